Context: an optimization exercise on an open-source flow, tuned for small area, a short achievable clock period and few clock cycles per item. The choices shown serve that exercise and are no tape-out recipe. At most, simulation tests tie the RTL to the original design; equivalence was not proved. Order is by start time. A run may have started before the one above it ended, and the first run may already hold edits. The series may have gaps, and a smaller design here may also do less where the tests do not look. No functional check of the RTL was part of runs 2 to 5, 12 to 16, 21, 23, 25 and 30 to 33.

### flow/config.mk
export PLATFORM = sky130hd
export DESIGN_NAME = bitcoin_miner
export DESIGN_NICKNAME = bitcoin_miner
export VERILOG_FILES = /design/flow/design.v
export SDC_FILE = /design/flow/constraint.sdc
export NUM_CORES = 8
export LEC_CHECK = 0
export CAP_MARGIN = 20
export CORE_MARGIN = 2
export CORE_UTILIZATION = 40
export SLEW_MARGIN = 20
### flow/constraint.sdc
create_clock -name core_clock -period 8.5 [get_ports {clk}]
set_input_delay 1.7000 -clock core_clock [delete_from_list [all_inputs] [get_ports {clk}]]
set_output_delay 1.7000 -clock core_clock [all_outputs]
set_load 0.01 [all_outputs]
### flow/design.v
module swap_endian #(
  parameter UNIT_WIDTH = 8,
  parameter UNIT_COUNT = 4
  ) (
    input wire [(UNIT_WIDTH*UNIT_COUNT)-1:0] src,
    output reg [(UNIT_WIDTH*UNIT_COUNT)-1:0] dst
  );
 integer i;
  always @* begin
    for (i = 0; i < UNIT_COUNT; i = i + 1) begin
      dst[(i * UNIT_WIDTH) +: UNIT_WIDTH] = src[((UNIT_COUNT - i) * UNIT_WIDTH - 1) -: UNIT_WIDTH];
    end
  end
endmodule
module sha256 (
  input wire clk,
  input wire rst,
  input wire [BLOCKSIZE-1:0] block,
  input wire block_valid,
  input wire [HASHSIZE-1:0] prev_hash,
  output wire [HASHSIZE-1:0] hash,
  output wire hash_valid,
  output wire ready
  );
  localparam  WORDSIZE = 32;
  localparam  BLOCKSIZE = 512;
  localparam  HASHSIZE = 256;
  reg running;
  reg [6:0] round;
  reg valid;
  reg [WORDSIZE-1:0] h_0, h_1, h_2, h_3, h_4, h_5, h_6, h_7;
  reg [WORDSIZE-1:0] reg_a, reg_b, reg_c, reg_d, reg_e, reg_f, reg_g, reg_h;
  wire [WORDSIZE-1:0] kt;
  wire [WORDSIZE-1:0] wt;
  wire req_update = ~running & block_valid;
  wire finished = (round == 64);
  assign hash = {h_0, h_1, h_2, h_3, h_4, h_5, h_6, h_7};
  assign hash_valid = valid;
  assign ready = ~running;
  always @ (posedge clk) begin
    if (rst) begin
      running <= 0;
    end else if (running) begin
      if (finished) begin
        running <= 0;
      end
    end else begin
      if (req_update) begin
        running <= 1;
      end
    end
  end
  always @ (posedge clk) begin
    if (rst) begin
      round <= 0;
    end else if (running) begin
      round <= round + 1;
    end else if (req_update) begin
      round <= 0;
    end
  end
  always @ (posedge clk) begin
    if (rst) begin
      valid <= 0;
    end else if (req_update) begin
      valid <= 0;
    end else if (finished) begin
      valid <= 1;
    end
  end
  wire [WORDSIZE-1:0] iv_0 = prev_hash[WORDSIZE*7 +: WORDSIZE];
  wire [WORDSIZE-1:0] iv_1 = prev_hash[WORDSIZE*6 +: WORDSIZE];
  wire [WORDSIZE-1:0] iv_2 = prev_hash[WORDSIZE*5 +: WORDSIZE];
  wire [WORDSIZE-1:0] iv_3 = prev_hash[WORDSIZE*4 +: WORDSIZE];
  wire [WORDSIZE-1:0] iv_4 = prev_hash[WORDSIZE*3 +: WORDSIZE];
  wire [WORDSIZE-1:0] iv_5 = prev_hash[WORDSIZE*2 +: WORDSIZE];
  wire [WORDSIZE-1:0] iv_6 = prev_hash[WORDSIZE*1 +: WORDSIZE];
  wire [WORDSIZE-1:0] iv_7 = prev_hash[WORDSIZE*0 +: WORDSIZE];
  always @ (posedge clk) begin
      if (req_update) begin
        h_0 <= iv_0;
        h_1 <= iv_1;
        h_2 <= iv_2;
        h_3 <= iv_3;
        h_4 <= iv_4;
        h_5 <= iv_5;
        h_6 <= iv_6;
        h_7 <= iv_7;
      end else if (running & finished) begin
        h_0 <= h_0 + reg_a;
        h_1 <= h_1 + reg_b;
        h_2 <= h_2 + reg_c;
        h_3 <= h_3 + reg_d;
        h_4 <= h_4 + reg_e;
        h_5 <= h_5 + reg_f;
        h_6 <= h_6 + reg_g;
        h_7 <= h_7 + reg_h;
      end
  end
  wire [WORDSIZE-1:0] t1 = reg_h + calc_sum_1(reg_e) + calc_ch(reg_e, reg_f, reg_g) + kt + wt;
  wire [WORDSIZE-1:0] t2 = calc_sum_0(reg_a) + calc_maj(reg_a, reg_b, reg_c);
  always @ (posedge clk) begin
    if (req_update) begin
      reg_a <= iv_0;
      reg_b <= iv_1;
      reg_c <= iv_2;
      reg_d <= iv_3;
      reg_e <= iv_4;
      reg_f <= iv_5;
      reg_g <= iv_6;
      reg_h <= iv_7;
    end else begin
      reg_a <= t1 + t2;
      reg_b <= reg_a;
      reg_c <= reg_b;
      reg_d <= reg_c;
      reg_e <= reg_d + t1;
      reg_f <= reg_e;
      reg_g <= reg_f;
      reg_h <= reg_g;
    end
  end
  reg [WORDSIZE*16-1:0] message;
  wire [WORDSIZE-1:0] wt_2 = message[WORDSIZE*1 +: WORDSIZE];
  wire [WORDSIZE-1:0] wt_7 = message[WORDSIZE*6 +: WORDSIZE];
  wire [WORDSIZE-1:0] wt_15 = message[WORDSIZE*14 +: WORDSIZE];
  wire [WORDSIZE-1:0] wt_16 = message[WORDSIZE*15 +: WORDSIZE];
  wire [WORDSIZE-1:0] wt_next = calc_s_sum_1(wt_2) + wt_7 + calc_s_sum_0(wt_15) + wt_16;
  assign wt = message[WORDSIZE*15 +: WORDSIZE];
  always @(posedge clk) begin
    if (req_update) begin
      message <= block;
    end else begin
      message <= {message[0 +: WORDSIZE*15], wt_next};
    end
  end
  function [WORDSIZE-1:0] calc_ch;
    input [WORDSIZE-1:0] x;
    input [WORDSIZE-1:0] y;
    input [WORDSIZE-1:0] z;
    begin
      calc_ch = (x & y) ^ (~x & z);
    end
  endfunction
  function [WORDSIZE-1:0] calc_maj;
    input [WORDSIZE-1:0] x;
    input [WORDSIZE-1:0] y;
    input [WORDSIZE-1:0] z;
    begin
      calc_maj = (x & y) ^ (x & z) ^ (y & z);
    end
  endfunction
  function [WORDSIZE-1:0] calc_sum_0;
    input [WORDSIZE-1:0] x;
    begin
      calc_sum_0 = {x[1:0], x[31:2]} ^ {x[12:0], x[31:13]} ^ {x[21:0], x[31:22]};
    end
  endfunction
  function [WORDSIZE-1:0] calc_sum_1;
    input [WORDSIZE-1:0] x;
    begin
      calc_sum_1 = {x[5:0], x[31:6]} ^ {x[10:0], x[31:11]} ^ {x[24:0], x[31:25]};
    end
  endfunction
  function [WORDSIZE-1:0] calc_s_sum_0;
    input [WORDSIZE-1:0] x;
    begin
      calc_s_sum_0 = {x[6:0], x[31:7]} ^ {x[17:0], x[31:18]} ^ (x >> 3);
    end
  endfunction
  function [WORDSIZE-1:0] calc_s_sum_1;
    input [WORDSIZE-1:0] x;
    begin
      calc_s_sum_1 = {x[16:0], x[31:17]} ^ {x[18:0], x[31:19]} ^ (x >> 10);
    end
  endfunction
  assign kt = k_table(round[5:0]);
  function [WORDSIZE-1:0] k_table;
    input [5:0] addr;
    begin
      case(addr)
        00: k_table = 32'h428a2f98;
        01: k_table = 32'h71374491;
        02: k_table = 32'hb5c0fbcf;
        03: k_table = 32'he9b5dba5;
        04: k_table = 32'h3956c25b;
        05: k_table = 32'h59f111f1;
        06: k_table = 32'h923f82a4;
        07: k_table = 32'hab1c5ed5;
        08: k_table = 32'hd807aa98;
        09: k_table = 32'h12835b01;
        10: k_table = 32'h243185be;
        11: k_table = 32'h550c7dc3;
        12: k_table = 32'h72be5d74;
        13: k_table = 32'h80deb1fe;
        14: k_table = 32'h9bdc06a7;
        15: k_table = 32'hc19bf174;
        16: k_table = 32'he49b69c1;
        17: k_table = 32'hefbe4786;
        18: k_table = 32'h0fc19dc6;
        19: k_table = 32'h240ca1cc;
        20: k_table = 32'h2de92c6f;
        21: k_table = 32'h4a7484aa;
        22: k_table = 32'h5cb0a9dc;
        23: k_table = 32'h76f988da;
        24: k_table = 32'h983e5152;
        25: k_table = 32'ha831c66d;
        26: k_table = 32'hb00327c8;
        27: k_table = 32'hbf597fc7;
        28: k_table = 32'hc6e00bf3;
        29: k_table = 32'hd5a79147;
        30: k_table = 32'h06ca6351;
        31: k_table = 32'h14292967;
        32: k_table = 32'h27b70a85;
        33: k_table = 32'h2e1b2138;
        34: k_table = 32'h4d2c6dfc;
        35: k_table = 32'h53380d13;
        36: k_table = 32'h650a7354;
        37: k_table = 32'h766a0abb;
        38: k_table = 32'h81c2c92e;
        39: k_table = 32'h92722c85;
        40: k_table = 32'ha2bfe8a1;
        41: k_table = 32'ha81a664b;
        42: k_table = 32'hc24b8b70;
        43: k_table = 32'hc76c51a3;
        44: k_table = 32'hd192e819;
        45: k_table = 32'hd6990624;
        46: k_table = 32'hf40e3585;
        47: k_table = 32'h106aa070;
        48: k_table = 32'h19a4c116;
        49: k_table = 32'h1e376c08;
        50: k_table = 32'h2748774c;
        51: k_table = 32'h34b0bcb5;
        52: k_table = 32'h391c0cb3;
        53: k_table = 32'h4ed8aa4a;
        54: k_table = 32'h5b9cca4f;
        55: k_table = 32'h682e6ff3;
        56: k_table = 32'h748f82ee;
        57: k_table = 32'h78a5636f;
        58: k_table = 32'h84c87814;
        59: k_table = 32'h8cc70208;
        60: k_table = 32'h90befffa;
        61: k_table = 32'ha4506ceb;
        62: k_table = 32'hbef9a3f7;
        63: k_table = 32'hc67178f2;
      endcase
    end
  endfunction
endmodule
module bitcoin_miner (
  input wire clk,
  input wire rst,
  input wire start,
  input wire [255:0] first_block_hash,
  input wire [127:0] second_block,
  input wire [255:0] target,
  input wire [31:0]  max_nonce,
  output reg running,
  output reg found,
  output reg [31:0] nonce
  );
  localparam  BLOCKSIZE = 512;
  localparam  HASHSIZE = 256;
  localparam  ST_IDLE  = 2'd0;
  localparam  ST_ISSUE = 2'd1;
  localparam  ST_HASH0 = 2'd2;
  localparam  ST_HASH1 = 2'd3;
  reg [1:0] state;
  reg [31:0] current_nonce_be;
  wire [31:0] current_nonce_le;
  swap_endian swap_nonce_b2l(.src(current_nonce_be),.dst(current_nonce_le));
  wire [31:0] start_nonce_le = second_block[31:0];
  wire [31:0] start_nonce_be;
  swap_endian swap_nonce_l2b(.src(start_nonce_le), .dst(start_nonce_be));
  wire [HASHSIZE-1:0] hash_0, hash_1;
  wire hash_valid_0, hash_valid_1;
  wire ready_0, ready_1;
  wire [BLOCKSIZE-1:0] block_0 = {
    second_block[127:32], current_nonce_le,
    32'h80000000, 32'h00000000, 32'h00000000, 32'h00000000,
    32'h00000000, 32'h00000000, 32'h00000000, 32'h00000000,
    32'h00000000, 32'h00000000, 32'h00000000, 32'h00000280};
  wire [BLOCKSIZE-1:0] block_1 = {
    hash_0,
    32'h80000000, 32'h00000000, 32'h00000000, 32'h00000000,
    32'h00000000, 32'h00000000, 32'h00000000, 32'h00000100};
  wire [HASHSIZE-1:0] prev_hash_0 = first_block_hash;
  wire [HASHSIZE-1:0] prev_hash_1 = {
    32'h6a09e667, 32'hbb67ae85, 32'h3c6ef372, 32'ha54ff53a,
    32'h510e527f, 32'h9b05688c, 32'h1f83d9ab, 32'h5be0cd19};
  wire block_valid_0 = (state == ST_ISSUE);
  wire block_valid_1 = (state == ST_HASH0) & hash_valid_0;
  sha256 sha256_0 (
    .clk(clk),
    .rst(rst),
    .block_valid(block_valid_0),
    .block(block_0),
    .prev_hash(prev_hash_0),
    .hash(hash_0),
    .hash_valid(hash_valid_0),
    .ready(ready_0));
  sha256 sha256_1 (
    .clk(clk),
    .rst(rst),
    .block_valid(block_valid_1),
    .block(block_1),
    .prev_hash(prev_hash_1),
    .hash(hash_1),
    .hash_valid(hash_valid_1),
    .ready(ready_1));
  wire [HASHSIZE-1:0] hash_sw;
  swap_endian #(.UNIT_WIDTH(8),
                .UNIT_COUNT(HASHSIZE/8)) swap_hash(.src(hash_1),
                                                   .dst(hash_sw));
  wire nonce_end_flag = (current_nonce_be == max_nonce);
  wire found_flag = (hash_sw <= target);
  always @ (posedge clk) begin
    if (rst) begin
      running <= 0;
      found <= 0;
      state <= ST_IDLE;
    end else begin
      case (state)
        ST_IDLE: begin
          if (start) begin
            running <= 1;
            found <= 0;
            current_nonce_be <= start_nonce_be;
            nonce <= start_nonce_be;
            state <= ST_ISSUE;
          end
        end
        ST_ISSUE: begin
          if (ready_0) begin
            state <= ST_HASH0;
          end
        end
        ST_HASH0: begin
          if (hash_valid_0 & ready_1) begin
            state <= ST_HASH1;
          end
        end
        ST_HASH1: begin
          if (hash_valid_1) begin
            nonce <= current_nonce_be;
            found <= found_flag;
            if (nonce_end_flag || found_flag) begin
              running <= 0;
              state <= ST_IDLE;
            end else begin
              current_nonce_be <= current_nonce_be + 1;
              state <= ST_ISSUE;
            end
          end
        end
      endcase
    end
  end
endmodule
### flow/run.sh
#!/bin/bash
# synth_recipe.tcl (not shown) runs the flow's synth.tcl, then flattens the netlist and writes it again
# the make line also repeats each setting of config.mk as NAME=value (left out here)
make -C /OpenROAD-flow-scripts/flow DESIGN_CONFIG=/design/flow/config.mk WORK_HOME=/design/flow/orfs CLKGATE_MAP_FILE= SYNTH_SCRIPT=/design/flow/synth_recipe.tcl finish
==> impl_metrics.csv, run 1 <==
group,metric,value,unit
route,drt-total-wl,469,mm
global_routing,globalRoute.totalOverflow,0,
logic_synthesis,synth_top_family_by_area,"simple AND/OR/NAND/NOR gates",
final_layout,area_growth,15.2,%
clocking,cts_buffers,239,
setup_path,crit_required,9.30,ns
final_layout,drive_above_1_share,4.52,%
clocking,tritoncts,"yes",
logic_synthesis,ys_async_sr_fraction,0,%
floorplan,die_x,570,um
global_routing,gr-max-usage-layer,"met2",
setup_path,cpMostUsedCell,"fa_1",
floorplan,die_y,570,um
sta,max_slew.worst_pin.slew,1.19,ns
floorplan,die-area,325000,sq um
place,gp_congestion,0.992,
logic_synthesis,synthAdderAreaFrac,16.6,%
setup_path,critical_path.endpoint_type,"flip-flop",
route,first_pass_iters,6,
setup_path,critPathMaxFanout,6,
job,drv_cap,0,
status,status,"complete, no violations",
setup_path,crit_type,"flip-flop to flip-flop",
sta,drv_slew,0,
clocking,clock_latency,0.95,ns
logic_synthesis,ys_types,103,
clocking,clkTransAtPathRegs,0.06,ns
sta,finClkSkew,0.0814,ns
logic_synthesis,synthXorXnorAreaFrac,8.29,%
global_routing,grt_pass1_wl,670,mm
place,post-dp-hpwl,368,mm
logic_synthesis,yosys_most_used_dff,"dfxtp_1",
final_layout,layout.nets,17036,
setup_path,start_kind,"flip-flop",
route,drt_iter0_drc,10883,
place,dpl_cell_area,139000,sq um
final_layout,utilization,46.3,%
logic_synthesis,synth.yosys.seq_area_share,36.9,%
sta,max_slew_margin,20.2,%
route,vias,106020,
global_routing,grt_util_met2,44.2,%
floorplan,initial_core_util,40.2,%
place,numPortBuffers,708,
route,ant_nets,0,
clocking,cts_max_level,4,
setup_path,cpPeakStageDelay,0.55,ns
sta,finalHoldViolations,0,
sta,fin_tns_setup,0,ns
clocking,postCtsSetupBuffers,0,
route,wl_per_cell,24.3,um
setup_path,slowest_stage,"dfxtp_1",
logic_synthesis,synth_seq_cells,2198,
logic_synthesis,synth_edf_count,320,
clocking,ctsRootBufferMaster,"clkbuf_16",
sta,setup_viol_count_final,0,
global_routing,grt_max_degree,230,
logic_synthesis,yosysWarningCount,4,
logic_synthesis,synthSimpleGateAreaFrac,17.4,%
final_layout,finalNonFillerCells,19328,
logic_synthesis,syn-mean-instance-area,8.83,sq um
clocking,numClockSinks,2198,
global_routing,grt_pass1_vias,99547,
logic_synthesis,synth_compound_area_share,15.6,%
final_layout,top_regs,"sha256_0.message: 512 flops, sha256_1.message: 512 flops",
logic_synthesis,syn_inst,14497,
setup_path,worst_ep_arrival_time,8.86,ns
global_routing,gr-usage-met1,37.6,%
sta,layout_min_cycle_time,8.05,ns
sta,fmax,124,MHz
clocking,clock_path_buffers,4,
floorplan,row_count,207,
route,drc,0,
logic_synthesis,synth_mux_area_share,0.909,%
global_routing,antenna_found_initial,33,
floorplan,io_pins,709,
global_routing,grtUsageTotal,27.9,%
logic_synthesis,synth.net_count,16604,
floorplan,coreArea,318000,sq um
logic_synthesis,syn_area,128000,sq um
global_routing,grt.met3_usage,4.23,%
place,dp_cells,18866,
sta,min_period_over_period,94.8,%
final_layout,design_area,147000,sq um
worst_hold_path,hp-class,"flip-flop to flip-flop",
route,avgViaCountPerCell,5.49,
==> worst max-delay path: cells and delay by family, from the launching register on <==
kind | cells | cell delay, ns
AO/OA/AOI/OAI | 10 | 2.10
flip-flops | 1 | 0.55
adder cells (fa/ha/maj) | 7 | 2.74
AND/OR/NAND/NOR | 8 | 1.42
buffers and inverters | 1 | 0.04
XOR/XNOR | 4 | 1.07
==> what timing repair did <==
action / CTS / global route
hold buffers: 0 / 0
endpoints found under the setup margin: 0 / 4
gates resized for setup: 0 / 4
==> cell families (layout without fill, tap and decap cells) <==
logic type,after synthesis,after routing
flops,2198,2198
fa+ha+maj,1468,1468
compound gates,3219,3219
buf+inv,1478,2114
simple gates,4820,4820
xor+xnor,1209,1209
other cells,0,15
mux,105,105
==> metrics by stage <==
step / hold slack [ns] / worst slack (ns)
after CTS: 0.392 / 0.256
after global routing: 0.410 / -0.00172
after detailed placement: 0.406 / 0.361
after global placement: 0.402 / 0.446
final: 0.389 / 0.446
after floorplan: 0.393 / 0.972
==> layer usage <==
layer | vias up | routed length, um
li1 | 50265 | -
met2 | 4343 | 208000
met1 | 50609 | 201000
met5 | - | 68
met3 | 793 | 37100
met4 | 10 | 22200
==> synthesized netlist by cell type, types with 76 or more instances <==
| cell | count | share of area [%] |
|---|---|---|
| o211ai_1 | 88 | 0.52 |
| nand2_1 | 2354 | 6.9 |
| nand2b_1 | 228 | 1.1 |
| o21ai_1 | 93 | 0.36 |
| and2_1 | 337 | 1.6 |
| a21oi_1 | 866 | 3.4 |
| o21a_1 | 123 | 0.72 |
| o21ai_0 | 877 | 3.4 |
| nand4_1 | 108 | 0.53 |
| edfxtp_1 | 320 | 7.5 |
| xor2_1 | 418 | 2.9 |
| o21bai_1 | 94 | 0.55 |
| nor2_1 | 605 | 1.8 |
| o31ai_1 | 76 | 0.45 |
| clkbuf_1 | 589 | 1.7 |
| a21o_1 | 433 | 2.5 |
| nor3_1 | 221 | 0.86 |
| inv_1 | 833 | 2.4 |
| fa_1 | 390 | 6.1 |
| nand3_1 | 276 | 1.1 |
| nor2b_1 | 454 | 2.2 |
| dfxtp_1 | 1878 | 29 |
| a211oi_1 | 105 | 0.62 |
| ha_1 | 1042 | 10 |
| a31oi_1 | 88 | 0.43 |
| xnor2_1 | 789 | 5.4 |
==> placed cells by master, fill, tap and decap left out, types with 453 or more instances in the layout <==
master and count:
nand2_1 2349, dfxtp_1 1878, ha_1 1041, o21ai_0 876, a21oi_1 866, inv_1 833, xnor2_1 788, clkdlybuf4s50_1 707
nor2_1 603, nor2b_1 453
==> final timing paths <==
kind                         start                    end  slack, ns  cells after the start
min reg2reg  sha256_1.message[119]  sha256_1.message[151]       0.39                      1
max             sha256_0.reg_e[11]     sha256_0.reg_a[31]       0.45                     30
max reg2reg     sha256_0.reg_e[11]     sha256_0.reg_a[31]       0.45                     30
min          sha256_1.message[119]  sha256_1.message[151]       0.39                      1
==> cell type report <==
| type | count | area, sq um |
|---|---|---|
| Clock inverter | 128 | 1440 |
| Clock buffer | 317 | 6840 |
| Inverter | 839 | 3150 |
| Fill cell | 30813 | 171000 |
| Timing Repair Buffer | 830 | 8180 |
| Multi-Input combinational cell | 10821 | 75400 |
| Tap cell | 4180 | 5230 |
| Antenna cell | 15 | 37.5 |
| Sequential cell | 2198 | 47200 |
Testbench counts, summed over its fixed seeds: cycles 251,011, nonces 1,887.
Power of run 1 is left out: the tool's default activity adds up to more than one toggle a clock period on the data nets, which glitch-free logic cannot reach.
==> run 2, diff against run 1 <==
==> flow/design.v (replaced) <==
module swap_endian #(
  parameter UNIT_WIDTH = 8,
  parameter UNIT_COUNT = 4
  ) (
    input wire [(UNIT_WIDTH*UNIT_COUNT)-1:0] src,
    output reg [(UNIT_WIDTH*UNIT_COUNT)-1:0] dst
  );
 integer i;
  always @* begin
    for (i = 0; i < UNIT_COUNT; i = i + 1) begin
      dst[(i * UNIT_WIDTH) +: UNIT_WIDTH] = src[((UNIT_COUNT - i) * UNIT_WIDTH - 1) -: UNIT_WIDTH];
    end
  end
endmodule
module sha256_k (
  input  wire [5:0]  idx,
  output reg  [31:0] k
  );
  always @* begin
    case (idx)
      6'd0: k = 32'h428a2f98;
      6'd1: k = 32'h71374491;
      6'd2: k = 32'hb5c0fbcf;
      6'd3: k = 32'he9b5dba5;
      6'd4: k = 32'h3956c25b;
      6'd5: k = 32'h59f111f1;
      6'd6: k = 32'h923f82a4;
      6'd7: k = 32'hab1c5ed5;
      6'd8: k = 32'hd807aa98;
      6'd9: k = 32'h12835b01;
      6'd10: k = 32'h243185be;
      6'd11: k = 32'h550c7dc3;
      6'd12: k = 32'h72be5d74;
      6'd13: k = 32'h80deb1fe;
      6'd14: k = 32'h9bdc06a7;
      6'd15: k = 32'hc19bf174;
      6'd16: k = 32'he49b69c1;
      6'd17: k = 32'hefbe4786;
      6'd18: k = 32'h0fc19dc6;
      6'd19: k = 32'h240ca1cc;
      6'd20: k = 32'h2de92c6f;
      6'd21: k = 32'h4a7484aa;
      6'd22: k = 32'h5cb0a9dc;
      6'd23: k = 32'h76f988da;
      6'd24: k = 32'h983e5152;
      6'd25: k = 32'ha831c66d;
      6'd26: k = 32'hb00327c8;
      6'd27: k = 32'hbf597fc7;
      6'd28: k = 32'hc6e00bf3;
      6'd29: k = 32'hd5a79147;
      6'd30: k = 32'h06ca6351;
      6'd31: k = 32'h14292967;
      6'd32: k = 32'h27b70a85;
      6'd33: k = 32'h2e1b2138;
      6'd34: k = 32'h4d2c6dfc;
      6'd35: k = 32'h53380d13;
      6'd36: k = 32'h650a7354;
      6'd37: k = 32'h766a0abb;
      6'd38: k = 32'h81c2c92e;
      6'd39: k = 32'h92722c85;
      6'd40: k = 32'ha2bfe8a1;
      6'd41: k = 32'ha81a664b;
      6'd42: k = 32'hc24b8b70;
      6'd43: k = 32'hc76c51a3;
      6'd44: k = 32'hd192e819;
      6'd45: k = 32'hd6990624;
      6'd46: k = 32'hf40e3585;
      6'd47: k = 32'h106aa070;
      6'd48: k = 32'h19a4c116;
      6'd49: k = 32'h1e376c08;
      6'd50: k = 32'h2748774c;
      6'd51: k = 32'h34b0bcb5;
      6'd52: k = 32'h391c0cb3;
      6'd53: k = 32'h4ed8aa4a;
      6'd54: k = 32'h5b9cca4f;
      6'd55: k = 32'h682e6ff3;
      6'd56: k = 32'h748f82ee;
      6'd57: k = 32'h78a5636f;
      6'd58: k = 32'h84c87814;
      6'd59: k = 32'h8cc70208;
      6'd60: k = 32'h90befffa;
      6'd61: k = 32'ha4506ceb;
      6'd62: k = 32'hbef9a3f7;
      default: k = 32'hc67178f2;
    endcase
  end
endmodule
module csa32 (
  input  wire [31:0] x,
  input  wire [31:0] y,
  input  wire [31:0] z,
  output wire [31:0] s,
  output wire [31:0] c
  );
  wire [31:0] m = (x & y) | (x & z) | (y & z);
  assign s = x ^ y ^ z;
  assign c = {m[30:0], 1'b0};
endmodule
module add32 (
  input  wire [31:0] x,
  input  wire [31:0] y,
  output reg  [31:0] s
  );
  reg [31:0] p, G, P;
  integer i, d;
  always @* begin
    p = x ^ y;
    G = x & y;
    P = p;
    for (d = 1; d < 32; d = d * 2)
      for (i = 2 * d - 1; i < 32; i = i + 2 * d) begin
        G[i] = G[i] | (P[i] & G[i - d]);
        P[i] = P[i] & P[i - d];
      end
    for (d = 8; d >= 1; d = d / 2)
      for (i = 3 * d - 1; i < 32; i = i + 2 * d) begin
        G[i] = G[i] | (P[i] & G[i - d]);
        P[i] = P[i] & P[i - d];
      end
    s[0] = p[0];
    for (i = 1; i < 32; i = i + 1)
      s[i] = p[i] ^ G[i - 1];
  end
endmodule
module bitcoin_miner (
  input wire clk,
  input wire rst,
  input wire start,
  input wire [255:0] first_block_hash,
  input wire [127:0] second_block,
  input wire [255:0] target,
  input wire [31:0]  max_nonce,
  output reg running,
  output reg found,
  output reg [31:0] nonce
  );
  localparam [255:0] IV = {
    32'h6a09e667, 32'hbb67ae85, 32'h3c6ef372, 32'ha54ff53a,
    32'h510e527f, 32'h9b05688c, 32'h1f83d9ab, 32'h5be0cd19};
  localparam [1:0] PH_IDLE = 2'd0;
  localparam [1:0] PH_RF   = 2'd1;
  localparam [1:0] PH_H1   = 2'd2;
  localparam [1:0] PH_H2   = 2'd3;
  reg [1:0] phase;
  reg [6:0] rnd;
  reg [31:0] kreg;
  reg hi_eq, hi_lt, lo_eq, lo_lt, reject;
  reg [3:0] sel_m, sel_v, sel_t;
  reg [31:0] a, b, c, d, e, f, g, h;
  reg [511:0] w;
  function [31:0] bswap;
    input [31:0] x;
    bswap = {x[7:0], x[15:8], x[23:16], x[31:24]};
  endfunction
  function [31:0] word;
    input [255:0] v;
    input integer i;
    word = v[255 - 32 * i -: 32];
  endfunction
  wire [31:0] sig1 = {e[5:0], e[31:6]} ^ {e[10:0], e[31:11]} ^ {e[24:0], e[31:25]};
  wire [31:0] sig0 = {a[1:0], a[31:2]} ^ {a[12:0], a[31:13]} ^ {a[21:0], a[31:22]};
  wire [31:0] ch   = (e & f) ^ (~e & g);
  wire [31:0] maj  = (a & b) | (a & c) | (b & c);
  wire [31:0] w0   = w[32*0 +: 32];
  wire [31:0] s_hkw, c_hkw, s_t, c_t, s_a1, c_a1, s_a2, c_a2, s_e1, c_e1, s_e2, c_e2;
  csa32 u_hkw (.x(h), .y(kreg), .z(w0), .s(s_hkw), .c(c_hkw));
  csa32 u_t   (.x(sig1), .y(sig0), .z(maj), .s(s_t), .c(c_t));
  csa32 u_a1  (.x(s_hkw), .y(c_hkw), .z(ch), .s(s_a1), .c(c_a1));
  csa32 u_a2  (.x(s_t), .y(c_t), .z(s_a1), .s(s_a2), .c(c_a2));
  wire [31:0] s_a3, c_a3;
  csa32 u_a3  (.x(s_a2), .y(c_a2), .z(c_a1), .s(s_a3), .c(c_a3));
  wire [31:0] a_new;
  add32 u_aadd (.x(s_a3), .y(c_a3), .s(a_new));
  csa32 u_e1  (.x(d), .y(sig1), .z(ch), .s(s_e1), .c(c_e1));
  csa32 u_e2  (.x(s_hkw), .y(c_hkw), .z(s_e1), .s(s_e2), .c(c_e2));
  wire [31:0] s_e3, c_e3;
  csa32 u_e3  (.x(s_e2), .y(c_e2), .z(c_e1), .s(s_e3), .c(c_e3));
  wire [31:0] e_new;
  add32 u_eadd (.x(s_e3), .y(c_e3), .s(e_new));
  wire [31:0] w1  = w[32*1  +: 32];
  wire [31:0] w9  = w[32*9  +: 32];
  wire [31:0] w14 = w[32*14 +: 32];
  wire [31:0] ss0 = {w1[6:0], w1[31:7]} ^ {w1[17:0], w1[31:18]} ^ {3'b000, w1[31:3]};
  wire [31:0] ss1 = {w14[16:0], w14[31:17]} ^ {w14[18:0], w14[31:19]} ^ {10'b0, w14[31:10]};
  wire [31:0] s_x1, c_x1, s_x2, c_x2, w_next;
  csa32 u_x1 (.x(w0), .y(w9), .z(ss1), .s(s_x1), .c(c_x1));
  csa32 u_x2 (.x(s_x1), .y(c_x1), .z(ss0), .s(s_x2), .c(c_x2));
  add32 u_xadd (.x(s_x2), .y(c_x2), .s(w_next));
  reg [31:0] op_a, op_e, t_hi, t_lo;
  integer k;
  always @* begin
    op_a = 32'h0; op_e = 32'h0; t_hi = 32'h0; t_lo = 32'h0;
    for (k = 0; k < 4; k = k + 1) begin
      op_a = op_a | ({32{sel_m[k]}} & word(first_block_hash, 3 - k))
                  | ({32{sel_v[k]}} & word(IV, 3 - k));
      op_e = op_e | ({32{sel_m[k]}} & word(first_block_hash, 7 - k))
                  | ({32{sel_v[k]}} & word(IV, 7 - k));
      t_hi = t_hi | ({32{sel_t[k]}} & word(target, k));
      t_lo = t_lo | ({32{sel_t[k]}} & word(target, 4 + k));
    end
  end
  wire [31:0] ff_a, ff_e;
  add32 u_ffa (.x(op_a), .y(a), .s(ff_a));
  add32 u_ffe (.x(op_e), .y(e), .s(ff_e));
  wire [31:0] v_hi = bswap(ff_e);
  wire [31:0] v_lo = bswap(ff_a);
  wire hi_w_lt = v_hi < t_hi;
  wire hi_w_eq = v_hi == t_hi;
  wire lo_w_lt = v_lo < t_lo;
  wire lo_w_eq = v_lo == t_lo;
  wire first_w = sel_t[0];
  wire hi_lt_n = first_w ? hi_w_lt : (hi_lt | (hi_eq & hi_w_lt));
  wire hi_eq_n = first_w ? hi_w_eq : (hi_eq & hi_w_eq);
  wire lo_lt_n = first_w ? lo_w_lt : (lo_lt | (lo_eq & lo_w_lt));
  wire lo_eq_n = first_w ? lo_w_eq : (lo_eq & lo_w_eq);
  always @(posedge clk) begin
    hi_lt <= hi_lt_n; hi_eq <= hi_eq_n;
    lo_lt <= lo_lt_n; lo_eq <= lo_eq_n;
    if (first_w) reject <= ~(hi_w_lt | hi_w_eq);
  end
  wire hit = hi_lt | (hi_eq & (lo_lt | lo_eq));
  wire in_h1 = (phase == PH_H1);
  wire in_h2 = (phase == PH_H2);
  wire in_rf = (phase == PH_RF);
  wire r62 = (rnd == 7'd62);
  wire r64 = (rnd == 7'd64);
  wire r65 = (rnd == 7'd65);
  wire last_nonce = (nonce == max_nonce);
  wire [31:0] nonce_inc = nonce + {31'd0, in_h2};
  wire early_end = in_h2 & r62 & reject;            
  wire full_end  = in_h2 & r65;                     
  wire load_h1   = (early_end & ~last_nonce) | (in_rf & r62);
  wire to_rf     = full_end & ~hit & ~last_nonce;
  wire stop      = (early_end & last_nonce) | (full_end & (hit | last_nonce));
  wire load_iv   = in_h1 & r64;
  wire start_ok  = (phase == PH_IDLE) & start;
  wire [6:0] rnd_inc = rnd + 7'd1;
  reg [6:0] rnd_nxt;
  always @* begin
    if (load_h1 | load_iv) rnd_nxt = 7'd0;
    else if (to_rf | start_ok) rnd_nxt = 7'd48;
    else rnd_nxt = rnd_inc;
  end
  wire [31:0] k_inc;
  sha256_k u_k (.idx(rnd_inc[5:0]), .k(k_inc));
  wire [1:0] phase_nxt_h = load_h1 ? PH_H1 : load_iv ? PH_H2 : phase;
  wire ff_nxt = (rnd_nxt >= 7'd61) & (rnd_nxt <= 7'd64);
  always @(posedge clk) begin
    rnd <= rnd_nxt;
    kreg <= (load_h1 | load_iv) ? 32'h428a2f98 : k_inc;
    for (k = 0; k < 4; k = k + 1) begin
      sel_t[k] <= ff_nxt & (rnd_nxt[1:0] == ((k + 1) & 3));
      sel_m[k] <= ff_nxt & (rnd_nxt[1:0] == ((k + 1) & 3)) & (phase_nxt_h == PH_H1);
      sel_v[k] <= ff_nxt & (rnd_nxt[1:0] == ((k + 1) & 3)) & (phase_nxt_h == PH_H2);
    end
  end
  always @(posedge clk) begin
    if (rst) begin
      phase <= PH_IDLE;
      running <= 1'b0;
      found <= 1'b0;
    end else begin
      if (start_ok) begin
        phase <= PH_RF;
        running <= 1'b1;
        found <= 1'b0;
      end
      if (load_h1) phase <= PH_H1;
      if (load_iv) phase <= PH_H2;
      if (to_rf) phase <= PH_RF;
      if (stop) begin
        phase <= PH_IDLE;
        running <= 1'b0;
        found <= full_end & hit;
      end
    end
  end
  always @(posedge clk) begin
    if (start_ok) nonce <= bswap(second_block[31:0]);
    else if ((early_end & ~last_nonce) | to_rf) nonce <= nonce_inc;
  end
  always @(posedge clk) begin
    if (load_h1) begin
      {a, b, c, d, e, f, g, h} <= first_block_hash;
    end else if (load_iv) begin
      {a, b, c, d, e, f, g, h} <= IV;
    end else begin
      a <= a_new; b <= a; c <= b; d <= c;
      e <= e_new; f <= e; g <= f; h <= g;
    end
  end
  reg [31:0] tail;
  always @* begin
    tail = w_next;
    if (in_h1 & (rnd >= 7'd57)) begin
      tail = (rnd == 7'd57) ? 32'h80000000 : r64 ? 32'h00000100 : 32'h0;
    end else if ((in_h2 | in_rf) & (rnd >= 7'd48)) begin
      case (rnd[5:0])
        6'd48:   tail = second_block[95:64];
        6'd49:   tail = second_block[63:32];
        6'd50:   tail = bswap(nonce_inc);
        6'd51:   tail = 32'h80000000;
        6'd62:   tail = 32'h00000280;
        default: tail = 32'h0;
      endcase
    end
  end
  wire h1_ff = in_h1 & (rnd >= 7'd61);
  reg [511:0] w_nxt;
  always @* begin
    w_nxt = {tail, w[511:32]};
    if (h1_ff) begin
      if (sel_t[0]) begin w_nxt[32*6 +: 32] = ff_a; w_nxt[32*10 +: 32] = ff_e; end
      if (sel_t[1]) begin w_nxt[32*4 +: 32] = ff_a; w_nxt[32*8  +: 32] = ff_e; end
      if (sel_t[2]) begin w_nxt[32*2 +: 32] = ff_a; w_nxt[32*6  +: 32] = ff_e; end
      if (sel_t[3]) begin w_nxt[32*0 +: 32] = ff_a; w_nxt[32*4  +: 32] = ff_e; end
    end
    if (load_h1) w_nxt[32*0 +: 32] = second_block[127:96];
  end
  always @(posedge clk) w <= w_nxt;
endmodule
==> impl_metrics.csv, run 2 <==
group,metric,value,unit
status,status,"complete, no violations",
floorplan,die_x,363,um
clocking,postCtsResizedCells,0,
logic_synthesis,synth_edf_count,33,
sta,max_slew_margin,19.5,%
logic_synthesis,syn-mean-instance-area,8.82,sq um
floorplan,coreArea,128000,sq um
global_routing,grtUsageTotal,37.0,%
setup_path,critical_path.endpoint_type,"flip-flop",
sta,finClkSkew,0.0681,ns
setup_path,crit_type,"input port to flip-flop",
route,drc,0,
logic_synthesis,synth_top_cell_by_area,"dfxtp_1",
final_layout,final_common_cell,"nand2_1",
global_routing,grt_max_degree,178,
route,first_pass_iters,10,
final_layout,area_growth,23.7,%
sta,drv_slew,0,
final_layout,drive_above_1_share,5.43,%
logic_synthesis,synth_seq_cells,860,
logic_synthesis,ys_async_sr_fraction,0,%
route,ant_nets,0,
logic_synthesis,yosys-top-cells-area,"dfxtp_1 32%, fa_1 15%, nand2_1 6.1%, ha_1 5.6%, xnor2_1 5.3%",
clocking,cts_buffers,93,
sta,fmax,138,MHz
sta,setup_viol_count_final,0,
route,vias,47291,
logic_synthesis,ys_types,79,
global_routing,grt_pass1_wl,344,mm
clocking,tritoncts,"yes",
setup_path,crit_required,9.09,ns
clocking,clock_latency,0.73,ns
route,drt_iter0_drc,6183,
clocking,clock_path_buffers,3,
logic_synthesis,synth.yosys.seq_area_share,33.9,%
sta,layout_min_cycle_time,7.24,ns
sta,min_period_over_period,85.2,%
place,numPortBuffers,708,
clocking,postCtsHoldBufs,0,
global_routing,antenna_found_initial,41,
sta,fin_tns_setup,0,ns
final_layout,layout.nets,7692,
worst_hold_path,hp-class,"flip-flop to flip-flop",
setup_path,critPathMaxFanout,5,
floorplan,die_y,363,um
clocking,cts_max_level,3,
logic_synthesis,synth_top_area_share,32.0,%
route,wl_per_cell,30.7,um
setup_path,start_kind,"input port",
job,drv_cap,0,
logic_synthesis,yosys_most_used_dff,"dfxtp_1",
logic_synthesis,syn_area,51700,sq um
sta,max_slew.worst_pin.slew,1.17,ns
clocking,postCtsSetupBuffers,0,
global_routing,grt_pass1_vias,45437,
logic_synthesis,synth_common_cells,"836 x nand2_1, 827 x dfxtp_1, 661 x inv_1, 384 x o21ai_0, 382 x fa_1",
floorplan,row_count,131,
setup_path,reg2reg_slack,1.43,ns
final_layout,top_register,"w",
floorplan,initial_core_util,40.4,%
clocking,ctsRootBufferMaster,"clkbuf_16",
place,gp_congestion,1.03,
clocking,numClockSinks,860,
route,avgViaCountPerCell,5.80,
global_routing,globalRoute.totalOverflow,0,
final_layout,largest_reg_flops,512,
logic_synthesis,syn_inst,5863,
logic_synthesis,yosysWarningCount,3,
sta,rsz0062_at_grt,"false",
place,post-dp-hpwl,200,mm
floorplan,die-area,132000,sq um
logic_synthesis,yosysMostFrequentCell,"nand2_1",
floorplan,io_pins,709,
clocking,clkTransAtPathRegs,0.07,ns
sta,finalHoldViolations,0,
final_layout,final_cell_mix,"833 x nand2_1, 819 x dfxtp_1, 708 x clkdlybuf4s50_1, 661 x inv_1, 384 x o21ai_0",
route,drt-total-wl,251,mm
setup_path,worst_ep_arrival_time,7.83,ns
logic_synthesis,synth.net_count,7151,
run 2: changes by cell type after synthesis, moves of 319 or more:
| cell | delta |
|---|---|
| and2_1 | -319 |
| nand2_1 | -1518 |
| xnor2_1 | -479 |
| o21ai_0 | -493 |
| xor2_1 | -319 |
| nor2b_1 | -435 |
| dfxtp_1 | -1051 |
| a21o_1 | -359 |
| a21oi_1 | -660 |
| ha_1 | -811 |
run 2: worst paths after layout:
| kind | endpoint | from | depth (start not counted) |
|---|---|---|---|
| min reg2reg | w[463] | w[495] | 0 |
| max | lo_lt | first_block_hash[160] | 23 |
| max reg2reg | a[31] | w[2] | 24 |
| min | w[463] | w[495] | 0 |
run 2: cell families (layout without fill, tap and decap cells):
| group | Yosys count | count (layout) | synth area share, % |
|---|---|---|---|
| fa+ha+maj | 643 | 643 | 21.0 |
| flops | 860 | 860 | 33.9 |
| compound gates | 1281 | 1281 | 16.3 |
| buf+inv | 1044 | 1660 | 7.72 |
| simple gates | 1558 | 1558 | 12.8 |
| xor+xnor | 410 | 410 | 6.96 |
| other cells | 0 | 12 | 0 |
| mux | 67 | 67 | 1.36 |
run 2: layout make-up:
| cell class | count | area (sq um) |
|---|---|---|
| Multi-Input combinational cell | 3959 | 30300 |
| Tap cell | 1662 | 2080 |
| Antenna cell | 12 | 30.0 |
| Clock buffer | 120 | 2660 |
| Inverter | 666 | 2500 |
| Clock inverter | 50 | 773 |
| Fill cell | 12154 | 63900 |
| Timing Repair Buffer | 824 | 8020 |
| Sequential cell | 860 | 17600 |
run 2: per-layer routing:
layer | up-vias | wire [um] | track usage (%)
li1 | 20680 | - | -
met1 | 23346 | 102000 | 50.1
met2 | 2752 | 107000 | 55.4
met3 | 495 | 27100 | 8.33
met4 | 18 | 14400 | 18.9
met5 | - | 127 | 0
run 2: worst max-delay path: stages:
cell             delay (ns)
clkdlybuf4s50_1        0.44
a22oi_1                0.18
nand3_1                0.12
ha_1                   0.22
fa_1                   0.45
a211oi_1               0.26
o21ai_1                0.20
o211ai_1               0.29
o211ai_1               0.41
o211a_1                0.37
a31o_2                 0.27
o41a_1                 0.36
a31o_2                 0.28
fa_1                   0.40
xor2_1                 0.16
xnor2_1                0.44
inv_1                  0.14
ha_1                   0.34
o21ai_0                0.09
a21oi_1                0.15
o21ai_0                0.11
a21o_1                 0.19
a32o_1                 0.24
run 2: stage by stage:
| step | cell area [sq um] | worst slack, ns | hold WS (ns) | util [%] | instances |
|---|---|---|---|---|---|
| final | 64000 | 1.26 | 0.293 | 50.0 | 8153 |
| after global routing | 64000 | 0.836 | 0.286 | 50.0 | 8149 |
| after floorplan | 51700 | 2.09 | 0.310 | - | 5863 |
| after detailed placement | 60500 | 0.684 | 0.312 | 47.3 | 7971 |
| after global placement | 60500 | 0.790 | 0.310 | 47.3 | 7967 |
| after CTS | 63900 | 1.40 | 0.289 | 50.0 | 8141 |
Power of run 2 is left out for the same reason.
==> run 3, diff against run 2 <==
--- a/flow/config.mk
+++ b/flow/config.mk
@@ -5,6 +5,7 @@
 export SDC_FILE = /design/flow/constraint.sdc
 export NUM_CORES = 8
 export LEC_CHECK = 0
+export ABC_CLOCK_PERIOD_IN_PS = 4000
 export CAP_MARGIN = 20
 export CORE_MARGIN = 2
 export CORE_UTILIZATION = 40
==> impl_metrics.csv, run 3 <==
group,metric,value,unit
sta,min_period_over_period,85.2,%
logic_synthesis,ys_types,79,
sta,rsz0062_at_grt,"false",
clocking,postCtsResizedCells,0,
final_layout,final_common_cell,"nand2_1",
setup_path,worst_ep_arrival_time,7.83,ns
setup_path,crit_type,"input port to flip-flop",
final_layout,largest_reg_flops,512,
setup_path,path_cells,"clkdlybuf4s50_1 -> a22oi_1 -> nand3_1 -> ha_1 -> fa_1 -> a211oi_1 -> o21ai_1 -> o211ai_1 -> o211ai_1 -> o211a_1 -> a31o_2 -> o41a_1 -> a31o_2 -> fa_1 -> xor2_1 -> xnor2_1 -> inv_1 -> ha_1 -> o21ai_0 -> a21oi_1 -> o21ai_0 -> a21o_1 -> a32o_1",
logic_synthesis,yosysMostFrequentCell,"nand2_1",
worst_hold_path,hp-class,"flip-flop to flip-flop",
clocking,cts_max_level,3,
clocking,clock_latency,0.73,ns
setup_path,cp_num_buf_inv,2,
place,gp_congestion,1.03,
logic_synthesis,ys_async_sr_fraction,0,%
sta,setup_viol_count_final,0,
setup_path,path_delay_family,"compound AO/OA/AOI/OAI gates",
setup_path,critPathMaxFanout,5,
clocking,clkTransAtPathRegs,0.07,ns
logic_synthesis,synth.net_count,7151,
floorplan,row_count,131,
sta,fmax,138,MHz
job,drv_cap,0,
final_layout,layout.nets,7692,
clocking,numClockSinks,860,
global_routing,globalRoute.totalOverflow,0,
global_routing,gr-max-usage-layer,"met2",
place,pre_cts_ws,0.684,ns
sta,holdWs,0.293,ns
route,drt_iter0_drc,6183,
setup_path,slowest_stage,"fa_1",
floorplan,initial_core_util,40.4,%
sta,setup_ws,1.26,ns
final_layout,top_register,"w",
route,avgViaCountPerCell,5.80,
floorplan,coreArea,128000,sq um
logic_synthesis,syn_area,51700,sq um
logic_synthesis,synth_seq_cells,860,
global_routing,antenna_found_initial,41,
sta,finalHoldViolations,0,
floorplan,io_pins,709,
clocking,ctsRootBufferMaster,"clkbuf_16",
clocking,postCtsSetupBuffers,0,
logic_synthesis,syn-mean-instance-area,8.82,sq um
global_routing,grt.met3_usage,8.33,%
route,wl_per_cell,30.7,um
logic_synthesis,synth_common_cells,"836 x nand2_1, 827 x dfxtp_1, 661 x inv_1, 384 x o21ai_0, 382 x fa_1",
final_layout,area_growth,23.7,%
global_routing,grt_pass1_vias,45437,
route,drc,0,
sta,max_slew.worst_pin.slew,1.17,ns
global_routing,grt_max_degree,178,
setup_path,cpPeakStageDelay,0.45,ns
global_routing,gr-usage-met1,50.1,%
sta,fin_tns_setup,0,ns
route,drt-total-wl,251,mm
sta,max_slew_margin,19.5,%
route,ant_nets,0,
logic_synthesis,synth.yosys.seq_area_share,33.9,%
logic_synthesis,synth_edf_count,33,
logic_synthesis,yosys_most_used_dff,"dfxtp_1",
sta,layout_min_cycle_time,7.24,ns
logic_synthesis,synth_top_area_share,32.0,%
logic_synthesis,yosys-top-cells-area,"dfxtp_1 32%, fa_1 15%, nand2_1 6.1%, ha_1 5.6%, xnor2_1 5.3%",
clocking,cts_buffers,93,
clocking,clock_path_buffers,3,
global_routing,grt_util_met2,55.4,%
global_routing,grt_pass1_wl,344,mm
route,first_pass_iters,10,
sta,drv_slew,0,
clocking,tritoncts,"yes",
place,post-dp-hpwl,200,mm
place,numPortBuffers,708,
floorplan,die_x,363,um
floorplan,die_y,363,um
logic_synthesis,synth_top_cell_by_area,"dfxtp_1",
floorplan,die-area,132000,sq um
clocking,postCtsHoldBufs,0,
route,vias,47291,
setup_path,start_kind,"input port",
setup_path,crit_required,9.09,ns
final_layout,final_cell_mix,"833 x nand2_1, 819 x dfxtp_1, 708 x clkdlybuf4s50_1, 661 x inv_1, 384 x o21ai_0",
global_routing,grtUsageTotal,37.0,%
logic_synthesis,yosysWarningCount,3,
final_layout,drive_above_1_share,5.43,%
logic_synthesis,syn_inst,5863,
setup_path,critical_path.endpoint_type,"flip-flop",
status,status,"complete, no violations",
sta,finClkSkew,0.0681,ns
## run 3: cell counts in the layout (fill, tap and decap cells not counted)
No cell type changed its count.
## run 3: stage by stage
step | instance area [sq um] | util (%) | cells
floorplan | 51700 | - | 5863
global placement | 60500 | 47.3 | 7967
detailed placement | 60500 | 47.3 | 7971
CTS | 63900 | 50.0 | 8141
global route | 64000 | 50.0 | 8149
finish | 64000 | 50.0 | 8153
## run 3: layer usage
| metal | vias up | part of all wire (%) |
|---|---|---|
| met5 | - | 0.051 |
| met4 | 18 | 5.7 |
| met3 | 495 | 11 |
| met2 | 2752 | 43 |
| met1 | 23346 | 41 |
| li1 | 20680 | - |
## run 3: path summary, 6_finish.rpt
path | from | to | slack [ns] | cells past startpoint
worst min register to register | w[495] | w[463] | 0.29 | 0
worst max-delay path | first_block_hash[160] | lo_lt | 1.26 | 23
worst min-delay path | w[495] | w[463] | 0.29 | 0
worst max register to register | w[2] | a[31] | 1.43 | 24
## run 3: cell families after synthesis
group                    Yosys count  synth area share, %
flip-flops                       860                 33.9
multiplexers                      67                 1.36
XOR/XNOR                         410                 6.96
buffers and inverters           1044                 7.72
AO/OA/AOI/OAI                   1281                 16.3
AND/OR/NAND/NOR                 1558                 12.8
adder cells (fa/ha/maj)          643                 21.0
## run 3: cell type report
type                    count  area, sq um
fillers                 12154        63900
multi-input cells        3959        30300
flip-flops and latches    860        17600
repair buffers            824         8020
clock buffers             120         2660
inverters                 666         2500
well taps                1662         2080
clock inverters            50          773
diodes                     12         30.0
## run 3: worst reg2reg max path: cells and delay by family (launching register included)
family / cells / cell delay, ns
AOI/OAI and AO/OA: 9 / 2.48
xor gates and xnor gates: 4 / 0.60
adders and majority gates: 7 / 3.14
buffers and inverters: 4 / 0.42
DFF: 1 / 0.30
Power of run 3 is left out for the same reason.
==> run 4, diff against run 3 <==
--- a/flow/config.mk
+++ b/flow/config.mk
@@ -5,8 +5,8 @@
 export SDC_FILE = /design/flow/constraint.sdc
 export NUM_CORES = 8
 export LEC_CHECK = 0
-export ABC_CLOCK_PERIOD_IN_PS = 4000
 export CAP_MARGIN = 20
 export CORE_MARGIN = 2
 export CORE_UTILIZATION = 40
+export SETUP_SLACK_MARGIN = 2.0
 export SLEW_MARGIN = 20
==> impl_metrics.csv, run 4 <==
group,metric,value,unit
logic_synthesis,yosysMostFrequentCell,"nand2_1",
sta,rsz0062_at_grt,"true",
route,avgViaCountPerCell,5.80,
setup_path,worstSetupEndpoint,"hi_lt",
final_layout,drive_above_1_share,6.67,%
route,first_pass_iters,8,
sta,holdWs,0.288,ns
final_layout,utilization,50.4,%
clocking,clkTransAtPathRegs,0.07,ns
logic_synthesis,synth_top_cell_by_area,"dfxtp_1",
floorplan,io_pins,709,
route,wl_per_cell,30.7,um
clocking,postCtsHoldBufs,0,
final_layout,fillers,12114,
logic_synthesis,synth_seq_cells,860,
route,drt-total-wl,251,mm
logic_synthesis,synth_common_cells,"836 x nand2_1, 827 x dfxtp_1, 661 x inv_1, 384 x o21ai_0, 382 x fa_1",
global_routing,grtUsageTotal,37.0,%
global_routing,grt_pass1_vias,45513,
logic_synthesis,ys_async_sr_fraction,0,%
final_layout,final_common_cell,"nand2_1",
sta,max_slew.worst_pin.slew,1.24,ns
sta,finalHoldViolations,0,
floorplan,die_x,363,um
logic_synthesis,synth_edf_count,33,
setup_path,setup.worst_path.start,"first_block_hash[41]",
sta,setup_viol_count_final,0,
setup_path,r2r_cells,22,
worst_hold_path,hp-class,"flip-flop to flip-flop",
sta,min_period_over_period,75.5,%
status,status,"complete, no violations",
global_routing,globalRoute.totalOverflow,0,
clocking,cts_buffers,93,
final_layout,final-seq-area,17600,sq um
logic_synthesis,syn-mean-instance-area,8.82,sq um
setup_path,worstReg2RegEnd,"a[31]",
place,numPortBuffers,708,
final_layout,area_growth,24.8,%
clocking,tritoncts,"yes",
setup_path,critPathMaxFanout,3,
clocking,numClockSinks,860,
final_layout,top_register,"w",
logic_synthesis,ys_types,79,
final_layout,layout.nets,7707,
global_routing,antenna_found_initial,39,
sta,max_slew_margin,17.3,%
logic_synthesis,syn_inst,5863,
route,drt_iter0_drc,6190,
place,gp_congestion,1.03,
route,ant_nets,0,
route,drc,0,
final_layout,largest_reg_flops,512,
setup_path,worst_ep_arrival_time,7.00,ns
place,post-dp-hpwl,200,mm
floorplan,coreArea,128000,sq um
floorplan,row_count,131,
floorplan,die_y,363,um
sta,drv_slew,0,
clocking,ctsRootBufferMaster,"clkbuf_16",
logic_synthesis,yosys_most_used_dff,"dfxtp_1",
logic_synthesis,synth.net_count,7151,
clocking,clock_path_buffers,3,
logic_synthesis,yosys-top-cells-area,"dfxtp_1 32%, fa_1 15%, nand2_1 6.1%, ha_1 5.6%, xnor2_1 5.3%",
logic_synthesis,yosysWarningCount,3,
setup_path,start_kind,"input port",
global_routing,grt_max_degree,178,
floorplan,initial_core_util,40.4,%
clocking,clock_latency,0.72,ns
logic_synthesis,synth_top_area_share,32.0,%
final_layout,design_area,64500,sq um
job,drv_cap,0,
sta,fin_tns_setup,0,ns
route,vias,47377,
setup_path,critical_path.endpoint_type,"flip-flop",
sta,layout_min_cycle_time,6.42,ns
final_layout,final_cell_mix,"833 x nand2_1, 803 x dfxtp_1, 702 x clkdlybuf4s50_1, 659 x inv_1",
setup_path,r2r-start,"a[16]",
sta,fmax,156,MHz
floorplan,die-area,132000,sq um
global_routing,grt_pass1_wl,344,mm
clocking,cts_max_level,3,
setup_path,crit_required,9.08,ns
sta,finClkSkew,0.0666,ns
setup_path,reg2reg_slack,2.12,ns
logic_synthesis,syn_area,51700,sq um
setup_path,crit_type,"input port to flip-flop",
place,dpl_cell_area,60500,sq um
final_layout,multi_input_area,30700,sq um
logic_synthesis,synth.yosys.seq_area_share,33.9,%
-- run 4: cell counts after synthesis --
No cell type changed its count.
-- run 4: through the flow --
stage / worst slack (ns) / std cells
after floorplan: 2.09 / 5863
after CTS: 1.96 / 8145
after global routing: 1.88 / 8166
final: 2.08 / 8169
after detailed placement: 0.684 / 7971
after global placement: 0.790 / 7967
-- run 4: cell type report --
| cell class | count | area share [%] |
|---|---|---|
| Timing Repair Buffer | 839 | 12.6 |
| Clock inverter | 50 | 1.20 |
| Inverter | 666 | 3.88 |
| Sequential cell | 860 | 27.3 |
| Clock buffer | 120 | 4.13 |
| Tap cell | 1662 | 3.22 |
| Antenna cell | 13 | 0.0504 |
| Multi-Input combinational cell | 3959 | 47.6 |
-- run 4: critical path, cell delays in order --
cell and delay (ns):
clkdlybuf4s50_1 0.42, a222oi_1 0.51, nand2_1 0.19, ha_1 0.41, a21oi_1 0.23, o21ai_0 0.16
a221oi_4 0.40, a311oi_4 0.18, nor4_2 0.29, nor2_1 0.09, nor4_1 0.33, nor3_1 0.16
fa_1 0.45, xnor2_2 0.19, inv_1 0.07, ha_1 0.29, o21ai_0 0.08, a21oi_1 0.17
nor3_2 0.06, o32a_1 0.34, a32o_1 0.24
-- run 4: routing by layer --
layer | track usage, % | vias to the layer above | share of wire, %
li1 | - | 20702 | -
met1 | 50.1 | 23438 | 41
met2 | 55.8 | 2719 | 43
met3 | 8.21 | 504 | 10
met4 | 18.1 | 14 | 5.6
met5 | 0 | - | 0.033
-- run 4: repair_timing --
action                     in CTS  in global routing
pin swaps                       5                 40
setup endpoints to repair      11                 11
setup buffers                   4                 10
gates resized for setup        26                 67
-- run 4: kinds of logic (layout without fill, tap and decap cells) --
kind of cell	after synthesis	after routing	share of synthesized area, %
simple gates	1558	1558	12.8
compound gates	1281	1281	16.3
buf+inv	1044	1675	7.72
flops	860	860	33.9
fa+ha+maj	643	643	21.0
xor+xnor	410	410	6.96
mux	67	67	1.36
other cells	0	13	0
-- run 4: worst min-delay path by stage --
| stage | from | cells after the start | slack [ns] | endpoint |
|---|---|---|---|---|
| floorplan | w[132] | 0 | 0.31 | w[100] |
| global placement | w[400] | 0 | 0.31 | w[368] |
| detailed placement | w[144] | 0 | 0.31 | w[112] |
| CTS | w[495] | 0 | 0.29 | w[463] |
| global route | w[495] | 0 | 0.29 | w[463] |
| finish | w[495] | 0 | 0.29 | w[463] |
Power of run 4 is left out for the same reason.
==> run 5, diff against run 4 <==
--- a/flow/config.mk
+++ b/flow/config.mk
@@ -5,6 +5,7 @@
 export SDC_FILE = /design/flow/constraint.sdc
 export NUM_CORES = 8
 export LEC_CHECK = 0
+export ABC_AREA = 1
 export CAP_MARGIN = 20
 export CORE_MARGIN = 2
 export CORE_UTILIZATION = 40
==> impl_metrics.csv, run 5 <==
group,metric,value,unit
logic_synthesis,yosys_most_used_dff,"dfxtp_1",
setup_path,slowest_stage,"fa_1",
sta,max_slew_margin,14.2,%
final_layout,drive_above_1_share,5.63,%
sta,fmax,160,MHz
final_layout,layout.nets,8000,
logic_synthesis,ys_types,65,
setup_path,crit_type,"flip-flop to flip-flop",
sta,rsz0062_at_grt,"false",
global_routing,grtUsageTotal,36.8,%
place,post-dp-hpwl,199,mm
setup_path,path_delay_family,"adder cells",
route,first_pass_iters,6,
global_routing,grt_pass1_vias,45756,
logic_synthesis,yosysMostFrequentCell,"inv_1",
logic_synthesis,syn_inst,6093,
floorplan,die_x,362,um
route,vias,47037,
global_routing,globalRoute.totalOverflow,0,
logic_synthesis,synth_seq_cells,860,
sta,layout_min_cycle_time,6.24,ns
global_routing,grt_max_degree,132,
logic_synthesis,yosysWarningCount,3,
final_layout,fillers,12318,
clocking,clock_latency,0.72,ns
clocking,clock_path_buffers,3,
final_layout,final-seq-area,17600,sq um
floorplan,coreArea,127000,sq um
global_routing,grt_pass1_wl,341,mm
logic_synthesis,ys_async_sr_fraction,0,%
sta,setup_ws,2.26,ns
logic_synthesis,synth_edf_count,33,
sta,finClkSkew,0.0576,ns
setup_path,crit_required,9.01,ns
route,drc,0,
status,status,"complete, no violations",
floorplan,initial_core_util,40.2,%
route,ant_nets,0,
place,numPortBuffers,708,
logic_synthesis,synth_top_area_share,32.3,%
place,pre_cts_ws,1.21,ns
setup_path,cpPeakStageDelay,0.54,ns
floorplan,die_y,362,um
clocking,clkTransAtPathRegs,0.07,ns
route,drt_iter0_drc,5313,
clocking,tritoncts,"yes",
place,gp_congestion,1.07,
sta,finalHoldViolations,0,
setup_path,cp_num_buf_inv,5,
final_layout,final_cell_mix,"1,035 x inv_1, 961 x nand2_1, 816 x dfxtp_1, 708 x clkdlybuf4s50_1, 422 x a21oi_1",
final_layout,multi_input_area,28600,sq um
logic_synthesis,syn_area,51300,sq um
final_layout,largest_reg_flops,512,
sta,drv_slew,0,
sta,setup_viol_count_final,0,
logic_synthesis,syn-mean-instance-area,8.41,sq um
setup_path,worst_ep_arrival_time,6.75,ns
final_layout,design_area,63500,sq um
setup_path,cpMostUsedCell,"nand2_1",
sta,min_period_over_period,73.4,%
job,drv_cap,0,
logic_synthesis,synth.yosys.seq_area_share,34.2,%
final_layout,final_common_cell,"inv_1",
logic_synthesis,synth.net_count,7381,
final_layout,area_growth,23.9,%
floorplan,die-area,131000,sq um
global_routing,antenna_found_initial,23,
route,avgViaCountPerCell,5.56,
setup_path,start_kind,"flip-flop",
worst_hold_path,hp-class,"flip-flop to flip-flop",
logic_synthesis,synth_common_cells,"1,036 x inv_1, 963 x nand2_1, 827 x dfxtp_1, 427 x a21oi_1, 404 x o21ai_0",
setup_path,reg2reg_slack,2.26,ns
place,dpl_cell_area,60000,sq um
final_layout,top_register,"w",
sta,holdWs,0.299,ns
logic_synthesis,yosys-top-cells-area,"dfxtp_1 32%, fa_1 15%, inv_1 7.6%, nand2_1 7.1%, ha_1 5.6%",
route,wl_per_cell,29.2,um
clocking,cts_buffers,95,
route,drt-total-wl,247,mm
clocking,cts_max_level,3,
logic_synthesis,synth_top_cell_by_area,"dfxtp_1",
clocking,numClockSinks,860,
clocking,ctsRootBufferMaster,"clkbuf_16",
sta,max_slew.worst_pin.slew,1.29,ns
floorplan,row_count,131,
setup_path,critical_path.endpoint_type,"flip-flop",
setup_path,critPathMaxFanout,3,
sta,fin_tns_setup,0,ns
floorplan,io_pins,709,
==> run 5: final cells by class <==
| cell class | instances | area share, % |
|---|---|---|
| clock buffer | 134 | 4.31 |
| inverter | 1056 | 6.26 |
| timing repair buffer | 817 | 12.5 |
| clock inverter | 39 | 0.924 |
| sequential | 860 | 27.7 |
| tap | 1662 | 3.28 |
| antenna | 12 | 0.0473 |
| multi-input combinational | 3882 | 45.0 |
==> run 5: path summary, 6_finish.rpt <==
check	to	start	depth (start not counted)
max	a[31]	w[2]	28
min	w[250]	w[282]	0
max reg2reg	a[31]	w[2]	28
min reg2reg	w[250]	w[282]	0
==> run 5: what timing repair did <==
action,in CTS,in global routing
pin swaps,0,1
hold buffers,0,0
setup endpoints to repair,1,9
buffers inserted,0,0
resized for setup,1,23
==> run 5: cells by family (layout without fill, tap and decap cells) <==
family / count (synthesis) / in the layout / synth area share [%]
AOI/OAI and AO/OA: 1316 / 1316 / 15.7
DFF: 860 / 860 / 34.2
other: 0 / 12 / 0
adders and majority gates: 639 / 639 / 21.1
buffers and inverters: 1351 / 2046 / 10.3
xor gates and xnor gates: 341 / 341 / 5.86
and+or+nand+nor: 1586 / 1586 / 12.9
==> run 5: layer usage <==
metal  vias to the layer above  share of wire (%)  track usage, %
met2                      2625                 43            56.3
met3                       517                9.6            7.24
met1                     23010                 40            48.2
met4                         8                6.8            21.7
met5                         -              0.018               0
li1                      20877                  -               -
==> run 5: stage by stage <==
step	util, %	instances
6_report	49.9	8462
5_1_grt	49.8	8458
4_1_cts	49.7	8445
3_5_place_dp	47.1	8272
3_3_place_gp	47.1	8269
2_1_floorplan	-	6093
==> run 5: worst reg2reg max path: cells and delay by family, from the launching register on <==
kind / cells / cell delay (ns)
AOI/OAI and AO/OA: 4 / 0.71
and+or+nand+nor: 10 / 0.87
buffers and inverters: 5 / 0.49
xor gates and xnor gates: 2 / 0.56
DFF: 1 / 0.30
adders and majority gates: 7 / 3.12
Power of run 5 is left out for the same reason.
==> run 6, diff against run 5 <==
--- a/flow/design.v
+++ b/flow/design.v
@@ -170,13 +170,13 @@
   wire [31:0] s_a3, c_a3;
   csa32 u_a3  (.x(s_a2), .y(c_a2), .z(c_a1), .s(s_a3), .c(c_a3));
   wire [31:0] a_new;
-  add32 u_aadd (.x(s_a3), .y(c_a3), .s(a_new));
+  assign a_new = s_a3 + c_a3;
   csa32 u_e1  (.x(d), .y(sig1), .z(ch), .s(s_e1), .c(c_e1));
   csa32 u_e2  (.x(s_hkw), .y(c_hkw), .z(s_e1), .s(s_e2), .c(c_e2));
   wire [31:0] s_e3, c_e3;
   csa32 u_e3  (.x(s_e2), .y(c_e2), .z(c_e1), .s(s_e3), .c(c_e3));
   wire [31:0] e_new;
-  add32 u_eadd (.x(s_e3), .y(c_e3), .s(e_new));
+  assign e_new = s_e3 + c_e3;
   wire [31:0] w1  = w[32*1  +: 32];
   wire [31:0] w9  = w[32*9  +: 32];
   wire [31:0] w14 = w[32*14 +: 32];
@@ -185,7 +185,7 @@
   wire [31:0] s_x1, c_x1, s_x2, c_x2, w_next;
   csa32 u_x1 (.x(w0), .y(w9), .z(ss1), .s(s_x1), .c(c_x1));
   csa32 u_x2 (.x(s_x1), .y(c_x1), .z(ss0), .s(s_x2), .c(c_x2));
-  add32 u_xadd (.x(s_x2), .y(c_x2), .s(w_next));
+  assign w_next = s_x2 + c_x2;
   reg [31:0] op_a, op_e, t_hi, t_lo;
   integer k;
   always @* begin
@@ -200,8 +200,8 @@
     end
   end
   wire [31:0] ff_a, ff_e;
-  add32 u_ffa (.x(op_a), .y(a), .s(ff_a));
-  add32 u_ffe (.x(op_e), .y(e), .s(ff_e));
+  assign ff_a = op_a + a;
+  assign ff_e = op_e + e;
   wire [31:0] v_hi = bswap(ff_e);
   wire [31:0] v_lo = bswap(ff_a);
   wire hi_w_lt = v_hi < t_hi;
--- a/flow/config.mk
+++ b/flow/config.mk
@@ -9,5 +9,5 @@
 export CAP_MARGIN = 20
 export CORE_MARGIN = 2
 export CORE_UTILIZATION = 40
-export SETUP_SLACK_MARGIN = 2.0
+export SETUP_SLACK_MARGIN = 3.0
 export SLEW_MARGIN = 20
==> impl_metrics.csv, run 6 <==
group,metric,value,unit
route,vias,51683,
clocking,ctsRootBufferMaster,"clkbuf_16",
global_routing,globalRoute.totalOverflow,0,
floorplan,row_count,134,
setup_path,setup.worst_path.start,"first_block_hash[16]",
sta,layout_min_cycle_time,5.59,ns
clocking,postCtsHoldBufs,0,
logic_synthesis,ys_types,70,
setup_path,cpPeakStageDelay,0.51,ns
route,drc,0,
sta,finalHoldViolations,0,
setup_path,crit_type,"input port to flip-flop",
sta,rsz0062_at_grt,"true",
final_layout,final-seq-area,17600,sq um
route,first_pass_iters,8,
final_layout,area_growth,23.4,%
route,avgViaCountPerCell,5.63,
logic_synthesis,synth_seq_cells,860,
clocking,tritoncts,"yes",
setup_path,worstReg2RegEnd,"a[31]",
logic_synthesis,syn_inst,6732,
sta,fin_tns_setup,0,ns
sta,min_period_over_period,65.7,%
sta,fmax,179,MHz
floorplan,die_y,370,um
logic_synthesis,synth_top_area_share,31.0,%
sta,max_slew_margin,14.1,%
setup_path,critPathMaxFanout,5,
final_layout,top_register,"w",
logic_synthesis,yosys_most_used_dff,"dfxtp_1",
logic_synthesis,synth_edf_count,33,
final_layout,final_common_cell,"nand2_1",
final_layout,design_area,66000,sq um
final_layout,fillers,13020,
setup_path,r2r_cells,20,
final_layout,final_cell_mix,"1,265 x nand2_1, 1,031 x inv_1, 814 x dfxtp_1, 708 x clkdlybuf4s50_1, 437 x a21oi_1",
global_routing,grt_pass1_vias,49691,
global_routing,grtUsageTotal,38.7,%
logic_synthesis,synth.net_count,7959,
place,gp_congestion,1.05,
sta,finClkSkew,0.0811,ns
logic_synthesis,ys_async_sr_fraction,0,%
place,post-dp-hpwl,221,mm
final_layout,largest_reg_flops,512,
clocking,clkTransAtPathRegs,0.06,ns
job,drv_cap,0,
route,drt-total-wl,272,mm
logic_synthesis,yosys-top-cells-area,"dfxtp_1 31%, fa_1 12%, nand2_1 8.9%, inv_1 7.2%, ha_1 5.7%",
logic_synthesis,syn-mean-instance-area,7.94,sq um
logic_synthesis,yosysMostFrequentCell,"nand2_1",
global_routing,grt_pass1_wl,375,mm
logic_synthesis,syn_area,53500,sq um
status,status,"complete, no violations",
setup_path,r2r-start,"e[3]",
clocking,cts_buffers,90,
setup_path,worst_ep_arrival_time,6.06,ns
place,numPortBuffers,708,
route,wl_per_cell,29.6,um
sta,setup_ws,2.91,ns
global_routing,antenna_found_initial,18,
setup_path,path_cells,"clkdlybuf4s50_1 -> a221oi_4 -> nand4_1 -> ha_4 -> nand2_1 -> nor4_2 -> nand3_1 -> nand3_2 -> a21oi_1 -> xor2_1 -> ha_1 -> nand2_1 -> o21ai_0 -> o21ai_0 -> o2111ai_1 -> nand2_1 -> a21boi_0",
final_layout,multi_input_area,31200,sq um
final_layout,layout.nets,8557,
setup_path,worstSetupEndpoint,"reject",
floorplan,die_x,370,um
floorplan,coreArea,133000,sq um
setup_path,slowest_stage,"nand4_1",
clocking,numClockSinks,860,
logic_synthesis,synth.yosys.seq_area_share,32.8,%
place,dpl_cell_area,62200,sq um
floorplan,die-area,137000,sq um
route,ant_nets,0,
setup_path,crit_required,8.98,ns
place,pre_cts_ws,1.66,ns
clocking,cts_max_level,3,
global_routing,grt_max_degree,140,
route,drt_iter0_drc,6506,
sta,max_slew.worst_pin.slew,1.28,ns
logic_synthesis,synth_common_cells,"1,269 x nand2_1, 1,032 x inv_1, 827 x dfxtp_1, 441 x a21oi_1, 432 x o21ai_0",
setup_path,cpMostUsedCell,"nand2_1",
clocking,clock_latency,0.76,ns
worst_hold_path,hp-class,"flip-flop to flip-flop",
setup_path,start_kind,"input port",
floorplan,io_pins,709,
logic_synthesis,yosysWarningCount,2,
final_layout,drive_above_1_share,5.23,%
setup_path,critical_path.endpoint_type,"flip-flop",
sta,drv_slew,0,
setup_path,reg2reg_slack,2.96,ns
sta,setup_viol_count_final,0,
logic_synthesis,synth_top_cell_by_area,"dfxtp_1",
floorplan,initial_core_util,40.2,%
clocking,clock_path_buffers,3,
run 6: cell count changes after synthesis, sizes merged, moves of 17 or more:
cell    previous run  this run
a21o               6        40
a31oi             13        34
fa               382       310
nand2            977      1282
nand3            153       277
nand4             37        64
nor2             287       406
nor3              79        52
o221ai            21        38
xor2             182       209
run 6: cells by family after synthesis:
kind of cell | Yosys count | share of synthesized area (%)
buf+inv | 1329 | 9.61
fa+ha+maj | 579 | 17.8
mux | 13 | 0.243
simple gates | 2150 | 16.9
xor+xnor | 367 | 6.03
flops | 860 | 32.8
compound gates | 1434 | 16.6
run 6: metal layers:
layer | up-vias | wire, um | GRT usage, %
met3 | 541 | 26600 | 8.18
li1 | 23188 | - | -
met2 | 2944 | 116000 | 59.0
met1 | 24992 | 113000 | 51.8
met5 | - | 120 | 0
met4 | 18 | 16200 | 19.8
run 6: cell type report:
cell class              instances  share of cell area, %
clock buffers                 121                   3.89
diodes                          9                 0.0341
inverters                    1048                   5.97
repair buffers                787                   11.7
well taps                    1768                   3.35
multi-input cells            4543                   47.3
flip-flops and latches        860                   26.6
clock inverters                44                   1.09
run 6: repair_timing:
action	CTS	global route
resized for setup	23	60
endpoints found under the setup margin	16	17
setup buffers	5	3
pin swaps	1	10
run 6: worst min path at each step:
| stage | startpoint | to | slack (ns) | cells past startpoint |
|---|---|---|---|---|
| floorplan | w[132] | w[100] | 0.31 | 0 |
| global placement | w[197] | w[165] | 0.31 | 0 |
| detailed placement | w[135] | w[103] | 0.31 | 0 |
| CTS | w[261] | w[229] | 0.31 | 0 |
| global route | w[410] | w[378] | 0.32 | 0 |
| finish | w[410] | w[378] | 0.31 | 0 |
run 6: stage by stage:
step / hold slack, ns / utilization [%] / instances
after floorplan: 0.310 / - / 6732
after detailed placement: 0.312 / 46.7 / 8997
after CTS: 0.307 / 49.3 / 9167
final: 0.307 / 49.6 / 9180
after global routing: 0.316 / 49.6 / 9172
after global placement: 0.310 / 46.7 / 8997
run 6: critical path, delay by kind of cell:
kind,cells,cell delay (ns)
adders and majority gates,2,0.84
and+or+nand+nor,7,1.61
xor gates and xnor gates,1,0.44
buffers and inverters,1,0.46
AOI/OAI and AO/OA,6,1.01
Testbench counts for the RTL of run 6, summed over its fixed seeds: cycles 242,107, nonces 1,887.
Power of run 6 is left out for the same reason.
==> run 7, diff against run 6 <==
==> flow/flow/run.sh (new file) <==
#!/bin/bash
# The standard layout, with the port buffers made of the smallest
# buffer cell instead of the flow's default delay buffer.
set -euo pipefail
bash standard.sh "BUFFER_PORTS_ARGS=-buffer_cell sky130_fd_sc_hd__buf_1" finish > standard.log 2>&1
==> flow/standard.sh (new file) <==
#!/bin/bash
# synth_recipe.tcl (not shown) runs the flow's synth.tcl, then flattens the netlist and writes it again
# the make line also repeats each setting of config.mk as NAME=value (left out here)
make -C /OpenROAD-flow-scripts/flow DESIGN_CONFIG=/design/flow/config.mk WORK_HOME=/design/flow/orfs CLKGATE_MAP_FILE= SYNTH_SCRIPT=/design/flow/synth_recipe.tcl "${@:-finish}"
--- a/flow/config.mk
+++ b/flow/config.mk
@@ -11,3 +11,4 @@
 export CORE_UTILIZATION = 40
 export SETUP_SLACK_MARGIN = 3.0
 export SLEW_MARGIN = 20
+export SYNTH_HIERARCHICAL = 1
removed: flow/run.sh
==> impl_metrics.csv, run 7 <==
group,metric,value,unit
route,drt-total-wl,270,mm
final_layout,largest_reg_flops,512,
logic_synthesis,ys_types,66,
sta,holdWs,0.289,ns
logic_synthesis,syn_area,52700,sq um
logic_synthesis,yosysWarningCount,8,
logic_synthesis,synth_top_cell_by_area,"dfxtp_1",
final_layout,layout.nets,8453,
route,drc,0,
logic_synthesis,yosysMostFrequentCell,"nand2_1",
logic_synthesis,synth_top_area_share,31.4,%
floorplan,coreArea,131000,sq um
setup_path,slowest_stage,"dfxtp_1",
logic_synthesis,syn-mean-instance-area,8.01,sq um
global_routing,antenna_found_initial,17,
final_layout,final_common_cell,"nand2_1",
setup_path,worst_ep_arrival_time,6.12,ns
logic_synthesis,yosys-top-cells-area,"dfxtp_1 31%, fa_1 12%, nand2_1 11%, ha_1 5.9%, a21oi_1 4.6%",
global_routing,globalRoute.totalOverflow,0,
sta,layout_min_cycle_time,5.55,ns
worst_hold_path,hp-class,"flip-flop to flip-flop",
sta,rsz0062_at_grt,"true",
sta,min_period_over_period,65.3,%
logic_synthesis,synth.yosys.seq_area_share,33.3,%
setup_path,crit_required,9.07,ns
setup_path,start_kind,"flip-flop",
setup_path,critical_path.endpoint_type,"flip-flop",
logic_synthesis,synth_edf_count,33,
floorplan,die-area,135000,sq um
place,gp_congestion,1.06,
setup_path,crit_type,"flip-flop to flip-flop",
clocking,ctsRootBufferMaster,"clkbuf_16",
logic_synthesis,synth_seq_cells,860,
clocking,cts_buffers,97,
global_routing,grt.met3_usage,8.53,%
clocking,postCtsHoldBufs,0,
sta,max_slew_margin,16.3,%
setup_path,cpPeakStageDelay,0.68,ns
clocking,cts_max_level,3,
global_routing,gr-max-usage-layer,"met2",
setup_path,worstReg2RegEnd,"a[31]",
clocking,clock_path_buffers,3,
route,avgViaCountPerCell,5.74,
setup_path,setup.worst_path.start,"e[29]",
clocking,clock_latency,0.76,ns
clocking,tritoncts,"yes",
final_layout,area_growth,15.2,%
status,status,"complete, no violations",
global_routing,grt_pass1_wl,375,mm
sta,fmax,180,MHz
floorplan,row_count,133,
setup_path,reg2reg_slack,2.95,ns
sta,finalHoldViolations,0,
logic_synthesis,yosys_most_used_dff,"dfxtp_1",
global_routing,grt_util_met2,58.1,%
global_routing,grt_max_degree,124,
floorplan,initial_core_util,40.2,%
route,drt_iter0_drc,6258,
final_layout,final_cell_mix,"1,510 x nand2_1, 816 x dfxtp_1, 708 x buf_1, 605 x inv_1, 478 x a21oi_1",
sta,finClkSkew,0.0681,ns
worst_hold_path,min_to,"w[397]",
final_layout,top_register,"w",
route,first_pass_iters,6,
route,wl_per_cell,29.8,um
global_routing,grt_pass1_vias,49867,
logic_synthesis,synth_common_cells,"1,510 x nand2_1, 827 x dfxtp_1, 609 x inv_1, 480 x a21oi_1, 448 x nor2_1",
place,numPortBuffers,708,
sta,drv_slew,0,
setup_path,cp_num_buf_inv,2,
clocking,clkTransAtPathRegs,0.06,ns
setup_path,r2r-start,"e[29]",
global_routing,gr-usage-met1,52.1,%
sta,fin_tns_setup,0,ns
floorplan,io_pins,709,
final_layout,fillers,13401,
floorplan,die_x,367,um
logic_synthesis,ys_async_sr_fraction,0,%
setup_path,path_cells,"inv_1 -> xor2_1 -> fa_1 -> fa_1 -> fa_1 -> ha_1 -> nand2_1 -> inv_1 -> a21oi_1 -> o21ai_0 -> nand3_1 -> nand2_1 -> nand3_1 -> nand2_1 -> xor2_1 -> o21ai_0",
worst_hold_path,hold_depth,0,
final_layout,drive_above_1_share,5.15,%
setup_path,r2r_cells,16,
global_routing,grtUsageTotal,39.0,%
sta,setup_viol_count_final,0,
worst_hold_path,min_from,"w[429]",
route,ant_nets,0,
sta,max_slew.worst_pin.slew,1.24,ns
logic_synthesis,synth.net_count,7822,
route,vias,51987,
floorplan,die_y,367,um
setup_path,path_delay_family,"adder cells",
logic_synthesis,syn_inst,6585,
place,post-dp-hpwl,221,mm
job,drv_cap,0,
clocking,numClockSinks,860,
setup_path,critPathMaxFanout,6,
==> run 7: kinds of logic (layout without fill, tap and decap cells) <==
| group | Yosys count | in the layout | share of synthesized area (%) |
|---|---|---|---|
| buf+inv | 876 | 1590 | 6.71 |
| xor+xnor | 370 | 370 | 6.14 |
| fa+ha+maj | 593 | 593 | 18.4 |
| mux | 8 | 8 | 0.152 |
| simple gates | 2537 | 2537 | 20.0 |
| other cells | 10 | 18 | 0.0712 |
| compound gates | 1331 | 1331 | 15.3 |
| flops | 860 | 860 | 33.3 |
==> run 7: area by class of cell <==
cell class | instances | area, sq um | share of cell area [%]
antenna | 8 | 20.0 | 0.0330
clock buffer | 127 | 2720 | 4.48
clock inverter | 55 | 729 | 1.20
inverter | 627 | 2370 | 3.90
multi-input combinational | 4849 | 31900 | 52.5
sequential | 860 | 17600 | 28.9
tap | 1755 | 2200 | 3.62
timing repair buffer | 781 | 3230 | 5.32
==> run 7: per-module statistics from Yosys, one instance, submodules excluded <==
module	cells	area (sq um)
bitcoin_miner	5529	43100
csa32	42	667
sha256_k	636	2950
==> run 7: how the worst max path moves through the flow <==
stage	endpoint	slack (ns)	depth (start not counted)
after floorplan	reject	3.74	20
after global placement	reject	2.28	22
after detailed placement	reject	2.19	22
after CTS	reject	2.97	24
after global routing	reject	3.00	23
final	a[31]	2.95	16
==> run 7: stage by stage <==
step / area (sq um) / instances / utilization (%) / worst slack (ns)
4_1_cts: 60600 / 9052 / 46.2 / 2.97
5_1_grt: 60700 / 9057 / 46.3 / 3.00
2_1_floorplan: 52700 / 6585 / - / 3.74
3_5_place_dp: 57100 / 8870 / 43.5 / 2.19
6_report: 60700 / 9062 / 46.3 / 2.95
3_3_place_gp: 57100 / 8870 / 43.5 / 2.28
==> run 7: what timing repair did <==
item / 4_1_cts / 5_1_grt
gates resized for setup: 9 / 25
cloned: 0 / 0
buffers inserted: 0 / 2
endpoints found under the setup margin: 10 / 15
==> run 7: worst reg2reg max path: stages, from the launching register on <==
cell and delay [ns]:
dfxtp_1 0.68, inv_1 0.23, xor2_1 0.60, fa_1 0.57, fa_1 0.53, fa_1 0.42, ha_1 0.48, nand2_1 0.09
inv_1 0.06, a21oi_1 0.14, o21ai_0 0.56, nand3_1 0.20, nand2_1 0.20, nand3_1 0.10, nand2_1 0.30, xor2_1 0.17
o21ai_0 0.08
==> run 7: metal layers <==
layer  part of all wire (%)  wire [um]
met4                    6.6      17700
met2                     42     114000
met1                     41     109000
met5                  0.027         73
met3                     11      28600
Power of run 7 is left out for the same reason.
==> run 8, diff against run 7 <==
==> flow/run.sh (new file) <==
#!/bin/bash
# synth_recipe.tcl (not shown) runs the flow's synth.tcl, then flattens the netlist and writes it again
# the make line also repeats each setting of config.mk as NAME=value (left out here)
make -C /OpenROAD-flow-scripts/flow DESIGN_CONFIG=/design/flow/config.mk WORK_HOME=/design/flow/orfs CLKGATE_MAP_FILE= SYNTH_SCRIPT=/design/flow/synth_recipe.tcl finish
removed: flow/flow/run.sh
removed: flow/standard.sh
==> impl_metrics.csv, run 8 <==
group,metric,value,unit
status,status,"complete, no violations",
logic_synthesis,ys_async_sr_fraction,0,%
final_layout,finalNonFillerCells,9069,
sta,max_slew_margin,18.4,%
global_routing,grt_pass1_vias,50571,
clocking,cts_max_level,3,
logic_synthesis,synth_common_cells,"1,510 x nand2_1, 827 x dfxtp_1, 609 x inv_1, 480 x a21oi_1, 448 x nor2_1",
route,avgViaCountPerCell,5.73,
clocking,tritoncts,"yes",
clocking,clock_path_buffers,3,
sta,max_slew.worst_pin.slew,1.22,ns
setup_path,worst_ep_arrival_time,6.08,ns
final_layout,area_growth,24.0,%
logic_synthesis,synth_top_cell_by_area,"dfxtp_1",
job,drv_cap,0,
sta,layout_min_cycle_time,5.44,ns
sta,fin_tns_setup,0,ns
logic_synthesis,synth_edf_count,33,
floorplan,die_x,367,um
setup_path,start_kind,"flip-flop",
floorplan,row_count,133,
logic_synthesis,ys_types,66,
place,gp_congestion,1.05,
floorplan,die-area,135000,sq um
final_layout,largest_reg_flops,512,
clocking,clock_latency,0.74,ns
route,ant_nets,0,
logic_synthesis,synth_mux_area_share,0.152,%
sta,drv_slew,0,
logic_synthesis,syn_area,52700,sq um
logic_synthesis,synth_seq_cells,860,
worst_hold_path,min_from,"w[80]",
setup_path,crit_required,9.14,ns
global_routing,grt_max_degree,98,
setup_path,critPathMaxFanout,6,
logic_synthesis,synthXorXnorAreaFrac,6.14,%
clocking,clkTransAtPathRegs,0.06,ns
global_routing,grt_pass1_wl,383,mm
setup_path,cpPeakStageDelay,0.70,ns
logic_synthesis,synth_top_area_share,31.4,%
setup_path,cp_num_buf_inv,1,
final_layout,final_cell_mix,"1,508 x nand2_1, 811 x dfxtp_1, 707 x clkdlybuf4s50_1, 606 x inv_1, 473 x a21oi_1",
global_routing,globalRoute.totalOverflow,0,
setup_path,r2r-start,"e[2]",
sta,rsz0062_at_grt,"true",
place,numPortBuffers,708,
setup_path,cpMostUsedCell,"fa_1",
final_layout,drive_above_1_share,5.76,%
worst_hold_path,hp-class,"flip-flop to flip-flop",
logic_synthesis,yosys_most_used_dff,"dfxtp_1",
logic_synthesis,syn_inst,6585,
final_layout,fillers,12903,
place,dp_cells,8874,
final_layout,layout.nets,8465,
route,vias,51926,
setup_path,worstSetupEndpoint,"a[31]",
route,drt_iter0_drc,6462,
clocking,ctsRootBufferMaster,"clkbuf_16",
floorplan,coreArea,131000,sq um
setup_path,r2r_cells,14,
place,post-dp-hpwl,225,mm
final_layout,utilization,49.9,%
sta,holdWs,0.297,ns
floorplan,io_pins,709,
route,wl_per_cell,30.5,um
global_routing,antenna_found_initial,20,
setup_path,slowest_stage,"dfxtp_1",
setup_path,worstReg2RegEnd,"a[31]",
final_layout,final_common_cell,"nand2_1",
global_routing,grtUsageTotal,39.9,%
logic_synthesis,synthSimpleGateAreaFrac,20.0,%
floorplan,die_y,367,um
setup_path,crit_type,"flip-flop to flip-flop",
sta,finalHoldViolations,0,
route,drc,0,
sta,fmax,184,MHz
setup_path,path_depth,14,
sta,min_period_over_period,64.0,%
clocking,numClockSinks,860,
setup_path,reg2reg_slack,3.06,ns
setup_path,path_cells,"inv_1 -> xor2_2 -> fa_1 -> fa_1 -> fa_1 -> ha_1 -> a21oi_1 -> o21ai_0 -> a21boi_1 -> nand2_1 -> nand3_1 -> nand2_1 -> xor2_1 -> o21ai_0",
logic_synthesis,yosys-top-cells-area,"dfxtp_1 31%, fa_1 12%, nand2_1 11%, ha_1 5.9%, a21oi_1 4.6%",
logic_synthesis,synthAdderAreaFrac,18.4,%
route,drt-total-wl,276,mm
logic_synthesis,syn-mean-instance-area,8.01,sq um
route,first_pass_iters,6,
setup_path,path_delay_family,"adder cells",
logic_synthesis,yosysWarningCount,8,
sta,setup_viol_count_final,0,
logic_synthesis,synth_compound_area_share,15.3,%
logic_synthesis,yosysMostFrequentCell,"nand2_1",
final_layout,top_register,"w",
setup_path,critical_path.endpoint_type,"flip-flop",
logic_synthesis,synth.yosys.seq_area_share,33.3,%
clocking,cts_buffers,93,
logic_synthesis,synth_top_family_by_area,"simple AND/OR/NAND/NOR gates",
sta,finClkSkew,0.0612,ns
logic_synthesis,synth.net_count,7822,
floorplan,initial_core_util,40.2,%
setup_path,setup.worst_path.start,"e[2]",
## run 8: cell counts after synthesis
Identical to the previous run, type by type.
## run 8: repair_timing
item	4_1_cts	5_1_grt
setup endpoints to repair	13	13
buffers inserted	0	13
hold buffers	0	0
pin swaps	0	12
gates resized for setup	26	62
## run 8: cell families (layout without fill, tap and decap cells)
kind of cell	after synthesis	after routing
other	10	19
buffers and inverters	876	1596
xor gates and xnor gates	370	370
and+or+nand+nor	2537	2537
muxes	8	8
adders and majority gates	593	593
DFF	860	860
AOI/OAI and AO/OA	1331	1331
## run 8: area by class of cell
type	instances	area [sq um]	share of cell area (%)
clock buffers	125	2630	4.02
diodes	9	22.5	0.0344
multi-input cells	4849	32200	49.2
clock inverters	47	671	1.03
inverters	627	2360	3.62
repair buffers	797	7790	11.9
flip-flops and latches	860	17600	26.9
well taps	1755	2200	3.36
## run 8: worst min-delay path by stage
stage	slack [ns]	to	depth (start not counted)
6_report	0.30	w[48]	0
3_5_place_dp	0.31	w[163]	0
2_1_floorplan	0.31	w[100]	0
4_1_cts	0.29	w[48]	0
5_1_grt	0.32	w[48]	0
3_3_place_gp	0.31	w[108]	0
## run 8: layer usage
metal	track usage, %	vias to the layer above	wire, um
li1	-	23121	-
met1	51.8	25153	111000
met2	60.1	3049	117000
met3	10.5	581	29000
met4	22.2	22	18400
met5	0	-	129
## run 8: metrics by stage
stage | area, sq um | setup slack, ns
floorplan | 52700 | 3.74
global placement | 61500 | 2.04
detailed placement | 61600 | 1.99
CTS | 65000 | 3.00
global route | 65400 | 2.97
finish | 65400 | 3.06
## run 8: modules after synthesis (local to each module, per instance)
module / flops+latches / cells inside / area [sq um] / copies in the design
csa32: 0 / 42 / 667 / 10
sha256_k: 0 / 636 / 2950 / 1
bitcoin_miner: 860 / 5529 / 43100 / 1
## run 8: worst reg2reg max path, stage by stage, from the launching register on
cell	delay [ns]
dfxtp_1	0.70
inv_1	0.35
xor2_2	0.38
fa_1	0.49
fa_1	0.41
fa_1	0.51
ha_1	0.40
a21oi_1	0.44
o21ai_0	0.36
a21boi_1	0.35
nand2_1	0.22
nand3_1	0.12
nand2_1	0.25
xor2_1	0.23
o21ai_0	0.14
Power of run 8 is left out for the same reason.
==> run 9, diff against run 8 <==
==> flow/flow/run.sh (new file) <==
#!/bin/bash
# The standard layout, with the port buffers made of the smallest
# buffer cell instead of the flow's default delay buffer.
set -euo pipefail
bash standard.sh "BUFFER_PORTS_ARGS=-buffer_cell sky130_fd_sc_hd__buf_1" finish > standard.log 2>&1
==> flow/standard.sh (new file) <==
#!/bin/bash
# synth_recipe.tcl (not shown) runs the flow's synth.tcl, then flattens the netlist and writes it again
# the make line also repeats each setting of config.mk as NAME=value (left out here)
make -C /OpenROAD-flow-scripts/flow DESIGN_CONFIG=/design/flow/config.mk WORK_HOME=/design/flow/orfs CLKGATE_MAP_FILE= SYNTH_SCRIPT=/design/flow/synth_recipe.tcl "${@:-finish}"
--- a/flow/config.mk
+++ b/flow/config.mk
@@ -9,6 +9,7 @@
 export CAP_MARGIN = 20
 export CORE_MARGIN = 2
 export CORE_UTILIZATION = 40
+export CTS_BUF_LIST = sky130_fd_sc_hd__clkbuf_4 sky130_fd_sc_hd__clkbuf_8
 export SETUP_SLACK_MARGIN = 3.0
 export SLEW_MARGIN = 20
 export SYNTH_HIERARCHICAL = 1
removed: flow/run.sh
==> impl_metrics.csv, run 9 <==
group,metric,value,unit
logic_synthesis,ys_async_sr_fraction,0,%
sta,finClkSkew,0.0575,ns
final_layout,final_common_cell,"nand2_1",
worst_hold_path,hp-class,"flip-flop to flip-flop",
sta,drv_slew,0,
clocking,ctsRootBufferMaster,"clkbuf_8",
global_routing,grt_pass1_vias,50194,
worst_hold_path,hold_depth,0,
setup_path,reg2reg_slack,2.99,ns
setup_path,r2r-start,"sel_v[3]",
floorplan,coreArea,131000,sq um
clocking,cts_buffers,153,
final_layout,final_cell_mix,"1,510 x nand2_1, 816 x dfxtp_1, 708 x buf_1, 605 x inv_1, 478 x a21oi_1",
global_routing,grt_pass1_wl,376,mm
setup_path,crit_type,"flip-flop to flip-flop",
logic_synthesis,synth_top_area_share,31.4,%
sta,fmax,181,MHz
logic_synthesis,synth_top_family_by_area,"simple AND/OR/NAND/NOR gates",
clocking,cts_max_level,4,
place,gp_congestion,1.06,
place,dpl_cell_area,57100,sq um
clocking,clock_latency,0.91,ns
setup_path,crit_required,9.32,ns
worst_hold_path,min_from,"w[446]",
logic_synthesis,yosysWarningCount,8,
route,wl_per_cell,29.6,um
clocking,clkTransAtPathRegs,0.07,ns
floorplan,die_x,367,um
setup_path,r2r_cells,24,
worst_hold_path,min_to,"w[414]",
sta,fin_tns_setup,0,ns
place,numPortBuffers,708,
global_routing,grt_max_degree,124,
final_layout,top_register,"w",
sta,setup_viol_count_final,0,
place,post-dp-hpwl,221,mm
setup_path,critPathMaxFanout,7,
logic_synthesis,yosys_most_used_dff,"dfxtp_1",
sta,min_period_over_period,64.9,%
logic_synthesis,synth.yosys.seq_area_share,33.3,%
logic_synthesis,yosysMostFrequentCell,"nand2_1",
logic_synthesis,ys_types,66,
route,ant_nets,0,
route,drc,0,
status,status,"complete, no violations",
route,avgViaCountPerCell,5.73,
clocking,postCtsHoldBufs,0,
setup_path,critical_path.endpoint_type,"flip-flop",
sta,max_slew.worst_pin.slew,1.26,ns
logic_synthesis,syn_inst,6585,
final_layout,area_growth,15.3,%
logic_synthesis,synthSimpleGateAreaFrac,20.0,%
logic_synthesis,synthAdderAreaFrac,18.4,%
logic_synthesis,synthXorXnorAreaFrac,6.14,%
final_layout,drive_above_1_share,6.61,%
clocking,clock_path_buffers,3,
route,drt_iter0_drc,6241,
logic_synthesis,synth_seq_cells,860,
floorplan,die-area,135000,sq um
final_layout,largest_reg_flops,512,
logic_synthesis,synth_mux_area_share,0.152,%
setup_path,worst_ep_arrival_time,6.33,ns
sta,finalHoldViolations,0,
logic_synthesis,synth_compound_area_share,15.3,%
logic_synthesis,syn-mean-instance-area,8.01,sq um
job,drv_cap,0,
logic_synthesis,synth_top_cell_by_area,"dfxtp_1",
setup_path,worstReg2RegEnd,"lo_lt",
floorplan,row_count,133,
sta,max_slew_margin,15.2,%
global_routing,grtUsageTotal,39.2,%
logic_synthesis,synth.net_count,7822,
clocking,tritoncts,"yes",
logic_synthesis,syn_area,52700,sq um
logic_synthesis,yosys-top-cells-area,"dfxtp_1 31%, fa_1 12%, nand2_1 11%, ha_1 5.9%, a21oi_1 4.6%",
global_routing,antenna_found_initial,21,
floorplan,io_pins,709,
route,drt-total-wl,271,mm
sta,layout_min_cycle_time,5.51,ns
clocking,numClockSinks,860,
logic_synthesis,synth_edf_count,33,
setup_path,start_kind,"flip-flop",
floorplan,die_y,367,um
final_layout,design_area,60800,sq um
logic_synthesis,synth_common_cells,"1,510 x nand2_1, 827 x dfxtp_1, 609 x inv_1, 480 x a21oi_1, 448 x nor2_1",
final_layout,layout.nets,8509,
sta,rsz0062_at_grt,"false",
route,vias,52474,
global_routing,globalRoute.totalOverflow,0,
route,first_pass_iters,10,
floorplan,initial_core_util,40.2,%
==> run 9: cell counts after synthesis <==
No cell type changed its count.
==> run 9: cells by family (layout without fill, tap and decap cells) <==
group	after synthesis	after routing
and+or+nand+nor	2537	2537
adders and majority gates	593	593
AOI/OAI and AO/OA	1331	1331
buffers and inverters	876	1684
DFF	860	860
other	10	19
muxes	8	8
xor gates and xnor gates	370	370
==> run 9: routing by layer <==
metal  GRT usage, %  vias to the layer above  wire length [um]
li1               -                    23253                 -
met1           52.1                    25435            110000
met2           58.7                     3233            116000
met3           9.49                      535             28500
met4           20.7                       18             16600
met5              0                        -               117
==> run 9: Yosys stat by module, one instance, submodules excluded <==
module / cells inside / cell area, sq um
bitcoin_miner: 5529 / 43100
sha256_k: 636 / 2950
csa32: 42 / 667
==> run 9: worst max path at each step <==
stage                               start     end  slack (ns)
finish                           sel_v[3]   lo_lt        2.99
global route                        e[27]   e[30]        3.00
CTS                              sel_m[3]  reject        2.98
detailed placement   first_block_hash[99]  reject        2.19
global placement     first_block_hash[99]  reject        2.28
floorplan           first_block_hash[110]  reject        3.74
==> run 9: timing repair <==
| item | in CTS | in global routing |
|---|---|---|
| resized for setup | 12 | 26 |
| buffers inserted | 0 | 2 |
| setup endpoints to repair | 10 | 21 |
==> run 9: worst max-delay path, cell delays in order, from the launching register on <==
cell	delay (ns)
dfxtp_1	0.49
nor2_2	0.52
inv_1	0.25
nor2_1	0.16
buf_4	0.24
inv_1	0.10
a21oi_1	0.12
nand4_1	0.31
ha_1	0.46
nand2_1	0.09
inv_1	0.06
a21oi_1	0.14
nand2_1	0.14
a31o_2	0.27
xor2_1	0.71
ha_1	0.39
nand2_1	0.12
nor2_1	0.06
a211oi_1	0.20
o21ai_0	0.11
nand2_1	0.07
a21oi_1	0.06
a211oi_1	0.25
nand2_1	0.09
nand2_1	0.06
==> run 9: final cells by class <==
type | count | area [sq um]
Tap cell | 1755 | 2200
Clock inverter | 51 | 619
Timing Repair Buffer | 781 | 3230
Sequential cell | 860 | 17600
Clock buffer | 225 | 2880
Inverter | 627 | 2370
Multi-Input combinational cell | 4849 | 31900
Fill cell | 13412 | 70300
Antenna cell | 9 | 22.5
==> run 9: per-stage QoR <==
step	hold slack [ns]	setup slack, ns	util, %	cells
2_1_floorplan	0.310	3.74	-	6585
3_3_place_gp	0.310	2.28	43.5	8870
3_5_place_dp	0.312	2.19	43.5	8870
4_1_cts	0.316	2.98	46.2	9146
5_1_grt	0.323	3.00	46.4	9154
6_report	0.306	2.99	46.4	9157
Power of run 9 is left out for the same reason.
==> run 10, diff against run 9 <==
--- a/flow/config.mk
+++ b/flow/config.mk
@@ -9,7 +9,6 @@
 export CAP_MARGIN = 20
 export CORE_MARGIN = 2
 export CORE_UTILIZATION = 40
-export CTS_BUF_LIST = sky130_fd_sc_hd__clkbuf_4 sky130_fd_sc_hd__clkbuf_8
-export SETUP_SLACK_MARGIN = 3.0
+export SETUP_SLACK_MARGIN = 4.0
 export SLEW_MARGIN = 20
 export SYNTH_HIERARCHICAL = 1
==> impl_metrics.csv, run 10 <==
group,metric,value,unit
route,avgViaCountPerCell,5.73,
logic_synthesis,ys_types,66,
final_layout,area_growth,24.0,%
sta,rsz0062_at_grt,"true",
clocking,postCtsHoldBufs,0,
sta,finalHoldViolations,0,
setup_path,setup.worst_path.start,"first_block_hash[119]",
clocking,clock_path_buffers,3,
clocking,cts_buffers,98,
final_layout,fillers,12942,
logic_synthesis,synth_seq_cells,860,
global_routing,grt_pass1_wl,375,mm
final_layout,multi_input_area,35000,sq um
sta,fin_tns_setup,0,ns
worst_hold_path,hp-class,"flip-flop to flip-flop",
final_layout,utilization,49.9,%
final_layout,largest_reg_flops,512,
final_layout,final-seq-area,17800,sq um
place,gp_congestion,1.05,
route,first_pass_iters,6,
setup_path,cpPeakStageDelay,0.41,ns
logic_synthesis,yosys_most_used_dff,"dfxtp_1",
sta,setup_viol_count_final,0,
setup_path,worst_ep_arrival_time,5.13,ns
global_routing,grt_pass1_vias,49851,
setup_path,r2r_cells,24,
place,dpl_cell_area,57300,sq um
sta,drv_slew,0,
floorplan,coreArea,131000,sq um
sta,max_slew_margin,17.8,%
logic_synthesis,yosysWarningCount,8,
setup_path,r2r-start,"sel_m[2]",
setup_path,crit_required,9.04,ns
setup_path,critPathMaxFanout,3,
logic_synthesis,synth_top_cell_by_area,"dfxtp_1",
place,numPortBuffers,708,
clocking,ctsRootBufferMaster,"clkbuf_16",
floorplan,io_pins,709,
global_routing,grt_max_degree,170,
setup_path,start_kind,"input port",
sta,fmax,218,MHz
sta,layout_min_cycle_time,4.60,ns
logic_synthesis,ys_async_sr_fraction,0,%
sta,finClkSkew,0.0661,ns
global_routing,antenna_found_initial,13,
worst_hold_path,min_from,"w[436]",
setup_path,slowest_stage,"ha_4",
logic_synthesis,syn_inst,6585,
clocking,numClockSinks,860,
clocking,clock_latency,0.78,ns
sta,min_period_over_period,54.1,%
setup_path,worstReg2RegEnd,"reject",
final_layout,top_register,"w",
logic_synthesis,synth_top_area_share,31.4,%
global_routing,globalRoute.totalOverflow,0,
clocking,tritoncts,"yes",
clocking,cts_max_level,3,
floorplan,initial_core_util,40.2,%
floorplan,die-area,135000,sq um
setup_path,cpMostUsedCell,"nand2_2",
floorplan,die_x,367,um
floorplan,die_y,367,um
route,vias,52700,
logic_synthesis,synth_edf_count,33,
clocking,clkTransAtPathRegs,0.07,ns
logic_synthesis,synth.net_count,7822,
worst_hold_path,hold_depth,0,
final_layout,design_area,65400,sq um
setup_path,crit_type,"input port to flip-flop",
final_layout,drive_above_1_share,14.1,%
logic_synthesis,synth_common_cells,"1,510 x nand2_1, 827 x dfxtp_1, 609 x inv_1, 480 x a21oi_1, 448 x nor2_1",
route,drt_iter0_drc,6588,
worst_hold_path,min_to,"w[404]",
route,wl_per_cell,29.6,um
route,ant_nets,0,
sta,max_slew.worst_pin.slew,1.23,ns
final_layout,layout.nets,8591,
logic_synthesis,yosysMostFrequentCell,"nand2_1",
global_routing,grtUsageTotal,39.1,%
place,post-dp-hpwl,217,mm
job,drv_cap,0,
route,drt-total-wl,272,mm
floorplan,row_count,133,
status,status,"complete, no violations",
logic_synthesis,syn-mean-instance-area,8.01,sq um
logic_synthesis,yosys-top-cells-area,"dfxtp_1 31%, fa_1 12%, nand2_1 11%, ha_1 5.9%, a21oi_1 4.6%",
route,drc,0,
logic_synthesis,synth.yosys.seq_area_share,33.3,%
final_layout,final_cell_mix,"1,458 x nand2_1, 732 x dfxtp_1, 703 x buf_1, 586 x inv_1, 421 x nor2_1",
final_layout,final_common_cell,"nand2_1",
setup_path,critical_path.endpoint_type,"flip-flop",
logic_synthesis,syn_area,52700,sq um
setup_path,reg2reg_slack,3.93,ns
run 10: cell counts after synthesis:
No cell type changed its count.
run 10: timing repair:
| item | CTS | global route |
|---|---|---|
| endpoints found under the hold margin | 0 | 0 |
| pin swaps | 49 | 131 |
| setup buffers | 54 | 78 |
| resized for setup | 376 | 416 |
| setup endpoints to repair | 118 | 38 |
run 10: cells by family after synthesis:
kind of cell | Yosys count | share of synthesized area [%]
AOI/OAI and AO/OA | 1331 | 15.3
xor gates and xnor gates | 370 | 6.14
adders and majority gates | 593 | 18.4
buffers and inverters | 876 | 6.71
DFF | 860 | 33.3
muxes | 8 | 0.152
other | 10 | 0.0712
and+or+nand+nor | 2537 | 20.0
run 10: modules after synthesis, one instance, submodules excluded:
module | copies in the design | area, sq um
sha256_k | 1 | 2950
bitcoin_miner | 1 | 43100
csa32 | 10 | 667
run 10: routing by layer:
layer	global-route usage [%]	vias up	part of all wire, %
met5	0	-	0.022
met4	21.3	10	7.0
met3	8.27	635	11
met2	58.3	3280	42
met1	52.7	25418	40
li1	-	23357	-
run 10: final cells by class:
cell class              instances  share of cell area, %
diodes                          4                 0.0153
clock buffers                 127                   4.15
clock inverters                57                   1.28
flip-flops and latches        860                   27.2
inverters                     627                   3.73
well taps                    1755                   3.36
repair buffers                918                   6.77
multi-input cells            4849                   53.5
run 10: critical path, delay by kind of cell:
kind,cells,cell delay [ns]
AOI/OAI and AO/OA,8,1.17
xor gates and xnor gates,1,0.22
buffers and inverters,6,0.53
and+or+nand+nor,9,0.81
adders and majority gates,2,0.69
run 10: worst max-delay path by stage:
stage               cells past startpoint     end  slack (ns)
finish                                 26  reject        3.90
global route                           23  reject        3.79
CTS                                    23  reject        3.94
detailed placement                     18  reject        2.34
global placement                       19  reject        2.45
floorplan                              26  reject        3.91
run 10: stage by stage:
stage | setup WS, ns | hold slack, ns | std cells
after floorplan | 3.91 | 0.310 | 6585
after global placement | 2.45 | 0.310 | 8875
after detailed placement | 2.34 | 0.312 | 8877
after CTS | 3.94 | 0.306 | 9115
after global routing | 3.79 | 0.302 | 9194
final | 3.90 | 0.296 | 9197
Power of run 10 is left out for the same reason.
==> run 11, diff against run 10 <==
--- a/flow/config.mk
+++ b/flow/config.mk
@@ -9,6 +9,6 @@
 export CAP_MARGIN = 20
 export CORE_MARGIN = 2
 export CORE_UTILIZATION = 40
-export SETUP_SLACK_MARGIN = 4.0
+export SETUP_SLACK_MARGIN = 5.0
 export SLEW_MARGIN = 20
 export SYNTH_HIERARCHICAL = 1
==> impl_metrics.csv, run 11 <==
group,metric,value,unit
floorplan,die_y,367,um
logic_synthesis,yosys-top-cells-area,"dfxtp_1 31%, fa_1 12%, nand2_1 11%, ha_1 5.9%, a21oi_1 4.6%",
logic_synthesis,synth_edf_count,33,
floorplan,die-area,135000,sq um
setup_path,start_kind,"flip-flop",
final_layout,final_cell_mix,"1,289 x nand2_1, 694 x buf_1, 682 x dfxtp_1, 521 x inv_1, 372 x buf_4",
sta,drv_slew,0,
floorplan,initial_core_util,40.2,%
logic_synthesis,syn_inst,6585,
sta,fmax,222,MHz
clocking,numClockSinks,860,
sta,max_slew.worst_pin.slew,1.30,ns
logic_synthesis,ys_types,66,
setup_path,cpPeakStageDelay,0.82,ns
place,post-dp-hpwl,223,mm
logic_synthesis,synth.yosys.seq_area_share,33.3,%
sta,rsz0062_at_grt,"true",
setup_path,slowest_stage,"o211ai_1",
place,gp_congestion,1.04,
floorplan,die_x,367,um
floorplan,coreArea,131000,sq um
sta,layout_min_cycle_time,4.51,ns
sta,finalHoldViolations,0,
setup_path,cpMostUsedCell,"nand2_1",
global_routing,antenna_found_initial,18,
worst_hold_path,hold_depth,0,
worst_hold_path,min_to,"w[183]",
setup_path,critPathMaxFanout,25,
route,drc,0,
clocking,clock_latency,0.77,ns
route,ant_nets,0,
final_layout,final_common_cell,"nand2_1",
logic_synthesis,synth_top_area_share,31.4,%
final_layout,top_register,"w",
final_layout,layout.nets,8944,
logic_synthesis,syn_area,52700,sq um
final_layout,fillers,11710,
route,first_pass_iters,6,
global_routing,globalRoute.totalOverflow,0,
logic_synthesis,yosysWarningCount,8,
floorplan,row_count,133,
setup_path,r2r_cells,24,
status,status,"complete, no violations",
final_layout,largest_reg_flops,512,
clocking,clkTransAtPathRegs,0.06,ns
logic_synthesis,ys_async_sr_fraction,0,%
clocking,postCtsHoldBufs,0,
logic_synthesis,syn-mean-instance-area,8.01,sq um
setup_path,r2r-start,"sel_m[0]",
global_routing,grt_pass1_vias,53441,
sta,min_period_over_period,53.0,%
route,vias,55655,
logic_synthesis,synth.net_count,7822,
sta,setup_viol_count_final,0,
setup_path,path_cells,"buf_12 -> inv_8 -> o211ai_1 -> ha_4 -> nand2_4 -> nor2_4 -> buf_4 -> buf_4 -> nand2_1 -> o2111ai_2 -> xor2_2 -> ha_1 -> inv_2 -> nor2_1 -> nor2_1 -> o21a_1 -> o21ai_2 -> nand2_1 -> nand2_1 -> nand2_1 -> o2111ai_2 -> nand2_1 -> o211ai_1 -> nand2_1",
logic_synthesis,yosys_most_used_dff,"dfxtp_1",
clocking,tritoncts,"yes",
setup_path,worst_ep_arrival_time,5.14,ns
worst_hold_path,min_from,"w[215]",
setup_path,crit_type,"flip-flop to flip-flop",
global_routing,grt_pass1_wl,400,mm
sta,fin_tns_setup,0,ns
logic_synthesis,synth_common_cells,"1,510 x nand2_1, 827 x dfxtp_1, 609 x inv_1, 480 x a21oi_1, 448 x nor2_1",
clocking,ctsRootBufferMaster,"clkbuf_16",
worst_hold_path,hp-class,"flip-flop to flip-flop",
setup_path,path_delay_family,"compound AO/OA/AOI/OAI gates",
setup_path,setup.worst_path.start,"sel_m[0]",
logic_synthesis,synth_seq_cells,860,
final_layout,drive_above_1_share,28.9,%
route,drt_iter0_drc,6338,
final_layout,area_growth,42.4,%
place,numPortBuffers,708,
route,avgViaCountPerCell,5.83,
setup_path,cp_num_buf_inv,5,
logic_synthesis,synth_top_cell_by_area,"dfxtp_1",
floorplan,io_pins,709,
logic_synthesis,yosysMostFrequentCell,"nand2_1",
setup_path,reg2reg_slack,3.99,ns
setup_path,worstReg2RegEnd,"hi_lt",
sta,max_slew_margin,13.2,%
global_routing,grtUsageTotal,41.7,%
setup_path,critical_path.endpoint_type,"flip-flop",
sta,finClkSkew,0.0695,ns
clocking,cts_buffers,97,
setup_path,crit_required,9.13,ns
route,drt-total-wl,292,mm
route,wl_per_cell,30.5,um
clocking,cts_max_level,3,
job,drv_cap,0,
global_routing,grt_max_degree,73,
clocking,clock_path_buffers,3,
run 11: cell types whose count changed in the layout (fill, tap and decap cells not counted), sizes merged, moves of 2 or more:
cell      previous run  this run
inv                622       620
buf                917      1264
clkinvlp            17        21
clkinv              31        25
nand2             1524      1527
clkbuf             128       131
run 11: Yosys stat by module (local to each module, per instance):
module,times used,area (sq um)
bitcoin_miner,1,43100
csa32,10,667
sha256_k,1,2950
run 11: area by class of cell:
type	instances	area [sq um]	share of cell area, %
repair buffers	1266	8050	10.7
multi-input cells	4854	40800	54.3
well taps	1755	2200	2.92
clock inverters	52	788	1.05
diodes	4	10.0	0.0133
repair inverters	1	8.76	0.0117
inverters	627	2530	3.38
flip-flops and latches	860	18000	23.9
clock buffers	130	2790	3.71
run 11: how the worst max path moves through the flow:
stage | endpoint | slack [ns] | cells after the start
6_report | hi_lt | 3.99 | 24
5_1_grt | hi_lt | 3.88 | 24
4_1_cts | reject | 4.20 | 22
3_5_place_dp | reject | 2.33 | 22
3_3_place_gp | reject | 2.46 | 20
2_1_floorplan | reject | 3.92 | 21
run 11: timing repair:
item | 4_1_cts | 5_1_grt
resized for setup | 1337 | 669
pin swaps | 407 | 437
buffers inserted | 342 | 147
gates cloned | 8 | 0
endpoints found under the setup margin | 530 | 264
run 11: metal layers:
layer | vias up | GRT usage [%] | share of wire [%]
met5 | - | 0 | 0.055
met4 | 20 | 25.3 | 7.6
met3 | 745 | 10.3 | 11
met2 | 3547 | 62.3 | 42
met1 | 27255 | 54.3 | 39
li1 | 24088 | - | -
run 11: logic make-up after synthesis:
kind of cell / share of synthesized area [%]
flip-flops: 33.3
AND/OR/NAND/NOR: 20.0
buffers and inverters: 6.71
AO/OA/AOI/OAI: 15.3
other: 0.0712
adder cells (fa/ha/maj): 18.4
multiplexers: 0.152
XOR/XNOR: 6.14
run 11: per-stage QoR:
stage	setup WS [ns]	area [sq um]	utilization, %	hold WS [ns]	std cells
after global routing	3.88	75100	57.3	0.320	9545
after global placement	2.46	58500	44.6	0.309	8865
after floorplan	3.92	54300	-	0.310	6585
final	3.99	75100	57.3	0.304	9549
after detailed placement	2.33	58600	44.7	0.312	8866
after CTS	4.20	70900	54.1	0.322	9398
Power of run 11 is left out for the same reason.
==> run 12, diff against run 11 <==
--- a/flow/design.v
+++ b/flow/design.v
@@ -145,7 +145,9 @@
   reg [6:0] rnd;
   reg [31:0] kreg;
   reg hi_eq, hi_lt, lo_eq, lo_lt, reject;
-  reg [3:0] sel_m, sel_v, sel_t;
+  reg [3:0] sel_t;
+  reg [31:0] op_a, op_e;
+  reg last_nonce;
   reg [31:0] a, b, c, d, e, f, g, h;
   reg [511:0] w;
   function [31:0] bswap;
@@ -186,15 +188,11 @@
   csa32 u_x1 (.x(w0), .y(w9), .z(ss1), .s(s_x1), .c(c_x1));
   csa32 u_x2 (.x(s_x1), .y(c_x1), .z(ss0), .s(s_x2), .c(c_x2));
   assign w_next = s_x2 + c_x2;
-  reg [31:0] op_a, op_e, t_hi, t_lo;
+  reg [31:0] t_hi, t_lo;
   integer k;
   always @* begin
-    op_a = 32'h0; op_e = 32'h0; t_hi = 32'h0; t_lo = 32'h0;
+    t_hi = 32'h0; t_lo = 32'h0;
     for (k = 0; k < 4; k = k + 1) begin
-      op_a = op_a | ({32{sel_m[k]}} & word(first_block_hash, 3 - k))
-                  | ({32{sel_v[k]}} & word(IV, 3 - k));
-      op_e = op_e | ({32{sel_m[k]}} & word(first_block_hash, 7 - k))
-                  | ({32{sel_v[k]}} & word(IV, 7 - k));
       t_hi = t_hi | ({32{sel_t[k]}} & word(target, k));
       t_lo = t_lo | ({32{sel_t[k]}} & word(target, 4 + k));
     end
@@ -225,7 +223,6 @@
   wire r62 = (rnd == 7'd62);
   wire r64 = (rnd == 7'd64);
   wire r65 = (rnd == 7'd65);
-  wire last_nonce = (nonce == max_nonce);
   wire [31:0] nonce_inc = nonce + {31'd0, in_h2};
   wire early_end = in_h2 & r62 & reject;            
   wire full_end  = in_h2 & r65;                     
@@ -245,14 +242,28 @@
   sha256_k u_k (.idx(rnd_inc[5:0]), .k(k_inc));
   wire [1:0] phase_nxt_h = load_h1 ? PH_H1 : load_iv ? PH_H2 : phase;
   wire ff_nxt = (rnd_nxt >= 7'd61) & (rnd_nxt <= 7'd64);
+  reg [3:0] sel_nxt;
+  reg [31:0] op_a_nxt, op_e_nxt;
+  always @* begin
+    op_a_nxt = 32'h0; op_e_nxt = 32'h0;
+    for (k = 0; k < 4; k = k + 1) begin
+      sel_nxt[k] = ff_nxt & (rnd_nxt[1:0] == ((k + 1) & 3));
+      if (phase_nxt_h == PH_H1) begin
+        op_a_nxt = op_a_nxt | ({32{sel_nxt[k]}} & word(first_block_hash, 3 - k));
+        op_e_nxt = op_e_nxt | ({32{sel_nxt[k]}} & word(first_block_hash, 7 - k));
+      end else begin
+        op_a_nxt = op_a_nxt | ({32{sel_nxt[k]}} & word(IV, 3 - k));
+        op_e_nxt = op_e_nxt | ({32{sel_nxt[k]}} & word(IV, 7 - k));
+      end
+    end
+  end
   always @(posedge clk) begin
     rnd <= rnd_nxt;
     kreg <= (load_h1 | load_iv) ? 32'h428a2f98 : k_inc;
-    for (k = 0; k < 4; k = k + 1) begin
-      sel_t[k] <= ff_nxt & (rnd_nxt[1:0] == ((k + 1) & 3));
-      sel_m[k] <= ff_nxt & (rnd_nxt[1:0] == ((k + 1) & 3)) & (phase_nxt_h == PH_H1);
-      sel_v[k] <= ff_nxt & (rnd_nxt[1:0] == ((k + 1) & 3)) & (phase_nxt_h == PH_H2);
-    end
+    sel_t <= sel_nxt;
+    op_a <= op_a_nxt;
+    op_e <= op_e_nxt;
+    last_nonce <= (nonce == max_nonce);
   end
   always @(posedge clk) begin
     if (rst) begin
--- a/flow/config.mk
+++ b/flow/config.mk
@@ -9,6 +9,6 @@
 export CAP_MARGIN = 20
 export CORE_MARGIN = 2
 export CORE_UTILIZATION = 40
-export SETUP_SLACK_MARGIN = 5.0
+export SETUP_SLACK_MARGIN = 4.0
 export SLEW_MARGIN = 20
 export SYNTH_HIERARCHICAL = 1
==> impl_metrics.csv, run 12 <==
group,metric,value,unit
status,status,"complete, no violations",
logic_synthesis,yosys-top-cells-area,"dfxtp_1 32%, fa_1 11%, nand2_1 11%, ha_1 5.4%, nand3_1 4.9%",
route,avgViaCountPerCell,5.82,
route,ant_nets,0,
sta,drv_slew,0,
setup_path,path_cells,"buf_4 -> xnor2_1 -> xnor2_2 -> fa_1 -> fa_1 -> fa_1 -> ha_4 -> nand2_2 -> nor2_2 -> inv_1 -> nor2_4 -> buf_12 -> nand3_1 -> o21ai_1 -> a21oi_1 -> o21ai_1 -> buf_4 -> nand2_1",
route,drc,0,
worst_hold_path,hp-class,"flip-flop to flip-flop",
sta,layout_min_cycle_time,4.57,ns
clocking,numClockSinks,917,
global_routing,grtUsageTotal,42.8,%
floorplan,coreArea,139000,sq um
final_layout,final_cell_mix,"1,596 x nand2_1, 807 x dfxtp_1, 708 x buf_1, 671 x inv_1, 543 x nand3_1",
logic_synthesis,synth.yosys.seq_area_share,33.4,%
global_routing,globalRoute.totalOverflow,0,
sta,finClkSkew,0.115,ns
floorplan,io_pins,709,
sta,fin_tns_setup,0,ns
logic_synthesis,yosysMostFrequentCell,"nand2_1",
logic_synthesis,ys_async_sr_fraction,0,%
place,gp_congestion,1.09,
floorplan,row_count,137,
setup_path,path_delay_family,"adder cells",
final_layout,final_common_cell,"nand2_1",
setup_path,start_kind,"flip-flop",
logic_synthesis,synth_seq_cells,917,
logic_synthesis,synth.net_count,8413,
logic_synthesis,yosysWarningCount,8,
logic_synthesis,ys_types,62,
final_layout,area_growth,18.5,%
job,drv_cap,0,
place,post-dp-hpwl,252,mm
sta,rsz0062_at_grt,"true",
final_layout,layout.nets,9049,
clocking,ctsRootBufferMaster,"clkbuf_16",
global_routing,grt_max_degree,120,
route,wl_per_cell,32.2,um
clocking,clkTransAtPathRegs,0.07,ns
sta,max_slew_margin,11.6,%
logic_synthesis,syn_inst,7182,
final_layout,fillers,14098,
setup_path,crit_type,"flip-flop to flip-flop",
logic_synthesis,synth_common_cells,"1,617 x nand2_1, 884 x dfxtp_1, 679 x inv_1, 551 x nand3_1, 549 x nor2_1",
floorplan,die_x,378,um
global_routing,grt_pass1_wl,423,mm
clocking,clock_path_buffers,3,
sta,max_slew.worst_pin.slew,1.33,ns
global_routing,antenna_found_initial,43,
route,vias,57020,
final_layout,top_register,"w",
route,drt-total-wl,316,mm
setup_path,worst_ep_arrival_time,5.23,ns
setup_path,critical_path.endpoint_type,"flip-flop",
sta,fmax,219,MHz
logic_synthesis,syn_area,56000,sq um
clocking,tritoncts,"yes",
logic_synthesis,synth_top_area_share,31.6,%
final_layout,multi_input_area,35000,sq um
logic_synthesis,synth_top_cell_by_area,"dfxtp_1",
worst_hold_path,min_from,"w[432]",
setup_path,crit_required,9.16,ns
final_layout,final-seq-area,18900,sq um
route,first_pass_iters,9,
global_routing,grt_pass1_vias,53290,
setup_path,setup.worst_path.start,"a[18]",
final_layout,largest_reg_flops,512,
sta,setup_viol_count_final,0,
setup_path,r2r-start,"a[18]",
setup_path,cpPeakStageDelay,0.53,ns
setup_path,cpMostUsedCell,"fa_1",
place,numPortBuffers,708,
setup_path,cp_num_buf_inv,4,
clocking,cts_buffers,102,
setup_path,critPathMaxFanout,6,
setup_path,slowest_stage,"fa_1",
floorplan,die-area,143000,sq um
logic_synthesis,synth_edf_count,33,
logic_synthesis,yosys_most_used_dff,"dfxtp_1",
logic_synthesis,syn-mean-instance-area,7.80,sq um
route,drt_iter0_drc,6998,
sta,min_period_over_period,53.8,%
clocking,cts_max_level,3,
sta,finalHoldViolations,0,
final_layout,drive_above_1_share,9.78,%
floorplan,die_y,378,um
floorplan,initial_core_util,40.2,%
clocking,clock_latency,0.79,ns
==> run 12: cells by family after synthesis <==
group / share of synthesized area [%]
AND/OR/NAND/NOR: 22.9
AO/OA/AOI/OAI: 14.0
buffers and inverters: 7.26
flip-flops: 33.4
adder cells (fa/ha/maj): 17.2
XOR/XNOR: 5.10
other: 0.0670
multiplexers: 0.161
==> run 12: area by class of cell <==
cell class | instances | area share [%]
multi-input cells | 5246 | 52.7
flip-flops and latches | 917 | 28.5
repair buffers | 855 | 5.81
clock buffers | 133 | 4.34
inverters | 696 | 3.98
clock inverters | 54 | 1.10
well taps | 1876 | 3.54
diodes | 20 | 0.0754
==> run 12: path summary, 6_finish.rpt <==
kind | cells after the start | end | slack (ns)
max reg2reg | 18 | a[22] | 3.93
max | 18 | a[22] | 3.93
min reg2reg | 0 | w[400] | 0.26
min | 0 | w[400] | 0.26
==> run 12: what timing repair did <==
action / 4_1_cts / 5_1_grt
endpoints found under the hold margin: 0 / 0
setup endpoints to repair: 126 / 59
resized for setup: 283 / 196
pin swaps: 23 / 30
buffers inserted: 33 / 23
cloned: 4 / 1
hold buffers: 0 / 0
==> run 12: worst reg2reg max path, stage by stage (launching register included) <==
cell	delay, ns
dfxtp_1	0.31
buf_4	0.28
xnor2_1	0.16
xnor2_2	0.38
fa_1	0.50
fa_1	0.53
fa_1	0.47
ha_4	0.36
nand2_2	0.14
nor2_2	0.15
inv_1	0.09
nor2_4	0.13
buf_12	0.14
nand3_1	0.16
o21ai_1	0.22
a21oi_1	0.09
o21ai_1	0.13
buf_4	0.18
nand2_1	0.05
==> run 12: per-layer routing <==
| layer | part of all wire [%] | GRT usage (%) | vias up |
|---|---|---|---|
| met5 | 0.098 | 0 | - |
| met4 | 6.4 | 23.9 | 40 |
| met3 | 13 | 15.0 | 757 |
| met2 | 41 | 61.5 | 3657 |
| met1 | 40 | 55.6 | 27633 |
| li1 | - | - | 24933 |
==> run 12: Yosys stat by module, one instance, submodules excluded <==
module / cells / flip-flops and latches
bitcoin_miner: 6155 / 917
sha256_k: 607 / 0
csa32: 42 / 0
==> run 12: metrics by stage <==
step	instances	setup slack, ns	util (%)	cell area [sq um]	hold slack, ns
3_5_place_dp	9528	2.45	43.4	60300	0.312
2_1_floorplan	7182	4.57	-	56000	0.310
6_report	9797	3.93	47.7	66300	0.259
3_3_place_gp	9528	2.40	43.4	60300	0.310
5_1_grt	9781	3.92	47.6	66300	0.258
4_1_cts	9752	3.98	46.9	65300	0.252
Power of run 12 is left out for the same reason.
==> run 13, diff against run 12 <==
--- a/flow/design.v
+++ b/flow/design.v
@@ -187,7 +187,9 @@
   wire [31:0] s_x1, c_x1, s_x2, c_x2, w_next;
   csa32 u_x1 (.x(w0), .y(w9), .z(ss1), .s(s_x1), .c(c_x1));
   csa32 u_x2 (.x(s_x1), .y(c_x1), .z(ss0), .s(s_x2), .c(c_x2));
-  assign w_next = s_x2 + c_x2;
+  wire ff_time = |sel_t;
+  wire [31:0] xsum = (ff_time ? op_a : s_x2) + (ff_time ? a : c_x2);
+  assign w_next = xsum;
   reg [31:0] t_hi, t_lo;
   integer k;
   always @* begin
@@ -198,7 +200,7 @@
     end
   end
   wire [31:0] ff_a, ff_e;
-  assign ff_a = op_a + a;
+  assign ff_a = xsum;
   assign ff_e = op_e + e;
   wire [31:0] v_hi = bswap(ff_e);
   wire [31:0] v_lo = bswap(ff_a);
==> impl_metrics.csv, run 13 <==
group,metric,value,unit
final_layout,top_register,"w",
global_routing,grtUsageTotal,40.2,%
logic_synthesis,syn_inst,6531,
setup_path,critical_path.endpoint_type,"flip-flop",
setup_path,r2r-start,"w[453]",
sta,finClkSkew,0.0640,ns
logic_synthesis,yosys_most_used_dff,"dfxtp_1",
route,first_pass_iters,6,
logic_synthesis,yosysWarningCount,8,
logic_synthesis,syn-mean-instance-area,8.16,sq um
final_layout,final_cell_mix,"1,377 x nand2_1, 749 x dfxtp_1, 708 x buf_1, 497 x inv_1, 431 x nor2_1",
setup_path,reg2reg_slack,3.77,ns
route,ant_nets,0,
global_routing,grt_pass1_wl,384,mm
sta,finalHoldViolations,0,
setup_path,crit_required,9.18,ns
global_routing,grt_max_degree,70,
floorplan,die_y,369,um
floorplan,die-area,136000,sq um
logic_synthesis,synth_top_area_share,33.2,%
worst_hold_path,min_to,"w[49]",
sta,max_slew.worst_pin.slew,1.24,ns
clocking,postCtsHoldBufs,0,
worst_hold_path,min_from,"w[81]",
clocking,tritoncts,"yes",
floorplan,coreArea,132000,sq um
logic_synthesis,synth.yosys.seq_area_share,35.1,%
sta,min_period_over_period,55.7,%
logic_synthesis,synth.net_count,7734,
clocking,clock_latency,0.79,ns
setup_path,slowest_stage,"fa_1",
final_layout,final_common_cell,"nand2_1",
place,post-dp-hpwl,228,mm
clocking,clkTransAtPathRegs,0.06,ns
clocking,cts_buffers,101,
final_layout,largest_reg_flops,512,
clocking,ctsRootBufferMaster,"clkbuf_16",
route,drt-total-wl,283,mm
route,avgViaCountPerCell,5.89,
route,drc,0,
setup_path,start_kind,"flip-flop",
worst_hold_path,hp-class,"flip-flop to flip-flop",
place,gp_congestion,1.10,
setup_path,setup.worst_path.start,"w[453]",
floorplan,row_count,133,
global_routing,grt_pass1_vias,49712,
final_layout,layout.nets,8446,
route,wl_per_cell,31.2,um
logic_synthesis,ys_types,68,
logic_synthesis,ys_async_sr_fraction,0,%
logic_synthesis,synth_common_cells,"1,438 x nand2_1, 884 x dfxtp_1, 534 x inv_1, 469 x o21ai_0, 456 x nor2_1",
status,status,"complete, no violations",
sta,layout_min_cycle_time,4.73,ns
sta,fin_tns_setup,0,ns
final_layout,drive_above_1_share,15.3,%
setup_path,r2r_cells,27,
setup_path,crit_type,"flip-flop to flip-flop",
logic_synthesis,yosys-top-cells-area,"dfxtp_1 33%, fa_1 12%, nand2_1 10%, ha_1 5.0%, o21ai_0 4.4%",
final_layout,utilization,49.8,%
setup_path,cpMostUsedCell,"nand2_1",
sta,max_slew_margin,16.5,%
setup_path,cpPeakStageDelay,0.58,ns
clocking,cts_max_level,3,
final_layout,area_growth,23.1,%
logic_synthesis,synth_edf_count,33,
logic_synthesis,synth_seq_cells,917,
route,drt_iter0_drc,7618,
floorplan,io_pins,709,
sta,rsz0062_at_grt,"true",
floorplan,initial_core_util,40.4,%
setup_path,worst_ep_arrival_time,5.41,ns
floorplan,die_x,369,um
setup_path,worstReg2RegEnd,"lo_lt",
job,drv_cap,0,
sta,drv_slew,0,
logic_synthesis,syn_area,53300,sq um
route,vias,53499,
clocking,clock_path_buffers,3,
sta,fmax,211,MHz
worst_hold_path,hold_depth,0,
sta,setup_viol_count_final,0,
logic_synthesis,synth_top_cell_by_area,"dfxtp_1",
global_routing,antenna_found_initial,34,
setup_path,critPathMaxFanout,5,
global_routing,globalRoute.totalOverflow,0,
clocking,numClockSinks,917,
logic_synthesis,yosysMostFrequentCell,"nand2_1",
place,numPortBuffers,708,
[run 13: cell count changes after synthesis, moves of 17 or more]
cell / delta
nand3_1: -184
nand2_1: -179
inv_1: -145
nor2_1: -93
a21oi_1: -59
xor2_1: +43
o21ai_1: +36
xnor2_1: -32
buf_2: -31
mux2_2: +31
ha_1: -27
a22o_1: -26
o22a_1: +25
or2_2: -17
[run 13: worst max path at each step]
stage,to,slack [ns]
2_1_floorplan,lo_lt,4.02
3_3_place_gp,op_a[5],2.51
3_5_place_dp,op_a[5],2.41
4_1_cts,lo_lt,3.77
5_1_grt,lo_lt,3.58
6_report,lo_lt,3.77
[run 13: per-layer routing]
metal / share of wire [%] / GRT usage (%) / vias up
li1: - / - / 23159
met1: 39 / 54.0 / 25912
met2: 41 / 58.2 / 3705
met3: 13 / 11.7 / 683
met4: 6.3 / 21.0 / 40
met5: 0.090 / 0 / -
[run 13: final cells by class]
cell class                 count  area (sq um)
antenna                        6          15.0
clock buffer                 131          2860
clock inverter                53           706
fill                       12923         66200
inverter                     552          2160
multi-input combinational   4774         34400
sequential                   917         19000
tap                         1755          2200
timing repair buffer         897          4240
[run 13: timing repair]
| action | 4_1_cts | 5_1_grt |
|---|---|---|
| pin swaps | 97 | 84 |
| resized for setup | 543 | 336 |
| buffers inserted | 66 | 52 |
| endpoints found under the setup margin | 208 | 92 |
[run 13: worst max-delay path, delay by kind of cell (launching register included)]
kind | cells | cell delay [ns]
DFF | 1 | 0.39
buffers and inverters | 3 | 0.22
xor gates and xnor gates | 2 | 0.32
muxes | 1 | 0.30
AOI/OAI and AO/OA | 2 | 0.26
adders and majority gates | 4 | 1.59
and+or+nand+nor | 15 | 1.55
[run 13: per-module statistics from Yosys, one instance, submodules excluded]
module / times used / cell area (sq um) / flip-flops and latches
bitcoin_miner: 1 / 43600 / 917
csa32: 10 / 667 / 0
sha256_k: 1 / 3020 / 0
[run 13: through the flow]
stage	hold WS [ns]	instance area (sq um)	cells	worst slack (ns)
2_1_floorplan	0.310	53300	6531	4.02
3_3_place_gp	0.310	57500	8776	2.51
3_5_place_dp	0.312	57500	8777	2.41
4_1_cts	0.313	63500	9027	3.77
5_1_grt	0.319	65600	9081	3.58
6_report	0.315	65600	9085	3.77
[run 13: cell families (layout without fill, tap and decap cells)]
family / count (synthesis) / in the layout / share of synthesized area, %
and+or+nand+nor: 2538 / 2538 / 20.1
AOI/OAI and AO/OA: 1284 / 1284 / 14.6
adders and majority gates: 559 / 559 / 17.4
xor gates and xnor gates: 337 / 337 / 5.54
other: 10 / 16 / 0.0705
buffers and inverters: 840 / 1633 / 6.27
DFF: 917 / 917 / 35.1
muxes: 46 / 46 / 0.937
Power of run 13 is left out for the same reason.
==> run 14, diff against run 13 <==
==> flow/design.v (replaced) <==
module swap_endian #(
  parameter UNIT_WIDTH = 8,
  parameter UNIT_COUNT = 4
  ) (
    input wire [(UNIT_WIDTH*UNIT_COUNT)-1:0] src,
    output reg [(UNIT_WIDTH*UNIT_COUNT)-1:0] dst
  );
 integer i;
  always @* begin
    for (i = 0; i < UNIT_COUNT; i = i + 1) begin
      dst[(i * UNIT_WIDTH) +: UNIT_WIDTH] = src[((UNIT_COUNT - i) * UNIT_WIDTH - 1) -: UNIT_WIDTH];
    end
  end
endmodule
module sha256_k (
  input  wire [5:0]  idx,
  output reg  [31:0] k
  );
  always @* begin
    case (idx)
      6'd0: k = 32'h428a2f98;
      6'd1: k = 32'h71374491;
      6'd2: k = 32'hb5c0fbcf;
      6'd3: k = 32'he9b5dba5;
      6'd4: k = 32'h3956c25b;
      6'd5: k = 32'h59f111f1;
      6'd6: k = 32'h923f82a4;
      6'd7: k = 32'hab1c5ed5;
      6'd8: k = 32'hd807aa98;
      6'd9: k = 32'h12835b01;
      6'd10: k = 32'h243185be;
      6'd11: k = 32'h550c7dc3;
      6'd12: k = 32'h72be5d74;
      6'd13: k = 32'h80deb1fe;
      6'd14: k = 32'h9bdc06a7;
      6'd15: k = 32'hc19bf174;
      6'd16: k = 32'he49b69c1;
      6'd17: k = 32'hefbe4786;
      6'd18: k = 32'h0fc19dc6;
      6'd19: k = 32'h240ca1cc;
      6'd20: k = 32'h2de92c6f;
      6'd21: k = 32'h4a7484aa;
      6'd22: k = 32'h5cb0a9dc;
      6'd23: k = 32'h76f988da;
      6'd24: k = 32'h983e5152;
      6'd25: k = 32'ha831c66d;
      6'd26: k = 32'hb00327c8;
      6'd27: k = 32'hbf597fc7;
      6'd28: k = 32'hc6e00bf3;
      6'd29: k = 32'hd5a79147;
      6'd30: k = 32'h06ca6351;
      6'd31: k = 32'h14292967;
      6'd32: k = 32'h27b70a85;
      6'd33: k = 32'h2e1b2138;
      6'd34: k = 32'h4d2c6dfc;
      6'd35: k = 32'h53380d13;
      6'd36: k = 32'h650a7354;
      6'd37: k = 32'h766a0abb;
      6'd38: k = 32'h81c2c92e;
      6'd39: k = 32'h92722c85;
      6'd40: k = 32'ha2bfe8a1;
      6'd41: k = 32'ha81a664b;
      6'd42: k = 32'hc24b8b70;
      6'd43: k = 32'hc76c51a3;
      6'd44: k = 32'hd192e819;
      6'd45: k = 32'hd6990624;
      6'd46: k = 32'hf40e3585;
      6'd47: k = 32'h106aa070;
      6'd48: k = 32'h19a4c116;
      6'd49: k = 32'h1e376c08;
      6'd50: k = 32'h2748774c;
      6'd51: k = 32'h34b0bcb5;
      6'd52: k = 32'h391c0cb3;
      6'd53: k = 32'h4ed8aa4a;
      6'd54: k = 32'h5b9cca4f;
      6'd55: k = 32'h682e6ff3;
      6'd56: k = 32'h748f82ee;
      6'd57: k = 32'h78a5636f;
      6'd58: k = 32'h84c87814;
      6'd59: k = 32'h8cc70208;
      6'd60: k = 32'h90befffa;
      6'd61: k = 32'ha4506ceb;
      6'd62: k = 32'hbef9a3f7;
      default: k = 32'hc67178f2;
    endcase
  end
endmodule
module csa32 (
  input  wire [31:0] x,
  input  wire [31:0] y,
  input  wire [31:0] z,
  output wire [31:0] s,
  output wire [31:0] c
  );
  wire [31:0] m = (x & y) | (x & z) | (y & z);
  assign s = x ^ y ^ z;
  assign c = {m[30:0], 1'b0};
endmodule
module add32 (
  input  wire [31:0] x,
  input  wire [31:0] y,
  output reg  [31:0] s
  );
  reg [31:0] p, G, P;
  integer i, d;
  always @* begin
    p = x ^ y;
    G = x & y;
    P = p;
    for (d = 1; d < 32; d = d * 2)
      for (i = 2 * d - 1; i < 32; i = i + 2 * d) begin
        G[i] = G[i] | (P[i] & G[i - d]);
        P[i] = P[i] & P[i - d];
      end
    for (d = 8; d >= 1; d = d / 2)
      for (i = 3 * d - 1; i < 32; i = i + 2 * d) begin
        G[i] = G[i] | (P[i] & G[i - d]);
        P[i] = P[i] & P[i - d];
      end
    s[0] = p[0];
    for (i = 1; i < 32; i = i + 1)
      s[i] = p[i] ^ G[i - 1];
  end
endmodule
module bitcoin_miner (
  input wire clk,
  input wire rst,
  input wire start,
  input wire [255:0] first_block_hash,
  input wire [127:0] second_block,
  input wire [255:0] target,
  input wire [31:0]  max_nonce,
  output reg running,
  output reg found,
  output reg [31:0] nonce
  );
  localparam [255:0] IV = {
    32'h6a09e667, 32'hbb67ae85, 32'h3c6ef372, 32'ha54ff53a,
    32'h510e527f, 32'h9b05688c, 32'h1f83d9ab, 32'h5be0cd19};
  localparam [1:0] PH_IDLE = 2'd0;
  localparam [1:0] PH_RF   = 2'd1;
  localparam [1:0] PH_H1   = 2'd2;
  localparam [1:0] PH_H2   = 2'd3;
  function [31:0] bswap;
    input [31:0] x;
    bswap = {x[7:0], x[15:8], x[23:16], x[31:24]};
  endfunction
  function [31:0] word;
    input [255:0] v;
    input integer i;
    word = v[255 - 32 * i -: 32];
  endfunction
  reg [1:0] phase;
  reg [6:0] rnd;           
  reg slot;                
  reg [31:0] kreg;         
  reg [3:0] sel_t;         
  reg [31:0] op_a, op_e;   
  reg [31:0] ff_a, ff_e;   
  reg [3:0] sel_c;         
  reg slot_c;              
  reg ffw;                 
  reg [31:0] t_hi, t_lo;   
  reg hi_eq_x, hi_lt_x, lo_eq_x, lo_lt_x, reject_x;
  reg hi_eq_y, hi_lt_y, lo_eq_y, lo_lt_y, reject_y;
  reg last_x, last_y;      
  reg [31:0] pa, pb, pc, pd, pe, pf, pg, ph;
  reg [31:0] qa, qb, qc, qe, qf, qg;
  reg [31:0] s_a, c_a, s_e, c_e;
  reg [991:0] w;
  reg [31:0] xs, xc;
  wire [31:0] sig1 = {pe[5:0], pe[31:6]} ^ {pe[10:0], pe[31:11]} ^ {pe[24:0], pe[31:25]};
  wire [31:0] sig0 = {pa[1:0], pa[31:2]} ^ {pa[12:0], pa[31:13]} ^ {pa[21:0], pa[31:22]};
  wire [31:0] ch   = (pe & pf) ^ (~pe & pg);
  wire [31:0] maj  = (pa & pb) | (pa & pc) | (pb & pc);
  wire [31:0] w0   = w[32*0 +: 32];
  wire [31:0] s_hkw, c_hkw, s_t, c_t, s_a1, c_a1, s_a2, c_a2, s_a3, c_a3;
  wire [31:0] s_e1, c_e1, s_e2, c_e2, s_e3, c_e3;
  csa32 u_hkw (.x(ph), .y(kreg), .z(w0), .s(s_hkw), .c(c_hkw));
  csa32 u_t   (.x(sig1), .y(sig0), .z(maj), .s(s_t), .c(c_t));
  csa32 u_a1  (.x(s_hkw), .y(c_hkw), .z(ch), .s(s_a1), .c(c_a1));
  csa32 u_a2  (.x(s_t), .y(c_t), .z(s_a1), .s(s_a2), .c(c_a2));
  csa32 u_a3  (.x(s_a2), .y(c_a2), .z(c_a1), .s(s_a3), .c(c_a3));
  csa32 u_e1  (.x(pd), .y(sig1), .z(ch), .s(s_e1), .c(c_e1));
  csa32 u_e2  (.x(s_hkw), .y(c_hkw), .z(s_e1), .s(s_e2), .c(c_e2));
  csa32 u_e3  (.x(s_e2), .y(c_e2), .z(c_e1), .s(s_e3), .c(c_e3));
  wire [31:0] a_new = s_a + c_a;
  wire [31:0] e_new = s_e + c_e;
  wire [31:0] w2  = w[32*2  +: 32];
  wire [31:0] w18 = w[32*18 +: 32];
  wire [31:0] w28 = w[32*28 +: 32];
  wire [31:0] ss0 = {w2[6:0], w2[31:7]} ^ {w2[17:0], w2[31:18]} ^ {3'b000, w2[31:3]};
  wire [31:0] ss1 = {w28[16:0], w28[31:17]} ^ {w28[18:0], w28[31:19]} ^ {10'b0, w28[31:10]};
  wire [31:0] s_x1, c_x1, s_x2, c_x2;
  csa32 u_x1 (.x(w0), .y(w18), .z(ss1), .s(s_x1), .c(c_x1));
  csa32 u_x2 (.x(s_x1), .y(c_x1), .z(ss0), .s(s_x2), .c(c_x2));
  wire ff_time = |sel_t;
  wire [31:0] xsum = (ff_time ? op_a : xs) + (ff_time ? pa : xc);
  always @(posedge clk) begin
    ff_a <= xsum;
    ff_e <= op_e + pe;
    sel_c <= sel_t;
    slot_c <= slot;
    ffw <= (phase == PH_H1) & ff_time;
    for (k = 0; k < 4; k = k + 1) begin
      if (sel_t[k]) begin
        t_hi <= word(target, k);
        t_lo <= word(target, 4 + k);
      end
    end
  end
  wire [31:0] v_hi = bswap(ff_e);
  wire [31:0] v_lo = bswap(ff_a);
  wire hi_w_lt = v_hi < t_hi;
  wire hi_w_eq = v_hi == t_hi;
  wire lo_w_lt = v_lo < t_lo;
  wire lo_w_eq = v_lo == t_lo;
  wire first_w = sel_c[0];
  wire cmp_time = |sel_c;
  wire hi_lt_o = slot_c ? hi_lt_y : hi_lt_x;
  wire hi_eq_o = slot_c ? hi_eq_y : hi_eq_x;
  wire lo_lt_o = slot_c ? lo_lt_y : lo_lt_x;
  wire lo_eq_o = slot_c ? lo_eq_y : lo_eq_x;
  wire hi_lt_n = first_w ? hi_w_lt : (hi_lt_o | (hi_eq_o & hi_w_lt));
  wire hi_eq_n = first_w ? hi_w_eq : (hi_eq_o & hi_w_eq);
  wire lo_lt_n = first_w ? lo_w_lt : (lo_lt_o | (lo_eq_o & lo_w_lt));
  wire lo_eq_n = first_w ? lo_w_eq : (lo_eq_o & lo_w_eq);
  wire rej_n = ~(hi_w_lt | hi_w_eq);
  always @(posedge clk) begin
    if (cmp_time & ~slot_c) begin
      hi_lt_x <= hi_lt_n; hi_eq_x <= hi_eq_n;
      lo_lt_x <= lo_lt_n; lo_eq_x <= lo_eq_n;
    end
    if (cmp_time & slot_c) begin
      hi_lt_y <= hi_lt_n; hi_eq_y <= hi_eq_n;
      lo_lt_y <= lo_lt_n; lo_eq_y <= lo_eq_n;
    end
    if (first_w & ~slot_c) reject_x <= rej_n;
    if (first_w & slot_c) reject_y <= rej_n;
  end
  wire hit_x = hi_lt_x | (hi_eq_x & (lo_lt_x | lo_eq_x));
  wire hit_y = hi_lt_y | (hi_eq_y & (lo_lt_y | lo_eq_y));
  wire in_h1 = (phase == PH_H1);
  wire in_h2 = (phase == PH_H2);
  wire in_rf = (phase == PH_RF);
  wire [7:0] step = {rnd, slot};                  
  wire dec_early = in_h2 & (step == 8'd125);
  wire both_rej  = reject_x & reject_y;
  wire dec_full  = in_h2 & (step == 8'd131);
  wire rf_end    = in_rf & (step == 8'd125);
  wire start_ok  = (phase == PH_IDLE) & start;
  wire early_next = dec_early & both_rej & ~last_x & ~last_y;
  wire early_stop = dec_early & both_rej & (last_x | last_y);
  wire full_stop  = dec_full & (hit_x | last_x | hit_y | last_y);
  wire to_rf      = dec_full & ~(hit_x | last_x | hit_y | last_y);
  wire to_h1      = early_next | rf_end;      
  wire to_h2      = in_h1 & (step == 8'd129);   
  wire stop       = early_stop | full_stop;
  wire [1:0] n_add = {in_h2, ~slot};
  wire [31:0] nonce_add = nonce + {30'd0, n_add};
  wire [31:0] nonce_p1 = nonce + 32'd1;
  wire [31:0] nonce_p2 = nonce + 32'd2;
  reg [1:0] phase_nxt;
  reg [6:0] rnd_nxt;
  reg slot_nxt;
  always @* begin
    phase_nxt = phase;
    rnd_nxt = rnd_step;
    slot_nxt = ~slot;
    if (to_h1) begin
      phase_nxt = PH_H1; rnd_nxt = 7'd0; slot_nxt = 1'b0;
    end else if (to_h2) begin
      phase_nxt = PH_H2; rnd_nxt = 7'd0; slot_nxt = 1'b0;
    end else if (to_rf | start_ok) begin
      phase_nxt = PH_RF; rnd_nxt = 7'd48; slot_nxt = 1'b1;
    end
    if (stop) phase_nxt = PH_IDLE;
  end
  wire load_mid = (phase_nxt == PH_H1) & (rnd_nxt == 7'd0);
  wire load_iv  = (phase_nxt == PH_H2) & (rnd_nxt == 7'd0);
  wire load_w01 = to_h1;
  wire [6:0] rnd_step = slot ? rnd + 7'd1 : rnd;
  wire [31:0] k_step;
  sha256_k u_k (.idx(rnd_step[5:0]), .k(k_step));
  wire ff_nxt = (phase_nxt[1]) & (rnd_nxt >= 7'd61) & (rnd_nxt <= 7'd64);
  reg [3:0] sel_nxt;
  reg [31:0] op_a_nxt, op_e_nxt;
  integer k;
  always @* begin
    op_a_nxt = 32'h0; op_e_nxt = 32'h0;
    for (k = 0; k < 4; k = k + 1) begin
      sel_nxt[k] = ff_nxt & (rnd_nxt[1:0] == ((k + 1) & 3));
      if (phase_nxt == PH_H1) begin
        op_a_nxt = op_a_nxt | ({32{sel_nxt[k]}} & word(first_block_hash, 3 - k));
        op_e_nxt = op_e_nxt | ({32{sel_nxt[k]}} & word(first_block_hash, 7 - k));
      end else begin
        op_a_nxt = op_a_nxt | ({32{sel_nxt[k]}} & word(IV, 3 - k));
        op_e_nxt = op_e_nxt | ({32{sel_nxt[k]}} & word(IV, 7 - k));
      end
    end
  end
  always @(posedge clk) begin
    rnd <= rnd_nxt;
    slot <= slot_nxt;
    kreg <= (load_mid | load_iv) ? 32'h428a2f98 : k_step;
    sel_t <= sel_nxt;
    op_a <= op_a_nxt;
    op_e <= op_e_nxt;
    last_x <= (nonce == max_nonce);
    last_y <= (nonce_p1 == max_nonce);
  end
  always @(posedge clk) begin
    if (rst) begin
      phase <= PH_IDLE;
      running <= 1'b0;
      found <= 1'b0;
    end else begin
      phase <= phase_nxt;
      if (start_ok) begin
        running <= 1'b1;
        found <= 1'b0;
      end
      if (stop) begin
        running <= 1'b0;
        found <= full_stop & (hit_x | (~last_x & hit_y));
      end
    end
  end
  wire stop_y = (early_stop & ~last_x) | (full_stop & ~hit_x & ~last_x);
  always @(posedge clk) begin
    if (start_ok) nonce <= bswap(second_block[31:0]);
    else if (early_next | to_rf) nonce <= nonce_p2;
    else if (stop_y) nonce <= nonce_p1;
  end
  always @(posedge clk) begin
    if (load_mid) begin
      {pa, pb, pc, pd, pe, pf, pg, ph} <= first_block_hash;
    end else if (load_iv) begin
      {pa, pb, pc, pd, pe, pf, pg, ph} <= IV;
    end else begin
      pa <= a_new; pb <= qa; pc <= qb; pd <= qc;
      pe <= e_new; pf <= qe; pg <= qf; ph <= qg;
    end
    qa <= pa; qb <= pb; qc <= pc;
    qe <= pe; qf <= pf; qg <= pg;
    s_a <= s_a3; c_a <= c_a3;
    s_e <= s_e3; c_e <= c_e3;
  end
  wire [7:0] k_h2 = step - 8'd99;
  wire [7:0] k_h1 = step - 8'd95;
  wire inj_h2 = (in_h1 & (step >= 8'd115)) | (in_h2 & (step == 8'd0));
  wire inj_h1 = ((in_h2 | in_rf) & (step >= 8'd97) & (step <= 8'd125)) | (in_h1 & (step == 8'd0));
  wire [3:0] j_h2 = (in_h2 ? 8'd31 : k_h2) >> 1;
  wire [3:0] j_h1 = (in_h1 ? 8'd31 : k_h1) >> 1;
  reg [31:0] tail;
  always @* begin
    tail = xsum;
    if (inj_h2) begin
      tail = (j_h2 == 4'd8) ? 32'h80000000 : (j_h2 == 4'd15) ? 32'h00000100 : 32'h0;
    end else if (inj_h1) begin
      case (j_h1)
        4'd1:    tail = second_block[95:64];
        4'd2:    tail = second_block[63:32];
        4'd3:    tail = bswap(nonce_add);
        4'd4:    tail = 32'h80000000;
        4'd15:   tail = 32'h00000280;
        default: tail = 32'h0;
      endcase
    end
  end
  reg [991:0] w_nxt;
  always @* begin
    w_nxt = {tail, w[991:32]};
    if (ffw) begin
      if (sel_c[0]) begin w_nxt[32*12 +: 32] = ff_a; w_nxt[32*20 +: 32] = ff_e; end
      if (sel_c[1]) begin w_nxt[32*8  +: 32] = ff_a; w_nxt[32*16 +: 32] = ff_e; end
      if (sel_c[2]) begin w_nxt[32*4  +: 32] = ff_a; w_nxt[32*12 +: 32] = ff_e; end
      if (sel_c[3]) begin w_nxt[32*0  +: 32] = ff_a; w_nxt[32*8  +: 32] = ff_e; end
    end
    if (load_w01) begin
      w_nxt[32*0 +: 32] = second_block[127:96];
      w_nxt[32*1 +: 32] = second_block[127:96];
    end
  end
  always @(posedge clk) begin
    w <= w_nxt;
    xs <= s_x2;
    xc <= c_x2;
  end
endmodule
--- a/flow/config.mk
+++ b/flow/config.mk
@@ -9,6 +9,6 @@
 export CAP_MARGIN = 20
 export CORE_MARGIN = 2
 export CORE_UTILIZATION = 40
-export SETUP_SLACK_MARGIN = 4.0
+export SETUP_SLACK_MARGIN = 5.0
 export SLEW_MARGIN = 20
 export SYNTH_HIERARCHICAL = 1
==> impl_metrics.csv, run 14 <==
group,metric,value,unit
setup_path,crit_type,"flip-flop to flip-flop",
global_routing,grt_pass1_vias,59260,
logic_synthesis,synth_common_cells,"1,816 x dfxtp_1, 1,430 x nand2_1, 711 x o21ai_0, 682 x inv_1, 458 x a21oi_1",
global_routing,grt_pass1_wl,454,mm
logic_synthesis,yosysWarningCount,8,
setup_path,worstSetupEndpoint,"s_e[21]",
setup_path,r2r_cells,5,
logic_synthesis,synth.yosys.seq_area_share,51.5,%
global_routing,antenna_found_initial,37,
setup_path,crit_required,9.26,ns
global_routing,grtUsageTotal,32.9,%
sta,max_slew_margin,27.7,%
sta,finalHoldViolations,0,
sta,fmax,280,MHz
final_layout,final_cell_mix,"1,807 x dfxtp_1, 1,407 x nand2_1, 708 x buf_1, 699 x o21ai_0, 671 x inv_1",
sta,fin_tns_setup,0,ns
floorplan,initial_core_util,40.3,%
setup_path,worst_ep_arrival_time,4.33,ns
global_routing,grt_max_degree,108,
place,gp_congestion,1.07,
sta,finClkSkew,0.0703,ns
final_layout,area_growth,17.3,%
floorplan,die_x,442,um
final_layout,layout.nets,9948,
floorplan,coreArea,190000,sq um
logic_synthesis,ys_types,68,
place,post-dp-hpwl,257,mm
final_layout,largest_reg_flops,992,
logic_synthesis,synth.net_count,9223,
setup_path,worstReg2RegEnd,"s_e[21]",
route,ant_nets,0,
logic_synthesis,synth_seq_cells,1922,
clocking,cts_buffers,188,
logic_synthesis,yosys-top-cells-area,"dfxtp_1 47%, fa_1 8.2%, nand2_1 7.0%, o21ai_0 4.6%, edfxtp_1 4.1%",
logic_synthesis,syn_inst,8019,
logic_synthesis,syn_area,76700,sq um
sta,layout_min_cycle_time,3.57,ns
clocking,numClockSinks,1922,
logic_synthesis,syn-mean-instance-area,9.57,sq um
logic_synthesis,synth_top_cell_by_area,"dfxtp_1",
route,first_pass_iters,8,
logic_synthesis,yosys_most_used_dff,"dfxtp_1",
global_routing,globalRoute.totalOverflow,0,
worst_hold_path,hp-class,"flip-flop to flip-flop",
final_layout,top_register,"w",
clocking,clock_latency,0.89,ns
clocking,clkTransAtPathRegs,0.06,ns
final_layout,drive_above_1_share,8.23,%
route,vias,61856,
sta,setup_viol_count_final,0,
setup_path,reg2reg_slack,4.93,ns
logic_synthesis,synth_edf_count,106,
logic_synthesis,synth_top_area_share,47.4,%
clocking,postCtsHoldBufs,0,
floorplan,die-area,195000,sq um
setup_path,start_kind,"flip-flop",
route,drc,0,
sta,drv_slew,0,
clocking,ctsRootBufferMaster,"clkbuf_16",
sta,min_period_over_period,42.0,%
clocking,cts_max_level,4,
clocking,tritoncts,"yes",
place,numPortBuffers,708,
route,drt_iter0_drc,6683,
logic_synthesis,ys_async_sr_fraction,0,%
status,status,"complete, no violations",
floorplan,die_y,442,um
sta,rsz0062_at_grt,"true",
job,drv_cap,0,
sta,max_slew.worst_pin.slew,1.08,ns
setup_path,critical_path.endpoint_type,"flip-flop",
route,avgViaCountPerCell,5.42,
setup_path,critPathMaxFanout,6,
setup_path,setup.worst_path.start,"pe[26]",
route,wl_per_cell,29.2,um
clocking,clock_path_buffers,3,
floorplan,row_count,160,
final_layout,final_common_cell,"dfxtp_1",
setup_path,r2r-start,"pe[26]",
route,drt-total-wl,334,mm
floorplan,io_pins,709,
logic_synthesis,yosysMostFrequentCell,"dfxtp_1",
-- run 14: changes by cell type in the layout (fill, tap and decap cells not counted), moves of 64 or more --
| cell | change |
|---|---|
| a21oi_1 | +144 |
| inv_1 | +174 |
| edfxtp_1 | +73 |
| xnor2_1 | +123 |
| xor2_1 | +87 |
| buf_4 | -71 |
| xnor2_2 | -75 |
| a221oi_1 | -64 |
| dfxtp_1 | +1058 |
| o21ai_0 | +306 |
| clkbuf_16 | +95 |
-- run 14: per-layer routing --
layer  GRT usage, %  up-vias  part of all wire (%)
li1               -    27673                     -
met1           44.1    30347                    42
met2           49.6     3214                    43
met3           6.80      608                   9.0
met4           17.7       14                   6.1
met5              0        -                 0.026
-- run 14: how the worst min path moves through the flow --
stage / start / endpoint / slack, ns / cells past startpoint
6_report: w[107] / w[75] / 0.27 / 0
5_1_grt: w[375] / w[343] / 0.28 / 0
4_1_cts: w[107] / w[75] / 0.27 / 0
3_5_place_dp: w[141] / w[109] / 0.31 / 0
3_3_place_gp: w[285] / w[253] / 0.31 / 0
2_1_floorplan: w[132] / w[100] / 0.31 / 0
-- run 14: area by class of cell --
type	count	area [sq um]
fill	18122	100000
sequential	1922	39600
multi-input combinational	5085	33700
clock buffer	246	5280
timing repair buffer	842	4130
tap	2511	3140
inverter	704	2750
clock inverter	98	1380
antenna	13	32.5
timing repair inverter	1	8.76
-- run 14: cells by family (layout without fill, tap and decap cells) --
group,after synthesis,in the layout,share of synthesized area [%]
xor gates and xnor gates,438,438,5.00
muxes,95,95,1.29
DFF,1922,1922,51.5
adders and majority gates,561,561,12.1
other,10,23,0.0489
AOI/OAI and AO/OA,1521,1521,11.2
buffers and inverters,1019,1891,5.28
and+or+nand+nor,2453,2460,13.5
-- run 14: stage by stage --
stage	hold slack (ns)	util (%)	instances	worst slack, ns	cell area, sq um
floorplan	0.310	-	8019	5.15	76700
finish	0.274	47.3	11422	4.93	90000
detailed placement	0.312	42.9	10979	2.03	81600
CTS	0.273	46.8	11362	4.97	89100
global route	0.275	47.3	11412	4.97	90000
global placement	0.310	42.9	10979	2.15	81600
-- run 14: modules after synthesis (local to each module, per instance) --
module         flops+latches  times used  cells
bitcoin_miner           1922           1   6992
sha256_k                   0           1    607
csa32                      0          10     42
-- run 14: repair_timing --
item | CTS | global route
buffers inserted | 32 | 38
pin swaps | 11 | 15
gates resized for setup | 118 | 87
cloned | 7 | 9
endpoints found under the setup margin | 432 | 291
-- run 14: critical path, stage by stage, from the launching register on --
cell and delay (ns):
dfxtp_1 0.73, xnor2_1 0.16, xnor2_1 0.84, fa_1 0.57
fa_1 0.44, fa_1 0.71
Power of run 14 is not shown: the default activity estimate is doubtful for this run.
==> run 15, diff against run 14 <==
==> flow/design.v (replaced) <==
module swap_endian #(
  parameter UNIT_WIDTH = 8,
  parameter UNIT_COUNT = 4
  ) (
    input wire [(UNIT_WIDTH*UNIT_COUNT)-1:0] src,
    output reg [(UNIT_WIDTH*UNIT_COUNT)-1:0] dst
  );
 integer i;
  always @* begin
    for (i = 0; i < UNIT_COUNT; i = i + 1) begin
      dst[(i * UNIT_WIDTH) +: UNIT_WIDTH] = src[((UNIT_COUNT - i) * UNIT_WIDTH - 1) -: UNIT_WIDTH];
    end
  end
endmodule
module sha256_k (
  input  wire [5:0]  idx,
  output reg  [31:0] k
  );
  always @* begin
    case (idx)
      6'd0: k = 32'h428a2f98;
      6'd1: k = 32'h71374491;
      6'd2: k = 32'hb5c0fbcf;
      6'd3: k = 32'he9b5dba5;
      6'd4: k = 32'h3956c25b;
      6'd5: k = 32'h59f111f1;
      6'd6: k = 32'h923f82a4;
      6'd7: k = 32'hab1c5ed5;
      6'd8: k = 32'hd807aa98;
      6'd9: k = 32'h12835b01;
      6'd10: k = 32'h243185be;
      6'd11: k = 32'h550c7dc3;
      6'd12: k = 32'h72be5d74;
      6'd13: k = 32'h80deb1fe;
      6'd14: k = 32'h9bdc06a7;
      6'd15: k = 32'hc19bf174;
      6'd16: k = 32'he49b69c1;
      6'd17: k = 32'hefbe4786;
      6'd18: k = 32'h0fc19dc6;
      6'd19: k = 32'h240ca1cc;
      6'd20: k = 32'h2de92c6f;
      6'd21: k = 32'h4a7484aa;
      6'd22: k = 32'h5cb0a9dc;
      6'd23: k = 32'h76f988da;
      6'd24: k = 32'h983e5152;
      6'd25: k = 32'ha831c66d;
      6'd26: k = 32'hb00327c8;
      6'd27: k = 32'hbf597fc7;
      6'd28: k = 32'hc6e00bf3;
      6'd29: k = 32'hd5a79147;
      6'd30: k = 32'h06ca6351;
      6'd31: k = 32'h14292967;
      6'd32: k = 32'h27b70a85;
      6'd33: k = 32'h2e1b2138;
      6'd34: k = 32'h4d2c6dfc;
      6'd35: k = 32'h53380d13;
      6'd36: k = 32'h650a7354;
      6'd37: k = 32'h766a0abb;
      6'd38: k = 32'h81c2c92e;
      6'd39: k = 32'h92722c85;
      6'd40: k = 32'ha2bfe8a1;
      6'd41: k = 32'ha81a664b;
      6'd42: k = 32'hc24b8b70;
      6'd43: k = 32'hc76c51a3;
      6'd44: k = 32'hd192e819;
      6'd45: k = 32'hd6990624;
      6'd46: k = 32'hf40e3585;
      6'd47: k = 32'h106aa070;
      6'd48: k = 32'h19a4c116;
      6'd49: k = 32'h1e376c08;
      6'd50: k = 32'h2748774c;
      6'd51: k = 32'h34b0bcb5;
      6'd52: k = 32'h391c0cb3;
      6'd53: k = 32'h4ed8aa4a;
      6'd54: k = 32'h5b9cca4f;
      6'd55: k = 32'h682e6ff3;
      6'd56: k = 32'h748f82ee;
      6'd57: k = 32'h78a5636f;
      6'd58: k = 32'h84c87814;
      6'd59: k = 32'h8cc70208;
      6'd60: k = 32'h90befffa;
      6'd61: k = 32'ha4506ceb;
      6'd62: k = 32'hbef9a3f7;
      default: k = 32'hc67178f2;
    endcase
  end
endmodule
module csa32 (
  input  wire [31:0] x,
  input  wire [31:0] y,
  input  wire [31:0] z,
  output wire [31:0] s,
  output wire [31:0] c
  );
  wire [31:0] m = (x & y) | (x & z) | (y & z);
  assign s = x ^ y ^ z;
  assign c = {m[30:0], 1'b0};
endmodule
module add32 (
  input  wire [31:0] x,
  input  wire [31:0] y,
  output reg  [31:0] s
  );
  reg [31:0] p, G, P;
  integer i, d;
  always @* begin
    p = x ^ y;
    G = x & y;
    P = p;
    for (d = 1; d < 32; d = d * 2)
      for (i = 2 * d - 1; i < 32; i = i + 2 * d) begin
        G[i] = G[i] | (P[i] & G[i - d]);
        P[i] = P[i] & P[i - d];
      end
    for (d = 8; d >= 1; d = d / 2)
      for (i = 3 * d - 1; i < 32; i = i + 2 * d) begin
        G[i] = G[i] | (P[i] & G[i - d]);
        P[i] = P[i] & P[i - d];
      end
    s[0] = p[0];
    for (i = 1; i < 32; i = i + 1)
      s[i] = p[i] ^ G[i - 1];
  end
endmodule
module bitcoin_miner (
  input wire clk,
  input wire rst,
  input wire start,
  input wire [255:0] first_block_hash,
  input wire [127:0] second_block,
  input wire [255:0] target,
  input wire [31:0]  max_nonce,
  output reg running,
  output reg found,
  output reg [31:0] nonce
  );
  localparam [255:0] IV = {
    32'h6a09e667, 32'hbb67ae85, 32'h3c6ef372, 32'ha54ff53a,
    32'h510e527f, 32'h9b05688c, 32'h1f83d9ab, 32'h5be0cd19};
  localparam [1:0] PH_IDLE = 2'd0;
  localparam [1:0] PH_RF   = 2'd1;
  localparam [1:0] PH_H1   = 2'd2;
  localparam [1:0] PH_H2   = 2'd3;
  reg [1:0] phase;
  reg [6:0] rnd;
  reg [31:0] kreg;
  reg hi_eq, hi_lt, lo_eq, lo_lt;
  reg [3:0] sel_t;
  reg [31:0] op_a, op_e;
  reg last_nonce;
  reg [31:0] a, b, c, d, e, f, g, h;
  reg [511:0] w;
  function [31:0] bswap;
    input [31:0] x;
    bswap = {x[7:0], x[15:8], x[23:16], x[31:24]};
  endfunction
  function [31:0] word;
    input [255:0] v;
    input integer i;
    word = v[255 - 32 * i -: 32];
  endfunction
  wire [31:0] sig1 = {e[5:0], e[31:6]} ^ {e[10:0], e[31:11]} ^ {e[24:0], e[31:25]};
  wire [31:0] sig0 = {a[1:0], a[31:2]} ^ {a[12:0], a[31:13]} ^ {a[21:0], a[31:22]};
  wire [31:0] ch   = (e & f) ^ (~e & g);
  wire [31:0] maj  = (a & b) | (a & c) | (b & c);
  wire [31:0] w0   = w[32*0 +: 32];
  wire [31:0] s_hkw, c_hkw, s_t, c_t, s_a1, c_a1, s_a2, c_a2, s_e1, c_e1, s_e2, c_e2;
  csa32 u_hkw (.x(h), .y(kreg), .z(w0), .s(s_hkw), .c(c_hkw));
  csa32 u_t   (.x(sig1), .y(sig0), .z(maj), .s(s_t), .c(c_t));
  csa32 u_a1  (.x(s_hkw), .y(c_hkw), .z(ch), .s(s_a1), .c(c_a1));
  csa32 u_a2  (.x(s_t), .y(c_t), .z(s_a1), .s(s_a2), .c(c_a2));
  wire [31:0] s_a3, c_a3;
  csa32 u_a3  (.x(s_a2), .y(c_a2), .z(c_a1), .s(s_a3), .c(c_a3));
  wire [31:0] a_new;
  assign a_new = s_a3 + c_a3;
  csa32 u_e1  (.x(d), .y(sig1), .z(ch), .s(s_e1), .c(c_e1));
  csa32 u_e2  (.x(s_hkw), .y(c_hkw), .z(s_e1), .s(s_e2), .c(c_e2));
  wire [31:0] s_e3, c_e3;
  csa32 u_e3  (.x(s_e2), .y(c_e2), .z(c_e1), .s(s_e3), .c(c_e3));
  wire [31:0] e_new;
  assign e_new = s_e3 + c_e3;
  wire [31:0] w1  = w[32*1  +: 32];
  wire [31:0] w9  = w[32*9  +: 32];
  wire [31:0] w14 = w[32*14 +: 32];
  wire [31:0] ss0 = {w1[6:0], w1[31:7]} ^ {w1[17:0], w1[31:18]} ^ {3'b000, w1[31:3]};
  wire [31:0] ss1 = {w14[16:0], w14[31:17]} ^ {w14[18:0], w14[31:19]} ^ {10'b0, w14[31:10]};
  wire [31:0] s_x1, c_x1, s_x2, c_x2, w_next;
  csa32 u_x1 (.x(w0), .y(w9), .z(ss1), .s(s_x1), .c(c_x1));
  csa32 u_x2 (.x(s_x1), .y(c_x1), .z(ss0), .s(s_x2), .c(c_x2));
  wire ff_time = |sel_t;
  wire [31:0] xsum = (ff_time ? op_a : s_x2) + (ff_time ? a : c_x2);
  assign w_next = xsum;
  reg [31:0] t_hi, t_lo;
  integer k;
  always @* begin
    t_hi = 32'h0; t_lo = 32'h0;
    for (k = 0; k < 4; k = k + 1) begin
      t_hi = t_hi | ({32{sel_t[k]}} & word(target, k));
      t_lo = t_lo | ({32{sel_t[k]}} & word(target, 4 + k));
    end
  end
  wire [31:0] ff_a, ff_e;
  assign ff_a = xsum;
  assign ff_e = op_e + e;
  wire [31:0] v_hi = bswap(ff_e);
  wire [31:0] v_lo = bswap(ff_a);
  wire hi_w_lt = v_hi < t_hi;
  wire hi_w_eq = v_hi == t_hi;
  wire lo_w_lt = v_lo < t_lo;
  wire lo_w_eq = v_lo == t_lo;
  wire first_w = sel_t[0];
  wire hi_lt_n = first_w ? hi_w_lt : (hi_lt | (hi_eq & hi_w_lt));
  wire hi_eq_n = first_w ? hi_w_eq : (hi_eq & hi_w_eq);
  wire lo_lt_n = first_w ? lo_w_lt : (lo_lt | (lo_eq & lo_w_lt));
  wire lo_eq_n = first_w ? lo_w_eq : (lo_eq & lo_w_eq);
  always @(posedge clk) begin
    hi_lt <= hi_lt_n; hi_eq <= hi_eq_n;
    lo_lt <= lo_lt_n; lo_eq <= lo_eq_n;
  end
  wire hit = hi_lt | (hi_eq & (lo_lt | lo_eq));
  wire in_h1 = (phase == PH_H1);
  wire in_h2 = (phase == PH_H2);
  wire in_rf = (phase == PH_RF);
  wire r61 = (rnd == 7'd61);
  wire reject = ~(hi_w_lt | hi_w_eq);
  wire r64 = (rnd == 7'd64);
  wire r65 = (rnd == 7'd65);
  wire [31:0] nonce_inc = nonce + {31'd0, in_h2};
  wire early_end = in_h2 & r61 & reject;            
  wire full_end  = in_h2 & r65;                     
  wire load_h1   = (early_end & ~last_nonce) | (in_rf & r61);
  wire to_rf     = full_end & ~hit & ~last_nonce;
  wire stop      = (early_end & last_nonce) | (full_end & (hit | last_nonce));
  wire load_iv   = in_h1 & r64;
  wire start_ok  = (phase == PH_IDLE) & start;
  wire [6:0] rnd_inc = rnd + 7'd1;
  reg [6:0] rnd_nxt;
  always @* begin
    if (load_h1 | load_iv) rnd_nxt = 7'd0;
    else if (to_rf | start_ok) rnd_nxt = 7'd48;
    else rnd_nxt = rnd_inc;
  end
  wire [31:0] k_inc;
  sha256_k u_k (.idx(rnd_inc[5:0]), .k(k_inc));
  wire [1:0] phase_nxt_h = load_h1 ? PH_H1 : load_iv ? PH_H2 : phase;
  wire ff_nxt = (rnd_nxt >= 7'd61) & (rnd_nxt <= 7'd64);
  reg [3:0] sel_nxt;
  reg [31:0] op_a_nxt, op_e_nxt;
  always @* begin
    op_a_nxt = 32'h0; op_e_nxt = 32'h0;
    for (k = 0; k < 4; k = k + 1) begin
      sel_nxt[k] = ff_nxt & (rnd_nxt[1:0] == ((k + 1) & 3));
      if (phase_nxt_h == PH_H1) begin
        op_a_nxt = op_a_nxt | ({32{sel_nxt[k]}} & word(first_block_hash, 3 - k));
        op_e_nxt = op_e_nxt | ({32{sel_nxt[k]}} & word(first_block_hash, 7 - k));
      end else begin
        op_a_nxt = op_a_nxt | ({32{sel_nxt[k]}} & word(IV, 3 - k));
        op_e_nxt = op_e_nxt | ({32{sel_nxt[k]}} & word(IV, 7 - k));
      end
    end
  end
  always @(posedge clk) begin
    rnd <= rnd_nxt;
    kreg <= (load_h1 | load_iv) ? 32'h428a2f98 : k_inc;
    sel_t <= sel_nxt;
    op_a <= op_a_nxt;
    op_e <= op_e_nxt;
    last_nonce <= (nonce == max_nonce);
  end
  always @(posedge clk) begin
    if (rst) begin
      phase <= PH_IDLE;
      running <= 1'b0;
      found <= 1'b0;
    end else begin
      if (start_ok) begin
        phase <= PH_RF;
        running <= 1'b1;
        found <= 1'b0;
      end
      if (load_h1) phase <= PH_H1;
      if (load_iv) phase <= PH_H2;
      if (to_rf) phase <= PH_RF;
      if (stop) begin
        phase <= PH_IDLE;
        running <= 1'b0;
        found <= full_end & hit;
      end
    end
  end
  always @(posedge clk) begin
    if (start_ok) nonce <= bswap(second_block[31:0]);
    else if ((early_end & ~last_nonce) | to_rf) nonce <= nonce_inc;
  end
  always @(posedge clk) begin
    if (load_h1) begin
      {a, b, c, d, e, f, g, h} <= first_block_hash;
    end else if (load_iv) begin
      {a, b, c, d, e, f, g, h} <= IV;
    end else begin
      a <= a_new; b <= a; c <= b; d <= c;
      e <= e_new; f <= e; g <= f; h <= g;
    end
  end
  reg [31:0] tail;
  always @* begin
    tail = w_next;
    if (in_h1 & (rnd >= 7'd57)) begin
      tail = (rnd == 7'd57) ? 32'h80000000 : r64 ? 32'h00000100 : 32'h0;
    end else if ((in_h2 | in_rf) & (rnd >= 7'd48)) begin
      case (rnd[5:0])
        6'd48:   tail = second_block[63:32];
        6'd49:   tail = bswap(nonce_inc);
        6'd50:   tail = 32'h80000000;
        6'd61:   tail = 32'h00000280;
        default: tail = 32'h0;
      endcase
    end
  end
  wire h1_ff = in_h1 & (rnd >= 7'd61);
  reg [511:0] w_nxt;
  always @* begin
    w_nxt = {tail, w[511:32]};
    if (h1_ff) begin
      if (sel_t[0]) begin w_nxt[32*6 +: 32] = ff_a; w_nxt[32*10 +: 32] = ff_e; end
      if (sel_t[1]) begin w_nxt[32*4 +: 32] = ff_a; w_nxt[32*8  +: 32] = ff_e; end
      if (sel_t[2]) begin w_nxt[32*2 +: 32] = ff_a; w_nxt[32*6  +: 32] = ff_e; end
      if (sel_t[3]) begin w_nxt[32*0 +: 32] = ff_a; w_nxt[32*4  +: 32] = ff_e; end
    end
    if (load_h1) begin
      w_nxt[32*0 +: 32] = second_block[127:96];
      w_nxt[32*1 +: 32] = second_block[95:64];
    end
  end
  always @(posedge clk) w <= w_nxt;
endmodule
--- a/flow/config.mk
+++ b/flow/config.mk
@@ -9,6 +9,6 @@
 export CAP_MARGIN = 20
 export CORE_MARGIN = 2
 export CORE_UTILIZATION = 40
-export SETUP_SLACK_MARGIN = 5.0
+export SETUP_SLACK_MARGIN = 4.0
 export SLEW_MARGIN = 20
 export SYNTH_HIERARCHICAL = 1
==> impl_metrics.csv, run 15 <==
group,metric,value,unit
status,status,"complete, no violations",
route,drc,0,
sta,fmax,185,MHz
route,ant_nets,0,
sta,finalHoldViolations,0,
clocking,ctsRootBufferMaster,"clkbuf_16",
setup_path,setup.worst_path.start,"w[469]",
sta,layout_min_cycle_time,5.40,ns
final_layout,final_common_cell,"nand2_1",
floorplan,coreArea,130000,sq um
worst_hold_path,hp-class,"flip-flop to flip-flop",
floorplan,die_y,365,um
logic_synthesis,synth_top_area_share,33.9,%
setup_path,worst_ep_arrival_time,6.08,ns
route,wl_per_cell,34.5,um
floorplan,io_pins,709,
route,drt-total-wl,317,mm
logic_synthesis,synth_seq_cells,916,
setup_path,start_kind,"flip-flop",
setup_path,critical_path.endpoint_type,"flip-flop",
global_routing,grt_pass1_wl,409,mm
final_layout,drive_above_1_share,25.6,%
place,gp_congestion,1.07,
place,dpl_cell_area,56800,sq um
final_layout,utilization,57.0,%
final_layout,area_growth,41.5,%
route,vias,55878,
logic_synthesis,yosys-top-cells-area,"dfxtp_1 34%, fa_1 12%, nand2_1 8.9%, ha_1 5.0%, o21ai_0 4.7%",
route,avgViaCountPerCell,6.09,
sta,setup_viol_count_final,0,
final_layout,largest_reg_flops,512,
clocking,cts_max_level,3,
sta,max_slew_margin,12.9,%
job,drv_cap,0,
logic_synthesis,synth_edf_count,32,
sta,holdWs,0.315,ns
logic_synthesis,syn-mean-instance-area,8.34,sq um
logic_synthesis,ys_async_sr_fraction,0,%
clocking,numClockSinks,916,
setup_path,crit_required,9.18,ns
sta,rsz0062_at_grt,"true",
setup_path,critPathMaxFanout,6,
logic_synthesis,syn_area,52200,sq um
logic_synthesis,syn_inst,6265,
global_routing,antenna_found_initial,28,
global_routing,grt_max_degree,90,
route,drt_iter0_drc,8515,
sta,min_period_over_period,63.5,%
clocking,cts_buffers,99,
setup_path,worstReg2RegEnd,"lo_lt",
clocking,clock_latency,0.76,ns
setup_path,r2r_cells,26,
logic_synthesis,ys_types,66,
setup_path,crit_type,"flip-flop to flip-flop",
logic_synthesis,yosysWarningCount,8,
global_routing,grt_pass1_vias,51265,
logic_synthesis,synth_top_cell_by_area,"dfxtp_1",
floorplan,initial_core_util,40.3,%
route,first_pass_iters,10,
place,numPortBuffers,708,
clocking,clock_path_buffers,3,
floorplan,die_x,365,um
clocking,postCtsHoldBufs,0,
logic_synthesis,synth_common_cells,"1,240 x nand2_1, 884 x dfxtp_1, 524 x inv_1, 494 x o21ai_0, 451 x nor2_1",
sta,fin_tns_setup,0,ns
final_layout,layout.nets,8548,
floorplan,die-area,134000,sq um
setup_path,reg2reg_slack,3.10,ns
clocking,tritoncts,"yes",
sta,max_slew.worst_pin.slew,1.30,ns
logic_synthesis,synth.net_count,7464,
setup_path,r2r-start,"w[469]",
place,post-dp-hpwl,220,mm
logic_synthesis,yosys_most_used_dff,"dfxtp_1",
final_layout,final_cell_mix,"1,068 x nand2_1, 760 x dfxtp_1, 708 x buf_1, 493 x inv_1, 342 x nor2_1",
sta,finClkSkew,0.0399,ns
global_routing,globalRoute.totalOverflow,0,
final_layout,design_area,73900,sq um
sta,drv_slew,0,
setup_path,worstSetupEndpoint,"lo_lt",
logic_synthesis,yosysMostFrequentCell,"nand2_1",
final_layout,top_register,"w",
logic_synthesis,synth.yosys.seq_area_share,35.7,%
global_routing,grtUsageTotal,44.4,%
clocking,clkTransAtPathRegs,0.06,ns
floorplan,row_count,132,
run 15: how the worst min path moves through the flow:
stage	start	end	slack [ns]	depth (start not counted)
after floorplan	w[497]	w[465]	0.31	0
after global placement	w[209]	w[177]	0.31	0
after detailed placement	w[136]	w[104]	0.31	0
after CTS	w[432]	w[400]	0.32	0
after global routing	w[280]	w[248]	0.32	0
final	w[494]	w[462]	0.32	0
run 15: critical path, cell delays in order (launching register included):
cell	delay (ns)
dfxtp_4	0.41
buf_4	0.16
xnor2_2	0.26
fa_1	0.48
fa_1	0.43
mux2_2	0.32
ha_1	0.39
nand2_2	0.18
nor2_1	0.07
nand2_1	0.07
o211ai_1	0.16
nand2_1	0.17
o2111ai_4	0.20
a21oi_2	0.21
xnor2_2	0.13
buf_6	0.19
ha_1	0.28
a21oi_1	0.23
o21ai_2	0.10
a21o_1	0.19
a21oi_2	0.11
o21ai_1	0.07
nand2_1	0.08
o2111ai_2	0.11
nand2_1	0.12
o211ai_1	0.12
nand2_1	0.08
run 15: repair_timing:
action | in CTS | in global routing
endpoints found under the setup margin | 556 | 533
gates resized for setup | 1231 | 764
gates cloned | 85 | 25
pin swaps | 255 | 237
buffers inserted | 243 | 121
hold endpoints to repair | 0 | 0
run 15: through the flow:
stage	setup slack (ns)	instances
3_5_place_dp	1.30	8515
6_report	3.10	9173
4_1_cts	3.16	9018
5_1_grt	2.97	9166
3_3_place_gp	1.46	8514
2_1_floorplan	3.85	6265
run 15: cells by family after synthesis:
| group | after synthesis | share of synthesized area [%] |
|---|---|---|
| AOI/OAI and AO/OA | 1345 | 15.4 |
| DFF | 916 | 35.7 |
| and+or+nand+nor | 2154 | 17.1 |
| adders and majority gates | 555 | 17.7 |
| muxes | 62 | 1.27 |
| xor gates and xnor gates | 387 | 6.49 |
| other | 10 | 0.0719 |
| buffers and inverters | 836 | 6.35 |
run 15: Yosys stat by module, one instance, submodules excluded:
module / cells / area, sq um
csa32: 42 / 667
bitcoin_miner: 5235 / 42700
sha256_k: 610 / 2840
run 15: layout make-up:
| type | count | area, sq um |
|---|---|---|
| fill | 11438 | 55700 |
| multi-input combinational | 4518 | 36500 |
| sequential | 916 | 19000 |
| timing repair buffer | 1247 | 10100 |
| clock buffer | 139 | 2850 |
| inverter | 540 | 2250 |
| tap | 1742 | 2180 |
| timing repair inverter | 27 | 609 |
| clock inverter | 36 | 428 |
| antenna | 8 | 20.0 |
run 15: routing by layer:
| layer | global-route usage, % | routed length, um |
|---|---|---|
| met1 | 57.5 | 116000 |
| met2 | 61.2 | 123000 |
| met3 | 17.9 | 49200 |
| met4 | 27.6 | 27800 |
| met5 | 0.0726 | 291 |
Power of run 15 is not shown: default switching activity piles up to over one toggle a cycle in this logic, so the estimate is an artifact.
==> run 16, diff against run 15 <==
==> flow/design.v: back to that of run 12 <==
--- a/flow/config.mk
+++ b/flow/config.mk
@@ -9,6 +9,8 @@
 export CAP_MARGIN = 20
 export CORE_MARGIN = 2
 export CORE_UTILIZATION = 40
+export CTS_CLUSTER_DIAMETER = 80
+export CTS_CLUSTER_SIZE = 24
 export SETUP_SLACK_MARGIN = 4.0
 export SLEW_MARGIN = 20
 export SYNTH_HIERARCHICAL = 1
==> impl_metrics.csv, run 16 <==
group,metric,value,unit
global_routing,grtUsageTotal,42.6,%
clocking,tritoncts,"yes",
setup_path,crit_required,9.09,ns
floorplan,die_y,378,um
logic_synthesis,synth_edf_count,33,
final_layout,final_common_cell,"nand2_1",
logic_synthesis,syn-mean-instance-area,7.80,sq um
setup_path,worst_ep_arrival_time,5.20,ns
clocking,clock_latency,0.72,ns
logic_synthesis,synth.net_count,8413,
final_layout,fillers,14175,
logic_synthesis,ys_async_sr_fraction,0,%
logic_synthesis,synthAdderAreaFrac,17.2,%
logic_synthesis,ys_types,62,
logic_synthesis,synthXorXnorAreaFrac,5.10,%
global_routing,grt_max_degree,120,
sta,max_slew.worst_pin.slew,1.15,ns
final_layout,top_register,"w",
sta,finClkSkew,0.0644,ns
clocking,cts_max_level,3,
final_layout,drive_above_1_share,8.72,%
floorplan,die-area,143000,sq um
route,wl_per_cell,32.5,um
logic_synthesis,syn_inst,7182,
floorplan,coreArea,139000,sq um
global_routing,grt_pass1_wl,421,mm
place,post-dp-hpwl,252,mm
place,gp_congestion,1.09,
logic_synthesis,yosysMostFrequentCell,"nand2_1",
route,ant_nets,0,
logic_synthesis,yosysWarningCount,8,
sta,layout_min_cycle_time,4.62,ns
logic_synthesis,synth_common_cells,"1,617 x nand2_1, 884 x dfxtp_1, 679 x inv_1, 551 x nand3_1, 549 x nor2_1",
clocking,clkTransAtPathRegs,0.09,ns
sta,min_period_over_period,54.3,%
final_layout,largest_reg_flops,512,
route,drt_iter0_drc,6796,
global_routing,grt_pass1_vias,52752,
sta,finalHoldViolations,0,
final_layout,area_growth,15.8,%
final_layout,final_cell_mix,"1,598 x nand2_1, 807 x dfxtp_1, 708 x buf_1, 671 x inv_1, 544 x nand3_1",
setup_path,crit_type,"flip-flop to flip-flop",
setup_path,start_kind,"flip-flop",
sta,fin_tns_setup,0,ns
route,drc,0,
sta,drv_slew,0,
floorplan,row_count,137,
logic_synthesis,synth_top_family_by_area,"simple AND/OR/NAND/NOR gates",
route,drt-total-wl,316,mm
job,drv_cap,0,
sta,rsz0062_at_grt,"true",
clocking,cts_buffers,67,
clocking,clock_path_buffers,3,
sta,fmax,217,MHz
floorplan,die_x,378,um
clocking,numClockSinks,917,
logic_synthesis,yosys_most_used_dff,"dfxtp_1",
route,vias,57054,
logic_synthesis,synth_top_cell_by_area,"dfxtp_1",
global_routing,globalRoute.totalOverflow,0,
logic_synthesis,synth_seq_cells,917,
floorplan,io_pins,709,
logic_synthesis,synth_top_area_share,31.6,%
clocking,ctsRootBufferMaster,"clkbuf_16",
route,first_pass_iters,9,
sta,setup_viol_count_final,0,
status,status,"complete, no violations",
sta,max_slew_margin,23.3,%
floorplan,initial_core_util,40.2,%
logic_synthesis,synthSimpleGateAreaFrac,22.9,%
global_routing,antenna_found_initial,45,
setup_path,critPathMaxFanout,6,
logic_synthesis,yosys-top-cells-area,"dfxtp_1 32%, fa_1 11%, nand2_1 11%, ha_1 5.4%, nand3_1 4.9%",
logic_synthesis,synth_mux_area_share,0.161,%
logic_synthesis,syn_area,56000,sq um
logic_synthesis,synth_compound_area_share,14.0,%
logic_synthesis,synth.yosys.seq_area_share,33.4,%
final_layout,layout.nets,9012,
route,avgViaCountPerCell,5.87,
place,numPortBuffers,708,
setup_path,critical_path.endpoint_type,"flip-flop",
worst_hold_path,hp-class,"flip-flop to flip-flop",
run 16: changes by cell type after synthesis, moves of 47 or more:
cell     change
xor2_1      -90
nor2_1      +98
nand3_1    +269
inv_1      +155
nand2_1    +377
nand4_1     +47
run 16: cell type report:
class                           instances  area (sq um)  share of cell area, %
Clock buffer                           74          1740                   2.69
Multi-Input combinational cell       5245         34900                   53.8
Tap cell                             1876          2350                   3.62
Sequential cell                       917         18900                   29.1
Inverter                              696          2640                   4.06
Timing Repair Buffer                  854          3840                   5.93
Antenna cell                           22          55.1                 0.0849
Clock inverter                         37           463                  0.714
run 16: kinds of logic (layout without fill, tap and decap cells):
kind of cell,after synthesis,in the layout
XOR/XNOR,326,326
AO/OA/AOI/OAI,1300,1300
buffers and inverters,1024,1661
multiplexers,9,9
adder cells (fa/ha/maj),587,587
AND/OR/NAND/NOR,3009,3013
flip-flops,917,917
other,10,32
run 16: layer usage:
layer  GRT usage, %  up-vias  wire length [um]
met1           56.0    27752            126000
met3           14.3      704             40400
met5              0        -               277
met4           23.3       34             19700
li1               -    24821                 -
met2           61.3     3743            129000
run 16: path summary, 6_finish.rpt:
check,start,end,slack (ns),cells after the start
hold reg to reg,w[347],w[315],0.30,0
hold / removal,w[347],w[315],0.30,0
setup reg to reg,a[14],a[23],3.88,17
setup / recovery,a[14],a[23],3.88,17
run 16: critical path: stages (launching register included):
cell and delay, ns:
dfxtp_2 0.55, maj3_1 0.54, fa_1 0.52, fa_1 0.51, fa_1 0.49, ha_4 0.36
nand2_2 0.13, nor2_4 0.23, nand2_1 0.07, and2_1 0.16, nand2_4 0.15, nand2_1 0.07
nand2_1 0.12, nand2_1 0.11, nand2_1 0.07, nand2_1 0.05, nand3_1 0.20, nand2_2 0.14
run 16: per-module statistics from Yosys, one instance, submodules excluded:
module / cells inside / copies in the design / area (sq um) / flip-flops and latches
sha256_k: 607 / 1 / 2780 / 0
csa32: 42 / 10 / 667 / 0
bitcoin_miner: 6155 / 1 / 46600 / 917
run 16: per-stage QoR:
step | hold WS, ns | cells | worst slack (ns) | instance area (sq um) | utilization, %
6_report | 0.302 | 9721 | 3.88 | 64800 | 46.6
5_1_grt | 0.317 | 9705 | 3.87 | 64800 | 46.6
4_1_cts | 0.312 | 9677 | 3.84 | 63800 | 45.8
3_5_place_dp | 0.312 | 9528 | 2.45 | 60300 | 43.4
3_3_place_gp | 0.310 | 9528 | 2.40 | 60300 | 43.4
2_1_floorplan | 0.310 | 7182 | 4.57 | 56000 | -
run 16: timing repair:
action | CTS | global route
resized for setup | 251 | 203
hold buffers | 0 | 0
cloned | 3 | 1
setup buffers | 35 | 21
pin swaps | 19 | 30
endpoints found under the setup margin | 126 | 82
Power of run 16 is left out for the same reason.
==> run 17, diff against run 16 <==
--- a/flow/design.v
+++ b/flow/design.v
@@ -144,7 +144,7 @@
   reg [1:0] phase;
   reg [6:0] rnd;
   reg [31:0] kreg;
-  reg hi_eq, hi_lt, lo_eq, lo_lt, reject;
+  reg hi_eq, hi_lt, lo_eq, lo_lt;
   reg [3:0] sel_t;
   reg [31:0] op_a, op_e;
   reg last_nonce;
@@ -214,22 +214,32 @@
   always @(posedge clk) begin
     hi_lt <= hi_lt_n; hi_eq <= hi_eq_n;
     lo_lt <= lo_lt_n; lo_eq <= lo_eq_n;
-    if (first_w) reject <= ~(hi_w_lt | hi_w_eq);
   end
   wire hit = hi_lt | (hi_eq & (lo_lt | lo_eq));
   wire in_h1 = (phase == PH_H1);
   wire in_h2 = (phase == PH_H2);
   wire in_rf = (phase == PH_RF);
-  wire r62 = (rnd == 7'd62);
+  wire r61 = (rnd == 7'd61);
+  wire r63 = (rnd == 7'd63);
   wire r64 = (rnd == 7'd64);
   wire r65 = (rnd == 7'd65);
   wire [31:0] nonce_inc = nonce + {31'd0, in_h2};
-  wire early_end = in_h2 & r62 & reject;            
+  reg load_h1, load_iv, early_stop;
+  wire rej_now = first_w & ~(hi_w_lt | hi_w_eq);
+  always @(posedge clk) begin
+    if (rst) begin
+      load_h1 <= 1'b0;
+      load_iv <= 1'b0;
+      early_stop <= 1'b0;
+    end else begin
+      load_h1 <= (in_h2 & r61 & rej_now & ~last_nonce) | (in_rf & r61);
+      load_iv <= in_h1 & r63;
+      early_stop <= in_h2 & r61 & rej_now & last_nonce;
+    end
+  end
   wire full_end  = in_h2 & r65;                     
-  wire load_h1   = (early_end & ~last_nonce) | (in_rf & r62);
   wire to_rf     = full_end & ~hit & ~last_nonce;
-  wire stop      = (early_end & last_nonce) | (full_end & (hit | last_nonce));
-  wire load_iv   = in_h1 & r64;
+  wire stop      = early_stop | (full_end & (hit | last_nonce));
   wire start_ok  = (phase == PH_IDLE) & start;
   wire [6:0] rnd_inc = rnd + 7'd1;
   reg [6:0] rnd_nxt;
@@ -240,15 +250,14 @@
   end
   wire [31:0] k_inc;
   sha256_k u_k (.idx(rnd_inc[5:0]), .k(k_inc));
-  wire [1:0] phase_nxt_h = load_h1 ? PH_H1 : load_iv ? PH_H2 : phase;
-  wire ff_nxt = (rnd_nxt >= 7'd61) & (rnd_nxt <= 7'd64);
+  wire ff_nxt = phase[1] & ~load_h1 & ~load_iv & (rnd_inc >= 7'd61) & (rnd_inc <= 7'd64);
   reg [3:0] sel_nxt;
   reg [31:0] op_a_nxt, op_e_nxt;
   always @* begin
     op_a_nxt = 32'h0; op_e_nxt = 32'h0;
     for (k = 0; k < 4; k = k + 1) begin
-      sel_nxt[k] = ff_nxt & (rnd_nxt[1:0] == ((k + 1) & 3));
-      if (phase_nxt_h == PH_H1) begin
+      sel_nxt[k] = ff_nxt & (rnd_inc[1:0] == ((k + 1) & 3));
+      if (in_h1) begin
         op_a_nxt = op_a_nxt | ({32{sel_nxt[k]}} & word(first_block_hash, 3 - k));
         op_e_nxt = op_e_nxt | ({32{sel_nxt[k]}} & word(first_block_hash, 7 - k));
       end else begin
@@ -288,7 +297,7 @@
   end
   always @(posedge clk) begin
     if (start_ok) nonce <= bswap(second_block[31:0]);
-    else if ((early_end & ~last_nonce) | to_rf) nonce <= nonce_inc;
+    else if ((load_h1 & in_h2) | to_rf) nonce <= nonce_inc;
   end
   always @(posedge clk) begin
     if (load_h1) begin
--- a/flow/config.mk
+++ b/flow/config.mk
@@ -9,8 +9,6 @@
 export CAP_MARGIN = 20
 export CORE_MARGIN = 2
 export CORE_UTILIZATION = 40
-export CTS_CLUSTER_DIAMETER = 80
-export CTS_CLUSTER_SIZE = 24
 export SETUP_SLACK_MARGIN = 4.0
 export SLEW_MARGIN = 20
 export SYNTH_HIERARCHICAL = 1
==> impl_metrics.csv, run 17 <==
group,metric,value,unit
place,numPortBuffers,708,
sta,layout_min_cycle_time,4.46,ns
sta,fmax,224,MHz
clocking,cts_max_level,3,
worst_hold_path,hp-class,"flip-flop to flip-flop",
sta,rsz0062_at_grt,"true",
global_routing,grtUsageTotal,42.0,%
route,ant_nets,0,
clocking,cts_buffers,101,
logic_synthesis,yosys_most_used_dff,"dfxtp_1",
sta,drv_slew,0,
sta,max_slew.worst_pin.slew,1.23,ns
route,drt-total-wl,305,mm
setup_path,cpMostUsedCell,"nand2_1",
place,post-dp-hpwl,245,mm
setup_path,crit_type,"flip-flop to flip-flop",
floorplan,initial_core_util,40.3,%
sta,fin_tns_setup,0,ns
setup_path,critPathMaxFanout,6,
final_layout,largest_reg_flops,512,
setup_path,r2r_cells,17,
final_layout,final_cell_mix,"1,791 x nand2_1, 802 x dfxtp_1, 706 x buf_1, 577 x inv_1, 547 x nand3_1",
logic_synthesis,syn_inst,7114,
clocking,clock_latency,0.78,ns
floorplan,die_y,377,um
clocking,numClockSinks,919,
global_routing,gr-max-usage-layer,"met2",
final_layout,multi_input_area,34000,sq um
final_layout,drive_above_1_share,8.02,%
global_routing,grt_pass1_wl,414,mm
setup_path,cp_num_buf_inv,2,
final_layout,design_area,64600,sq um
logic_synthesis,synth.net_count,8345,
logic_synthesis,syn-mean-instance-area,7.80,sq um
setup_path,slowest_stage,"fa_1",
clocking,ctsRootBufferMaster,"clkbuf_16",
floorplan,die-area,142000,sq um
global_routing,grt_util_met2,60.9,%
final_layout,final_common_cell,"nand2_1",
final_layout,fillers,13880,
logic_synthesis,yosys-top-cells-area,"dfxtp_1 32%, nand2_1 12%, fa_1 11%, ha_1 5.4%, nand3_1 4.9%",
setup_path,r2r-start,"e[31]",
global_routing,antenna_found_initial,58,
route,wl_per_cell,31.7,um
setup_path,reg2reg_slack,4.04,ns
final_layout,final-seq-area,18900,sq um
logic_synthesis,synth_top_area_share,32.0,%
sta,finClkSkew,0.0929,ns
setup_path,crit_required,9.10,ns
clocking,clkTransAtPathRegs,0.06,ns
logic_synthesis,ys_async_sr_fraction,0,%
route,drt_iter0_drc,7117,
setup_path,path_cells,"clkinvlp_4 -> xor2_4 -> buf_12 -> fa_1 -> fa_1 -> fa_1 -> ha_2 -> nand2_1 -> nor2_1 -> nand2_1 -> nand3_4 -> nand2_1 -> nand2_1 -> a21oi_1 -> or2_2 -> nand3_1 -> nand2_1",
logic_synthesis,synth_seq_cells,919,
logic_synthesis,synth.yosys.seq_area_share,33.7,%
global_routing,globalRoute.totalOverflow,0,
final_layout,top_register,"w",
setup_path,start_kind,"flip-flop",
setup_path,critical_path.endpoint_type,"flip-flop",
sta,min_period_over_period,52.4,%
logic_synthesis,yosysWarningCount,8,
global_routing,grt_max_degree,103,
sta,max_slew_margin,17.8,%
clocking,postCtsHoldBufs,0,
logic_synthesis,synth_top_cell_by_area,"dfxtp_1",
logic_synthesis,yosysMostFrequentCell,"nand2_1",
floorplan,die_x,377,um
final_layout,layout.nets,8925,
final_layout,area_growth,16.4,%
clocking,clock_path_buffers,3,
global_routing,grt_pass1_vias,52175,
sta,finalHoldViolations,0,
floorplan,io_pins,709,
sta,setup_viol_count_final,0,
setup_path,path_delay_family,"adder cells",
global_routing,grt.met3_usage,12.2,%
job,drv_cap,0,
route,vias,55866,
floorplan,row_count,136,
logic_synthesis,ys_types,56,
status,status,"complete, no violations",
place,dpl_cell_area,59600,sq um
global_routing,gr-usage-met1,54.4,%
clocking,tritoncts,"yes",
floorplan,coreArea,138000,sq um
setup_path,worstReg2RegEnd,"e[20]",
worst_hold_path,min_from,"w[339]",
route,first_pass_iters,8,
logic_synthesis,synth_edf_count,32,
logic_synthesis,synth_common_cells,"1,809 x nand2_1, 887 x dfxtp_1, 582 x inv_1, 549 x nand3_1, 490 x o21ai_0",
worst_hold_path,hold_depth,0,
route,avgViaCountPerCell,5.81,
worst_hold_path,min_to,"w[307]",
route,drc,0,
logic_synthesis,syn_area,55500,sq um
setup_path,cpPeakStageDelay,0.53,ns
final_layout,utilization,47.0,%
setup_path,worst_ep_arrival_time,5.06,ns
place,gp_congestion,1.05,
-- run 17: cell types whose count changed after synthesis, sizes merged, moves of 32 or more --
cell | previous run | this run
clkbuf | 200 | 232
a21oi | 429 | 354
inv | 693 | 597
o22a | 31 | 84
nand2 | 1628 | 1830
o21ai | 466 | 508
nor2 | 564 | 451
-- run 17: final cells by class --
class | instances | share of cell area (%)
Multi-Input combinational cell | 5266 | 52.6
Tap cell | 1794 | 3.47
Clock inverter | 58 | 1.14
Clock buffer | 133 | 4.47
Antenna cell | 35 | 0.135
Sequential cell | 919 | 29.2
Timing Repair Buffer | 805 | 5.45
Inverter | 601 | 3.52
-- run 17: metrics by stage --
stage               hold WS [ns]  cells  worst slack, ns
floorplan                  0.310   7114             4.63
finish                     0.311   9611             4.04
detailed placement         0.312   9348             2.90
CTS                        0.300   9555             3.97
global placement           0.310   9346             2.62
global route               0.322   9588             3.95
-- run 17: how the worst max path moves through the flow --
| stage | from | end | slack, ns | cells after the start |
|---|---|---|---|---|
| after floorplan | e[14] | e[30] | 4.63 | 18 |
| after global placement | e[7] | a[16] | 2.62 | 15 |
| after detailed placement | e[13] | a[16] | 2.90 | 15 |
| after CTS | e[20] | e[18] | 3.97 | 17 |
| after global routing | w[26] | a[28] | 3.95 | 12 |
| final | e[31] | e[20] | 4.04 | 17 |
-- run 17: per-module statistics from Yosys (local to each module, per instance) --
module	flip-flops and latches	copies in the design	area (sq um)
csa32	0	10	667
sha256_k	0	1	2880
bitcoin_miner	919	1	46000
-- run 17: repair_timing --
action                     in CTS  in global routing
pin swaps                      11                 13
setup buffers                  14                 19
gates resized for setup       112                176
cloned                          2                  0
setup endpoints to repair      86                 73
-- run 17: per-layer routing --
metal | part of all wire [%] | up-vias
li1 | - | 24705
met1 | 40 | 26924
met2 | 41 | 3453
met3 | 11 | 738
met4 | 7.6 | 46
met5 | 0.099 | -
-- run 17: logic make-up after synthesis --
kind of cell               Yosys count  share of synthesized area, %
AOI/OAI and AO/OA                 1263                          13.8
and+or+nand+nor                   3094                          23.5
other                               10                        0.0676
DFF                                919                          33.7
adders and majority gates          587                          17.3
buffers and inverters              931                          6.66
muxes                                2                        0.0361
xor gates and xnor gates           308                          4.86
Testbench counts for the RTL of run 17, summed over its fixed seeds: cycles 242,107, nonces 1,887.
Power of run 17 is left out for the same reason.
==> run 18, diff against run 17 <==
--- a/flow/config.mk
+++ b/flow/config.mk
@@ -9,6 +9,8 @@
 export CAP_MARGIN = 20
 export CORE_MARGIN = 2
 export CORE_UTILIZATION = 40
+export CTS_CLUSTER_DIAMETER = 80
+export CTS_CLUSTER_SIZE = 24
 export SETUP_SLACK_MARGIN = 4.0
 export SLEW_MARGIN = 20
 export SYNTH_HIERARCHICAL = 1
==> impl_metrics.csv, run 18 <==
group,metric,value,unit
worst_hold_path,hp-class,"flip-flop to flip-flop",
logic_synthesis,syn_area,55500,sq um
sta,fin_tns_setup,0,ns
sta,layout_min_cycle_time,4.50,ns
final_layout,final_common_cell,"nand2_1",
setup_path,worstReg2RegEnd,"e[23]",
logic_synthesis,synth_top_area_share,32.0,%
clocking,tritoncts,"yes",
floorplan,initial_core_util,40.3,%
logic_synthesis,ys_types,56,
floorplan,die_x,377,um
logic_synthesis,synth.net_count,8345,
final_layout,top_register,"w",
place,gp_congestion,1.05,
global_routing,grt_pass1_vias,51537,
status,status,"complete, no violations",
final_layout,area_growth,13.5,%
setup_path,critPathMaxFanout,5,
sta,finClkSkew,0.0759,ns
floorplan,die_y,377,um
logic_synthesis,yosysMostFrequentCell,"nand2_1",
floorplan,coreArea,138000,sq um
clocking,cts_max_level,2,
worst_hold_path,min_from,"w[156]",
route,vias,55612,
logic_synthesis,synth_seq_cells,919,
logic_synthesis,yosys-top-cells-area,"dfxtp_1 32%, nand2_1 12%, fa_1 11%, ha_1 5.4%, nand3_1 4.9%",
setup_path,start_kind,"flip-flop",
final_layout,drive_above_1_share,6.82,%
worst_hold_path,min_to,"w[124]",
setup_path,reg2reg_slack,4.00,ns
place,numPortBuffers,708,
floorplan,die-area,142000,sq um
clocking,clock_latency,0.75,ns
clocking,cts_buffers,60,
final_layout,largest_reg_flops,512,
place,post-dp-hpwl,245,mm
global_routing,grt_max_degree,103,
route,drt-total-wl,304,mm
logic_synthesis,syn_inst,7114,
route,wl_per_cell,31.9,um
setup_path,worst_ep_arrival_time,5.09,ns
logic_synthesis,synth_common_cells,"1,809 x nand2_1, 887 x dfxtp_1, 582 x inv_1, 549 x nand3_1, 490 x o21ai_0",
logic_synthesis,yosysWarningCount,8,
sta,drv_slew,0,
sta,max_slew.worst_pin.slew,1.37,ns
logic_synthesis,syn-mean-instance-area,7.80,sq um
global_routing,antenna_found_initial,62,
sta,min_period_over_period,52.9,%
sta,finalHoldViolations,0,
clocking,clock_path_buffers,3,
floorplan,io_pins,709,
final_layout,layout.nets,8887,
sta,rsz0062_at_grt,"true",
route,avgViaCountPerCell,5.84,
route,drt_iter0_drc,6993,
worst_hold_path,hold_depth,0,
global_routing,globalRoute.totalOverflow,0,
global_routing,grt_pass1_wl,411,mm
route,ant_nets,0,
logic_synthesis,yosys_most_used_dff,"dfxtp_1",
logic_synthesis,ys_async_sr_fraction,0,%
logic_synthesis,synth_edf_count,32,
sta,setup_viol_count_final,0,
sta,max_slew_margin,8.35,%
global_routing,grtUsageTotal,41.7,%
logic_synthesis,synth_top_cell_by_area,"dfxtp_1",
setup_path,crit_required,9.09,ns
clocking,numClockSinks,919,
clocking,ctsRootBufferMaster,"clkbuf_16",
route,drc,0,
setup_path,r2r_cells,19,
sta,fmax,222,MHz
final_layout,final_cell_mix,"1,796 x nand2_1, 799 x dfxtp_1, 706 x buf_1, 578 x inv_1, 548 x nand3_1",
logic_synthesis,synth.yosys.seq_area_share,33.7,%
setup_path,r2r-start,"e[7]",
route,first_pass_iters,6,
setup_path,critical_path.endpoint_type,"flip-flop",
clocking,clkTransAtPathRegs,0.09,ns
floorplan,row_count,136,
setup_path,crit_type,"flip-flop to flip-flop",
job,drv_cap,0,
run 18: changes by cell type in the layout (fill, tap and decap cells not counted), sizes merged:
| cell | change |
|---|---|
| inv | +11 |
| clkinvlp | -8 |
| clkinv | -21 |
| bufinv | -5 |
| buf | +2 |
| clkbuf | -68 |
run 18: how the worst max path moves through the flow:
stage / endpoint / start / cells past startpoint / slack (ns)
6_report: e[23] / e[7] / 19 / 4.00
5_1_grt: e[24] / e[21] / 15 / 3.92
4_1_cts: e[20] / e[11] / 17 / 3.97
3_5_place_dp: a[16] / e[13] / 15 / 2.90
3_3_place_gp: a[16] / e[7] / 15 / 2.62
2_1_floorplan: e[30] / e[14] / 18 / 4.63
run 18: layer usage:
metal	track usage [%]	routed length, um	vias to the layer above	part of all wire [%]
met2	61.1	126000	3379	42
met4	25.4	22000	42	7.3
met3	11.8	32900	709	11
met5	0	271	-	0.089
met1	54.4	122000	26903	40
li1	-	-	24579	-
run 18: cell type report:
class | count | area, sq um
Timing Repair Buffer | 808 | 3520
Sequential cell | 919 | 18900
Antenna cell | 35 | 87.6
Fill cell | 14048 | 74600
Multi-Input combinational cell | 5266 | 33900
Tap cell | 1794 | 2240
Clock buffer | 64 | 1550
Inverter | 601 | 2270
Clock inverter | 35 | 572
run 18: Yosys stat by module, one instance, submodules excluded:
module / copies in the design / cell area (sq um) / flip-flops and latches
bitcoin_miner: 1 / 46000 / 919
csa32: 10 / 667 / 0
sha256_k: 1 / 2880 / 0
run 18: metrics by stage:
| step | instances | setup WS (ns) | utilization, % | hold WS [ns] | area, sq um |
|---|---|---|---|---|---|
| 6_report | 9522 | 4.00 | 45.8 | 0.319 | 63000 |
| 5_1_grt | 9497 | 3.92 | 45.7 | 0.320 | 63000 |
| 4_1_cts | 9464 | 3.97 | 45.2 | 0.323 | 62200 |
| 3_5_place_dp | 9348 | 2.90 | 43.3 | 0.312 | 59600 |
| 3_3_place_gp | 9346 | 2.62 | 43.2 | 0.310 | 59500 |
| 2_1_floorplan | 7114 | 4.63 | - | 0.310 | 55500 |
run 18: logic make-up after synthesis:
logic type,after synthesis,share of synthesized area [%]
compound gates,1263,13.8
buf+inv,931,6.66
mux,2,0.0361
flops,919,33.7
other cells,10,0.0676
xor+xnor,308,4.86
fa+ha+maj,587,17.3
simple gates,3094,23.5
run 18: timing repair:
| action | 4_1_cts | 5_1_grt |
|---|---|---|
| hold buffers | 0 | 0 |
| setup buffers | 15 | 20 |
| setup endpoints to repair | 86 | 72 |
| resized for setup | 118 | 156 |
| cloned | 2 | 0 |
| pin swaps | 11 | 14 |
run 18: critical path: stages, from the launching register on:
cell	delay (ns)
dfxtp_4	0.43
xnor2_2	0.20
xnor2_4	0.39
fa_1	0.49
fa_1	0.46
fa_1	0.48
ha_1	0.40
nand2_1	0.08
inv_1	0.18
nand2_1	0.12
nand2_2	0.17
nand2_1	0.07
nand2_1	0.17
nand2_1	0.15
nand2_2	0.17
nand2_1	0.11
nand2_1	0.07
nand2_1	0.05
nand3_1	0.08
nand2_1	0.06
Power of run 18 is left out for the same reason.
==> run 19, diff against run 18 <==
--- a/flow/config.mk
+++ b/flow/config.mk
@@ -11,6 +11,6 @@
 export CORE_UTILIZATION = 40
 export CTS_CLUSTER_DIAMETER = 80
 export CTS_CLUSTER_SIZE = 24
-export SETUP_SLACK_MARGIN = 4.0
+export SETUP_SLACK_MARGIN = 4.5
 export SLEW_MARGIN = 20
 export SYNTH_HIERARCHICAL = 1
==> impl_metrics.csv, run 19 <==
group,metric,value,unit
route,vias,56578,
floorplan,row_count,136,
place,gp_congestion,1.05,
route,drt_iter0_drc,7005,
sta,min_period_over_period,48.7,%
setup_path,crit_type,"flip-flop to flip-flop",
sta,max_slew.worst_pin.slew,1.24,ns
clocking,clkTransAtPathRegs,0.09,ns
route,drt-total-wl,307,mm
sta,finalHoldViolations,0,
logic_synthesis,synth_top_cell_by_area,"dfxtp_1",
route,wl_per_cell,31.7,um
place,post-dp-hpwl,245,mm
clocking,tritoncts,"yes",
final_layout,fillers,13539,
global_routing,globalRoute.totalOverflow,0,
logic_synthesis,syn_area,55500,sq um
sta,fmax,242,MHz
setup_path,path_cells,"buf_6 -> buf_12 -> nand2_4 -> o21ai_4 -> fa_1 -> fa_2 -> fa_1 -> ha_4 -> a21oi_4 -> o21ai_4 -> a21oi_2 -> o21ai_1 -> buf_4 -> nand2_2 -> nand2_1 -> nand2_1 -> nand3_2 -> nand2_2 -> inv_1",
route,first_pass_iters,6,
setup_path,critPathMaxFanout,5,
logic_synthesis,ys_async_sr_fraction,0,%
setup_path,cp_num_buf_inv,4,
global_routing,grt_pass1_vias,52457,
logic_synthesis,synth.net_count,8345,
route,route.met3.wl,33.9,mm
setup_path,path_delay_family,"adder cells",
setup_path,slowest_stage,"fa_1",
job,drv_cap,0,
setup_path,cpPeakStageDelay,0.58,ns
logic_synthesis,yosys-top-cells-area,"dfxtp_1 32%, nand2_1 12%, fa_1 11%, ha_1 5.4%, nand3_1 4.9%",
sta,layout_min_cycle_time,4.14,ns
floorplan,die_y,377,um
route,avgViaCountPerCell,5.83,
global_routing,grt_pass1_wl,415,mm
clocking,numClockSinks,919,
setup_path,worst_ep_arrival_time,4.75,ns
sta,holdWs,0.318,ns
clocking,postCtsHoldBufs,0,
logic_synthesis,synth_top_area_share,32.0,%
logic_synthesis,synth_seq_cells,919,
final_layout,layout.nets,9075,
logic_synthesis,yosysMostFrequentCell,"nand2_1",
route,top_layer_used,"met5",
logic_synthesis,synth_common_cells,"1,809 x nand2_1, 887 x dfxtp_1, 582 x inv_1, 549 x nand3_1, 490 x o21ai_0",
setup_path,start_kind,"flip-flop",
logic_synthesis,ys_types,56,
worst_hold_path,hp-class,"flip-flop to flip-flop",
floorplan,die_x,377,um
route,drc,0,
final_layout,area_growth,22.2,%
setup_path,r2r-start,"e[7]",
logic_synthesis,yosysWarningCount,8,
logic_synthesis,syn-mean-instance-area,7.80,sq um
sta,setup_viol_count_final,0,
global_routing,antenna_found_initial,55,
final_layout,top_register,"w",
setup_path,crit_required,9.11,ns
global_routing,grtUsageTotal,42.1,%
sta,drv_slew,0,
floorplan,initial_core_util,40.3,%
floorplan,coreArea,138000,sq um
final_layout,final_common_cell,"nand2_1",
logic_synthesis,yosys_most_used_dff,"dfxtp_1",
floorplan,io_pins,709,
logic_synthesis,synth.yosys.seq_area_share,33.7,%
sta,rsz0062_at_grt,"true",
clocking,cts_buffers,60,
clocking,ctsRootBufferMaster,"clkbuf_16",
sta,fin_tns_setup,0,ns
setup_path,setup.worst_path.start,"e[7]",
sta,finClkSkew,0.0726,ns
worst_hold_path,min_from,"w[156]",
sta,max_slew_margin,16.7,%
place,numPortBuffers,708,
route,wl_met1,122,mm
global_routing,grt_max_degree,103,
route,ant_nets,0,
logic_synthesis,synth_edf_count,32,
clocking,clock_path_buffers,3,
floorplan,die-area,142000,sq um
final_layout,drive_above_1_share,15.3,%
clocking,clock_latency,0.75,ns
setup_path,critical_path.endpoint_type,"flip-flop",
clocking,cts_max_level,2,
final_layout,largest_reg_flops,512,
final_layout,final_cell_mix,"1,715 x nand2_1, 762 x dfxtp_1, 706 x buf_1, 551 x inv_1, 532 x nand3_1",
route,wl_met2,127,mm
status,status,"complete, no violations",
logic_synthesis,syn_inst,7114,
[run 19: changes by cell type in the layout (fill, tap and decap cells not counted), moves of 54 or more]
| cell | change |
|---|---|
| dfxtp_4 | +55 |
| fa_1 | -56 |
| ha_4 | +54 |
| nand2_1 | -81 |
| buf_4 | +148 |
| fa_2 | +56 |
[run 19: metal layers]
layer,vias to the layer above,global-route usage (%)
met4,60,27.8
met2,3379,60.8
met1,27335,54.2
met3,810,12.6
li1,24994,-
met5,-,0
[run 19: path summary, 6_finish.rpt]
path,slack (ns),depth (start not counted),endpoint
max,4.36,19,e[18]
min,0.32,0,w[124]
max reg2reg,4.36,19,e[18]
min reg2reg,0.32,0,w[124]
[run 19: metrics by stage]
| step | setup slack (ns) | std cells | instance area, sq um | utilization, % |
|---|---|---|---|---|
| 2_1_floorplan | 4.63 | 7114 | 55500 | - |
| 3_3_place_gp | 2.62 | 9346 | 59500 | 43.2 |
| 3_5_place_dp | 2.90 | 9348 | 59600 | 43.3 |
| 4_1_cts | 4.35 | 9560 | 65000 | 47.2 |
| 5_1_grt | 4.30 | 9684 | 67800 | 49.2 |
| 6_report | 4.36 | 9699 | 67800 | 49.3 |
[run 19: cell type report]
type,instances,area (sq um),share of cell area [%]
antenna,24,60.1,0.0885
multi-input combinational,5266,36800,54.3
sequential,919,19100,28.1
clock inverter,35,572,0.843
clock buffer,64,1550,2.28
tap,1794,2240,3.31
timing repair buffer,996,5210,7.68
inverter,601,2290,3.38
[run 19: cell families (layout without fill, tap and decap cells)]
| kind of cell | count (synthesis) | in the layout | share of synthesized area, % |
|---|---|---|---|
| AOI/OAI and AO/OA | 1263 | 1264 | 13.8 |
| xor gates and xnor gates | 308 | 308 | 4.86 |
| adders and majority gates | 587 | 587 | 17.3 |
| buffers and inverters | 931 | 1696 | 6.66 |
| DFF | 919 | 919 | 33.7 |
| muxes | 2 | 2 | 0.0361 |
| other | 10 | 34 | 0.0676 |
| and+or+nand+nor | 3094 | 3095 | 23.5 |
[run 19: modules after synthesis, one instance, submodules excluded]
| module | times used | flops+latches | cells inside | area (sq um) |
|---|---|---|---|---|
| bitcoin_miner | 1 | 919 | 6097 | 46000 |
| sha256_k | 1 | 0 | 597 | 2880 |
| csa32 | 10 | 0 | 42 | 667 |
[run 19: repair_timing]
| item | CTS | global route |
|---|---|---|
| pin swaps | 92 | 213 |
| gates resized for setup | 601 | 467 |
| cloned | 2 | 0 |
| setup buffers | 111 | 113 |
| setup endpoints to repair | 151 | 139 |
Power of run 19 is left out for the same reason.
==> run 20, diff against run 19 <==
--- a/flow/config.mk
+++ b/flow/config.mk
@@ -11,6 +11,6 @@
 export CORE_UTILIZATION = 40
 export CTS_CLUSTER_DIAMETER = 80
 export CTS_CLUSTER_SIZE = 24
-export SETUP_SLACK_MARGIN = 4.5
+export SETUP_SLACK_MARGIN = 5.0
 export SLEW_MARGIN = 20
 export SYNTH_HIERARCHICAL = 1
==> impl_metrics.csv, run 20 <==
group,metric,value,unit
final_layout,top_register,"w",
final_layout,final_cell_mix,"1,616 x nand2_1, 738 x dfxtp_1, 706 x buf_1, 534 x inv_1, 501 x nand3_1",
setup_path,slowest_stage,"fa_1",
route,drt-total-wl,300,mm
logic_synthesis,yosysMostFrequentCell,"nand2_1",
final_layout,layout.nets,9097,
logic_synthesis,ys_types,56,
worst_hold_path,hp-class,"flip-flop to flip-flop",
global_routing,grt_pass1_vias,52740,
setup_path,critPathMaxFanout,6,
status,status,"complete, no violations",
sta,max_slew_margin,20.5,%
sta,drv_slew,0,
sta,finClkSkew,0.0674,ns
sta,fin_tns_setup,0,ns
logic_synthesis,syn_inst,7114,
sta,min_period_over_period,48.7,%
floorplan,die-area,142000,sq um
setup_path,start_kind,"flip-flop",
sta,max_slew.worst_pin.slew,1.19,ns
logic_synthesis,synth_top_area_share,32.0,%
clocking,cts_buffers,58,
setup_path,path_delay_family,"adder cells",
sta,setup_viol_count_final,0,
floorplan,die_y,377,um
final_layout,largest_reg_flops,512,
clocking,clkTransAtPathRegs,0.10,ns
route,first_pass_iters,8,
route,wl_per_cell,30.9,um
place,numPortBuffers,708,
floorplan,row_count,136,
logic_synthesis,yosys-top-cells-area,"dfxtp_1 32%, nand2_1 12%, fa_1 11%, ha_1 5.4%, nand3_1 4.9%",
sta,fmax,242,MHz
setup_path,cp_num_buf_inv,2,
logic_synthesis,yosys_most_used_dff,"dfxtp_1",
global_routing,antenna_found_initial,59,
setup_path,cpPeakStageDelay,0.62,ns
clocking,clock_path_buffers,3,
global_routing,grtUsageTotal,40.9,%
clocking,clock_latency,0.74,ns
logic_synthesis,synth.net_count,8345,
sta,rsz0062_at_grt,"true",
clocking,postCtsHoldBufs,0,
logic_synthesis,synth_common_cells,"1,809 x nand2_1, 887 x dfxtp_1, 582 x inv_1, 549 x nand3_1, 490 x o21ai_0",
place,post-dp-hpwl,239,mm
route,avgViaCountPerCell,5.85,
sta,finalHoldViolations,0,
route,drt_iter0_drc,7017,
setup_path,path_cells,"xnor2_1 -> xnor2_2 -> fa_1 -> fa_1 -> fa_1 -> ha_4 -> inv_1 -> o21ai_0 -> o21bai_1 -> nand2_1 -> nand2_1 -> a21oi_2 -> nand2_1 -> nand2_1 -> nand3_2 -> nand2_1 -> inv_1",
floorplan,die_x,377,um
final_layout,final_common_cell,"nand2_1",
setup_path,crit_required,9.08,ns
global_routing,grt_pass1_wl,407,mm
clocking,ctsRootBufferMaster,"clkbuf_16",
setup_path,worst_ep_arrival_time,4.72,ns
final_layout,area_growth,25.2,%
route,vias,56899,
floorplan,coreArea,138000,sq um
route,drc,0,
setup_path,cpMostUsedCell,"nand2_1",
final_layout,drive_above_1_share,19.7,%
logic_synthesis,synth_edf_count,32,
global_routing,globalRoute.totalOverflow,0,
clocking,tritoncts,"yes",
global_routing,grt_max_degree,139,
job,drv_cap,0,
logic_synthesis,synth_top_cell_by_area,"dfxtp_1",
setup_path,crit_type,"flip-flop to flip-flop",
route,ant_nets,0,
logic_synthesis,syn-mean-instance-area,7.80,sq um
setup_path,critical_path.endpoint_type,"flip-flop",
place,gp_congestion,1.04,
clocking,numClockSinks,919,
clocking,cts_max_level,2,
floorplan,initial_core_util,40.3,%
floorplan,io_pins,709,
logic_synthesis,synth_seq_cells,919,
logic_synthesis,syn_area,55500,sq um
logic_synthesis,yosysWarningCount,8,
sta,layout_min_cycle_time,4.14,ns
logic_synthesis,synth.yosys.seq_area_share,33.7,%
logic_synthesis,ys_async_sr_fraction,0,%
==> run 20: changes by cell type in the layout (fill, tap and decap cells not counted), moves of 24 or more <==
cell | before | now
nor2_1 | 371 | 347
o21ai_0 | 404 | 376
nand2_1 | 1715 | 1616
dfxtp_1 | 762 | 738
a21oi_2 | 44 | 91
nand2_2 | 74 | 146
a21oi_1 | 288 | 230
nand3_2 | 20 | 46
nand3_1 | 532 | 501
ha_1 | 180 | 140
==> run 20: cell families after synthesis <==
kind of cell	count (synthesis)	synth area share, %
DFF	919	33.7
adders and majority gates	587	17.3
other	10	0.0676
and+or+nand+nor	3094	23.5
xor gates and xnor gates	308	4.86
AOI/OAI and AO/OA	1263	13.8
muxes	2	0.0361
buffers and inverters	931	6.66
==> run 20: worst paths after layout <==
| path | startpoint | to | slack, ns | cells past startpoint |
|---|---|---|---|---|
| worst max-delay path | a[5] | a[30] | 4.36 | 17 |
| worst min-delay path | w[94] | w[62] | 0.33 | 0 |
| worst max register to register | a[5] | a[30] | 4.36 | 17 |
| worst min register to register | w[94] | w[62] | 0.33 | 0 |
==> run 20: timing repair <==
item | 4_1_cts | 5_1_grt
endpoints found under the setup margin | 231 | 161
gates resized for setup | 880 | 550
gates cloned | 2 | 0
pin swaps | 193 | 230
buffers inserted | 151 | 98
==> run 20: routing by layer <==
layer  wire, um  vias to the layer above  track usage (%)
met4      22900                       34             25.1
met5        212                        -                0
met1     120000                    27656             54.8
met2     123000                     3506             58.8
met3      34000                      713             10.3
li1           -                    24990                -
==> run 20: through the flow <==
stage	util (%)	instances	setup WS, ns	cell area [sq um]	hold WS (ns)
2_1_floorplan	-	7114	4.96	56400	0.310
3_3_place_gp	43.8	9345	3.26	60300	0.310
3_5_place_dp	43.8	9345	3.26	60300	0.312
4_1_cts	48.2	9592	4.47	66400	0.328
5_1_grt	50.5	9714	4.34	69500	0.329
6_report	50.5	9727	4.36	69500	0.326
==> run 20: modules after synthesis (local to each module, per instance) <==
module | flops+latches | copies in the design | cells | cell area (sq um)
csa32 | 0 | 10 | 42 | 667
sha256_k | 0 | 1 | 597 | 2880
bitcoin_miner | 919 | 1 | 6097 | 46000
==> run 20: cell type report <==
| class | count | area [sq um] |
|---|---|---|
| diodes | 33 | 82.6 |
| clock buffers | 63 | 1500 |
| clock inverters | 31 | 452 |
| fillers | 13464 | 68100 |
| inverters | 601 | 2320 |
| multi-input cells | 5265 | 38400 |
| flip-flops and latches | 919 | 19200 |
| well taps | 1794 | 2240 |
| repair buffers | 1020 | 5370 |
| repair inverters | 1 | 7.51 |
Power of run 20 is left out for the same reason.
==> run 21, diff against run 20 <==
--- a/flow/design.v
+++ b/flow/design.v
@@ -241,7 +241,7 @@
   wire to_rf     = full_end & ~hit & ~last_nonce;
   wire stop      = early_stop | (full_end & (hit | last_nonce));
   wire start_ok  = (phase == PH_IDLE) & start;
-  wire [6:0] rnd_inc = rnd + 7'd1;
+  reg [6:0] rnd_inc;
   reg [6:0] rnd_nxt;
   always @* begin
     if (load_h1 | load_iv) rnd_nxt = 7'd0;
@@ -268,6 +268,7 @@
   end
   always @(posedge clk) begin
     rnd <= rnd_nxt;
+    rnd_inc <= rnd_nxt + 7'd1;
     kreg <= (load_h1 | load_iv) ? 32'h428a2f98 : k_inc;
     sel_t <= sel_nxt;
     op_a <= op_a_nxt;
--- a/flow/config.mk
+++ b/flow/config.mk
@@ -11,6 +11,6 @@
 export CORE_UTILIZATION = 40
 export CTS_CLUSTER_DIAMETER = 80
 export CTS_CLUSTER_SIZE = 24
-export SETUP_SLACK_MARGIN = 5.0
+export SETUP_SLACK_MARGIN = 4.5
 export SLEW_MARGIN = 20
 export SYNTH_HIERARCHICAL = 1
==> impl_metrics.csv, run 21 <==
group,metric,value,unit
status,status,"complete, no violations",
logic_synthesis,synth_common_cells,"2,114 x nand2_1, 894 x dfxtp_1, 744 x inv_1, 510 x nand3_1, 500 x nor2_1",
place,numPortBuffers,708,
logic_synthesis,synth.yosys.seq_area_share,33.1,%
clocking,ctsRootBufferMaster,"clkbuf_16",
logic_synthesis,synth.net_count,8708,
global_routing,grt_pass1_vias,53128,
setup_path,cp_num_buf_inv,0,
route,wl_per_cell,29.2,um
route,drc,0,
worst_hold_path,hold_depth,0,
route,drt-total-wl,294,mm
logic_synthesis,yosysMostFrequentCell,"nand2_1",
setup_path,setup.worst_path.start,"a[26]",
setup_path,slowest_stage,"dfxtp_2",
global_routing,grt_pass1_wl,401,mm
clocking,clkTransAtPathRegs,0.09,ns
worst_hold_path,min_to,"w[233]",
logic_synthesis,synth_seq_cells,926,
final_layout,area_growth,17.8,%
clocking,cts_max_level,2,
clocking,cts_buffers,61,
job,drv_cap,0,
worst_hold_path,min_from,"w[265]",
clocking,postCtsHoldBufs,0,
floorplan,io_pins,709,
place,gp_congestion,1.09,
sta,layout_min_cycle_time,4.05,ns
setup_path,critPathMaxFanout,6,
logic_synthesis,syn-mean-instance-area,7.61,sq um
setup_path,cpMostUsedCell,"nand2_1",
place,post-dp-hpwl,239,mm
floorplan,die-area,145000,sq um
setup_path,critical_path.endpoint_type,"flip-flop",
logic_synthesis,syn_inst,7480,
global_routing,antenna_found_initial,34,
final_layout,utilization,47.4,%
setup_path,worst_ep_arrival_time,4.68,ns
floorplan,die_y,381,um
setup_path,worstReg2RegEnd,"a[31]",
sta,fmax,247,MHz
sta,finClkSkew,0.0319,ns
setup_path,crit_type,"flip-flop to flip-flop",
final_layout,drive_above_1_share,11.2,%
logic_synthesis,yosys_most_used_dff,"dfxtp_1",
setup_path,r2r-start,"a[26]",
final_layout,layout.nets,9345,
logic_synthesis,synth_top_cell_by_area,"dfxtp_1",
setup_path,path_delay_family,"adder cells",
logic_synthesis,synth_top_area_share,31.5,%
route,ant_nets,0,
setup_path,reg2reg_slack,4.45,ns
global_routing,globalRoute.totalOverflow,0,
route,avgViaCountPerCell,5.70,
logic_synthesis,synth_edf_count,32,
floorplan,row_count,138,
clocking,clock_latency,0.75,ns
route,drt_iter0_drc,7415,
global_routing,grt_max_degree,69,
final_layout,largest_reg_flops,512,
logic_synthesis,yosysWarningCount,8,
route,first_pass_iters,8,
setup_path,crit_required,9.13,ns
sta,finalHoldViolations,0,
logic_synthesis,ys_async_sr_fraction,0,%
worst_hold_path,hp-class,"flip-flop to flip-flop",
setup_path,path_cells,"xnor2_1 -> xnor2_1 -> fa_1 -> fa_1 -> fa_1 -> ha_4 -> nand2_2 -> nor4_4 -> nand2_4 -> nand2_4 -> nand2_1 -> nand2_1 -> nand2_1 -> nand3_1 -> nand2_1",
setup_path,r2r_cells,15,
logic_synthesis,syn_area,56900,sq um
final_layout,final_cell_mix,"2,047 x nand2_1, 774 x dfxtp_1, 737 x inv_1, 708 x buf_1, 491 x nand3_1",
floorplan,coreArea,141000,sq um
floorplan,die_x,381,um
logic_synthesis,yosys-top-cells-area,"dfxtp_1 31%, nand2_1 14%, fa_1 11%, ha_1 5.2%, inv_1 4.9%",
sta,drv_slew,0,
setup_path,cpPeakStageDelay,0.58,ns
route,vias,57369,
sta,setup_viol_count_final,0,
clocking,tritoncts,"yes",
clocking,clock_path_buffers,3,
logic_synthesis,ys_types,61,
sta,max_slew_margin,23.4,%
final_layout,final_common_cell,"nand2_1",
sta,min_period_over_period,47.6,%
sta,fin_tns_setup,0,ns
global_routing,grtUsageTotal,38.8,%
final_layout,top_register,"w",
clocking,numClockSinks,926,
floorplan,initial_core_util,40.2,%
sta,rsz0062_at_grt,"true",
setup_path,start_kind,"flip-flop",
sta,max_slew.worst_pin.slew,1.14,ns
[run 21: final cells by class]
cell class                 count  area [sq um]
inverter                     767          2920
timing repair buffer         886          4170
fill                       14197         74400
antenna                       11          27.5
sequential                   926         19200
tap                         1890          2360
multi-input combinational   5475         36200
clock inverter                37           593
clock buffer                  65          1580
[run 21: per-module statistics from Yosys (local to each module, per instance)]
| module | copies in the design | flops+latches | cell area [sq um] | cells |
|---|---|---|---|---|
| sha256_k | 1 | 0 | 2990 | 602 |
| csa32 | 10 | 0 | 667 | 42 |
| bitcoin_miner | 1 | 926 | 47200 | 6458 |
[run 21: worst max-delay path by stage]
stage / endpoint / slack [ns] / depth (start not counted)
finish: a[31] / 4.45 / 15
global route: load_h1 / 4.34 / 21
CTS: e[29] / 4.45 / 15
detailed placement: e[29] / 3.11 / 14
global placement: e[13] / 3.08 / 12
floorplan: nonce[0] / 4.70 / 4
[run 21: timing repair]
action | CTS | global route
setup buffers | 39 | 77
resized for setup | 353 | 395
pin swaps | 30 | 122
endpoints found under the setup margin | 125 | 78
hold endpoints to repair | 0 | 0
[run 21: routing by layer]
metal,GRT usage (%),share of wire (%)
met4,18.8,6.0
met1,52.5,40
met5,0,0.077
met3,10.4,12
met2,57.0,42
[run 21: kinds of logic (layout without fill, tap and decap cells)]
kind of cell	Yosys count	count (layout)	synth area share, %
and+or+nand+nor	3444	3444	25.3
DFF	926	926	33.1
adders and majority gates	584	584	16.9
other	10	21	0.0660
buffers and inverters	1079	1755	7.53
AOI/OAI and AO/OA	1132	1132	12.4
xor gates and xnor gates	305	305	4.69
[run 21: worst reg2reg max path, stage by stage (launching register included)]
cell and delay, ns:
dfxtp_2 0.58, xnor2_1 0.16, xnor2_1 0.31, fa_1 0.48
fa_1 0.52, fa_1 0.46, ha_4 0.36, nand2_2 0.14
nor4_4 0.38, nand2_4 0.11, nand2_4 0.12, nand2_1 0.08
nand2_1 0.07, nand2_1 0.04, nand3_1 0.10, nand2_1 0.06
[run 21: per-stage QoR]
| stage | hold WS (ns) | worst slack [ns] | std cells | instance area (sq um) |
|---|---|---|---|---|
| global placement | 0.310 | 3.08 | 9826 | 61100 |
| global route | 0.328 | 4.34 | 10048 | 67000 |
| CTS | 0.315 | 4.45 | 9968 | 64600 |
| detailed placement | 0.312 | 3.11 | 9827 | 61100 |
| finish | 0.316 | 4.45 | 10057 | 67000 |
| floorplan | 0.310 | 4.70 | 7480 | 56900 |
Power of run 21 is left out for the same reason.
==> run 22, diff against run 21 <==
--- a/flow/design.v
+++ b/flow/design.v
@@ -241,7 +241,7 @@
   wire to_rf     = full_end & ~hit & ~last_nonce;
   wire stop      = early_stop | (full_end & (hit | last_nonce));
   wire start_ok  = (phase == PH_IDLE) & start;
-  reg [6:0] rnd_inc;
+  wire [6:0] rnd_inc = rnd + 7'd1;
   reg [6:0] rnd_nxt;
   always @* begin
     if (load_h1 | load_iv) rnd_nxt = 7'd0;
@@ -268,7 +268,6 @@
   end
   always @(posedge clk) begin
     rnd <= rnd_nxt;
-    rnd_inc <= rnd_nxt + 7'd1;
     kreg <= (load_h1 | load_iv) ? 32'h428a2f98 : k_inc;
     sel_t <= sel_nxt;
     op_a <= op_a_nxt;
==> flow/flow/run.sh (replaced) <==
#!/bin/bash
# The standard layout, with the port buffers made of the smallest
# buffer cell, and timing repair limited to resizing, pin swaps, buffer
# removal and gate cloning (no new buffer trees).
set -euo pipefail
bash standard.sh "BUFFER_PORTS_ARGS=-buffer_cell sky130_fd_sc_hd__buf_1" \
  "SETUP_MOVE_SEQUENCE=unbuffer,sizeup,swap,clone" finish > standard.log 2>&1
==> impl_metrics.csv, run 22 <==
group,metric,value,unit
status,status,"complete, no violations",
logic_synthesis,synth_top_family_by_area,"simple AND/OR/NAND/NOR gates",
sta,max_slew.worst_pin.slew,1.25,ns
setup_path,crit_required,9.11,ns
floorplan,row_count,136,
floorplan,io_pins,709,
global_routing,antenna_found_initial,60,
setup_path,critPathMaxFanout,7,
clocking,tritoncts,"yes",
final_layout,final_common_cell,"nand2_1",
final_layout,final_cell_mix,"1,717 x nand2_1, 762 x dfxtp_1, 705 x buf_1, 555 x inv_1, 531 x nand3_1",
route,drt_iter0_drc,6828,
final_layout,largest_reg_flops,512,
sta,fmax,237,MHz
setup_path,path_delay_family,"adder cells",
clocking,clkTransAtPathRegs,0.09,ns
route,drt-total-wl,304,mm
place,post-dp-hpwl,245,mm
clocking,cts_buffers,60,
logic_synthesis,synth_top_cell_by_area,"dfxtp_1",
global_routing,grt_pass1_vias,52084,
final_layout,layout.nets,8855,
setup_path,path_cells,"xnor2_4 -> xnor2_4 -> fa_1 -> fa_1 -> fa_1 -> ha_4 -> a21oi_2 -> nand2_2 -> inv_2 -> nor2_4 -> nor2_4 -> o21ai_2 -> buf_6 -> nand2_2 -> nand2_1 -> nand2_1 -> nand3_2 -> nand2_2 -> inv_1",
place,numPortBuffers,708,
logic_synthesis,synthAdderAreaFrac,17.3,%
sta,rsz0062_at_grt,"true",
final_layout,area_growth,18.1,%
logic_synthesis,yosysWarningCount,8,
place,gp_congestion,1.05,
clocking,ctsRootBufferMaster,"clkbuf_16",
clocking,cts_max_level,2,
setup_path,slowest_stage,"fa_1",
global_routing,grt_pass1_wl,413,mm
floorplan,coreArea,138000,sq um
logic_synthesis,yosys-top-cells-area,"dfxtp_1 32%, nand2_1 12%, fa_1 11%, ha_1 5.4%, nand3_1 4.9%",
floorplan,die-area,142000,sq um
sta,layout_min_cycle_time,4.22,ns
sta,finalHoldViolations,0,
final_layout,drive_above_1_share,12.1,%
global_routing,grtUsageTotal,41.9,%
logic_synthesis,synth_edf_count,32,
setup_path,worst_ep_arrival_time,4.83,ns
clocking,clock_path_buffers,3,
final_layout,design_area,65600,sq um
clocking,clock_latency,0.75,ns
floorplan,die_x,377,um
final_layout,fillers,13729,
logic_synthesis,synth_common_cells,"1,809 x nand2_1, 887 x dfxtp_1, 582 x inv_1, 549 x nand3_1, 490 x o21ai_0",
route,first_pass_iters,6,
logic_synthesis,yosys_most_used_dff,"dfxtp_1",
place,dpl_cell_area,59600,sq um
logic_synthesis,syn_inst,7114,
logic_synthesis,synth.yosys.seq_area_share,33.7,%
setup_path,critical_path.endpoint_type,"flip-flop",
logic_synthesis,synthSimpleGateAreaFrac,23.5,%
global_routing,grt_max_degree,103,
logic_synthesis,synth_top_area_share,32.0,%
final_layout,final-seq-area,19000,sq um
clocking,postCtsSetupBuffers,0,
sta,max_slew_margin,16.5,%
sta,finClkSkew,0.0745,ns
logic_synthesis,syn-mean-instance-area,7.80,sq um
global_routing,globalRoute.totalOverflow,0,
sta,setup_viol_count_final,0,
logic_synthesis,yosysMostFrequentCell,"nand2_1",
route,ant_nets,0,
logic_synthesis,syn_area,55500,sq um
logic_synthesis,ys_async_sr_fraction,0,%
setup_path,cp_num_buf_inv,3,
route,wl_per_cell,32.1,um
route,vias,55765,
final_layout,multi_input_area,36600,sq um
job,drv_cap,0,
sta,drv_slew,0,
logic_synthesis,synth_compound_area_share,13.8,%
clocking,postCtsHoldBufs,0,
route,avgViaCountPerCell,5.88,
route,drc,0,
sta,min_period_over_period,49.7,%
floorplan,initial_core_util,40.3,%
logic_synthesis,synth.net_count,8345,
logic_synthesis,ys_types,56,
sta,fin_tns_setup,0,ns
clocking,numClockSinks,919,
worst_hold_path,hp-class,"flip-flop to flip-flop",
setup_path,start_kind,"flip-flop",
final_layout,top_register,"w",
setup_path,cpPeakStageDelay,0.60,ns
logic_synthesis,synthXorXnorAreaFrac,4.86,%
logic_synthesis,synth_mux_area_share,0.0361,%
setup_path,crit_type,"flip-flop to flip-flop",
logic_synthesis,synth_seq_cells,919,
floorplan,die_y,377,um
run 22: cell count changes in the layout (fill, tap and decap cells not counted), moves of 21 or more:
cell,delta
a21boi_0,-30
a22oi_1,-22
buf_4,-104
diode_2,+21
inv_1,-182
nand2_1,-330
nand3_1,+40
nor2_1,-82
o21ai_0,+105
run 22: what timing repair did:
action | CTS | global route
setup endpoints to repair | 151 | 104
cloned | 5 | 0
resized for setup | 599 | 368
pin swaps | 111 | 143
run 22: cell type report:
class                           count  area share, %
Multi-Input combinational cell   5268           55.8
Sequential cell                   919           29.0
Timing Repair Buffer              773           4.88
Inverter                          601           3.52
Tap cell                         1794           3.42
Clock buffer                       64           2.36
Clock inverter                     35          0.872
Antenna cell                       32          0.122
Timing Repair inverter              1        0.00763
run 22: layer usage:
layer	wire, um	GRT usage (%)	part of all wire [%]	vias to the layer above
met4	23900	27.3	7.8	56
met2	126000	60.6	41	3291
li1	-	-	-	24558
met1	122000	54.5	40	27100
met3	32100	11.8	11	760
met5	370	0	0.12	-
run 22: path summary, 6_finish.rpt:
check / start / end / slack, ns / depth (start not counted)
worst min-delay path: w[156] / w[124] / 0.32 / 0
worst min register to register: w[156] / w[124] / 0.32 / 0
worst max register to register: e[9] / e[18] / 4.28 / 19
worst max-delay path: e[9] / e[18] / 4.28 / 19
run 22: metrics by stage:
step | hold WS [ns] | worst slack, ns | utilization [%] | instances
after global placement | 0.310 | 2.62 | 43.2 | 9346
after detailed placement | 0.312 | 2.90 | 43.3 | 9348
after CTS | 0.323 | 4.33 | 46.4 | 9452
after floorplan | 0.310 | 4.63 | - | 7114
after global routing | 0.315 | 4.23 | 47.6 | 9466
final | 0.317 | 4.28 | 47.6 | 9487
run 22: logic make-up after synthesis:
| family | Yosys count |
|---|---|
| AND/OR/NAND/NOR | 3094 |
| AO/OA/AOI/OAI | 1263 |
| buffers and inverters | 931 |
| flip-flops | 919 |
| adder cells (fa/ha/maj) | 587 |
| XOR/XNOR | 308 |
| other | 10 |
| multiplexers | 2 |
run 22: per-module statistics from Yosys, one instance, submodules excluded:
module         times used  area (sq um)  cells
sha256_k                1          2880    597
csa32                  10           667     42
bitcoin_miner           1         46000   6097
Testbench counts for the RTL of run 22, summed over its fixed seeds: cycles 242,107, nonces 1,887.
Power of run 22 is left out for the same reason.
==> run 23, diff against run 22 <==
--- a/flow/design.v
+++ b/flow/design.v
@@ -241,7 +241,7 @@
   wire to_rf     = full_end & ~hit & ~last_nonce;
   wire stop      = early_stop | (full_end & (hit | last_nonce));
   wire start_ok  = (phase == PH_IDLE) & start;
-  wire [6:0] rnd_inc = rnd + 7'd1;
+  reg [6:0] rnd_inc;
   reg [6:0] rnd_nxt;
   always @* begin
     if (load_h1 | load_iv) rnd_nxt = 7'd0;
@@ -268,6 +268,7 @@
   end
   always @(posedge clk) begin
     rnd <= rnd_nxt;
+    rnd_inc <= rnd_nxt + 7'd1;
     kreg <= (load_h1 | load_iv) ? 32'h428a2f98 : k_inc;
     sel_t <= sel_nxt;
     op_a <= op_a_nxt;
==> flow/flow/run.sh (replaced) <==
#!/bin/bash
# The standard layout, with the port buffers made of the smallest
# buffer cell instead of the flow's default delay buffer.
set -euo pipefail
bash standard.sh "BUFFER_PORTS_ARGS=-buffer_cell sky130_fd_sc_hd__buf_1" finish > standard.log 2>&1
--- a/flow/config.mk
+++ b/flow/config.mk
@@ -9,8 +9,8 @@
 export CAP_MARGIN = 20
 export CORE_MARGIN = 2
 export CORE_UTILIZATION = 40
-export CTS_CLUSTER_DIAMETER = 80
-export CTS_CLUSTER_SIZE = 24
+export CTS_CLUSTER_DIAMETER = 90
+export CTS_CLUSTER_SIZE = 28
 export SETUP_SLACK_MARGIN = 4.5
 export SLEW_MARGIN = 20
 export SYNTH_HIERARCHICAL = 1
==> impl_metrics.csv, run 23 <==
group,metric,value,unit
status,status,"complete, no violations",
final_layout,drive_above_1_share,11.1,%
clocking,clock_latency,0.74,ns
logic_synthesis,synth_top_area_share,31.5,%
logic_synthesis,yosys-top-cells-area,"dfxtp_1 31%, nand2_1 14%, fa_1 11%, ha_1 5.2%, inv_1 4.9%",
sta,finClkSkew,0.0375,ns
logic_synthesis,synth_top_cell_by_area,"dfxtp_1",
place,post-dp-hpwl,239,mm
sta,drv_slew,0,
sta,fin_tns_setup,0,ns
clocking,cts_max_level,2,
clocking,postCtsHoldBufs,0,
sta,max_slew.worst_pin.slew,1.13,ns
final_layout,final_cell_mix,"2,045 x nand2_1, 771 x dfxtp_1, 738 x inv_1, 708 x buf_1, 491 x nand3_1",
final_layout,top_register,"w",
route,drt-total-wl,293,mm
logic_synthesis,synth_seq_cells,926,
route,wl_per_cell,29.2,um
final_layout,final_common_cell,"nand2_1",
floorplan,coreArea,141000,sq um
route,first_pass_iters,6,
route,ant_nets,0,
global_routing,grt_max_degree,69,
floorplan,io_pins,709,
logic_synthesis,yosys_most_used_dff,"dfxtp_1",
global_routing,grtUsageTotal,38.7,%
global_routing,globalRoute.totalOverflow,0,
logic_synthesis,synth_edf_count,32,
final_layout,fillers,14238,
route,vias,57122,
route,drt_iter0_drc,7658,
global_routing,antenna_found_initial,33,
logic_synthesis,synth_common_cells,"2,114 x nand2_1, 894 x dfxtp_1, 744 x inv_1, 510 x nand3_1, 500 x nor2_1",
sta,layout_min_cycle_time,4.09,ns
sta,finalHoldViolations,0,
setup_path,crit_type,"flip-flop to flip-flop",
logic_synthesis,ys_types,61,
logic_synthesis,ys_async_sr_fraction,0,%
logic_synthesis,syn_inst,7480,
clocking,ctsRootBufferMaster,"clkbuf_16",
logic_synthesis,syn-mean-instance-area,7.61,sq um
route,avgViaCountPerCell,5.69,
global_routing,grt_pass1_vias,52766,
setup_path,worst_ep_arrival_time,4.70,ns
setup_path,crit_required,9.11,ns
floorplan,die_y,381,um
final_layout,layout.nets,9338,
sta,min_period_over_period,48.1,%
global_routing,grt_pass1_wl,401,mm
clocking,tritoncts,"yes",
floorplan,die_x,381,um
final_layout,area_growth,17.0,%
worst_hold_path,hp-class,"flip-flop to flip-flop",
place,gp_congestion,1.09,
clocking,cts_buffers,48,
sta,max_slew_margin,24.2,%
clocking,numClockSinks,926,
clocking,clock_path_buffers,3,
clocking,clkTransAtPathRegs,0.11,ns
sta,rsz0062_at_grt,"true",
logic_synthesis,synth.yosys.seq_area_share,33.1,%
logic_synthesis,yosysMostFrequentCell,"nand2_1",
setup_path,start_kind,"flip-flop",
route,drc,0,
setup_path,critical_path.endpoint_type,"flip-flop",
sta,fmax,245,MHz
place,numPortBuffers,708,
floorplan,initial_core_util,40.2,%
final_layout,largest_reg_flops,512,
floorplan,row_count,138,
setup_path,critPathMaxFanout,6,
logic_synthesis,yosysWarningCount,8,
job,drv_cap,0,
sta,setup_viol_count_final,0,
logic_synthesis,synth.net_count,8708,
logic_synthesis,syn_area,56900,sq um
floorplan,die-area,145000,sq um
-- run 23: changes by cell type after synthesis, sizes merged, moves of 28 or more --
| cell | previous run | this run |
|---|---|---|
| a21boi | 6 | 34 |
| inv | 597 | 763 |
| nand2 | 1830 | 2136 |
| nand3 | 553 | 512 |
| nor2 | 451 | 510 |
| o21ai | 508 | 387 |
-- run 23: Yosys stat by module (local to each module, per instance) --
| module | cell area (sq um) | cells | copies in the design | flops+latches |
|---|---|---|---|---|
| csa32 | 667 | 42 | 10 | 0 |
| bitcoin_miner | 47200 | 6458 | 1 | 926 |
| sha256_k | 2990 | 602 | 1 | 0 |
-- run 23: logic make-up after synthesis --
family | share of synthesized area, %
flip-flops | 33.1
AND/OR/NAND/NOR | 25.3
other | 0.0660
adder cells (fa/ha/maj) | 16.9
AO/OA/AOI/OAI | 12.4
buffers and inverters | 7.53
XOR/XNOR | 4.69
-- run 23: repair_timing --
| action | CTS | global route |
|---|---|---|
| buffers inserted | 37 | 85 |
| hold endpoints to repair | 0 | 0 |
| resized for setup | 369 | 388 |
| pin swaps | 33 | 129 |
| endpoints found under the setup margin | 127 | 80 |
-- run 23: layer usage --
layer / routed length (um) / track usage (%) / vias to the layer above
met1: 117000 / 52.3 / 27432
met2: 122000 / 56.9 / 3488
met3: 35800 / 10.8 / 646
met4: 17900 / 18.7 / 34
li1: - / - / 25522
met5: 238 / 0 / -
-- run 23: cell type report --
cell class	instances	area, sq um	share of cell area [%]
timing repair buffer	892	4180	6.28
sequential	926	19200	28.8
inverter	767	2920	4.38
antenna	10	25.0	0.0376
clock inverter	23	379	0.569
multi-input combinational	5475	36300	54.5
clock buffer	51	1220	1.84
tap	1890	2360	3.55
-- run 23: metrics by stage --
step | area [sq um] | hold slack [ns] | instances | worst slack [ns] | util [%]
3_3_place_gp | 61100 | 0.310 | 9826 | 3.08 | 43.2
2_1_floorplan | 56900 | 0.310 | 7480 | 4.70 | -
3_5_place_dp | 61100 | 0.312 | 9827 | 3.11 | 43.2
6_report | 66600 | 0.321 | 10034 | 4.41 | 47.1
4_1_cts | 64200 | 0.322 | 9938 | 4.44 | 45.4
5_1_grt | 66600 | 0.322 | 10026 | 4.35 | 47.1
-- run 23: path summary, 6_finish.rpt --
kind	startpoint	endpoint	slack, ns	cells past startpoint
worst min-delay path	w[145]	w[113]	0.32	0
worst max-delay path	a[21]	a[31]	4.41	15
worst max register to register	a[21]	a[31]	4.41	15
worst min register to register	w[145]	w[113]	0.32	0
-- run 23: worst max-delay path: stages (launching register included) --
cell and delay [ns]:
dfxtp_2 0.52, xnor2_1 0.13, xnor2_1 0.42, fa_1 0.50, fa_2 0.55, fa_1 0.46, ha_4 0.37, nand2_4 0.09
nor4_4 0.33, nand2_2 0.14, nand2_4 0.11, nand2_1 0.07, nand2_1 0.07, nand2_1 0.04, nand3_1 0.10, nand2_1 0.07
Power of run 23 is left out for the same reason.
==> run 24, diff against run 23 <==
--- a/flow/design.v
+++ b/flow/design.v
@@ -250,19 +250,21 @@
   end
   wire [31:0] k_inc;
   sha256_k u_k (.idx(rnd_inc[5:0]), .k(k_inc));
-  wire ff_nxt = phase[1] & ~load_h1 & ~load_iv & (rnd_inc >= 7'd61) & (rnd_inc <= 7'd64);
-  reg [3:0] sel_nxt;
+  wire ff_rng = (rnd_inc >= 7'd61) & (rnd_inc <= 7'd64);
+  wire ff_nxt = phase[1] & ~load_h1 & ~load_iv & ff_rng;
+  reg [3:0] sel_nxt, opsel;
   reg [31:0] op_a_nxt, op_e_nxt;
   always @* begin
     op_a_nxt = 32'h0; op_e_nxt = 32'h0;
     for (k = 0; k < 4; k = k + 1) begin
       sel_nxt[k] = ff_nxt & (rnd_inc[1:0] == ((k + 1) & 3));
+      opsel[k] = ff_rng & (rnd_inc[1:0] == ((k + 1) & 3));
       if (in_h1) begin
-        op_a_nxt = op_a_nxt | ({32{sel_nxt[k]}} & word(first_block_hash, 3 - k));
-        op_e_nxt = op_e_nxt | ({32{sel_nxt[k]}} & word(first_block_hash, 7 - k));
+        op_a_nxt = op_a_nxt | ({32{opsel[k]}} & word(first_block_hash, 3 - k));
+        op_e_nxt = op_e_nxt | ({32{opsel[k]}} & word(first_block_hash, 7 - k));
       end else begin
-        op_a_nxt = op_a_nxt | ({32{sel_nxt[k]}} & word(IV, 3 - k));
-        op_e_nxt = op_e_nxt | ({32{sel_nxt[k]}} & word(IV, 7 - k));
+        op_a_nxt = op_a_nxt | ({32{opsel[k]}} & word(IV, 3 - k));
+        op_e_nxt = op_e_nxt | ({32{opsel[k]}} & word(IV, 7 - k));
       end
     end
   end
==> flow/flow/run.sh (replaced) <==
#!/bin/bash
# The standard layout, with the port buffers made of the smallest
# buffer cell, and timing repair limited to resizing, pin swaps, buffer
# removal and gate cloning (no new buffer trees).
set -euo pipefail
bash standard.sh "BUFFER_PORTS_ARGS=-buffer_cell sky130_fd_sc_hd__buf_1" \
  "SETUP_MOVE_SEQUENCE=unbuffer,sizeup,swap,clone" finish > standard.log 2>&1
--- a/flow/config.mk
+++ b/flow/config.mk
@@ -9,8 +9,8 @@
 export CAP_MARGIN = 20
 export CORE_MARGIN = 2
 export CORE_UTILIZATION = 40
-export CTS_CLUSTER_DIAMETER = 90
-export CTS_CLUSTER_SIZE = 28
+export CTS_CLUSTER_DIAMETER = 80
+export CTS_CLUSTER_SIZE = 24
 export SETUP_SLACK_MARGIN = 4.5
 export SLEW_MARGIN = 20
 export SYNTH_HIERARCHICAL = 1
==> impl_metrics.csv, run 24 <==
group,metric,value,unit
final_layout,top_register,"w",
final_layout,final_common_cell,"nand2_1",
setup_path,crit_type,"flip-flop to flip-flop",
logic_synthesis,syn-mean-instance-area,7.64,sq um
sta,max_slew_margin,18.8,%
logic_synthesis,synth_common_cells,"2,080 x nand2_1, 894 x dfxtp_1, 804 x inv_1, 481 x nand3_1, 464 x nor2_1",
logic_synthesis,yosysMostFrequentCell,"nand2_1",
worst_hold_path,hold_depth,0,
setup_path,r2r_cells,16,
place,gp_congestion,1.05,
setup_path,reg2reg_slack,4.40,ns
logic_synthesis,synthSimpleGateAreaFrac,24.5,%
clocking,clock_latency,0.77,ns
clocking,cts_buffers,61,
job,drv_cap,0,
sta,layout_min_cycle_time,4.10,ns
clocking,clkTransAtPathRegs,0.10,ns
logic_synthesis,synth_edf_count,32,
worst_hold_path,min_from,"w[344]",
logic_synthesis,ys_async_sr_fraction,0,%
logic_synthesis,synth_seq_cells,926,
setup_path,critical_path.endpoint_type,"flip-flop",
route,avgViaCountPerCell,5.62,
status,status,"complete, no violations",
global_routing,grt_pass1_wl,394,mm
final_layout,final_cell_mix,"2,005 x nand2_1, 788 x inv_1, 776 x dfxtp_1, 708 x buf_1, 466 x nand3_1",
logic_synthesis,synth_compound_area_share,12.8,%
sta,max_slew.worst_pin.slew,1.22,ns
route,vias,55845,
clocking,ctsRootBufferMaster,"clkbuf_16",
floorplan,initial_core_util,40.4,%
logic_synthesis,syn_area,57200,sq um
setup_path,worst_ep_arrival_time,4.70,ns
global_routing,grt_pass1_vias,52670,
sta,rsz0062_at_grt,"true",
logic_synthesis,synth_top_cell_by_area,"dfxtp_1",
clocking,numClockSinks,926,
route,drt_iter0_drc,7036,
sta,finalHoldViolations,0,
floorplan,row_count,138,
setup_path,start_kind,"flip-flop",
global_routing,grt_max_degree,104,
setup_path,crit_required,9.10,ns
global_routing,globalRoute.totalOverflow,0,
worst_hold_path,min_to,"w[312]",
setup_path,worstReg2RegEnd,"e[27]",
route,drt-total-wl,285,mm
route,drc,0,
floorplan,coreArea,142000,sq um
floorplan,die-area,146000,sq um
setup_path,r2r-start,"e[0]",
global_routing,grtUsageTotal,37.9,%
clocking,postCtsHoldBufs,0,
logic_synthesis,yosysWarningCount,8,
final_layout,area_growth,16.1,%
logic_synthesis,synth_mux_area_share,0,%
logic_synthesis,syn_inst,7491,
sta,fmax,244,MHz
final_layout,drive_above_1_share,10.7,%
floorplan,die_x,382,um
clocking,cts_max_level,2,
global_routing,antenna_found_initial,20,
worst_hold_path,hp-class,"flip-flop to flip-flop",
clocking,clock_path_buffers,3,
setup_path,critPathMaxFanout,7,
place,numPortBuffers,708,
sta,fin_tns_setup,0,ns
clocking,postCtsSetupBuffers,0,
final_layout,layout.nets,9228,
logic_synthesis,yosys_most_used_dff,"dfxtp_1",
logic_synthesis,synth_top_area_share,31.3,%
sta,drv_slew,0,
logic_synthesis,synthXorXnorAreaFrac,4.67,%
sta,setup_viol_count_final,0,
logic_synthesis,synth.net_count,8719,
sta,min_period_over_period,48.2,%
final_layout,largest_reg_flops,512,
route,wl_per_cell,28.7,um
floorplan,die_y,382,um
floorplan,io_pins,709,
logic_synthesis,yosys-top-cells-area,"dfxtp_1 31%, nand2_1 14%, fa_1 11%, inv_1 5.3%, ha_1 5.2%",
logic_synthesis,synth.yosys.seq_area_share,33.0,%
route,first_pass_iters,6,
logic_synthesis,ys_types,67,
clocking,tritoncts,"yes",
place,dpl_cell_area,61200,sq um
logic_synthesis,synthAdderAreaFrac,16.8,%
sta,finClkSkew,0.0735,ns
final_layout,fillers,14479,
route,ant_nets,0,
logic_synthesis,synth_top_family_by_area,"simple AND/OR/NAND/NOR gates",
final_layout,design_area,66400,sq um
place,post-dp-hpwl,231,mm
run 24: cell types whose count changed after synthesis, sizes merged, moves of 19 or more:
cell and delta:
a22o -29, buf +19, inv +64, nand2 -28, nand3 -24, nand4 -27
nor2 -32, o2111ai +28, o21ai +20, o22ai +27
run 24: metal layers:
layer	part of all wire [%]	track usage (%)
met2	41	54.6
met4	5.3	16.5
met3	11	9.20
met1	43	53.5
met5	0.038	0
run 24: timing repair:
item | 4_1_cts | 5_1_grt
pin swaps | 68 | 142
gates resized for setup | 424 | 391
gates cloned | 1 | 0
endpoints found under the setup margin | 77 | 68
run 24: worst max-delay path: stages, from the launching register on:
cell and delay [ns]:
dfxtp_1 0.33, buf_8 0.15, xnor2_4 0.16, xnor2_4 0.36, fa_1 0.51, fa_1 0.54
fa_1 0.45, ha_4 0.33, nand2_1 0.11, nor2_2 0.18, inv_1 0.09, nor4_2 0.26
nand2_1 0.10, nand2_1 0.08, nand2_1 0.05, nand3_1 0.13, nand2_1 0.07
run 24: cell type report:
cell class | instances | area (sq um) | area share (%)
Sequential cell | 926 | 19200 | 28.9
Tap cell | 1890 | 2360 | 3.56
Clock inverter | 39 | 573 | 0.863
Inverter | 830 | 3150 | 4.74
Clock buffer | 63 | 1530 | 2.31
Multi-Input combinational cell | 5421 | 36500 | 55.0
Antenna cell | 5 | 12.5 | 0.0188
Timing Repair Buffer | 760 | 3100 | 4.68
run 24: cells by family after synthesis:
logic type	after synthesis
other	10
adders and majority gates	584
buffers and inverters	1145
xor gates and xnor gates	305
AOI/OAI and AO/OA	1182
and+or+nand+nor	3339
DFF	926
run 24: worst max path at each step:
stage	from	to	slack, ns
after floorplan	load_h1	nonce[0]	4.65
after global placement	e[7]	e[29]	3.30
after detailed placement	e[6]	e[29]	3.38
after CTS	e[30]	e[28]	4.41
after global routing	e[28]	e[27]	4.34
final	e[0]	e[27]	4.40
run 24: per-module statistics from Yosys, one instance, submodules excluded:
| module | cell area (sq um) | flip-flops and latches | cells inside |
|---|---|---|---|
| bitcoin_miner | 47500 | 926 | 6469 |
| sha256_k | 2990 | 0 | 602 |
| csa32 | 667 | 0 | 42 |
run 24: stage by stage:
stage	worst slack, ns	util, %	hold WS, ns	instances
2_1_floorplan	4.65	-	0.310	7491
3_3_place_gp	3.30	43.1	0.310	9825
3_5_place_dp	3.38	43.2	0.312	9826
4_1_cts	4.41	45.7	0.319	9929
5_1_grt	4.34	46.8	0.326	9931
6_report	4.40	46.8	0.308	9934
Testbench counts for the RTL of run 24, summed over its fixed seeds: cycles 242,107, nonces 1,887.
Power of run 24 is left out for the same reason.
==> run 25, diff against run 24 <==
--- a/flow/design.v
+++ b/flow/design.v
@@ -225,7 +225,8 @@
   wire r65 = (rnd == 7'd65);
   wire [31:0] nonce_inc = nonce + {31'd0, in_h2};
   reg load_h1, load_iv, early_stop;
-  wire rej_now = first_w & ~(hi_w_lt | hi_w_eq);
+  wire [7:0] top_byte = e[7:0] + 8'h19;
+  wire rej_now = top_byte > target[255:248];
   always @(posedge clk) begin
     if (rst) begin
       load_h1 <= 1'b0;
==> flow/flow/run.sh (replaced) <==
#!/bin/bash
# The standard layout, with the port buffers made of the smallest
# buffer cell instead of the flow's default delay buffer.
set -euo pipefail
bash standard.sh "BUFFER_PORTS_ARGS=-buffer_cell sky130_fd_sc_hd__buf_1" finish > standard.log 2>&1
==> impl_metrics.csv, run 25 <==
group,metric,value,unit
setup_path,worstReg2RegEnd,"e[18]",
floorplan,coreArea,142000,sq um
logic_synthesis,yosys_most_used_dff,"dfxtp_1",
place,post-dp-hpwl,252,mm
worst_hold_path,hp-class,"flip-flop to flip-flop",
logic_synthesis,synth.yosys.seq_area_share,33.0,%
setup_path,slowest_stage,"fa_2",
clocking,clkTransAtPathRegs,0.09,ns
setup_path,start_kind,"flip-flop",
setup_path,cpPeakStageDelay,0.61,ns
final_layout,fillers,14210,
final_layout,largest_reg_flops,512,
sta,max_slew_margin,18.2,%
worst_hold_path,min_to,"w[358]",
setup_path,reg2reg_slack,4.35,ns
place,numPortBuffers,708,
logic_synthesis,synth_edf_count,32,
logic_synthesis,synth_top_area_share,31.3,%
setup_path,path_depth,17,
worst_hold_path,hold_depth,0,
final_layout,layout.nets,9420,
logic_synthesis,synth_top_cell_by_area,"dfxtp_1",
route,first_pass_iters,6,
floorplan,io_pins,709,
floorplan,die_x,382,um
route,drt-total-wl,310,mm
route,vias,58379,
sta,fin_tns_setup,0,ns
global_routing,globalRoute.totalOverflow,0,
floorplan,row_count,138,
logic_synthesis,synth.net_count,8755,
clocking,ctsRootBufferMaster,"clkbuf_16",
route,drc,0,
sta,setup_viol_count_final,0,
global_routing,grtUsageTotal,41.1,%
route,avgViaCountPerCell,5.76,
logic_synthesis,syn-mean-instance-area,7.61,sq um
setup_path,crit_required,9.06,ns
status,status,"complete, no violations",
sta,min_period_over_period,48.8,%
global_routing,antenna_found_initial,37,
setup_path,critPathMaxFanout,7,
global_routing,grt_pass1_wl,420,mm
job,drv_cap,0,
clocking,postCtsHoldBufs,0,
final_layout,drive_above_1_share,12.0,%
setup_path,crit_type,"flip-flop to flip-flop",
logic_synthesis,synth_seq_cells,926,
setup_path,cp_num_buf_inv,3,
logic_synthesis,ys_types,60,
setup_path,critical_path.endpoint_type,"flip-flop",
logic_synthesis,synth_common_cells,"2,081 x nand2_1, 894 x dfxtp_1, 817 x inv_1, 544 x nand3_1, 431 x nor2_1",
clocking,tritoncts,"yes",
global_routing,grt_pass1_vias,53998,
sta,drv_slew,0,
sta,rsz0062_at_grt,"true",
logic_synthesis,ys_async_sr_fraction,0,%
clocking,clock_latency,0.75,ns
setup_path,path_delay_family,"adder cells",
final_layout,top_register,"w",
sta,layout_min_cycle_time,4.15,ns
logic_synthesis,syn_area,57200,sq um
final_layout,final_cell_mix,"2,007 x nand2_1, 798 x inv_1, 778 x dfxtp_1, 708 x buf_1, 527 x nand3_1",
setup_path,cpMostUsedCell,"nand2_1",
sta,fmax,241,MHz
place,gp_congestion,1.10,
final_layout,final_common_cell,"nand2_1",
route,ant_nets,0,
setup_path,r2r-start,"e[6]",
final_layout,area_growth,19.0,%
setup_path,worst_ep_arrival_time,4.71,ns
setup_path,path_cells,"clkinvlp_4 -> xor2_4 -> fa_2 -> fa_1 -> fa_1 -> ha_4 -> buf_4 -> a21oi_4 -> o21ai_4 -> a21oi_2 -> nand2_4 -> nand2_1 -> nand2_1 -> nand2_1 -> nand3_1 -> nand2_1 -> inv_1",
route,wl_per_cell,30.6,um
floorplan,die_y,382,um
worst_hold_path,min_from,"w[390]",
global_routing,grt_max_degree,138,
sta,max_slew.worst_pin.slew,1.23,ns
floorplan,die-area,146000,sq um
clocking,numClockSinks,926,
clocking,clock_path_buffers,3,
logic_synthesis,yosys-top-cells-area,"dfxtp_1 31%, nand2_1 14%, fa_1 11%, ha_1 5.4%, inv_1 5.4%",
logic_synthesis,yosysMostFrequentCell,"nand2_1",
floorplan,initial_core_util,40.4,%
clocking,cts_buffers,68,
clocking,cts_max_level,3,
logic_synthesis,yosysWarningCount,8,
route,drt_iter0_drc,7467,
sta,finalHoldViolations,0,
setup_path,r2r_cells,17,
sta,finClkSkew,0.0897,ns
logic_synthesis,syn_inst,7518,
[run 25: cell count changes after synthesis, sizes merged, moves of 10 or more]
cell    previous run  this run
a31oi             15         3
a22o             101        91
a21boi            33         0
nand3b            30        15
o21ai            407       438
nor2             478       446
nand3            488       546
inv              827       837
nand2           2108      2098
o21a               4        17
o211ai            15        27
[run 25: layout make-up]
cell class	instances	area, sq um	share of cell area (%)
Tap cell	1890	2360	3.47
Inverter	839	3190	4.68
Multi-Input combinational cell	5437	36600	53.8
Clock buffer	74	1770	2.61
Antenna cell	13	32.5	0.0478
Sequential cell	926	19200	28.2
Clock inverter	39	667	0.980
Timing Repair Buffer	911	4280	6.29
[run 25: Yosys stat by module (local to each module, per instance)]
module,times used,flip-flops and latches
sha256_k,1,0
bitcoin_miner,1,926
csa32,10,0
[run 25: worst max path at each step]
stage               start  endpoint
finish               e[6]     e[18]
global route         e[6]     a[28]
CTS                  w[8]     a[22]
detailed placement   e[6]     a[22]
global placement     e[6]     a[22]
floorplan            e[7]     a[31]
[run 25: layer usage]
| layer | part of all wire, % | global-route usage [%] | vias up | routed length [um] |
|---|---|---|---|---|
| met1 | 41 | 56.1 | 28369 | 129000 |
| met2 | 41 | 59.9 | 3609 | 128000 |
| met3 | 11 | 10.2 | 659 | 34500 |
| met4 | 5.9 | 20.8 | 20 | 18400 |
| met5 | 0.041 | 0 | - | 126 |
| li1 | - | - | 25722 | - |
[run 25: metrics by stage]
step | utilization, % | cells | hold WS, ns | instance area, sq um | setup slack (ns)
floorplan | - | 7518 | 0.310 | 57200 | 4.73
global placement | 43.3 | 9871 | 0.310 | 61400 | 2.85
detailed placement | 43.3 | 9871 | 0.312 | 61400 | 2.92
CTS | 46.8 | 10049 | 0.307 | 66400 | 4.45
global route | 48.0 | 10118 | 0.307 | 68100 | 4.31
finish | 48.0 | 10129 | 0.308 | 68100 | 4.35
[run 25: logic make-up after synthesis]
group	share of synthesized area, %
buf+inv	8.08
flops	33.0
xor+xnor	4.85
compound gates	12.6
mux	0.0175
simple gates	24.5
fa+ha+maj	17.0
other cells	0.0656
[run 25: timing repair]
item	in CTS	in global routing
pin swaps	96	113
cloned	0	0
resized for setup	548	269
setup endpoints to repair	66	48
setup buffers	65	66
Power of run 25 is left out for the same reason.
==> run 26, diff against run 25 <==
--- a/flow/design.v
+++ b/flow/design.v
@@ -225,8 +225,7 @@
   wire r65 = (rnd == 7'd65);
   wire [31:0] nonce_inc = nonce + {31'd0, in_h2};
   reg load_h1, load_iv, early_stop;
-  wire [7:0] top_byte = e[7:0] + 8'h19;
-  wire rej_now = top_byte > target[255:248];
+  wire rej_now = first_w & ~(hi_w_lt | hi_w_eq);
   always @(posedge clk) begin
     if (rst) begin
       load_h1 <= 1'b0;
==> impl_metrics.csv, run 26 <==
group,metric,value,unit
global_routing,grt_pass1_vias,52724,
sta,drv_slew,0,
clocking,clock_path_buffers,3,
final_layout,top_register,"w",
clocking,clock_latency,0.77,ns
global_routing,grt_pass1_wl,395,mm
final_layout,drive_above_1_share,11.1,%
route,vias,56413,
setup_path,cpMostUsedCell,"nand2_1",
final_layout,design_area,66800,sq um
logic_synthesis,syn-mean-instance-area,7.64,sq um
setup_path,crit_type,"flip-flop to flip-flop",
sta,layout_min_cycle_time,4.02,ns
sta,max_slew_margin,15.9,%
route,drt-total-wl,286,mm
setup_path,crit_required,9.17,ns
clocking,cts_max_level,2,
setup_path,start_kind,"flip-flop",
logic_synthesis,yosysWarningCount,8,
logic_synthesis,syn_inst,7491,
final_layout,final_common_cell,"nand2_1",
setup_path,critical_path.endpoint_type,"flip-flop",
route,ant_nets,0,
logic_synthesis,synth_common_cells,"2,080 x nand2_1, 894 x dfxtp_1, 804 x inv_1, 481 x nand3_1, 464 x nor2_1",
sta,min_period_over_period,47.3,%
setup_path,cpPeakStageDelay,0.62,ns
logic_synthesis,synth_edf_count,32,
setup_path,critPathMaxFanout,5,
final_layout,utilization,47.1,%
logic_synthesis,synth_top_area_share,31.3,%
place,gp_congestion,1.05,
global_routing,globalRoute.totalOverflow,0,
logic_synthesis,synth_top_cell_by_area,"dfxtp_1",
clocking,ctsRootBufferMaster,"clkbuf_16",
logic_synthesis,synth_top_family_by_area,"simple AND/OR/NAND/NOR gates",
setup_path,path_cells,"fa_2 -> fa_1 -> fa_1 -> fa_1 -> ha_4 -> nand2_1 -> nand2_1 -> nand2_1 -> nand2_1 -> nand2_1 -> a21oi_1 -> nor2_1 -> nand3_1 -> nand3_1 -> nand2_1 -> inv_1",
sta,fin_tns_setup,0,ns
sta,rsz0062_at_grt,"true",
logic_synthesis,synth_compound_area_share,12.8,%
logic_synthesis,synthSimpleGateAreaFrac,24.5,%
logic_synthesis,synth.yosys.seq_area_share,33.0,%
sta,finClkSkew,0.0745,ns
final_layout,area_growth,16.7,%
worst_hold_path,hp-class,"flip-flop to flip-flop",
clocking,postCtsHoldBufs,0,
logic_synthesis,ys_types,67,
logic_synthesis,yosys-top-cells-area,"dfxtp_1 31%, nand2_1 14%, fa_1 11%, inv_1 5.3%, ha_1 5.2%",
logic_synthesis,yosys_most_used_dff,"dfxtp_1",
floorplan,io_pins,709,
logic_synthesis,synth_seq_cells,926,
sta,max_slew.worst_pin.slew,1.26,ns
global_routing,antenna_found_initial,20,
worst_hold_path,min_from,"w[344]",
clocking,clkTransAtPathRegs,0.10,ns
final_layout,finalNonFillerCells,10049,
logic_synthesis,synth.net_count,8719,
logic_synthesis,ys_async_sr_fraction,0,%
logic_synthesis,yosysMostFrequentCell,"nand2_1",
setup_path,r2r-start,"w[14]",
floorplan,initial_core_util,40.4,%
floorplan,coreArea,142000,sq um
global_routing,grtUsageTotal,37.9,%
clocking,numClockSinks,926,
setup_path,worst_ep_arrival_time,4.69,ns
worst_hold_path,hold_depth,0,
clocking,tritoncts,"yes",
route,wl_per_cell,28.5,um
route,drt_iter0_drc,7447,
floorplan,die_y,382,um
final_layout,final-seq-area,19200,sq um
place,dp_cells,9826,
route,first_pass_iters,6,
logic_synthesis,synthAdderAreaFrac,16.8,%
setup_path,r2r_cells,16,
place,dpl_cell_area,61200,sq um
status,status,"complete, no violations",
place,numPortBuffers,708,
sta,fmax,249,MHz
sta,setup_viol_count_final,0,
place,post-dp-hpwl,231,mm
floorplan,die-area,146000,sq um
route,avgViaCountPerCell,5.61,
job,drv_cap,0,
global_routing,grt_max_degree,104,
logic_synthesis,synthXorXnorAreaFrac,4.67,%
final_layout,layout.nets,9343,
logic_synthesis,syn_area,57200,sq um
route,drc,0,
final_layout,multi_input_area,36000,sq um
final_layout,final_cell_mix,"2,032 x nand2_1, 795 x inv_1, 777 x dfxtp_1, 708 x buf_1, 472 x nand3_1",
floorplan,die_x,382,um
final_layout,largest_reg_flops,512,
sta,finalHoldViolations,0,
clocking,cts_buffers,61,
floorplan,row_count,138,
logic_synthesis,synth_mux_area_share,0,%
setup_path,slowest_stage,"fa_1",
final_layout,fillers,14453,
setup_path,setup.worst_path.start,"w[14]",
-- run 26: changes by cell type after synthesis, moves of 15 or more --
cell / previous run / this run
nor2_1: 431 / 464
nand3_1: 544 / 481
o21ai_1: 17 / 37
nand3b_1: 15 / 30
o21ai_0: 420 / 366
a21boi_0: 0 / 22
-- run 26: final timing paths --
| kind | end | slack [ns] |
|---|---|---|
| max | a[29] | 4.48 |
| min reg2reg | w[312] | 0.31 |
| min | w[312] | 0.31 |
| max reg2reg | a[29] | 4.48 |
-- run 26: cells by family (layout without fill, tap and decap cells) --
kind of cell,count (synthesis),in the layout
flops,926,926
buf+inv,1145,1807
fa+ha+maj,584,584
xor+xnor,305,305
simple gates,3339,3340
compound gates,1182,1182
other cells,10,15
-- run 26: cell type report --
class	count	share of cell area (%)
multi-input cells	5421	53.9
flip-flops and latches	926	28.7
repair buffers	875	6.00
inverters	830	4.72
well taps	1890	3.54
clock buffers	63	2.30
clock inverters	39	0.858
diodes	5	0.0187
-- run 26: per-stage QoR --
stage          hold WS (ns)  setup slack [ns]
6_report              0.306              4.48
3_3_place_gp          0.310              3.30
3_5_place_dp          0.312              3.38
4_1_cts               0.319              4.44
2_1_floorplan         0.310              4.65
5_1_grt               0.326              4.31
-- run 26: modules after synthesis (local to each module, per instance) --
module,times used,cells inside
bitcoin_miner,1,6469
sha256_k,1,602
csa32,10,42
-- run 26: repair_timing --
action,4_1_cts,5_1_grt
pin swaps,32,66
resized for setup,376,323
buffers inserted,44,71
endpoints found under the hold margin,0,0
setup endpoints to repair,77,72
gates cloned,1,0
-- run 26: routing by layer --
layer / vias to the layer above / share of wire, % / global-route usage (%)
met4: 18 / 5.2 / 16.6
met3: 490 / 11 / 8.30
li1: 25523 / - / -
met1: 27119 / 43 / 54.1
met5: - / 0.043 / 0
met2: 3263 / 41 / 54.7
-- run 26: worst max-delay path, delay by kind of cell, from the launching register on --
kind	cells	cell delay [ns]
adders and majority gates	5	2.48
and+or+nand+nor	9	0.81
DFF	1	0.42
AOI/OAI and AO/OA	1	0.18
buffers and inverters	1	0.03
Testbench counts for the RTL of run 26, summed over its fixed seeds: cycles 242,107, nonces 1,887.
Power of run 26 is left out for the same reason.
==> run 27, diff against run 26 <==
--- a/flow/config.mk
+++ b/flow/config.mk
@@ -14,3 +14,4 @@
 export SETUP_SLACK_MARGIN = 4.5
 export SLEW_MARGIN = 20
 export SYNTH_HIERARCHICAL = 1
+export TNS_END_PERCENT = 20
==> impl_metrics.csv, run 27 <==
group,metric,value,unit
final_layout,fillers,14492,
setup_path,path_cells,"buf_4 -> inv_1 -> nor4_1 -> nand2_1 -> buf_4 -> inv_2 -> buf_4 -> nand2_2 -> o2111ai_1",
clocking,cts_buffers,61,
global_routing,antenna_found_initial,20,
global_routing,grt_max_degree,104,
sta,holdWs,0.302,ns
setup_path,cpPeakStageDelay,0.87,ns
logic_synthesis,yosysMostFrequentCell,"nand2_1",
route,avgViaCountPerCell,5.60,
logic_synthesis,synth_top_cell_by_area,"dfxtp_1",
logic_synthesis,yosys_most_used_dff,"dfxtp_1",
floorplan,coreArea,142000,sq um
logic_synthesis,yosys-top-cells-area,"dfxtp_1 31%, nand2_1 14%, fa_1 11%, inv_1 5.3%, ha_1 5.2%",
global_routing,grt_pass1_wl,394,mm
logic_synthesis,ys_types,67,
sta,fmax,233,MHz
logic_synthesis,synth.net_count,8719,
setup_path,slowest_stage,"o2111ai_1",
setup_path,crit_required,9.05,ns
floorplan,io_pins,709,
job,drv_cap,0,
setup_path,r2r-start,"rnd_inc[3]",
sta,setup_viol_count_final,0,
clocking,postCtsHoldBufs,0,
route,ant_nets,0,
logic_synthesis,synth_seq_cells,926,
final_layout,final_common_cell,"nand2_1",
logic_synthesis,yosysWarningCount,8,
logic_synthesis,synth_edf_count,32,
place,numPortBuffers,708,
worst_hold_path,min_from,"w[344]",
clocking,ctsRootBufferMaster,"clkbuf_16",
setup_path,path_delay_family,"buffers and inverters",
global_routing,globalRoute.totalOverflow,0,
setup_path,worst_ep_arrival_time,4.84,ns
setup_path,start_kind,"flip-flop",
setup_path,critical_path.endpoint_type,"flip-flop",
floorplan,die_y,382,um
sta,max_slew.worst_pin.slew,1.25,ns
route,first_pass_iters,9,
logic_synthesis,syn_area,57200,sq um
floorplan,die_x,382,um
final_layout,largest_reg_flops,512,
clocking,clock_latency,0.78,ns
sta,drv_slew,0,
clocking,cts_max_level,2,
setup_path,cpMostUsedCell,"buf_4",
setup_path,cp_num_buf_inv,5,
logic_synthesis,synth.yosys.seq_area_share,33.0,%
sta,min_period_over_period,50.4,%
place,gp_congestion,1.05,
final_layout,area_growth,16.7,%
sta,finClkSkew,0.0812,ns
floorplan,row_count,138,
logic_synthesis,syn-mean-instance-area,7.64,sq um
sta,finalHoldViolations,0,
setup_path,critPathMaxFanout,55,
route,vias,56314,
route,drc,0,
sta,max_slew_margin,16.2,%
clocking,clock_path_buffers,3,
sta,rsz0062_at_grt,"true",
sta,layout_min_cycle_time,4.29,ns
sta,fin_tns_setup,0,ns
clocking,clkTransAtPathRegs,0.10,ns
final_layout,drive_above_1_share,11.3,%
logic_synthesis,syn_inst,7491,
route,wl_per_cell,28.4,um
setup_path,setup.worst_path.start,"rnd_inc[3]",
global_routing,grt_pass1_vias,52666,
clocking,numClockSinks,926,
clocking,tritoncts,"yes",
final_layout,final_cell_mix,"2,024 x nand2_1, 796 x inv_1, 777 x dfxtp_1, 708 x buf_1, 471 x nand3_1",
logic_synthesis,synth_common_cells,"2,080 x nand2_1, 894 x dfxtp_1, 804 x inv_1, 481 x nand3_1, 464 x nor2_1",
final_layout,layout.nets,9344,
route,drt_iter0_drc,7263,
worst_hold_path,hp-class,"flip-flop to flip-flop",
setup_path,crit_type,"flip-flop to flip-flop",
place,post-dp-hpwl,231,mm
logic_synthesis,synth_top_area_share,31.3,%
status,status,"complete, no violations",
final_layout,top_register,"w",
logic_synthesis,ys_async_sr_fraction,0,%
floorplan,die-area,146000,sq um
floorplan,initial_core_util,40.4,%
route,drt-total-wl,286,mm
global_routing,grtUsageTotal,37.8,%
[run 27: cell counts after synthesis]
Identical to the previous run, type by type.
[run 27: cell families after synthesis]
kind of cell	Yosys count	share of synthesized area, %
simple gates	3339	24.5
flops	926	33.0
buf+inv	1145	8.16
fa+ha+maj	584	16.8
xor+xnor	305	4.67
other cells	10	0.0656
compound gates	1182	12.8
[run 27: worst paths after layout]
| path | slack (ns) | cells past startpoint | endpoint |
|---|---|---|---|
| min reg2reg | 0.30 | 0 | w[312] |
| max reg2reg | 4.21 | 9 | op_e[17] |
| max | 4.21 | 9 | op_e[17] |
| min | 0.30 | 0 | w[312] |
[run 27: per-layer routing]
| layer | global-route usage, % | wire (um) | vias to the layer above |
|---|---|---|---|
| met5 | 0 | 109 | - |
| met4 | 16.3 | 15200 | 16 |
| met3 | 8.85 | 32700 | 498 |
| met2 | 54.6 | 116000 | 3288 |
| met1 | 53.6 | 121000 | 26976 |
| li1 | - | - | 25536 |
[run 27: per-module statistics from Yosys, one instance, submodules excluded]
module	copies in the design	cell area, sq um	flops+latches	cells inside
sha256_k	1	2990	0	602
bitcoin_miner	1	47500	926	6469
csa32	10	667	0	42
[run 27: repair_timing]
item                       4_1_cts  5_1_grt
resized for setup              315      387
pin swaps                       25      119
setup endpoints to repair       77       87
gates cloned                     0        1
setup buffers                   41       74
[run 27: layout make-up]
type | count | area (sq um) | share of cell area [%]
antenna | 8 | 20.0 | 0.0300
clock buffer | 63 | 1530 | 2.30
clock inverter | 39 | 573 | 0.858
inverter | 830 | 3150 | 4.72
multi-input combinational | 5421 | 35900 | 53.8
sequential | 926 | 19200 | 28.7
tap | 1890 | 2360 | 3.54
timing repair buffer | 876 | 4030 | 6.04
[run 27: through the flow]
step / worst slack, ns / area [sq um] / util (%) / cells
floorplan: 4.65 / 57200 / - / 7491
global placement: 3.30 / 61200 / 43.1 / 9825
detailed placement: 3.38 / 61200 / 43.2 / 9826
CTS: 4.41 / 64600 / 45.5 / 9969
global route: 4.21 / 66700 / 47.1 / 10048
finish: 4.21 / 66800 / 47.1 / 10053
Power of run 27 is left out for the same reason.
==> run 28, diff against run 27 <==
--- a/flow/config.mk
+++ b/flow/config.mk
@@ -11,7 +11,7 @@
 export CORE_UTILIZATION = 40
 export CTS_CLUSTER_DIAMETER = 80
 export CTS_CLUSTER_SIZE = 24
+export PLACE_DENSITY = 0.66
 export SETUP_SLACK_MARGIN = 4.5
 export SLEW_MARGIN = 20
 export SYNTH_HIERARCHICAL = 1
-export TNS_END_PERCENT = 20
==> impl_metrics.csv, run 28 <==
group,metric,value,unit
logic_synthesis,syn-mean-instance-area,7.64,sq um
setup_path,path_delay_family,"buffers and inverters",
sta,max_slew.worst_pin.slew,1.23,ns
worst_hold_path,hp-class,"flip-flop to flip-flop",
logic_synthesis,yosys-top-cells-area,"dfxtp_1 31%, nand2_1 14%, fa_1 11%, inv_1 5.3%, ha_1 5.2%",
clocking,clock_latency,0.75,ns
setup_path,crit_type,"flip-flop to flip-flop",
setup_path,critPathMaxFanout,43,
global_routing,grtUsageTotal,38.1,%
sta,finClkSkew,0.0596,ns
floorplan,row_count,138,
setup_path,slowest_stage,"o2111ai_1",
global_routing,gr-usage-met1,54.1,%
sta,rsz0062_at_grt,"true",
logic_synthesis,ys_types,67,
logic_synthesis,syn_area,57200,sq um
route,avgViaCountPerCell,5.67,
global_routing,grt.met3_usage,8.92,%
final_layout,area_growth,17.2,%
place,gp_congestion,1.08,
clocking,numClockSinks,926,
final_layout,drive_above_1_share,11.6,%
sta,finalHoldViolations,0,
route,first_pass_iters,8,
final_layout,top_register,"w",
global_routing,globalRoute.totalOverflow,0,
floorplan,io_pins,709,
sta,max_slew_margin,17.7,%
job,drv_cap,0,
logic_synthesis,synth_edf_count,32,
sta,fmax,248,MHz
logic_synthesis,syn_inst,7491,
sta,min_period_over_period,47.5,%
global_routing,grt_pass1_wl,396,mm
logic_synthesis,synth_common_cells,"2,080 x nand2_1, 894 x dfxtp_1, 804 x inv_1, 481 x nand3_1, 464 x nor2_1",
final_layout,final_cell_mix,"2,006 x nand2_1, 794 x inv_1, 777 x dfxtp_1, 708 x buf_1, 465 x nand3_1",
logic_synthesis,synth.net_count,8719,
sta,layout_min_cycle_time,4.04,ns
setup_path,crit_required,9.07,ns
route,drt_iter0_drc,7707,
global_routing,antenna_found_initial,23,
setup_path,cpMostUsedCell,"buf_4",
global_routing,grt_util_met2,55.0,%
setup_path,path_cells,"buf_4 -> inv_1 -> nor4_1 -> nand2_1 -> buf_4 -> inv_2 -> buf_4 -> nand2_4 -> o2111ai_1",
place,post-dp-hpwl,234,mm
route,wl_per_cell,28.7,um
final_layout,final_common_cell,"nand2_1",
final_layout,layout.nets,9352,
setup_path,cp_num_buf_inv,5,
clocking,cts_buffers,59,
sta,drv_slew,0,
floorplan,initial_core_util,40.4,%
floorplan,coreArea,142000,sq um
global_routing,grt_pass1_vias,52800,
logic_synthesis,synth.yosys.seq_area_share,33.0,%
global_routing,grt_max_degree,82,
global_routing,gr-max-usage-layer,"met2",
route,drc,0,
clocking,cts_max_level,2,
sta,setup_viol_count_final,0,
place,numPortBuffers,708,
logic_synthesis,synth_seq_cells,926,
logic_synthesis,ys_async_sr_fraction,0,%
final_layout,largest_reg_flops,512,
logic_synthesis,yosysMostFrequentCell,"nand2_1",
clocking,clock_path_buffers,3,
logic_synthesis,synth_top_area_share,31.3,%
route,drt-total-wl,289,mm
route,vias,57029,
floorplan,die_y,382,um
floorplan,die_x,382,um
setup_path,critical_path.endpoint_type,"flip-flop",
final_layout,fillers,14310,
logic_synthesis,yosys_most_used_dff,"dfxtp_1",
sta,fin_tns_setup,0,ns
status,status,"complete, no violations",
route,ant_nets,0,
setup_path,cpPeakStageDelay,0.89,ns
clocking,clkTransAtPathRegs,0.10,ns
setup_path,worst_ep_arrival_time,4.61,ns
clocking,tritoncts,"yes",
logic_synthesis,yosysWarningCount,8,
setup_path,start_kind,"flip-flop",
floorplan,die-area,146000,sq um
logic_synthesis,synth_top_cell_by_area,"dfxtp_1",
clocking,ctsRootBufferMaster,"clkbuf_16",
==> run 28: cell counts after synthesis <==
No cell type changed its count.
==> run 28: layout make-up <==
class / count / area [sq um] / area share, %
flip-flops and latches: 926 / 19200 / 28.6
clock buffers: 65 / 1520 / 2.26
inverters: 830 / 3150 / 4.69
repair buffers: 886 / 4080 / 6.08
well taps: 1890 / 2360 / 3.53
diodes: 13 / 32.5 / 0.0485
clock inverters: 34 / 552 / 0.823
multi-input cells: 5421 / 36200 / 54.0
==> run 28: kinds of logic after synthesis <==
logic type	synth area share, %
buffers and inverters	8.16
adder cells (fa/ha/maj)	16.8
AND/OR/NAND/NOR	24.5
AO/OA/AOI/OAI	12.8
other	0.0656
flip-flops	33.0
XOR/XNOR	4.67
==> run 28: worst register-to-register path, cell delays in order (launching register included) <==
cell,delay [ns]
dfxtp_1,0.32
buf_4,0.51
inv_1,0.19
nor4_1,0.26
nand2_1,0.17
buf_4,0.26
inv_2,0.26
buf_4,0.45
nand2_4,0.52
o2111ai_1,0.93
==> run 28: through the flow <==
stage	std cells	instance area (sq um)	hold WS [ns]	setup slack, ns	util [%]
2_1_floorplan	7491	57200	0.310	4.65	-
3_3_place_gp	9827	61200	0.310	3.18	43.2
3_5_place_dp	9828	61200	0.312	3.21	43.2
4_1_cts	9974	64900	0.329	4.43	45.8
5_1_grt	10053	67000	0.334	4.39	47.3
6_report	10065	67100	0.326	4.46	47.3
==> run 28: final timing paths <==
check	endpoint	cells after the start	from	slack, ns
worst min-delay path	w[293]	0	w[325]	0.33
worst min register to register	w[293]	0	w[325]	0.33
worst max-delay path	op_a[21]	9	rnd_inc[2]	4.46
worst max register to register	op_a[21]	9	rnd_inc[2]	4.46
==> run 28: routing by layer <==
layer,vias to the layer above,share of wire [%]
li1,25558,-
met1,27434,42
met2,3524,41
met3,501,12
met4,12,5.1
met5,-,0.028
==> run 28: repair_timing <==
| item | 4_1_cts | 5_1_grt |
|---|---|---|
| pin swaps | 43 | 152 |
| hold buffers | 0 | 0 |
| cloned | 1 | 0 |
| buffers inserted | 46 | 78 |
| setup endpoints to repair | 80 | 61 |
| resized for setup | 376 | 385 |
==> run 28: Yosys stat by module (local to each module, per instance) <==
module | times used | flip-flops and latches
bitcoin_miner | 1 | 926
sha256_k | 1 | 0
csa32 | 10 | 0
Power of run 28 is left out for the same reason.
==> run 29, diff against run 28 <==
--- a/flow/config.mk
+++ b/flow/config.mk
@@ -8,10 +8,9 @@
 export ABC_AREA = 1
 export CAP_MARGIN = 20
 export CORE_MARGIN = 2
-export CORE_UTILIZATION = 40
+export CORE_UTILIZATION = 50
 export CTS_CLUSTER_DIAMETER = 80
 export CTS_CLUSTER_SIZE = 24
-export PLACE_DENSITY = 0.66
 export SETUP_SLACK_MARGIN = 4.5
 export SLEW_MARGIN = 20
 export SYNTH_HIERARCHICAL = 1
==> impl_metrics.csv, run 29 <==
group,metric,value,unit
final_layout,largest_reg_flops,512,
final_layout,final_cell_mix,"2,023 x nand2_1, 798 x inv_1, 781 x dfxtp_1, 708 x buf_1, 464 x nand3_1",
setup_path,r2r_cells,14,
logic_synthesis,synth_common_cells,"2,080 x nand2_1, 894 x dfxtp_1, 804 x inv_1, 481 x nand3_1, 464 x nor2_1",
logic_synthesis,syn_inst,7491,
floorplan,die-area,117000,sq um
logic_synthesis,synth_top_cell_by_area,"dfxtp_1",
worst_hold_path,hp-class,"flip-flop to flip-flop",
global_routing,grt_pass1_vias,52224,
logic_synthesis,syn-mean-instance-area,7.64,sq um
sta,drv_slew,0,
route,wl_per_cell,27.7,um
sta,finalHoldViolations,0,
clocking,tritoncts,"yes",
clocking,cts_buffers,56,
final_layout,drive_above_1_share,10.2,%
setup_path,worstSetupEndpoint,"a[29]",
logic_synthesis,synth_top_area_share,31.3,%
sta,fin_tns_setup,0,ns
setup_path,crit_required,9.15,ns
floorplan,die_y,342,um
route,vias,56438,
setup_path,setup.worst_path.start,"kreg[27]",
route,drt_iter0_drc,6998,
logic_synthesis,synth_seq_cells,926,
global_routing,grt_pass1_wl,368,mm
floorplan,coreArea,114000,sq um
global_routing,globalRoute.totalOverflow,0,
sta,max_slew_margin,25.3,%
floorplan,row_count,124,
final_layout,final_common_cell,"nand2_1",
logic_synthesis,synth.yosys.seq_area_share,33.0,%
setup_path,worst_ep_arrival_time,4.70,ns
setup_path,critical_path.endpoint_type,"flip-flop",
setup_path,reg2reg_slack,4.45,ns
final_layout,top_register,"w",
logic_synthesis,yosysWarningCount,8,
job,drv_cap,0,
global_routing,antenna_found_initial,17,
floorplan,die_x,342,um
status,status,"complete, no violations",
clocking,clock_latency,0.75,ns
sta,setup_viol_count_final,0,
logic_synthesis,ys_async_sr_fraction,0,%
sta,rsz0062_at_grt,"true",
sta,fmax,247,MHz
final_layout,fillers,10816,
setup_path,worstReg2RegEnd,"a[29]",
route,drt-total-wl,267,mm
setup_path,start_kind,"flip-flop",
clocking,numClockSinks,926,
setup_path,critPathMaxFanout,5,
final_layout,final-seq-area,19200,sq um
clocking,cts_max_level,2,
sta,finClkSkew,0.0466,ns
logic_synthesis,yosys_most_used_dff,"dfxtp_1",
global_routing,grt_max_degree,132,
floorplan,initial_core_util,50.2,%
logic_synthesis,synth_edf_count,32,
clocking,clock_path_buffers,3,
logic_synthesis,ys_types,67,
final_layout,area_growth,14.6,%
setup_path,r2r-start,"kreg[27]",
place,post-dp-hpwl,214,mm
setup_path,crit_type,"flip-flop to flip-flop",
clocking,ctsRootBufferMaster,"clkbuf_16",
route,avgViaCountPerCell,5.86,
final_layout,multi_input_area,35700,sq um
logic_synthesis,synth.net_count,8719,
place,numPortBuffers,708,
route,first_pass_iters,9,
logic_synthesis,yosys-top-cells-area,"dfxtp_1 31%, nand2_1 14%, fa_1 11%, inv_1 5.3%, ha_1 5.2%",
global_routing,grtUsageTotal,44.0,%
clocking,clkTransAtPathRegs,0.10,ns
sta,layout_min_cycle_time,4.05,ns
route,drc,0,
place,gp_congestion,1.07,
sta,max_slew.worst_pin.slew,1.12,ns
sta,min_period_over_period,47.7,%
floorplan,io_pins,709,
route,ant_nets,0,
final_layout,layout.nets,9303,
logic_synthesis,syn_area,57200,sq um
logic_synthesis,yosysMostFrequentCell,"nand2_1",
[run 29: cell counts after synthesis]
Identical to the previous run, type by type.
[run 29: cell families (layout without fill, tap and decap cells)]
kind of cell	count (synthesis)	after routing	share of synthesized area [%]
buffers and inverters	1145	1761	8.16
DFF	926	926	33.0
AOI/OAI and AO/OA	1182	1182	12.8
adders and majority gates	584	584	16.8
xor gates and xnor gates	305	305	4.67
and+or+nand+nor	3339	3339	24.5
other	10	21	0.0656
[run 29: timing repair]
| action | 4_1_cts | 5_1_grt |
|---|---|---|
| setup buffers | 26 | 64 |
| resized for setup | 296 | 356 |
| pin swaps | 23 | 81 |
| hold buffers | 0 | 0 |
| setup endpoints to repair | 91 | 72 |
[run 29: metal layers]
layer	share of wire [%]	GRT usage, %	routed length [um]
met1	39	57.6	104000
met2	42	64.5	112000
met3	13	13.0	33400
met4	6.6	24.9	17600
met5	0.023	0	61
[run 29: how the worst min path moves through the flow]
stage / end / from / slack [ns] / cells past startpoint
finish: w[477] / w[509] / 0.32 / 0
global route: w[477] / w[509] / 0.32 / 0
CTS: w[477] / w[509] / 0.32 / 0
detailed placement: w[109] / w[141] / 0.31 / 0
global placement: w[179] / w[211] / 0.31 / 0
floorplan: w[100] / w[132] / 0.31 / 0
[run 29: final cells by class]
cell class | instances | share of cell area (%)
antenna | 11 | 0.0420
clock buffer | 61 | 2.21
clock inverter | 29 | 0.664
inverter | 830 | 4.80
multi-input combinational | 5420 | 54.5
sequential | 926 | 29.2
tap | 1512 | 2.89
timing repair buffer | 841 | 5.66
[run 29: through the flow]
step,hold WS [ns],std cells,setup slack [ns],area [sq um],utilization [%]
2_1_floorplan,0.310,7491,4.65,57200,-
3_3_place_gp,0.310,9438,3.35,60600,53.2
3_5_place_dp,0.312,9438,3.41,60600,53.2
6_report,0.321,9630,4.45,65500,57.6
5_1_grt,0.315,9624,4.35,65500,57.5
4_1_cts,0.320,9554,4.45,63600,55.8
[run 29: per-module statistics from Yosys, one instance, submodules excluded]
module | cells | cell area, sq um
bitcoin_miner | 6469 | 47500
sha256_k | 602 | 2990
csa32 | 42 | 667
[run 29: critical path: stages (launching register included)]
cell     delay [ns]
dfxtp_1        0.42
fa_1           0.65
fa_1           0.49
fa_1           0.56
fa_1           0.43
ha_1           0.40
nand2_1        0.14
nor2_1         0.27
nand2_1        0.12
a21oi_1        0.15
nor2_1         0.07
nand3_1        0.08
nand3_1        0.07
nand2_1        0.10
inv_1          0.04
Power of run 29 is left out for the same reason.
==> run 30, diff against run 29 <==
--- a/flow/design.v
+++ b/flow/design.v
@@ -187,7 +187,9 @@
   wire [31:0] s_x1, c_x1, s_x2, c_x2, w_next;
   csa32 u_x1 (.x(w0), .y(w9), .z(ss1), .s(s_x1), .c(c_x1));
   csa32 u_x2 (.x(s_x1), .y(c_x1), .z(ss0), .s(s_x2), .c(c_x2));
-  assign w_next = s_x2 + c_x2;
+  wire ff_time = |sel_t;
+  wire [31:0] xsum = (ff_time ? op_a : s_x2) + (ff_time ? a : c_x2);
+  assign w_next = xsum;
   reg [31:0] t_hi, t_lo;
   integer k;
   always @* begin
@@ -198,7 +200,7 @@
     end
   end
   wire [31:0] ff_a, ff_e;
-  assign ff_a = op_a + a;
+  assign ff_a = xsum;
   assign ff_e = op_e + e;
   wire [31:0] v_hi = bswap(ff_e);
   wire [31:0] v_lo = bswap(ff_a);
--- a/flow/config.mk
+++ b/flow/config.mk
@@ -8,7 +8,7 @@
 export ABC_AREA = 1
 export CAP_MARGIN = 20
 export CORE_MARGIN = 2
-export CORE_UTILIZATION = 50
+export CORE_UTILIZATION = 40
 export CTS_CLUSTER_DIAMETER = 80
 export CTS_CLUSTER_SIZE = 24
 export SETUP_SLACK_MARGIN = 4.5
==> impl_metrics.csv, run 30 <==
group,metric,value,unit
final_layout,area_growth,27.9,%
clocking,cts_buffers,61,
route,wl_per_cell,31.7,um
final_layout,fillers,13571,
logic_synthesis,syn_inst,7359,
sta,holdWs,0.318,ns
clocking,cts_max_level,2,
setup_path,r2r_cells,22,
setup_path,critPathMaxFanout,4,
setup_path,start_kind,"flip-flop",
clocking,tritoncts,"yes",
final_layout,final_cell_mix,"1,892 x nand2_1, 744 x dfxtp_1, 708 x buf_1, 653 x inv_1, 437 x nor2_1",
clocking,clkTransAtPathRegs,0.09,ns
final_layout,top_register,"w",
route,drc,0,
status,status,"complete, no violations",
route,ant_nets,0,
logic_synthesis,synth_edf_count,32,
sta,finalHoldViolations,0,
logic_synthesis,yosysWarningCount,8,
global_routing,globalRoute.totalOverflow,0,
clocking,ctsRootBufferMaster,"clkbuf_16",
floorplan,initial_core_util,40.4,%
clocking,numClockSinks,926,
final_layout,layout.nets,9365,
setup_path,worstReg2RegEnd,"lo_lt",
global_routing,grtUsageTotal,42.8,%
worst_hold_path,hold_depth,0,
floorplan,row_count,136,
setup_path,r2r-start,"w[468]",
clocking,postCtsHoldBufs,0,
final_layout,final_common_cell,"nand2_1",
logic_synthesis,yosys_most_used_dff,"dfxtp_1",
job,drv_cap,0,
final_layout,drive_above_1_share,20.0,%
logic_synthesis,yosys-top-cells-area,"dfxtp_1 32%, nand2_1 14%, fa_1 11%, inv_1 4.9%, ha_1 4.6%",
global_routing,antenna_found_initial,24,
logic_synthesis,syn-mean-instance-area,7.57,sq um
place,gp_congestion,1.10,
floorplan,die-area,142000,sq um
sta,finClkSkew,0.0600,ns
worst_hold_path,min_to,"w[304]",
sta,max_slew_margin,14.2,%
logic_synthesis,synth_common_cells,"2,140 x nand2_1, 894 x dfxtp_1, 722 x inv_1, 524 x nor2_1, 486 x nand3_1",
sta,max_slew.worst_pin.slew,1.29,ns
setup_path,crit_type,"flip-flop to flip-flop",
floorplan,coreArea,138000,sq um
sta,min_period_over_period,53.0,%
final_layout,final-seq-area,19300,sq um
route,first_pass_iters,8,
final_layout,largest_reg_flops,512,
place,numPortBuffers,708,
route,vias,58236,
logic_synthesis,synth_top_area_share,32.1,%
logic_synthesis,synth.yosys.seq_area_share,33.8,%
global_routing,grt_pass1_wl,422,mm
sta,rsz0062_at_grt,"true",
floorplan,io_pins,709,
final_layout,multi_input_area,39000,sq um
clocking,clock_latency,0.78,ns
global_routing,grt_max_degree,110,
logic_synthesis,yosysMostFrequentCell,"nand2_1",
route,avgViaCountPerCell,5.81,
logic_synthesis,syn_area,55700,sq um
global_routing,grt_pass1_vias,52930,
logic_synthesis,ys_async_sr_fraction,0,%
sta,fmax,222,MHz
setup_path,crit_required,9.16,ns
clocking,clock_path_buffers,3,
floorplan,die_x,377,um
logic_synthesis,ys_types,56,
worst_hold_path,hp-class,"flip-flop to flip-flop",
route,drt-total-wl,318,mm
sta,fin_tns_setup,0,ns
place,post-dp-hpwl,255,mm
setup_path,setup.worst_path.start,"w[468]",
setup_path,critical_path.endpoint_type,"flip-flop",
sta,drv_slew,0,
sta,setup_viol_count_final,0,
worst_hold_path,min_from,"w[336]",
setup_path,reg2reg_slack,4.00,ns
logic_synthesis,synth.net_count,8555,
setup_path,worst_ep_arrival_time,5.16,ns
logic_synthesis,synth_top_cell_by_area,"dfxtp_1",
logic_synthesis,synth_seq_cells,926,
sta,layout_min_cycle_time,4.50,ns
floorplan,die_y,377,um
route,drt_iter0_drc,7953,
## run 30: cell type report
type                       count  share of cell area (%)
antenna                       10                  0.0351
clock buffer                  65                    2.19
clock inverter                40                   0.927
inverter                     738                    4.00
multi-input combinational   5392                    54.8
sequential                   926                    27.0
tap                         1794                    3.15
timing repair buffer        1050                    7.90
## run 30: critical path, cell delays in order, from the launching register on
cell,delay (ns)
dfxtp_4,0.47
xnor2_4,0.16
xnor2_2,0.14
fa_1,0.49
fa_1,0.60
inv_2,0.06
o21ai_4,0.20
inv_2,0.06
fa_2,0.38
inv_4,0.11
buf_6,0.10
nand4_1,0.16
nand3_2,0.16
nand2_2,0.09
inv_2,0.10
nor2_4,0.05
ha_4,0.25
nand2_1,0.07
or3_4,0.41
a21oi_4,0.15
o21bai_4,0.06
nand2_1,0.07
nand2_1,0.04
## run 30: kinds of logic after synthesis
family	after synthesis	synth area share, %
DFF	926	33.8
adders and majority gates	552	16.5
buffers and inverters	1041	7.36
other	10	0.0673
AOI/OAI and AO/OA	1162	12.7
and+or+nand+nor	3362	24.7
xor gates and xnor gates	306	4.81
## run 30: per-stage QoR
stage	utilization (%)	instance area [sq um]	instances	worst slack, ns
after global placement	43.5	60000	9629	2.83
after floorplan	-	55800	7359	4.50
final	51.7	71300	10015	4.00
after detailed placement	43.6	60000	9629	2.92
after CTS	49.1	67700	9887	4.09
after global routing	51.7	71300	10007	3.89
## run 30: modules after synthesis, one instance, submodules excluded
| module | cells inside | area [sq um] | times used | flops+latches |
|---|---|---|---|---|
| bitcoin_miner | 6319 | 46200 | 1 | 926 |
| csa32 | 42 | 667 | 10 | 0 |
| sha256_k | 620 | 2830 | 1 | 0 |
## run 30: how the worst max path moves through the flow
stage / cells after the start / endpoint
after floorplan: 26 / lo_lt
after global placement: 18 / lo_lt
after detailed placement: 24 / lo_lt
after CTS: 23 / lo_lt
after global routing: 25 / lo_eq
final: 22 / lo_lt
## run 30: metal layers
| layer | part of all wire (%) | global-route usage, % | vias up |
|---|---|---|---|
| met4 | 5.6 | 18.9 | 16 |
| met1 | 41 | 59.6 | 28338 |
| met3 | 12 | 12.0 | 636 |
| met2 | 41 | 61.3 | 3800 |
| li1 | - | - | 25446 |
| met5 | 0.030 | 0 | - |
## run 30: repair_timing
action                                  in CTS  in global routing
buffers inserted                           152                117
endpoints found under the setup margin     216                107
pin swaps                                  248                352
gates resized for setup                   1037                621
cloned                                       1                  0
Power of run 30 is left out for the same reason.
==> run 31, diff against run 30 <==
--- a/flow/design.v
+++ b/flow/design.v
@@ -148,8 +148,30 @@
   reg [3:0] sel_t;
   reg [31:0] op_a, op_e;
   reg last_nonce;
+  reg load_h1, load_iv, early_stop;
+  wire ld_any = load_h1 | load_iv;
   reg [31:0] a, b, c, d, e, f, g, h;
-  reg [511:0] w;
+  reg [479:0] w;
+  reg [31:0] xs, xc;
+  function [31:0] add_load;
+    input [31:0] x;
+    input [31:0] y;
+    input ld;
+    input [31:0] v;
+    reg [31:0] p, gg, pp;
+    integer i, dd;
+    begin
+      p = x ^ y;
+      gg = x & y;
+      pp = p;
+      for (dd = 1; dd < 32; dd = dd * 2)
+        for (i = 31; i >= dd; i = i - 1) begin
+          gg[i] = gg[i] | (pp[i] & gg[i - dd]);
+          pp[i] = pp[i] & pp[i - dd];
+        end
+      add_load = (ld ? v : p) ^ ({gg[30:0], 1'b0} & {32{~ld}});
+    end
+  endfunction
   function [31:0] bswap;
     input [31:0] x;
     bswap = {x[7:0], x[15:8], x[23:16], x[31:24]};
@@ -171,25 +193,21 @@
   csa32 u_a2  (.x(s_t), .y(c_t), .z(s_a1), .s(s_a2), .c(c_a2));
   wire [31:0] s_a3, c_a3;
   csa32 u_a3  (.x(s_a2), .y(c_a2), .z(c_a1), .s(s_a3), .c(c_a3));
-  wire [31:0] a_new;
-  assign a_new = s_a3 + c_a3;
+  wire [31:0] a_nxt = add_load(s_a3, c_a3, ld_any, load_h1 ? word(first_block_hash, 0) : word(IV, 0));
   csa32 u_e1  (.x(d), .y(sig1), .z(ch), .s(s_e1), .c(c_e1));
   csa32 u_e2  (.x(s_hkw), .y(c_hkw), .z(s_e1), .s(s_e2), .c(c_e2));
   wire [31:0] s_e3, c_e3;
   csa32 u_e3  (.x(s_e2), .y(c_e2), .z(c_e1), .s(s_e3), .c(c_e3));
-  wire [31:0] e_new;
-  assign e_new = s_e3 + c_e3;
+  wire [31:0] e_nxt = add_load(s_e3, c_e3, ld_any, load_h1 ? word(first_block_hash, 4) : word(IV, 4));
   wire [31:0] w1  = w[32*1  +: 32];
   wire [31:0] w9  = w[32*9  +: 32];
   wire [31:0] w14 = w[32*14 +: 32];
   wire [31:0] ss0 = {w1[6:0], w1[31:7]} ^ {w1[17:0], w1[31:18]} ^ {3'b000, w1[31:3]};
   wire [31:0] ss1 = {w14[16:0], w14[31:17]} ^ {w14[18:0], w14[31:19]} ^ {10'b0, w14[31:10]};
-  wire [31:0] s_x1, c_x1, s_x2, c_x2, w_next;
+  wire [31:0] s_x1, c_x1, s_x2, c_x2;
   csa32 u_x1 (.x(w0), .y(w9), .z(ss1), .s(s_x1), .c(c_x1));
   csa32 u_x2 (.x(s_x1), .y(c_x1), .z(ss0), .s(s_x2), .c(c_x2));
-  wire ff_time = |sel_t;
-  wire [31:0] xsum = (ff_time ? op_a : s_x2) + (ff_time ? a : c_x2);
-  assign w_next = xsum;
+  wire [31:0] w15 = xs + xc;
   reg [31:0] t_hi, t_lo;
   integer k;
   always @* begin
@@ -200,7 +218,7 @@
     end
   end
   wire [31:0] ff_a, ff_e;
-  assign ff_a = xsum;
+  assign ff_a = op_a + a;
   assign ff_e = op_e + e;
   wire [31:0] v_hi = bswap(ff_e);
   wire [31:0] v_lo = bswap(ff_a);
@@ -226,7 +244,6 @@
   wire r64 = (rnd == 7'd64);
   wire r65 = (rnd == 7'd65);
   wire [31:0] nonce_inc = nonce + {31'd0, in_h2};
-  reg load_h1, load_iv, early_stop;
   wire rej_now = first_w & ~(hi_w_lt | hi_w_eq);
   always @(posedge clk) begin
     if (rst) begin
@@ -305,18 +322,24 @@
     else if ((load_h1 & in_h2) | to_rf) nonce <= nonce_inc;
   end
   always @(posedge clk) begin
+    a <= a_nxt;
+    e <= e_nxt;
     if (load_h1) begin
-      {a, b, c, d, e, f, g, h} <= first_block_hash;
+      {b, c, d} <= first_block_hash[223:128];
+      {f, g, h} <= first_block_hash[95:0];
     end else if (load_iv) begin
-      {a, b, c, d, e, f, g, h} <= IV;
+      {b, c, d} <= IV[223:128];
+      {f, g, h} <= IV[95:0];
     end else begin
-      a <= a_new; b <= a; c <= b; d <= c;
-      e <= e_new; f <= e; g <= f; h <= g;
+      b <= a; c <= b; d <= c;
+      f <= e; g <= f; h <= g;
     end
   end
   reg [31:0] tail;
+  reg inject;
   always @* begin
-    tail = w_next;
+    tail = s_x2;
+    inject = 1'b1;
     if (in_h1 & (rnd >= 7'd57)) begin
       tail = (rnd == 7'd57) ? 32'h80000000 : r64 ? 32'h00000100 : 32'h0;
     end else if ((in_h2 | in_rf) & (rnd >= 7'd48)) begin
@@ -328,12 +351,14 @@
         6'd62:   tail = 32'h00000280;
         default: tail = 32'h0;
       endcase
+    end else begin
+      inject = 1'b0;
     end
   end
   wire h1_ff = in_h1 & (rnd >= 7'd61);
-  reg [511:0] w_nxt;
+  reg [479:0] w_nxt;
   always @* begin
-    w_nxt = {tail, w[511:32]};
+    w_nxt = {w15, w[479:32]};
     if (h1_ff) begin
       if (sel_t[0]) begin w_nxt[32*6 +: 32] = ff_a; w_nxt[32*10 +: 32] = ff_e; end
       if (sel_t[1]) begin w_nxt[32*4 +: 32] = ff_a; w_nxt[32*8  +: 32] = ff_e; end
@@ -342,5 +367,9 @@
     end
     if (load_h1) w_nxt[32*0 +: 32] = second_block[127:96];
   end
-  always @(posedge clk) w <= w_nxt;
+  always @(posedge clk) begin
+    w <= w_nxt;
+    xs <= tail;
+    xc <= inject ? 32'h0 : c_x2;
+  end
 endmodule
==> impl_metrics.csv, run 31 <==
group,metric,value,unit
setup_path,start_kind,"flip-flop",
clocking,cts_buffers,66,
sta,fmax,246,MHz
floorplan,die_x,382,um
setup_path,critPathMaxFanout,7,
final_layout,layout.nets,9213,
logic_synthesis,syn_area,57100,sq um
sta,layout_min_cycle_time,4.07,ns
route,ant_nets,0,
sta,finalHoldViolations,0,
clocking,ctsRootBufferMaster,"clkbuf_16",
logic_synthesis,synth.net_count,8581,
logic_synthesis,synth.yosys.seq_area_share,34.1,%
setup_path,crit_type,"flip-flop to flip-flop",
final_layout,drive_above_1_share,10.7,%
logic_synthesis,syn-mean-instance-area,7.77,sq um
sta,fin_tns_setup,0,ns
logic_synthesis,yosys_most_used_dff,"dfxtp_1",
worst_hold_path,hp-class,"flip-flop to flip-flop",
setup_path,critical_path.endpoint_type,"flip-flop",
final_layout,largest_reg_flops,480,
global_routing,grtUsageTotal,39.4,%
clocking,tritoncts,"yes",
setup_path,setup.worst_path.start,"e[0]",
route,drt_iter0_drc,6228,
route,drc,0,
sta,max_slew_margin,15.2,%
setup_path,slowest_stage,"nand4_1",
floorplan,initial_core_util,40.4,%
floorplan,die-area,146000,sq um
route,vias,56454,
floorplan,coreArea,142000,sq um
final_layout,final_cell_mix,"1,954 x nand2_1, 817 x dfxtp_1, 709 x inv_1, 708 x buf_1, 450 x nand3_1",
sta,drv_slew,0,
global_routing,globalRoute.totalOverflow,0,
worst_hold_path,min_from,"w[385]",
logic_synthesis,yosysMostFrequentCell,"nand2_1",
sta,rsz0062_at_grt,"true",
final_layout,area_growth,17.6,%
floorplan,io_pins,709,
clocking,numClockSinks,958,
clocking,clock_latency,0.72,ns
sta,finClkSkew,0.0444,ns
final_layout,final_common_cell,"nand2_1",
global_routing,grt_pass1_vias,53779,
place,post-dp-hpwl,240,mm
job,drv_cap,0,
final_layout,fillers,14155,
global_routing,grt_max_degree,81,
logic_synthesis,ys_types,54,
logic_synthesis,synth_seq_cells,958,
global_routing,grt_pass1_wl,406,mm
floorplan,die_y,382,um
logic_synthesis,syn_inst,7355,
setup_path,r2r-start,"e[0]",
setup_path,path_cells,"buf_4 -> ha_4 -> fa_2 -> nand2_2 -> nand2_1 -> nand3b_1 -> nand2_1 -> nand2_1 -> nand2_2 -> nand2_2 -> nand2_1 -> nand2_2 -> nand2_1 -> ha_1 -> nand2_1 -> nor2_4 -> nand4_1 -> nor3_4 -> buf_4 -> a21oi_1 -> nand3_1 -> a21oi_1",
setup_path,worst_ep_arrival_time,4.64,ns
logic_synthesis,yosys-top-cells-area,"dfxtp_1 32%, nand2_1 13%, fa_1 11%, ha_1 5.2%, inv_1 4.7%",
status,status,"complete, no violations",
route,drt-total-wl,296,mm
logic_synthesis,synth_top_area_share,32.4,%
floorplan,row_count,138,
setup_path,cpMostUsedCell,"nand2_1",
setup_path,crit_required,9.07,ns
route,avgViaCountPerCell,5.68,
route,wl_per_cell,29.8,um
final_layout,top_register,"w",
logic_synthesis,yosysWarningCount,8,
global_routing,antenna_found_initial,26,
logic_synthesis,ys_async_sr_fraction,0,%
sta,max_slew.worst_pin.slew,1.26,ns
route,first_pass_iters,6,
logic_synthesis,synth_edf_count,32,
clocking,clkTransAtPathRegs,0.10,ns
setup_path,cpPeakStageDelay,0.53,ns
place,numPortBuffers,708,
logic_synthesis,synth_common_cells,"2,011 x nand2_1, 926 x dfxtp_1, 717 x inv_1, 465 x nor2_1, 454 x nand3_1",
clocking,clock_path_buffers,3,
place,dp_cells,9702,
sta,min_period_over_period,47.9,%
clocking,cts_max_level,3,
setup_path,reg2reg_slack,4.43,ns
sta,setup_viol_count_final,0,
logic_synthesis,synth_top_cell_by_area,"dfxtp_1",
place,gp_congestion,1.07,
final_layout,finalNonFillerCells,9932,
run 31: cell types whose count changed in the layout (fill, tap and decap cells not counted), moves of 62 or more:
| cell | before | now |
|---|---|---|
| nand2_4 | 78 | 6 |
| buf_4 | 285 | 168 |
| nand2_2 | 172 | 56 |
| nand2_1 | 1892 | 1954 |
| xnor2_1 | 93 | 178 |
| ha_1 | 107 | 174 |
| dfxtp_1 | 744 | 817 |
run 31: final cells by class:
cell class | instances | area, sq um | area share, %
antenna | 11 | 27.5 | 0.0410
clock buffer | 70 | 1670 | 2.48
clock inverter | 42 | 671 | 0.998
inverter | 727 | 2740 | 4.08
multi-input combinational | 5342 | 35700 | 53.2
sequential | 958 | 19800 | 29.5
tap | 1890 | 2360 | 3.52
timing repair buffer | 892 | 4170 | 6.20
run 31: logic make-up (layout without fill, tap and decap cells):
kind of cell | count (synthesis) | in the layout | synth area share, %
AND/OR/NAND/NOR | 3194 | 3194 | 23.1
AO/OA/AOI/OAI | 1194 | 1194 | 13.1
buffers and inverters | 1055 | 1731 | 7.30
flip-flops | 958 | 958 | 34.1
adder cells (fa/ha/maj) | 582 | 582 | 16.7
XOR/XNOR | 362 | 362 | 5.55
other | 10 | 21 | 0.0657
run 31: final timing paths:
kind                   to  cells after the start
hold reg to reg    w[353]                      0
hold / removal     w[353]                      0
setup / recovery  load_h1                     22
setup reg to reg  load_h1                     22
run 31: critical path, delay by kind of cell, from the launching register on:
family          cells  cell delay (ns)
compound gates      2             0.14
fa+ha+maj           3             0.81
buf+inv             2             0.33
flops               1             0.40
simple gates       15             2.21
run 31: timing repair:
| item | 4_1_cts | 5_1_grt |
|---|---|---|
| gates resized for setup | 378 | 289 |
| hold endpoints to repair | 0 | 0 |
| hold buffers | 0 | 0 |
| buffers inserted | 61 | 46 |
| setup endpoints to repair | 61 | 48 |
| pin swaps | 53 | 70 |
run 31: modules after synthesis (local to each module, per instance):
module         cells inside  cell area, sq um
bitcoin_miner          6331             47700
sha256_k                604              2780
csa32                    42               667
run 31: metrics by stage:
step                hold slack [ns]  utilization [%]  setup slack (ns)  cell area [sq um]
floorplan                     0.310                -              4.72              57100
global placement              0.310             43.4              3.56              61400
detailed placement            0.312             43.4              3.51              61400
CTS                           0.325             46.3              4.48              65500
global route                  0.330             47.4              4.36              67100
finish                        0.317             47.4              4.43              67200
run 31: per-layer routing:
metal | wire [um] | track usage (%) | up-vias
met2 | 133000 | 63.0 | 3164
li1 | - | - | 25239
met5 | 88 | 0 | -
met3 | 24600 | 6.91 | 795
met1 | 111000 | 47.1 | 27242
met4 | 27800 | 30.3 | 14
Power of run 31 is left out for the same reason.
==> run 32, diff against run 31 <==
--- a/flow/config.mk
+++ b/flow/config.mk
@@ -11,6 +11,6 @@
 export CORE_UTILIZATION = 40
 export CTS_CLUSTER_DIAMETER = 80
 export CTS_CLUSTER_SIZE = 24
-export SETUP_SLACK_MARGIN = 4.5
+export SETUP_SLACK_MARGIN = 5.0
 export SLEW_MARGIN = 20
 export SYNTH_HIERARCHICAL = 1
==> impl_metrics.csv, run 32 <==
group,metric,value,unit
global_routing,antenna_found_initial,15,
route,vias,56583,
clocking,cts_max_level,3,
status,status,"complete, no violations",
worst_hold_path,hp-class,"flip-flop to flip-flop",
logic_synthesis,synthAdderAreaFrac,16.7,%
logic_synthesis,yosys_most_used_dff,"dfxtp_1",
route,ant_nets,0,
sta,fmax,244,MHz
logic_synthesis,synth_common_cells,"2,011 x nand2_1, 926 x dfxtp_1, 717 x inv_1, 465 x nor2_1, 454 x nand3_1",
setup_path,path_cells,"fa_2 -> fa_1 -> fa_1 -> fa_1 -> ha_4 -> buf_12 -> nand2_8 -> nor2_4 -> nand2_2 -> inv_1 -> a21oi_1 -> nand2_1 -> nand2_1 -> xnor2_1",
route,first_pass_iters,6,
floorplan,row_count,138,
setup_path,cpMostUsedCell,"fa_1",
sta,max_slew.worst_pin.slew,1.26,ns
sta,fin_tns_setup,0,ns
logic_synthesis,synth_mux_area_share,0,%
floorplan,coreArea,142000,sq um
logic_synthesis,yosysWarningCount,8,
sta,setup_ws,4.40,ns
logic_synthesis,syn_inst,7355,
final_layout,final_common_cell,"nand2_1",
final_layout,fillers,14105,
setup_path,critPathMaxFanout,3,
clocking,ctsRootBufferMaster,"clkbuf_16",
logic_synthesis,syn-mean-instance-area,7.77,sq um
clocking,clock_path_buffers,3,
final_layout,largest_reg_flops,480,
clocking,clock_latency,0.73,ns
logic_synthesis,ys_async_sr_fraction,0,%
setup_path,worst_ep_arrival_time,4.69,ns
logic_synthesis,synth_compound_area_share,13.1,%
sta,layout_min_cycle_time,4.10,ns
sta,drv_slew,0,
logic_synthesis,synth_top_area_share,32.4,%
setup_path,crit_required,9.09,ns
logic_synthesis,synth.net_count,8581,
logic_synthesis,yosysMostFrequentCell,"nand2_1",
place,numPortBuffers,708,
floorplan,die_x,382,um
clocking,tritoncts,"yes",
final_layout,layout.nets,9310,
place,gp_congestion,1.06,
setup_path,crit_type,"flip-flop to flip-flop",
setup_path,r2r-start,"w[16]",
clocking,clkTransAtPathRegs,0.10,ns
route,wl_per_cell,30.3,um
sta,max_slew_margin,15.4,%
final_layout,top_register,"w",
final_layout,drive_above_1_share,15.3,%
global_routing,grt_pass1_vias,54857,
floorplan,die_y,382,um
sta,holdWs,0.312,ns
logic_synthesis,yosys-top-cells-area,"dfxtp_1 32%, nand2_1 13%, fa_1 11%, ha_1 5.2%, inv_1 4.7%",
route,drc,0,
setup_path,setup.worst_path.start,"w[16]",
logic_synthesis,synth_top_cell_by_area,"dfxtp_1",
clocking,numClockSinks,958,
route,avgViaCountPerCell,5.64,
worst_hold_path,min_from,"w[216]",
route,drt-total-wl,304,mm
job,drv_cap,0,
floorplan,io_pins,709,
final_layout,area_growth,21.9,%
logic_synthesis,synthXorXnorAreaFrac,5.55,%
logic_synthesis,synthSimpleGateAreaFrac,23.1,%
setup_path,cpPeakStageDelay,0.72,ns
logic_synthesis,ys_types,54,
sta,min_period_over_period,48.2,%
final_layout,final_cell_mix,"1,857 x nand2_1, 807 x dfxtp_1, 708 x buf_1, 681 x inv_1, 431 x nand3_1",
logic_synthesis,synth_edf_count,32,
setup_path,start_kind,"flip-flop",
route,drt_iter0_drc,5561,
global_routing,grtUsageTotal,40.5,%
global_routing,globalRoute.totalOverflow,0,
sta,rsz0062_at_grt,"true",
floorplan,die-area,146000,sq um
sta,finClkSkew,0.0448,ns
clocking,cts_buffers,67,
setup_path,critical_path.endpoint_type,"flip-flop",
setup_path,slowest_stage,"fa_2",
global_routing,grt_max_degree,87,
logic_synthesis,synth_top_family_by_area,"simple AND/OR/NAND/NOR gates",
logic_synthesis,synth.yosys.seq_area_share,34.1,%
place,post-dp-hpwl,246,mm
place,pre_cts_ws,3.43,ns
floorplan,initial_core_util,40.4,%
sta,finalHoldViolations,0,
sta,setup_viol_count_final,0,
global_routing,grt_pass1_wl,416,mm
logic_synthesis,syn_area,57100,sq um
logic_synthesis,synth_seq_cells,958,
run 32: per-module statistics from Yosys (local to each module, per instance):
module / cells / area, sq um / copies in the design
csa32: 42 / 667 / 10
sha256_k: 604 / 2780 / 1
bitcoin_miner: 6331 / 47700 / 1
run 32: layer usage:
layer	GRT usage, %	vias up	wire length [um]
li1	-	25448	-
met1	48.3	27525	115000
met2	66.1	2867	139000
met3	6.18	739	21500
met4	30.3	4	28300
met5	0	-	26
run 32: kinds of logic (layout without fill, tap and decap cells):
family,count (synthesis),after routing
simple gates,3194,3195
compound gates,1194,1194
xor+xnor,362,362
other cells,10,23
fa+ha+maj,582,582
flops,958,958
buf+inv,1055,1827
run 32: critical path: cells and delay by family (launching register included):
| kind | cells | cell delay, ns |
|---|---|---|
| compound gates | 1 | 0.08 |
| fa+ha+maj | 5 | 2.59 |
| flops | 1 | 0.40 |
| xor+xnor | 1 | 0.16 |
| buf+inv | 2 | 0.21 |
| simple gates | 5 | 0.50 |
run 32: final timing paths:
| kind | end | slack, ns | depth (start not counted) |
|---|---|---|---|
| max | a[17] | 4.40 | 14 |
| min | w[184] | 0.31 | 0 |
| max reg2reg | a[17] | 4.40 | 14 |
| min reg2reg | w[184] | 0.31 | 0 |
run 32: what timing repair did:
item	4_1_cts	5_1_grt
hold buffers	0	0
pin swaps	247	168
buffers inserted	153	50
gates cloned	0	1
resized for setup	845	243
setup endpoints to repair	105	69
run 32: area by class of cell:
type                            instances  area [sq um]  share of cell area [%]
Clock inverter                         41           606                   0.869
Sequential cell                       958         19800                    28.5
Antenna cell                           13          32.5                  0.0467
Multi-Input combinational cell       5343         37300                    53.6
Tap cell                             1890          2360                    3.40
Timing Repair Buffer                  987          5040                    7.23
Clock buffer                           72          1710                    2.45
Inverter                              727          2760                    3.96
run 32: stage by stage:
stage | cells | util [%] | instance area, sq um
global route | 10021 | 49.2 | 69600
global placement | 9701 | 43.4 | 61500
finish | 10031 | 49.2 | 69600
CTS | 9967 | 48.2 | 68200
detailed placement | 9701 | 43.4 | 61500
floorplan | 7355 | - | 57300
Power of run 32 is left out for the same reason.
==> run 33, diff against run 32 <==
--- a/flow/design.v
+++ b/flow/design.v
@@ -244,7 +244,8 @@
   wire r64 = (rnd == 7'd64);
   wire r65 = (rnd == 7'd65);
   wire [31:0] nonce_inc = nonce + {31'd0, in_h2};
-  wire rej_now = first_w & ~(hi_w_lt | hi_w_eq);
+  wire [7:0] top_byte = e[7:0] + 8'h19;
+  wire rej_now = top_byte > target[255:248];
   always @(posedge clk) begin
     if (rst) begin
       load_h1 <= 1'b0;
--- a/flow/config.mk
+++ b/flow/config.mk
@@ -11,6 +11,6 @@
 export CORE_UTILIZATION = 40
 export CTS_CLUSTER_DIAMETER = 80
 export CTS_CLUSTER_SIZE = 24
-export SETUP_SLACK_MARGIN = 5.0
+export SETUP_SLACK_MARGIN = 4.5
 export SLEW_MARGIN = 20
 export SYNTH_HIERARCHICAL = 1
==> impl_metrics.csv, run 33 <==
group,metric,value,unit
logic_synthesis,yosys_most_used_dff,"dfxtp_1",
setup_path,cpPeakStageDelay,0.75,ns
setup_path,critPathMaxFanout,22,
logic_synthesis,yosysWarningCount,8,
setup_path,cpMostUsedCell,"buf_4",
setup_path,worst_ep_arrival_time,4.66,ns
worst_hold_path,hp-class,"flip-flop to flip-flop",
final_layout,largest_reg_flops,480,
worst_hold_path,min_from,"w[396]",
clocking,postCtsHoldBufs,0,
logic_synthesis,syn_area,58000,sq um
final_layout,top_register,"w",
route,wl_per_cell,29.6,um
floorplan,die_x,385,um
global_routing,globalRoute.totalOverflow,0,
sta,finClkSkew,0.0408,ns
sta,setup_viol_count_final,0,
clocking,ctsRootBufferMaster,"clkbuf_16",
sta,rsz0062_at_grt,"true",
floorplan,die_y,385,um
global_routing,grt_pass1_vias,54171,
global_routing,grtUsageTotal,39.1,%
setup_path,path_cells,"inv_1 -> nor3_4 -> buf_4 -> nand2_2 -> buf_4 -> nor2_4 -> inv_2 -> o2111ai_1",
logic_synthesis,ys_types,59,
logic_synthesis,synth.yosys.seq_area_share,33.6,%
logic_synthesis,ys_async_sr_fraction,0,%
route,avgViaCountPerCell,5.67,
sta,max_slew.worst_pin.slew,1.13,ns
place,dp_cells,9856,
route,vias,57174,
route,drt-total-wl,298,mm
clocking,tritoncts,"yes",
route,first_pass_iters,6,
logic_synthesis,synth_common_cells,"2,086 x nand2_1, 926 x dfxtp_1, 728 x inv_1, 560 x nand3_1, 456 x nor2_1",
sta,drv_slew,0,
floorplan,initial_core_util,40.4,%
logic_synthesis,syn-mean-instance-area,7.73,sq um
final_layout,final_cell_mix,"2,027 x nand2_1, 819 x dfxtp_1, 715 x inv_1, 708 x buf_1, 551 x nand3_1",
place,post-dp-hpwl,242,mm
clocking,clock_latency,0.75,ns
clocking,numClockSinks,958,
place,numPortBuffers,708,
sta,setup_ws,4.40,ns
clocking,clock_path_buffers,3,
clocking,cts_max_level,3,
final_layout,finalNonFillerCells,10089,
final_layout,area_growth,17.5,%
sta,min_period_over_period,48.3,%
logic_synthesis,synth_seq_cells,958,
route,ant_nets,0,
final_layout,drive_above_1_share,10.6,%
clocking,cts_buffers,72,
logic_synthesis,yosysMostFrequentCell,"nand2_1",
floorplan,die-area,148000,sq um
floorplan,io_pins,709,
job,drv_cap,0,
sta,fin_tns_setup,0,ns
logic_synthesis,synth_top_cell_by_area,"dfxtp_1",
floorplan,coreArea,144000,sq um
place,pre_cts_ws,3.33,ns
final_layout,final_common_cell,"nand2_1",
clocking,clkTransAtPathRegs,0.09,ns
setup_path,setup.worst_path.start,"rnd_inc[0]",
setup_path,crit_type,"flip-flop to flip-flop",
place,gp_congestion,1.07,
setup_path,start_kind,"flip-flop",
global_routing,antenna_found_initial,28,
logic_synthesis,synth_top_area_share,31.9,%
setup_path,critical_path.endpoint_type,"flip-flop",
logic_synthesis,synth_edf_count,32,
sta,max_slew_margin,24.2,%
global_routing,grt_pass1_wl,407,mm
route,drc,0,
logic_synthesis,synth.net_count,8742,
setup_path,r2r-start,"rnd_inc[0]",
final_layout,layout.nets,9354,
route,drt_iter0_drc,6597,
logic_synthesis,yosys-top-cells-area,"dfxtp_1 32%, nand2_1 13%, fa_1 11%, ha_1 5.3%, nand3_1 4.8%",
sta,fmax,244,MHz
logic_synthesis,syn_inst,7507,
status,status,"complete, no violations",
sta,layout_min_cycle_time,4.10,ns
sta,finalHoldViolations,0,
global_routing,grt_max_degree,156,
setup_path,slowest_stage,"dfxtp_1",
floorplan,row_count,139,
setup_path,crit_required,9.06,ns
## run 33: worst max-delay path: cells and delay by family (launching register included)
family,cells,cell delay (ns)
DFF,1,0.75
and+or+nand+nor,3,0.86
AOI/OAI and AO/OA,1,0.71
buffers and inverters,4,1.50
## run 33: timing repair
action,4_1_cts,5_1_grt
endpoints found under the setup margin,70,49
resized for setup,392,254
pin swaps,59,87
setup buffers,56,36
gates cloned,0,0
## run 33: cell type report
| cell class | count | area (sq um) |
|---|---|---|
| diodes | 17 | 42.5 |
| clock buffers | 74 | 1810 |
| inverters | 745 | 2820 |
| clock inverters | 50 | 820 |
| flip-flops and latches | 958 | 19800 |
| well taps | 1903 | 2380 |
| multi-input cells | 5474 | 36500 |
| fillers | 14413 | 75700 |
| repair buffers | 868 | 4030 |
## run 33: layer usage
metal	global-route usage, %	vias up	wire, um
met5	0	-	136
met2	61.3	3155	131000
met1	51.0	27689	120000
met4	20.4	22	20000
met3	7.47	642	27700
li1	-	25666	-
## run 33: path summary, 6_finish.rpt
path	endpoint	slack [ns]	cells after the start
worst max-delay path	op_e[1]	4.40	8
worst min-delay path	w[364]	0.31	0
worst max register to register	op_e[1]	4.40	8
worst min register to register	w[364]	0.31	0
## run 33: logic make-up (layout without fill, tap and decap cells)
family,Yosys count,after routing,share of synthesized area [%]
AO/OA/AOI/OAI,1126,1126,12.3
XOR/XNOR,365,365,5.52
adder cells (fa/ha/maj),591,591,16.7
buffers and inverters,1075,1737,7.42
flip-flops,958,958,33.6
multiplexers,6,6,0.103
other,10,27,0.0647
AND/OR/NAND/NOR,3376,3376,24.3
## run 33: per-module statistics from Yosys (local to each module, per instance)
module         copies in the design  area (sq um)  flops+latches  cells inside
csa32                            10           667              0            42
bitcoin_miner                     1         48500            958          6467
sha256_k                          1          2870              0           620
## run 33: stage by stage
step | utilization (%) | hold slack (ns) | area (sq um)
floorplan | - | 0.310 | 58000
global placement | 43.2 | 0.310 | 62200
detailed placement | 43.2 | 0.312 | 62200
CTS | 46.4 | 0.319 | 66700
global route | 47.4 | 0.327 | 68200
finish | 47.4 | 0.313 | 68200
Power of run 33 is left out for the same reason.
==> run 34, diff against run 33 <==
==> flow/design.v: back to that of run 24 <==
--- a/flow/config.mk
+++ b/flow/config.mk
@@ -9,8 +9,9 @@
 export CAP_MARGIN = 20
 export CORE_MARGIN = 2
 export CORE_UTILIZATION = 40
-export CTS_CLUSTER_DIAMETER = 80
-export CTS_CLUSTER_SIZE = 24
+export CTS_CLUSTER_DIAMETER = 90
+export CTS_CLUSTER_SIZE = 28
+export PLACE_DENSITY = 0.66
 export SETUP_SLACK_MARGIN = 4.5
 export SLEW_MARGIN = 20
 export SYNTH_HIERARCHICAL = 1
==> impl_metrics.csv, run 34 <==
group,metric,value,unit
status,status,"complete, no violations",
logic_synthesis,yosys-top-cells-area,"dfxtp_1 31%, nand2_1 14%, fa_1 11%, inv_1 5.3%, ha_1 5.2%",
logic_synthesis,synthAdderAreaFrac,16.8,%
logic_synthesis,synth.yosys.seq_area_share,33.0,%
logic_synthesis,synth_top_family_by_area,"simple AND/OR/NAND/NOR gates",
setup_path,r2r_cells,9,
setup_path,reg2reg_slack,4.44,ns
global_routing,grt_max_degree,82,
logic_synthesis,yosys_most_used_dff,"dfxtp_1",
logic_synthesis,syn_inst,7491,
floorplan,die-area,146000,sq um
floorplan,die_y,382,um
setup_path,slowest_stage,"o2111ai_1",
global_routing,grtUsageTotal,38.1,%
final_layout,layout.nets,9325,
worst_hold_path,hold_depth,0,
floorplan,row_count,138,
worst_hold_path,min_to,"w[36]",
logic_synthesis,yosysMostFrequentCell,"nand2_1",
sta,finClkSkew,0.0935,ns
logic_synthesis,syn_area,57200,sq um
sta,setup_viol_count_final,0,
sta,rsz0062_at_grt,"true",
route,drc,0,
logic_synthesis,synth.net_count,8719,
worst_hold_path,hp-class,"flip-flop to flip-flop",
setup_path,cpMostUsedCell,"buf_4",
floorplan,io_pins,709,
global_routing,globalRoute.totalOverflow,0,
route,first_pass_iters,6,
clocking,clkTransAtPathRegs,0.11,ns
logic_synthesis,synthSimpleGateAreaFrac,24.5,%
logic_synthesis,yosysWarningCount,8,
logic_synthesis,synth_top_area_share,31.3,%
final_layout,area_growth,16.3,%
sta,drv_slew,0,
global_routing,grt_pass1_wl,396,mm
logic_synthesis,ys_types,67,
setup_path,r2r-start,"rnd_inc[2]",
sta,max_slew_margin,16.9,%
route,vias,56829,
job,drv_cap,0,
final_layout,utilization,46.9,%
logic_synthesis,synth_seq_cells,926,
clocking,postCtsHoldBufs,0,
logic_synthesis,synth_compound_area_share,12.8,%
logic_synthesis,synthXorXnorAreaFrac,4.67,%
setup_path,start_kind,"flip-flop",
setup_path,path_cells,"buf_4 -> inv_1 -> nor4_1 -> nand2_1 -> buf_4 -> inv_2 -> buf_4 -> nand2_4 -> o2111ai_1",
clocking,cts_buffers,51,
floorplan,initial_core_util,40.4,%
worst_hold_path,min_from,"w[68]",
logic_synthesis,synth_mux_area_share,0,%
logic_synthesis,synth_edf_count,32,
final_layout,top_register,"w",
setup_path,crit_required,9.05,ns
logic_synthesis,ys_async_sr_fraction,0,%
route,avgViaCountPerCell,5.67,
setup_path,worstReg2RegEnd,"op_a[21]",
place,post-dp-hpwl,234,mm
logic_synthesis,syn-mean-instance-area,7.64,sq um
setup_path,cpPeakStageDelay,0.87,ns
clocking,numClockSinks,926,
sta,max_slew.worst_pin.slew,1.24,ns
global_routing,gr-usage-met1,53.6,%
global_routing,grt_util_met2,55.3,%
global_routing,gr-max-usage-layer,"met2",
place,gp_congestion,1.08,
sta,fmax,246,MHz
final_layout,largest_reg_flops,512,
floorplan,coreArea,142000,sq um
logic_synthesis,synth_common_cells,"2,080 x nand2_1, 894 x dfxtp_1, 804 x inv_1, 481 x nand3_1, 464 x nor2_1",
route,drt_iter0_drc,7556,
place,numPortBuffers,708,
clocking,cts_max_level,2,
route,drt-total-wl,289,mm
final_layout,final_cell_mix,"2,004 x nand2_1, 794 x inv_1, 787 x dfxtp_1, 708 x buf_1, 462 x nand3_1",
sta,fin_tns_setup,0,ns
route,wl_per_cell,28.8,um
final_layout,final_common_cell,"nand2_1",
logic_synthesis,synth_top_cell_by_area,"dfxtp_1",
clocking,ctsRootBufferMaster,"clkbuf_16",
sta,layout_min_cycle_time,4.06,ns
setup_path,worst_ep_arrival_time,4.61,ns
clocking,tritoncts,"yes",
route,ant_nets,0,
global_routing,grt.met3_usage,9.45,%
sta,finalHoldViolations,0,
final_layout,drive_above_1_share,11.1,%
global_routing,antenna_found_initial,24,
floorplan,die_x,382,um
sta,min_period_over_period,47.7,%
setup_path,critPathMaxFanout,43,
clocking,clock_latency,0.75,ns
clocking,clock_path_buffers,3,
global_routing,grt_pass1_vias,52723,
setup_path,crit_type,"flip-flop to flip-flop",
setup_path,critical_path.endpoint_type,"flip-flop",
## run 34: cell types whose count changed after synthesis, sizes merged, moves of 13 or more
| cell | delta |
|---|---|
| o21ai | +36 |
| o21a | -23 |
| a21oi | +56 |
| o22ai | -13 |
| a21boi | +26 |
| buf | -15 |
| inv | +85 |
| or2 | -14 |
| xor2 | -53 |
| nand2 | +13 |
| nand4 | +33 |
| dfxtp | -32 |
| nand3 | -73 |
## run 34: cells by family after synthesis
kind of cell	count (synthesis)
AOI/OAI and AO/OA	1182
xor gates and xnor gates	305
adders and majority gates	584
buffers and inverters	1145
DFF	926
other	10
and+or+nand+nor	3339
## run 34: worst max-delay path by stage
stage | slack, ns | cells after the start | start | endpoint
after floorplan | 4.65 | 6 | load_h1 | nonce[0]
after global placement | 3.18 | 16 | e[15] | e[12]
after detailed placement | 3.21 | 16 | e[15] | e[12]
after CTS | 4.47 | 17 | e[10] | e[12]
after global routing | 4.36 | 16 | w[6] | a[23]
final | 4.44 | 9 | rnd_inc[2] | op_a[21]
## run 34: per-stage QoR
| stage | cell area [sq um] | cells | hold slack [ns] | setup WS [ns] |
|---|---|---|---|---|
| 2_1_floorplan | 57200 | 7491 | 0.310 | 4.65 |
| 3_3_place_gp | 61200 | 9827 | 0.310 | 3.18 |
| 3_5_place_dp | 61200 | 9828 | 0.312 | 3.21 |
| 4_1_cts | 64700 | 9954 | 0.319 | 4.47 |
| 5_1_grt | 66500 | 10019 | 0.318 | 4.36 |
| 6_report | 66500 | 10024 | 0.314 | 4.44 |
## run 34: repair_timing
| action | in CTS | in global routing |
|---|---|---|
| setup buffers | 41 | 64 |
| pin swaps | 45 | 119 |
| gates cloned | 1 | 0 |
| endpoints found under the setup margin | 78 | 62 |
| resized for setup | 383 | 342 |
## run 34: final cells by class
type / count / area (sq um)
flip-flops and latches: 926 / 19100
diodes: 6 / 15.0
multi-input cells: 5421 / 36100
repair buffers: 867 / 3960
inverters: 830 / 3150
clock buffers: 53 / 1290
clock inverters: 31 / 541
fillers: 14368 / 75200
well taps: 1890 / 2360
## run 34: modules after synthesis (local to each module, per instance)
module | flip-flops and latches | cells | cell area (sq um) | copies in the design
bitcoin_miner | 926 | 6469 | 47500 | 1
sha256_k | 0 | 602 | 2990 | 1
csa32 | 0 | 42 | 667 | 10
## run 34: metal layers
metal	part of all wire, %	up-vias
li1	-	25495
met1	42	27378
met2	41	3448
met3	12	488
met4	5.0	20
met5	0.046	-
## run 34: worst max-delay path, delay by kind of cell (launching register included)
family | cells | cell delay (ns)
buffers and inverters | 5 | 1.65
and+or+nand+nor | 3 | 0.90
AOI/OAI and AO/OA | 1 | 0.87
DFF | 1 | 0.32
Testbench counts for the RTL of run 34, summed over its fixed seeds: cycles 242,107, nonces 1,887.
Power of run 34 is left out for the same reason.
==> run 35, diff against run 34 <==
==> flow/config.mk (replaced) <==
export PLATFORM = sky130hd
export DESIGN_NAME = bitcoin_miner
export DESIGN_NICKNAME = bitcoin_miner
export VERILOG_FILES = /design/flow/design.v
export SDC_FILE = /design/flow/constraint.sdc
export NUM_CORES = 8
export LEC_CHECK = 0
export ABC_AREA = 0
export CAP_MARGIN = 20
export CORE_MARGIN = 2
export CORE_UTILIZATION = 40
export CTS_CLUSTER_DIAMETER = 80
export CTS_CLUSTER_SIZE = 24
export SETUP_SLACK_MARGIN = 4.5
export SLEW_MARGIN = 20
export SYNTH_HIERARCHICAL = 1
==> impl_metrics.csv, run 35 <==
group,metric,value,unit
floorplan,io_pins,709,
route,vias,47829,
clocking,postCtsHoldBufs,0,
setup_path,cpPeakStageDelay,0.62,ns
logic_synthesis,synth_mux_area_share,3.08,%
setup_path,r2r_cells,14,
sta,rsz0062_at_grt,"true",
floorplan,coreArea,132000,sq um
setup_path,slowest_stage,"fa_2",
clocking,tritoncts,"yes",
route,avgViaCountPerCell,5.98,
final_layout,design_area,63400,sq um
final_layout,area_growth,19.5,%
sta,finClkSkew,0.0739,ns
clocking,cts_buffers,55,
final_layout,fillers,12604,
sta,fmax,207,MHz
floorplan,die_y,368,um
logic_synthesis,synthXorXnorAreaFrac,7.79,%
place,post-dp-hpwl,191,mm
floorplan,row_count,133,
logic_synthesis,yosysMostFrequentCell,"dfxtp_1",
logic_synthesis,synth.yosys.seq_area_share,35.5,%
final_layout,utilization,48.2,%
global_routing,antenna_found_initial,18,
logic_synthesis,syn_inst,5579,
sta,layout_min_cycle_time,4.84,ns
logic_synthesis,ys_async_sr_fraction,0,%
final_layout,layout.nets,7427,
job,drv_cap,0,
worst_hold_path,min_from,"w[193]",
logic_synthesis,synth_top_cell_by_area,"dfxtp_1",
final_layout,largest_reg_flops,512,
worst_hold_path,hold_depth,0,
sta,drv_slew,0,
sta,min_period_over_period,56.9,%
logic_synthesis,synth_common_cells,"894 x dfxtp_1, 507 x nand2_1, 454 x o21ai_0, 343 x nor2_1, 322 x a21oi_1",
logic_synthesis,synth_compound_area_share,19.8,%
route,drc,0,
global_routing,grtUsageTotal,34.4,%
setup_path,start_kind,"flip-flop",
logic_synthesis,synth_edf_count,32,
final_layout,multi_input_area,35000,sq um
place,numPortBuffers,708,
global_routing,gr-max-usage-layer,"met2",
route,wl_per_cell,30.2,um
logic_synthesis,yosysWarningCount,8,
place,dpl_cell_area,57400,sq um
global_routing,grt_pass1_vias,46134,
clocking,ctsRootBufferMaster,"clkbuf_16",
setup_path,critPathMaxFanout,5,
logic_synthesis,yosys-top-cells-area,"dfxtp_1 34%, fa_1 12%, ha_1 5.6%, xnor2_1 5.3%, o21ai_0 4.3%",
global_routing,grt_max_degree,119,
final_layout,final_common_cell,"dfxtp_1",
final_layout,final-seq-area,19200,sq um
route,drt_iter0_drc,5377,
final_layout,final_cell_mix,"775 x dfxtp_1, 708 x buf_1, 496 x nand2_1, 394 x o21ai_0, 329 x nor2_1",
sta,max_slew.worst_pin.slew,1.17,ns
route,ant_nets,0,
logic_synthesis,synth_top_family_by_area,"compound AO/OA/AOI/OAI gates",
sta,holdWs,0.317,ns
final_layout,drive_above_1_share,15.7,%
setup_path,r2r-start,"w[10]",
floorplan,die_x,368,um
logic_synthesis,synthAdderAreaFrac,18.1,%
setup_path,worst_ep_arrival_time,5.46,ns
global_routing,grt_util_met2,54.8,%
logic_synthesis,syn_area,53100,sq um
clocking,clock_latency,0.74,ns
route,drt-total-wl,242,mm
logic_synthesis,synth_top_area_share,33.7,%
logic_synthesis,ys_types,104,
sta,finalHoldViolations,0,
worst_hold_path,hp-class,"flip-flop to flip-flop",
sta,max_slew_margin,21.4,%
sta,fin_tns_setup,0,ns
setup_path,setup.worst_path.start,"w[10]",
logic_synthesis,yosys_most_used_dff,"dfxtp_1",
clocking,cts_max_level,2,
floorplan,initial_core_util,40.3,%
place,gp_congestion,1.03,
route,first_pass_iters,5,
logic_synthesis,syn-mean-instance-area,9.51,sq um
global_routing,grt_pass1_wl,336,mm
global_routing,globalRoute.totalOverflow,0,
global_routing,gr-usage-met1,45.6,%
final_layout,top_register,"w",
clocking,clkTransAtPathRegs,0.10,ns
sta,setup_viol_count_final,0,
global_routing,grt.met3_usage,5.53,%
setup_path,crit_type,"flip-flop to flip-flop",
logic_synthesis,synth_seq_cells,926,
logic_synthesis,synthSimpleGateAreaFrac,11.7,%
clocking,numClockSinks,926,
setup_path,path_cells,"fa_2 -> fa_2 -> fa_1 -> fa_1 -> ha_4 -> nand3_2 -> o211ai_1 -> or4_4 -> o21ba_4 -> a2111oi_4 -> nor2_2 -> a31oi_1 -> xnor2_1 -> o31a_1",
setup_path,crit_required,9.12,ns
logic_synthesis,synth.net_count,6807,
setup_path,critical_path.endpoint_type,"flip-flop",
floorplan,die-area,136000,sq um
clocking,clock_path_buffers,3,
status,status,"complete, no violations",
run 35: changes by cell type after synthesis, sizes merged, moves of 69 or more:
cell and change:
xnor2 +69, a21o +84, o22a -78, inv -702
clkbuf +128, nand2 -1601, mux2 +80, nand3 -404
nor2 -133
run 35: kinds of logic (layout without fill, tap and decap cells):
logic type	count (synthesis)	count (layout)
AO/OA/AOI/OAI	1593	1593
XOR/XNOR	452	452
adder cells (fa/ha/maj)	585	585
buffers and inverters	513	1165
flip-flops	926	926
multiplexers	146	146
other	10	21
AND/OR/NAND/NOR	1354	1354
run 35: what timing repair did:
item | in CTS | in global routing
resized for setup | 477 | 187
endpoints found under the hold margin | 0 | 0
pin swaps | 168 | 160
setup endpoints to repair | 82 | 75
buffers inserted | 105 | 55
run 35: worst paths after layout:
check                           endpoint  slack [ns]
worst max-delay path               a[29]        3.66
worst min-delay path              w[161]        0.32
worst max register to register     a[29]        3.66
worst min register to register    w[161]        0.32
run 35: modules after synthesis, one instance, submodules excluded:
| module | area (sq um) | cells inside | times used |
|---|---|---|---|
| csa32 | 656 | 34 | 10 |
| sha256_k | 3090 | 508 | 1 |
| bitcoin_miner | 43400 | 4731 | 1 |
run 35: layer usage:
| layer | share of wire (%) | wire length [um] |
|---|---|---|
| met1 | 40 | 97500 |
| met2 | 45 | 109000 |
| met4 | 5.8 | 14100 |
| met3 | 8.6 | 20900 |
| met5 | 0.011 | 26 |
run 35: layout make-up:
cell class	instances	area share (%)
antenna	11	0.0434
clock buffer	61	2.24
clock inverter	28	0.642
inverter	127	0.762
multi-input combinational	4140	55.2
sequential	926	30.3
tap	1755	3.46
timing repair buffer	949	7.37
run 35: worst max-delay path: cells and delay by family, from the launching register on:
family | cells | cell delay, ns
fa+ha+maj | 5 | 2.36
compound gates | 5 | 1.26
simple gates | 3 | 0.59
flops | 1 | 0.44
xor+xnor | 1 | 0.09
run 35: through the flow:
| step | worst slack (ns) | instances |
|---|---|---|
| finish | 3.66 | 7997 |
| CTS | 3.67 | 7931 |
| global placement | 2.40 | 7737 |
| detailed placement | 2.45 | 7737 |
| floorplan | 4.03 | 5579 |
| global route | 3.55 | 7991 |
Power of run 35 is left out for the same reason.
==> run 36, diff against run 35 <==
--- a/flow/config.mk
+++ b/flow/config.mk
@@ -5,7 +5,7 @@
 export SDC_FILE = /design/flow/constraint.sdc
 export NUM_CORES = 8
 export LEC_CHECK = 0
-export ABC_AREA = 0
+export ABC_AREA = 1
 export CAP_MARGIN = 20
 export CORE_MARGIN = 2
 export CORE_UTILIZATION = 40
@@ -13,4 +13,4 @@
 export CTS_CLUSTER_SIZE = 24
 export SETUP_SLACK_MARGIN = 4.5
 export SLEW_MARGIN = 20
-export SYNTH_HIERARCHICAL = 1
+export SYNTH_HIERARCHICAL = 0
==> impl_metrics.csv, run 36 <==
group,metric,value,unit
floorplan,row_count,138,
logic_synthesis,yosysWarningCount,2,
logic_synthesis,syn-mean-instance-area,7.53,sq um
route,avgViaCountPerCell,5.67,
worst_hold_path,min_from,"w[278]",
final_layout,final_cell_mix,"1,652 x nand2_1, 1,085 x inv_1, 777 x dfxtp_1, 708 x buf_1, 470 x o21ai_0",
setup_path,start_kind,"flip-flop",
route,top_layer_used,"met5",
sta,max_slew_margin,20.2,%
setup_path,cpMostUsedCell,"nand2_1",
status,status,"complete, no violations",
worst_hold_path,min_to,"w[246]",
setup_path,crit_type,"flip-flop to flip-flop",
final_layout,final_common_cell,"nand2_1",
final_layout,layout.nets,9508,
clocking,numClockSinks,926,
job,drv_cap,0,
clocking,postCtsHoldBufs,0,
setup_path,cpPeakStageDelay,0.63,ns
setup_path,critPathMaxFanout,4,
final_layout,drive_above_1_share,12.4,%
logic_synthesis,synth_top_cell_by_area,"dfxtp_1",
global_routing,grt_pass1_wl,415,mm
setup_path,r2r_cells,18,
setup_path,reg2reg_slack,4.08,ns
floorplan,io_pins,709,
route,drc,0,
logic_synthesis,yosys-top-cells-area,"dfxtp_1 31%, nand2_1 12%, fa_1 11%, inv_1 7.6%, ha_1 5.2%",
clocking,tritoncts,"yes",
sta,holdWs,0.314,ns
setup_path,crit_required,9.14,ns
logic_synthesis,synth.yosys.seq_area_share,33.0,%
place,dpl_cell_area,61600,sq um
floorplan,die_y,382,um
floorplan,die_x,382,um
logic_synthesis,synth_common_cells,"1,753 x nand2_1, 1,161 x inv_1, 894 x dfxtp_1, 550 x o21ai_0, 486 x nor2_1",
global_routing,globalRoute.totalOverflow,0,
final_layout,fillers,14310,
final_layout,top_register,"w",
sta,finalHoldViolations,0,
setup_path,critical_path.endpoint_type,"flip-flop",
logic_synthesis,synth_edf_count,32,
clocking,ctsRootBufferMaster,"clkbuf_16",
sta,setup_viol_count_final,0,
sta,fmax,226,MHz
final_layout,largest_reg_flops,512,
final_layout,design_area,68200,sq um
route,vias,57999,
floorplan,die-area,146000,sq um
final_layout,multi_input_area,35600,sq um
clocking,cts_max_level,2,
setup_path,cp_num_buf_inv,4,
place,numPortBuffers,708,
global_routing,grt_pass1_vias,54242,
logic_synthesis,synth_top_area_share,31.3,%
sta,finClkSkew,0.0533,ns
route,route.met3.wl,31.7,mm
logic_synthesis,syn_area,57100,sq um
place,post-dp-hpwl,247,mm
setup_path,r2r-start,"e[23]",
route,ant_nets,0,
logic_synthesis,ys_types,62,
route,first_pass_iters,8,
worst_hold_path,hold_depth,0,
sta,fin_tns_setup,0,ns
setup_path,path_cells,"buf_12 -> buf_4 -> xnor2_1 -> xor2_1 -> fa_1 -> fa_1 -> fa_1 -> inv_1 -> ha_1 -> a21oi_1 -> a21boi_0 -> nand2_1 -> a21oi_1 -> nand2_1 -> inv_1 -> nand2_1 -> nand3_1 -> nand2_1",
global_routing,grt_max_degree,136,
global_routing,antenna_found_initial,35,
route,wl_per_cell,29.6,um
worst_hold_path,hp-class,"flip-flop to flip-flop",
clocking,clock_latency,0.77,ns
final_layout,area_growth,19.4,%
route,wl_met2,126,mm
logic_synthesis,ys_async_sr_fraction,0,%
global_routing,grtUsageTotal,40.2,%
floorplan,coreArea,142000,sq um
logic_synthesis,syn_inst,7581,
clocking,clkTransAtPathRegs,0.10,ns
clocking,clock_path_buffers,3,
route,drt-total-wl,303,mm
setup_path,worstReg2RegEnd,"e[31]",
logic_synthesis,yosysMostFrequentCell,"nand2_1",
sta,rsz0062_at_grt,"true",
sta,min_period_over_period,52.0,%
logic_synthesis,synth.net_count,8802,
floorplan,initial_core_util,40.3,%
place,gp_congestion,1.08,
logic_synthesis,yosys_most_used_dff,"dfxtp_1",
setup_path,worst_ep_arrival_time,5.06,ns
sta,layout_min_cycle_time,4.42,ns
setup_path,slowest_stage,"fa_1",
route,wl_met1,126,mm
logic_synthesis,synth_seq_cells,926,
sta,drv_slew,0,
route,drt_iter0_drc,7296,
final_layout,utilization,48.1,%
setup_path,path_delay_family,"adder cells",
final_layout,final-seq-area,19100,sq um
sta,max_slew.worst_pin.slew,1.19,ns
clocking,cts_buffers,59,
run 36: cell types whose count changed in the layout (fill, tap and decap cells not counted), moves of 76 or more:
cell     change
inv_1      +962
o21ai_0     +76
nand3_1    +353
xnor2_1    -102
mux2_2      -76
nor2_1     +103
nand2_1   +1156
run 36: worst reg2reg max path, cell delays in order, from the launching register on:
cell      delay, ns
dfxtp_4        0.36
buf_12         0.14
buf_4          0.14
xnor2_1        0.16
xor2_1         0.35
fa_1           0.52
fa_1           0.53
fa_1           0.63
inv_1          0.07
ha_1           0.37
a21oi_1        0.18
a21boi_0       0.29
nand2_1        0.10
a21oi_1        0.12
nand2_1        0.10
inv_1          0.06
nand2_1        0.05
nand3_1        0.06
nand2_1        0.08
run 36: stage by stage:
step / std cells / worst slack (ns)
final: 10235 / 4.08
after global routing: 10223 / 3.96
after CTS: 10161 / 4.11
after detailed placement: 9956 / 2.93
after global placement: 9956 / 2.80
after floorplan: 7581 / 4.51
run 36: worst max-delay path by stage:
stage                       end  depth (start not counted)  start
after CTS                 e[30]                         22  e[13]
after floorplan           a[28]                         21   w[2]
after global routing      a[14]                         22   w[2]
after global placement    e[14]                         16  e[20]
after detailed placement  e[14]                         16  e[20]
final                     e[31]                         18  e[23]
run 36: cells by family after synthesis:
logic type                 after synthesis  share of synthesized area, %
buffers and inverters                 1459                          9.72
and+or+nand+nor                       2962                          21.7
DFF                                    926                          33.0
AOI/OAI and AO/OA                     1344                          14.2
adders and majority gates              575                          16.5
xor gates and xnor gates               315                          4.83
run 36: final cells by class:
type                    count  area share [%]
repair buffers            928            6.62
flip-flops and latches    926            28.1
diodes                     22          0.0808
multi-input cells        5196            52.2
well taps                1890            3.47
clock inverters            35           0.780
inverters                1176            6.59
clock buffers              62            2.20
run 36: what timing repair did:
action	4_1_cts	5_1_grt
pin swaps	184	156
endpoints found under the setup margin	127	83
resized for setup	664	251
setup buffers	108	50
run 36: metal layers:
| layer | vias up | track usage, % |
|---|---|---|
| li1 | 25755 | - |
| met3 | 658 | 9.50 |
| met2 | 3496 | 58.9 |
| met5 | - | 0 |
| met1 | 28074 | 54.6 |
| met4 | 16 | 21.5 |
Power of run 36 is left out for the same reason.

==> afterwards: timing with drivers on the ports <==
The flow's constraints put no driver on any port. The routed layouts listed below were extracted and timed again, unchanged, in two steps.
Step 1 (the two cells are an assumption about what drives the block):
set clk [get_ports {clk}]
set_driving_cell -lib_cell sky130_fd_sc_hd__clkbuf_16 $clk
set_driving_cell -lib_cell sky130_fd_sc_hd__buf_2 [delete_from_list [all_inputs] $clk]
Step 2, shift: input delay + t, output delay - t, t = (earliest + latest rising clock arrival at the registers) / 2. This alone moves slack from input paths to output paths.
a / b / c = ideal / step 1 / step 2; a / b = the first two.
| run | t, ns | setup WS [ns] | worst setup path at the end |
|---|---|---|---|
| run 1 | 1.014 | 0.446 / 0.446 / 0.446 | register to register |
| run 2 | 0.772 | 1.261 / 1.307 / 0.535 | input to register |
| run 3 | 0.772 | 1.261 / 1.307 / 0.535 | input to register |
| run 4 | 0.766 | 2.079 / 2.123 / 1.358 | input to register |
| run 5 | 0.757 | 2.262 / 2.262 / 1.625 | input to register |
| run 6 | 0.805 | 2.914 / 2.959 / 2.165 | input to register |
| run 7 | 0.808 | 2.950 / 2.950 / 2.422 | input to register |
| run 8 | 0.795 | 3.061 / 3.061 / 2.355 | input to register |
| run 9 | 0.966 | 2.988 / 2.988 / 2.431 | input to register |
| run 10 | 0.838 | 3.904 / 3.932 / 3.119 | input to register |
| run 11 | 0.816 | 3.992 / 3.992 / 3.271 | input to register |
| run 12 | 0.807 | 3.926 / 3.926 / 3.427 | input to register |
| run 13 | 0.847 | 3.766 / 3.766 / 3.735 | input to register |
| run 14 | 0.939 | 4.929 / 4.929 / 4.141 | input to register |
| run 15 | 0.834 | 3.101 / 3.101 / 2.785 | input to register |
| run 16 | 0.765 | 3.883 / 3.883 / 3.287 | input to register |
| run 17 | 0.825 | 4.043 / 4.043 / 4.024 | input to register |
| run 18 | 0.803 | 4.000 / 4.000 / 3.997 | input to register |
| run 19 | 0.806 | 4.365 / 4.365 / 4.111 | input to register |
| run 20 | 0.785 | 4.360 / 4.360 / 4.135 | input to register |
| run 21 | 0.805 | 4.451 / 4.451 / 4.339 | input to register |
| run 22 | 0.801 | 4.275 / 4.275 / 3.685 | input to register |
| run 23 | 0.791 | 4.412 / 4.412 / 4.358 | input to register |
| run 24 | 0.814 | 4.404 / 4.404 / 4.373 | input to register |
| run 25 | 0.782 | 4.353 / 4.353 / 4.082 | input to register |
| run 26 | 0.814 | 4.482 / 4.482 / 4.368 | input to register |
| run 27 | 0.815 | 4.214 / 4.214 / 4.214 | register to register |
| run 28 | 0.794 | 4.462 / 4.462 / 4.395 | input to register |
| run 29 | 0.822 | 4.448 / 4.448 / 4.364 | input to register |
| run 30 | 0.839 | 3.996 / 3.996 / 3.996 | register to register |
| run 31 | 0.788 | 4.430 / 4.430 / 4.177 | input to register |
| run 32 | 0.791 | 4.404 / 4.404 / 4.278 | input to register |
| run 33 | 0.817 | 4.397 / 4.397 / 4.320 | input to register |
| run 34 | 0.765 | 4.443 / 4.443 / 4.435 | input to register |
| run 35 | 0.787 | 3.661 / 3.661 / 3.661 | register to register |
| run 36 | 0.821 | 4.081 / 4.081 / 4.079 | input to register |
After both steps every run listed still meets setup and hold. The setup slack of run 14, which loses most, moves by 0.000 ns with the drivers and by -0.788 ns with both steps.
